Source: an optimization exercise on an open RTL-to-GDS flow (aim: small area and a short achievable clock period). Production flows keep margins and buffers that such runs may drop.
At most, simulation tests tie the RTL to the original design; equivalence was not proved.
Order is by start time. A run may have started before the one above it ended, and the first run may already hold edits.
The series may have gaps, and a smaller design here may also do less where the tests do not look.
Function not checked in runs 14 to 18 and 21: the RTL went through the layout flow alone.

File: design.v
module fixed_point_alu (
    input clk,
    input rst,
    input [1:0] op,           
    input signed [15:0] a,    
    input signed [15:0] b,    
    output reg signed [23:0] out,   
    output reg overflow       
);
    localparam Q8_MAX_POS = 16'sh7FFF;    
    localparam Q8_MAX_NEG = 16'sh8000;    
    localparam Q16_MAX_POS = 24'sh7FFFFF;  
    localparam Q16_MAX_NEG = 24'sh800000;  
    reg signed [31:0] mul_result;   
    reg signed [23:0] add_sub_result;
    always @(posedge clk or posedge rst) begin
        if (rst) begin
            out <= 0;
            overflow <= 0;
        end else begin
            case (op)
                2'b00: begin
                    add_sub_result = a + b;
                    if ((a > 0 && b > 0 && add_sub_result < 0) || 
                        (a < 0 && b < 0 && add_sub_result > 0)) begin
                        overflow <= 1;
                        out <= (a[15] == 1) ? Q16_MAX_NEG : Q16_MAX_POS;
                    end else begin
                        overflow <= 0;
                        out <= { {8{add_sub_result[15]}}, add_sub_result };  
                    end
                end
                2'b01: begin
                    add_sub_result = a - b;
                    if ((a > 0 && b < 0 && add_sub_result < 0) || 
                        (a < 0 && b > 0 && add_sub_result > 0)) begin
                        overflow <= 1;
                        out <= (a[15] == 1) ? Q16_MAX_NEG : Q16_MAX_POS;
                    end else begin
                        overflow <= 0;
                        out <= { {8{add_sub_result[15]}}, add_sub_result };  
                    end
                end
               2'b10: begin
    mul_result = a * b;   
    if ($signed(mul_result[31:8]) > $signed(Q16_MAX_POS)) begin
        overflow <= 1;
        out <= Q16_MAX_POS;
    end else if ($signed(mul_result[31:8]) < $signed(Q16_MAX_NEG)) begin
        overflow <= 1;
        out <= Q16_MAX_NEG;
    end else begin
        overflow <= 0;
        out <= mul_result[31:8];   
    end
end
                2'b11: begin
                    if (b == 0) begin   
                        overflow <= 1;
                        out <= (a[15] == 1) ? Q16_MAX_NEG : Q16_MAX_POS;
                    end else begin
                        out <= (a << 8) / b;
                        overflow <= 0;
                    end
                end
                default: begin
                    out <= 0;
                    overflow <= 0;
                end
            endcase
        end
    end
endmodule
File: run.sh
#!/bin/bash
# synth_recipe.tcl (not shown) runs the flow's synth.tcl, then flattens the netlist and writes it again
# the make line also repeats each setting of config.mk as NAME=value (left out here)
make -C /OpenROAD-flow-scripts/flow DESIGN_CONFIG=/design/flow/config.mk WORK_HOME=/design/flow/orfs CLKGATE_MAP_FILE= SYNTH_SCRIPT=/design/flow/synth_recipe.tcl finish
File: config.mk
export PLATFORM = sky130hd
export DESIGN_NAME = fixed_point_alu
export DESIGN_NICKNAME = fixed_point_alu
export VERILOG_FILES = /design/flow/design.v
export SDC_FILE = /design/flow/constraint.sdc
export NUM_CORES = 4
export LEC_CHECK = 0
export CAP_MARGIN = 20
export CORE_MARGIN = 2
export CORE_UTILIZATION = 40
export SLEW_MARGIN = 20
File: constraint.sdc
create_clock -name core_clock -period 60.0 [get_ports {clk}]
set_input_delay 12.0000 -clock core_clock [delete_from_list [all_inputs] [get_ports {clk}]]
set_output_delay 12.0000 -clock core_clock [all_outputs]
set_load 0.01 [all_outputs]
==> results of run 1 <==
synthesized netlist by cell type, types with 52 or more instances:
cell type,count
inv_1,393
nor2_1,331
ha_1,407
a31oi_1,52
o21a_1,86
xor2_1,83
and2_1,73
nand3_1,86
a21oi_1,241
nand2_1,436
fa_1,264
clkbuf_1,111
o21ai_0,194
nor3_1,94
xnor2_1,195
a21o_1,117
sequential cells by signal, summed over array words and instances (netlist names):
signal	count
out	24
overflow	1
tightest hold or removal path, cell delays in order:
cell	delay [ns]
clkdlybuf4s50_1	0.39
inv_1	0.05
buf_4	0.39
repair_timing:
action / 4_1_cts / 5_1_grt
buffers inserted: 2 / 53
pin swaps: 4 / 75
cloned: 0 / 3
resized for setup: 45 / 209
setup endpoints to repair: 24 / 24
metal layers:
layer	vias to the layer above	global-route usage, %
li1	14730	-
met4	2	11.68
met2	1197	50.07
met5	-	0
met1	15130	37.69
met3	310	4.159
metrics by stage:
stage	hold WS (ns)	setup slack, ns	std cells
2_1_floorplan	12.03	0.02883	4066
3_3_place_gp	12.41	-1.883	5182
3_5_place_dp	12.42	-2.302	5182
4_1_cts	12.07	0.003297	5188
5_1_grt	12.12	-0.6351	5244
6_report	12.07	1.873	5245
layout make-up:
cell class                      instances  area, um2
Fill cell                            7482      39290
Multi-Input combinational cell       3493      28940
Timing Repair Buffer                  358       2932
Inverter                              395       1485
Tap cell                              969       1212
Sequential cell                        25      625.6
Clock buffer                            3      75.07
Clock inverter                          1      7.507
Antenna cell                            1      2.502
worst max path at each step:
stage | start | depth (start not counted) | end
floorplan | b[0] | 224 | out[18]$_DFF_PP0_
global placement | a[10] | 213 | out[6]$_DFF_PP0_
global route | a[0] | 222 | out[20]$_DFF_PP0_
detailed placement | a[10] | 214 | out[22]$_DFF_PP0_
finish | a[10] | 218 | out[4]$_DFF_PP0_
CTS | a[10] | 218 | out[22]$_DFF_PP0_
layout by cell type (no fill, tap or decap), types with 17 or more instances in the layout:
| cell type | netlist | final |
|---|---|---|
| nand2_1 | 436 | 429 |
| nand2b_1 | 45 | 45 |
| dfrtp_1 | 25 | 25 |
| and2_1 | 73 | 72 |
| a21boi_0 | 26 | 22 |
| and3_1 | 29 | 27 |
| a211oi_1 | 33 | 24 |
| mux2_2 | 34 | 34 |
| o31a_1 | 17 | 17 |
| nand4_1 | 43 | 43 |
| clkdlybuf4s50_1 | 0 | 58 |
| a21oi_1 | 241 | 221 |
| o21bai_1 | 22 | 20 |
| or2_2 | 30 | 28 |
| xnor2_1 | 195 | 184 |
| o21ai_1 | 9 | 21 |
| or3_1 | 42 | 39 |
| conb_1 | 1 | 36 |
| a31oi_1 | 52 | 45 |
| nor2_1 | 331 | 319 |
| o211ai_1 | 47 | 47 |
| o21a_1 | 86 | 82 |
| a41oi_1 | 22 | 20 |
| nor3_1 | 94 | 84 |
| mux2i_1 | 28 | 19 |
| inv_1 | 393 | 393 |
| buf_4 | 4 | 281 |
| o31ai_1 | 46 | 38 |
| nor2b_1 | 35 | 32 |
| xor2_1 | 83 | 83 |
| fa_1 | 264 | 264 |
| nand3_1 | 86 | 82 |
| ha_1 | 407 | 390 |
| o21ai_0 | 194 | 173 |
| a21o_1 | 117 | 116 |
| a21oi_2 | 1 | 20 |
cells by family (layout without fill, tap and decap cells):
logic type | after synthesis | count (layout) | synth area share [%]
simple gates | 1326 | 1327 | 20.80
buf+inv | 550 | 757 | 7.001
mux | 63 | 63 | 2.241
fa+ha+maj | 671 | 671 | 34.36
compound gates | 1116 | 1117 | 25.40
xor+xnor | 279 | 279 | 8.115
other cells | 1 | 37 | 0.01242
flops | 25 | 25 | 2.071
==> results.cfg, run 1 <==
[outcome]
outcome = complete, no violations

[clocking]
numClockSinks = 25
htree_num_levels = 1
cts_tree = done
cts-root-buf = clkbuf_16
cts.clk_slew.worst_paths_ns = 0.10
clock_path_buffers = 2
cts_hold_buf = 0
cts_buffers = 3

[die]
core_area_um2 = 74570
dieArea_um2 = 77730
die_w_um = 278.8
start_util_pct = 40.51
io_pins = 61
die_h_um = 278.8
core.rowCount = 100

[sta]
min_period_over_period_pct = 96.88
slew_headroom_pct = 34.34
setup_violations = 0
period_needed_ns = 58.13
final_hold_viol_count = 0
fin_tns_setup_ns = 0
tightest_slew_ns = 0.9766
drv_slew = 0
max_clock_freq_mhz = 17.20

[synth]
avgSynthCellArea_um2 = 7.493
synthCells = 4031
ys_ff_latch = 25
syn_area_um2 = 30210
yosysTopAreaCell = fa_1
async_flop_share_pct = 100.0
synth_edf_count = 0
synth_warnings = 1
ys.flop_type = dfrtp_1
ys_types = 107
synth_top_area_share_pct = 17.50
synth_area_leaders = fa_1 17%, ha_1 17%, xnor2_1 5.7%
synth-seq-area-share_pct = 2.071

[place]
gp_congestion = 1.006
io_buffers = 60
post-dp-hpwl_um = 94460
dpl_cell_area_um2 = 33540

[cells_and_area]
drive_gt1_share_pct = 14.67
final_area_um2 = 35280
fin_util_pct = 47.31
nNetsFinal = 4983
area_growth_pct = 16.80

[routing]
wl_met3_um = 8062
initialDrtViolationCount = 2759
drt.antenna.violating_nets = 0
wl_per_cell_um = 22.64
viasPerCell = 5.981
highest_layer = met5
drcViolationCount = 0
wl_met1_um = 49450
wirelength_um = 118700
firstDrtPassIters = 6
dr_wl_met2_um = 55180
via_count = 31370

[critical_path]
worst_setup_path_end_kind = register
crit_path_max_fanout = 14
start_kind = input port
cpLargestDelayFamily = compound AO/OA/AOI/OAI gates
worstSetupPathType = in2reg
required_ns = 60.15
slowest_stage = or4_4
slowest_delay_ns = 0.60
path_buf_inv = 23
crit_top_cell = ha_1
crit_arrival_ns = 58.27

[run]
drv_cap = 0

[grt]
grt_max_degree = 41
antenna_found_initial = 3
grt_pass1_vias = 30480
grt_remaining_overflow = 0
track_usage_pct = 29.50
grt_pass1_wl_um = 179200

[min_path]
hp-class = in2async
Power of run 1 is not shown: default switching activity piles up to over one toggle a cycle in this logic, so the estimate is an artifact.
==> inputs of run 2 (changes only) <==
==> design.v (replaced) <==
module fixed_point_alu (
    input clk,
    input rst,
    input [1:0] op,
    input signed [15:0] a,
    input signed [15:0] b,
    output signed [23:0] out,
    output overflow
);
    localparam K = 12;    
    wire [16:0] sum  = {a[15], a} + {b[15], b};
    wire [16:0] diff = {a[15], a} - {b[15], b};
    wire signed [31:0] prod = a * b;
    wire [15:0] na = a[15] ? -a : a;    
    wire [15:0] nb = b[15] ? -b : b;    
    wire [23:0] N = {na, 8'd0};
    wire [14:0] r [0:24];
    wire [23:0] q1;
    assign r[24] = 15'd0;
    genvar j;
    generate
        for (j = 23; j >= 24 - K; j = j - 1) begin : row1
            localparam integer WP = (24 - j) < 16 ? (24 - j) : 16;
            localparam integer WR = (24 - j) < 15 ? (24 - j) : 15;
            wire [WP-1:0] p;
            if (WP == 1) begin : p1
                assign p = N[j];
            end else begin : pn
                assign p = {r[j+1][WP-2:0], N[j]};
            end
            wire [WP:0] t = {1'b0, p} - {1'b0, nb[WP-1:0]};
            wire hi_zero;
            if (WP < 16) begin : hz
                assign hi_zero = ~|nb[15:WP];
            end else begin : hz1
                assign hi_zero = 1'b1;
            end
            assign q1[j] = hi_zero & ~t[WP];
            wire [WP-1:0] rn = q1[j] ? t[WP-1:0] : p;
            if (WR < 15) begin : rz
                assign r[j] = {{(15-WR){1'b0}}, rn[WR-1:0]};
            end else begin : rf
                assign r[j] = rn[14:0];
            end
        end
    endgenerate
    reg [1:0]  op_r;
    reg [23:0] res_r;       
    reg [15:0] d_r;         
    reg [15-K:0] n_r;       
    reg [14:0] rem_r;       
    reg sgn_r, neg_r, bz_r;
    always @(posedge clk or posedge rst) begin
        if (rst) begin
            op_r <= 2'd0;
            res_r <= 24'd0;
        end else begin
            op_r <= op;
            case (op)
                2'b00: res_r <= {{7{sum[16]}}, sum};
                2'b01: res_r <= {{7{diff[16]}}, diff};
                2'b10: res_r <= prod[31:8];
                default: res_r <= {q1[23:24-K], {(24-K){1'b0}}};
            endcase
        end
    end
    always @(posedge clk) begin
        d_r <= nb;
        n_r <= na[15-K:0];
        rem_r <= r[24-K];
        sgn_r <= a[15] ^ b[15];
        neg_r <= a[15];
        bz_r <= (b == 16'd0);
    end
    wire [14:0] s [0:24];
    wire [23:0] q;
    assign q[23:24-K] = res_r[23:24-K];
    assign s[24-K] = rem_r;
    wire [23:0] N2 = {{K{1'b0}}, n_r, 8'd0};
    generate
        for (j = 23 - K; j >= 0; j = j - 1) begin : row2
            localparam integer WP = (24 - j) < 16 ? (24 - j) : 16;
            localparam integer WR = (24 - j) < 15 ? (24 - j) : 15;
            wire [WP-1:0] p = {s[j+1][WP-2:0], N2[j]};
            wire [WP:0] t = {1'b0, p} - {1'b0, d_r[WP-1:0]};
            wire hi_zero;
            if (WP < 16) begin : hz
                assign hi_zero = ~|d_r[15:WP];
            end else begin : hz1
                assign hi_zero = 1'b1;
            end
            assign q[j] = hi_zero & ~t[WP];
            wire [WP-1:0] rn = q[j] ? t[WP-1:0] : p;
            if (WR < 15) begin : rz
                assign s[j] = {{(15-WR){1'b0}}, rn[WR-1:0]};
            end else begin : rf
                assign s[j] = rn[14:0];
            end
        end
    endgenerate
    wire [23:0] qs = sgn_r ? -q : q;
    wire div = (op_r == 2'b11);
    assign out = !div ? res_r : bz_r ? (neg_r ? 24'h800000 : 24'h7FFFFF) : qs;
    assign overflow = div & bz_r;
endmodule
--- a/config.mk
+++ b/config.mk
@@ -5,6 +5,7 @@
 export SDC_FILE = /design/flow/constraint.sdc
 export NUM_CORES = 4
 export LEC_CHECK = 0
+export ABC_AREA = 1
 export CAP_MARGIN = 20
 export CORE_MARGIN = 2
 export CORE_UTILIZATION = 40
==> results.cfg, run 2 <==
[synth]
synth_warnings = 1
synthCells = 4065
synth_top_family_by_area = adder cells
synth-adder-area-share_pct = 36.72
synth_top_area_share_pct = 20.10
synth_common_cells = 913 x nand2_1, 737 x inv_1, 369 x ha_1
synth_edf_count = 0
synth_xor_xnor_area_share_pct = 5.674
async_flop_share_pct = 42.62
ys_types = 69
synth_compound_area_share_pct = 15.37
syn_area_um2 = 27780
synth-seq-area-share_pct = 4.864
yosys.area_share.simple_pct = 24.91
ys_ff_latch = 61
yosysTopAreaCell = fa_1
muxShareOfSynthArea_pct = 0.07205
ys.flop_type = dfxtp_1
synth_most_common_cell = nand2_1
avgSynthCellArea_um2 = 6.835
synth_area_leaders = fa_1 20%, ha_1 17%, nand2_1 12%

[cells_and_area]
n_antenna_cell = 0
drive_gt1_share_pct = 6.199
reg_top3 = res_r (24), d_r (16), rem_r (12)
regMostFlops = res_r
area_growth_pct = 6.521
nNetsFinal = 4744
largest_reg_flops = 24
final_common_cell = nand2_1
layout_common_cells = 913 x nand2_1, 737 x inv_1, 369 x ha_1, 301 x a21oi_1, 279 x fa_1

[critical_path]
crit_top_cell = nand2_1
slowest_stage = and2_1
crit_path_max_fanout = 29
required_ns = 48.00
path_buf_inv = 18
start_kind = register
startpoint = d_r[1]$_DFF_P_
crit_arrival_ns = 29.59
worst_setup_path_end_kind = primary output
slowest_delay_ns = 0.73
cpLargestDelayFamily = simple AND/OR/NAND/NOR gates
worstSetupPathType = reg2out

[grt]
grt_remaining_overflow = 0
grt_pass1_vias = 25350
grt_max_degree = 38
track_usage_pct = 23.87
grt_pass1_wl_um = 136000
antenna_found_initial = 2

[sta]
slew_headroom_pct = 35.24
final_hold_viol_count = 0
fin_tns_setup_ns = 0
tightest_slew_ns = 0.9703
min_period_over_period_pct = 69.32
period_needed_ns = 41.59
rsz0062_at_grt = no
drv_slew = 0
max_clock_freq_mhz = 24.04
setup_violations = 0

[die]
die_w_um = 267.6
core.rowCount = 96
die_h_um = 267.6
io_pins = 61
dieArea_um2 = 71590
core_area_um2 = 68710
start_util_pct = 40.44

[clocking]
cts_setup_buffers = 0
cts_buffers = 9
clock_path_buffers = 2
cts.clk_slew.worst_paths_ns = 0.06
cts.repair.resized = 0
cts_hold_buf = 0
cts-root-buf = clkbuf_16
numClockSinks = 61
htree_num_levels = 3
cts_tree = done

[routing]
firstDrtPassIters = 5
via_count = 25830
viasPerCell = 5.171
drt.antenna.violating_nets = 0
drcViolationCount = 0
wl_per_cell_um = 16.77
wirelength_um = 83790
initialDrtViolationCount = 1769

[place]
post-dp-hpwl_um = 67330
gp_congestion = 0.9429
io_buffers = 60

[min_path]
min_from = b[0]
hp-class = in2reg

[run]
drv_cap = 0

[outcome]
outcome = complete, no violations
==> run 2: cell count changes after synthesis, moves of 60 or more <==
cell	delta
nand2_1	+477
inv_1	+344
nand3_1	+134
xnor2_1	-131
nor2_1	-121
a21o_1	-104
o21a_1	-79
nor3_1	-61
a21oi_1	+60
==> run 2: cell families after synthesis <==
group           Yosys count
xor+xnor                180
fa+ha+maj               648
buf+inv                 877
mux                       2
simple gates           1574
flops                    61
compound gates          723
==> run 2: worst paths after layout <==
check,endpoint,slack (ns),cells after the start
min in group asynchronous,res_r[10]$_DFF_PP0_,12.34,2
hold / removal,d_r[0]$_DFF_P_,12.24,2
max in group asynchronous,res_r[16]$_DFF_PP0_,47.06,2
setup / recovery,out[14],18.41,142
==> run 2: through the flow <==
| step | area (um2) | instances | hold slack (ns) | util (%) | worst slack [ns] |
|---|---|---|---|---|---|
| 3_3_place_gp | 29290 | 4980 | 12.57 | 42.63 | 19.42 |
| 4_1_cts | 29600 | 4996 | 12.21 | 43.08 | 18.38 |
| 6_report | 29600 | 4996 | 12.24 | 43.08 | 18.41 |
| 5_1_grt | 29600 | 4996 | 12.24 | 43.08 | 14.97 |
| 3_5_place_dp | 29290 | 4980 | 12.56 | 42.63 | 18.84 |
| 2_1_floorplan | 27780 | 4065 | 12.03 | - | 26.51 |
==> run 2: per-layer routing <==
layer | up-vias | global-route usage, % | routed length (um)
li1 | 12970 | - | -
met3 | 94 | 1.784 | 4671
met5 | - | 0 | 7
met2 | 676 | 39.96 | 38240
met4 | 2 | 5.073 | 1775
met1 | 12100 | 33.63 | 39100
==> run 2: area by class of cell <==
cell class | instances | area [um2]
Fill cell | 7248 | 39110
Clock inverter | 7 | 80.08
Inverter | 754 | 2833
Clock buffer | 9 | 225.2
Timing Repair Buffer | 107 | 948.4
Multi-Input combinational cell | 3127 | 22990
Sequential cell | 61 | 1351
Tap cell | 931 | 1165
Power of run 2 is left out for the same reason.
==> inputs of run 3 (changes only) <==
==> design.v (replaced) <==
module fixed_point_alu (
    input clk,
    input rst,
    input [1:0] op,
    input signed [15:0] a,
    input signed [15:0] b,
    output signed [23:0] out,
    output overflow
);
    wire sub = op[0];
    wire [16:0] bx = {b[15], b} ^ {17{sub}};
    wire [17:0] acy;
    wire [16:0] addsub;
    assign acy[0] = sub;
    genvar ai;
    generate for (ai = 0; ai < 17; ai = ai + 1) begin : asum
        wire xa = (ai == 16) ? a[15] : a[ai];
        assign addsub[ai] = xa ^ bx[ai] ^ acy[ai];
        assign acy[ai+1] = (xa & bx[ai]) | (xa & acy[ai]) | (bx[ai] & acy[ai]);
    end endgenerate
    wire pp_0_0 = a[0] & b[0];
    wire pp_0_1 = a[0] & b[1];
    wire pp_0_2 = a[0] & b[2];
    wire pp_0_3 = a[0] & b[3];
    wire pp_0_4 = a[0] & b[4];
    wire pp_0_5 = a[0] & b[5];
    wire pp_0_6 = a[0] & b[6];
    wire pp_0_7 = a[0] & b[7];
    wire pp_0_8 = a[0] & b[8];
    wire pp_0_9 = a[0] & b[9];
    wire pp_0_10 = a[0] & b[10];
    wire pp_0_11 = a[0] & b[11];
    wire pp_0_12 = a[0] & b[12];
    wire pp_0_13 = a[0] & b[13];
    wire pp_0_14 = a[0] & b[14];
    wire pp_0_15 = ~(a[0] & b[15]);
    wire pp_1_0 = a[1] & b[0];
    wire pp_1_1 = a[1] & b[1];
    wire pp_1_2 = a[1] & b[2];
    wire pp_1_3 = a[1] & b[3];
    wire pp_1_4 = a[1] & b[4];
    wire pp_1_5 = a[1] & b[5];
    wire pp_1_6 = a[1] & b[6];
    wire pp_1_7 = a[1] & b[7];
    wire pp_1_8 = a[1] & b[8];
    wire pp_1_9 = a[1] & b[9];
    wire pp_1_10 = a[1] & b[10];
    wire pp_1_11 = a[1] & b[11];
    wire pp_1_12 = a[1] & b[12];
    wire pp_1_13 = a[1] & b[13];
    wire pp_1_14 = a[1] & b[14];
    wire pp_1_15 = ~(a[1] & b[15]);
    wire pp_2_0 = a[2] & b[0];
    wire pp_2_1 = a[2] & b[1];
    wire pp_2_2 = a[2] & b[2];
    wire pp_2_3 = a[2] & b[3];
    wire pp_2_4 = a[2] & b[4];
    wire pp_2_5 = a[2] & b[5];
    wire pp_2_6 = a[2] & b[6];
    wire pp_2_7 = a[2] & b[7];
    wire pp_2_8 = a[2] & b[8];
    wire pp_2_9 = a[2] & b[9];
    wire pp_2_10 = a[2] & b[10];
    wire pp_2_11 = a[2] & b[11];
    wire pp_2_12 = a[2] & b[12];
    wire pp_2_13 = a[2] & b[13];
    wire pp_2_14 = a[2] & b[14];
    wire pp_2_15 = ~(a[2] & b[15]);
    wire pp_3_0 = a[3] & b[0];
    wire pp_3_1 = a[3] & b[1];
    wire pp_3_2 = a[3] & b[2];
    wire pp_3_3 = a[3] & b[3];
    wire pp_3_4 = a[3] & b[4];
    wire pp_3_5 = a[3] & b[5];
    wire pp_3_6 = a[3] & b[6];
    wire pp_3_7 = a[3] & b[7];
    wire pp_3_8 = a[3] & b[8];
    wire pp_3_9 = a[3] & b[9];
    wire pp_3_10 = a[3] & b[10];
    wire pp_3_11 = a[3] & b[11];
    wire pp_3_12 = a[3] & b[12];
    wire pp_3_13 = a[3] & b[13];
    wire pp_3_14 = a[3] & b[14];
    wire pp_3_15 = ~(a[3] & b[15]);
    wire pp_4_0 = a[4] & b[0];
    wire pp_4_1 = a[4] & b[1];
    wire pp_4_2 = a[4] & b[2];
    wire pp_4_3 = a[4] & b[3];
    wire pp_4_4 = a[4] & b[4];
    wire pp_4_5 = a[4] & b[5];
    wire pp_4_6 = a[4] & b[6];
    wire pp_4_7 = a[4] & b[7];
    wire pp_4_8 = a[4] & b[8];
    wire pp_4_9 = a[4] & b[9];
    wire pp_4_10 = a[4] & b[10];
    wire pp_4_11 = a[4] & b[11];
    wire pp_4_12 = a[4] & b[12];
    wire pp_4_13 = a[4] & b[13];
    wire pp_4_14 = a[4] & b[14];
    wire pp_4_15 = ~(a[4] & b[15]);
    wire pp_5_0 = a[5] & b[0];
    wire pp_5_1 = a[5] & b[1];
    wire pp_5_2 = a[5] & b[2];
    wire pp_5_3 = a[5] & b[3];
    wire pp_5_4 = a[5] & b[4];
    wire pp_5_5 = a[5] & b[5];
    wire pp_5_6 = a[5] & b[6];
    wire pp_5_7 = a[5] & b[7];
    wire pp_5_8 = a[5] & b[8];
    wire pp_5_9 = a[5] & b[9];
    wire pp_5_10 = a[5] & b[10];
    wire pp_5_11 = a[5] & b[11];
    wire pp_5_12 = a[5] & b[12];
    wire pp_5_13 = a[5] & b[13];
    wire pp_5_14 = a[5] & b[14];
    wire pp_5_15 = ~(a[5] & b[15]);
    wire pp_6_0 = a[6] & b[0];
    wire pp_6_1 = a[6] & b[1];
    wire pp_6_2 = a[6] & b[2];
    wire pp_6_3 = a[6] & b[3];
    wire pp_6_4 = a[6] & b[4];
    wire pp_6_5 = a[6] & b[5];
    wire pp_6_6 = a[6] & b[6];
    wire pp_6_7 = a[6] & b[7];
    wire pp_6_8 = a[6] & b[8];
    wire pp_6_9 = a[6] & b[9];
    wire pp_6_10 = a[6] & b[10];
    wire pp_6_11 = a[6] & b[11];
    wire pp_6_12 = a[6] & b[12];
    wire pp_6_13 = a[6] & b[13];
    wire pp_6_14 = a[6] & b[14];
    wire pp_6_15 = ~(a[6] & b[15]);
    wire pp_7_0 = a[7] & b[0];
    wire pp_7_1 = a[7] & b[1];
    wire pp_7_2 = a[7] & b[2];
    wire pp_7_3 = a[7] & b[3];
    wire pp_7_4 = a[7] & b[4];
    wire pp_7_5 = a[7] & b[5];
    wire pp_7_6 = a[7] & b[6];
    wire pp_7_7 = a[7] & b[7];
    wire pp_7_8 = a[7] & b[8];
    wire pp_7_9 = a[7] & b[9];
    wire pp_7_10 = a[7] & b[10];
    wire pp_7_11 = a[7] & b[11];
    wire pp_7_12 = a[7] & b[12];
    wire pp_7_13 = a[7] & b[13];
    wire pp_7_14 = a[7] & b[14];
    wire pp_7_15 = ~(a[7] & b[15]);
    wire pp_8_0 = a[8] & b[0];
    wire pp_8_1 = a[8] & b[1];
    wire pp_8_2 = a[8] & b[2];
    wire pp_8_3 = a[8] & b[3];
    wire pp_8_4 = a[8] & b[4];
    wire pp_8_5 = a[8] & b[5];
    wire pp_8_6 = a[8] & b[6];
    wire pp_8_7 = a[8] & b[7];
    wire pp_8_8 = a[8] & b[8];
    wire pp_8_9 = a[8] & b[9];
    wire pp_8_10 = a[8] & b[10];
    wire pp_8_11 = a[8] & b[11];
    wire pp_8_12 = a[8] & b[12];
    wire pp_8_13 = a[8] & b[13];
    wire pp_8_14 = a[8] & b[14];
    wire pp_8_15 = ~(a[8] & b[15]);
    wire pp_9_0 = a[9] & b[0];
    wire pp_9_1 = a[9] & b[1];
    wire pp_9_2 = a[9] & b[2];
    wire pp_9_3 = a[9] & b[3];
    wire pp_9_4 = a[9] & b[4];
    wire pp_9_5 = a[9] & b[5];
    wire pp_9_6 = a[9] & b[6];
    wire pp_9_7 = a[9] & b[7];
    wire pp_9_8 = a[9] & b[8];
    wire pp_9_9 = a[9] & b[9];
    wire pp_9_10 = a[9] & b[10];
    wire pp_9_11 = a[9] & b[11];
    wire pp_9_12 = a[9] & b[12];
    wire pp_9_13 = a[9] & b[13];
    wire pp_9_14 = a[9] & b[14];
    wire pp_9_15 = ~(a[9] & b[15]);
    wire pp_10_0 = a[10] & b[0];
    wire pp_10_1 = a[10] & b[1];
    wire pp_10_2 = a[10] & b[2];
    wire pp_10_3 = a[10] & b[3];
    wire pp_10_4 = a[10] & b[4];
    wire pp_10_5 = a[10] & b[5];
    wire pp_10_6 = a[10] & b[6];
    wire pp_10_7 = a[10] & b[7];
    wire pp_10_8 = a[10] & b[8];
    wire pp_10_9 = a[10] & b[9];
    wire pp_10_10 = a[10] & b[10];
    wire pp_10_11 = a[10] & b[11];
    wire pp_10_12 = a[10] & b[12];
    wire pp_10_13 = a[10] & b[13];
    wire pp_10_14 = a[10] & b[14];
    wire pp_10_15 = ~(a[10] & b[15]);
    wire pp_11_0 = a[11] & b[0];
    wire pp_11_1 = a[11] & b[1];
    wire pp_11_2 = a[11] & b[2];
    wire pp_11_3 = a[11] & b[3];
    wire pp_11_4 = a[11] & b[4];
    wire pp_11_5 = a[11] & b[5];
    wire pp_11_6 = a[11] & b[6];
    wire pp_11_7 = a[11] & b[7];
    wire pp_11_8 = a[11] & b[8];
    wire pp_11_9 = a[11] & b[9];
    wire pp_11_10 = a[11] & b[10];
    wire pp_11_11 = a[11] & b[11];
    wire pp_11_12 = a[11] & b[12];
    wire pp_11_13 = a[11] & b[13];
    wire pp_11_14 = a[11] & b[14];
    wire pp_11_15 = ~(a[11] & b[15]);
    wire pp_12_0 = a[12] & b[0];
    wire pp_12_1 = a[12] & b[1];
    wire pp_12_2 = a[12] & b[2];
    wire pp_12_3 = a[12] & b[3];
    wire pp_12_4 = a[12] & b[4];
    wire pp_12_5 = a[12] & b[5];
    wire pp_12_6 = a[12] & b[6];
    wire pp_12_7 = a[12] & b[7];
    wire pp_12_8 = a[12] & b[8];
    wire pp_12_9 = a[12] & b[9];
    wire pp_12_10 = a[12] & b[10];
    wire pp_12_11 = a[12] & b[11];
    wire pp_12_12 = a[12] & b[12];
    wire pp_12_13 = a[12] & b[13];
    wire pp_12_14 = a[12] & b[14];
    wire pp_12_15 = ~(a[12] & b[15]);
    wire pp_13_0 = a[13] & b[0];
    wire pp_13_1 = a[13] & b[1];
    wire pp_13_2 = a[13] & b[2];
    wire pp_13_3 = a[13] & b[3];
    wire pp_13_4 = a[13] & b[4];
    wire pp_13_5 = a[13] & b[5];
    wire pp_13_6 = a[13] & b[6];
    wire pp_13_7 = a[13] & b[7];
    wire pp_13_8 = a[13] & b[8];
    wire pp_13_9 = a[13] & b[9];
    wire pp_13_10 = a[13] & b[10];
    wire pp_13_11 = a[13] & b[11];
    wire pp_13_12 = a[13] & b[12];
    wire pp_13_13 = a[13] & b[13];
    wire pp_13_14 = a[13] & b[14];
    wire pp_13_15 = ~(a[13] & b[15]);
    wire pp_14_0 = a[14] & b[0];
    wire pp_14_1 = a[14] & b[1];
    wire pp_14_2 = a[14] & b[2];
    wire pp_14_3 = a[14] & b[3];
    wire pp_14_4 = a[14] & b[4];
    wire pp_14_5 = a[14] & b[5];
    wire pp_14_6 = a[14] & b[6];
    wire pp_14_7 = a[14] & b[7];
    wire pp_14_8 = a[14] & b[8];
    wire pp_14_9 = a[14] & b[9];
    wire pp_14_10 = a[14] & b[10];
    wire pp_14_11 = a[14] & b[11];
    wire pp_14_12 = a[14] & b[12];
    wire pp_14_13 = a[14] & b[13];
    wire pp_14_14 = a[14] & b[14];
    wire pp_14_15 = ~(a[14] & b[15]);
    wire pp_15_0 = ~(a[15] & b[0]);
    wire pp_15_1 = ~(a[15] & b[1]);
    wire pp_15_2 = ~(a[15] & b[2]);
    wire pp_15_3 = ~(a[15] & b[3]);
    wire pp_15_4 = ~(a[15] & b[4]);
    wire pp_15_5 = ~(a[15] & b[5]);
    wire pp_15_6 = ~(a[15] & b[6]);
    wire pp_15_7 = ~(a[15] & b[7]);
    wire pp_15_8 = ~(a[15] & b[8]);
    wire pp_15_9 = ~(a[15] & b[9]);
    wire pp_15_10 = ~(a[15] & b[10]);
    wire pp_15_11 = ~(a[15] & b[11]);
    wire pp_15_12 = ~(a[15] & b[12]);
    wire pp_15_13 = ~(a[15] & b[13]);
    wire pp_15_14 = ~(a[15] & b[14]);
    wire pp_15_15 = a[15] & b[15];
    wire ms1 = pp_0_13 ^ pp_1_12;
    wire mc2 = pp_0_13 & pp_1_12;
    wire ms3 = pp_0_14 ^ pp_1_13 ^ pp_2_12;
    wire mc4 = (pp_0_14 & pp_1_13) | (pp_0_14 & pp_2_12) | (pp_1_13 & pp_2_12);
    wire ms5 = pp_3_11 ^ pp_4_10;
    wire mc6 = pp_3_11 & pp_4_10;
    wire ms7 = pp_0_15 ^ pp_1_14 ^ pp_2_13;
    wire mc8 = (pp_0_15 & pp_1_14) | (pp_0_15 & pp_2_13) | (pp_1_14 & pp_2_13);
    wire ms9 = pp_3_12 ^ pp_4_11 ^ pp_5_10;
    wire mc10 = (pp_3_12 & pp_4_11) | (pp_3_12 & pp_5_10) | (pp_4_11 & pp_5_10);
    wire ms11 = pp_6_9 ^ pp_7_8;
    wire mc12 = pp_6_9 & pp_7_8;
    wire ms13 = pp_1_15 ^ pp_2_14 ^ pp_3_13;
    wire mc14 = (pp_1_15 & pp_2_14) | (pp_1_15 & pp_3_13) | (pp_2_14 & pp_3_13);
    wire ms15 = pp_4_12 ^ pp_5_11 ^ pp_6_10;
    wire mc16 = (pp_4_12 & pp_5_11) | (pp_4_12 & pp_6_10) | (pp_5_11 & pp_6_10);
    wire ms17 = pp_7_9 ^ pp_8_8 ^ pp_9_7;
    wire mc18 = (pp_7_9 & pp_8_8) | (pp_7_9 & pp_9_7) | (pp_8_8 & pp_9_7);
    wire ms19 = pp_2_15 ^ pp_3_14 ^ pp_4_13;
    wire mc20 = (pp_2_15 & pp_3_14) | (pp_2_15 & pp_4_13) | (pp_3_14 & pp_4_13);
    wire ms21 = pp_5_12 ^ pp_6_11 ^ pp_7_10;
    wire mc22 = (pp_5_12 & pp_6_11) | (pp_5_12 & pp_7_10) | (pp_6_11 & pp_7_10);
    wire ms23 = pp_3_15 ^ pp_4_14 ^ pp_5_13;
    wire mc24 = (pp_3_15 & pp_4_14) | (pp_3_15 & pp_5_13) | (pp_4_14 & pp_5_13);
    wire ms25 = pp_0_9 ^ pp_1_8;
    wire mc26 = pp_0_9 & pp_1_8;
    wire ms27 = pp_0_10 ^ pp_1_9 ^ pp_2_8;
    wire mc28 = (pp_0_10 & pp_1_9) | (pp_0_10 & pp_2_8) | (pp_1_9 & pp_2_8);
    wire ms29 = pp_3_7 ^ pp_4_6;
    wire mc30 = pp_3_7 & pp_4_6;
    wire ms31 = pp_0_11 ^ pp_1_10 ^ pp_2_9;
    wire mc32 = (pp_0_11 & pp_1_10) | (pp_0_11 & pp_2_9) | (pp_1_10 & pp_2_9);
    wire ms33 = pp_3_8 ^ pp_4_7 ^ pp_5_6;
    wire mc34 = (pp_3_8 & pp_4_7) | (pp_3_8 & pp_5_6) | (pp_4_7 & pp_5_6);
    wire ms35 = pp_6_5 ^ pp_7_4;
    wire mc36 = pp_6_5 & pp_7_4;
    wire ms37 = pp_0_12 ^ pp_1_11 ^ pp_2_10;
    wire mc38 = (pp_0_12 & pp_1_11) | (pp_0_12 & pp_2_10) | (pp_1_11 & pp_2_10);
    wire ms39 = pp_3_9 ^ pp_4_8 ^ pp_5_7;
    wire mc40 = (pp_3_9 & pp_4_8) | (pp_3_9 & pp_5_7) | (pp_4_8 & pp_5_7);
    wire ms41 = pp_6_6 ^ pp_7_5 ^ pp_8_4;
    wire mc42 = (pp_6_6 & pp_7_5) | (pp_6_6 & pp_8_4) | (pp_7_5 & pp_8_4);
    wire ms43 = pp_9_3 ^ pp_10_2;
    wire mc44 = pp_9_3 & pp_10_2;
    wire ms45 = pp_2_11 ^ pp_3_10 ^ pp_4_9;
    wire mc46 = (pp_2_11 & pp_3_10) | (pp_2_11 & pp_4_9) | (pp_3_10 & pp_4_9);
    wire ms47 = pp_5_8 ^ pp_6_7 ^ pp_7_6;
    wire mc48 = (pp_5_8 & pp_6_7) | (pp_5_8 & pp_7_6) | (pp_6_7 & pp_7_6);
    wire ms49 = pp_8_5 ^ pp_9_4 ^ pp_10_3;
    wire mc50 = (pp_8_5 & pp_9_4) | (pp_8_5 & pp_10_3) | (pp_9_4 & pp_10_3);
    wire ms51 = pp_11_2 ^ pp_12_1 ^ pp_13_0;
    wire mc52 = (pp_11_2 & pp_12_1) | (pp_11_2 & pp_13_0) | (pp_12_1 & pp_13_0);
    wire ms53 = pp_5_9 ^ pp_6_8 ^ pp_7_7;
    wire mc54 = (pp_5_9 & pp_6_8) | (pp_5_9 & pp_7_7) | (pp_6_8 & pp_7_7);
    wire ms55 = pp_8_6 ^ pp_9_5 ^ pp_10_4;
    wire mc56 = (pp_8_6 & pp_9_5) | (pp_8_6 & pp_10_4) | (pp_9_5 & pp_10_4);
    wire ms57 = pp_11_3 ^ pp_12_2 ^ pp_13_1;
    wire mc58 = (pp_11_3 & pp_12_2) | (pp_11_3 & pp_13_1) | (pp_12_2 & pp_13_1);
    wire ms59 = pp_14_0 ^ ms3 ^ ms5;
    wire mc60 = (pp_14_0 & ms3) | (pp_14_0 & ms5) | (ms3 & ms5);
    wire ms61 = pp_8_7 ^ pp_9_6 ^ pp_10_5;
    wire mc62 = (pp_8_7 & pp_9_6) | (pp_8_7 & pp_10_5) | (pp_9_6 & pp_10_5);
    wire ms63 = pp_11_4 ^ pp_12_3 ^ pp_13_2;
    wire mc64 = (pp_11_4 & pp_12_3) | (pp_11_4 & pp_13_2) | (pp_12_3 & pp_13_2);
    wire ms65 = pp_14_1 ^ pp_15_0 ^ ms7;
    wire mc66 = (pp_14_1 & pp_15_0) | (pp_14_1 & ms7) | (pp_15_0 & ms7);
    wire ms67 = ms9 ^ ms11 ^ mc4;
    wire mc68 = (ms9 & ms11) | (ms9 & mc4) | (ms11 & mc4);
    wire ms69 = pp_10_6 ^ pp_11_5 ^ pp_12_4;
    wire mc70 = (pp_10_6 & pp_11_5) | (pp_10_6 & pp_12_4) | (pp_11_5 & pp_12_4);
    wire ms71 = pp_13_3 ^ pp_14_2 ^ pp_15_1;
    wire mc72 = (pp_13_3 & pp_14_2) | (pp_13_3 & pp_15_1) | (pp_14_2 & pp_15_1);
    wire ms73 = 1'b1 ^ ms13 ^ ms15;
    wire mc74 = (1'b1 & ms13) | (1'b1 & ms15) | (ms13 & ms15);
    wire ms75 = ms17 ^ mc8 ^ mc10;
    wire mc76 = (ms17 & mc8) | (ms17 & mc10) | (mc8 & mc10);
    wire ms77 = pp_8_9 ^ pp_9_8 ^ pp_10_7;
    wire mc78 = (pp_8_9 & pp_9_8) | (pp_8_9 & pp_10_7) | (pp_9_8 & pp_10_7);
    wire ms79 = pp_11_6 ^ pp_12_5 ^ pp_13_4;
    wire mc80 = (pp_11_6 & pp_12_5) | (pp_11_6 & pp_13_4) | (pp_12_5 & pp_13_4);
    wire ms81 = pp_14_3 ^ pp_15_2 ^ ms19;
    wire mc82 = (pp_14_3 & pp_15_2) | (pp_14_3 & ms19) | (pp_15_2 & ms19);
    wire ms83 = ms21 ^ mc14 ^ mc16;
    wire mc84 = (ms21 & mc14) | (ms21 & mc16) | (mc14 & mc16);
    wire ms85 = pp_6_12 ^ pp_7_11 ^ pp_8_10;
    wire mc86 = (pp_6_12 & pp_7_11) | (pp_6_12 & pp_8_10) | (pp_7_11 & pp_8_10);
    wire ms87 = pp_9_9 ^ pp_10_8 ^ pp_11_7;
    wire mc88 = (pp_9_9 & pp_10_8) | (pp_9_9 & pp_11_7) | (pp_10_8 & pp_11_7);
    wire ms89 = pp_12_6 ^ pp_13_5 ^ pp_14_4;
    wire mc90 = (pp_12_6 & pp_13_5) | (pp_12_6 & pp_14_4) | (pp_13_5 & pp_14_4);
    wire ms91 = pp_15_3 ^ ms23 ^ mc20;
    wire mc92 = (pp_15_3 & ms23) | (pp_15_3 & mc20) | (ms23 & mc20);
    wire ms93 = pp_4_15 ^ pp_5_14 ^ pp_6_13;
    wire mc94 = (pp_4_15 & pp_5_14) | (pp_4_15 & pp_6_13) | (pp_5_14 & pp_6_13);
    wire ms95 = pp_7_12 ^ pp_8_11 ^ pp_9_10;
    wire mc96 = (pp_7_12 & pp_8_11) | (pp_7_12 & pp_9_10) | (pp_8_11 & pp_9_10);
    wire ms97 = pp_10_9 ^ pp_11_8 ^ pp_12_7;
    wire mc98 = (pp_10_9 & pp_11_8) | (pp_10_9 & pp_12_7) | (pp_11_8 & pp_12_7);
    wire ms99 = pp_13_6 ^ pp_14_5 ^ pp_15_4;
    wire mc100 = (pp_13_6 & pp_14_5) | (pp_13_6 & pp_15_4) | (pp_14_5 & pp_15_4);
    wire ms101 = pp_5_15 ^ pp_6_14 ^ pp_7_13;
    wire mc102 = (pp_5_15 & pp_6_14) | (pp_5_15 & pp_7_13) | (pp_6_14 & pp_7_13);
    wire ms103 = pp_8_12 ^ pp_9_11 ^ pp_10_10;
    wire mc104 = (pp_8_12 & pp_9_11) | (pp_8_12 & pp_10_10) | (pp_9_11 & pp_10_10);
    wire ms105 = pp_11_9 ^ pp_12_8 ^ pp_13_7;
    wire mc106 = (pp_11_9 & pp_12_8) | (pp_11_9 & pp_13_7) | (pp_12_8 & pp_13_7);
    wire ms107 = pp_6_15 ^ pp_7_14 ^ pp_8_13;
    wire mc108 = (pp_6_15 & pp_7_14) | (pp_6_15 & pp_8_13) | (pp_7_14 & pp_8_13);
    wire ms109 = pp_9_12 ^ pp_10_11 ^ pp_11_10;
    wire mc110 = (pp_9_12 & pp_10_11) | (pp_9_12 & pp_11_10) | (pp_10_11 & pp_11_10);
    wire ms111 = pp_7_15 ^ pp_8_14 ^ pp_9_13;
    wire mc112 = (pp_7_15 & pp_8_14) | (pp_7_15 & pp_9_13) | (pp_8_14 & pp_9_13);
    wire ms113 = pp_0_6 ^ pp_1_5;
    wire mc114 = pp_0_6 & pp_1_5;
    wire ms115 = pp_0_7 ^ pp_1_6 ^ pp_2_5;
    wire mc116 = (pp_0_7 & pp_1_6) | (pp_0_7 & pp_2_5) | (pp_1_6 & pp_2_5);
    wire ms117 = pp_3_4 ^ pp_4_3;
    wire mc118 = pp_3_4 & pp_4_3;
    wire ms119 = pp_0_8 ^ pp_1_7 ^ pp_2_6;
    wire mc120 = (pp_0_8 & pp_1_7) | (pp_0_8 & pp_2_6) | (pp_1_7 & pp_2_6);
    wire ms121 = pp_3_5 ^ pp_4_4 ^ pp_5_3;
    wire mc122 = (pp_3_5 & pp_4_4) | (pp_3_5 & pp_5_3) | (pp_4_4 & pp_5_3);
    wire ms123 = pp_6_2 ^ pp_7_1;
    wire mc124 = pp_6_2 & pp_7_1;
    wire ms125 = pp_2_7 ^ pp_3_6 ^ pp_4_5;
    wire mc126 = (pp_2_7 & pp_3_6) | (pp_2_7 & pp_4_5) | (pp_3_6 & pp_4_5);
    wire ms127 = pp_5_4 ^ pp_6_3 ^ pp_7_2;
    wire mc128 = (pp_5_4 & pp_6_3) | (pp_5_4 & pp_7_2) | (pp_6_3 & pp_7_2);
    wire ms129 = pp_8_1 ^ pp_9_0 ^ ms25;
    wire mc130 = (pp_8_1 & pp_9_0) | (pp_8_1 & ms25) | (pp_9_0 & ms25);
    wire ms131 = pp_5_5 ^ pp_6_4 ^ pp_7_3;
    wire mc132 = (pp_5_5 & pp_6_4) | (pp_5_5 & pp_7_3) | (pp_6_4 & pp_7_3);
    wire ms133 = pp_8_2 ^ pp_9_1 ^ pp_10_0;
    wire mc134 = (pp_8_2 & pp_9_1) | (pp_8_2 & pp_10_0) | (pp_9_1 & pp_10_0);
    wire ms135 = ms27 ^ ms29 ^ mc26;
    wire mc136 = (ms27 & ms29) | (ms27 & mc26) | (ms29 & mc26);
    wire ms137 = pp_8_3 ^ pp_9_2 ^ pp_10_1;
    wire mc138 = (pp_8_3 & pp_9_2) | (pp_8_3 & pp_10_1) | (pp_9_2 & pp_10_1);
    wire ms139 = pp_11_0 ^ ms31 ^ ms33;
    wire mc140 = (pp_11_0 & ms31) | (pp_11_0 & ms33) | (ms31 & ms33);
    wire ms141 = ms35 ^ mc28 ^ mc30;
    wire mc142 = (ms35 & mc28) | (ms35 & mc30) | (mc28 & mc30);
    wire ms143 = pp_11_1 ^ pp_12_0 ^ ms37;
    wire mc144 = (pp_11_1 & pp_12_0) | (pp_11_1 & ms37) | (pp_12_0 & ms37);
    wire ms145 = ms39 ^ ms41 ^ ms43;
    wire mc146 = (ms39 & ms41) | (ms39 & ms43) | (ms41 & ms43);
    wire ms147 = mc32 ^ mc34 ^ mc36;
    wire mc148 = (mc32 & mc34) | (mc32 & mc36) | (mc34 & mc36);
    wire ms149 = ms1 ^ ms45 ^ ms47;
    wire mc150 = (ms1 & ms45) | (ms1 & ms47) | (ms45 & ms47);
    wire ms151 = ms49 ^ ms51 ^ mc38;
    wire mc152 = (ms49 & ms51) | (ms49 & mc38) | (ms51 & mc38);
    wire ms153 = mc40 ^ mc42 ^ mc44;
    wire mc154 = (mc40 & mc42) | (mc40 & mc44) | (mc42 & mc44);
    wire ms155 = mc2 ^ ms53 ^ ms55;
    wire mc156 = (mc2 & ms53) | (mc2 & ms55) | (ms53 & ms55);
    wire ms157 = ms57 ^ ms59 ^ mc46;
    wire mc158 = (ms57 & ms59) | (ms57 & mc46) | (ms59 & mc46);
    wire ms159 = mc48 ^ mc50 ^ mc52;
    wire mc160 = (mc48 & mc50) | (mc48 & mc52) | (mc50 & mc52);
    wire ms161 = mc6 ^ ms61 ^ ms63;
    wire mc162 = (mc6 & ms61) | (mc6 & ms63) | (ms61 & ms63);
    wire ms163 = ms65 ^ ms67 ^ mc54;
    wire mc164 = (ms65 & ms67) | (ms65 & mc54) | (ms67 & mc54);
    wire ms165 = mc56 ^ mc58 ^ mc60;
    wire mc166 = (mc56 & mc58) | (mc56 & mc60) | (mc58 & mc60);
    wire ms167 = mc12 ^ ms69 ^ ms71;
    wire mc168 = (mc12 & ms69) | (mc12 & ms71) | (ms69 & ms71);
    wire ms169 = ms73 ^ ms75 ^ mc62;
    wire mc170 = (ms73 & ms75) | (ms73 & mc62) | (ms75 & mc62);
    wire ms171 = mc64 ^ mc66 ^ mc68;
    wire mc172 = (mc64 & mc66) | (mc64 & mc68) | (mc66 & mc68);
    wire ms173 = mc18 ^ ms77 ^ ms79;
    wire mc174 = (mc18 & ms77) | (mc18 & ms79) | (ms77 & ms79);
    wire ms175 = ms81 ^ ms83 ^ mc70;
    wire mc176 = (ms81 & ms83) | (ms81 & mc70) | (ms83 & mc70);
    wire ms177 = mc72 ^ mc74 ^ mc76;
    wire mc178 = (mc72 & mc74) | (mc72 & mc76) | (mc74 & mc76);
    wire ms179 = mc22 ^ ms85 ^ ms87;
    wire mc180 = (mc22 & ms85) | (mc22 & ms87) | (ms85 & ms87);
    wire ms181 = ms89 ^ ms91 ^ mc78;
    wire mc182 = (ms89 & ms91) | (ms89 & mc78) | (ms91 & mc78);
    wire ms183 = mc80 ^ mc82 ^ mc84;
    wire mc184 = (mc80 & mc82) | (mc80 & mc84) | (mc82 & mc84);
    wire ms185 = mc24 ^ ms93 ^ ms95;
    wire mc186 = (mc24 & ms93) | (mc24 & ms95) | (ms93 & ms95);
    wire ms187 = ms97 ^ ms99 ^ mc86;
    wire mc188 = (ms97 & ms99) | (ms97 & mc86) | (ms99 & mc86);
    wire ms189 = mc88 ^ mc90 ^ mc92;
    wire mc190 = (mc88 & mc90) | (mc88 & mc92) | (mc90 & mc92);
    wire ms191 = pp_14_6 ^ pp_15_5 ^ ms101;
    wire mc192 = (pp_14_6 & pp_15_5) | (pp_14_6 & ms101) | (pp_15_5 & ms101);
    wire ms193 = ms103 ^ ms105 ^ mc94;
    wire mc194 = (ms103 & ms105) | (ms103 & mc94) | (ms105 & mc94);
    wire ms195 = mc96 ^ mc98 ^ mc100;
    wire mc196 = (mc96 & mc98) | (mc96 & mc100) | (mc98 & mc100);
    wire ms197 = pp_12_9 ^ pp_13_8 ^ pp_14_7;
    wire mc198 = (pp_12_9 & pp_13_8) | (pp_12_9 & pp_14_7) | (pp_13_8 & pp_14_7);
    wire ms199 = pp_15_6 ^ ms107 ^ ms109;
    wire mc200 = (pp_15_6 & ms107) | (pp_15_6 & ms109) | (ms107 & ms109);
    wire ms201 = mc102 ^ mc104 ^ mc106;
    wire mc202 = (mc102 & mc104) | (mc102 & mc106) | (mc104 & mc106);
    wire ms203 = pp_10_12 ^ pp_11_11 ^ pp_12_10;
    wire mc204 = (pp_10_12 & pp_11_11) | (pp_10_12 & pp_12_10) | (pp_11_11 & pp_12_10);
    wire ms205 = pp_13_9 ^ pp_14_8 ^ pp_15_7;
    wire mc206 = (pp_13_9 & pp_14_8) | (pp_13_9 & pp_15_7) | (pp_14_8 & pp_15_7);
    wire ms207 = ms111 ^ mc108 ^ mc110;
    wire mc208 = (ms111 & mc108) | (ms111 & mc110) | (mc108 & mc110);
    wire ms209 = pp_8_15 ^ pp_9_14 ^ pp_10_13;
    wire mc210 = (pp_8_15 & pp_9_14) | (pp_8_15 & pp_10_13) | (pp_9_14 & pp_10_13);
    wire ms211 = pp_11_12 ^ pp_12_11 ^ pp_13_10;
    wire mc212 = (pp_11_12 & pp_12_11) | (pp_11_12 & pp_13_10) | (pp_12_11 & pp_13_10);
    wire ms213 = pp_14_9 ^ pp_15_8 ^ mc112;
    wire mc214 = (pp_14_9 & pp_15_8) | (pp_14_9 & mc112) | (pp_15_8 & mc112);
    wire ms215 = pp_9_15 ^ pp_10_14 ^ pp_11_13;
    wire mc216 = (pp_9_15 & pp_10_14) | (pp_9_15 & pp_11_13) | (pp_10_14 & pp_11_13);
    wire ms217 = pp_12_12 ^ pp_13_11 ^ pp_14_10;
    wire mc218 = (pp_12_12 & pp_13_11) | (pp_12_12 & pp_14_10) | (pp_13_11 & pp_14_10);
    wire ms219 = pp_10_15 ^ pp_11_14 ^ pp_12_13;
    wire mc220 = (pp_10_15 & pp_11_14) | (pp_10_15 & pp_12_13) | (pp_11_14 & pp_12_13);
    wire ms221 = pp_0_4 ^ pp_1_3;
    wire mc222 = pp_0_4 & pp_1_3;
    wire ms223 = pp_0_5 ^ pp_1_4 ^ pp_2_3;
    wire mc224 = (pp_0_5 & pp_1_4) | (pp_0_5 & pp_2_3) | (pp_1_4 & pp_2_3);
    wire ms225 = pp_3_2 ^ pp_4_1;
    wire mc226 = pp_3_2 & pp_4_1;
    wire ms227 = pp_2_4 ^ pp_3_3 ^ pp_4_2;
    wire mc228 = (pp_2_4 & pp_3_3) | (pp_2_4 & pp_4_2) | (pp_3_3 & pp_4_2);
    wire ms229 = pp_5_1 ^ pp_6_0 ^ ms113;
    wire mc230 = (pp_5_1 & pp_6_0) | (pp_5_1 & ms113) | (pp_6_0 & ms113);
    wire ms231 = pp_5_2 ^ pp_6_1 ^ pp_7_0;
    wire mc232 = (pp_5_2 & pp_6_1) | (pp_5_2 & pp_7_0) | (pp_6_1 & pp_7_0);
    wire ms233 = ms115 ^ ms117 ^ mc114;
    wire mc234 = (ms115 & ms117) | (ms115 & mc114) | (ms117 & mc114);
    wire ms235 = pp_8_0 ^ ms119 ^ ms121;
    wire mc236 = (pp_8_0 & ms119) | (pp_8_0 & ms121) | (ms119 & ms121);
    wire ms237 = ms123 ^ mc116 ^ mc118;
    wire mc238 = (ms123 & mc116) | (ms123 & mc118) | (mc116 & mc118);
    wire ms239 = ms125 ^ ms127 ^ ms129;
    wire mc240 = (ms125 & ms127) | (ms125 & ms129) | (ms127 & ms129);
    wire ms241 = mc120 ^ mc122 ^ mc124;
    wire mc242 = (mc120 & mc122) | (mc120 & mc124) | (mc122 & mc124);
    wire ms243 = ms131 ^ ms133 ^ ms135;
    wire mc244 = (ms131 & ms133) | (ms131 & ms135) | (ms133 & ms135);
    wire ms245 = mc126 ^ mc128 ^ mc130;
    wire mc246 = (mc126 & mc128) | (mc126 & mc130) | (mc128 & mc130);
    wire ms247 = ms137 ^ ms139 ^ ms141;
    wire mc248 = (ms137 & ms139) | (ms137 & ms141) | (ms139 & ms141);
    wire ms249 = mc132 ^ mc134 ^ mc136;
    wire mc250 = (mc132 & mc134) | (mc132 & mc136) | (mc134 & mc136);
    wire ms251 = ms143 ^ ms145 ^ ms147;
    wire mc252 = (ms143 & ms145) | (ms143 & ms147) | (ms145 & ms147);
    wire ms253 = mc138 ^ mc140 ^ mc142;
    wire mc254 = (mc138 & mc140) | (mc138 & mc142) | (mc140 & mc142);
    wire ms255 = ms149 ^ ms151 ^ ms153;
    wire mc256 = (ms149 & ms151) | (ms149 & ms153) | (ms151 & ms153);
    wire ms257 = mc144 ^ mc146 ^ mc148;
    wire mc258 = (mc144 & mc146) | (mc144 & mc148) | (mc146 & mc148);
    wire ms259 = ms155 ^ ms157 ^ ms159;
    wire mc260 = (ms155 & ms157) | (ms155 & ms159) | (ms157 & ms159);
    wire ms261 = mc150 ^ mc152 ^ mc154;
    wire mc262 = (mc150 & mc152) | (mc150 & mc154) | (mc152 & mc154);
    wire ms263 = ms161 ^ ms163 ^ ms165;
    wire mc264 = (ms161 & ms163) | (ms161 & ms165) | (ms163 & ms165);
    wire ms265 = mc156 ^ mc158 ^ mc160;
    wire mc266 = (mc156 & mc158) | (mc156 & mc160) | (mc158 & mc160);
    wire ms267 = ms167 ^ ms169 ^ ms171;
    wire mc268 = (ms167 & ms169) | (ms167 & ms171) | (ms169 & ms171);
    wire ms269 = mc162 ^ mc164 ^ mc166;
    wire mc270 = (mc162 & mc164) | (mc162 & mc166) | (mc164 & mc166);
    wire ms271 = ms173 ^ ms175 ^ ms177;
    wire mc272 = (ms173 & ms175) | (ms173 & ms177) | (ms175 & ms177);
    wire ms273 = mc168 ^ mc170 ^ mc172;
    wire mc274 = (mc168 & mc170) | (mc168 & mc172) | (mc170 & mc172);
    wire ms275 = ms179 ^ ms181 ^ ms183;
    wire mc276 = (ms179 & ms181) | (ms179 & ms183) | (ms181 & ms183);
    wire ms277 = mc174 ^ mc176 ^ mc178;
    wire mc278 = (mc174 & mc176) | (mc174 & mc178) | (mc176 & mc178);
    wire ms279 = ms185 ^ ms187 ^ ms189;
    wire mc280 = (ms185 & ms187) | (ms185 & ms189) | (ms187 & ms189);
    wire ms281 = mc180 ^ mc182 ^ mc184;
    wire mc282 = (mc180 & mc182) | (mc180 & mc184) | (mc182 & mc184);
    wire ms283 = ms191 ^ ms193 ^ ms195;
    wire mc284 = (ms191 & ms193) | (ms191 & ms195) | (ms193 & ms195);
    wire ms285 = mc186 ^ mc188 ^ mc190;
    wire mc286 = (mc186 & mc188) | (mc186 & mc190) | (mc188 & mc190);
    wire ms287 = ms197 ^ ms199 ^ ms201;
    wire mc288 = (ms197 & ms199) | (ms197 & ms201) | (ms199 & ms201);
    wire ms289 = mc192 ^ mc194 ^ mc196;
    wire mc290 = (mc192 & mc194) | (mc192 & mc196) | (mc194 & mc196);
    wire ms291 = ms203 ^ ms205 ^ ms207;
    wire mc292 = (ms203 & ms205) | (ms203 & ms207) | (ms205 & ms207);
    wire ms293 = mc198 ^ mc200 ^ mc202;
    wire mc294 = (mc198 & mc200) | (mc198 & mc202) | (mc200 & mc202);
    wire ms295 = ms209 ^ ms211 ^ ms213;
    wire mc296 = (ms209 & ms211) | (ms209 & ms213) | (ms211 & ms213);
    wire ms297 = mc204 ^ mc206 ^ mc208;
    wire mc298 = (mc204 & mc206) | (mc204 & mc208) | (mc206 & mc208);
    wire ms299 = pp_15_9 ^ ms215 ^ ms217;
    wire mc300 = (pp_15_9 & ms215) | (pp_15_9 & ms217) | (ms215 & ms217);
    wire ms301 = mc210 ^ mc212 ^ mc214;
    wire mc302 = (mc210 & mc212) | (mc210 & mc214) | (mc212 & mc214);
    wire ms303 = pp_13_12 ^ pp_14_11 ^ pp_15_10;
    wire mc304 = (pp_13_12 & pp_14_11) | (pp_13_12 & pp_15_10) | (pp_14_11 & pp_15_10);
    wire ms305 = ms219 ^ mc216 ^ mc218;
    wire mc306 = (ms219 & mc216) | (ms219 & mc218) | (mc216 & mc218);
    wire ms307 = pp_11_15 ^ pp_12_14 ^ pp_13_13;
    wire mc308 = (pp_11_15 & pp_12_14) | (pp_11_15 & pp_13_13) | (pp_12_14 & pp_13_13);
    wire ms309 = pp_14_12 ^ pp_15_11 ^ mc220;
    wire mc310 = (pp_14_12 & pp_15_11) | (pp_14_12 & mc220) | (pp_15_11 & mc220);
    wire ms311 = pp_12_15 ^ pp_13_14 ^ pp_14_13;
    wire mc312 = (pp_12_15 & pp_13_14) | (pp_12_15 & pp_14_13) | (pp_13_14 & pp_14_13);
    wire ms313 = pp_0_3 ^ pp_1_2;
    wire mc314 = pp_0_3 & pp_1_2;
    wire ms315 = pp_2_2 ^ pp_3_1 ^ pp_4_0;
    wire mc316 = (pp_2_2 & pp_3_1) | (pp_2_2 & pp_4_0) | (pp_3_1 & pp_4_0);
    wire ms317 = pp_5_0 ^ ms223 ^ ms225;
    wire mc318 = (pp_5_0 & ms223) | (pp_5_0 & ms225) | (ms223 & ms225);
    wire ms319 = ms227 ^ ms229 ^ mc224;
    wire mc320 = (ms227 & ms229) | (ms227 & mc224) | (ms229 & mc224);
    wire ms321 = ms231 ^ ms233 ^ mc228;
    wire mc322 = (ms231 & ms233) | (ms231 & mc228) | (ms233 & mc228);
    wire ms323 = ms235 ^ ms237 ^ mc232;
    wire mc324 = (ms235 & ms237) | (ms235 & mc232) | (ms237 & mc232);
    wire ms325 = ms239 ^ ms241 ^ mc236;
    wire mc326 = (ms239 & ms241) | (ms239 & mc236) | (ms241 & mc236);
    wire ms327 = ms243 ^ ms245 ^ mc240;
    wire mc328 = (ms243 & ms245) | (ms243 & mc240) | (ms245 & mc240);
    wire ms329 = ms247 ^ ms249 ^ mc244;
    wire mc330 = (ms247 & ms249) | (ms247 & mc244) | (ms249 & mc244);
    wire ms331 = ms251 ^ ms253 ^ mc248;
    wire mc332 = (ms251 & ms253) | (ms251 & mc248) | (ms253 & mc248);
    wire ms333 = ms255 ^ ms257 ^ mc252;
    wire mc334 = (ms255 & ms257) | (ms255 & mc252) | (ms257 & mc252);
    wire ms335 = ms259 ^ ms261 ^ mc256;
    wire mc336 = (ms259 & ms261) | (ms259 & mc256) | (ms261 & mc256);
    wire ms337 = ms263 ^ ms265 ^ mc260;
    wire mc338 = (ms263 & ms265) | (ms263 & mc260) | (ms265 & mc260);
    wire ms339 = ms267 ^ ms269 ^ mc264;
    wire mc340 = (ms267 & ms269) | (ms267 & mc264) | (ms269 & mc264);
    wire ms341 = ms271 ^ ms273 ^ mc268;
    wire mc342 = (ms271 & ms273) | (ms271 & mc268) | (ms273 & mc268);
    wire ms343 = ms275 ^ ms277 ^ mc272;
    wire mc344 = (ms275 & ms277) | (ms275 & mc272) | (ms277 & mc272);
    wire ms345 = ms279 ^ ms281 ^ mc276;
    wire mc346 = (ms279 & ms281) | (ms279 & mc276) | (ms281 & mc276);
    wire ms347 = ms283 ^ ms285 ^ mc280;
    wire mc348 = (ms283 & ms285) | (ms283 & mc280) | (ms285 & mc280);
    wire ms349 = ms287 ^ ms289 ^ mc284;
    wire mc350 = (ms287 & ms289) | (ms287 & mc284) | (ms289 & mc284);
    wire ms351 = ms291 ^ ms293 ^ mc288;
    wire mc352 = (ms291 & ms293) | (ms291 & mc288) | (ms293 & mc288);
    wire ms353 = ms295 ^ ms297 ^ mc292;
    wire mc354 = (ms295 & ms297) | (ms295 & mc292) | (ms297 & mc292);
    wire ms355 = ms299 ^ ms301 ^ mc296;
    wire mc356 = (ms299 & ms301) | (ms299 & mc296) | (ms301 & mc296);
    wire ms357 = ms303 ^ ms305 ^ mc300;
    wire mc358 = (ms303 & ms305) | (ms303 & mc300) | (ms305 & mc300);
    wire ms359 = ms307 ^ ms309 ^ mc304;
    wire mc360 = (ms307 & ms309) | (ms307 & mc304) | (ms309 & mc304);
    wire ms361 = pp_15_12 ^ ms311 ^ mc308;
    wire mc362 = (pp_15_12 & ms311) | (pp_15_12 & mc308) | (ms311 & mc308);
    wire ms363 = pp_13_15 ^ pp_14_14 ^ pp_15_13;
    wire mc364 = (pp_13_15 & pp_14_14) | (pp_13_15 & pp_15_13) | (pp_14_14 & pp_15_13);
    wire ms365 = pp_0_2 ^ pp_1_1;
    wire mc366 = pp_0_2 & pp_1_1;
    wire ms367 = pp_2_1 ^ pp_3_0 ^ ms313;
    wire mc368 = (pp_2_1 & pp_3_0) | (pp_2_1 & ms313) | (pp_3_0 & ms313);
    wire ms369 = ms221 ^ ms315 ^ mc314;
    wire mc370 = (ms221 & ms315) | (ms221 & mc314) | (ms315 & mc314);
    wire ms371 = mc222 ^ ms317 ^ mc316;
    wire mc372 = (mc222 & ms317) | (mc222 & mc316) | (ms317 & mc316);
    wire ms373 = mc226 ^ ms319 ^ mc318;
    wire mc374 = (mc226 & ms319) | (mc226 & mc318) | (ms319 & mc318);
    wire ms375 = mc230 ^ ms321 ^ mc320;
    wire mc376 = (mc230 & ms321) | (mc230 & mc320) | (ms321 & mc320);
    wire ms377 = mc234 ^ ms323 ^ mc322;
    wire mc378 = (mc234 & ms323) | (mc234 & mc322) | (ms323 & mc322);
    wire ms379 = mc238 ^ ms325 ^ mc324;
    wire mc380 = (mc238 & ms325) | (mc238 & mc324) | (ms325 & mc324);
    wire ms381 = mc242 ^ ms327 ^ mc326;
    wire mc382 = (mc242 & ms327) | (mc242 & mc326) | (ms327 & mc326);
    wire ms383 = mc246 ^ ms329 ^ mc328;
    wire mc384 = (mc246 & ms329) | (mc246 & mc328) | (ms329 & mc328);
    wire ms385 = mc250 ^ ms331 ^ mc330;
    wire mc386 = (mc250 & ms331) | (mc250 & mc330) | (ms331 & mc330);
    wire ms387 = mc254 ^ ms333 ^ mc332;
    wire mc388 = (mc254 & ms333) | (mc254 & mc332) | (ms333 & mc332);
    wire ms389 = mc258 ^ ms335 ^ mc334;
    wire mc390 = (mc258 & ms335) | (mc258 & mc334) | (ms335 & mc334);
    wire ms391 = mc262 ^ ms337 ^ mc336;
    wire mc392 = (mc262 & ms337) | (mc262 & mc336) | (ms337 & mc336);
    wire ms393 = mc266 ^ ms339 ^ mc338;
    wire mc394 = (mc266 & ms339) | (mc266 & mc338) | (ms339 & mc338);
    wire ms395 = mc270 ^ ms341 ^ mc340;
    wire mc396 = (mc270 & ms341) | (mc270 & mc340) | (ms341 & mc340);
    wire ms397 = mc274 ^ ms343 ^ mc342;
    wire mc398 = (mc274 & ms343) | (mc274 & mc342) | (ms343 & mc342);
    wire ms399 = mc278 ^ ms345 ^ mc344;
    wire mc400 = (mc278 & ms345) | (mc278 & mc344) | (ms345 & mc344);
    wire ms401 = mc282 ^ ms347 ^ mc346;
    wire mc402 = (mc282 & ms347) | (mc282 & mc346) | (ms347 & mc346);
    wire ms403 = mc286 ^ ms349 ^ mc348;
    wire mc404 = (mc286 & ms349) | (mc286 & mc348) | (ms349 & mc348);
    wire ms405 = mc290 ^ ms351 ^ mc350;
    wire mc406 = (mc290 & ms351) | (mc290 & mc350) | (ms351 & mc350);
    wire ms407 = mc294 ^ ms353 ^ mc352;
    wire mc408 = (mc294 & ms353) | (mc294 & mc352) | (ms353 & mc352);
    wire ms409 = mc298 ^ ms355 ^ mc354;
    wire mc410 = (mc298 & ms355) | (mc298 & mc354) | (ms355 & mc354);
    wire ms411 = mc302 ^ ms357 ^ mc356;
    wire mc412 = (mc302 & ms357) | (mc302 & mc356) | (ms357 & mc356);
    wire ms413 = mc306 ^ ms359 ^ mc358;
    wire mc414 = (mc306 & ms359) | (mc306 & mc358) | (ms359 & mc358);
    wire ms415 = mc310 ^ ms361 ^ mc360;
    wire mc416 = (mc310 & ms361) | (mc310 & mc360) | (ms361 & mc360);
    wire ms417 = mc312 ^ ms363 ^ mc362;
    wire mc418 = (mc312 & ms363) | (mc312 & mc362) | (ms363 & mc362);
    wire ms419 = pp_14_15 ^ pp_15_14 ^ mc364;
    wire mc420 = (pp_14_15 & pp_15_14) | (pp_14_15 & mc364) | (pp_15_14 & mc364);
    wire [31:0] mra = {1'b1, pp_15_15, ms419, ms417, ms415, ms413, ms411, ms409, ms407, ms405, ms403, ms401, ms399, ms397, ms395, ms393, ms391, ms389, ms387, ms385, ms383, ms381, ms379, ms377, ms375, ms373, ms371, ms369, ms367, pp_2_0, pp_0_1, pp_0_0};
    wire [31:0] mrb = {1'b0, mc420, mc418, mc416, mc414, mc412, mc410, mc408, mc406, mc404, mc402, mc400, mc398, mc396, mc394, mc392, mc390, mc388, mc386, mc384, mc382, mc380, mc378, mc376, mc374, mc372, mc370, mc368, mc366, ms365, pp_1_0, 1'b0};
    wire [32:0] mcy;
    wire [31:0] prod;
    assign mcy[0] = 1'b0;
    genvar mi;
    generate for (mi = 0; mi < 32; mi = mi + 1) begin : mcpa
        assign prod[mi] = mra[mi] ^ mrb[mi] ^ mcy[mi];
        assign mcy[mi+1] = (mra[mi] & mrb[mi]) | (mra[mi] & mcy[mi]) | (mrb[mi] & mcy[mi]);
    end endgenerate
    wire [15:0] na = a[15] ? -a : a;
    wire [15:0] E = b[15] ? b : ~b;
    wire cin = ~b[15];
    wire [23:0] N = {na, 8'd0};
    wire [23:0] q1;
    wire [0:0] d1_p23 = N[23];
    wire [1:0] d1_r23_t = {1'b0, d1_p23} + {1'b1, E[0:0]} + cin;
    assign q1[23] = (&E[15:1]) & ~d1_r23_t[1];
    wire [0:0] d1_rn23 = q1[23] ? d1_r23_t[0:0] : d1_p23;
    wire [14:0] d1_rem23 = {14'd0, d1_rn23[0:0]};
    wire [1:0] d1_p22 = {d1_rem23[0:0], N[22]};
    wire [2:0] d1_r22_t = {1'b0, d1_p22} + {1'b1, E[1:0]} + cin;
    assign q1[22] = (&E[15:2]) & ~d1_r22_t[2];
    wire [1:0] d1_rn22 = q1[22] ? d1_r22_t[1:0] : d1_p22;
    wire [14:0] d1_rem22 = {13'd0, d1_rn22[1:0]};
    wire [2:0] d1_p21 = {d1_rem22[1:0], N[21]};
    wire [3:0] d1_r21_t = {1'b0, d1_p21} + {1'b1, E[2:0]} + cin;
    assign q1[21] = (&E[15:3]) & ~d1_r21_t[3];
    wire [2:0] d1_rn21 = q1[21] ? d1_r21_t[2:0] : d1_p21;
    wire [14:0] d1_rem21 = {12'd0, d1_rn21[2:0]};
    wire [3:0] d1_p20 = {d1_rem21[2:0], N[20]};
    wire [4:0] d1_r20_t = {1'b0, d1_p20} + {1'b1, E[3:0]} + cin;
    assign q1[20] = (&E[15:4]) & ~d1_r20_t[4];
    wire [3:0] d1_rn20 = q1[20] ? d1_r20_t[3:0] : d1_p20;
    wire [14:0] d1_rem20 = {11'd0, d1_rn20[3:0]};
    wire [4:0] d1_p19 = {d1_rem20[3:0], N[19]};
    wire [5:0] d1_r19_t = {1'b0, d1_p19} + {1'b1, E[4:0]} + cin;
    assign q1[19] = (&E[15:5]) & ~d1_r19_t[5];
    wire [4:0] d1_rn19 = q1[19] ? d1_r19_t[4:0] : d1_p19;
    wire [14:0] d1_rem19 = {10'd0, d1_rn19[4:0]};
    wire [5:0] d1_p18 = {d1_rem19[4:0], N[18]};
    wire [6:0] d1_r18_t = {1'b0, d1_p18} + {1'b1, E[5:0]} + cin;
    assign q1[18] = (&E[15:6]) & ~d1_r18_t[6];
    wire [5:0] d1_rn18 = q1[18] ? d1_r18_t[5:0] : d1_p18;
    wire [14:0] d1_rem18 = {9'd0, d1_rn18[5:0]};
    wire [6:0] d1_p17 = {d1_rem18[5:0], N[17]};
    wire [7:0] d1_r17_t = {1'b0, d1_p17} + {1'b1, E[6:0]} + cin;
    assign q1[17] = (&E[15:7]) & ~d1_r17_t[7];
    wire [6:0] d1_rn17 = q1[17] ? d1_r17_t[6:0] : d1_p17;
    wire [14:0] d1_rem17 = {8'd0, d1_rn17[6:0]};
    wire [7:0] d1_p16 = {d1_rem17[6:0], N[16]};
    wire [8:0] d1_r16_t = {1'b0, d1_p16} + {1'b1, E[7:0]} + cin;
    assign q1[16] = (&E[15:8]) & ~d1_r16_t[8];
    wire [7:0] d1_rn16 = q1[16] ? d1_r16_t[7:0] : d1_p16;
    wire [14:0] d1_rem16 = {7'd0, d1_rn16[7:0]};
    wire [8:0] d1_p15 = {d1_rem16[7:0], N[15]};
    wire [9:0] d1_r15_t = {1'b0, d1_p15} + {1'b1, E[8:0]} + cin;
    assign q1[15] = (&E[15:9]) & ~d1_r15_t[9];
    wire [8:0] d1_rn15 = q1[15] ? d1_r15_t[8:0] : d1_p15;
    wire [14:0] d1_rem15 = {6'd0, d1_rn15[8:0]};
    wire [9:0] d1_p14 = {d1_rem15[8:0], N[14]};
    wire [10:0] d1_r14_t = {1'b0, d1_p14} + {1'b1, E[9:0]} + cin;
    assign q1[14] = (&E[15:10]) & ~d1_r14_t[10];
    wire [9:0] d1_rn14 = q1[14] ? d1_r14_t[9:0] : d1_p14;
    wire [14:0] d1_rem14 = {5'd0, d1_rn14[9:0]};
    wire [10:0] d1_p13 = {d1_rem14[9:0], N[13]};
    wire [11:0] d1_r13_t = {1'b0, d1_p13} + {1'b1, E[10:0]} + cin;
    assign q1[13] = (&E[15:11]) & ~d1_r13_t[11];
    wire [10:0] d1_rn13 = q1[13] ? d1_r13_t[10:0] : d1_p13;
    wire [14:0] d1_rem13 = {4'd0, d1_rn13[10:0]};
    wire [11:0] d1_p12 = {d1_rem13[10:0], N[12]};
    wire [12:0] d1_r12_t = {1'b0, d1_p12} + {1'b1, E[11:0]} + cin;
    assign q1[12] = (&E[15:12]) & ~d1_r12_t[12];
    wire [11:0] d1_rn12 = q1[12] ? d1_r12_t[11:0] : d1_p12;
    wire [14:0] d1_rem12 = {3'd0, d1_rn12[11:0]};
    wire [12:0] d1_p11 = {d1_rem12[11:0], N[11]};
    wire [13:0] d1_r11_t = {1'b0, d1_p11} + {1'b1, E[12:0]} + cin;
    assign q1[11] = (&E[15:13]) & ~d1_r11_t[13];
    wire [12:0] d1_rn11 = q1[11] ? d1_r11_t[12:0] : d1_p11;
    wire [14:0] d1_rem11 = {2'd0, d1_rn11[12:0]};
    wire [13:0] d1_p10 = {d1_rem11[12:0], N[10]};
    wire [14:0] d1_r10_t = {1'b0, d1_p10} + {1'b1, E[13:0]} + cin;
    assign q1[10] = (&E[15:14]) & ~d1_r10_t[14];
    wire [13:0] d1_rn10 = q1[10] ? d1_r10_t[13:0] : d1_p10;
    wire [14:0] d1_rem10 = {1'd0, d1_rn10[13:0]};
    reg [1:0] op_r;
    reg [23:0] res_r;   
    reg [14:0] e_r;     
    reg cin_r, a15_r;
    reg [4:0] remh_r;   
    reg [1:0] n_r;     
    always @(posedge clk or posedge rst) begin
        if (rst) begin
            op_r <= 2'd0;
            res_r <= 24'd0;
        end else begin
            op_r <= op;
            case (op)
                2'b00, 2'b01: res_r <= {{7{addsub[16]}}, addsub};
                2'b10: res_r <= prod[31:8];
                default: res_r <= {q1[23:10], d1_rem10[9:0]};
            endcase
        end
    end
    always @(posedge clk) begin
        e_r <= E[14:0];
        cin_r <= cin;
        a15_r <= a[15];
        n_r <= na[1:0];
        remh_r <= d1_rem10[14:10];
    end
    wire [15:0] E2 = {1'b1, e_r};
    wire [14:0] rem2 = {remh_r, res_r[9:0]};
    wire [23:0] N2 = {14'd0, n_r, 8'd0};
    wire [23:0] q;
    assign q[23:10] = res_r[23:10];
    wire [14:0] d2_p9 = {rem2[13:0], N2[9]};
    wire [15:0] d2_r9_t = {1'b0, d2_p9} + {1'b1, E2[14:0]} + cin_r;
    assign q[9] = (&E2[15:15]) & ~d2_r9_t[15];
    wire [14:0] d2_rn9 = q[9] ? d2_r9_t[14:0] : d2_p9;
    wire [14:0] d2_rem9 = d2_rn9[14:0];
    wire [15:0] d2_p8 = {d2_rem9[14:0], N2[8]};
    wire [16:0] d2_r8_t = {1'b0, d2_p8} + {1'b1, E2[15:0]} + cin_r;
    assign q[8] = 1'b1 & ~d2_r8_t[16];
    wire [15:0] d2_rn8 = q[8] ? d2_r8_t[15:0] : d2_p8;
    wire [14:0] d2_rem8 = d2_rn8[14:0];
    wire [15:0] d2_p7 = {d2_rem8[14:0], N2[7]};
    wire [16:0] d2_r7_t = {1'b0, d2_p7} + {1'b1, E2[15:0]} + cin_r;
    assign q[7] = 1'b1 & ~d2_r7_t[16];
    wire [15:0] d2_rn7 = q[7] ? d2_r7_t[15:0] : d2_p7;
    wire [14:0] d2_rem7 = d2_rn7[14:0];
    wire [15:0] d2_p6 = {d2_rem7[14:0], N2[6]};
    wire [16:0] d2_r6_t = {1'b0, d2_p6} + {1'b1, E2[15:0]} + cin_r;
    assign q[6] = 1'b1 & ~d2_r6_t[16];
    wire [15:0] d2_rn6 = q[6] ? d2_r6_t[15:0] : d2_p6;
    wire [14:0] d2_rem6 = d2_rn6[14:0];
    wire [15:0] d2_p5 = {d2_rem6[14:0], N2[5]};
    wire [16:0] d2_r5_t = {1'b0, d2_p5} + {1'b1, E2[15:0]} + cin_r;
    assign q[5] = 1'b1 & ~d2_r5_t[16];
    wire [15:0] d2_rn5 = q[5] ? d2_r5_t[15:0] : d2_p5;
    wire [14:0] d2_rem5 = d2_rn5[14:0];
    wire [15:0] d2_p4 = {d2_rem5[14:0], N2[4]};
    wire [16:0] d2_r4_t = {1'b0, d2_p4} + {1'b1, E2[15:0]} + cin_r;
    assign q[4] = 1'b1 & ~d2_r4_t[16];
    wire [15:0] d2_rn4 = q[4] ? d2_r4_t[15:0] : d2_p4;
    wire [14:0] d2_rem4 = d2_rn4[14:0];
    wire [15:0] d2_p3 = {d2_rem4[14:0], N2[3]};
    wire [16:0] d2_r3_t = {1'b0, d2_p3} + {1'b1, E2[15:0]} + cin_r;
    assign q[3] = 1'b1 & ~d2_r3_t[16];
    wire [15:0] d2_rn3 = q[3] ? d2_r3_t[15:0] : d2_p3;
    wire [14:0] d2_rem3 = d2_rn3[14:0];
    wire [15:0] d2_p2 = {d2_rem3[14:0], N2[2]};
    wire [16:0] d2_r2_t = {1'b0, d2_p2} + {1'b1, E2[15:0]} + cin_r;
    assign q[2] = 1'b1 & ~d2_r2_t[16];
    wire [15:0] d2_rn2 = q[2] ? d2_r2_t[15:0] : d2_p2;
    wire [14:0] d2_rem2 = d2_rn2[14:0];
    wire [15:0] d2_p1 = {d2_rem2[14:0], N2[1]};
    wire [16:0] d2_r1_t = {1'b0, d2_p1} + {1'b1, E2[15:0]} + cin_r;
    assign q[1] = 1'b1 & ~d2_r1_t[16];
    wire [15:0] d2_rn1 = q[1] ? d2_r1_t[15:0] : d2_p1;
    wire [14:0] d2_rem1 = d2_rn1[14:0];
    wire [15:0] d2_p0 = {d2_rem1[14:0], N2[0]};
    wire [16:0] d2_r0_t = {1'b0, d2_p0} + {1'b1, E2[15:0]} + cin_r;
    assign q[0] = 1'b1 & ~d2_r0_t[16];
    wire [15:0] d2_rn0 = q[0] ? d2_r0_t[15:0] : d2_p0;
    wire [14:0] d2_rem0 = d2_rn0[14:0];
    wire sgn = a15_r ^ ~cin_r;
    wire bz = cin_r & (&e_r);
    wire [23:0] qs;
    assign qs[0] = q[0];
    genvar qi;
    generate for (qi = 1; qi < 24; qi = qi + 1) begin : qneg
        assign qs[qi] = q[qi] ^ (sgn & (|q[qi-1:0]));
    end endgenerate
    wire div = op_r[1] & op_r[0];
    assign out = !div ? res_r : bz ? {a15_r, {23{~a15_r}}} : qs;
    assign overflow = div & bz;
endmodule
==> results.cfg, run 3 <==
[outcome]
outcome = complete, no violations

[routing]
via_count = 22000
drcViolationCount = 0
initialDrtViolationCount = 1164
drt.antenna.violating_nets = 0
firstDrtPassIters = 6
wirelength_um = 72290
wl_per_cell_um = 16.94
viasPerCell = 5.155

[sta]
slew_headroom_pct = 43.51
max_clock_freq_mhz = 25.44
setup_violations = 0
drv_slew = 0
fin_tns_setup_ns = 0
min_period_over_period_pct = 65.52
tightest_slew_ns = 0.8465
period_needed_ns = 39.31
final_hold_viol_count = 0
rsz0062_at_grt = no

[clocking]
cts_hold_buf = 0
cts_tree = done
cts_buffers = 5
numClockSinks = 49
cts.clk_slew.worst_paths_ns = 0.07
cts_setup_buffers = 0
cts.repair.resized = 0
cts-root-buf = clkbuf_16
htree_num_levels = 2
clock_path_buffers = 2

[cells_and_area]
largest_reg_flops = 24
drive_gt1_share_pct = 3.769
nNetsFinal = 4041
regMostFlops = res_r
seq_area_um2 = 1111
multi_input_area_um2 = 19120
area_growth_pct = 7.151
final_common_cell = nand2_1
layout_common_cells = 915 x nand2_1, 662 x inv_1, 257 x fa_1, 247 x ha_1, 230 x a21oi_1
reg_top3 = res_r (24), e_r (15), remh_r (4)
n_antenna_cell = 0
nFillCells = 6167

[place]
gp_congestion = 0.9180
io_buffers = 60
post-dp-hpwl_um = 55970

[synth]
synth_top_area_share_pct = 22.14
synth_most_common_cell = nand2_1
ys_ff_latch = 49
avgSynthCellArea_um2 = 6.646
synth_warnings = 1
synth-seq-area-share_pct = 4.782
async_flop_share_pct = 53.06
synthCells = 3496
ys_types = 58
synth_common_cells = 915 x nand2_1, 663 x inv_1, 257 x fa_1
yosysTopAreaCell = fa_1
synth_area_leaders = fa_1 22%, nand2_1 15%, ha_1 13%
ys.flop_type = dfrtp_1
synth_edf_count = 0
syn_area_um2 = 23240

[critical_path]
slowest_stage = clkdlybuf4s50_1
required_ns = 60.17
worstSetupPathType = in2reg
startpoint = a[1]
worst_setup_path_end_kind = register
start_kind = input port
crit_arrival_ns = 39.48
slowest_delay_ns = 0.72
crit_top_cell = nand2_1
crit_path_max_fanout = 21

[grt]
track_usage_pct = 24.26
grt_remaining_overflow = 0
grt_pass1_vias = 21730
grt_max_degree = 41
grt_pass1_wl_um = 116000
antenna_found_initial = 1

[die]
io_pins = 61
core.rowCount = 88
start_util_pct = 40.35
die_h_um = 245.0
die_w_um = 245.0
dieArea_um2 = 60030
core_area_um2 = 57590

[run]
drv_cap = 0

[min_path]
hp-class = in2async
run 3: stage by stage:
stage               setup slack [ns]  hold WS [ns]  utilization (%)  cells  area, um2
floorplan                      25.67         12.03                -   3496      23240
global placement               21.28         12.38            42.92   4258      24720
detailed placement             20.68         12.38            42.92   4258      24720
CTS                            20.84         12.08            43.21   4266      24880
global route                   17.00         12.08            43.24   4267      24900
finish                         20.69         12.10            43.24   4267      24900
run 3: final timing paths:
kind	endpoint	slack [ns]	cells after the start
max	res_r[2]$_DFF_PP0_	20.69	165
min	res_r[8]$_DFF_PP0_	12.10	2
max in group asynchronous	res_r[13]$_DFF_PP0_	47.48	3
min in group core_clock	cin_r$_DFF_P_	12.11	2
run 3: cell families after synthesis:
group	Yosys count	share of synthesized area [%]
xor+xnor	223	8.406
buf+inv	791	12.99
simple gates	1372	24.87
flops	49	4.782
compound gates	557	13.50
fa+ha+maj	504	35.44
run 3: area by class of cell:
type | count | share of cell area (%)
clock buffer | 6 | 0.6030
inverter | 675 | 10.18
multi-input combinational | 2656 | 76.80
tap | 765 | 3.844
clock inverter | 2 | 0.06533
timing repair buffer | 114 | 4.050
sequential | 49 | 4.463
run 3: layer usage:
metal  vias up  GRT usage [%]  wire length, um
met3       123          1.028             3385
met4         0          7.747             2443
met2       623          42.33            34090
met1     10290          32.25            32380
met5         -              0                0
li1      10960              -                -
run 3: critical path: cells and delay by family:
kind	cells	cell delay (ns)
AOI/OAI and AO/OA	54	7.70
adders and majority gates	14	4.79
xor gates and xnor gates	12	2.56
buffers and inverters	20	2.95
and+or+nand+nor	65	9.40
Power of run 3 is left out for the same reason.
==> inputs of run 4 (changes only) <==
--- a/config.mk
+++ b/config.mk
@@ -8,5 +8,5 @@
 export ABC_AREA = 1
 export CAP_MARGIN = 20
 export CORE_MARGIN = 2
-export CORE_UTILIZATION = 40
+export CORE_UTILIZATION = 65
 export SLEW_MARGIN = 20
==> results.cfg, run 4 <==
[outcome]
outcome = complete, no violations

[synth]
yosysTopAreaCell = fa_1
ys_ff_latch = 49
synth_xor_xnor_area_share_pct = 8.406
avgSynthCellArea_um2 = 6.646
ys.flop_type = dfrtp_1
synth_area_leaders = fa_1 22%, nand2_1 15%, ha_1 13%
async_flop_share_pct = 53.06
synth_common_cells = 915 x nand2_1, 663 x inv_1, 257 x fa_1
synth_edf_count = 0
synth_top_area_share_pct = 22.14
synth-adder-area-share_pct = 35.44
synthCells = 3496
ys_types = 58
syn_area_um2 = 23240
yosys.area_share.simple_pct = 24.87
synth_warnings = 1
synth-seq-area-share_pct = 4.782
muxShareOfSynthArea_pct = 0
synth_top_family_by_area = adder cells
synth_most_common_cell = nand2_1
synth_compound_area_share_pct = 13.50

[sta]
slew_headroom_pct = 43.48
rsz0062_at_grt = no
setup_violations = 0
period_needed_ns = 39.89
min_period_over_period_pct = 66.48
fin_tns_setup_ns = 0
final_hold_viol_count = 0
drv_slew = 0
max_clock_freq_mhz = 25.07
tightest_slew_ns = 0.8450

[min_path]
hp-class = in2async

[critical_path]
worstSetupPathType = in2reg
start_kind = input port
crit_arrival_ns = 40.14
required_ns = 60.25
slowest_delay_ns = 0.64
slowest_stage = nor4_1
worst_setup_path_end_kind = register
crit_path_max_fanout = 21
crit_top_cell = nand2_1

[grt]
grt_pass1_vias = 23060
antenna_found_initial = 2
grt_max_degree = 41
grt_remaining_overflow = 0
track_usage_pct = 40.59
grt_pass1_wl_um = 118200

[clocking]
cts-root-buf = clkbuf_16
htree_num_levels = 2
clock_path_buffers = 2
numClockSinks = 49
cts_setup_buffers = 0
cts_tree = done
cts.repair.resized = 0
cts.clk_slew.worst_paths_ns = 0.07
cts_hold_buf = 0
cts_buffers = 5

[routing]
drcViolationCount = 0
initialDrtViolationCount = 1805
firstDrtPassIters = 6
wirelength_um = 74050
via_count = 23170
wl_per_cell_um = 18.70
drt.antenna.violating_nets = 0
viasPerCell = 5.849

[cells_and_area]
nFillCells = 3122
area_growth_pct = 5.514
largest_reg_flops = 24
final_common_cell = nand2_1
nNetsFinal = 4039
drive_gt1_share_pct = 3.743
final_cells = 3961
reg_top3 = res_r (24), e_r (15), remh_r (4)
n_antenna_cell = 0
layout_common_cells = 915 x nand2_1, 662 x inv_1, 257 x fa_1, 247 x ha_1, 230 x a21oi_1
regMostFlops = res_r

[place]
io_buffers = 60
gp_congestion = 0.9948
post-dp-hpwl_um = 56680
place_inst = 3953

[die]
io_pins = 61
start_util_pct = 65.65
die_h_um = 193.1
core_area_um2 = 35400
dieArea_um2 = 37280
die_w_um = 193.1
core.rowCount = 69

[run]
drv_cap = 0
run 4: cell count changes in the layout (fill, tap and decap cells not counted), sizes merged:
cell	before	now
bufinv	0	1
buf	55	53
inv	670	672
clkinvlp	1	0
clkinv	6	4
run 4: cell families after synthesis:
family,Yosys count
xor gates and xnor gates,223
DFF,49
adders and majority gates,504
and+or+nand+nor,1372
AOI/OAI and AO/OA,557
buffers and inverters,791
run 4: routing by layer:
metal	track usage [%]	wire, um	up-vias
li1	-	-	10940
met1	49.90	28200	10870
met2	68.43	34320	1113
met3	9.466	8377	242
met4	17.07	3144	2
met5	0	10	-
run 4: through the flow:
step	worst slack (ns)	instance area, um2	hold slack (ns)	utilization (%)
2_1_floorplan	25.67	23240	12.03	-
3_3_place_gp	21.56	24330	12.68	68.75
3_5_place_dp	20.36	24330	12.44	68.75
4_1_cts	20.56	24520	12.12	69.28
5_1_grt	16.95	24520	12.13	69.26
6_report	20.11	24520	12.12	69.26
run 4: area by class of cell:
cell class / count / area [um2] / area share [%]
Clock buffer: 6 / 150.1 / 0.6124
Clock inverter: 2 / 38.79 / 0.1582
Inverter: 675 / 2534 / 10.33
Sequential cell: 49 / 1111 / 4.532
Tap cell: 461 / 576.8 / 2.353
Multi-Input combinational cell: 2656 / 19120 / 77.99
Timing Repair Buffer: 112 / 985.9 / 4.021
run 4: worst paths after layout:
check	slack, ns	startpoint	to	cells past startpoint
max in group asynchronous	47.44	rst	res_r[12]$_DFF_PP0_	2
setup / recovery	20.11	a[1]	res_r[7]$_DFF_PP0_	165
hold / removal	12.12	rst	res_r[7]$_DFF_PP0_	2
min in group core_clock	12.13	op[0]	op_r[0]$_DFF_PP0_	1
run 4: worst max-delay path: cells and delay by family:
kind	cells	cell delay, ns
xor gates and xnor gates	13	2.91
buffers and inverters	21	2.63
and+or+nand+nor	65	10.00
adders and majority gates	14	4.65
AOI/OAI and AO/OA	52	7.90
Power of run 4 is left out for the same reason.
==> inputs of run 5 (changes only) <==
==> design.v (replaced) <==
module fixed_point_alu (
    input clk,
    input rst,
    input [1:0] op,
    input signed [15:0] a,
    input signed [15:0] b,
    output signed [23:0] out,
    output overflow
);
    wire sub = op[0];
    wire [16:0] bx = {b[15], b} ^ {17{sub}};
    wire [17:0] acy;
    wire [16:0] addsub;
    assign acy[0] = sub;
    genvar ai;
    generate for (ai = 0; ai < 17; ai = ai + 1) begin : asum
        wire xa = (ai == 16) ? a[15] : a[ai];
        assign addsub[ai] = xa ^ bx[ai] ^ acy[ai];
        assign acy[ai+1] = (xa & bx[ai]) | (xa & acy[ai]) | (bx[ai] & acy[ai]);
    end endgenerate
    wire [16:0] bb = {b, 1'b0};
    wire [16:0] ax = {a[15], a};
    wire [17:0] ax2 = {a[15], a, 1'b0};
    wire bone0 = bb[1] ^ bb[0];
    wire btwo0 = (bb[2] & ~bb[1] & ~bb[0]) | (~bb[2] & bb[1] & bb[0]);
    wire bneg0 = bb[2];
    wire [16:0] bpp0 = ({17{bone0}} & ax | {17{btwo0}} & ax2[16:0]) ^ {17{bneg0}};
    wire bone1 = bb[3] ^ bb[2];
    wire btwo1 = (bb[4] & ~bb[3] & ~bb[2]) | (~bb[4] & bb[3] & bb[2]);
    wire bneg1 = bb[4];
    wire [16:0] bpp1 = ({17{bone1}} & ax | {17{btwo1}} & ax2[16:0]) ^ {17{bneg1}};
    wire bone2 = bb[5] ^ bb[4];
    wire btwo2 = (bb[6] & ~bb[5] & ~bb[4]) | (~bb[6] & bb[5] & bb[4]);
    wire bneg2 = bb[6];
    wire [16:0] bpp2 = ({17{bone2}} & ax | {17{btwo2}} & ax2[16:0]) ^ {17{bneg2}};
    wire bone3 = bb[7] ^ bb[6];
    wire btwo3 = (bb[8] & ~bb[7] & ~bb[6]) | (~bb[8] & bb[7] & bb[6]);
    wire bneg3 = bb[8];
    wire [16:0] bpp3 = ({17{bone3}} & ax | {17{btwo3}} & ax2[16:0]) ^ {17{bneg3}};
    wire bone4 = bb[9] ^ bb[8];
    wire btwo4 = (bb[10] & ~bb[9] & ~bb[8]) | (~bb[10] & bb[9] & bb[8]);
    wire bneg4 = bb[10];
    wire [16:0] bpp4 = ({17{bone4}} & ax | {17{btwo4}} & ax2[16:0]) ^ {17{bneg4}};
    wire bone5 = bb[11] ^ bb[10];
    wire btwo5 = (bb[12] & ~bb[11] & ~bb[10]) | (~bb[12] & bb[11] & bb[10]);
    wire bneg5 = bb[12];
    wire [16:0] bpp5 = ({17{bone5}} & ax | {17{btwo5}} & ax2[16:0]) ^ {17{bneg5}};
    wire bone6 = bb[13] ^ bb[12];
    wire btwo6 = (bb[14] & ~bb[13] & ~bb[12]) | (~bb[14] & bb[13] & bb[12]);
    wire bneg6 = bb[14];
    wire [16:0] bpp6 = ({17{bone6}} & ax | {17{btwo6}} & ax2[16:0]) ^ {17{bneg6}};
    wire bone7 = bb[15] ^ bb[14];
    wire btwo7 = (bb[16] & ~bb[15] & ~bb[14]) | (~bb[16] & bb[15] & bb[14]);
    wire bneg7 = bb[16];
    wire [16:0] bpp7 = ({17{bone7}} & ax | {17{btwo7}} & ax2[16:0]) ^ {17{bneg7}};
    wire ms1 = bpp0[10] ^ bpp1[8];
    wire mc2 = bpp0[10] & bpp1[8];
    wire ms3 = bpp0[11] ^ bpp1[9];
    wire mc4 = bpp0[11] & bpp1[9];
    wire ms5 = bpp0[12] ^ bpp1[10] ^ bpp2[8];
    wire mc6 = (bpp0[12] & bpp1[10]) | (bpp0[12] & bpp2[8]) | (bpp1[10] & bpp2[8]);
    wire ms7 = bpp3[6] ^ bpp4[4];
    wire mc8 = bpp3[6] & bpp4[4];
    wire ms9 = bpp0[13] ^ bpp1[11] ^ bpp2[9];
    wire mc10 = (bpp0[13] & bpp1[11]) | (bpp0[13] & bpp2[9]) | (bpp1[11] & bpp2[9]);
    wire ms11 = bpp3[7] ^ bpp4[5];
    wire mc12 = bpp3[7] & bpp4[5];
    wire ms13 = bpp0[14] ^ bpp1[12] ^ bpp2[10];
    wire mc14 = (bpp0[14] & bpp1[12]) | (bpp0[14] & bpp2[10]) | (bpp1[12] & bpp2[10]);
    wire ms15 = bpp3[8] ^ bpp4[6] ^ bpp5[4];
    wire mc16 = (bpp3[8] & bpp4[6]) | (bpp3[8] & bpp5[4]) | (bpp4[6] & bpp5[4]);
    wire ms17 = bpp6[2] ^ bpp7[0];
    wire mc18 = bpp6[2] & bpp7[0];
    wire ms19 = bpp0[15] ^ bpp1[13] ^ bpp2[11];
    wire mc20 = (bpp0[15] & bpp1[13]) | (bpp0[15] & bpp2[11]) | (bpp1[13] & bpp2[11]);
    wire ms21 = bpp3[9] ^ bpp4[7] ^ bpp5[5];
    wire mc22 = (bpp3[9] & bpp4[7]) | (bpp3[9] & bpp5[5]) | (bpp4[7] & bpp5[5]);
    wire ms23 = bpp6[3] ^ bpp7[1];
    wire mc24 = bpp6[3] & bpp7[1];
    wire ms25 = ~bpp0[16] ^ bpp1[14] ^ bpp2[12];
    wire mc26 = (~bpp0[16] & bpp1[14]) | (~bpp0[16] & bpp2[12]) | (bpp1[14] & bpp2[12]);
    wire ms27 = bpp3[10] ^ bpp4[8] ^ bpp5[6];
    wire mc28 = (bpp3[10] & bpp4[8]) | (bpp3[10] & bpp5[6]) | (bpp4[8] & bpp5[6]);
    wire ms29 = bpp6[4] ^ bpp7[2] ^ 1'b1;
    wire mc30 = (bpp6[4] & bpp7[2]) | (bpp6[4] & 1'b1) | (bpp7[2] & 1'b1);
    wire ms31 = bpp1[15] ^ bpp2[13] ^ bpp3[11];
    wire mc32 = (bpp1[15] & bpp2[13]) | (bpp1[15] & bpp3[11]) | (bpp2[13] & bpp3[11]);
    wire ms33 = bpp4[9] ^ bpp5[7] ^ bpp6[5];
    wire mc34 = (bpp4[9] & bpp5[7]) | (bpp4[9] & bpp6[5]) | (bpp5[7] & bpp6[5]);
    wire ms35 = bpp7[3] ^ 1'b1;
    wire mc36 = bpp7[3] & 1'b1;
    wire ms37 = ~bpp1[16] ^ bpp2[14] ^ bpp3[12];
    wire mc38 = (~bpp1[16] & bpp2[14]) | (~bpp1[16] & bpp3[12]) | (bpp2[14] & bpp3[12]);
    wire ms39 = bpp4[10] ^ bpp5[8] ^ bpp6[6];
    wire mc40 = (bpp4[10] & bpp5[8]) | (bpp4[10] & bpp6[6]) | (bpp5[8] & bpp6[6]);
    wire ms41 = bpp2[15] ^ bpp3[13] ^ bpp4[11];
    wire mc42 = (bpp2[15] & bpp3[13]) | (bpp2[15] & bpp4[11]) | (bpp3[13] & bpp4[11]);
    wire ms43 = bpp5[9] ^ bpp6[7];
    wire mc44 = bpp5[9] & bpp6[7];
    wire ms45 = ~bpp2[16] ^ bpp3[14] ^ bpp4[12];
    wire mc46 = (~bpp2[16] & bpp3[14]) | (~bpp2[16] & bpp4[12]) | (bpp3[14] & bpp4[12]);
    wire ms47 = bpp3[15] ^ bpp4[13];
    wire mc48 = bpp3[15] & bpp4[13];
    wire ms49 = bpp0[6] ^ bpp1[4];
    wire mc50 = bpp0[6] & bpp1[4];
    wire ms51 = bpp0[7] ^ bpp1[5];
    wire mc52 = bpp0[7] & bpp1[5];
    wire ms53 = bpp0[8] ^ bpp1[6] ^ bpp2[4];
    wire mc54 = (bpp0[8] & bpp1[6]) | (bpp0[8] & bpp2[4]) | (bpp1[6] & bpp2[4]);
    wire ms55 = bpp3[2] ^ bpp4[0];
    wire mc56 = bpp3[2] & bpp4[0];
    wire ms57 = bpp0[9] ^ bpp1[7] ^ bpp2[5];
    wire mc58 = (bpp0[9] & bpp1[7]) | (bpp0[9] & bpp2[5]) | (bpp1[7] & bpp2[5]);
    wire ms59 = bpp3[3] ^ bpp4[1];
    wire mc60 = bpp3[3] & bpp4[1];
    wire ms61 = bpp2[6] ^ bpp3[4] ^ bpp4[2];
    wire mc62 = (bpp2[6] & bpp3[4]) | (bpp2[6] & bpp4[2]) | (bpp3[4] & bpp4[2]);
    wire ms63 = bpp5[0] ^ bneg5 ^ ms1;
    wire mc64 = (bpp5[0] & bneg5) | (bpp5[0] & ms1) | (bneg5 & ms1);
    wire ms65 = bpp2[7] ^ bpp3[5] ^ bpp4[3];
    wire mc66 = (bpp2[7] & bpp3[5]) | (bpp2[7] & bpp4[3]) | (bpp3[5] & bpp4[3]);
    wire ms67 = bpp5[1] ^ ms3 ^ mc2;
    wire mc68 = (bpp5[1] & ms3) | (bpp5[1] & mc2) | (ms3 & mc2);
    wire ms69 = bpp5[2] ^ bpp6[0] ^ bneg6;
    wire mc70 = (bpp5[2] & bpp6[0]) | (bpp5[2] & bneg6) | (bpp6[0] & bneg6);
    wire ms71 = ms5 ^ ms7 ^ mc4;
    wire mc72 = (ms5 & ms7) | (ms5 & mc4) | (ms7 & mc4);
    wire ms73 = bpp5[3] ^ bpp6[1] ^ ms9;
    wire mc74 = (bpp5[3] & bpp6[1]) | (bpp5[3] & ms9) | (bpp6[1] & ms9);
    wire ms75 = ms11 ^ mc6 ^ mc8;
    wire mc76 = (ms11 & mc6) | (ms11 & mc8) | (mc6 & mc8);
    wire ms77 = bneg7 ^ ms13 ^ ms15;
    wire mc78 = (bneg7 & ms13) | (bneg7 & ms15) | (ms13 & ms15);
    wire ms79 = ms17 ^ mc10 ^ mc12;
    wire mc80 = (ms17 & mc10) | (ms17 & mc12) | (mc10 & mc12);
    wire ms81 = ms19 ^ ms21 ^ ms23;
    wire mc82 = (ms19 & ms21) | (ms19 & ms23) | (ms21 & ms23);
    wire ms83 = mc14 ^ mc16 ^ mc18;
    wire mc84 = (mc14 & mc16) | (mc14 & mc18) | (mc16 & mc18);
    wire ms85 = ms25 ^ ms27 ^ ms29;
    wire mc86 = (ms25 & ms27) | (ms25 & ms29) | (ms27 & ms29);
    wire ms87 = mc20 ^ mc22 ^ mc24;
    wire mc88 = (mc20 & mc22) | (mc20 & mc24) | (mc22 & mc24);
    wire ms89 = ms31 ^ ms33 ^ ms35;
    wire mc90 = (ms31 & ms33) | (ms31 & ms35) | (ms33 & ms35);
    wire ms91 = mc26 ^ mc28 ^ mc30;
    wire mc92 = (mc26 & mc28) | (mc26 & mc30) | (mc28 & mc30);
    wire ms93 = bpp7[4] ^ ms37 ^ ms39;
    wire mc94 = (bpp7[4] & ms37) | (bpp7[4] & ms39) | (ms37 & ms39);
    wire ms95 = mc32 ^ mc34 ^ mc36;
    wire mc96 = (mc32 & mc34) | (mc32 & mc36) | (mc34 & mc36);
    wire ms97 = bpp7[5] ^ 1'b1 ^ ms41;
    wire mc98 = (bpp7[5] & 1'b1) | (bpp7[5] & ms41) | (1'b1 & ms41);
    wire ms99 = ms43 ^ mc38 ^ mc40;
    wire mc100 = (ms43 & mc38) | (ms43 & mc40) | (mc38 & mc40);
    wire ms101 = bpp5[10] ^ bpp6[8] ^ bpp7[6];
    wire mc102 = (bpp5[10] & bpp6[8]) | (bpp5[10] & bpp7[6]) | (bpp6[8] & bpp7[6]);
    wire ms103 = ms45 ^ mc42 ^ mc44;
    wire mc104 = (ms45 & mc42) | (ms45 & mc44) | (mc42 & mc44);
    wire ms105 = bpp5[11] ^ bpp6[9] ^ bpp7[7];
    wire mc106 = (bpp5[11] & bpp6[9]) | (bpp5[11] & bpp7[7]) | (bpp6[9] & bpp7[7]);
    wire ms107 = 1'b1 ^ ms47 ^ mc46;
    wire mc108 = (1'b1 & ms47) | (1'b1 & mc46) | (ms47 & mc46);
    wire ms109 = ~bpp3[16] ^ bpp4[14] ^ bpp5[12];
    wire mc110 = (~bpp3[16] & bpp4[14]) | (~bpp3[16] & bpp5[12]) | (bpp4[14] & bpp5[12]);
    wire ms111 = bpp6[10] ^ bpp7[8] ^ mc48;
    wire mc112 = (bpp6[10] & bpp7[8]) | (bpp6[10] & mc48) | (bpp7[8] & mc48);
    wire ms113 = bpp4[15] ^ bpp5[13] ^ bpp6[11];
    wire mc114 = (bpp4[15] & bpp5[13]) | (bpp4[15] & bpp6[11]) | (bpp5[13] & bpp6[11]);
    wire ms115 = bpp7[9] ^ 1'b1;
    wire mc116 = bpp7[9] & 1'b1;
    wire ms117 = ~bpp4[16] ^ bpp5[14] ^ bpp6[12];
    wire mc118 = (~bpp4[16] & bpp5[14]) | (~bpp4[16] & bpp6[12]) | (bpp5[14] & bpp6[12]);
    wire ms119 = bpp5[15] ^ bpp6[13];
    wire mc120 = bpp5[15] & bpp6[13];
    wire ms121 = bpp0[4] ^ bpp1[2];
    wire mc122 = bpp0[4] & bpp1[2];
    wire ms123 = bpp0[5] ^ bpp1[3];
    wire mc124 = bpp0[5] & bpp1[3];
    wire ms125 = bpp2[2] ^ bpp3[0] ^ bneg3;
    wire mc126 = (bpp2[2] & bpp3[0]) | (bpp2[2] & bneg3) | (bpp3[0] & bneg3);
    wire ms127 = bpp2[3] ^ bpp3[1] ^ ms51;
    wire mc128 = (bpp2[3] & bpp3[1]) | (bpp2[3] & ms51) | (bpp3[1] & ms51);
    wire ms129 = bneg4 ^ ms53 ^ ms55;
    wire mc130 = (bneg4 & ms53) | (bneg4 & ms55) | (ms53 & ms55);
    wire ms131 = ms57 ^ ms59 ^ mc54;
    wire mc132 = (ms57 & ms59) | (ms57 & mc54) | (ms59 & mc54);
    wire ms133 = ms61 ^ ms63 ^ mc58;
    wire mc134 = (ms61 & ms63) | (ms61 & mc58) | (ms63 & mc58);
    wire ms135 = ms65 ^ ms67 ^ mc62;
    wire mc136 = (ms65 & ms67) | (ms65 & mc62) | (ms67 & mc62);
    wire ms137 = ms69 ^ ms71 ^ mc66;
    wire mc138 = (ms69 & ms71) | (ms69 & mc66) | (ms71 & mc66);
    wire ms139 = ms73 ^ ms75 ^ mc70;
    wire mc140 = (ms73 & ms75) | (ms73 & mc70) | (ms75 & mc70);
    wire ms141 = ms77 ^ ms79 ^ mc74;
    wire mc142 = (ms77 & ms79) | (ms77 & mc74) | (ms79 & mc74);
    wire ms143 = ms81 ^ ms83 ^ mc78;
    wire mc144 = (ms81 & ms83) | (ms81 & mc78) | (ms83 & mc78);
    wire ms145 = ms85 ^ ms87 ^ mc82;
    wire mc146 = (ms85 & ms87) | (ms85 & mc82) | (ms87 & mc82);
    wire ms147 = ms89 ^ ms91 ^ mc86;
    wire mc148 = (ms89 & ms91) | (ms89 & mc86) | (ms91 & mc86);
    wire ms149 = ms93 ^ ms95 ^ mc90;
    wire mc150 = (ms93 & ms95) | (ms93 & mc90) | (ms95 & mc90);
    wire ms151 = ms97 ^ ms99 ^ mc94;
    wire mc152 = (ms97 & ms99) | (ms97 & mc94) | (ms99 & mc94);
    wire ms153 = ms101 ^ ms103 ^ mc98;
    wire mc154 = (ms101 & ms103) | (ms101 & mc98) | (ms103 & mc98);
    wire ms155 = ms105 ^ ms107 ^ mc102;
    wire mc156 = (ms105 & ms107) | (ms105 & mc102) | (ms107 & mc102);
    wire ms157 = ms109 ^ ms111 ^ mc106;
    wire mc158 = (ms109 & ms111) | (ms109 & mc106) | (ms111 & mc106);
    wire ms159 = ms113 ^ ms115 ^ mc110;
    wire mc160 = (ms113 & ms115) | (ms113 & mc110) | (ms115 & mc110);
    wire ms161 = bpp7[10] ^ ms117 ^ mc114;
    wire mc162 = (bpp7[10] & ms117) | (bpp7[10] & mc114) | (ms117 & mc114);
    wire ms163 = bpp7[11] ^ 1'b1 ^ ms119;
    wire mc164 = (bpp7[11] & 1'b1) | (bpp7[11] & ms119) | (1'b1 & ms119);
    wire ms165 = ~bpp5[16] ^ bpp6[14] ^ bpp7[12];
    wire mc166 = (~bpp5[16] & bpp6[14]) | (~bpp5[16] & bpp7[12]) | (bpp6[14] & bpp7[12]);
    wire ms167 = bpp6[15] ^ bpp7[13];
    wire mc168 = bpp6[15] & bpp7[13];
    wire ms169 = bpp0[2] ^ bpp1[0];
    wire mc170 = bpp0[2] & bpp1[0];
    wire ms171 = bpp0[3] ^ bpp1[1];
    wire mc172 = bpp0[3] & bpp1[1];
    wire ms173 = bpp2[0] ^ bneg2 ^ ms121;
    wire mc174 = (bpp2[0] & bneg2) | (bpp2[0] & ms121) | (bneg2 & ms121);
    wire ms175 = bpp2[1] ^ ms123 ^ mc122;
    wire mc176 = (bpp2[1] & ms123) | (bpp2[1] & mc122) | (ms123 & mc122);
    wire ms177 = ms49 ^ ms125 ^ mc124;
    wire mc178 = (ms49 & ms125) | (ms49 & mc124) | (ms125 & mc124);
    wire ms179 = mc50 ^ ms127 ^ mc126;
    wire mc180 = (mc50 & ms127) | (mc50 & mc126) | (ms127 & mc126);
    wire ms181 = mc52 ^ ms129 ^ mc128;
    wire mc182 = (mc52 & ms129) | (mc52 & mc128) | (ms129 & mc128);
    wire ms183 = mc56 ^ ms131 ^ mc130;
    wire mc184 = (mc56 & ms131) | (mc56 & mc130) | (ms131 & mc130);
    wire ms185 = mc60 ^ ms133 ^ mc132;
    wire mc186 = (mc60 & ms133) | (mc60 & mc132) | (ms133 & mc132);
    wire ms187 = mc64 ^ ms135 ^ mc134;
    wire mc188 = (mc64 & ms135) | (mc64 & mc134) | (ms135 & mc134);
    wire ms189 = mc68 ^ ms137 ^ mc136;
    wire mc190 = (mc68 & ms137) | (mc68 & mc136) | (ms137 & mc136);
    wire ms191 = mc72 ^ ms139 ^ mc138;
    wire mc192 = (mc72 & ms139) | (mc72 & mc138) | (ms139 & mc138);
    wire ms193 = mc76 ^ ms141 ^ mc140;
    wire mc194 = (mc76 & ms141) | (mc76 & mc140) | (ms141 & mc140);
    wire ms195 = mc80 ^ ms143 ^ mc142;
    wire mc196 = (mc80 & ms143) | (mc80 & mc142) | (ms143 & mc142);
    wire ms197 = mc84 ^ ms145 ^ mc144;
    wire mc198 = (mc84 & ms145) | (mc84 & mc144) | (ms145 & mc144);
    wire ms199 = mc88 ^ ms147 ^ mc146;
    wire mc200 = (mc88 & ms147) | (mc88 & mc146) | (ms147 & mc146);
    wire ms201 = mc92 ^ ms149 ^ mc148;
    wire mc202 = (mc92 & ms149) | (mc92 & mc148) | (ms149 & mc148);
    wire ms203 = mc96 ^ ms151 ^ mc150;
    wire mc204 = (mc96 & ms151) | (mc96 & mc150) | (ms151 & mc150);
    wire ms205 = mc100 ^ ms153 ^ mc152;
    wire mc206 = (mc100 & ms153) | (mc100 & mc152) | (ms153 & mc152);
    wire ms207 = mc104 ^ ms155 ^ mc154;
    wire mc208 = (mc104 & ms155) | (mc104 & mc154) | (ms155 & mc154);
    wire ms209 = mc108 ^ ms157 ^ mc156;
    wire mc210 = (mc108 & ms157) | (mc108 & mc156) | (ms157 & mc156);
    wire ms211 = mc112 ^ ms159 ^ mc158;
    wire mc212 = (mc112 & ms159) | (mc112 & mc158) | (ms159 & mc158);
    wire ms213 = mc116 ^ ms161 ^ mc160;
    wire mc214 = (mc116 & ms161) | (mc116 & mc160) | (ms161 & mc160);
    wire ms215 = mc118 ^ ms163 ^ mc162;
    wire mc216 = (mc118 & ms163) | (mc118 & mc162) | (ms163 & mc162);
    wire ms217 = mc120 ^ ms165 ^ mc164;
    wire mc218 = (mc120 & ms165) | (mc120 & mc164) | (ms165 & mc164);
    wire ms219 = 1'b1 ^ ms167 ^ mc166;
    wire mc220 = (1'b1 & ms167) | (1'b1 & mc166) | (ms167 & mc166);
    wire ms221 = ~bpp6[16] ^ bpp7[14] ^ mc168;
    wire mc222 = (~bpp6[16] & bpp7[14]) | (~bpp6[16] & mc168) | (bpp7[14] & mc168);
    wire ms223 = bpp7[15] ^ 1'b1;
    wire mc224 = bpp7[15] & 1'b1;
    wire [31:0] mra = {1'b1, ~bpp7[16], ms223, ms221, ms219, ms217, ms215, ms213, ms211, ms209, ms207, ms205, ms203, ms201, ms199, ms197, ms195, ms193, ms191, ms189, ms187, ms185, ms183, ms181, ms179, ms177, ms175, ms173, ms171, bneg1, bpp0[1], bpp0[0]};
    wire [31:0] mrb = {1'b0, mc224, mc222, mc220, mc218, mc216, mc214, mc212, mc210, mc208, mc206, mc204, mc202, mc200, mc198, mc196, mc194, mc192, mc190, mc188, mc186, mc184, mc182, mc180, mc178, mc176, mc174, mc172, mc170, ms169, 1'b0, bneg0};
    wire [32:0] mcy;
    wire [31:0] prod;
    assign mcy[0] = 1'b0;
    genvar mi;
    generate for (mi = 0; mi < 32; mi = mi + 1) begin : mcpa
        assign prod[mi] = mra[mi] ^ mrb[mi] ^ mcy[mi];
        assign mcy[mi+1] = (mra[mi] & mrb[mi]) | (mra[mi] & mcy[mi]) | (mrb[mi] & mcy[mi]);
    end endgenerate
    wire [15:0] na = a[15] ? -a : a;
    wire [15:0] E = b[15] ? b : ~b;
    wire cin = ~b[15];
    wire [23:0] N = {na, 8'd0};
    wire [23:0] q1;
    wire [0:0] d1_p23 = N[23];
    wire [1:0] d1_r23_t = {1'b0, d1_p23} + {1'b1, E[0:0]} + cin;
    assign q1[23] = (&E[15:1]) & ~d1_r23_t[1];
    wire [0:0] d1_rn23 = q1[23] ? d1_r23_t[0:0] : d1_p23;
    wire [14:0] d1_rem23 = {14'd0, d1_rn23[0:0]};
    wire [1:0] d1_p22 = {d1_rem23[0:0], N[22]};
    wire [2:0] d1_r22_t = {1'b0, d1_p22} + {1'b1, E[1:0]} + cin;
    assign q1[22] = (&E[15:2]) & ~d1_r22_t[2];
    wire [1:0] d1_rn22 = q1[22] ? d1_r22_t[1:0] : d1_p22;
    wire [14:0] d1_rem22 = {13'd0, d1_rn22[1:0]};
    wire [2:0] d1_p21 = {d1_rem22[1:0], N[21]};
    wire [3:0] d1_r21_t = {1'b0, d1_p21} + {1'b1, E[2:0]} + cin;
    assign q1[21] = (&E[15:3]) & ~d1_r21_t[3];
    wire [2:0] d1_rn21 = q1[21] ? d1_r21_t[2:0] : d1_p21;
    wire [14:0] d1_rem21 = {12'd0, d1_rn21[2:0]};
    wire [3:0] d1_p20 = {d1_rem21[2:0], N[20]};
    wire [4:0] d1_r20_t = {1'b0, d1_p20} + {1'b1, E[3:0]} + cin;
    assign q1[20] = (&E[15:4]) & ~d1_r20_t[4];
    wire [3:0] d1_rn20 = q1[20] ? d1_r20_t[3:0] : d1_p20;
    wire [14:0] d1_rem20 = {11'd0, d1_rn20[3:0]};
    wire [4:0] d1_p19 = {d1_rem20[3:0], N[19]};
    wire [5:0] d1_r19_t = {1'b0, d1_p19} + {1'b1, E[4:0]} + cin;
    assign q1[19] = (&E[15:5]) & ~d1_r19_t[5];
    wire [4:0] d1_rn19 = q1[19] ? d1_r19_t[4:0] : d1_p19;
    wire [14:0] d1_rem19 = {10'd0, d1_rn19[4:0]};
    wire [5:0] d1_p18 = {d1_rem19[4:0], N[18]};
    wire [6:0] d1_r18_t = {1'b0, d1_p18} + {1'b1, E[5:0]} + cin;
    assign q1[18] = (&E[15:6]) & ~d1_r18_t[6];
    wire [5:0] d1_rn18 = q1[18] ? d1_r18_t[5:0] : d1_p18;
    wire [14:0] d1_rem18 = {9'd0, d1_rn18[5:0]};
    wire [6:0] d1_p17 = {d1_rem18[5:0], N[17]};
    wire [7:0] d1_r17_t = {1'b0, d1_p17} + {1'b1, E[6:0]} + cin;
    assign q1[17] = (&E[15:7]) & ~d1_r17_t[7];
    wire [6:0] d1_rn17 = q1[17] ? d1_r17_t[6:0] : d1_p17;
    wire [14:0] d1_rem17 = {8'd0, d1_rn17[6:0]};
    wire [7:0] d1_p16 = {d1_rem17[6:0], N[16]};
    wire [8:0] d1_r16_t = {1'b0, d1_p16} + {1'b1, E[7:0]} + cin;
    assign q1[16] = (&E[15:8]) & ~d1_r16_t[8];
    wire [7:0] d1_rn16 = q1[16] ? d1_r16_t[7:0] : d1_p16;
    wire [14:0] d1_rem16 = {7'd0, d1_rn16[7:0]};
    wire [8:0] d1_p15 = {d1_rem16[7:0], N[15]};
    wire [9:0] d1_r15_t = {1'b0, d1_p15} + {1'b1, E[8:0]} + cin;
    assign q1[15] = (&E[15:9]) & ~d1_r15_t[9];
    wire [8:0] d1_rn15 = q1[15] ? d1_r15_t[8:0] : d1_p15;
    wire [14:0] d1_rem15 = {6'd0, d1_rn15[8:0]};
    wire [9:0] d1_p14 = {d1_rem15[8:0], N[14]};
    wire [10:0] d1_r14_t = {1'b0, d1_p14} + {1'b1, E[9:0]} + cin;
    assign q1[14] = (&E[15:10]) & ~d1_r14_t[10];
    wire [9:0] d1_rn14 = q1[14] ? d1_r14_t[9:0] : d1_p14;
    wire [14:0] d1_rem14 = {5'd0, d1_rn14[9:0]};
    wire [10:0] d1_p13 = {d1_rem14[9:0], N[13]};
    wire [11:0] d1_r13_t = {1'b0, d1_p13} + {1'b1, E[10:0]} + cin;
    assign q1[13] = (&E[15:11]) & ~d1_r13_t[11];
    wire [10:0] d1_rn13 = q1[13] ? d1_r13_t[10:0] : d1_p13;
    wire [14:0] d1_rem13 = {4'd0, d1_rn13[10:0]};
    wire [11:0] d1_p12 = {d1_rem13[10:0], N[12]};
    wire [12:0] d1_r12_t = {1'b0, d1_p12} + {1'b1, E[11:0]} + cin;
    assign q1[12] = (&E[15:12]) & ~d1_r12_t[12];
    wire [11:0] d1_rn12 = q1[12] ? d1_r12_t[11:0] : d1_p12;
    wire [14:0] d1_rem12 = {3'd0, d1_rn12[11:0]};
    wire [12:0] d1_p11 = {d1_rem12[11:0], N[11]};
    wire [13:0] d1_r11_t = {1'b0, d1_p11} + {1'b1, E[12:0]} + cin;
    assign q1[11] = (&E[15:13]) & ~d1_r11_t[13];
    wire [12:0] d1_rn11 = q1[11] ? d1_r11_t[12:0] : d1_p11;
    wire [14:0] d1_rem11 = {2'd0, d1_rn11[12:0]};
    wire [13:0] d1_p10 = {d1_rem11[12:0], N[10]};
    wire [14:0] d1_r10_t = {1'b0, d1_p10} + {1'b1, E[13:0]} + cin;
    assign q1[10] = (&E[15:14]) & ~d1_r10_t[14];
    wire [13:0] d1_rn10 = q1[10] ? d1_r10_t[13:0] : d1_p10;
    wire [14:0] d1_rem10 = {1'd0, d1_rn10[13:0]};
    reg [1:0] op_r;
    reg [23:0] res_r;   
    reg [14:0] e_r;     
    reg cin_r, a15_r;
    reg [4:0] remh_r;   
    reg [1:0] n_r;     
    always @(posedge clk or posedge rst) begin
        if (rst) begin
            op_r <= 2'd0;
            res_r <= 24'd0;
        end else begin
            op_r <= op;
            case (op)
                2'b00, 2'b01: res_r <= {{7{addsub[16]}}, addsub};
                2'b10: res_r <= prod[31:8];
                default: res_r <= {q1[23:10], d1_rem10[9:0]};
            endcase
        end
    end
    always @(posedge clk) begin
        e_r <= E[14:0];
        cin_r <= cin;
        a15_r <= a[15];
        n_r <= na[1:0];
        remh_r <= d1_rem10[14:10];
    end
    wire [15:0] E2 = {1'b1, e_r};
    wire [14:0] rem2 = {remh_r, res_r[9:0]};
    wire [23:0] N2 = {14'd0, n_r, 8'd0};
    wire [23:0] q;
    assign q[23:10] = res_r[23:10];
    wire [14:0] d2_p9 = {rem2[13:0], N2[9]};
    wire [15:0] d2_r9_t = {1'b0, d2_p9} + {1'b1, E2[14:0]} + cin_r;
    assign q[9] = (&E2[15:15]) & ~d2_r9_t[15];
    wire [14:0] d2_rn9 = q[9] ? d2_r9_t[14:0] : d2_p9;
    wire [14:0] d2_rem9 = d2_rn9[14:0];
    wire [15:0] d2_p8 = {d2_rem9[14:0], N2[8]};
    wire [16:0] d2_r8_t = {1'b0, d2_p8} + {1'b1, E2[15:0]} + cin_r;
    assign q[8] = 1'b1 & ~d2_r8_t[16];
    wire [15:0] d2_rn8 = q[8] ? d2_r8_t[15:0] : d2_p8;
    wire [14:0] d2_rem8 = d2_rn8[14:0];
    wire [15:0] d2_p7 = {d2_rem8[14:0], N2[7]};
    wire [16:0] d2_r7_t = {1'b0, d2_p7} + {1'b1, E2[15:0]} + cin_r;
    assign q[7] = 1'b1 & ~d2_r7_t[16];
    wire [15:0] d2_rn7 = q[7] ? d2_r7_t[15:0] : d2_p7;
    wire [14:0] d2_rem7 = d2_rn7[14:0];
    wire [15:0] d2_p6 = {d2_rem7[14:0], N2[6]};
    wire [16:0] d2_r6_t = {1'b0, d2_p6} + {1'b1, E2[15:0]} + cin_r;
    assign q[6] = 1'b1 & ~d2_r6_t[16];
    wire [15:0] d2_rn6 = q[6] ? d2_r6_t[15:0] : d2_p6;
    wire [14:0] d2_rem6 = d2_rn6[14:0];
    wire [15:0] d2_p5 = {d2_rem6[14:0], N2[5]};
    wire [16:0] d2_r5_t = {1'b0, d2_p5} + {1'b1, E2[15:0]} + cin_r;
    assign q[5] = 1'b1 & ~d2_r5_t[16];
    wire [15:0] d2_rn5 = q[5] ? d2_r5_t[15:0] : d2_p5;
    wire [14:0] d2_rem5 = d2_rn5[14:0];
    wire [15:0] d2_p4 = {d2_rem5[14:0], N2[4]};
    wire [16:0] d2_r4_t = {1'b0, d2_p4} + {1'b1, E2[15:0]} + cin_r;
    assign q[4] = 1'b1 & ~d2_r4_t[16];
    wire [15:0] d2_rn4 = q[4] ? d2_r4_t[15:0] : d2_p4;
    wire [14:0] d2_rem4 = d2_rn4[14:0];
    wire [15:0] d2_p3 = {d2_rem4[14:0], N2[3]};
    wire [16:0] d2_r3_t = {1'b0, d2_p3} + {1'b1, E2[15:0]} + cin_r;
    assign q[3] = 1'b1 & ~d2_r3_t[16];
    wire [15:0] d2_rn3 = q[3] ? d2_r3_t[15:0] : d2_p3;
    wire [14:0] d2_rem3 = d2_rn3[14:0];
    wire [15:0] d2_p2 = {d2_rem3[14:0], N2[2]};
    wire [16:0] d2_r2_t = {1'b0, d2_p2} + {1'b1, E2[15:0]} + cin_r;
    assign q[2] = 1'b1 & ~d2_r2_t[16];
    wire [15:0] d2_rn2 = q[2] ? d2_r2_t[15:0] : d2_p2;
    wire [14:0] d2_rem2 = d2_rn2[14:0];
    wire [15:0] d2_p1 = {d2_rem2[14:0], N2[1]};
    wire [16:0] d2_r1_t = {1'b0, d2_p1} + {1'b1, E2[15:0]} + cin_r;
    assign q[1] = 1'b1 & ~d2_r1_t[16];
    wire [15:0] d2_rn1 = q[1] ? d2_r1_t[15:0] : d2_p1;
    wire [14:0] d2_rem1 = d2_rn1[14:0];
    wire [15:0] d2_p0 = {d2_rem1[14:0], N2[0]};
    wire [16:0] d2_r0_t = {1'b0, d2_p0} + {1'b1, E2[15:0]} + cin_r;
    assign q[0] = 1'b1 & ~d2_r0_t[16];
    wire [15:0] d2_rn0 = q[0] ? d2_r0_t[15:0] : d2_p0;
    wire [14:0] d2_rem0 = d2_rn0[14:0];
    wire sgn = a15_r ^ ~cin_r;
    wire bz = cin_r & (&e_r);
    wire [23:0] qs;
    assign qs[0] = q[0];
    genvar qi;
    generate for (qi = 1; qi < 24; qi = qi + 1) begin : qneg
        assign qs[qi] = q[qi] ^ (sgn & (|q[qi-1:0]));
    end endgenerate
    wire div = op_r[1] & op_r[0];
    assign out = !div ? res_r : bz ? {a15_r, {23{~a15_r}}} : qs;
    assign overflow = div & bz;
endmodule
--- a/config.mk
+++ b/config.mk
@@ -8,5 +8,5 @@
 export ABC_AREA = 1
 export CAP_MARGIN = 20
 export CORE_MARGIN = 2
-export CORE_UTILIZATION = 65
+export CORE_UTILIZATION = 40
 export SLEW_MARGIN = 20
==> results.cfg, run 5 <==
[die]
die_w_um = 235.4
die_h_um = 235.4
core_area_um2 = 52760
dieArea_um2 = 55430
io_pins = 61
core.rowCount = 84
start_util_pct = 40.61

[critical_path]
crit_top_cell = nand2_1
path_buf_inv = 20
cpLargestDelayFamily = simple AND/OR/NAND/NOR gates
slowest_delay_ns = 0.60
slowest_stage = clkinv_1
crit_arrival_ns = 40.84
crit_path_max_fanout = 25
start_kind = input port
required_ns = 60.21
worst_setup_path_end_kind = register
worstSetupPathType = in2reg

[synth]
synth-seq-area-share_pct = 5.186
synth_warnings = 1
synth_top_area_share_pct = 15.01
yosysTopAreaCell = ha_1
ys.flop_type = dfrtp_1
synthCells = 3207
avgSynthCellArea_um2 = 6.681
ys_ff_latch = 49
synth_most_common_cell = nand2_1
ys_types = 58
syn_area_um2 = 21430
async_flop_share_pct = 53.06
synth_edf_count = 0
synth_area_leaders = ha_1 15%, fa_1 13%, nand2_1 12%
synth_common_cells = 691 x nand2_1, 407 x inv_1, 267 x xor2_1

[cells_and_area]
final_cells = 3907
layout_common_cells = 691 x nand2_1, 407 x inv_1, 267 x xor2_1, 257 x ha_1, 241 x a21oi_1
largest_reg_flops = 24
final_common_cell = nand2_1
nNetsFinal = 3655
n_antenna_cell = 0
drive_gt1_share_pct = 4.318
area_growth_pct = 7.306
reg_top3 = res_r (24), e_r (15), remh_r (4)
regMostFlops = res_r

[clocking]
cts_setup_buffers = 0
cts_buffers = 5
cts-root-buf = clkbuf_16
cts_hold_buf = 0
cts.clk_slew.worst_paths_ns = 0.07
numClockSinks = 49
clock_path_buffers = 2
cts_tree = done
htree_num_levels = 2
cts.repair.resized = 0

[sta]
drv_slew = 0
final_hold_viol_count = 0
rsz0062_at_grt = no
slew_headroom_pct = 36.74
setup_violations = 0
min_period_over_period_pct = 67.72
tightest_slew_ns = 0.9478
max_clock_freq_mhz = 24.61
period_needed_ns = 40.63
fin_tns_setup_ns = 0

[run]
drv_cap = 0

[grt]
grt_pass1_vias = 20360
antenna_found_initial = 1
grt_remaining_overflow = 0
grt_pass1_wl_um = 109900
track_usage_pct = 24.63
grt_max_degree = 38

[place]
gp_congestion = 0.9436
io_buffers = 60
place_inst = 3898
post-dp-hpwl_um = 54760

[routing]
via_count = 21160
drcViolationCount = 0
drt.antenna.violating_nets = 0
wirelength_um = 69320
viasPerCell = 5.415
wl_per_cell_um = 17.74
firstDrtPassIters = 6
initialDrtViolationCount = 1627

[min_path]
hp-class = in2async

[outcome]
outcome = complete, no violations
[run 5: cell types whose count changed in the layout (fill, tap and decap cells not counted), moves of 16 or more]
cell	delta
fa_1	-113
o22ai_1	+116
clkinv_1	+16
nand2_1	-224
xor2_1	+120
inv_1	-255
o21ai_0	+28
[run 5: through the flow]
| stage | worst slack [ns] | hold WS, ns | utilization (%) | cell area (um2) |
|---|---|---|---|---|
| floorplan | 24.75 | 12.03 | - | 21430 |
| global placement | 20.22 | 12.71 | 43.23 | 22810 |
| detailed placement | 19.37 | 12.72 | 43.23 | 22810 |
| CTS | 19.56 | 12.40 | 43.52 | 22960 |
| global route | 15.62 | 12.12 | 43.58 | 22990 |
| finish | 19.37 | 12.07 | 43.58 | 22990 |
[run 5: cell families after synthesis]
logic type               Yosys count  synth area share, %
AND/OR/NAND/NOR                 1149                23.20
AO/OA/AOI/OAI                    705                18.70
buffers and inverters            549                9.916
adder cells (fa/ha/maj)          407                28.74
XOR/XNOR                         343                14.02
flip-flops                        49                5.186
multiplexers                       5               0.2336
[run 5: routing by layer]
metal | global-route usage (%) | routed length (um)
met1 | 33.23 | 31170
met2 | 40.25 | 30820
met3 | 3.553 | 4989
met4 | 8.280 | 2332
met5 | 0 | 12
[run 5: area by class of cell]
cell class | count | area (um2)
multi-input cells | 2609 | 18210
clock buffers | 6 | 138.9
flip-flops and latches | 49 | 1111
repair buffers | 109 | 988.4
well taps | 688 | 860.8
inverters | 444 | 1667
fillers | 5613 | 29770
clock inverters | 2 | 17.52
[run 5: worst max-delay path by stage]
stage / startpoint / to / slack, ns / cells after the start
floorplan: b[15] / res_r[7]$_DFF_PP0_ / 24.75 / 160
global placement: b[15] / res_r[1]$_DFF_PP0_ / 20.22 / 164
detailed placement: b[15] / res_r[1]$_DFF_PP0_ / 19.37 / 164
CTS: b[15] / res_r[8]$_DFF_PP0_ / 19.56 / 164
global route: b[15] / res_r[7]$_DFF_PP0_ / 15.62 / 166
finish: b[15] / res_r[8]$_DFF_PP0_ / 19.37 / 164
Power of run 5 is left out for the same reason.
==> inputs of run 6 (changes only) <==
--- a/design.v
+++ b/design.v
@@ -357,17 +357,12 @@
     assign q1[11] = (&E[15:13]) & ~d1_r11_t[13];
     wire [12:0] d1_rn11 = q1[11] ? d1_r11_t[12:0] : d1_p11;
     wire [14:0] d1_rem11 = {2'd0, d1_rn11[12:0]};
-    wire [13:0] d1_p10 = {d1_rem11[12:0], N[10]};
-    wire [14:0] d1_r10_t = {1'b0, d1_p10} + {1'b1, E[13:0]} + cin;
-    assign q1[10] = (&E[15:14]) & ~d1_r10_t[14];
-    wire [13:0] d1_rn10 = q1[10] ? d1_r10_t[13:0] : d1_p10;
-    wire [14:0] d1_rem10 = {1'd0, d1_rn10[13:0]};
     reg [1:0] op_r;
     reg [23:0] res_r;   
     reg [14:0] e_r;     
     reg cin_r, a15_r;
-    reg [4:0] remh_r;   
-    reg [1:0] n_r;     
+    reg [3:0] remh_r;   
+    reg [2:0] n_r;     
     always @(posedge clk or posedge rst) begin
         if (rst) begin
             op_r <= 2'd0;
@@ -377,7 +372,7 @@
             case (op)
                 2'b00, 2'b01: res_r <= {{7{addsub[16]}}, addsub};
                 2'b10: res_r <= prod[31:8];
-                default: res_r <= {q1[23:10], d1_rem10[9:0]};
+                default: res_r <= {q1[23:11], d1_rem11[10:0]};
             endcase
         end
     end
@@ -385,15 +380,20 @@
         e_r <= E[14:0];
         cin_r <= cin;
         a15_r <= a[15];
-        n_r <= na[1:0];
-        remh_r <= d1_rem10[14:10];
+        n_r <= na[2:0];
+        remh_r <= d1_rem11[14:11];
     end
     wire [15:0] E2 = {1'b1, e_r};
-    wire [14:0] rem2 = {remh_r, res_r[9:0]};
-    wire [23:0] N2 = {14'd0, n_r, 8'd0};
+    wire [14:0] rem2 = {remh_r, res_r[10:0]};
+    wire [23:0] N2 = {13'd0, n_r, 8'd0};
     wire [23:0] q;
-    assign q[23:10] = res_r[23:10];
-    wire [14:0] d2_p9 = {rem2[13:0], N2[9]};
+    assign q[23:11] = res_r[23:11];
+    wire [13:0] d2_p10 = {rem2[12:0], N2[10]};
+    wire [14:0] d2_r10_t = {1'b0, d2_p10} + {1'b1, E2[13:0]} + cin_r;
+    assign q[10] = (&E2[15:14]) & ~d2_r10_t[14];
+    wire [13:0] d2_rn10 = q[10] ? d2_r10_t[13:0] : d2_p10;
+    wire [14:0] d2_rem10 = {1'd0, d2_rn10[13:0]};
+    wire [14:0] d2_p9 = {d2_rem10[13:0], N2[9]};
     wire [15:0] d2_r9_t = {1'b0, d2_p9} + {1'b1, E2[14:0]} + cin_r;
     assign q[9] = (&E2[15:15]) & ~d2_r9_t[15];
     wire [14:0] d2_rn9 = q[9] ? d2_r9_t[14:0] : d2_p9;
==> results.cfg, run 6 <==
[outcome]
outcome = complete, no violations

[die]
die_h_um = 236.9
start_util_pct = 40.38
dieArea_um2 = 56100
core.rowCount = 85
core_area_um2 = 53710
io_pins = 61
die_w_um = 236.9

[clocking]
cts.clk_slew.worst_paths_ns = 0.07
cts_setup_buffers = 0
clock_path_buffers = 2
cts_buffers = 5
cts_hold_buf = 0
numClockSinks = 48
cts.repair.resized = 0
cts_tree = done
htree_num_levels = 2
cts-root-buf = clkbuf_16

[routing]
initialDrtViolationCount = 1807
drcViolationCount = 0
wl_per_cell_um = 17.98
via_count = 21420
drt.antenna.violating_nets = 0
firstDrtPassIters = 9
wirelength_um = 70730
viasPerCell = 5.445

[critical_path]
crit_path_max_fanout = 27
worstSetupPathType = reg2out
slowest_stage = clkdlybuf4s50_1
slowest_delay_ns = 0.63
start_kind = register
required_ns = 48.00
worst_setup_path_end_kind = primary output
crit_arrival_ns = 28.22
crit_top_cell = a21oi_1

[synth]
synth_most_common_cell = nand2_1
ys.flop_type = dfrtp_1
synth_common_cells = 667 x nand2_1, 428 x inv_1, 274 x xor2_1
synth_compound_area_share_pct = 19.01
async_flop_share_pct = 54.17
synth_edf_count = 0
synth_warnings = 1
yosysTopAreaCell = ha_1
synth_area_leaders = ha_1 15%, fa_1 13%, nand2_1 12%
synth_xor_xnor_area_share_pct = 14.01
muxShareOfSynthArea_pct = 0.1904
synth_top_area_share_pct = 15.23
synth-adder-area-share_pct = 28.89
avgSynthCellArea_um2 = 6.711
yosys.area_share.simple_pct = 22.80
syn_area_um2 = 21690
synthCells = 3232
synth-seq-area-share_pct = 5.030
ys_types = 64
ys_ff_latch = 48
synth_top_family_by_area = adder cells

[cells_and_area]
largest_reg_flops = 24
nNetsFinal = 3680
final_cells = 3933
final_area_um2 = 23170
regMostFlops = res_r
reg_top3 = res_r (24), e_r (15), n_r (3)
layout_common_cells = 667 x nand2_1, 427 x inv_1, 274 x xor2_1, 264 x ha_1, 230 x a21oi_1
area_growth_pct = 6.836
drive_gt1_share_pct = 4.141
final_common_cell = nand2_1

[place]
gp_congestion = 0.9380
io_buffers = 60
place_inst = 3924
post-dp-hpwl_um = 56640
dpl_cell_area_um2 = 23030

[run]
drv_cap = 0

[grt]
antenna_found_initial = 3
grt_remaining_overflow = 0
grt_max_degree = 39
track_usage_pct = 25.01
grt_pass1_wl_um = 112400
grt_pass1_vias = 20590

[sta]
fin_tns_setup_ns = 0
max_clock_freq_mhz = 24.86
drv_slew = 0
final_hold_viol_count = 0
rsz0062_at_grt = no
tightest_slew_ns = 1.002
setup_violations = 0
slew_headroom_pct = 33.02
period_needed_ns = 40.22
min_period_over_period_pct = 67.03

[min_path]
hp-class = in2async
==> run 6: cell count changes after synthesis, sizes merged, moves of 4 or more <==
cell    previous run  this run
clkbuf            75        79
nand2            711       692
inv              424       442
o21ai            227       259
clkinv            20        16
ha               257       264
o211ai            17        12
a21o               7        16
a21oi            244       233
o21bai            46        32
nand3            175       179
xor2             267       274
==> run 6: worst max-delay path by stage <==
stage	depth (start not counted)	slack, ns	from	endpoint
after global routing	145	16.61	e_r[1]$_DFF_P_	out[10]
after CTS	144	19.92	e_r[1]$_DFF_P_	out[19]
after floorplan	155	24.43	e_r[1]$_DFF_P_	out[4]
after global placement	144	20.22	e_r[1]$_DFF_P_	out[19]
after detailed placement	144	20.32	e_r[1]$_DFF_P_	out[19]
final	143	19.78	e_r[1]$_DFF_P_	out[15]
==> run 6: kinds of logic (layout without fill, tap and decap cells) <==
group | Yosys count | after routing
other cells | 0 | 1
fa+ha+maj | 415 | 415
simple gates | 1128 | 1128
buf+inv | 564 | 568
xor+xnor | 347 | 347
flops | 48 | 48
compound gates | 726 | 726
mux | 4 | 4
==> run 6: metrics by stage <==
step | hold WS (ns) | setup slack [ns] | utilization [%]
floorplan | 12.03 | 24.43 | -
global placement | 12.69 | 20.22 | 42.87
detailed placement | 12.70 | 20.32 | 42.87
CTS | 12.38 | 19.92 | 43.14
global route | 12.31 | 16.61 | 43.14
finish | 12.24 | 19.78 | 43.15
==> run 6: metal layers <==
metal | share of wire (%) | track usage [%] | routed length, um | vias up
met5 | 0 | 0 | 0 | -
met4 | 3.0 | 7.461 | 2123 | 0
met3 | 5.3 | 1.644 | 3753 | 117
met2 | 46 | 42.50 | 32810 | 664
met1 | 45 | 34.03 | 32050 | 9943
li1 | - | - | - | 10690
==> run 6: area by class of cell <==
| cell class | count | area, um2 |
|---|---|---|
| clock inverters | 3 | 18.77 |
| repair buffers | 102 | 915.9 |
| multi-input cells | 2620 | 18430 |
| well taps | 696 | 870.8 |
| fillers | 5679 | 30540 |
| diodes | 1 | 2.502 |
| inverters | 458 | 1722 |
| clock buffers | 5 | 125.1 |
| flip-flops and latches | 48 | 1091 |
==> run 6: worst max-delay path, delay by kind of cell, from the launching register on <==
kind | cells | cell delay [ns]
compound gates | 66 | 13.50
simple gates | 52 | 6.13
fa+ha+maj | 11 | 4.02
buf+inv | 14 | 3.94
flops | 1 | 0.31
Power of run 6 is left out for the same reason.
==> inputs of run 7 (changes only) <==
==> flow/run.sh (new file) <==
#!/bin/bash
# Standard layout, with timing repair asked for more setup slack than the
# clock needs, so that the critical paths get sized up.
export SETUP_SLACK_MARGIN=20
bash standard.sh > standard.log 2>&1
==> standard.sh (new file) <==
#!/bin/bash
# synth_recipe.tcl (not shown) runs the flow's synth.tcl, then flattens the netlist and writes it again
# the make line also repeats each setting of config.mk as NAME=value (left out here)
make -C /OpenROAD-flow-scripts/flow DESIGN_CONFIG=/design/flow/config.mk WORK_HOME=/design/flow/orfs CLKGATE_MAP_FILE= SYNTH_SCRIPT=/design/flow/synth_recipe.tcl "${@:-finish}"
removed: run.sh
==> results.cfg, run 7 <==
[die]
io_pins = 61
die_w_um = 236.9
core.rowCount = 85
dieArea_um2 = 56100
die_h_um = 236.9
core_area_um2 = 53710
start_util_pct = 40.38

[critical_path]
cpLargestDelayFamily = compound AO/OA/AOI/OAI gates
slowest_stage = clkdlybuf4s50_1
slowest_delay_ns = 0.60
crit_path_max_fanout = 27
start_kind = register
required_ns = 48.00
crit_arrival_ns = 25.44
worstSetupPathType = reg2out
path_buf_inv = 16
worst_setup_path_end_kind = primary output
crit_top_cell = nand2_1

[clocking]
htree_num_levels = 2
cts.clk_slew.worst_paths_ns = 0.07
cts_tree = done
cts_buffers = 5
cts-root-buf = clkbuf_16
cts_hold_buf = 0
clock_path_buffers = 2
numClockSinks = 48

[synth]
yosysTopAreaCell = ha_1
synthCells = 3232
ys.flop_type = dfrtp_1
synth_area_leaders = ha_1 15%, fa_1 13%, nand2_1 12%
synth_most_common_cell = nand2_1
synth_edf_count = 0
avgSynthCellArea_um2 = 6.711
async_flop_share_pct = 54.17
synth-seq-area-share_pct = 5.030
syn_area_um2 = 21690
ys_types = 64
synth_top_area_share_pct = 15.23
synth_warnings = 1
ys_ff_latch = 48
synth_common_cells = 667 x nand2_1, 428 x inv_1, 274 x xor2_1

[place]
io_buffers = 60
gp_congestion = 0.9380
post-dp-hpwl_um = 56640
dpl_cell_area_um2 = 23030

[sta]
max_clock_freq_mhz = 26.71
rsz0062_at_grt = yes
fin_tns_setup_ns = 0
setup_violations = 0
slew_headroom_pct = 36.04
tightest_slew_ns = 0.9563
drv_slew = 0
min_period_over_period_pct = 62.40
final_hold_viol_count = 0
period_needed_ns = 37.44

[routing]
via_count = 21480
wl_per_cell_um = 18.03
initialDrtViolationCount = 1868
drt.antenna.violating_nets = 0
viasPerCell = 5.446
firstDrtPassIters = 6
drcViolationCount = 0
wirelength_um = 71100

[grt]
track_usage_pct = 25.01
grt_remaining_overflow = 0
grt_pass1_vias = 20590
grt_pass1_wl_um = 112400
grt_max_degree = 39
antenna_found_initial = 3

[run]
drv_cap = 0

[cells_and_area]
layout_common_cells = 665 x nand2_1, 423 x inv_1, 274 x xor2_1, 264 x ha_1, 222 x a21oi_1
final_common_cell = nand2_1
drive_gt1_share_pct = 5.020
area_growth_pct = 7.655
nNetsFinal = 3691
final_area_um2 = 23350
regMostFlops = res_r
largest_reg_flops = 24
reg_top3 = res_r (24), e_r (15), n_r (3)

[min_path]
hp-class = in2async

[outcome]
outcome = complete, no violations
run 7: changes by cell type in the layout (fill, tap and decap cells not counted), moves of 4 or more:
cell,before,now
a21oi_1,230,222
a21oi_2,2,9
o21ai_0,212,193
inv_1,427,423
clkinvlp_4,0,6
buf_4,42,48
o21ai_1,46,63
run 7: kinds of logic after synthesis:
kind of cell	synth area share, %
and+or+nand+nor	22.80
AOI/OAI and AO/OA	19.01
buffers and inverters	10.06
adders and majority gates	28.89
xor gates and xnor gates	14.01
DFF	5.030
muxes	0.1904
run 7: routing by layer:
layer	routed length (um)	GRT usage (%)	vias to the layer above
li1	-	-	10720
met1	32000	34.02	9963
met2	33070	42.52	677
met3	3784	1.644	117
met4	2244	7.422	0
met5	0	0	-
run 7: per-stage QoR:
step                hold WS, ns  worst slack (ns)  util, %  std cells
floorplan                 12.03             24.43        -       3232
global route              12.31             19.92    43.47       3943
detailed placement        12.70             20.32    42.87       3924
finish                    12.23             22.56    43.48       3944
global placement          12.69             20.22    42.87       3924
CTS                       12.38             20.04    43.15       3932
run 7: what timing repair did:
item | CTS | global route
endpoints found under the setup margin | 6 | 30
cloned | 0 | 4
pin swaps | 0 | 2
gates resized for setup | 1 | 45
hold endpoints to repair | 0 | 0
buffers inserted | 0 | 7
run 7: final timing paths:
| path | start | end | slack, ns | cells past startpoint |
|---|---|---|---|---|
| max | e_r[1]$_DFF_P_ | out[10] | 22.56 | 143 |
| min | rst | res_r[5]$_DFF_PP0_ | 12.23 | 2 |
| max in group asynchronous | rst | res_r[14]$_DFF_PP0_ | 47.33 | 2 |
| min in group core_clock | a[0] | n_r[0]$_DFF_P_ | 12.39 | 1 |
run 7: area by class of cell:
type	count	area, um2
Antenna cell	1	2.502
Clock buffer	5	125.1
Clock inverter	3	18.77
Fill cell	5676	30360
Inverter	458	1743
Multi-Input combinational cell	2621	18500
Sequential cell	48	1094
Tap cell	696	870.8
Timing Repair Buffer	109	980.9
Timing Repair inverter	3	20.02
Power of run 7 is left out for the same reason.
==> inputs of run 8 (changes only) <==
==> flow/run.sh (replaced) <==
#!/bin/bash
# Standard layout, with timing repair asked for more setup slack than the
# clock needs, so that the critical paths get sized up.
export SETUP_SLACK_MARGIN=30
bash standard.sh > standard.log 2>&1
==> results.cfg, run 8 <==
[outcome]
outcome = complete, no violations

[grt]
antenna_found_initial = 2
grt_remaining_overflow = 0
grt_max_degree = 39
grt_pass1_vias = 23630
track_usage_pct = 28.30
grt_pass1_wl_um = 127000

[min_path]
hp-class = in2reg
whs_path_depth = 2

[die]
dieArea_um2 = 56100
core.rowCount = 85
die_w_um = 236.9
core_area_um2 = 53710
io_pins = 61
start_util_pct = 40.38
die_h_um = 236.9

[clocking]
clock_path_buffers = 2
cts-root-buf = clkbuf_16
cts_tree = done
cts.clk_slew.worst_paths_ns = 0.06
cts_buffers = 5
numClockSinks = 48
htree_num_levels = 2

[cells_and_area]
final_common_cell = nand2_1
multi_input_area_um2 = 22790
layout_common_cells = 531 x nand2_1, 428 x buf_4, 377 x inv_1, 257 x xor2_1, 168 x ha_1
largest_reg_flops = 24
nNetsFinal = 4168
seq_area_um2 = 1119
n_antenna_cell = 0
area_growth_pct = 46.76
reg_top3 = res_r (24), e_r (15), n_r (3)
drive_gt1_share_pct = 35.58
regMostFlops = res_r
nFillCells = 4667

[critical_path]
slowest_delay_ns = 0.45
path_buf_inv = 53
cpLargestDelayFamily = buffers and inverters
crit_top_cell = buf_4
cp_num_cells = 149
worstSetupPathType = reg2out
start_kind = register
worst_setup_path_end_kind = primary output
crit_arrival_ns = 20.38
required_ns = 48.00
crit_path_max_fanout = 8
slowest_stage = o21ai_0

[routing]
highest_layer = met5
initialDrtViolationCount = 1978
viasPerCell = 5.630
wl_per_cell_um = 19.63
dr_wl_met2_um = 40470
firstDrtPassIters = 7
wirelength_um = 86750
drt.antenna.violating_nets = 0
wl_met3_um = 6026
wl_met1_um = 35710
drcViolationCount = 0
via_count = 24890

[place]
post-dp-hpwl_um = 56560
gp_congestion = 0.9346
io_buffers = 60

[sta]
whs_ns = 12.03
slew_headroom_pct = 16.44
tightest_slew_ns = 1.246
max_clock_freq_mhz = 30.88
final_hold_viol_count = 0
min_period_over_period_pct = 53.97
fin_tns_setup_ns = 0
period_needed_ns = 32.38
drv_slew = 0
setup_violations = 0
rsz0062_at_grt = yes

[synth]
synth_common_cells = 667 x nand2_1, 428 x inv_1, 274 x xor2_1
synth-seq-area-share_pct = 5.030
synth_warnings = 1
yosysTopAreaCell = ha_1
synth_edf_count = 0
ys.flop_type = dfrtp_1
synth_top_area_share_pct = 15.23
avgSynthCellArea_um2 = 6.711
ys_ff_latch = 48
ys_types = 64
synthCells = 3232
syn_area_um2 = 21690
synth_most_common_cell = nand2_1
synth_area_leaders = ha_1 15%, fa_1 13%, nand2_1 12%
async_flop_share_pct = 54.17

[run]
drv_cap = 0
## run 8: path summary, 6_finish.rpt
| kind | to | from |
|---|---|---|
| max in group asynchronous | res_r[12]$_DFF_PP0_ | rst |
| hold / removal | e_r[0]$_DFF_P_ | b[15] |
| min in group asynchronous | res_r[0]$_DFF_PP0_ | rst |
| setup / recovery | out[9] | e_r[0]$_DFF_P_ |
## run 8: per-stage QoR
| step | area [um2] | util, % | setup WS [ns] | cells |
|---|---|---|---|---|
| after CTS | 28310 | 52.72 | 28.26 | 4255 |
| after global placement | 23950 | 44.59 | 24.66 | 3926 |
| after detailed placement | 23950 | 44.59 | 24.31 | 3926 |
| final | 31830 | 59.27 | 27.62 | 4420 |
| after global routing | 31830 | 59.27 | 26.60 | 4420 |
| after floorplan | 22900 | - | 28.04 | 3232 |
## run 8: area by class of cell
| cell class | count | area share [%] |
|---|---|---|
| Timing Repair inverter | 11 | 0.3184 |
| Clock inverter | 2 | 0.1101 |
| Timing Repair Buffer | 565 | 15.40 |
| Multi-Input combinational cell | 2634 | 71.60 |
| Sequential cell | 48 | 3.514 |
| Inverter | 458 | 5.912 |
| Tap cell | 696 | 2.736 |
| Clock buffer | 6 | 0.4049 |
## run 8: repair_timing
item / CTS / global route
pin swaps: 261 / 315
cloned: 23 / 3
setup buffers: 298 / 161
hold buffers: 0 / 0
gates resized for setup: 516 / 497
endpoints found under the setup margin: 40 / 39
endpoints found under the hold margin: 0 / 0
## run 8: per-layer routing
metal,vias to the layer above,global-route usage [%]
met4,2,10.93
met3,324,2.390
met5,-,0
met1,11750,36.73
met2,1106,48.72
li1,11710,-
## run 8: logic make-up after synthesis
logic type / Yosys count / share of synthesized area [%]
AND/OR/NAND/NOR: 1128 / 22.80
AO/OA/AOI/OAI: 726 / 19.01
buffers and inverters: 564 / 10.06
adder cells (fa/ha/maj): 415 / 28.89
XOR/XNOR: 347 / 14.01
flip-flops: 48 / 5.030
multiplexers: 4 / 0.1904
Power of run 8 is left out for the same reason.
==> inputs of run 9 (changes only) <==
==> flow/run.sh (replaced) <==
#!/bin/bash
# Standard layout, with timing repair asked for more setup slack than the
# clock needs, so that the critical paths get sized up.
export SETUP_SLACK_MARGIN=25
bash standard.sh > standard.log 2>&1
==> results.cfg, run 9 <==
[grt]
use_met3_pct = 2.017
antenna_found_initial = 1
track_usage_pct = 25.14
grt_remaining_overflow = 0
use_met2_pct = 42.83
grt_pass1_wl_um = 113600
grt_pass1_vias = 21080
top_usage_layer = met2
grt_max_degree = 40
gr-usage-met1_pct = 33.79

[synth]
synth_area_leaders = ha_1 15%, fa_1 13%, nand2_1 12%
synth_common_cells = 667 x nand2_1, 428 x inv_1, 274 x xor2_1
synth-seq-area-share_pct = 5.030
yosysTopAreaCell = ha_1
avgSynthCellArea_um2 = 6.711
ys_ff_latch = 48
synthCells = 3232
ys_types = 64
syn_area_um2 = 21690
synth_top_area_share_pct = 15.23
synth_edf_count = 0
ys.flop_type = dfrtp_1
async_flop_share_pct = 54.17
synth_warnings = 1
synth_most_common_cell = nand2_1

[sta]
rsz0062_at_grt = yes
setup_violations = 0
max_clock_freq_mhz = 29.69
drv_slew = 0
period_needed_ns = 33.69
slew_headroom_pct = 32.31
fin_tns_setup_ns = 0
final_hold_viol_count = 0
tightest_slew_ns = 1.012
min_period_over_period_pct = 56.14

[critical_path]
crit_top_cell = nand2_1
crit_arrival_ns = 21.69
required_ns = 48.00
slowest_stage = clkdlybuf4s50_1
worstSetupPathType = reg2out
slowest_delay_ns = 0.59
start_kind = register
worst_setup_path_end_kind = primary output
crit_path_max_fanout = 16

[routing]
initialDrtViolationCount = 1513
via_count = 22310
drt.antenna.violating_nets = 0
wl_per_cell_um = 18.08
viasPerCell = 5.462
drcViolationCount = 0
wirelength_um = 73830
firstDrtPassIters = 7

[clocking]
clock_path_buffers = 2
cts.clk_slew.worst_paths_ns = 0.06
cts-root-buf = clkbuf_16
cts_tree = done
cts_hold_buf = 0
htree_num_levels = 2
numClockSinks = 48
cts_buffers = 5

[die]
io_pins = 61
core.rowCount = 85
dieArea_um2 = 56100
start_util_pct = 40.38
core_area_um2 = 53710
die_h_um = 236.9
die_w_um = 236.9

[cells_and_area]
final_common_cell = nand2_1
fin_util_pct = 47.27
largest_reg_flops = 24
multi_input_area_um2 = 19330
seq_area_um2 = 1104
regMostFlops = res_r
nNetsFinal = 3832
drive_gt1_share_pct = 13.37
reg_top3 = res_r (24), e_r (15), n_r (3)
nFillCells = 5463
n_antenna_cell = 0
area_growth_pct = 17.05
layout_common_cells = 655 x nand2_1, 416 x inv_1, 268 x xor2_1, 251 x ha_1, 185 x a21oi_1

[run]
drv_cap = 0

[place]
gp_congestion = 0.9419
post-dp-hpwl_um = 55730
io_buffers = 60

[min_path]
hp-class = in2reg

[outcome]
outcome = complete, no violations
[run 9: critical path: cells and delay by family, from the launching register on]
family / cells / cell delay (ns)
AND/OR/NAND/NOR: 57 / 6.10
AO/OA/AOI/OAI: 55 / 7.94
buffers and inverters: 19 / 2.75
adder cells (fa/ha/maj): 11 / 4.07
flip-flops: 1 / 0.47
[run 9: per-layer routing]
metal  vias to the layer above  wire length (um)  share of wire, %
li1                      11020                 -                 -
met1                     10360             32170                44
met2                       773             34970                47
met3                       149              4226               5.7
met4                         2              2446               3.3
met5                         -                13             0.018
[run 9: logic make-up after synthesis]
logic type	Yosys count	share of synthesized area [%]
muxes	4	0.1904
buffers and inverters	564	10.06
DFF	48	5.030
and+or+nand+nor	1128	22.80
adders and majority gates	415	28.89
AOI/OAI and AO/OA	726	19.01
xor gates and xnor gates	347	14.01
[run 9: final timing paths]
kind | from | to | slack (ns) | cells past startpoint
max | res_r[6]$_DFF_PP0_ | out[1] | 26.31 | 142
min | a[0] | n_r[0]$_DFF_P_ | 12.22 | 1
max in group asynchronous | rst | res_r[22]$_DFF_PP0_ | 47.32 | 2
min in group asynchronous | rst | res_r[0]$_DFF_PP0_ | 12.24 | 2
[run 9: timing repair]
action,in CTS,in global routing
cloned,7,10
pin swaps,10,84
endpoints found under the setup margin,39,38
setup buffers,17,116
resized for setup,107,223
[run 9: area by class of cell]
| type | count | area share, % |
|---|---|---|
| sequential | 48 | 4.347 |
| clock buffer | 5 | 0.4929 |
| timing repair buffer | 238 | 8.191 |
| timing repair inverter | 7 | 0.1873 |
| clock inverter | 3 | 0.1824 |
| multi-input combinational | 2629 | 76.14 |
| tap | 696 | 3.430 |
| inverter | 458 | 7.033 |
[run 9: per-stage QoR]
step | hold slack (ns) | instance area (um2) | worst slack, ns | std cells
after floorplan | 12.03 | 21710 | 25.01 | 3232
after global placement | 12.72 | 23050 | 21.48 | 3925
after detailed placement | 12.72 | 23050 | 21.52 | 3925
after CTS | 12.20 | 23720 | 25.03 | 3957
after global routing | 12.20 | 25390 | 24.72 | 4084
final | 12.22 | 25390 | 26.31 | 4084
Power of run 9 is left out for the same reason.
==> inputs of run 10 (changes only) <==
==> flow/run.sh (replaced) <==
#!/bin/bash
# Standard layout, with timing repair asked for more setup slack than the
# clock needs, so that the critical paths get sized up.
export SETUP_SLACK_MARGIN=23
bash standard.sh > standard.log 2>&1
==> results.cfg, run 10 <==
[place]
place_ws_ns = 20.32
io_buffers = 60
gp_congestion = 0.9380
place_inst = 3924
dpl_cell_area_um2 = 23030
post-dp-hpwl_um = 56640

[synth]
synthCells = 3232
ys_types = 64
synth_warnings = 1
syn_area_um2 = 21690
ys.flop_type = dfrtp_1
avgSynthCellArea_um2 = 6.711
synth_top_area_share_pct = 15.23
synth_common_cells = 667 x nand2_1, 428 x inv_1, 274 x xor2_1
synth_area_leaders = ha_1 15%, fa_1 13%, nand2_1 12%
async_flop_share_pct = 54.17
yosysTopAreaCell = ha_1
synth-seq-area-share_pct = 5.030
ys_ff_latch = 48
synth_edf_count = 0
synth_most_common_cell = nand2_1

[cells_and_area]
regMostFlops = res_r
multi_input_area_um2 = 18860
seq_area_um2 = 1096
largest_reg_flops = 24
layout_common_cells = 660 x nand2_1, 423 x inv_1, 270 x xor2_1, 262 x ha_1, 211 x a21oi_1
final_area_um2 = 24110
final_common_cell = nand2_1
nNetsFinal = 3742
reg_top3 = res_r (24), e_r (15), n_r (3)
final_cells = 3995
nFillCells = 5614
area_growth_pct = 11.16
drive_gt1_share_pct = 8.126

[clocking]
htree_num_levels = 2
numClockSinks = 48
cts-root-buf = clkbuf_16
cts_buffers = 5
cts_hold_buf = 0
cts_tree = done
cts.clk_slew.worst_paths_ns = 0.07
clock_path_buffers = 2

[sta]
slew_headroom_pct = 19.62
tightest_slew_ns = 1.200
fin_tns_setup_ns = 0
setup_violations = 0
setup_ws_ns = 24.85
period_needed_ns = 35.15
max_clock_freq_mhz = 28.45
final_hold_viol_count = 0
drv_slew = 0
rsz0062_at_grt = no
min_period_over_period_pct = 58.59

[critical_path]
crit_path_max_fanout = 27
worst_setup_path_end_kind = primary output
required_ns = 48.00
worstSetupPathType = reg2out
worstSetupEndpoint = out[10]
startpoint = e_r[1]$_DFF_P_
crit_top_cell = nand2_1
slowest_stage = clkdlybuf4s50_1
slowest_delay_ns = 0.57
crit_arrival_ns = 23.15
start_kind = register

[min_path]
hp-class = in2async

[routing]
drcViolationCount = 0
wl_per_cell_um = 18.17
firstDrtPassIters = 5
viasPerCell = 5.477
via_count = 21880
initialDrtViolationCount = 1768
wirelength_um = 72580
drt.antenna.violating_nets = 0

[outcome]
outcome = complete, no violations

[grt]
track_usage_pct = 25.24
grt_max_degree = 39
grt_pass1_wl_um = 113500
grt_pass1_vias = 20740
antenna_found_initial = 2
grt_remaining_overflow = 0

[die]
core.rowCount = 85
io_pins = 61
core_area_um2 = 53710
die_w_um = 236.9
start_util_pct = 40.38
dieArea_um2 = 56100
die_h_um = 236.9

[run]
drv_cap = 0
==> run 10: cell counts after synthesis <==
No cell type changed its count.
==> run 10: worst min path at each step <==
stage	from	to	slack, ns	cells past startpoint
after floorplan	a[15]	a15_r$_DFF_P_	12.03	0
after global placement	a[0]	n_r[0]$_DFF_P_	12.69	1
after detailed placement	a[0]	n_r[0]$_DFF_P_	12.70	1
after CTS	a[0]	n_r[0]$_DFF_P_	12.38	1
after global routing	rst	res_r[3]$_DFF_PP0_	12.31	2
final	rst	res_r[5]$_DFF_PP0_	12.23	2
==> run 10: critical path, delay by kind of cell, from the launching register on <==
kind                       cells  cell delay, ns
AOI/OAI and AO/OA             58            9.62
adders and majority gates     11            3.94
buffers and inverters         17            2.61
DFF                            1            0.34
and+or+nand+nor               56            6.27
==> run 10: logic make-up (layout without fill, tap and decap cells) <==
family                   Yosys count  after routing  share of synthesized area [%]
AND/OR/NAND/NOR                 1128           1133                          22.80
multiplexers                       4              4                         0.1904
other                              0              1                              0
adder cells (fa/ha/maj)          415            415                          28.89
buffers and inverters            564            625                          10.06
flip-flops                        48             48                          5.030
AO/OA/AOI/OAI                    726            726                          19.01
XOR/XNOR                         347            347                          14.01
==> run 10: layout make-up <==
| type | instances | share of cell area [%] |
|---|---|---|
| Inverter | 458 | 7.359 |
| Clock inverter | 3 | 0.07785 |
| Tap cell | 696 | 3.612 |
| Multi-Input combinational cell | 2625 | 78.22 |
| Antenna cell | 1 | 0.01038 |
| Timing Repair Buffer | 155 | 5.548 |
| Sequential cell | 48 | 4.546 |
| Clock buffer | 5 | 0.5190 |
| Timing Repair inverter | 4 | 0.1038 |
==> run 10: metal layers <==
| layer | global-route usage, % | share of wire, % | vias to the layer above |
|---|---|---|---|
| met5 | 0 | 0 | - |
| met2 | 43.19 | 47 | 728 |
| met1 | 34.04 | 45 | 10210 |
| met3 | 1.644 | 5.5 | 111 |
| li1 | - | - | 10830 |
| met4 | 7.710 | 3.2 | 0 |
==> run 10: metrics by stage <==
| stage | utilization (%) | hold WS [ns] |
|---|---|---|
| floorplan | - | 12.03 |
| global placement | 42.87 | 12.69 |
| detailed placement | 42.87 | 12.70 |
| CTS | 43.51 | 12.38 |
| global route | 44.89 | 12.31 |
| finish | 44.89 | 12.23 |
==> run 10: repair_timing <==
action,CTS,global route
gates resized for setup,47,107
setup buffers,7,46
pin swaps,2,25
setup endpoints to repair,26,38
cloned,5,4
Power of run 10 is left out for the same reason.
==> inputs of run 11 (changes only) <==
==> flow/run.sh (replaced) <==
#!/bin/bash
# Standard layout, with timing repair asked for more setup slack than the
# clock needs, so that the critical paths get sized up.
export SETUP_SLACK_MARGIN=27
bash standard.sh > standard.log 2>&1
==> results.cfg, run 11 <==
[synth]
synthCells = 3232
synth_warnings = 1
synth_top_area_share_pct = 15.23
async_flop_share_pct = 54.17
ys_ff_latch = 48
synth-seq-area-share_pct = 5.030
yosysTopAreaCell = ha_1
synth_most_common_cell = nand2_1
ys_types = 64
synth_edf_count = 0
ys.flop_type = dfrtp_1
synth_area_leaders = ha_1 15%, fa_1 13%, nand2_1 12%
syn_area_um2 = 21690
synth_common_cells = 667 x nand2_1, 428 x inv_1, 274 x xor2_1
avgSynthCellArea_um2 = 6.711

[critical_path]
start_kind = register
crit_path_max_fanout = 7
slowest_delay_ns = 0.40
slowest_stage = fa_2
crit_top_cell = nand2_1
required_ns = 48.00
crit_arrival_ns = 20.52
worst_setup_path_end_kind = primary output
worstSetupPathType = reg2out

[grt]
antenna_found_initial = 2
grt_max_degree = 39
grt_pass1_wl_um = 118000
grt_remaining_overflow = 0
track_usage_pct = 26.33
grt_pass1_vias = 21820

[routing]
highest_layer = met4
firstDrtPassIters = 6
viasPerCell = 5.564
dr_wl_met2_um = 38210
via_count = 23550
initialDrtViolationCount = 1974
wl_per_cell_um = 19.00
wirelength_um = 80440
wl_met3_um = 5734
wl_met1_um = 33440
drcViolationCount = 0
drt.antenna.violating_nets = 0

[cells_and_area]
layout_common_cells = 592 x nand2_1, 394 x inv_1, 281 x buf_4, 261 x xor2_1, 194 x ha_1
nFillCells = 5099
n_antenna_cell = 0
nNetsFinal = 3981
largest_reg_flops = 24
regMostFlops = res_r
final_common_cell = nand2_1
reg_top3 = res_r (24), e_r (15), n_r (3)
area_growth_pct = 31.57
drive_gt1_share_pct = 25.73

[sta]
final_hold_viol_count = 0
max_clock_freq_mhz = 30.75
drv_slew = 0
min_period_over_period_pct = 54.21
tightest_slew_ns = 1.126
rsz0062_at_grt = yes
setup_violations = 0
period_needed_ns = 32.52
slew_headroom_pct = 24.88
fin_tns_setup_ns = 0

[die]
die_w_um = 236.9
dieArea_um2 = 56100
io_pins = 61
start_util_pct = 40.38
core_area_um2 = 53710
die_h_um = 236.9
core.rowCount = 85

[clocking]
cts_buffers = 5
clock_path_buffers = 2
numClockSinks = 48
htree_num_levels = 2
cts_tree = done
cts-root-buf = clkbuf_16
cts.clk_slew.worst_paths_ns = 0.07

[place]
post-dp-hpwl_um = 55950
io_buffers = 60
gp_congestion = 0.9252

[run]
drv_cap = 0

[min_path]
hp-class = in2reg

[outcome]
outcome = complete, no violations
==> run 11: worst paths after layout <==
check                                      end  slack (ns)           start  depth (start not counted)
max                                     out[5]       27.48  e_r[0]$_DFF_P_                        151
min                             n_r[0]$_DFF_P_       11.92            a[0]                          1
max in group asynchronous   res_r[6]$_DFF_PP0_       46.99             rst                          2
min in group asynchronous  res_r[10]$_DFF_PP0_       12.37             rst                          2
==> run 11: cells by family (layout without fill, tap and decap cells) <==
kind of cell,Yosys count,after routing,share of synthesized area [%]
compound gates,726,726,19.01
xor+xnor,347,347,14.01
fa+ha+maj,415,415,28.89
buf+inv,564,859,10.06
flops,48,48,5.030
mux,4,4,0.1904
simple gates,1128,1138,22.80
==> run 11: final cells by class <==
class / count / area [um2] / share of cell area [%]
multi-input cells: 2630 / 21200 / 74.28
inverters: 458 / 1808 / 6.336
flip-flops and latches: 48 / 1112 / 3.898
clock buffers: 5 / 125.1 / 0.4385
repair buffers: 381 / 3264 / 11.44
clock inverters: 3 / 68.82 / 0.2412
repair inverters: 12 / 90.09 / 0.3157
well taps: 696 / 870.8 / 3.052
==> run 11: critical path: cells and delay by family (launching register included) <==
kind | cells | cell delay, ns
AOI/OAI and AO/OA | 57 | 7.84
adders and majority gates | 12 | 3.51
buffers and inverters | 22 | 2.63
DFF | 1 | 0.36
and+or+nand+nor | 60 | 5.79
==> run 11: repair_timing <==
| action | CTS | global route |
|---|---|---|
| gates cloned | 13 | 10 |
| pin swaps | 86 | 233 |
| hold buffers | 0 | 0 |
| endpoints found under the setup margin | 39 | 38 |
| endpoints found under the hold margin | 0 | 0 |
| setup buffers | 101 | 175 |
| gates resized for setup | 263 | 542 |
==> run 11: metal layers <==
| metal | vias up | global-route usage (%) |
|---|---|---|
| met4 | 0 | 8.400 |
| met1 | 11080 | 34.78 |
| met5 | - | 0 |
| li1 | 11320 | - |
| met3 | 188 | 2.938 |
| met2 | 968 | 44.85 |
==> run 11: through the flow <==
stage | cell area (um2) | hold slack (ns) | utilization (%) | instances | worst slack, ns
finish | 28540 | 11.92 | 53.13 | 4233 | 27.48
CTS | 24860 | 12.08 | 46.29 | 4047 | 27.00
global placement | 23120 | 12.61 | 43.04 | 3925 | 21.73
floorplan | 21820 | 12.03 | - | 3232 | 27.01
detailed placement | 23120 | 12.62 | 43.04 | 3925 | 21.71
global route | 28540 | 11.92 | 53.13 | 4233 | 26.28
Power of run 11 is left out for the same reason.
==> inputs of run 12 (changes only) <==
--- a/design.v
+++ b/design.v
@@ -357,12 +357,17 @@
     assign q1[11] = (&E[15:13]) & ~d1_r11_t[13];
     wire [12:0] d1_rn11 = q1[11] ? d1_r11_t[12:0] : d1_p11;
     wire [14:0] d1_rem11 = {2'd0, d1_rn11[12:0]};
+    wire [13:0] d1_p10 = {d1_rem11[12:0], N[10]};
+    wire [14:0] d1_r10_t = {1'b0, d1_p10} + {1'b1, E[13:0]} + cin;
+    assign q1[10] = (&E[15:14]) & ~d1_r10_t[14];
+    wire [13:0] d1_rn10 = q1[10] ? d1_r10_t[13:0] : d1_p10;
+    wire [14:0] d1_rem10 = {1'd0, d1_rn10[13:0]};
     reg [1:0] op_r;
     reg [23:0] res_r;   
     reg [14:0] e_r;     
     reg cin_r, a15_r;
-    reg [3:0] remh_r;   
-    reg [2:0] n_r;     
+    reg [4:0] remh_r;   
+    reg [1:0] n_r;     
     always @(posedge clk or posedge rst) begin
         if (rst) begin
             op_r <= 2'd0;
@@ -372,7 +377,7 @@
             case (op)
                 2'b00, 2'b01: res_r <= {{7{addsub[16]}}, addsub};
                 2'b10: res_r <= prod[31:8];
-                default: res_r <= {q1[23:11], d1_rem11[10:0]};
+                default: res_r <= {q1[23:10], d1_rem10[9:0]};
             endcase
         end
     end
@@ -380,20 +385,15 @@
         e_r <= E[14:0];
         cin_r <= cin;
         a15_r <= a[15];
-        n_r <= na[2:0];
-        remh_r <= d1_rem11[14:11];
+        n_r <= na[1:0];
+        remh_r <= d1_rem10[14:10];
     end
     wire [15:0] E2 = {1'b1, e_r};
-    wire [14:0] rem2 = {remh_r, res_r[10:0]};
-    wire [23:0] N2 = {13'd0, n_r, 8'd0};
+    wire [14:0] rem2 = {remh_r, res_r[9:0]};
+    wire [23:0] N2 = {14'd0, n_r, 8'd0};
     wire [23:0] q;
-    assign q[23:11] = res_r[23:11];
-    wire [13:0] d2_p10 = {rem2[12:0], N2[10]};
-    wire [14:0] d2_r10_t = {1'b0, d2_p10} + {1'b1, E2[13:0]} + cin_r;
-    assign q[10] = (&E2[15:14]) & ~d2_r10_t[14];
-    wire [13:0] d2_rn10 = q[10] ? d2_r10_t[13:0] : d2_p10;
-    wire [14:0] d2_rem10 = {1'd0, d2_rn10[13:0]};
-    wire [14:0] d2_p9 = {d2_rem10[13:0], N2[9]};
+    assign q[23:10] = res_r[23:10];
+    wire [14:0] d2_p9 = {rem2[13:0], N2[9]};
     wire [15:0] d2_r9_t = {1'b0, d2_p9} + {1'b1, E2[14:0]} + cin_r;
     assign q[9] = (&E2[15:15]) & ~d2_r9_t[15];
     wire [14:0] d2_rn9 = q[9] ? d2_r9_t[14:0] : d2_p9;
==> flow/run.sh (replaced) <==
#!/bin/bash
# The standard layout (standard.sh), with timing repair asked for more setup
# slack than the clock needs, so that it sizes up the critical paths.
export SETUP_SLACK_MARGIN=23

bash standard.sh > standard.log 2>&1
==> results.cfg, run 12 <==
[die]
start_util_pct = 40.61
die_w_um = 235.4
dieArea_um2 = 55430
io_pins = 61
die_h_um = 235.4
core.rowCount = 84
core_area_um2 = 52760

[synth]
ys_ff_latch = 49
synth_most_common_cell = nand2_1
synth_top_area_share_pct = 15.01
synth_common_cells = 691 x nand2_1, 407 x inv_1, 267 x xor2_1
synth-seq-area-share_pct = 5.186
synthCells = 3207
avgSynthCellArea_um2 = 6.681
ys_types = 58
synth_warnings = 1
synth_edf_count = 0
async_flop_share_pct = 53.06
ys.flop_type = dfrtp_1
syn_area_um2 = 21430
yosysTopAreaCell = ha_1
synth_area_leaders = ha_1 15%, fa_1 13%, nand2_1 12%

[clocking]
cts-root-buf = clkbuf_16
numClockSinks = 49
clock_path_buffers = 2
htree_num_levels = 2
cts_tree = done
cts_hold_buf = 0
cts_buffers = 5
cts.clk_slew.worst_paths_ns = 0.07

[routing]
via_count = 21810
wirelength_um = 72380
drcViolationCount = 0
initialDrtViolationCount = 1820
viasPerCell = 5.440
drt.antenna.violating_nets = 0
wl_per_cell_um = 18.05
firstDrtPassIters = 6

[critical_path]
crit_path_max_fanout = 13
crit_arrival_ns = 35.49
start_kind = input port
crit_top_cell = nand2_1
startpoint = b[5]
slowest_stage = clkdlybuf4s50_1
worst_setup_path_end_kind = register
worstSetupPathType = in2reg
required_ns = 60.17
slowest_delay_ns = 0.94

[place]
gp_congestion = 0.9436
post-dp-hpwl_um = 54760
io_buffers = 60

[sta]
drv_slew = 0
max_clock_freq_mhz = 28.31
rsz0062_at_grt = no
min_period_over_period_pct = 58.88
final_hold_viol_count = 0
tightest_slew_ns = 0.9406
fin_tns_setup_ns = 0
setup_violations = 0
slew_headroom_pct = 37.23
period_needed_ns = 35.33

[cells_and_area]
regMostFlops = res_r
largest_reg_flops = 24
nNetsFinal = 3756
layout_common_cells = 680 x nand2_1, 393 x inv_1, 261 x xor2_1, 253 x ha_1, 222 x a21oi_1
final_common_cell = nand2_1
drive_gt1_share_pct = 10.57
area_growth_pct = 14.04
reg_top3 = res_r (24), e_r (15), remh_r (4)
nFillCells = 5518

[grt]
track_usage_pct = 24.85
grt_pass1_vias = 20470
antenna_found_initial = 1
grt_max_degree = 38
grt_pass1_wl_um = 110800
grt_remaining_overflow = 0

[outcome]
outcome = complete, no violations

[min_path]
hp-class = in2async

[run]
drv_cap = 0
run 12: changes by cell type after synthesis, moves of 5 or more:
cell,delta
a21oi_1,+11
xor2_1,-7
o211ai_1,+5
nand2_1,+24
a21o_1,-9
ha_1,-7
o21bai_1,+14
nand2_4,-8
inv_1,-21
o21ai_1,-28
run 12: repair_timing:
action | CTS | global route
setup endpoints to repair | 40 | 40
hold endpoints to repair | 0 | 0
buffers inserted | 10 | 75
gates cloned | 4 | 12
gates resized for setup | 49 | 154
pin swaps | 3 | 46
run 12: per-layer routing:
layer  global-route usage (%)  share of wire (%)
met1                    33.61                 45
met2                    40.86                 45
met3                    3.377                6.9
met4                    7.933                3.5
met5                        0              0.017
run 12: cells by family (layout without fill, tap and decap cells):
family | after synthesis | after routing | synth area share, %
XOR/XNOR | 343 | 343 | 14.02
AO/OA/AOI/OAI | 705 | 705 | 18.70
other | 0 | 1 | 0
multiplexers | 5 | 5 | 0.2336
AND/OR/NAND/NOR | 1149 | 1158 | 23.20
flip-flops | 49 | 49 | 5.186
adder cells (fa/ha/maj) | 407 | 407 | 28.74
buffers and inverters | 549 | 653 | 9.916
run 12: final cells by class:
type,count,area [um2],area share [%]
antenna,1,2.502,0.01024
clock buffer,6,138.9,0.5684
clock inverter,2,17.52,0.07169
inverter,444,1744,7.138
multi-input combinational,2618,18780,76.85
sequential,49,1115,4.562
tap,688,860.8,3.523
timing repair buffer,196,1747,7.148
timing repair inverter,5,31.28,0.1280
run 12: metrics by stage:
step           hold slack [ns]  area [um2]  setup WS (ns)  utilization (%)  std cells
3_3_place_gp             12.71       22810          20.22            43.23       3898
2_1_floorplan            12.03       21430          24.75                -       3207
3_5_place_dp             12.72       22810          19.37            43.23       3898
5_1_grt                  12.12       24430          22.64            46.31       4008
4_1_cts                  12.17       23220          22.98            44.02       3920
6_report                 12.07       24430          24.67            46.31       4009
run 12: path summary, 6_finish.rpt:
kind | endpoint | cells after the start
min | res_r[3]$_DFF_PP0_ | 2
max in group asynchronous | res_r[11]$_DFF_PP0_ | 3
min in group core_clock | n_r[0]$_DFF_P_ | 1
max | res_r[10]$_DFF_PP0_ | 150
run 12: critical path, delay by kind of cell:
kind            cells  cell delay [ns]
compound gates     57             8.21
buf+inv            14             2.33
fa+ha+maj          13             4.79
xor+xnor            8             1.60
mux                 1             0.26
simple gates       57             6.25
Power of run 12 is left out for the same reason.
==> inputs of run 13 (changes only) <==
--- a/design.v
+++ b/design.v
@@ -357,17 +357,12 @@
     assign q1[11] = (&E[15:13]) & ~d1_r11_t[13];
     wire [12:0] d1_rn11 = q1[11] ? d1_r11_t[12:0] : d1_p11;
     wire [14:0] d1_rem11 = {2'd0, d1_rn11[12:0]};
-    wire [13:0] d1_p10 = {d1_rem11[12:0], N[10]};
-    wire [14:0] d1_r10_t = {1'b0, d1_p10} + {1'b1, E[13:0]} + cin;
-    assign q1[10] = (&E[15:14]) & ~d1_r10_t[14];
-    wire [13:0] d1_rn10 = q1[10] ? d1_r10_t[13:0] : d1_p10;
-    wire [14:0] d1_rem10 = {1'd0, d1_rn10[13:0]};
     reg [1:0] op_r;
     reg [23:0] res_r;   
     reg [14:0] e_r;     
     reg cin_r, a15_r;
-    reg [4:0] remh_r;   
-    reg [1:0] n_r;     
+    reg [3:0] remh_r;   
+    reg [2:0] n_r;     
     always @(posedge clk or posedge rst) begin
         if (rst) begin
             op_r <= 2'd0;
@@ -377,7 +372,7 @@
             case (op)
                 2'b00, 2'b01: res_r <= {{7{addsub[16]}}, addsub};
                 2'b10: res_r <= prod[31:8];
-                default: res_r <= {q1[23:10], d1_rem10[9:0]};
+                default: res_r <= {q1[23:11], d1_rem11[10:0]};
             endcase
         end
     end
@@ -385,15 +380,20 @@
         e_r <= E[14:0];
         cin_r <= cin;
         a15_r <= a[15];
-        n_r <= na[1:0];
-        remh_r <= d1_rem10[14:10];
+        n_r <= na[2:0];
+        remh_r <= d1_rem11[14:11];
     end
     wire [15:0] E2 = {1'b1, e_r};
-    wire [14:0] rem2 = {remh_r, res_r[9:0]};
-    wire [23:0] N2 = {14'd0, n_r, 8'd0};
+    wire [14:0] rem2 = {remh_r, res_r[10:0]};
+    wire [23:0] N2 = {13'd0, n_r, 8'd0};
     wire [23:0] q;
-    assign q[23:10] = res_r[23:10];
-    wire [14:0] d2_p9 = {rem2[13:0], N2[9]};
+    assign q[23:11] = res_r[23:11];
+    wire [13:0] d2_p10 = {rem2[12:0], N2[10]};
+    wire [14:0] d2_r10_t = {1'b0, d2_p10} + {1'b1, E2[13:0]} + cin_r;
+    assign q[10] = (&E2[15:14]) & ~d2_r10_t[14];
+    wire [13:0] d2_rn10 = q[10] ? d2_r10_t[13:0] : d2_p10;
+    wire [14:0] d2_rem10 = {1'd0, d2_rn10[13:0]};
+    wire [14:0] d2_p9 = {d2_rem10[13:0], N2[9]};
     wire [15:0] d2_r9_t = {1'b0, d2_p9} + {1'b1, E2[14:0]} + cin_r;
     assign q[9] = (&E2[15:15]) & ~d2_r9_t[15];
     wire [14:0] d2_rn9 = q[9] ? d2_r9_t[14:0] : d2_p9;
==> flow/run.sh (replaced) <==
#!/bin/bash
# The standard layout (standard.sh), with timing repair asked for more setup
# slack than the clock needs, so that it sizes up the critical paths.
export SETUP_SLACK_MARGIN=23
export BUFFER_PORTS_ARGS="-buffer_cell sky130_fd_sc_hd__buf_2"
bash standard.sh > standard.log 2>&1
==> results.cfg, run 13 <==
[critical_path]
crit_top_cell = nand2_1
start_kind = register
worstSetupPathType = reg2out
worst_setup_path_end_kind = primary output
slowest_delay_ns = 0.46
crit_path_max_fanout = 27
crit_arrival_ns = 23.06
cpLargestDelayFamily = compound AO/OA/AOI/OAI gates
cp_num_cells = 147
worstSetupEndpoint = out[4]
required_ns = 48.00
path_buf_inv = 16
startpoint = e_r[1]$_DFF_P_
slowest_stage = fa_1

[place]
post-dp-hpwl_um = 55990
gp_congestion = 0.9320
io_buffers = 60

[sta]
final_hold_viol_count = 0
fin_tns_setup_ns = 0
period_needed_ns = 35.06
min_period_over_period_pct = 58.43
max_clock_freq_mhz = 28.52
drv_slew = 0
slew_headroom_pct = 39.37
rsz0062_at_grt = no
tightest_slew_ns = 0.9038
setup_violations = 0

[synth]
synth_most_common_cell = nand2_1
synth_top_family_by_area = adder cells
yosys.area_share.simple_pct = 22.80
synth_xor_xnor_area_share_pct = 14.01
synth_edf_count = 0
synth-adder-area-share_pct = 28.89
synthCells = 3232
ys.flop_type = dfrtp_1
synth_top_area_share_pct = 15.23
synth_warnings = 1
synth_common_cells = 667 x nand2_1, 428 x inv_1, 274 x xor2_1
synth_compound_area_share_pct = 19.01
muxShareOfSynthArea_pct = 0.1904
ys_ff_latch = 48
yosysTopAreaCell = ha_1
syn_area_um2 = 21690
avgSynthCellArea_um2 = 6.711
ys_types = 64
synth-seq-area-share_pct = 5.030
async_flop_share_pct = 54.17
synth_area_leaders = ha_1 15%, fa_1 13%, nand2_1 12%

[die]
io_pins = 61
dieArea_um2 = 56100
die_h_um = 236.9
core_area_um2 = 53710
die_w_um = 236.9
core.rowCount = 85
start_util_pct = 40.38

[grt]
use_met2_pct = 42.62
grt_remaining_overflow = 0
grt_pass1_wl_um = 112500
track_usage_pct = 24.95
grt_max_degree = 40
gr-usage-met1_pct = 34.21
grt_pass1_vias = 20630
use_met3_pct = 1.784
top_usage_layer = met2
antenna_found_initial = 1

[cells_and_area]
nNetsFinal = 3731
layout_common_cells = 660 x nand2_1, 423 x inv_1, 270 x xor2_1, 262 x ha_1, 215 x a21oi_1
n_antenna_cell = 0
largest_reg_flops = 24
reg_top3 = res_r (24), e_r (15), n_r (3)
final_common_cell = nand2_1
drive_gt1_share_pct = 9.522
area_growth_pct = 9.230
regMostFlops = res_r

[routing]
initialDrtViolationCount = 1455
drt.antenna.violating_nets = 0
via_count = 21750
viasPerCell = 5.461
wirelength_um = 71570
wl_per_cell_um = 17.97
firstDrtPassIters = 5
drcViolationCount = 0

[clocking]
cts_buffers = 5
numClockSinks = 48
cts.clk_slew.worst_paths_ns = 0.06
cts-root-buf = clkbuf_16
clock_path_buffers = 2
cts_tree = done
htree_num_levels = 2

[run]
drv_cap = 0

[min_path]
hp-class = in2async

[outcome]
outcome = complete, no violations
[run 13: worst min-delay path by stage]
stage	startpoint	endpoint	slack [ns]	depth (start not counted)
floorplan	a[15]	a15_r$_DFF_P_	12.03	0
detailed placement	a[0]	n_r[0]$_DFF_P_	12.25	1
global placement	a[0]	n_r[0]$_DFF_P_	12.25	1
global route	rst	res_r[1]$_DFF_PP0_	11.90	2
finish	rst	res_r[8]$_DFF_PP0_	11.84	2
CTS	a[0]	n_r[0]$_DFF_P_	11.94	1
[run 13: through the flow]
step | hold slack, ns | std cells | worst slack (ns) | instance area (um2) | util, %
4_1_cts | 11.94 | 3936 | 23.00 | 22980 | 42.78
6_report | 11.84 | 3983 | 24.94 | 23690 | 44.11
5_1_grt | 11.90 | 3983 | 22.85 | 23690 | 44.11
3_3_place_gp | 12.25 | 3916 | 20.83 | 22670 | 42.20
2_1_floorplan | 12.03 | 3232 | 24.43 | 21690 | -
3_5_place_dp | 12.25 | 3916 | 20.78 | 22670 | 42.20
[run 13: kinds of logic after synthesis]
kind of cell | Yosys count
DFF | 48
and+or+nand+nor | 1128
AOI/OAI and AO/OA | 726
muxes | 4
buffers and inverters | 564
adders and majority gates | 415
xor gates and xnor gates | 347
[run 13: timing repair]
action | CTS | global route
resized for setup | 32 | 117
hold endpoints to repair | 0 | 0
hold buffers | 0 | 0
gates cloned | 4 | 5
buffers inserted | 8 | 41
pin swaps | 3 | 24
endpoints found under the setup margin | 24 | 38
[run 13: layout make-up]
cell class	instances	area [um2]
fillers	5627	30020
multi-input cells	2624	18810
inverters	458	1770
flip-flops and latches	48	1096
repair buffers	144	955.9
well taps	696	870.8
clock buffers	6	138.9
repair inverters	5	30.03
clock inverters	2	15.01
[run 13: layer usage]
layer  vias to the layer above  part of all wire (%)
li1                      10820                     -
met1                     10200                    45
met2                       643                    47
met3                        93                   5.5
met4                         0                   2.3
met5                         -                     0
Power of run 13 is left out for the same reason.
==> run 14: too many edits to list; what changed since run 13 <==
design.v: 457 -> 1033 lines; modules unchanged: 0
  fixed_point_alu: edited, 457 -> 1033 lines, shown in part
==> module fixed_point_alu, changes in run 14, first 37 of 778 lines <==
@@ -293,69 +293,277 @@
     wire [23:0] N = {na, 8'd0};
     wire [23:0] q1;
     wire [0:0] d1_p23 = N[23];
-    wire [1:0] d1_r23_t = {1'b0, d1_p23} + {1'b1, E[0:0]} + cin;
-    assign q1[23] = (&E[15:1]) & ~d1_r23_t[1];
-    wire [0:0] d1_rn23 = q1[23] ? d1_r23_t[0:0] : d1_p23;
+    wire [0:0] d1_r23_g = d1_p23 & E[0:0];
+    wire [0:0] d1_r23_o = d1_p23 | E[0:0];
+    wire d1_r23_G1 = d1_r23_g[0] | (d1_r23_o[0] & cin);
+    assign q1[23] = (&E[15:1]) & d1_r23_G1;
+    wire [0:0] d1_r23_r;
+    assign d1_r23_r[0] = d1_p23[0] ^ (q1[23] & (E[0] ^ cin));
+    wire [0:0] d1_rn23 = d1_r23_r;
     wire [14:0] d1_rem23 = {14'd0, d1_rn23[0:0]};
     wire [1:0] d1_p22 = {d1_rem23[0:0], N[22]};
-    wire [2:0] d1_r22_t = {1'b0, d1_p22} + {1'b1, E[1:0]} + cin;
-    assign q1[22] = (&E[15:2]) & ~d1_r22_t[2];
-    wire [1:0] d1_rn22 = q1[22] ? d1_r22_t[1:0] : d1_p22;
+    wire [1:0] d1_r22_g = d1_p22 & E[1:0];
+    wire [1:0] d1_r22_o = d1_p22 | E[1:0];
+    wire d1_r22_G1 = d1_r22_g[0] | (d1_r22_o[0] & cin);
+    wire d1_r22_G2 = d1_r22_g[1] | (d1_r22_o[1] & d1_r22_G1);
+    assign q1[22] = (&E[15:2]) & d1_r22_G2;
+    wire [1:0] d1_r22_r;
+    assign d1_r22_r[0] = d1_p22[0] ^ (q1[22] & (E[0] ^ cin));
+    assign d1_r22_r[1] = d1_p22[1] ^ (q1[22] & (E[1] ^ d1_r22_G1));
+    wire [1:0] d1_rn22 = d1_r22_r;
     wire [14:0] d1_rem22 = {13'd0, d1_rn22[1:0]};
     wire [2:0] d1_p21 = {d1_rem22[1:0], N[21]};
-    wire [3:0] d1_r21_t = {1'b0, d1_p21} + {1'b1, E[2:0]} + cin;
-    assign q1[21] = (&E[15:3]) & ~d1_r21_t[3];
-    wire [2:0] d1_rn21 = q1[21] ? d1_r21_t[2:0] : d1_p21;
+    wire [2:0] d1_r21_g = d1_p21 & E[2:0];
+    wire [2:0] d1_r21_o = d1_p21 | E[2:0];
+    wire d1_r21_G1 = d1_r21_g[0] | (d1_r21_o[0] & cin);
+    wire d1_r21_G2 = d1_r21_g[1] | (d1_r21_o[1] & d1_r21_G1);
==> flow/run.sh (replaced) <==
#!/bin/bash
# The standard layout (standard.sh), with timing repair asked for more setup
# slack than the clock needs, so that it sizes up the critical paths.
export SETUP_SLACK_MARGIN=0
export BUFFER_PORTS_ARGS="-buffer_cell sky130_fd_sc_hd__buf_2"
bash standard.sh > standard.log 2>&1
==> results.cfg, run 14 <==
[outcome]
outcome = complete, no violations

[sta]
min_period_over_period_pct = 60.47
period_needed_ns = 36.28
drv_slew = 0
fin_tns_setup_ns = 0
slew_headroom_pct = 29.92
setup_violations = 0
max_clock_freq_mhz = 27.56
final_hold_viol_count = 0
rsz0062_at_grt = no
whs_ns = 11.69
tightest_slew_ns = 1.051

[die]
start_util_pct = 40.24
core.rowCount = 85
dieArea_um2 = 55680
core_area_um2 = 53500
die_w_um = 236.0
die_h_um = 236.0
io_pins = 61

[synth]
avgSynthCellArea_um2 = 6.241
synth_area_leaders = nand2_1 15%, xor2_1 12%, fa_1 11%
ys_types = 82
synth-seq-area-share_pct = 5.069
synth_most_common_cell = nand2_1
yosysTopAreaCell = nand2_1
synth_warnings = 1
synth_edf_count = 0
ys.flop_type = dfrtp_1
synth_top_area_share_pct = 15.26
synth_common_cells = 875 x nand2_1, 498 x inv_1, 356 x nand3_1
synthCells = 3449
ys_ff_latch = 48
syn_area_um2 = 21520
async_flop_share_pct = 54.17

[critical_path]
crit_path_max_fanout = 24
worst_setup_path_end_kind = primary output
crit_top_cell = nand3_1
required_ns = 48.00
cpLargestDelayFamily = simple AND/OR/NAND/NOR gates
worstSetupPathType = reg2out
slowest_stage = a21oi_1
start_kind = register
path_buf_inv = 8
slowest_delay_ns = 0.82
crit_arrival_ns = 24.28

[clocking]
cts_buffers = 5
cts-root-buf = clkbuf_16
cts_hold_buf = 0
cts_tree = done
cts.clk_slew.worst_paths_ns = 0.07
clock_path_buffers = 2
htree_num_levels = 2
numClockSinks = 48
cts_setup_buffers = 0
cts.repair.resized = 0

[grt]
grt_pass1_wl_um = 108100
grt_remaining_overflow = 0
track_usage_pct = 24.28
grt_max_degree = 36
antenna_found_initial = 0
grt_pass1_vias = 19700

[routing]
drt.antenna.violating_nets = 0
wl_per_cell_um = 16.78
viasPerCell = 5.244
via_count = 21530
initialDrtViolationCount = 1825
firstDrtPassIters = 6
drcViolationCount = 0
wirelength_um = 68890

[cells_and_area]
area_growth_pct = 1.506
largest_reg_flops = 24
drive_gt1_share_pct = 12.29
nNetsFinal = 3591
regMostFlops = res_r
reg_top3 = res_r (24), e_r (15), n_r (3)
layout_common_cells = 875 x nand2_1, 498 x inv_1, 356 x nand3_1, 303 x xor2_1, 267 x nor2_1
nFillCells = 5833
final_common_cell = nand2_1

[place]
io_buffers = 60
post-dp-hpwl_um = 53100
gp_congestion = 0.9559

[min_path]
hp-class = in2async

[run]
drv_cap = 0
## run 14: through the flow
stage	cells	cell area [um2]	worst slack [ns]	util (%)
3_5_place_dp	4096	21680	24.13	40.52
3_3_place_gp	4096	21680	24.69	40.52
5_1_grt	4105	21850	20.19	40.84
4_1_cts	4104	21830	23.83	40.81
6_report	4106	21850	23.72	40.84
2_1_floorplan	3449	21520	30.48	-
## run 14: final timing paths
check	startpoint	end	slack, ns	depth (start not counted)
min	rst	res_r[5]$_DFF_PP0_	11.69	2
max	e_r[2]$_DFF_P_	out[14]	23.72	188
min in group core_clock	op[1]	op_r[1]$_DFF_PP0_	11.92	1
max in group asynchronous	rst	res_r[22]$_DFF_PP0_	47.88	3
## run 14: cells by family (layout without fill, tap and decap cells)
kind of cell,after synthesis,after routing,share of synthesized area (%)
AO/OA/AOI/OAI,367,367,11.00
XOR/XNOR,348,348,15.15
adder cells (fa/ha/maj),153,153,13.01
buffers and inverters,712,672,16.66
flip-flops,48,48,5.069
multiplexers,3,3,0.1395
other,0,1,0
AND/OR/NAND/NOR,1818,1818,38.96
## run 14: metal layers
metal  track usage [%]  wire length, um  part of all wire, %  up-vias
met1             32.52            30420                   44     9838
met5                 0                0                    0        -
met2             40.93            31580                   46      743
met4             8.879             2518                  3.7        0
met3             1.779             4369                  6.3      117
li1                  -                -                    -    10830
## run 14: cell type report
type,instances,area [um2],area share (%)
diodes,1,2.502,0.01145
clock buffers,6,138.9,0.6357
clock inverters,2,13.76,0.06299
inverters,549,2153,9.856
multi-input cells,2689,16860,77.16
flip-flops and latches,48,1091,4.994
well taps,696,870.8,3.986
repair buffers,115,720.7,3.299
Power of run 14 is left out for the same reason.
--- run 15: outline of the changes from run 14 ---
design.v: 1033 -> 1361 lines; modules unchanged: 0
  fixed_point_alu: edited, 1033 -> 1361 lines, shown in part
==> module fixed_point_alu, changes in run 15, first 33 of 1465 lines <==
@@ -316,27 +316,31 @@
     wire [2:0] d1_r21_g = d1_p21 & E[2:0];
     wire [2:0] d1_r21_o = d1_p21 | E[2:0];
     wire d1_r21_G1 = d1_r21_g[0] | (d1_r21_o[0] & cin);
-    wire d1_r21_G2 = d1_r21_g[1] | (d1_r21_o[1] & d1_r21_G1);
-    wire d1_r21_G3 = d1_r21_g[2] | (d1_r21_o[2] & d1_r21_G2);
+    wire d1_r21_G2 = d1_r21_g[2] | (d1_r21_o[2] & d1_r21_g[1]);
+    wire d1_r21_P2 = d1_r21_o[2] & d1_r21_o[1];
+    wire d1_r21_G3 = d1_r21_G2 | (d1_r21_P2 & d1_r21_G1);
+    wire d1_r21_G4 = d1_r21_g[1] | (d1_r21_o[1] & d1_r21_G1);
     assign q1[21] = (&E[15:3]) & d1_r21_G3;
     wire [2:0] d1_r21_r;
     assign d1_r21_r[0] = d1_p21[0] ^ (q1[21] & (E[0] ^ cin));
     assign d1_r21_r[1] = d1_p21[1] ^ (q1[21] & (E[1] ^ d1_r21_G1));
-    assign d1_r21_r[2] = d1_p21[2] ^ (q1[21] & (E[2] ^ d1_r21_G2));
+    assign d1_r21_r[2] = d1_p21[2] ^ (q1[21] & (E[2] ^ d1_r21_G4));
     wire [2:0] d1_rn21 = d1_r21_r;
     wire [14:0] d1_rem21 = {12'd0, d1_rn21[2:0]};
     wire [3:0] d1_p20 = {d1_rem21[2:0], N[20]};
     wire [3:0] d1_r20_g = d1_p20 & E[3:0];
     wire [3:0] d1_r20_o = d1_p20 | E[3:0];
     wire d1_r20_G1 = d1_r20_g[0] | (d1_r20_o[0] & cin);
-    wire d1_r20_G2 = d1_r20_g[1] | (d1_r20_o[1] & d1_r20_G1);
-    wire d1_r20_G3 = d1_r20_g[2] | (d1_r20_o[2] & d1_r20_G2);
-    wire d1_r20_G4 = d1_r20_g[3] | (d1_r20_o[3] & d1_r20_G3);
-    assign q1[20] = (&E[15:4]) & d1_r20_G4;
+    wire d1_r20_G2 = d1_r20_g[2] | (d1_r20_o[2] & d1_r20_g[1]);
+    wire d1_r20_P2 = d1_r20_o[2] & d1_r20_o[1];
+    wire d1_r20_G3 = d1_r20_G2 | (d1_r20_P2 & d1_r20_G1);
+    wire d1_r20_G4 = d1_r20_g[1] | (d1_r20_o[1] & d1_r20_G1);
+    wire d1_r20_G5 = d1_r20_g[3] | (d1_r20_o[3] & d1_r20_G3);
+    assign q1[20] = (&E[15:4]) & d1_r20_G5;
     wire [3:0] d1_r20_r;
==> results.cfg, run 15 <==
[outcome]
outcome = complete, no violations

[critical_path]
crit_path_max_fanout = 38
required_ns = 48.00
worstSetupPathType = reg2out
slowest_stage = dfxtp_1
start_kind = register
crit_top_cell = nand2_1
worst_setup_path_end_kind = primary output
crit_arrival_ns = 17.81
slowest_delay_ns = 0.78

[routing]
wl_per_cell_um = 16.36
firstDrtPassIters = 6
wirelength_um = 82020
initialDrtViolationCount = 1849
drt.antenna.violating_nets = 0
via_count = 27090
viasPerCell = 5.403
drcViolationCount = 0

[grt]
grt_pass1_vias = 25410
track_usage_pct = 25.88
grt_remaining_overflow = 0
antenna_found_initial = 0
grt_max_degree = 39
grt_pass1_wl_um = 133300

[place]
place_inst = 5004
io_buffers = 60
gp_congestion = 0.9217
post-dp-hpwl_um = 64650

[clocking]
clock_path_buffers = 2
numClockSinks = 48
cts_setup_buffers = 0
cts_buffers = 5
cts.clk_slew.worst_paths_ns = 0.06
cts_hold_buf = 0
htree_num_levels = 2
cts_tree = done
cts.repair.resized = 0
cts-root-buf = clkbuf_16

[cells_and_area]
largest_reg_flops = 24
layout_common_cells = 1,441 x nand2_1, 626 x nand3_1, 552 x inv_1, 249 x xor2_1, 235 x nor2_1
reg_top3 = res_r (24), e_r (15), n_r (3)
nNetsFinal = 4413
area_growth_pct = 1.835
final_cells = 5013
drive_gt1_share_pct = 9.454
final_common_cell = nand2_1
n_antenna_cell = 0
regMostFlops = res_r

[sta]
rsz0062_at_grt = no
max_clock_freq_mhz = 33.54
period_needed_ns = 29.81
slew_headroom_pct = 27.42
setup_violations = 0
fin_tns_setup_ns = 0
drv_slew = 0
final_hold_viol_count = 0
tightest_slew_ns = 1.081
min_period_over_period_pct = 49.69

[synth]
synth-seq-area-share_pct = 4.470
syn_area_um2 = 24410
ys_types = 73
avgSynthCellArea_um2 = 5.685
synth_area_leaders = nand2_1 22%, nand3_1 13%, fa_1 9.8%
yosysTopAreaCell = nand2_1
synth_common_cells = 1,441 x nand2_1, 626 x nand3_1, 553 x inv_1
synth_edf_count = 0
ys_ff_latch = 48
synth_warnings = 1
synth_top_area_share_pct = 22.16
ys.flop_type = dfrtp_1
synth_most_common_cell = nand2_1
async_flop_share_pct = 54.17
synthCells = 4293

[min_path]
hp-class = in2async

[die]
core_area_um2 = 60360
start_util_pct = 40.44
io_pins = 61
die_h_um = 251.0
dieArea_um2 = 63010
die_w_um = 251.0
core.rowCount = 90

[run]
drv_cap = 0
==> run 15: cell count changes after synthesis, moves of 19 or more <==
cell	before	now
clkbuf_1	43	63
inv_1	498	553
nand2_1	875	1441
nand2_2	65	98
nand3_1	356	626
nand4_1	41	125
nor2_1	268	237
nor3_1	33	14
o21ai_2	30	4
or2_2	36	5
xnor2_1	30	10
xor2_1	303	252
==> run 15: area by class of cell <==
cell class	instances	area [um2]
Fill cell	6768	35500
Tap cell	782	978.4
Clock inverter	2	38.79
Clock buffer	6	138.9
Inverter	604	2282
Sequential cell	48	1092
Multi-Input combinational cell	3449	19520
Timing Repair Buffer	122	805.8
==> run 15: through the flow <==
stage,hold WS [ns],setup slack [ns],util (%),instance area (um2)
2_1_floorplan,12.03,34.64,-,24410
3_3_place_gp,12.23,30.64,40.78,24610
3_5_place_dp,12.07,30.34,40.82,24640
4_1_cts,11.75,29.99,41.12,24820
5_1_grt,11.76,28.22,41.18,24850
6_report,11.73,30.19,41.18,24850
==> run 15: worst paths after layout <==
kind / startpoint / end / slack [ns]
max: e_r[2]$_DFF_P_ / out[13] / 30.19
min: rst / op_r[0]$_DFF_PP0_ / 11.73
max in group asynchronous: rst / res_r[11]$_DFF_PP0_ / 47.80
min in group core_clock: a[0] / n_r[0]$_DFF_P_ / 11.93
==> run 15: worst max-delay path, delay by kind of cell (launching register included) <==
kind	cells	cell delay, ns
buf+inv	10	2.33
compound gates	7	1.25
flops	1	0.78
simple gates	90	13.04
==> run 15: cell families (layout without fill, tap and decap cells) <==
group,count (synthesis),in the layout,share of synthesized area (%)
buffers and inverters,796,734,15.74
flip-flops,48,48,4.470
multiplexers,3,3,0.1230
AND/OR/NAND/NOR,2702,2702,50.40
adder cells (fa/ha/maj),149,149,11.31
XOR/XNOR,265,265,9.602
AO/OA/AOI/OAI,330,330,8.351
==> run 15: routing by layer <==
metal  track usage [%]  part of all wire (%)  vias to the layer above
met5                 0                     0                        -
met4             9.150                   3.5                        0
met3             1.584                   5.2                      153
met2             46.90                    49                      789
met1             32.33                    42                    12530
li1                  -                     -                    13610
Power of run 15 is left out for the same reason.
==> inputs of run 16 (changes only) <==
--- a/design.v
+++ b/design.v
@@ -279,14 +279,125 @@
     wire mc224 = bpp7[15] & 1'b1;
     wire [31:0] mra = {1'b1, ~bpp7[16], ms223, ms221, ms219, ms217, ms215, ms213, ms211, ms209, ms207, ms205, ms203, ms201, ms199, ms197, ms195, ms193, ms191, ms189, ms187, ms185, ms183, ms181, ms179, ms177, ms175, ms173, ms171, bneg1, bpp0[1], bpp0[0]};
     wire [31:0] mrb = {1'b0, mc224, mc222, mc220, mc218, mc216, mc214, mc212, mc210, mc208, mc206, mc204, mc202, mc200, mc198, mc196, mc194, mc192, mc190, mc188, mc186, mc184, mc182, mc180, mc178, mc176, mc174, mc172, mc170, ms169, 1'b0, bneg0};
-    wire [32:0] mcy;
+    wire [31:0] mg = mra & mrb;
+    wire [31:0] mo = mra | mrb;
+    wire mc_G1 = mg[0];
+    wire mc_G2 = mg[2] | (mo[2] & mg[1]);
+    wire mc_P2 = mo[2] & mo[1];
+    wire mc_G3 = mg[4] | (mo[4] & mg[3]);
+    wire mc_P3 = mo[4] & mo[3];
+    wire mc_G4 = mg[6] | (mo[6] & mg[5]);
+    wire mc_P4 = mo[6] & mo[5];
+    wire mc_G5 = mg[8] | (mo[8] & mg[7]);
+    wire mc_P5 = mo[8] & mo[7];
+    wire mc_G6 = mg[10] | (mo[10] & mg[9]);
+    wire mc_P6 = mo[10] & mo[9];
+    wire mc_G7 = mg[12] | (mo[12] & mg[11]);
+    wire mc_P7 = mo[12] & mo[11];
+    wire mc_G8 = mg[14] | (mo[14] & mg[13]);
+    wire mc_P8 = mo[14] & mo[13];
+    wire mc_G9 = mg[16] | (mo[16] & mg[15]);
+    wire mc_P9 = mo[16] & mo[15];
+    wire mc_G10 = mg[18] | (mo[18] & mg[17]);
+    wire mc_P10 = mo[18] & mo[17];
+    wire mc_G11 = mg[20] | (mo[20] & mg[19]);
+    wire mc_P11 = mo[20] & mo[19];
+    wire mc_G12 = mg[22] | (mo[22] & mg[21]);
+    wire mc_P12 = mo[22] & mo[21];
+    wire mc_G13 = mg[24] | (mo[24] & mg[23]);
+    wire mc_P13 = mo[24] & mo[23];
+    wire mc_G14 = mg[26] | (mo[26] & mg[25]);
+    wire mc_P14 = mo[26] & mo[25];
+    wire mc_G15 = mg[28] | (mo[28] & mg[27]);
+    wire mc_P15 = mo[28] & mo[27];
+    wire mc_G16 = mg[30] | (mo[30] & mg[29]);
+    wire mc_P16 = mo[30] & mo[29];
+    wire mc_G17 = mc_G2 | (mc_P2 & mc_G1);
+    wire mc_G18 = mc_G4 | (mc_P4 & mc_G3);
+    wire mc_P18 = mc_P4 & mc_P3;
+    wire mc_G19 = mc_G6 | (mc_P6 & mc_G5);
+    wire mc_P19 = mc_P6 & mc_P5;
+    wire mc_G20 = mc_G8 | (mc_P8 & mc_G7);
+    wire mc_P20 = mc_P8 & mc_P7;
+    wire mc_G21 = mc_G10 | (mc_P10 & mc_G9);
+    wire mc_P21 = mc_P10 & mc_P9;
+    wire mc_G22 = mc_G12 | (mc_P12 & mc_G11);
+    wire mc_P22 = mc_P12 & mc_P11;
+    wire mc_G23 = mc_G14 | (mc_P14 & mc_G13);
+    wire mc_P23 = mc_P14 & mc_P13;
+    wire mc_G24 = mc_G16 | (mc_P16 & mc_G15);
+    wire mc_P24 = mc_P16 & mc_P15;
+    wire mc_G25 = mc_G18 | (mc_P18 & mc_G17);
+    wire mc_G26 = mc_G20 | (mc_P20 & mc_G19);
+    wire mc_P26 = mc_P20 & mc_P19;
+    wire mc_G27 = mc_G22 | (mc_P22 & mc_G21);
+    wire mc_P27 = mc_P22 & mc_P21;
+    wire mc_G28 = mc_G24 | (mc_P24 & mc_G23);
+    wire mc_P28 = mc_P24 & mc_P23;
+    wire mc_G29 = mc_G26 | (mc_P26 & mc_G25);
+    wire mc_G30 = mc_G28 | (mc_P28 & mc_G27);
+    wire mc_P30 = mc_P28 & mc_P27;
+    wire mc_G31 = mc_G30 | (mc_P30 & mc_G29);
+    wire mc_G32 = mc_G27 | (mc_P27 & mc_G29);
+    wire mc_G33 = mc_G19 | (mc_P19 & mc_G25);
+    wire mc_G34 = mc_G21 | (mc_P21 & mc_G29);
+    wire mc_G35 = mc_G23 | (mc_P23 & mc_G32);
+    wire mc_G36 = mc_G3 | (mc_P3 & mc_G17);
+    wire mc_G37 = mc_G5 | (mc_P5 & mc_G25);
+    wire mc_G38 = mc_G7 | (mc_P7 & mc_G33);
+    wire mc_G39 = mc_G9 | (mc_P9 & mc_G29);
+    wire mc_G40 = mc_G11 | (mc_P11 & mc_G34);
+    wire mc_G41 = mc_G13 | (mc_P13 & mc_G32);
+    wire mc_G42 = mc_G15 | (mc_P15 & mc_G35);
+    wire mc_G43 = mg[1] | (mo[1] & mc_G1);
+    wire mc_G44 = mg[3] | (mo[3] & mc_G17);
+    wire mc_G45 = mg[5] | (mo[5] & mc_G36);
+    wire mc_G46 = mg[7] | (mo[7] & mc_G25);
+    wire mc_G47 = mg[9] | (mo[9] & mc_G37);
+    wire mc_G48 = mg[11] | (mo[11] & mc_G33);
+    wire mc_G49 = mg[13] | (mo[13] & mc_G38);
+    wire mc_G50 = mg[15] | (mo[15] & mc_G29);
+    wire mc_G51 = mg[17] | (mo[17] & mc_G39);
+    wire mc_G52 = mg[19] | (mo[19] & mc_G34);
+    wire mc_G53 = mg[21] | (mo[21] & mc_G40);
+    wire mc_G54 = mg[23] | (mo[23] & mc_G32);
+    wire mc_G55 = mg[25] | (mo[25] & mc_G41);
+    wire mc_G56 = mg[27] | (mo[27] & mc_G35);
+    wire mc_G57 = mg[29] | (mo[29] & mc_G42);
+    wire mc_G58 = mg[31] | (mo[31] & mc_G31);
     wire [31:0] prod;
-    assign mcy[0] = 1'b0;
-    genvar mi;
-    generate for (mi = 0; mi < 32; mi = mi + 1) begin : mcpa
-        assign prod[mi] = mra[mi] ^ mrb[mi] ^ mcy[mi];
-        assign mcy[mi+1] = (mra[mi] & mrb[mi]) | (mra[mi] & mcy[mi]) | (mrb[mi] & mcy[mi]);
-    end endgenerate
+    assign prod[0] = mra[0] ^ mrb[0] ^ 1'b0;
+    assign prod[1] = mra[1] ^ mrb[1] ^ mc_G1;
+    assign prod[2] = mra[2] ^ mrb[2] ^ mc_G43;
+    assign prod[3] = mra[3] ^ mrb[3] ^ mc_G17;
+    assign prod[4] = mra[4] ^ mrb[4] ^ mc_G44;
+    assign prod[5] = mra[5] ^ mrb[5] ^ mc_G36;
+    assign prod[6] = mra[6] ^ mrb[6] ^ mc_G45;
+    assign prod[7] = mra[7] ^ mrb[7] ^ mc_G25;
+    assign prod[8] = mra[8] ^ mrb[8] ^ mc_G46;
+    assign prod[9] = mra[9] ^ mrb[9] ^ mc_G37;
+    assign prod[10] = mra[10] ^ mrb[10] ^ mc_G47;
+    assign prod[11] = mra[11] ^ mrb[11] ^ mc_G33;
+    assign prod[12] = mra[12] ^ mrb[12] ^ mc_G48;
+    assign prod[13] = mra[13] ^ mrb[13] ^ mc_G38;
+    assign prod[14] = mra[14] ^ mrb[14] ^ mc_G49;
+    assign prod[15] = mra[15] ^ mrb[15] ^ mc_G29;
+    assign prod[16] = mra[16] ^ mrb[16] ^ mc_G50;
+    assign prod[17] = mra[17] ^ mrb[17] ^ mc_G39;
+    assign prod[18] = mra[18] ^ mrb[18] ^ mc_G51;
+    assign prod[19] = mra[19] ^ mrb[19] ^ mc_G34;
+    assign prod[20] = mra[20] ^ mrb[20] ^ mc_G52;
+    assign prod[21] = mra[21] ^ mrb[21] ^ mc_G40;
+    assign prod[22] = mra[22] ^ mrb[22] ^ mc_G53;
+    assign prod[23] = mra[23] ^ mrb[23] ^ mc_G32;
+    assign prod[24] = mra[24] ^ mrb[24] ^ mc_G54;
+    assign prod[25] = mra[25] ^ mrb[25] ^ mc_G41;
+    assign prod[26] = mra[26] ^ mrb[26] ^ mc_G55;
+    assign prod[27] = mra[27] ^ mrb[27] ^ mc_G35;
+    assign prod[28] = mra[28] ^ mrb[28] ^ mc_G56;
+    assign prod[29] = mra[29] ^ mrb[29] ^ mc_G42;
+    assign prod[30] = mra[30] ^ mrb[30] ^ mc_G57;
+    assign prod[31] = mra[31] ^ mrb[31] ^ mc_G31;
     wire [15:0] na = a[15] ? -a : a;
     wire [15:0] E = b[15] ? b : ~b;
     wire cin = ~b[15];
==> results.cfg, run 16 <==
[outcome]
outcome = complete, no violations

[routing]
via_count = 27650
wl_per_cell_um = 15.93
wirelength_um = 82070
firstDrtPassIters = 5
viasPerCell = 5.370
drt.antenna.violating_nets = 0
drcViolationCount = 0
initialDrtViolationCount = 2432

[synth]
synth-seq-area-share_pct = 4.467
ys.flop_type = dfrtp_1
synth_warnings = 1
synth_area_leaders = nand2_1 24%, nand3_1 13%, inv_1 9.2%
synth_most_common_cell = nand2_1
ys_types = 66
yosysTopAreaCell = nand2_1
synth_edf_count = 0
async_flop_share_pct = 54.17
synth_top_area_share_pct = 23.63
synthCells = 4447
syn_area_um2 = 24430
avgSynthCellArea_um2 = 5.493
ys_ff_latch = 48
synth_common_cells = 1,538 x nand2_1, 626 x nand3_1, 600 x inv_1

[cells_and_area]
reg_top3 = res_r (24), e_r (15), n_r (3)
fin_util_pct = 41.52
regMostFlops = res_r
area_growth_pct = 2.602
layout_common_cells = 1,538 x nand2_1, 626 x nand3_1, 599 x inv_1, 284 x nor2_1, 250 x xor2_1
largest_reg_flops = 24
drive_gt1_share_pct = 6.067
nFillCells = 6811
final_common_cell = nand2_1
n_antenna_cell = 0
final_cells = 5150
nNetsFinal = 4584

[die]
die_h_um = 251.1
dieArea_um2 = 63060
core_area_um2 = 60360
core.rowCount = 90
io_pins = 61
die_w_um = 251.1
start_util_pct = 40.47

[critical_path]
slowest_stage = a21oi_2
crit_arrival_ns = 18.72
crit_path_max_fanout = 39
worstSetupPathType = reg2out
start_kind = register
crit_top_cell = nand2_1
slowest_delay_ns = 0.94
worst_setup_path_end_kind = primary output
required_ns = 48.00

[min_path]
hp-class = in2async

[clocking]
htree_num_levels = 2
cts_tree = done
cts_setup_buffers = 0
cts_buffers = 5
cts_hold_buf = 0
cts-root-buf = clkbuf_16
numClockSinks = 48
cts.clk_slew.worst_paths_ns = 0.07
cts.repair.resized = 0
clock_path_buffers = 2

[sta]
min_period_over_period_pct = 51.20
max_clock_freq_mhz = 32.56
rsz0062_at_grt = no
whs_ns = 11.62
fin_tns_setup_ns = 0
setup_violations = 0
period_needed_ns = 30.72
drv_slew = 0
final_hold_viol_count = 0
slew_headroom_pct = 27.94
tightest_slew_ns = 1.077

[grt]
grt_pass1_wl_um = 132700
antenna_found_initial = 0
grt_max_degree = 40
track_usage_pct = 25.75
grt_pass1_vias = 25320
grt_remaining_overflow = 0

[place]
gp_congestion = 0.9706
post-dp-hpwl_um = 65220
place_inst = 5141
io_buffers = 60

[run]
drv_cap = 0
run 16: logic make-up (layout without fill, tap and decap cells):
logic type	Yosys count	after routing	synth area share (%)
buffers and inverters	845	766	15.16
AOI/OAI and AO/OA	360	360	8.928
DFF	48	48	4.467
xor gates and xnor gates	269	269	9.737
muxes	2	2	0.08196
adders and majority gates	181	181	12.59
and+or+nand+nor	2742	2742	49.03
run 16: cell type report:
type	instances	area [um2]	share of cell area [%]
Multi-Input combinational cell	3554	19680	78.51
Inverter	649	2437	9.725
Clock inverter	3	68.82	0.2746
Clock buffer	5	125.1	0.4992
Sequential cell	48	1091	4.353
Tap cell	782	978.4	3.904
Timing Repair Buffer	109	685.7	2.736
run 16: stage by stage:
step,cell area [um2],worst slack (ns)
final,25060,29.28
after detailed placement,24840,29.98
after floorplan,24430,36.95
after CTS,25040,29.64
after global routing,25060,27.28
after global placement,24840,30.15
run 16: critical path: cells and delay by family, from the launching register on:
| kind | cells | cell delay, ns |
|---|---|---|
| buffers and inverters | 4 | 1.36 |
| AO/OA/AOI/OAI | 11 | 3.21 |
| flip-flops | 1 | 0.80 |
| AND/OR/NAND/NOR | 75 | 12.84 |
run 16: final timing paths:
kind                                  from                   to  cells past startpoint
worst max-delay path       e_r[13]$_DFF_P_              out[13]                     90
worst min-delay path                   rst   res_r[5]$_DFF_PP0_                      2
max in group asynchronous              rst  res_r[10]$_DFF_PP0_                      3
min in group core_clock              op[1]    op_r[1]$_DFF_PP0_                      1
run 16: metal layers:
layer  GRT usage (%)  vias to the layer above  routed length (um)
met1           33.30                    12630               35690
li1                -                    14010                   -
met2           44.84                      873               38130
met3           2.040                      141                5244
met5               0                        -                   0
met4           9.218                        0                3004
Power of run 16 is left out for the same reason.
==> inputs of run 17 (changes only) <==
==> flow/run.sh (replaced) <==
#!/bin/bash
# The standard layout (standard.sh), with timing repair asked for more setup
# slack than the clock needs, so that it sizes up the critical paths.
export SETUP_SLACK_MARGIN=33
export BUFFER_PORTS_ARGS="-buffer_cell sky130_fd_sc_hd__buf_2"
bash standard.sh > standard.log 2>&1
==> results.cfg, run 17 <==
[outcome]
outcome = complete, no violations

[grt]
grt_remaining_overflow = 0
antenna_found_initial = 0
grt_pass1_wl_um = 140800
grt_pass1_vias = 26270
grt_max_degree = 37
track_usage_pct = 27.61

[die]
start_util_pct = 40.47
die_h_um = 251.1
dieArea_um2 = 63060
core_area_um2 = 60360
die_w_um = 251.1
io_pins = 61
core.rowCount = 90

[critical_path]
worstSetupPathType = reg2out
required_ns = 48.00
slowest_delay_ns = 0.40
slowest_stage = a22oi_2
start_kind = register
crit_arrival_ns = 14.73
worst_setup_path_end_kind = primary output
path_buf_inv = 24
cpLargestDelayFamily = simple AND/OR/NAND/NOR gates
crit_top_cell = nand2_1
crit_path_max_fanout = 8

[sta]
fin_tns_setup_ns = 0
min_period_over_period_pct = 44.55
max_clock_freq_mhz = 37.41
tightest_slew_ns = 1.174
setup_violations = 0
drv_slew = 0
rsz0062_at_grt = no
final_hold_viol_count = 0
period_needed_ns = 26.73
slew_headroom_pct = 21.47

[cells_and_area]
drive_gt1_share_pct = 18.68
final_common_cell = nand2_1
reg_top3 = res_r (24), e_r (15), n_r (3)
fin_util_pct = 48.61
area_growth_pct = 20.11
final_area_um2 = 29340
regMostFlops = res_r
layout_common_cells = 1,353 x nand2_1, 589 x inv_1, 551 x nand3_1, 248 x xor2_1, 233 x nor2_1
nNetsFinal = 4798
nFillCells = 6410
n_antenna_cell = 0
largest_reg_flops = 24

[routing]
wirelength_um = 93780
viasPerCell = 5.524
firstDrtPassIters = 9
via_count = 29630
initialDrtViolationCount = 2569
drt.antenna.violating_nets = 0
drcViolationCount = 0
wl_per_cell_um = 17.48

[clocking]
clock_path_buffers = 2
cts.clk_slew.worst_paths_ns = 0.07
cts_hold_buf = 0
cts_tree = done
cts_buffers = 5
numClockSinks = 48
htree_num_levels = 2
cts-root-buf = clkbuf_16

[synth]
synth_area_leaders = nand2_1 24%, nand3_1 13%, inv_1 9.2%
ys_ff_latch = 48
muxShareOfSynthArea_pct = 0.08195
syn_area_um2 = 24430
yosysTopAreaCell = nand2_1
synth-adder-area-share_pct = 12.59
synth_common_cells = 1,538 x nand2_1, 626 x nand3_1, 600 x inv_1
synth-seq-area-share_pct = 4.467
synth_top_area_share_pct = 23.63
ys_types = 66
synth_top_family_by_area = simple AND/OR/NAND/NOR gates
synth_warnings = 1
ys.flop_type = dfrtp_1
synthCells = 4447
yosys.area_share.simple_pct = 49.03
async_flop_share_pct = 54.17
avgSynthCellArea_um2 = 5.493
synth_compound_area_share_pct = 8.928
synth_xor_xnor_area_share_pct = 9.737
synth_edf_count = 0
synth_most_common_cell = nand2_1

[place]
post-dp-hpwl_um = 65220
io_buffers = 60
gp_congestion = 0.9706
dpl_cell_area_um2 = 24840

[min_path]
hp-class = in2async

[run]
drv_cap = 0
-- run 17: cell count changes in the layout (fill, tap and decap cells not counted), sizes merged, moves of 3 or more --
cell / change
nand2: +6
nand3: +25
buf: +172
clkbuf: +8
inv: -3
clkinvlp: +5
-- run 17: layer usage --
layer / GRT usage [%] / share of wire (%)
met5: 0 / 0
met4: 13.95 / 6.3
met3: 2.765 / 7.3
met2: 47.61 / 47
met1: 34.20 / 40
-- run 17: repair_timing --
action	CTS	global route
setup endpoints to repair	38	39
resized for setup	117	458
pin swaps	36	173
setup buffers	44	130
gates cloned	23	16
-- run 17: final cells by class --
| type | count | area (um2) | share of cell area, % |
|---|---|---|---|
| well taps | 782 | 978.4 | 3.335 |
| inverters | 649 | 2501 | 8.525 |
| repair inverters | 2 | 13.76 | 0.04691 |
| repair buffers | 289 | 2510 | 8.554 |
| flip-flops and latches | 48 | 1120 | 3.817 |
| multi-input cells | 3586 | 22020 | 75.06 |
| clock buffers | 5 | 125.1 | 0.4264 |
| clock inverters | 3 | 68.82 | 0.2345 |
-- run 17: cell families (layout without fill, tap and decap cells) --
family | Yosys count | after routing
DFF | 48 | 48
xor gates and xnor gates | 269 | 269
buffers and inverters | 845 | 948
and+or+nand+nor | 2742 | 2773
adders and majority gates | 181 | 181
muxes | 2 | 2
AOI/OAI and AO/OA | 360 | 361
-- run 17: worst paths after layout --
check,startpoint,endpoint,slack [ns],cells after the start
hold / removal,rst,res_r[5]$_DFF_PP0_,11.62,2
max in group asynchronous,rst,res_r[10]$_DFF_PP0_,47.99,3
setup / recovery,e_r[4]$_DFF_P_,out[11],33.27,117
min in group core_clock,op[1],op_r[1]$_DFF_PP0_,11.93,1
-- run 17: stage by stage --
| stage | setup WS, ns | std cells | hold slack (ns) |
|---|---|---|---|
| after floorplan | 36.95 | 4447 | 12.03 |
| after global placement | 30.15 | 5141 | 12.23 |
| final | 33.27 | 5364 | 11.62 |
| after detailed placement | 29.98 | 5141 | 12.23 |
| after CTS | 33.01 | 5216 | 11.91 |
| after global routing | 32.59 | 5364 | 11.62 |
Power of run 17 is left out for the same reason.
==> inputs of run 18 (changes only) <==
==> flow/run.sh (replaced) <==
#!/bin/bash
# The standard layout (standard.sh), with timing repair asked for more setup
# slack than the clock needs, so that it sizes up the critical paths.
export SETUP_SLACK_MARGIN=30
export BUFFER_PORTS_ARGS="-buffer_cell sky130_fd_sc_hd__buf_2"
bash standard.sh > standard.log 2>&1
==> results.cfg, run 18 <==
[cells_and_area]
largest_reg_flops = 24
drive_gt1_share_pct = 6.778
final_common_cell = nand2_1
n_antenna_cell = 0
nFillCells = 6784
nNetsFinal = 4598
layout_common_cells = 1,537 x nand2_1, 625 x nand3_1, 598 x inv_1, 281 x nor2_1, 250 x xor2_1
fin_util_pct = 42.12
multi_input_area_um2 = 19980
reg_top3 = res_r (24), e_r (15), n_r (3)
regMostFlops = res_r
seq_area_um2 = 1094
area_growth_pct = 4.072

[sta]
max_clock_freq_mhz = 34.98
rsz0062_at_grt = no
tightest_slew_ns = 1.254
min_period_over_period_pct = 47.64
drv_slew = 0
setup_violations = 0
fin_tns_setup_ns = 0
period_needed_ns = 28.58
slew_headroom_pct = 16.30
final_hold_viol_count = 0

[die]
core_area_um2 = 60360
start_util_pct = 40.47
die_h_um = 251.1
dieArea_um2 = 63060
die_w_um = 251.1
io_pins = 61
core.rowCount = 90

[grt]
track_usage_pct = 25.75
antenna_found_initial = 0
grt_pass1_vias = 25340
grt_max_degree = 40
grt_pass1_wl_um = 132700
grt_remaining_overflow = 0

[critical_path]
slowest_delay_ns = 0.71
crit_top_cell = nand2_1
crit_path_max_fanout = 34
required_ns = 48.00
crit_arrival_ns = 16.58
start_kind = register
worst_setup_path_end_kind = primary output
slowest_stage = dfxtp_1
worstSetupPathType = reg2out

[routing]
firstDrtPassIters = 6
initialDrtViolationCount = 2519
wirelength_um = 84950
viasPerCell = 5.394
drcViolationCount = 0
via_count = 27850
wl_per_cell_um = 16.45
drt.antenna.violating_nets = 0

[synth]
synth_area_leaders = nand2_1 24%, nand3_1 13%, inv_1 9.2%
avgSynthCellArea_um2 = 5.493
synth_edf_count = 0
ys.flop_type = dfrtp_1
ys_types = 66
yosysTopAreaCell = nand2_1
synth-seq-area-share_pct = 4.467
async_flop_share_pct = 54.17
synth_top_area_share_pct = 23.63
synthCells = 4447
synth_common_cells = 1,538 x nand2_1, 626 x nand3_1, 600 x inv_1
ys_ff_latch = 48
syn_area_um2 = 24430
synth_warnings = 1
synth_most_common_cell = nand2_1

[clocking]
cts_buffers = 5
cts_hold_buf = 0
cts-root-buf = clkbuf_16
htree_num_levels = 2
clock_path_buffers = 2
cts.clk_slew.worst_paths_ns = 0.07
numClockSinks = 48
cts_tree = done

[min_path]
hp-class = in2async

[place]
io_buffers = 60
gp_congestion = 0.9706
post-dp-hpwl_um = 65220

[run]
drv_cap = 0

[outcome]
outcome = complete, no violations
==> run 18: cell counts after synthesis <==
No cell type changed its count.
==> run 18: worst max-delay path by stage <==
stage,start,endpoint,slack [ns],cells after the start
CTS,e_r[5]$_DFF_P_,out[13],30.14,98
global placement,e_r[13]$_DFF_P_,out[15],30.15,93
floorplan,res_r[7]$_DFF_PP0_,out[12],36.95,114
global route,e_r[4]$_DFF_P_,out[18],30.03,113
finish,e_r[5]$_DFF_P_,out[18],31.42,107
detailed placement,e_r[13]$_DFF_P_,out[13],29.98,91
==> run 18: metrics by stage <==
step           instances  setup slack (ns)  instance area, um2  hold WS [ns]
2_1_floorplan       4447             36.95               24430         12.03
3_3_place_gp        5141             30.15               24840         12.23
3_5_place_dp        5141             29.98               24840         12.23
4_1_cts             5149             30.14               25050         11.91
5_1_grt             5164             30.03               25420         11.62
6_report            5164             31.42               25420         11.62
==> run 18: kinds of logic after synthesis <==
family / after synthesis / share of synthesized area (%)
AOI/OAI and AO/OA: 360 / 8.928
xor gates and xnor gates: 269 / 9.737
adders and majority gates: 181 / 12.59
buffers and inverters: 845 / 15.16
DFF: 48 / 4.467
muxes: 2 / 0.08196
and+or+nand+nor: 2742 / 49.03
==> run 18: worst max-delay path, delay by kind of cell, from the launching register on <==
family | cells | cell delay (ns)
compound gates | 8 | 1.57
buf+inv | 10 | 1.21
flops | 1 | 0.71
simple gates | 89 | 12.65
==> run 18: area by class of cell <==
type | instances | share of cell area (%)
clock buffer | 5 | 0.4922
timing repair buffer | 112 | 2.835
multi-input combinational | 3564 | 78.61
clock inverter | 3 | 0.2707
timing repair inverter | 1 | 0.01969
tap | 782 | 3.849
sequential | 48 | 4.302
inverter | 649 | 9.622
==> run 18: metal layers <==
layer	share of wire (%)	GRT usage, %	wire length [um]	up-vias
li1	-	-	-	14080
met1	42	33.30	36060	12740
met2	47	44.90	40210	875
met3	6.3	2.029	5384	158
met4	3.9	9.150	3293	0
met5	0	0	0	-
==> run 18: repair_timing <==
action | CTS | global route
cloned | 0 | 11
gates resized for setup | 3 | 39
endpoints found under the hold margin | 0 | 0
endpoints found under the setup margin | 20 | 24
pin swaps | 0 | 5
buffers inserted | 0 | 3
Power of run 18 is left out for the same reason.
==> inputs of run 19 (changes only) <==
--- a/design.v
+++ b/design.v
@@ -768,12 +768,63 @@
     assign d1_r11_r[12] = d1_p11[12] ^ (q1[11] & (E[12] ^ d1_r11_G21));
     wire [12:0] d1_rn11 = d1_r11_r;
     wire [14:0] d1_rem11 = {2'd0, d1_rn11[12:0]};
+    wire [13:0] d1_p10 = {d1_rem11[12:0], N[10]};
+    wire [13:0] d1_r10_g = d1_p10 & E[13:0];
+    wire [13:0] d1_r10_o = d1_p10 | E[13:0];
+    wire d1_r10_G1 = d1_r10_g[0] | (d1_r10_o[0] & cin);
+    wire d1_r10_G2 = d1_r10_g[2] | (d1_r10_o[2] & d1_r10_g[1]);
+    wire d1_r10_P2 = d1_r10_o[2] & d1_r10_o[1];
+    wire d1_r10_G3 = d1_r10_g[4] | (d1_r10_o[4] & d1_r10_g[3]);
+    wire d1_r10_P3 = d1_r10_o[4] & d1_r10_o[3];
+    wire d1_r10_G4 = d1_r10_g[6] | (d1_r10_o[6] & d1_r10_g[5]);
+    wire d1_r10_P4 = d1_r10_o[6] & d1_r10_o[5];
+    wire d1_r10_G5 = d1_r10_g[8] | (d1_r10_o[8] & d1_r10_g[7]);
+    wire d1_r10_P5 = d1_r10_o[8] & d1_r10_o[7];
+    wire d1_r10_G6 = d1_r10_g[10] | (d1_r10_o[10] & d1_r10_g[9]);
+    wire d1_r10_P6 = d1_r10_o[10] & d1_r10_o[9];
+    wire d1_r10_G7 = d1_r10_g[12] | (d1_r10_o[12] & d1_r10_g[11]);
+    wire d1_r10_P7 = d1_r10_o[12] & d1_r10_o[11];
+    wire d1_r10_G8 = d1_r10_G2 | (d1_r10_P2 & d1_r10_G1);
+    wire d1_r10_G9 = d1_r10_G4 | (d1_r10_P4 & d1_r10_G3);
+    wire d1_r10_P9 = d1_r10_P4 & d1_r10_P3;
+    wire d1_r10_G10 = d1_r10_G6 | (d1_r10_P6 & d1_r10_G5);
+    wire d1_r10_P10 = d1_r10_P6 & d1_r10_P5;
+    wire d1_r10_G11 = d1_r10_G9 | (d1_r10_P9 & d1_r10_G8);
+    wire d1_r10_G12 = d1_r10_G10 | (d1_r10_P10 & d1_r10_G11);
+    wire d1_r10_G13 = d1_r10_G3 | (d1_r10_P3 & d1_r10_G8);
+    wire d1_r10_G14 = d1_r10_G5 | (d1_r10_P5 & d1_r10_G11);
+    wire d1_r10_G15 = d1_r10_G7 | (d1_r10_P7 & d1_r10_G12);
+    wire d1_r10_G16 = d1_r10_g[1] | (d1_r10_o[1] & d1_r10_G1);
+    wire d1_r10_G17 = d1_r10_g[3] | (d1_r10_o[3] & d1_r10_G8);
+    wire d1_r10_G18 = d1_r10_g[5] | (d1_r10_o[5] & d1_r10_G13);
+    wire d1_r10_G19 = d1_r10_g[7] | (d1_r10_o[7] & d1_r10_G11);
+    wire d1_r10_G20 = d1_r10_g[9] | (d1_r10_o[9] & d1_r10_G14);
+    wire d1_r10_G21 = d1_r10_g[11] | (d1_r10_o[11] & d1_r10_G12);
+    wire d1_r10_G22 = d1_r10_g[13] | (d1_r10_o[13] & d1_r10_G15);
+    assign q1[10] = (&E[15:14]) & d1_r10_G22;
+    wire [13:0] d1_r10_r;
+    assign d1_r10_r[0] = d1_p10[0] ^ (q1[10] & (E[0] ^ cin));
+    assign d1_r10_r[1] = d1_p10[1] ^ (q1[10] & (E[1] ^ d1_r10_G1));
+    assign d1_r10_r[2] = d1_p10[2] ^ (q1[10] & (E[2] ^ d1_r10_G16));
+    assign d1_r10_r[3] = d1_p10[3] ^ (q1[10] & (E[3] ^ d1_r10_G8));
+    assign d1_r10_r[4] = d1_p10[4] ^ (q1[10] & (E[4] ^ d1_r10_G17));
+    assign d1_r10_r[5] = d1_p10[5] ^ (q1[10] & (E[5] ^ d1_r10_G13));
+    assign d1_r10_r[6] = d1_p10[6] ^ (q1[10] & (E[6] ^ d1_r10_G18));
+    assign d1_r10_r[7] = d1_p10[7] ^ (q1[10] & (E[7] ^ d1_r10_G11));
+    assign d1_r10_r[8] = d1_p10[8] ^ (q1[10] & (E[8] ^ d1_r10_G19));
+    assign d1_r10_r[9] = d1_p10[9] ^ (q1[10] & (E[9] ^ d1_r10_G14));
+    assign d1_r10_r[10] = d1_p10[10] ^ (q1[10] & (E[10] ^ d1_r10_G20));
+    assign d1_r10_r[11] = d1_p10[11] ^ (q1[10] & (E[11] ^ d1_r10_G12));
+    assign d1_r10_r[12] = d1_p10[12] ^ (q1[10] & (E[12] ^ d1_r10_G21));
+    assign d1_r10_r[13] = d1_p10[13] ^ (q1[10] & (E[13] ^ d1_r10_G15));
+    wire [13:0] d1_rn10 = d1_r10_r;
+    wire [14:0] d1_rem10 = {1'd0, d1_rn10[13:0]};
     reg [1:0] op_r;
     reg [23:0] res_r;   
     reg [14:0] e_r;     
     reg cin_r, a15_r;
-    reg [3:0] remh_r;   
-    reg [2:0] n_r;     
+    reg [4:0] remh_r;   
+    reg [1:0] n_r;     
     always @(posedge clk or posedge rst) begin
         if (rst) begin
             op_r <= 2'd0;
@@ -783,7 +834,7 @@
             case (op)
                 2'b00, 2'b01: res_r <= {{7{addsub[16]}}, addsub};
                 2'b10: res_r <= prod[31:8];
-                default: res_r <= {q1[23:11], d1_rem11[10:0]};
+                default: res_r <= {q1[23:10], d1_rem10[9:0]};
             endcase
         end
     end
@@ -791,66 +842,15 @@
         e_r <= E[14:0];
         cin_r <= cin;
         a15_r <= a[15];
-        n_r <= na[2:0];
-        remh_r <= d1_rem11[14:11];
+        n_r <= na[1:0];
+        remh_r <= d1_rem10[14:10];
     end
     wire [15:0] E2 = {1'b1, e_r};
-    wire [14:0] rem2 = {remh_r, res_r[10:0]};
-    wire [23:0] N2 = {13'd0, n_r, 8'd0};
+    wire [14:0] rem2 = {remh_r, res_r[9:0]};
+    wire [23:0] N2 = {14'd0, n_r, 8'd0};
     wire [23:0] q;
-    assign q[23:11] = res_r[23:11];
-    wire [13:0] d2_p10 = {rem2[12:0], N2[10]};
-    wire [13:0] d2_r10_g = d2_p10 & E2[13:0];
-    wire [13:0] d2_r10_o = d2_p10 | E2[13:0];
-    wire d2_r10_G1 = d2_r10_g[0] | (d2_r10_o[0] & cin_r);
-    wire d2_r10_G2 = d2_r10_g[2] | (d2_r10_o[2] & d2_r10_g[1]);
-    wire d2_r10_P2 = d2_r10_o[2] & d2_r10_o[1];
-    wire d2_r10_G3 = d2_r10_g[4] | (d2_r10_o[4] & d2_r10_g[3]);
-    wire d2_r10_P3 = d2_r10_o[4] & d2_r10_o[3];
-    wire d2_r10_G4 = d2_r10_g[6] | (d2_r10_o[6] & d2_r10_g[5]);
-    wire d2_r10_P4 = d2_r10_o[6] & d2_r10_o[5];
-    wire d2_r10_G5 = d2_r10_g[8] | (d2_r10_o[8] & d2_r10_g[7]);
-    wire d2_r10_P5 = d2_r10_o[8] & d2_r10_o[7];
-    wire d2_r10_G6 = d2_r10_g[10] | (d2_r10_o[10] & d2_r10_g[9]);
-    wire d2_r10_P6 = d2_r10_o[10] & d2_r10_o[9];
-    wire d2_r10_G7 = d2_r10_g[12] | (d2_r10_o[12] & d2_r10_g[11]);
-    wire d2_r10_P7 = d2_r10_o[12] & d2_r10_o[11];
-    wire d2_r10_G8 = d2_r10_G2 | (d2_r10_P2 & d2_r10_G1);
-    wire d2_r10_G9 = d2_r10_G4 | (d2_r10_P4 & d2_r10_G3);
-    wire d2_r10_P9 = d2_r10_P4 & d2_r10_P3;
-    wire d2_r10_G10 = d2_r10_G6 | (d2_r10_P6 & d2_r10_G5);
-    wire d2_r10_P10 = d2_r10_P6 & d2_r10_P5;
-    wire d2_r10_G11 = d2_r10_G9 | (d2_r10_P9 & d2_r10_G8);
-    wire d2_r10_G12 = d2_r10_G10 | (d2_r10_P10 & d2_r10_G11);
-    wire d2_r10_G13 = d2_r10_G3 | (d2_r10_P3 & d2_r10_G8);
-    wire d2_r10_G14 = d2_r10_G5 | (d2_r10_P5 & d2_r10_G11);
-    wire d2_r10_G15 = d2_r10_G7 | (d2_r10_P7 & d2_r10_G12);
-    wire d2_r10_G16 = d2_r10_g[1] | (d2_r10_o[1] & d2_r10_G1);
-    wire d2_r10_G17 = d2_r10_g[3] | (d2_r10_o[3] & d2_r10_G8);
-    wire d2_r10_G18 = d2_r10_g[5] | (d2_r10_o[5] & d2_r10_G13);
-    wire d2_r10_G19 = d2_r10_g[7] | (d2_r10_o[7] & d2_r10_G11);
-    wire d2_r10_G20 = d2_r10_g[9] | (d2_r10_o[9] & d2_r10_G14);
-    wire d2_r10_G21 = d2_r10_g[11] | (d2_r10_o[11] & d2_r10_G12);
-    wire d2_r10_G22 = d2_r10_g[13] | (d2_r10_o[13] & d2_r10_G15);
-    assign q[10] = (&E2[15:14]) & d2_r10_G22;
-    wire [13:0] d2_r10_r;
-    assign d2_r10_r[0] = d2_p10[0] ^ (q[10] & (E2[0] ^ cin_r));
-    assign d2_r10_r[1] = d2_p10[1] ^ (q[10] & (E2[1] ^ d2_r10_G1));
-    assign d2_r10_r[2] = d2_p10[2] ^ (q[10] & (E2[2] ^ d2_r10_G16));
-    assign d2_r10_r[3] = d2_p10[3] ^ (q[10] & (E2[3] ^ d2_r10_G8));
-    assign d2_r10_r[4] = d2_p10[4] ^ (q[10] & (E2[4] ^ d2_r10_G17));
-    assign d2_r10_r[5] = d2_p10[5] ^ (q[10] & (E2[5] ^ d2_r10_G13));
-    assign d2_r10_r[6] = d2_p10[6] ^ (q[10] & (E2[6] ^ d2_r10_G18));
-    assign d2_r10_r[7] = d2_p10[7] ^ (q[10] & (E2[7] ^ d2_r10_G11));
-    assign d2_r10_r[8] = d2_p10[8] ^ (q[10] & (E2[8] ^ d2_r10_G19));
-    assign d2_r10_r[9] = d2_p10[9] ^ (q[10] & (E2[9] ^ d2_r10_G14));
-    assign d2_r10_r[10] = d2_p10[10] ^ (q[10] & (E2[10] ^ d2_r10_G20));
-    assign d2_r10_r[11] = d2_p10[11] ^ (q[10] & (E2[11] ^ d2_r10_G12));
-    assign d2_r10_r[12] = d2_p10[12] ^ (q[10] & (E2[12] ^ d2_r10_G21));
-    assign d2_r10_r[13] = d2_p10[13] ^ (q[10] & (E2[13] ^ d2_r10_G15));
-    wire [13:0] d2_rn10 = d2_r10_r;
-    wire [14:0] d2_rem10 = {1'd0, d2_rn10[13:0]};
-    wire [14:0] d2_p9 = {d2_rem10[13:0], N2[9]};
+    assign q[23:10] = res_r[23:10];
+    wire [14:0] d2_p9 = {rem2[13:0], N2[9]};
     wire [14:0] d2_r9_g = d2_p9 & E2[14:0];
     wire [14:0] d2_r9_o = d2_p9 | E2[14:0];
     wire d2_r9_G1 = d2_r9_g[0] | (d2_r9_o[0] & cin_r);
==> flow/run.sh (replaced) <==
#!/bin/bash
# The standard layout (standard.sh), with timing repair asked for more setup
# slack than the clock needs, so that it sizes up the critical paths.
export SETUP_SLACK_MARGIN=0
export BUFFER_PORTS_ARGS="-buffer_cell sky130_fd_sc_hd__buf_2"
bash standard.sh > standard.log 2>&1
==> results.cfg, run 19 <==
[place]
io_buffers = 60
gp_congestion = 0.9620
post-dp-hpwl_um = 66020

[synth]
synth_warnings = 1
synth_top_area_share_pct = 22.16
avgSynthCellArea_um2 = 5.642
synth_area_leaders = nand2_1 22%, nand3_1 12%, xor2_1 9.1%
ys_types = 71
synth-seq-area-share_pct = 4.538
async_flop_share_pct = 53.06
ys_ff_latch = 49
synth_common_cells = 1,445 x nand2_1, 579 x nand3_1, 549 x inv_1
synthCells = 4339
yosysTopAreaCell = nand2_1
ys.flop_type = dfrtp_1
syn_area_um2 = 24480
synth_edf_count = 0
synth_most_common_cell = nand2_1

[cells_and_area]
largest_reg_flops = 24
layout_common_cells = 1,445 x nand2_1, 579 x nand3_1, 549 x inv_1, 271 x nor2_1, 255 x xor2_1
reg_top3 = res_r (24), e_r (15), remh_r (4)
regMostFlops = res_r
final_common_cell = nand2_1
drive_gt1_share_pct = 8.421
area_growth_pct = 2.545
nNetsFinal = 4479

[sta]
fin_tns_setup_ns = 0
final_hold_viol_count = 0
rsz0062_at_grt = no
setup_violations = 0
min_period_over_period_pct = 47.36
slew_headroom_pct = 33.45
period_needed_ns = 28.42
max_clock_freq_mhz = 35.19
whs_ns = 11.71
tightest_slew_ns = 0.9954
drv_slew = 0

[run]
drv_cap = 0

[die]
core_area_um2 = 60470
dieArea_um2 = 63200
core.rowCount = 90
start_util_pct = 40.48
die_h_um = 251.4
io_pins = 61
die_w_um = 251.4

[clocking]
cts-root-buf = clkbuf_16
cts.clk_slew.worst_paths_ns = 0.07
cts_setup_buffers = 0
cts_hold_buf = 0
htree_num_levels = 2
clock_path_buffers = 2
numClockSinks = 49
cts_tree = done
cts_buffers = 5
cts.repair.resized = 0

[critical_path]
worst_setup_path_end_kind = primary output
worstSetupPathType = reg2out
slowest_stage = nand2_1
crit_arrival_ns = 16.42
crit_top_cell = nand2_1
required_ns = 48.00
crit_path_max_fanout = 36
start_kind = register
slowest_delay_ns = 0.57

[routing]
wirelength_um = 84500
firstDrtPassIters = 8
initialDrtViolationCount = 2078
drcViolationCount = 0
drt.antenna.violating_nets = 0
via_count = 27210
viasPerCell = 5.392
wl_per_cell_um = 16.75

[outcome]
outcome = complete, no violations

[grt]
grt_remaining_overflow = 0
grt_pass1_vias = 24890
grt_max_degree = 39
track_usage_pct = 26.35
antenna_found_initial = 1
grt_pass1_wl_um = 134000

[min_path]
hp-class = in2async
[run 19: cell count changes after synthesis, moves of 12 or more]
cell and delta:
buf_4 -14, o21ai_0 -23, nand3_1 -47, inv_1 -51, nand2_2 +20, clkbuf_1 +12, nor2_1 -13, o21ai_1 +28
inv_2 +29, nand2_1 -93
[run 19: layer usage]
metal,vias up,GRT usage [%],wire [um],part of all wire (%)
met5,-,0,12,0.014
met4,2,10.41,3329,3.9
met3,154,2.226,5277,6.2
met2,901,45.83,39780,47
met1,12460,33.65,36090,43
li1,13690,-,-,-
[run 19: final cells by class]
class                           count  area [um2]
Antenna cell                        1       2.502
Clock buffer                        6       138.9
Clock inverter                      2       13.76
Fill cell                        6725       35370
Inverter                          628        2357
Multi-Input combinational cell   3473       19850
Sequential cell                    49        1111
Tap cell                          782       978.4
Timing Repair Buffer              105       653.1
[run 19: worst max-delay path, delay by kind of cell (launching register included)]
kind            cells  cell delay [ns]
buf+inv             6             0.79
fa+ha+maj           2             0.43
xor+xnor            3             0.68
simple gates       78            11.60
flops               1             0.48
compound gates     11             2.02
[run 19: worst max-delay path by stage]
stage | start | end | slack, ns | cells past startpoint
after floorplan | cin_r$_DFF_P_ | out[19] | 37.09 | 106
after global placement | cin_r$_DFF_P_ | out[3] | 32.32 | 101
after detailed placement | cin_r$_DFF_P_ | out[9] | 32.02 | 100
after CTS | cin_r$_DFF_P_ | out[9] | 31.66 | 100
after global routing | cin_r$_DFF_P_ | out[8] | 29.57 | 106
final | cin_r$_DFF_P_ | out[9] | 31.58 | 100
[run 19: cells by family after synthesis]
group                    count (synthesis)  synth area share, %
flip-flops                              49                4.538
XOR/XNOR                               283                10.57
AO/OA/AOI/OAI                          358                9.041
adder cells (fa/ha/maj)                184                12.70
multiplexers                             3               0.1227
buffers and inverters                  817                14.53
AND/OR/NAND/NOR                       2645                48.50
[run 19: per-stage QoR]
stage	utilization [%]	cells	worst slack [ns]	area, um2
final	41.51	5046	31.58	25100
after global routing	41.51	5045	29.57	25100
after CTS	41.45	5043	31.66	25060
after detailed placement	41.19	5035	32.02	24910
after global placement	41.18	5035	32.32	24900
after floorplan	-	4339	37.09	24480
Power of run 19 is left out for the same reason.
==> inputs of run 20 (changes only) <==
--- a/design.v
+++ b/design.v
@@ -819,12 +819,71 @@
     assign d1_r10_r[13] = d1_p10[13] ^ (q1[10] & (E[13] ^ d1_r10_G15));
     wire [13:0] d1_rn10 = d1_r10_r;
     wire [14:0] d1_rem10 = {1'd0, d1_rn10[13:0]};
+    wire [14:0] d1_p9 = {d1_rem10[13:0], N[9]};
+    wire [14:0] d1_r9_g = d1_p9 & E[14:0];
+    wire [14:0] d1_r9_o = d1_p9 | E[14:0];
+    wire d1_r9_G1 = d1_r9_g[0] | (d1_r9_o[0] & cin);
+    wire d1_r9_G2 = d1_r9_g[2] | (d1_r9_o[2] & d1_r9_g[1]);
+    wire d1_r9_P2 = d1_r9_o[2] & d1_r9_o[1];
+    wire d1_r9_G3 = d1_r9_g[4] | (d1_r9_o[4] & d1_r9_g[3]);
+    wire d1_r9_P3 = d1_r9_o[4] & d1_r9_o[3];
+    wire d1_r9_G4 = d1_r9_g[6] | (d1_r9_o[6] & d1_r9_g[5]);
+    wire d1_r9_P4 = d1_r9_o[6] & d1_r9_o[5];
+    wire d1_r9_G5 = d1_r9_g[8] | (d1_r9_o[8] & d1_r9_g[7]);
+    wire d1_r9_P5 = d1_r9_o[8] & d1_r9_o[7];
+    wire d1_r9_G6 = d1_r9_g[10] | (d1_r9_o[10] & d1_r9_g[9]);
+    wire d1_r9_P6 = d1_r9_o[10] & d1_r9_o[9];
+    wire d1_r9_G7 = d1_r9_g[12] | (d1_r9_o[12] & d1_r9_g[11]);
+    wire d1_r9_P7 = d1_r9_o[12] & d1_r9_o[11];
+    wire d1_r9_G8 = d1_r9_g[14] | (d1_r9_o[14] & d1_r9_g[13]);
+    wire d1_r9_P8 = d1_r9_o[14] & d1_r9_o[13];
+    wire d1_r9_G9 = d1_r9_G2 | (d1_r9_P2 & d1_r9_G1);
+    wire d1_r9_G10 = d1_r9_G4 | (d1_r9_P4 & d1_r9_G3);
+    wire d1_r9_P10 = d1_r9_P4 & d1_r9_P3;
+    wire d1_r9_G11 = d1_r9_G6 | (d1_r9_P6 & d1_r9_G5);
+    wire d1_r9_P11 = d1_r9_P6 & d1_r9_P5;
+    wire d1_r9_G12 = d1_r9_G8 | (d1_r9_P8 & d1_r9_G7);
+    wire d1_r9_P12 = d1_r9_P8 & d1_r9_P7;
+    wire d1_r9_G13 = d1_r9_G10 | (d1_r9_P10 & d1_r9_G9);
+    wire d1_r9_G14 = d1_r9_G12 | (d1_r9_P12 & d1_r9_G11);
+    wire d1_r9_P14 = d1_r9_P12 & d1_r9_P11;
+    wire d1_r9_G15 = d1_r9_G14 | (d1_r9_P14 & d1_r9_G13);
+    wire d1_r9_G16 = d1_r9_G11 | (d1_r9_P11 & d1_r9_G13);
+    wire d1_r9_G17 = d1_r9_G3 | (d1_r9_P3 & d1_r9_G9);
+    wire d1_r9_G18 = d1_r9_G5 | (d1_r9_P5 & d1_r9_G13);
+    wire d1_r9_G19 = d1_r9_G7 | (d1_r9_P7 & d1_r9_G16);
+    wire d1_r9_G20 = d1_r9_g[1] | (d1_r9_o[1] & d1_r9_G1);
+    wire d1_r9_G21 = d1_r9_g[3] | (d1_r9_o[3] & d1_r9_G9);
+    wire d1_r9_G22 = d1_r9_g[5] | (d1_r9_o[5] & d1_r9_G17);
+    wire d1_r9_G23 = d1_r9_g[7] | (d1_r9_o[7] & d1_r9_G13);
+    wire d1_r9_G24 = d1_r9_g[9] | (d1_r9_o[9] & d1_r9_G18);
+    wire d1_r9_G25 = d1_r9_g[11] | (d1_r9_o[11] & d1_r9_G16);
+    wire d1_r9_G26 = d1_r9_g[13] | (d1_r9_o[13] & d1_r9_G19);
+    assign q1[9] = (&E[15:15]) & d1_r9_G15;
+    wire [14:0] d1_r9_r;
+    assign d1_r9_r[0] = d1_p9[0] ^ (q1[9] & (E[0] ^ cin));
+    assign d1_r9_r[1] = d1_p9[1] ^ (q1[9] & (E[1] ^ d1_r9_G1));
+    assign d1_r9_r[2] = d1_p9[2] ^ (q1[9] & (E[2] ^ d1_r9_G20));
+    assign d1_r9_r[3] = d1_p9[3] ^ (q1[9] & (E[3] ^ d1_r9_G9));
+    assign d1_r9_r[4] = d1_p9[4] ^ (q1[9] & (E[4] ^ d1_r9_G21));
+    assign d1_r9_r[5] = d1_p9[5] ^ (q1[9] & (E[5] ^ d1_r9_G17));
+    assign d1_r9_r[6] = d1_p9[6] ^ (q1[9] & (E[6] ^ d1_r9_G22));
+    assign d1_r9_r[7] = d1_p9[7] ^ (q1[9] & (E[7] ^ d1_r9_G13));
+    assign d1_r9_r[8] = d1_p9[8] ^ (q1[9] & (E[8] ^ d1_r9_G23));
+    assign d1_r9_r[9] = d1_p9[9] ^ (q1[9] & (E[9] ^ d1_r9_G18));
+    assign d1_r9_r[10] = d1_p9[10] ^ (q1[9] & (E[10] ^ d1_r9_G24));
+    assign d1_r9_r[11] = d1_p9[11] ^ (q1[9] & (E[11] ^ d1_r9_G16));
+    assign d1_r9_r[12] = d1_p9[12] ^ (q1[9] & (E[12] ^ d1_r9_G25));
+    assign d1_r9_r[13] = d1_p9[13] ^ (q1[9] & (E[13] ^ d1_r9_G19));
+    assign d1_r9_r[14] = d1_p9[14] ^ (q1[9] & (E[14] ^ d1_r9_G26));
+    wire [14:0] d1_rn9 = d1_r9_r;
+    wire [14:0] d1_rem9 = d1_rn9[14:0];
     reg [1:0] op_r;
     reg [23:0] res_r;   
     reg [14:0] e_r;     
     reg cin_r, a15_r;
-    reg [4:0] remh_r;   
-    reg [1:0] n_r;     
+    reg [5:0] remh_r;   
+    reg [0:0] n_r;     
     always @(posedge clk or posedge rst) begin
         if (rst) begin
             op_r <= 2'd0;
@@ -834,7 +893,7 @@
             case (op)
                 2'b00, 2'b01: res_r <= {{7{addsub[16]}}, addsub};
                 2'b10: res_r <= prod[31:8];
-                default: res_r <= {q1[23:10], d1_rem10[9:0]};
+                default: res_r <= {q1[23:9], d1_rem9[8:0]};
             endcase
         end
     end
@@ -842,74 +901,15 @@
         e_r <= E[14:0];
         cin_r <= cin;
         a15_r <= a[15];
-        n_r <= na[1:0];
-        remh_r <= d1_rem10[14:10];
+        n_r <= na[0:0];
+        remh_r <= d1_rem9[14:9];
     end
     wire [15:0] E2 = {1'b1, e_r};
-    wire [14:0] rem2 = {remh_r, res_r[9:0]};
-    wire [23:0] N2 = {14'd0, n_r, 8'd0};
+    wire [14:0] rem2 = {remh_r, res_r[8:0]};
+    wire [23:0] N2 = {15'd0, n_r, 8'd0};
     wire [23:0] q;
-    assign q[23:10] = res_r[23:10];
-    wire [14:0] d2_p9 = {rem2[13:0], N2[9]};
-    wire [14:0] d2_r9_g = d2_p9 & E2[14:0];
-    wire [14:0] d2_r9_o = d2_p9 | E2[14:0];
-    wire d2_r9_G1 = d2_r9_g[0] | (d2_r9_o[0] & cin_r);
-    wire d2_r9_G2 = d2_r9_g[2] | (d2_r9_o[2] & d2_r9_g[1]);
-    wire d2_r9_P2 = d2_r9_o[2] & d2_r9_o[1];
-    wire d2_r9_G3 = d2_r9_g[4] | (d2_r9_o[4] & d2_r9_g[3]);
-    wire d2_r9_P3 = d2_r9_o[4] & d2_r9_o[3];
-    wire d2_r9_G4 = d2_r9_g[6] | (d2_r9_o[6] & d2_r9_g[5]);
-    wire d2_r9_P4 = d2_r9_o[6] & d2_r9_o[5];
-    wire d2_r9_G5 = d2_r9_g[8] | (d2_r9_o[8] & d2_r9_g[7]);
-    wire d2_r9_P5 = d2_r9_o[8] & d2_r9_o[7];
-    wire d2_r9_G6 = d2_r9_g[10] | (d2_r9_o[10] & d2_r9_g[9]);
-    wire d2_r9_P6 = d2_r9_o[10] & d2_r9_o[9];
-    wire d2_r9_G7 = d2_r9_g[12] | (d2_r9_o[12] & d2_r9_g[11]);
-    wire d2_r9_P7 = d2_r9_o[12] & d2_r9_o[11];
-    wire d2_r9_G8 = d2_r9_g[14] | (d2_r9_o[14] & d2_r9_g[13]);
-    wire d2_r9_P8 = d2_r9_o[14] & d2_r9_o[13];
-    wire d2_r9_G9 = d2_r9_G2 | (d2_r9_P2 & d2_r9_G1);
-    wire d2_r9_G10 = d2_r9_G4 | (d2_r9_P4 & d2_r9_G3);
-    wire d2_r9_P10 = d2_r9_P4 & d2_r9_P3;
-    wire d2_r9_G11 = d2_r9_G6 | (d2_r9_P6 & d2_r9_G5);
-    wire d2_r9_P11 = d2_r9_P6 & d2_r9_P5;
-    wire d2_r9_G12 = d2_r9_G8 | (d2_r9_P8 & d2_r9_G7);
-    wire d2_r9_P12 = d2_r9_P8 & d2_r9_P7;
-    wire d2_r9_G13 = d2_r9_G10 | (d2_r9_P10 & d2_r9_G9);
-    wire d2_r9_G14 = d2_r9_G12 | (d2_r9_P12 & d2_r9_G11);
-    wire d2_r9_P14 = d2_r9_P12 & d2_r9_P11;
-    wire d2_r9_G15 = d2_r9_G14 | (d2_r9_P14 & d2_r9_G13);
-    wire d2_r9_G16 = d2_r9_G11 | (d2_r9_P11 & d2_r9_G13);
-    wire d2_r9_G17 = d2_r9_G3 | (d2_r9_P3 & d2_r9_G9);
-    wire d2_r9_G18 = d2_r9_G5 | (d2_r9_P5 & d2_r9_G13);
-    wire d2_r9_G19 = d2_r9_G7 | (d2_r9_P7 & d2_r9_G16);
-    wire d2_r9_G20 = d2_r9_g[1] | (d2_r9_o[1] & d2_r9_G1);
-    wire d2_r9_G21 = d2_r9_g[3] | (d2_r9_o[3] & d2_r9_G9);
-    wire d2_r9_G22 = d2_r9_g[5] | (d2_r9_o[5] & d2_r9_G17);
-    wire d2_r9_G23 = d2_r9_g[7] | (d2_r9_o[7] & d2_r9_G13);
-    wire d2_r9_G24 = d2_r9_g[9] | (d2_r9_o[9] & d2_r9_G18);
-    wire d2_r9_G25 = d2_r9_g[11] | (d2_r9_o[11] & d2_r9_G16);
-    wire d2_r9_G26 = d2_r9_g[13] | (d2_r9_o[13] & d2_r9_G19);
-    assign q[9] = (&E2[15:15]) & d2_r9_G15;
-    wire [14:0] d2_r9_r;
-    assign d2_r9_r[0] = d2_p9[0] ^ (q[9] & (E2[0] ^ cin_r));
-    assign d2_r9_r[1] = d2_p9[1] ^ (q[9] & (E2[1] ^ d2_r9_G1));
-    assign d2_r9_r[2] = d2_p9[2] ^ (q[9] & (E2[2] ^ d2_r9_G20));
-    assign d2_r9_r[3] = d2_p9[3] ^ (q[9] & (E2[3] ^ d2_r9_G9));
-    assign d2_r9_r[4] = d2_p9[4] ^ (q[9] & (E2[4] ^ d2_r9_G21));
-    assign d2_r9_r[5] = d2_p9[5] ^ (q[9] & (E2[5] ^ d2_r9_G17));
-    assign d2_r9_r[6] = d2_p9[6] ^ (q[9] & (E2[6] ^ d2_r9_G22));
-    assign d2_r9_r[7] = d2_p9[7] ^ (q[9] & (E2[7] ^ d2_r9_G13));
-    assign d2_r9_r[8] = d2_p9[8] ^ (q[9] & (E2[8] ^ d2_r9_G23));
-    assign d2_r9_r[9] = d2_p9[9] ^ (q[9] & (E2[9] ^ d2_r9_G18));
-    assign d2_r9_r[10] = d2_p9[10] ^ (q[9] & (E2[10] ^ d2_r9_G24));
-    assign d2_r9_r[11] = d2_p9[11] ^ (q[9] & (E2[11] ^ d2_r9_G16));
-    assign d2_r9_r[12] = d2_p9[12] ^ (q[9] & (E2[12] ^ d2_r9_G25));
-    assign d2_r9_r[13] = d2_p9[13] ^ (q[9] & (E2[13] ^ d2_r9_G19));
-    assign d2_r9_r[14] = d2_p9[14] ^ (q[9] & (E2[14] ^ d2_r9_G26));
-    wire [14:0] d2_rn9 = d2_r9_r;
-    wire [14:0] d2_rem9 = d2_rn9[14:0];
-    wire [15:0] d2_p8 = {d2_rem9[14:0], N2[8]};
+    assign q[23:9] = res_r[23:9];
+    wire [15:0] d2_p8 = {rem2[14:0], N2[8]};
     wire [15:0] d2_r8_g = d2_p8 & E2[15:0];
     wire [15:0] d2_r8_o = d2_p8 | E2[15:0];
     wire d2_r8_G1 = d2_r8_g[0] | (d2_r8_o[0] & cin_r);
==> results.cfg, run 20 <==
[outcome]
outcome = complete, no violations

[grt]
track_usage_pct = 23.58
grt_max_degree = 42
antenna_found_initial = 0
grt_remaining_overflow = 0
grt_pass1_wl_um = 122200
grt_pass1_vias = 23110

[place]
dpl_cell_area_um2 = 24260
post-dp-hpwl_um = 58950
io_buffers = 60
gp_congestion = 0.9059

[clocking]
cts_tree = done
cts_hold_buf = 0
cts.clk_slew.worst_paths_ns = 0.07
cts-root-buf = clkbuf_16
cts_buffers = 5
cts.repair.resized = 0
numClockSinks = 50
htree_num_levels = 2
clock_path_buffers = 2
cts_setup_buffers = 0

[cells_and_area]
largest_reg_flops = 24
drive_gt1_share_pct = 9.406
regMostFlops = res_r
final_area_um2 = 24430
nNetsFinal = 4192
reg_top3 = res_r (24), e_r (15), remh_r (6)
layout_common_cells = 1,227 x nand2_1, 501 x inv_1, 466 x nand3_1, 281 x nor2_1, 262 x xor2_1
area_growth_pct = 0.5147
final_common_cell = nand2_1
n_antenna_cell = 0

[critical_path]
worst_setup_path_end_kind = primary output
required_ns = 48.00
slowest_stage = dfxtp_1
worstSetupPathType = reg2out
slowest_delay_ns = 0.71
start_kind = register
crit_top_cell = nand2_1
crit_path_max_fanout = 36
crit_arrival_ns = 16.67

[synth]
synth_common_cells = 1,227 x nand2_1, 501 x inv_1, 466 x nand3_1
synth_area_leaders = nand2_1 19%, nand3_1 9.6%, xor2_1 9.4%
synth-seq-area-share_pct = 4.654
avgSynthCellArea_um2 = 5.995
ys_ff_latch = 50
ys.flop_type = dfrtp_1
synth_edf_count = 0
synth_top_area_share_pct = 18.95
synthCells = 4054
synth_warnings = 1
syn_area_um2 = 24300
synth_most_common_cell = nand2_1
ys_types = 87
yosysTopAreaCell = nand2_1
async_flop_share_pct = 52.00

[sta]
setup_violations = 0
slew_headroom_pct = 27.93
rsz0062_at_grt = no
max_clock_freq_mhz = 34.87
tightest_slew_ns = 1.077
drv_slew = 0
fin_tns_setup_ns = 0
final_hold_viol_count = 0
min_period_over_period_pct = 47.79
period_needed_ns = 28.67
whs_ns = 11.68

[routing]
wl_per_cell_um = 15.77
drt.antenna.violating_nets = 0
via_count = 25310
viasPerCell = 5.319
initialDrtViolationCount = 1998
firstDrtPassIters = 8
drcViolationCount = 0
wirelength_um = 75050

[min_path]
hp-class = in2async

[die]
core_area_um2 = 60250
die_h_um = 250.5
start_util_pct = 40.34
die_w_um = 250.5
io_pins = 61
core.rowCount = 90
dieArea_um2 = 62750

[run]
drv_cap = 0
==> run 20: worst max path at each step <==
stage                   start            endpoint  slack (ns)  cells after the start
2_1_floorplan   cin_r$_DFF_P_             out[11]       36.05                    111
3_3_place_gp             b[0]  res_r[9]$_DFF_PP0_       31.45                    129
3_5_place_dp             b[0]  res_r[9]$_DFF_PP0_       31.30                    131
4_1_cts        e_r[2]$_DFF_P_             out[15]       31.41                    107
5_1_grt        e_r[2]$_DFF_P_             out[13]       29.00                    109
6_report       e_r[2]$_DFF_P_             out[15]       31.33                    107
==> run 20: logic make-up after synthesis <==
| logic type | after synthesis | synth area share (%) |
|---|---|---|
| buffers and inverters | 730 | 15.28 |
| AO/OA/AOI/OAI | 436 | 11.09 |
| XOR/XNOR | 316 | 12.22 |
| multiplexers | 3 | 0.1236 |
| flip-flops | 50 | 4.654 |
| adder cells (fa/ha/maj) | 182 | 12.70 |
| AND/OR/NAND/NOR | 2337 | 43.93 |
==> run 20: critical path: cells and delay by family (launching register included) <==
kind | cells | cell delay, ns
buffers and inverters | 7 | 0.67
AO/OA/AOI/OAI | 26 | 4.74
flip-flops | 1 | 0.71
XOR/XNOR | 1 | 0.18
AND/OR/NAND/NOR | 73 | 9.97
==> run 20: layer usage <==
metal  track usage (%)  routed length, um
met4             5.304               1483
met2             40.31              34930
met1             32.21              34270
met5                 0                  0
met3             1.922               4368
==> run 20: final cells by class <==
class | count | area [um2]
fillers | 6694 | 35820
multi-input cells | 3274 | 19480
inverters | 555 | 2158
flip-flops and latches | 50 | 1131
well taps | 782 | 978.4
repair buffers | 89 | 525.5
clock buffers | 5 | 125.1
clock inverters | 3 | 28.78
==> run 20: per-stage QoR <==
stage	setup slack, ns	util [%]	instances
2_1_floorplan	36.05	-	4054
3_3_place_gp	31.45	40.26	4749
3_5_place_dp	31.30	40.26	4749
4_1_cts	31.41	40.52	4757
5_1_grt	29.00	40.55	4758
6_report	31.33	40.55	4758
Power of run 20 is left out for the same reason.
==> inputs of run 21 (changes only) <==
--- a/design.v
+++ b/design.v
@@ -878,12 +878,73 @@
     assign d1_r9_r[14] = d1_p9[14] ^ (q1[9] & (E[14] ^ d1_r9_G26));
     wire [14:0] d1_rn9 = d1_r9_r;
     wire [14:0] d1_rem9 = d1_rn9[14:0];
+    wire [15:0] d1_p8 = {d1_rem9[14:0], N[8]};
+    wire [15:0] d1_r8_g = d1_p8 & E[15:0];
+    wire [15:0] d1_r8_o = d1_p8 | E[15:0];
+    wire d1_r8_G1 = d1_r8_g[0] | (d1_r8_o[0] & cin);
+    wire d1_r8_G2 = d1_r8_g[2] | (d1_r8_o[2] & d1_r8_g[1]);
+    wire d1_r8_P2 = d1_r8_o[2] & d1_r8_o[1];
+    wire d1_r8_G3 = d1_r8_g[4] | (d1_r8_o[4] & d1_r8_g[3]);
+    wire d1_r8_P3 = d1_r8_o[4] & d1_r8_o[3];
+    wire d1_r8_G4 = d1_r8_g[6] | (d1_r8_o[6] & d1_r8_g[5]);
+    wire d1_r8_P4 = d1_r8_o[6] & d1_r8_o[5];
+    wire d1_r8_G5 = d1_r8_g[8] | (d1_r8_o[8] & d1_r8_g[7]);
+    wire d1_r8_P5 = d1_r8_o[8] & d1_r8_o[7];
+    wire d1_r8_G6 = d1_r8_g[10] | (d1_r8_o[10] & d1_r8_g[9]);
+    wire d1_r8_P6 = d1_r8_o[10] & d1_r8_o[9];
+    wire d1_r8_G7 = d1_r8_g[12] | (d1_r8_o[12] & d1_r8_g[11]);
+    wire d1_r8_P7 = d1_r8_o[12] & d1_r8_o[11];
+    wire d1_r8_G8 = d1_r8_g[14] | (d1_r8_o[14] & d1_r8_g[13]);
+    wire d1_r8_P8 = d1_r8_o[14] & d1_r8_o[13];
+    wire d1_r8_G9 = d1_r8_G2 | (d1_r8_P2 & d1_r8_G1);
+    wire d1_r8_G10 = d1_r8_G4 | (d1_r8_P4 & d1_r8_G3);
+    wire d1_r8_P10 = d1_r8_P4 & d1_r8_P3;
+    wire d1_r8_G11 = d1_r8_G6 | (d1_r8_P6 & d1_r8_G5);
+    wire d1_r8_P11 = d1_r8_P6 & d1_r8_P5;
+    wire d1_r8_G12 = d1_r8_G8 | (d1_r8_P8 & d1_r8_G7);
+    wire d1_r8_P12 = d1_r8_P8 & d1_r8_P7;
+    wire d1_r8_G13 = d1_r8_G10 | (d1_r8_P10 & d1_r8_G9);
+    wire d1_r8_G14 = d1_r8_G12 | (d1_r8_P12 & d1_r8_G11);
+    wire d1_r8_P14 = d1_r8_P12 & d1_r8_P11;
+    wire d1_r8_G15 = d1_r8_G14 | (d1_r8_P14 & d1_r8_G13);
+    wire d1_r8_G16 = d1_r8_G11 | (d1_r8_P11 & d1_r8_G13);
+    wire d1_r8_G17 = d1_r8_G3 | (d1_r8_P3 & d1_r8_G9);
+    wire d1_r8_G18 = d1_r8_G5 | (d1_r8_P5 & d1_r8_G13);
+    wire d1_r8_G19 = d1_r8_G7 | (d1_r8_P7 & d1_r8_G16);
+    wire d1_r8_G20 = d1_r8_g[1] | (d1_r8_o[1] & d1_r8_G1);
+    wire d1_r8_G21 = d1_r8_g[3] | (d1_r8_o[3] & d1_r8_G9);
+    wire d1_r8_G22 = d1_r8_g[5] | (d1_r8_o[5] & d1_r8_G17);
+    wire d1_r8_G23 = d1_r8_g[7] | (d1_r8_o[7] & d1_r8_G13);
+    wire d1_r8_G24 = d1_r8_g[9] | (d1_r8_o[9] & d1_r8_G18);
+    wire d1_r8_G25 = d1_r8_g[11] | (d1_r8_o[11] & d1_r8_G16);
+    wire d1_r8_G26 = d1_r8_g[13] | (d1_r8_o[13] & d1_r8_G19);
+    wire d1_r8_G27 = d1_r8_g[15] | (d1_r8_o[15] & d1_r8_G15);
+    assign q1[8] = 1'b1 & d1_r8_G27;
+    wire [15:0] d1_r8_r;
+    assign d1_r8_r[0] = d1_p8[0] ^ (q1[8] & (E[0] ^ cin));
+    assign d1_r8_r[1] = d1_p8[1] ^ (q1[8] & (E[1] ^ d1_r8_G1));
+    assign d1_r8_r[2] = d1_p8[2] ^ (q1[8] & (E[2] ^ d1_r8_G20));
+    assign d1_r8_r[3] = d1_p8[3] ^ (q1[8] & (E[3] ^ d1_r8_G9));
+    assign d1_r8_r[4] = d1_p8[4] ^ (q1[8] & (E[4] ^ d1_r8_G21));
+    assign d1_r8_r[5] = d1_p8[5] ^ (q1[8] & (E[5] ^ d1_r8_G17));
+    assign d1_r8_r[6] = d1_p8[6] ^ (q1[8] & (E[6] ^ d1_r8_G22));
+    assign d1_r8_r[7] = d1_p8[7] ^ (q1[8] & (E[7] ^ d1_r8_G13));
+    assign d1_r8_r[8] = d1_p8[8] ^ (q1[8] & (E[8] ^ d1_r8_G23));
+    assign d1_r8_r[9] = d1_p8[9] ^ (q1[8] & (E[9] ^ d1_r8_G18));
+    assign d1_r8_r[10] = d1_p8[10] ^ (q1[8] & (E[10] ^ d1_r8_G24));
+    assign d1_r8_r[11] = d1_p8[11] ^ (q1[8] & (E[11] ^ d1_r8_G16));
+    assign d1_r8_r[12] = d1_p8[12] ^ (q1[8] & (E[12] ^ d1_r8_G25));
+    assign d1_r8_r[13] = d1_p8[13] ^ (q1[8] & (E[13] ^ d1_r8_G19));
+    assign d1_r8_r[14] = d1_p8[14] ^ (q1[8] & (E[14] ^ d1_r8_G26));
+    assign d1_r8_r[15] = d1_p8[15] ^ (q1[8] & (E[15] ^ d1_r8_G15));
+    wire [15:0] d1_rn8 = d1_r8_r;
+    wire [14:0] d1_rem8 = d1_rn8[14:0];
     reg [1:0] op_r;
     reg [23:0] res_r;   
     reg [14:0] e_r;     
     reg cin_r, a15_r;
-    reg [5:0] remh_r;   
-    reg [0:0] n_r;     
+    reg [6:0] remh_r;   
+    reg [-1:0] n_r;     
     always @(posedge clk or posedge rst) begin
         if (rst) begin
             op_r <= 2'd0;
@@ -893,7 +954,7 @@
             case (op)
                 2'b00, 2'b01: res_r <= {{7{addsub[16]}}, addsub};
                 2'b10: res_r <= prod[31:8];
-                default: res_r <= {q1[23:9], d1_rem9[8:0]};
+                default: res_r <= {q1[23:8], d1_rem8[7:0]};
             endcase
         end
     end
@@ -901,76 +962,15 @@
         e_r <= E[14:0];
         cin_r <= cin;
         a15_r <= a[15];
-        n_r <= na[0:0];
-        remh_r <= d1_rem9[14:9];
+        n_r <= na[-1:0];
+        remh_r <= d1_rem8[14:8];
     end
     wire [15:0] E2 = {1'b1, e_r};
-    wire [14:0] rem2 = {remh_r, res_r[8:0]};
-    wire [23:0] N2 = {15'd0, n_r, 8'd0};
+    wire [14:0] rem2 = {remh_r, res_r[7:0]};
+    wire [23:0] N2 = {16'd0, n_r, 8'd0};
     wire [23:0] q;
-    assign q[23:9] = res_r[23:9];
-    wire [15:0] d2_p8 = {rem2[14:0], N2[8]};
-    wire [15:0] d2_r8_g = d2_p8 & E2[15:0];
-    wire [15:0] d2_r8_o = d2_p8 | E2[15:0];
-    wire d2_r8_G1 = d2_r8_g[0] | (d2_r8_o[0] & cin_r);
-    wire d2_r8_G2 = d2_r8_g[2] | (d2_r8_o[2] & d2_r8_g[1]);
-    wire d2_r8_P2 = d2_r8_o[2] & d2_r8_o[1];
-    wire d2_r8_G3 = d2_r8_g[4] | (d2_r8_o[4] & d2_r8_g[3]);
-    wire d2_r8_P3 = d2_r8_o[4] & d2_r8_o[3];
-    wire d2_r8_G4 = d2_r8_g[6] | (d2_r8_o[6] & d2_r8_g[5]);
-    wire d2_r8_P4 = d2_r8_o[6] & d2_r8_o[5];
-    wire d2_r8_G5 = d2_r8_g[8] | (d2_r8_o[8] & d2_r8_g[7]);
-    wire d2_r8_P5 = d2_r8_o[8] & d2_r8_o[7];
-    wire d2_r8_G6 = d2_r8_g[10] | (d2_r8_o[10] & d2_r8_g[9]);
-    wire d2_r8_P6 = d2_r8_o[10] & d2_r8_o[9];
-    wire d2_r8_G7 = d2_r8_g[12] | (d2_r8_o[12] & d2_r8_g[11]);
-    wire d2_r8_P7 = d2_r8_o[12] & d2_r8_o[11];
-    wire d2_r8_G8 = d2_r8_g[14] | (d2_r8_o[14] & d2_r8_g[13]);
-    wire d2_r8_P8 = d2_r8_o[14] & d2_r8_o[13];
-    wire d2_r8_G9 = d2_r8_G2 | (d2_r8_P2 & d2_r8_G1);
-    wire d2_r8_G10 = d2_r8_G4 | (d2_r8_P4 & d2_r8_G3);
-    wire d2_r8_P10 = d2_r8_P4 & d2_r8_P3;
-    wire d2_r8_G11 = d2_r8_G6 | (d2_r8_P6 & d2_r8_G5);
-    wire d2_r8_P11 = d2_r8_P6 & d2_r8_P5;
-    wire d2_r8_G12 = d2_r8_G8 | (d2_r8_P8 & d2_r8_G7);
-    wire d2_r8_P12 = d2_r8_P8 & d2_r8_P7;
-    wire d2_r8_G13 = d2_r8_G10 | (d2_r8_P10 & d2_r8_G9);
-    wire d2_r8_G14 = d2_r8_G12 | (d2_r8_P12 & d2_r8_G11);
-    wire d2_r8_P14 = d2_r8_P12 & d2_r8_P11;
-    wire d2_r8_G15 = d2_r8_G14 | (d2_r8_P14 & d2_r8_G13);
-    wire d2_r8_G16 = d2_r8_G11 | (d2_r8_P11 & d2_r8_G13);
-    wire d2_r8_G17 = d2_r8_G3 | (d2_r8_P3 & d2_r8_G9);
-    wire d2_r8_G18 = d2_r8_G5 | (d2_r8_P5 & d2_r8_G13);
-    wire d2_r8_G19 = d2_r8_G7 | (d2_r8_P7 & d2_r8_G16);
-    wire d2_r8_G20 = d2_r8_g[1] | (d2_r8_o[1] & d2_r8_G1);
-    wire d2_r8_G21 = d2_r8_g[3] | (d2_r8_o[3] & d2_r8_G9);
-    wire d2_r8_G22 = d2_r8_g[5] | (d2_r8_o[5] & d2_r8_G17);
-    wire d2_r8_G23 = d2_r8_g[7] | (d2_r8_o[7] & d2_r8_G13);
-    wire d2_r8_G24 = d2_r8_g[9] | (d2_r8_o[9] & d2_r8_G18);
-    wire d2_r8_G25 = d2_r8_g[11] | (d2_r8_o[11] & d2_r8_G16);
-    wire d2_r8_G26 = d2_r8_g[13] | (d2_r8_o[13] & d2_r8_G19);
-    wire d2_r8_G27 = d2_r8_g[15] | (d2_r8_o[15] & d2_r8_G15);
-    assign q[8] = 1'b1 & d2_r8_G27;
-    wire [15:0] d2_r8_r;
-    assign d2_r8_r[0] = d2_p8[0] ^ (q[8] & (E2[0] ^ cin_r));
-    assign d2_r8_r[1] = d2_p8[1] ^ (q[8] & (E2[1] ^ d2_r8_G1));
-    assign d2_r8_r[2] = d2_p8[2] ^ (q[8] & (E2[2] ^ d2_r8_G20));
-    assign d2_r8_r[3] = d2_p8[3] ^ (q[8] & (E2[3] ^ d2_r8_G9));
-    assign d2_r8_r[4] = d2_p8[4] ^ (q[8] & (E2[4] ^ d2_r8_G21));
-    assign d2_r8_r[5] = d2_p8[5] ^ (q[8] & (E2[5] ^ d2_r8_G17));
-    assign d2_r8_r[6] = d2_p8[6] ^ (q[8] & (E2[6] ^ d2_r8_G22));
-    assign d2_r8_r[7] = d2_p8[7] ^ (q[8] & (E2[7] ^ d2_r8_G13));
-    assign d2_r8_r[8] = d2_p8[8] ^ (q[8] & (E2[8] ^ d2_r8_G23));
-    assign d2_r8_r[9] = d2_p8[9] ^ (q[8] & (E2[9] ^ d2_r8_G18));
-    assign d2_r8_r[10] = d2_p8[10] ^ (q[8] & (E2[10] ^ d2_r8_G24));
-    assign d2_r8_r[11] = d2_p8[11] ^ (q[8] & (E2[11] ^ d2_r8_G16));
-    assign d2_r8_r[12] = d2_p8[12] ^ (q[8] & (E2[12] ^ d2_r8_G25));
-    assign d2_r8_r[13] = d2_p8[13] ^ (q[8] & (E2[13] ^ d2_r8_G19));
-    assign d2_r8_r[14] = d2_p8[14] ^ (q[8] & (E2[14] ^ d2_r8_G26));
-    assign d2_r8_r[15] = d2_p8[15] ^ (q[8] & (E2[15] ^ d2_r8_G15));
-    wire [15:0] d2_rn8 = d2_r8_r;
-    wire [14:0] d2_rem8 = d2_rn8[14:0];
-    wire [15:0] d2_p7 = {d2_rem8[14:0], N2[7]};
+    assign q[23:8] = res_r[23:8];
+    wire [15:0] d2_p7 = {rem2[14:0], N2[7]};
     wire [15:0] d2_r7_g = d2_p7 & E2[15:0];
     wire [15:0] d2_r7_o = d2_p7 | E2[15:0];
     wire d2_r7_G1 = d2_r7_g[0] | (d2_r7_o[0] & cin_r);
==> results.cfg, run 21 <==
[synth]
ys_ff_latch = 50
async_flop_share_pct = 52.00
yosysTopAreaCell = nand2_1
synth_area_leaders = nand2_1 19%, nand3_1 9.7%, xor2_1 9.7%
yosys.area_share.simple_pct = 44.53
muxShareOfSynthArea_pct = 0.08195
synth_warnings = 2
synthCells = 4102
ys.flop_type = dfrtp_1
synth_most_common_cell = nand2_1
synth_common_cells = 1,205 x nand2_1, 517 x inv_1, 475 x nand3_1
synth-adder-area-share_pct = 12.63
synth-seq-area-share_pct = 4.630
ys_types = 85
synth_top_family_by_area = simple AND/OR/NAND/NOR gates
syn_area_um2 = 24430
synth_compound_area_share_pct = 10.73
synth_xor_xnor_area_share_pct = 11.84
synth_top_area_share_pct = 18.52
avgSynthCellArea_um2 = 5.955
synth_edf_count = 0

[routing]
wl_per_cell_um = 16.33
firstDrtPassIters = 6
viasPerCell = 5.325
wirelength_um = 78460
drt.antenna.violating_nets = 0
drcViolationCount = 0
initialDrtViolationCount = 2134
via_count = 25590

[clocking]
cts.repair.resized = 0
cts-root-buf = clkbuf_16
clock_path_buffers = 2
numClockSinks = 50
cts_setup_buffers = 0
cts.clk_slew.worst_paths_ns = 0.08
cts_buffers = 5
htree_num_levels = 2
cts_hold_buf = 0
cts_tree = done

[critical_path]
crit_arrival_ns = 18.31
slowest_stage = a211o_1
required_ns = 48.00
startpoint = cin_r$_DFF_P_
crit_top_cell = nand2_1
worst_setup_path_end_kind = primary output
start_kind = register
worstSetupPathType = reg2out
slowest_delay_ns = 0.65
crit_path_max_fanout = 34

[die]
io_pins = 61
core.rowCount = 90
die_w_um = 251.1
dieArea_um2 = 63060
start_util_pct = 40.47
core_area_um2 = 60360
die_h_um = 251.1

[cells_and_area]
reg_top3 = res_r (24), e_r (15), remh_r (7)
fin_util_pct = 40.76
area_growth_pct = 0.7169
layout_common_cells = 1,205 x nand2_1, 516 x inv_1, 475 x nand3_1, 278 x nor2_1, 270 x xor2_1
n_antenna_cell = 0
drive_gt1_share_pct = 10.31
final_common_cell = nand2_1
nNetsFinal = 4240
regMostFlops = res_r
largest_reg_flops = 24

[place]
gp_congestion = 0.9338
io_buffers = 60
post-dp-hpwl_um = 61590
place_ws_ns = 30.15

[sta]
rsz0062_at_grt = no
setup_ws_ns = 29.69
drv_slew = 0
min_period_over_period_pct = 50.52
max_clock_freq_mhz = 32.99
final_hold_viol_count = 0
fin_tns_setup_ns = 0
whs_ns = 11.85
tightest_slew_ns = 1.052
period_needed_ns = 30.31
slew_headroom_pct = 29.85
setup_violations = 0

[grt]
track_usage_pct = 24.76
grt_max_degree = 42
grt_pass1_vias = 23270
grt_pass1_wl_um = 126900
grt_remaining_overflow = 0
antenna_found_initial = 4

[min_path]
hp-class = in2async

[run]
drv_cap = 0

[outcome]
outcome = complete, no violations
==> run 21: worst max path at each step <==
stage	slack (ns)	endpoint	depth (start not counted)
after floorplan	35.18	out[11]	117
after global placement	30.23	res_r[7]$_DFF_PP0_	126
after detailed placement	30.15	res_r[2]$_DFF_PP0_	128
after CTS	29.98	out[20]	113
after global routing	27.48	out[20]	118
final	29.69	out[20]	113
==> run 21: area by class of cell <==
type,instances,area [um2]
Clock buffer,5,125.1
Clock inverter,3,28.78
Fill cell,6685,35760
Inverter,585,2261
Multi-Input combinational cell,3286,19520
Sequential cell,50,1131
Tap cell,782,978.4
Timing Repair Buffer,95,563.0
==> run 21: cell families (layout without fill, tap and decap cells) <==
| kind of cell | Yosys count | after routing |
|---|---|---|
| flip-flops | 50 | 50 |
| multiplexers | 2 | 2 |
| AND/OR/NAND/NOR | 2352 | 2352 |
| AO/OA/AOI/OAI | 433 | 433 |
| XOR/XNOR | 317 | 317 |
| buffers and inverters | 766 | 688 |
| adder cells (fa/ha/maj) | 182 | 182 |
==> run 21: metal layers <==
metal  global-route usage (%)  wire length (um)
met5                        0                 7
met2                    40.31             34770
met3                    2.899              5350
met4                    6.480              2181
met1                    34.60             36150
==> run 21: stage by stage <==
| stage | cell area, um2 | cells |
|---|---|---|
| 2_1_floorplan | 24430 | 4102 |
| 5_1_grt | 24600 | 4806 |
| 3_5_place_dp | 24440 | 4798 |
| 4_1_cts | 24600 | 4806 |
| 3_3_place_gp | 24440 | 4798 |
| 6_report | 24600 | 4806 |
==> run 21: worst max-delay path: cells and delay by family (launching register included) <==
family	cells	cell delay [ns]
and+or+nand+nor	75	9.37
AOI/OAI and AO/OA	33	6.95
buffers and inverters	3	0.78
DFF	1	0.42
adders and majority gates	1	0.25
xor gates and xnor gates	1	0.17
Power of run 21 is left out for the same reason.
==> inputs of run 22 (changes only) <==
==> design.v: back to that of run 20 <==
--- a/flow/run.sh
+++ b/flow/run.sh
@@ -3,4 +3,5 @@
 # slack than the clock needs, so that it sizes up the critical paths.
 export SETUP_SLACK_MARGIN=0
 export BUFFER_PORTS_ARGS="-buffer_cell sky130_fd_sc_hd__buf_2"
+export REMOVE_ABC_BUFFERS=1
 bash standard.sh > standard.log 2>&1
==> results.cfg, run 22 <==
[grt]
grt_remaining_overflow = 0
grt_pass1_wl_um = 128300
grt_pass1_vias = 23820
grt_max_degree = 37
track_usage_pct = 25.20
antenna_found_initial = 2

[cells_and_area]
drive_gt1_share_pct = 9.586
regMostFlops = res_r
reg_top3 = res_r (24), e_r (15), remh_r (6)
final_common_cell = nand2_1
area_growth_pct = 0.7772
largest_reg_flops = 24
layout_common_cells = 1,227 x nand2_1, 501 x inv_1, 466 x nand3_1, 281 x nor2_1, 262 x xor2_1
n_antenna_cell = 0
nNetsFinal = 4201

[synth]
async_flop_share_pct = 52.00
yosysTopAreaCell = nand2_1
synth-seq-area-share_pct = 4.654
synth_top_area_share_pct = 18.95
syn_area_um2 = 24300
synth_edf_count = 0
ys.flop_type = dfrtp_1
ys_types = 87
synthCells = 4054
avgSynthCellArea_um2 = 5.995
synth_area_leaders = nand2_1 19%, nand3_1 9.6%, xor2_1 9.4%
ys_ff_latch = 50
synth_warnings = 1
synth_most_common_cell = nand2_1
synth_common_cells = 1,227 x nand2_1, 501 x inv_1, 466 x nand3_1

[clocking]
cts_hold_buf = 0
clock_path_buffers = 2
numClockSinks = 50
cts_tree = done
cts.repair.resized = 0
cts-root-buf = clkbuf_16
cts_setup_buffers = 0
cts_buffers = 5
cts.clk_slew.worst_paths_ns = 0.07
htree_num_levels = 2

[die]
die_h_um = 250.5
core.rowCount = 90
core_area_um2 = 60250
die_w_um = 250.5
start_util_pct = 40.34
io_pins = 61
dieArea_um2 = 62750

[sta]
tightest_slew_ns = 0.9473
slew_headroom_pct = 36.61
drv_slew = 0
rsz0062_at_grt = no
fin_tns_setup_ns = 0
period_needed_ns = 29.57
setup_violations = 0
final_hold_viol_count = 0
min_period_over_period_pct = 49.28
max_clock_freq_mhz = 33.82

[critical_path]
slowest_delay_ns = 0.73
crit_path_max_fanout = 36
required_ns = 48.00
slowest_stage = dfxtp_1
start_kind = register
worstSetupPathType = reg2out
crit_arrival_ns = 17.57
crit_top_cell = nand2_1
worst_setup_path_end_kind = primary output

[routing]
wl_per_cell_um = 16.74
firstDrtPassIters = 6
wirelength_um = 79790
viasPerCell = 5.357
via_count = 25540
drcViolationCount = 0
drt.antenna.violating_nets = 0
initialDrtViolationCount = 2316

[min_path]
hp-class = in2async

[outcome]
outcome = complete, no violations

[run]
drv_cap = 0

[place]
post-dp-hpwl_um = 62840
gp_congestion = 0.9804
io_buffers = 60
[run 22: changes by cell type after synthesis, moves of 14 or more]
cell | before | now
nand2_1 | 1205 | 1227
o21ai_1 | 52 | 38
clkbuf_8 | 29 | 43
nand2_2 | 86 | 59
inv_1 | 517 | 501
nand3_2 | 48 | 30
[run 22: cell type report]
class / instances / area (um2)
Fill cell: 6645 / 35750
Multi-Input combinational cell: 3274 / 19480
Inverter: 555 / 2158
Sequential cell: 50 / 1131
Tap cell: 782 / 978.4
Timing Repair Buffer: 98 / 595.6
Clock buffer: 5 / 125.1
Clock inverter: 3 / 26.28
[run 22: final timing paths]
path,startpoint,to,slack [ns],cells past startpoint
setup / recovery,e_r[2]$_DFF_P_,out[9],30.43,108
hold / removal,rst,res_r[14]$_DFF_PP0_,11.64,2
max in group asynchronous,rst,res_r[16]$_DFF_PP0_,47.94,3
min in group core_clock,a[0],n_r$_DFF_P_,11.94,1
[run 22: cells by family (layout without fill, tap and decap cells)]
kind of cell    count (synthesis)  count (layout)  synth area share [%]
compound gates                436             436                 11.09
xor+xnor                      316             316                 12.22
fa+ha+maj                     182             182                 12.70
buf+inv                       730             661                 15.28
flops                          50              50                 4.654
mux                             3               3                0.1236
simple gates                 2337            2337                 43.93
[run 22: per-layer routing]
metal,vias up,global-route usage [%],routed length [um]
li1,12840,-,-
met1,11760,33.61,35570
met2,805,42.05,36360
met3,131,2.234,4811
met4,2,9.752,3034
met5,-,0,12
[run 22: per-stage QoR]
step	hold slack, ns	util, %	cells	cell area, um2	worst slack (ns)
detailed placement	12.25	40.38	4758	24330	30.75
floorplan	12.03	-	3879	22750	34.98
global route	11.65	40.65	4767	24490	28.19
CTS	11.94	40.63	4766	24480	30.38
finish	11.64	40.65	4767	24490	30.43
global placement	12.25	40.38	4758	24330	30.89
[run 22: worst max-delay path: cells and delay by family, from the launching register on]
kind	cells	cell delay [ns]
buffers and inverters	7	0.83
xor gates and xnor gates	2	0.35
DFF	1	0.73
and+or+nand+nor	75	10.62
AOI/OAI and AO/OA	24	4.54
Power of run 22 is left out for the same reason.
==> inputs of run 23 (changes only) <==
--- a/flow/run.sh
+++ b/flow/run.sh
@@ -3,5 +3,4 @@
 # slack than the clock needs, so that it sizes up the critical paths.
 export SETUP_SLACK_MARGIN=0
 export BUFFER_PORTS_ARGS="-buffer_cell sky130_fd_sc_hd__buf_2"
-export REMOVE_ABC_BUFFERS=1
 bash standard.sh > standard.log 2>&1
--- a/config.mk
+++ b/config.mk
@@ -8,5 +8,5 @@
 export ABC_AREA = 1
 export CAP_MARGIN = 20
 export CORE_MARGIN = 2
-export CORE_UTILIZATION = 40
+export CORE_UTILIZATION = 55
 export SLEW_MARGIN = 20
==> results.cfg, run 23 <==
[outcome]
outcome = complete, no violations

[clocking]
cts.clk_slew.worst_paths_ns = 0.07
cts_setup_buffers = 0
clock_path_buffers = 2
cts-root-buf = clkbuf_16
cts_hold_buf = 0
htree_num_levels = 2
numClockSinks = 50
cts_tree = done
cts.repair.resized = 0
cts_buffers = 5

[grt]
track_usage_pct = 34.83
grt_pass1_vias = 24850
gr-usage-met1_pct = 44.39
grt_remaining_overflow = 0
antenna_found_initial = 4
use_met2_pct = 60.89
grt_pass1_wl_um = 130400
use_met3_pct = 3.617
grt_max_degree = 42
top_usage_layer = met2

[cells_and_area]
area_growth_pct = -0.5510
layout_common_cells = 1,227 x nand2_1, 500 x inv_1, 466 x nand3_1, 281 x nor2_1, 262 x xor2_1
multi_input_area_um2 = 19470
n_antenna_cell = 0
seq_area_um2 = 1131
nNetsFinal = 4189
largest_reg_flops = 24
final_common_cell = nand2_1
regMostFlops = res_r
nFillCells = 4543
reg_top3 = res_r (24), e_r (15), remh_r (6)
drive_gt1_share_pct = 9.313

[sta]
setup_violations = 0
min_period_over_period_pct = 49.65
slew_headroom_pct = 23.56
final_hold_viol_count = 0
drv_slew = 0
rsz0062_at_grt = no
tightest_slew_ns = 1.142
period_needed_ns = 29.79
max_clock_freq_mhz = 33.57
fin_tns_setup_ns = 0

[synth]
syn_area_um2 = 24300
yosysTopAreaCell = nand2_1
synth-seq-area-share_pct = 4.654
synth_most_common_cell = nand2_1
synthCells = 4054
ys_ff_latch = 50
ys_types = 87
synth_top_area_share_pct = 18.95
ys.flop_type = dfrtp_1
async_flop_share_pct = 52.00
synth_common_cells = 1,227 x nand2_1, 501 x inv_1, 466 x nand3_1
synth_edf_count = 0
synth_warnings = 1
synth_area_leaders = nand2_1 19%, nand3_1 9.6%, xor2_1 9.4%
avgSynthCellArea_um2 = 5.995

[critical_path]
crit_arrival_ns = 17.79
slowest_stage = dfxtp_1
required_ns = 48.00
start_kind = register
crit_top_cell = nand2_1
crit_path_max_fanout = 36
worstSetupPathType = reg2out
worst_setup_path_end_kind = primary output
slowest_delay_ns = 0.72

[place]
post-dp-hpwl_um = 63780
io_buffers = 60
gp_congestion = 0.9732

[routing]
wirelength_um = 81900
via_count = 26550
initialDrtViolationCount = 2457
firstDrtPassIters = 8
drt.antenna.violating_nets = 0
drcViolationCount = 0
viasPerCell = 5.815
wl_per_cell_um = 17.94

[die]
die_h_um = 214.2
core.rowCount = 77
dieArea_um2 = 45890
core_area_um2 = 43930
die_w_um = 214.2
io_pins = 61
start_util_pct = 55.32

[min_path]
hp-class = in2async

[run]
drv_cap = 0
[run 23: cell types whose count changed in the layout (fill, tap and decap cells not counted), sizes merged]
cell | previous run | this run
bufinv | 2 | 3
buf | 98 | 86
inv | 533 | 531
clkbuf | 5 | 6
[run 23: area by class of cell]
class,count,share of cell area [%]
clock buffer,6,0.5746
multi-input combinational,3274,80.54
inverter,555,8.930
timing repair buffer,86,2.050
clock inverter,2,0.1605
sequential,50,4.680
tap,592,3.065
[run 23: through the flow]
stage | std cells | hold WS (ns) | util (%) | cell area (um2) | worst slack (ns)
2_1_floorplan | 4054 | 12.03 | - | 24300 | 36.05
3_3_place_gp | 4557 | 12.22 | 54.61 | 23990 | 30.76
3_5_place_dp | 4557 | 12.22 | 54.61 | 23990 | 30.51
4_1_cts | 4565 | 11.90 | 55.02 | 24170 | 30.51
5_1_grt | 4565 | 11.90 | 55.02 | 24170 | 28.28
6_report | 4565 | 11.83 | 55.02 | 24170 | 30.21
[run 23: worst max-delay path: cells and delay by family (launching register included)]
family	cells	cell delay (ns)
AND/OR/NAND/NOR	71	10.61
AO/OA/AOI/OAI	24	4.52
buffers and inverters	9	1.11
flip-flops	1	0.72
XOR/XNOR	2	0.37
[run 23: logic make-up (layout without fill, tap and decap cells)]
family | after synthesis | after routing | synth area share (%)
simple gates | 2337 | 2337 | 43.93
xor+xnor | 316 | 316 | 12.22
flops | 50 | 50 | 4.654
buf+inv | 730 | 649 | 15.28
fa+ha+maj | 182 | 182 | 12.70
compound gates | 436 | 436 | 11.09
mux | 3 | 3 | 0.1236
[run 23: layer usage]
layer / wire, um / vias up
met5: 27 / -
met4: 2781 / 4
met3: 6109 / 161
met2: 38940 / 1107
met1: 34050 / 12430
li1: - / 12840
[run 23: worst paths after layout]
kind	start	to	slack (ns)	cells past startpoint
worst min-delay path	rst	res_r[4]$_DFF_PP0_	11.83	2
worst max-delay path	e_r[2]$_DFF_P_	out[8]	30.21	106
min in group core_clock	op[1]	op_r[1]$_DFF_PP0_	11.93	1
max in group asynchronous	rst	res_r[22]$_DFF_PP0_	47.73	2
Power of run 23 is left out for the same reason.
==> inputs of run 24 (changes only) <==
==> flow/run.sh (replaced) <==
#!/bin/bash
# The standard layout (standard.sh), with timing repair asked for more setup
# slack than the clock needs, so that it sizes up the critical paths.
export SETUP_SLACK_MARGIN=30
export BUFFER_PORTS_ARGS="-buffer_cell sky130_fd_sc_hd__buf_2"
bash standard.sh > standard.log 2>&1
--- a/config.mk
+++ b/config.mk
@@ -8,5 +8,5 @@
 export ABC_AREA = 1
 export CAP_MARGIN = 20
 export CORE_MARGIN = 2
-export CORE_UTILIZATION = 55
+export CORE_UTILIZATION = 40
 export SLEW_MARGIN = 20
==> results.cfg, run 24 <==
[die]
dieArea_um2 = 62750
die_w_um = 250.5
core_area_um2 = 60250
start_util_pct = 40.34
die_h_um = 250.5
core.rowCount = 90
io_pins = 61

[synth]
async_flop_share_pct = 52.00
synth_top_area_share_pct = 18.95
synthCells = 4054
synth_warnings = 1
ys_types = 87
synth_top_family_by_area = simple AND/OR/NAND/NOR gates
synth_most_common_cell = nand2_1
syn_area_um2 = 24300
synth-seq-area-share_pct = 4.654
synth_common_cells = 1,227 x nand2_1, 501 x inv_1, 466 x nand3_1
synth_area_leaders = nand2_1 19%, nand3_1 9.6%, xor2_1 9.4%
yosysTopAreaCell = nand2_1
synth_compound_area_share_pct = 11.09
yosys.area_share.simple_pct = 43.93
avgSynthCellArea_um2 = 5.995
ys_ff_latch = 50
synth_edf_count = 0
synth-adder-area-share_pct = 12.70
muxShareOfSynthArea_pct = 0.1236
ys.flop_type = dfrtp_1
synth_xor_xnor_area_share_pct = 12.22

[routing]
drt.antenna.violating_nets = 0
wirelength_um = 75480
firstDrtPassIters = 6
viasPerCell = 5.332
via_count = 25380
initialDrtViolationCount = 1950
wl_per_cell_um = 15.86
drcViolationCount = 0

[cells_and_area]
nNetsFinal = 4194
seq_area_um2 = 1132
multi_input_area_um2 = 19540
regMostFlops = res_r
layout_common_cells = 1,226 x nand2_1, 501 x inv_1, 466 x nand3_1, 278 x nor2_1, 262 x xor2_1
largest_reg_flops = 24
drive_gt1_share_pct = 9.578
n_antenna_cell = 0
nFillCells = 6693
final_common_cell = nand2_1
area_growth_pct = 0.7669
reg_top3 = res_r (24), e_r (15), remh_r (6)
final_area_um2 = 24490

[clocking]
cts_buffers = 5
numClockSinks = 50
cts_tree = done
htree_num_levels = 2
cts_setup_buffers = 0
clock_path_buffers = 2
cts-root-buf = clkbuf_16
cts.clk_slew.worst_paths_ns = 0.07

[sta]
final_hold_viol_count = 0
period_needed_ns = 28.28
tightest_slew_ns = 1.033
setup_violations = 0
min_period_over_period_pct = 47.13
slew_headroom_pct = 30.72
rsz0062_at_grt = yes
drv_slew = 0
max_clock_freq_mhz = 35.36
fin_tns_setup_ns = 0

[grt]
antenna_found_initial = 0
track_usage_pct = 23.58
grt_pass1_wl_um = 122200
grt_pass1_vias = 23110
grt_remaining_overflow = 0
grt_max_degree = 42

[place]
gp_congestion = 0.9059
dpl_cell_area_um2 = 24260
post-dp-hpwl_um = 58950
io_buffers = 60

[critical_path]
required_ns = 60.17
worst_setup_path_end_kind = register
slowest_delay_ns = 0.97
crit_top_cell = nand2_1
cpLargestDelayFamily = simple AND/OR/NAND/NOR gates
crit_path_max_fanout = 41
start_kind = input port
worstSetupPathType = in2reg
crit_arrival_ns = 28.45
path_buf_inv = 12
slowest_stage = clkinv_1

[min_path]
hp-class = in2async

[run]
drv_cap = 0

[outcome]
outcome = complete, no violations
-- run 24: changes by cell type in the layout (fill, tap and decap cells not counted), moves of 2 or more --
| cell | before | now |
|---|---|---|
| buf_4 | 26 | 28 |
| nand3_4 | 5 | 9 |
| nand3_2 | 30 | 28 |
| nor2_1 | 281 | 278 |
| nor2_2 | 20 | 23 |
-- run 24: cell families (layout without fill, tap and decap cells) --
family,Yosys count,count (layout)
AND/OR/NAND/NOR,2337,2339
buffers and inverters,730,652
AO/OA/AOI/OAI,436,436
XOR/XNOR,316,316
adder cells (fa/ha/maj),182,182
flip-flops,50,50
multiplexers,3,3
-- run 24: layout make-up --
cell class	count	area share (%)
Clock buffer	5	0.5109
Clock inverter	3	0.1175
Inverter	555	8.813
Multi-Input combinational cell	3276	79.79
Sequential cell	50	4.624
Tap cell	782	3.995
Timing Repair Buffer	89	2.146
-- run 24: metrics by stage --
step                      util (%)  setup WS (ns)  hold WS (ns)  cells
after floorplan                  -          36.05         12.03   4054
after global placement       40.26          31.45         12.24   4749
after detailed placement     40.26          31.30         12.24   4749
after CTS                    40.52          31.41         11.92   4757
after global routing         40.65          30.00         11.68   4760
final                        40.65          31.72         11.68   4760
-- run 24: layer usage --
metal  vias to the layer above  routed length [um]  track usage, %  part of all wire [%]
met5                         -                   0               0                     0
met4                         0                1398           5.304                   1.9
li1                      12830                   -               -                     -
met3                        72                4750           1.922                   6.3
met2                       731               35160           40.31                    47
met1                     11750               34170           32.21                    45
-- run 24: path summary, 6_finish.rpt --
| check | startpoint | endpoint | slack (ns) | cells past startpoint |
|---|---|---|---|---|
| min | rst | res_r[1]$_DFF_PP0_ | 11.68 | 2 |
| min in group core_clock | op[1] | op_r[1]$_DFF_PP0_ | 11.93 | 1 |
| max | b[0] | res_r[9]$_DFF_PP0_ | 31.72 | 129 |
| max in group asynchronous | rst | res_r[23]$_DFF_PP0_ | 47.88 | 3 |
-- run 24: timing repair --
action | in CTS | in global routing
gates resized for setup | 0 | 9
hold buffers | 0 | 0
endpoints found under the setup margin | 0 | 40
Power of run 24 is left out for the same reason.
==> inputs of run 25 (changes only) <==
==> flow/run.sh (replaced) <==
#!/bin/bash
# The standard layout (standard.sh), with timing repair asked for more setup
# slack than the clock needs, so that it sizes up the critical paths.
export SETUP_SLACK_MARGIN=34
export BUFFER_PORTS_ARGS="-buffer_cell sky130_fd_sc_hd__buf_2"
bash standard.sh > standard.log 2>&1
==> results.cfg, run 25 <==
[synth]
ys.flop_type = dfrtp_1
synth_top_area_share_pct = 18.95
avgSynthCellArea_um2 = 5.995
synth_area_leaders = nand2_1 19%, nand3_1 9.6%, xor2_1 9.4%
synth_edf_count = 0
synth_warnings = 1
synth_common_cells = 1,227 x nand2_1, 501 x inv_1, 466 x nand3_1
yosysTopAreaCell = nand2_1
syn_area_um2 = 24300
synthCells = 4054
ys_ff_latch = 50
synth-seq-area-share_pct = 4.654
synth_most_common_cell = nand2_1
async_flop_share_pct = 52.00
ys_types = 87

[cells_and_area]
multi_input_area_um2 = 23240
layout_common_cells = 926 x nand2_1, 479 x inv_1, 346 x nand3_1, 280 x nand2_2, 243 x xor2_1
seq_area_um2 = 1145
area_growth_pct = 25.75
drive_gt1_share_pct = 30.25
final_area_um2 = 30560
regMostFlops = res_r
reg_top3 = res_r (24), e_r (15), remh_r (6)
largest_reg_flops = 24
nNetsFinal = 4471
nFillCells = 6071
final_common_cell = nand2_1

[run]
drv_cap = 0

[sta]
period_needed_ns = 25.84
min_period_over_period_pct = 43.06
drv_slew = 0
slew_headroom_pct = 24.53
max_clock_freq_mhz = 38.70
setup_violations = 0
rsz0062_at_grt = yes
fin_tns_setup_ns = 0
final_hold_viol_count = 0
tightest_slew_ns = 1.125

[grt]
grt_max_degree = 42
antenna_found_initial = 2
grt_pass1_wl_um = 127200
grt_remaining_overflow = 0
track_usage_pct = 24.68
grt_pass1_vias = 23730

[place]
gp_congestion = 0.9059
post-dp-hpwl_um = 58950
dpl_cell_area_um2 = 24260
io_buffers = 60

[critical_path]
required_ns = 48.00
start_kind = register
path_buf_inv = 6
slowest_delay_ns = 0.36
startpoint = e_r[0]$_DFF_P_
worst_setup_path_end_kind = primary output
cp_num_cells = 108
worstSetupPathType = reg2out
cpLargestDelayFamily = simple AND/OR/NAND/NOR gates
crit_arrival_ns = 13.84
slowest_stage = dfxtp_2
crit_path_max_fanout = 8
worstSetupEndpoint = out[11]

[routing]
drt.antenna.violating_nets = 0
wirelength_um = 87790
drcViolationCount = 0
viasPerCell = 5.532
via_count = 27870
wl_per_cell_um = 17.43
initialDrtViolationCount = 2430
firstDrtPassIters = 8

[clocking]
cts-root-buf = clkbuf_16
htree_num_levels = 2
numClockSinks = 50
cts_hold_buf = 0
cts_tree = done
cts_buffers = 5
clock_path_buffers = 2
cts.clk_slew.worst_paths_ns = 0.07

[die]
core.rowCount = 90
start_util_pct = 40.34
dieArea_um2 = 62750
die_w_um = 250.5
core_area_um2 = 60250
io_pins = 61
die_h_um = 250.5

[min_path]
hp-class = in2async

[outcome]
outcome = complete, no violations
-- run 25: what timing repair did --
| action | in CTS | in global routing |
|---|---|---|
| resized for setup | 118 | 836 |
| buffers inserted | 40 | 205 |
| cloned | 15 | 19 |
| setup endpoints to repair | 41 | 41 |
| pin swaps | 33 | 414 |
-- run 25: cell families (layout without fill, tap and decap cells) --
kind of cell	after synthesis	in the layout	share of synthesized area, %
AO/OA/AOI/OAI	436	436	11.09
AND/OR/NAND/NOR	2337	2363	43.93
multiplexers	3	3	0.1236
XOR/XNOR	316	316	12.22
flip-flops	50	50	4.654
other	0	1	0
adder cells (fa/ha/maj)	182	182	12.70
buffers and inverters	730	905	15.28
-- run 25: final cells by class --
cell class                 instances  share of cell area, %
sequential                        50                  3.746
timing repair buffer             339                  9.044
clock inverter                     3                0.09416
multi-input combinational       3300                  76.05
antenna                            1               0.008188
tap                              782                  3.202
inverter                         555                  7.398
clock buffer                       5                 0.4094
timing repair inverter             3                0.05322
-- run 25: routing by layer --
metal | part of all wire (%) | wire length (um) | track usage [%]
met1 | 42 | 36720 | 33.45
met2 | 48 | 41970 | 42.17
met3 | 6.6 | 5766 | 1.974
met4 | 3.8 | 3325 | 6.433
met5 | 0.011 | 10 | 0
-- run 25: how the worst min path moves through the flow --
stage | endpoint | depth (start not counted)
floorplan | a15_r$_DFF_P_ | 0
detailed placement | op_r[1]$_DFF_PP0_ | 1
global placement | op_r[1]$_DFF_PP0_ | 1
CTS | op_r[1]$_DFF_PP0_ | 1
finish | res_r[1]$_DFF_PP0_ | 2
global route | res_r[5]$_DFF_PP0_ | 2
-- run 25: per-stage QoR --
step / std cells / utilization [%] / hold slack, ns / setup WS, ns
after floorplan: 4054 / - / 12.03 / 36.05
after global placement: 4749 / 40.26 / 12.24 / 31.45
after detailed placement: 4749 / 40.26 / 12.24 / 31.30
after CTS: 4812 / 42.30 / 11.92 / 34.01
after global routing: 5037 / 50.72 / 11.68 / 33.38
final: 5038 / 50.73 / 11.69 / 34.16
Power of run 25 is left out for the same reason.
==> inputs of run 26 (changes only) <==
==> flow/run.sh (replaced) <==
#!/bin/bash
# The standard layout (standard.sh), with timing repair asked for more setup
# slack than the clock needs, so that it sizes up the critical paths.
export SETUP_SLACK_MARGIN=32
export BUFFER_PORTS_ARGS="-buffer_cell sky130_fd_sc_hd__buf_2"
bash standard.sh > standard.log 2>&1
--- a/config.mk
+++ b/config.mk
@@ -6,7 +6,7 @@
 export NUM_CORES = 4
 export LEC_CHECK = 0
 export ABC_AREA = 1
-export CAP_MARGIN = 20
+export CAP_MARGIN = 0
 export CORE_MARGIN = 2
 export CORE_UTILIZATION = 40
-export SLEW_MARGIN = 20
+export SLEW_MARGIN = 0
==> results.cfg, run 26 <==
[synth]
synth_most_common_cell = nand2_1
ys_types = 87
synth_warnings = 1
synth_common_cells = 1,227 x nand2_1, 501 x inv_1, 466 x nand3_1
synth_edf_count = 0
synthCells = 4054
async_flop_share_pct = 52.00
synth-seq-area-share_pct = 4.654
ys_ff_latch = 50
synth_area_leaders = nand2_1 19%, nand3_1 9.6%, xor2_1 9.4%
yosysTopAreaCell = nand2_1
syn_area_um2 = 24300
synth_top_area_share_pct = 18.95
avgSynthCellArea_um2 = 5.995
ys.flop_type = dfrtp_1

[critical_path]
crit_path_max_fanout = 14
crit_top_cell = nand2_1
required_ns = 60.22
crit_arrival_ns = 26.85
worstSetupPathType = in2reg
start_kind = input port
worst_setup_path_end_kind = register
slowest_delay_ns = 0.36
slowest_stage = nor3_2

[sta]
drv_slew = 0
final_hold_viol_count = 0
setup_ws_ns = 33.37
period_needed_ns = 26.63
whs_ns = 11.93
min_period_over_period_pct = 44.38
tightest_slew_ns = 1.225
fin_tns_setup_ns = 0
setup_violations = 0
max_clock_freq_mhz = 37.55
rsz0062_at_grt = no
slew_headroom_pct = 17.78

[routing]
via_count = 25790
drcViolationCount = 0
drt.antenna.violating_nets = 0
wirelength_um = 77770
firstDrtPassIters = 7
wl_per_cell_um = 16.13
initialDrtViolationCount = 1994
viasPerCell = 5.350

[place]
gp_congestion = 0.9059
post-dp-hpwl_um = 58950
io_buffers = 60
place_ws_ns = 31.30

[run]
drv_cap = 0

[die]
io_pins = 61
start_util_pct = 40.34
die_w_um = 250.5
core.rowCount = 90
dieArea_um2 = 62750
core_area_um2 = 60250
die_h_um = 250.5

[cells_and_area]
area_growth_pct = 4.958
seq_area_um2 = 1134
drive_gt1_share_pct = 12.33
n_antenna_cell = 0
layout_common_cells = 1,208 x nand2_1, 496 x inv_1, 462 x nand3_1, 270 x nor2_1, 261 x xor2_1
regMostFlops = res_r
fin_util_pct = 42.34
largest_reg_flops = 24
nFillCells = 6592
nNetsFinal = 4254
final_common_cell = nand2_1
multi_input_area_um2 = 20080
reg_top3 = res_r (24), e_r (15), remh_r (6)

[clocking]
htree_num_levels = 2
cts.clk_slew.worst_paths_ns = 0.07
cts-root-buf = clkbuf_16
cts_buffers = 5
numClockSinks = 50
cts_hold_buf = 0
clock_path_buffers = 2
cts_tree = done

[min_path]
min_from = op[1]
min_to = op_r[1]$_DFF_PP0_
hp-class = in2reg
whs_path_depth = 1

[grt]
antenna_found_initial = 0
grt_pass1_wl_um = 122300
track_usage_pct = 23.58
grt_pass1_vias = 23120
grt_remaining_overflow = 0
grt_max_degree = 42

[outcome]
outcome = complete, no violations
[run 26: cell count changes in the layout (fill, tap and decap cells not counted), sizes merged]
cell	before	now
buf	332	137
clkbuf	12	7
clkinv	19	18
clkinvlp	9	8
diode	1	0
inv	531	530
nand2	1327	1317
nand3	511	507
[run 26: repair_timing]
item | 4_1_cts | 5_1_grt
pin swaps | 0 | 25
gates resized for setup | 7 | 114
gates cloned | 0 | 13
buffers inserted | 0 | 50
endpoints found under the setup margin | 40 | 41
[run 26: stage by stage]
stage / area [um2] / std cells
3_3_place_gp: 24260 / 4749
3_5_place_dp: 24260 / 4749
4_1_cts: 24440 / 4757
6_report: 25510 / 4820
2_1_floorplan: 24300 / 4054
5_1_grt: 25510 / 4820
[run 26: area by class of cell]
| type | instances | share of cell area, % |
|---|---|---|
| multi-input combinational | 3286 | 78.71 |
| clock inverter | 3 | 0.1128 |
| sequential | 50 | 4.444 |
| inverter | 555 | 8.653 |
| clock buffer | 5 | 0.4905 |
| tap | 782 | 3.836 |
| timing repair buffer | 139 | 3.752 |
[run 26: worst max path at each step]
| stage | start | end | slack [ns] | cells past startpoint |
|---|---|---|---|---|
| after CTS | cin_r$_DFF_P_ | out[15] | 32.01 | 110 |
| after floorplan | cin_r$_DFF_P_ | out[11] | 36.05 | 111 |
| after detailed placement | b[0] | res_r[9]$_DFF_PP0_ | 31.30 | 131 |
| final | b[15] | res_r[0]$_DFF_PP0_ | 33.37 | 133 |
| after global routing | cin_r$_DFF_P_ | out[13] | 31.91 | 112 |
| after global placement | b[0] | res_r[9]$_DFF_PP0_ | 31.45 | 129 |
[run 26: kinds of logic (layout without fill, tap and decap cells)]
group	count (synthesis)	after routing	share of synthesized area (%)
AND/OR/NAND/NOR	2337	2349	43.93
multiplexers	3	3	0.1236
flip-flops	50	50	4.654
adder cells (fa/ha/maj)	182	182	12.70
XOR/XNOR	316	316	12.22
AO/OA/AOI/OAI	436	436	11.09
buffers and inverters	730	702	15.28
[run 26: critical path: cells and delay by family]
kind | cells | cell delay (ns)
compound gates | 5 | 1.01
xor+xnor | 1 | 0.20
fa+ha+maj | 1 | 0.35
buf+inv | 15 | 1.99
simple gates | 111 | 11.19
[run 26: routing by layer]
| metal | vias to the layer above | routed length (um) | GRT usage (%) |
|---|---|---|---|
| met1 | 11930 | 34880 | 32.21 |
| met5 | - | 0 | 0 |
| met4 | 0 | 1659 | 5.304 |
| met2 | 775 | 36390 | 40.33 |
| li1 | 13000 | - | - |
| met3 | 88 | 4846 | 1.922 |
Power of run 26 is left out for the same reason.
==> inputs of run 27 (changes only) <==
--- a/config.mk
+++ b/config.mk
@@ -6,7 +6,7 @@
 export NUM_CORES = 4
 export LEC_CHECK = 0
 export ABC_AREA = 1
-export CAP_MARGIN = 0
+export CAP_MARGIN = 20
 export CORE_MARGIN = 2
 export CORE_UTILIZATION = 40
-export SLEW_MARGIN = 0
+export SLEW_MARGIN = 20
==> results.cfg, run 27 <==
[outcome]
outcome = complete, no violations

[routing]
drt.antenna.violating_nets = 0
initialDrtViolationCount = 1985
firstDrtPassIters = 10
viasPerCell = 5.355
wl_per_cell_um = 16.18
via_count = 25820
wirelength_um = 77990
drcViolationCount = 0

[cells_and_area]
seq_area_um2 = 1134
final_common_cell = nand2_1
regMostFlops = res_r
n_antenna_cell = 0
reg_top3 = res_r (24), e_r (15), remh_r (6)
drive_gt1_share_pct = 12.38
multi_input_area_um2 = 20080
nFillCells = 6589
layout_common_cells = 1,208 x nand2_1, 496 x inv_1, 462 x nand3_1, 270 x nor2_1, 261 x xor2_1
nNetsFinal = 4255
area_growth_pct = 5.035
largest_reg_flops = 24

[synth]
synth_warnings = 1
ys.flop_type = dfrtp_1
syn_area_um2 = 24300
avgSynthCellArea_um2 = 5.995
synth_area_leaders = nand2_1 19%, nand3_1 9.6%, xor2_1 9.4%
ys_types = 87
synth_common_cells = 1,227 x nand2_1, 501 x inv_1, 466 x nand3_1
yosysTopAreaCell = nand2_1
synth_most_common_cell = nand2_1
synth_edf_count = 0
synthCells = 4054
synth-seq-area-share_pct = 4.654
async_flop_share_pct = 52.00
ys_ff_latch = 50
synth_top_area_share_pct = 18.95

[critical_path]
worstSetupPathType = in2reg
crit_arrival_ns = 26.85
crit_path_max_fanout = 14
required_ns = 60.22
crit_top_cell = nand2_1
worst_setup_path_end_kind = register
slowest_delay_ns = 0.37
cpLargestDelayFamily = simple AND/OR/NAND/NOR gates
slowest_stage = nor3_2
start_kind = input port
path_buf_inv = 15

[grt]
grt_pass1_wl_um = 122300
grt_pass1_vias = 23120
grt_remaining_overflow = 0
antenna_found_initial = 0
track_usage_pct = 23.58
grt_max_degree = 42

[sta]
rsz0062_at_grt = no
period_needed_ns = 26.62
min_period_over_period_pct = 44.37
fin_tns_setup_ns = 0
slew_headroom_pct = 32.38
final_hold_viol_count = 0
tightest_slew_ns = 1.014
setup_ws_ns = 33.38
max_clock_freq_mhz = 37.56
setup_violations = 0
drv_slew = 0

[clocking]
cts_hold_buf = 0
cts_buffers = 5
cts-root-buf = clkbuf_16
htree_num_levels = 2
cts_tree = done
numClockSinks = 50
clock_path_buffers = 2
cts.clk_slew.worst_paths_ns = 0.07

[die]
dieArea_um2 = 62750
die_h_um = 250.5
io_pins = 61
core_area_um2 = 60250
die_w_um = 250.5
start_util_pct = 40.34
core.rowCount = 90

[place]
post-dp-hpwl_um = 58950
place_ws_ns = 31.30
io_buffers = 60
gp_congestion = 0.9059

[run]
drv_cap = 0

[min_path]
hp-class = in2async
==> run 27: cells by family (layout without fill, tap and decap cells) <==
logic type | after synthesis | after routing | synth area share (%)
DFF | 50 | 50 | 4.654
muxes | 3 | 3 | 0.1236
buffers and inverters | 730 | 703 | 15.28
xor gates and xnor gates | 316 | 316 | 12.22
AOI/OAI and AO/OA | 436 | 436 | 11.09
and+or+nand+nor | 2337 | 2349 | 43.93
adders and majority gates | 182 | 182 | 12.70
==> run 27: final timing paths <==
kind / from / endpoint / slack (ns) / cells past startpoint
worst max-delay path: b[15] / res_r[0]$_DFF_PP0_ / 33.38 / 133
worst min-delay path: rst / res_r[5]$_DFF_PP0_ / 11.68 / 2
max in group asynchronous: rst / res_r[23]$_DFF_PP0_ / 47.88 / 3
min in group core_clock: op[1] / op_r[1]$_DFF_PP0_ / 11.93 / 1
==> run 27: through the flow <==
stage	utilization (%)	hold WS, ns	area (um2)	std cells
6_report	42.37	11.68	25530	4821
5_1_grt	42.37	11.68	25530	4821
4_1_cts	40.56	11.92	24440	4757
3_5_place_dp	40.26	12.24	24260	4749
3_3_place_gp	40.26	12.24	24260	4749
2_1_floorplan	-	12.03	24300	4054
==> run 27: cell type report <==
cell class	instances	area share (%)
clock buffers	5	0.4901
repair buffers	140	3.808
clock inverters	3	0.1127
multi-input cells	3286	78.67
inverters	555	8.646
well taps	782	3.833
flip-flops and latches	50	4.441
==> run 27: per-layer routing <==
layer | global-route usage (%) | wire [um] | up-vias
met3 | 1.922 | 4808 | 84
met5 | 0 | 0 | -
met1 | 32.21 | 34900 | 11980
met2 | 40.33 | 36550 | 762
met4 | 5.304 | 1729 | 0
li1 | - | - | 12990
==> run 27: timing repair <==
action                                  4_1_cts  5_1_grt
endpoints found under the setup margin       40       41
pin swaps                                     0       25
gates cloned                                  0       13
gates resized for setup                       7      114
buffers inserted                              0       50
Power of run 27 is left out for the same reason.
==> inputs of run 28 (changes only) <==
--- a/config.mk
+++ b/config.mk
@@ -9,4 +9,5 @@
 export CAP_MARGIN = 20
 export CORE_MARGIN = 2
 export CORE_UTILIZATION = 40
+export PLACE_DENSITY = 0.75
 export SLEW_MARGIN = 20
==> results.cfg, run 28 <==
[critical_path]
slowest_stage = ha_4
start_kind = input port
slowest_delay_ns = 0.34
startpoint = b[15]
crit_top_cell = nand2_1
worstSetupPathType = in2reg
worst_setup_path_end_kind = register
crit_path_max_fanout = 14
required_ns = 60.17
crit_arrival_ns = 26.79

[die]
core.rowCount = 90
die_w_um = 250.5
core_area_um2 = 60250
start_util_pct = 40.34
die_h_um = 250.5
dieArea_um2 = 62750
io_pins = 61

[synth]
muxShareOfSynthArea_pct = 0.1236
synth_top_area_share_pct = 18.95
synth-adder-area-share_pct = 12.70
yosysTopAreaCell = nand2_1
ys.flop_type = dfrtp_1
synth_edf_count = 0
async_flop_share_pct = 52.00
synth_xor_xnor_area_share_pct = 12.22
synth_top_family_by_area = simple AND/OR/NAND/NOR gates
synth_common_cells = 1,227 x nand2_1, 501 x inv_1, 466 x nand3_1
yosys.area_share.simple_pct = 43.93
ys_types = 87
avgSynthCellArea_um2 = 5.995
synth-seq-area-share_pct = 4.654
synth_area_leaders = nand2_1 19%, nand3_1 9.6%, xor2_1 9.4%
synth_most_common_cell = nand2_1
synth_compound_area_share_pct = 11.09
synth_warnings = 1
ys_ff_latch = 50
syn_area_um2 = 24300
synthCells = 4054

[run]
drv_cap = 0

[min_path]
hp-class = in2reg
min_from = op[1]

[clocking]
clock_path_buffers = 2
cts-root-buf = clkbuf_16
cts_tree = done
cts_buffers = 5
numClockSinks = 50
cts.clk_slew.worst_paths_ns = 0.07
htree_num_levels = 2

[routing]
firstDrtPassIters = 6
wl_per_cell_um = 15.38
initialDrtViolationCount = 2392
wirelength_um = 74240
via_count = 26350
drt.antenna.violating_nets = 0
drcViolationCount = 0
viasPerCell = 5.457

[cells_and_area]
area_growth_pct = 5.323
layout_common_cells = 1,209 x nand2_1, 498 x inv_1, 458 x nand3_1, 271 x nor2_1, 261 x xor2_1
drive_gt1_share_pct = 12.48
n_antenna_cell = 0
final_common_cell = nand2_1
multi_input_area_um2 = 20070
reg_top3 = res_r (24), e_r (15), remh_r (6)
nNetsFinal = 4262
largest_reg_flops = 24
nFillCells = 6285
seq_area_um2 = 1135
regMostFlops = res_r

[sta]
max_clock_freq_mhz = 37.56
period_needed_ns = 26.62
drv_slew = 0
rsz0062_at_grt = yes
tightest_slew_ns = 1.135
slew_headroom_pct = 23.80
final_hold_viol_count = 0
setup_violations = 0
fin_tns_setup_ns = 0
min_period_over_period_pct = 44.37

[place]
io_buffers = 60
gp_congestion = 0.9553
post-dp-hpwl_um = 55470

[outcome]
outcome = complete, no violations

[grt]
grt_pass1_wl_um = 115700
grt_max_degree = 42
grt_pass1_vias = 23270
antenna_found_initial = 1
grt_remaining_overflow = 0
track_usage_pct = 21.97
[run 28: cell counts after synthesis]
No cell type changed its count.
[run 28: cell families (layout without fill, tap and decap cells)]
logic type / count (synthesis) / count (layout)
AOI/OAI and AO/OA: 436 / 436
xor gates and xnor gates: 316 / 317
adders and majority gates: 182 / 182
muxes: 3 / 3
DFF: 50 / 50
buffers and inverters: 730 / 709
and+or+nand+nor: 2337 / 2349
[run 28: layout make-up]
type / instances / area share (%)
tap: 782 / 3.822
timing repair buffer: 146 / 4.140
sequential: 50 / 4.433
clock inverter: 3 / 0.1026
inverter: 555 / 8.593
multi-input combinational: 3287 / 78.42
clock buffer: 5 / 0.4888
[run 28: final timing paths]
check / endpoint / slack [ns] / depth (start not counted)
max in group asynchronous: res_r[21]$_DFF_PP0_ / 47.44 / 2
min in group asynchronous: res_r[2]$_DFF_PP0_ / 11.97 / 2
min: op_r[1]$_DFF_PP0_ / 11.92 / 1
max: res_r[9]$_DFF_PP0_ / 33.38 / 132
[run 28: metal layers]
layer,vias to the layer above,routed length (um),part of all wire (%),global-route usage [%]
met5,-,11,0.015,0
met4,2,2959,4.0,7.853
met3,208,6074,8.2,2.026
met2,1128,33420,45,37.02
met1,12020,31770,43,29.21
li1,12990,-,-,-
[run 28: repair_timing]
action	CTS	global route
gates resized for setup	4	113
cloned	0	14
endpoints found under the setup margin	33	41
hold buffers	0	0
setup buffers	0	56
pin swaps	0	32
[run 28: metrics by stage]
step                hold WS [ns]  cells  instance area [um2]  utilization [%]  worst slack (ns)
floorplan                  12.03   4054                24300                -             36.05
finish                     11.92   4828                25600            42.49             33.38
global placement           12.23   4750                24250            40.26             31.77
detailed placement         12.23   4750                24250            40.26             31.57
global route               11.92   4828                25600            42.49             31.84
CTS                        11.91   4758                24420            40.54             31.96
[run 28: critical path, delay by kind of cell]
| kind | cells | cell delay [ns] |
|---|---|---|
| buffers and inverters | 12 | 1.54 |
| adder cells (fa/ha/maj) | 1 | 0.34 |
| AND/OR/NAND/NOR | 112 | 11.48 |
| AO/OA/AOI/OAI | 7 | 1.36 |
Power of run 28 is left out for the same reason.
==> inputs of run 29 (changes only) <==
==> design.v: back to that of run 19 <==
--- a/config.mk
+++ b/config.mk
@@ -9,5 +9,4 @@
 export CAP_MARGIN = 20
 export CORE_MARGIN = 2
 export CORE_UTILIZATION = 40
-export PLACE_DENSITY = 0.75
 export SLEW_MARGIN = 20
==> results.cfg, run 29 <==
[outcome]
outcome = complete, no violations

[critical_path]
crit_arrival_ns = 14.63
crit_top_cell = nand2_1
required_ns = 48.00
worst_setup_path_end_kind = primary output
start_kind = register
slowest_stage = xnor2_1
worstSetupPathType = reg2out
slowest_delay_ns = 0.67
crit_path_max_fanout = 21

[sta]
fin_tns_setup_ns = 0
slew_headroom_pct = 33.86
setup_violations = 0
rsz0062_at_grt = no
setup_ws_ns = 33.37
final_hold_viol_count = 0
whs_ns = 11.71
drv_slew = 0
tightest_slew_ns = 0.9891
max_clock_freq_mhz = 37.55
period_needed_ns = 26.63
min_period_over_period_pct = 44.38

[cells_and_area]
drive_gt1_share_pct = 9.360
reg_top3 = res_r (24), e_r (15), remh_r (4)
largest_reg_flops = 24
nNetsFinal = 4500
layout_common_cells = 1,440 x nand2_1, 577 x nand3_1, 549 x inv_1, 269 x nor2_1, 253 x xor2_1
final_common_cell = nand2_1
area_growth_pct = 4.206
nFillCells = 6684
final_cells = 5067
regMostFlops = res_r

[synth]
ys_types = 71
synthCells = 4339
synth_edf_count = 0
synth_warnings = 1
avgSynthCellArea_um2 = 5.642
synth_area_leaders = nand2_1 22%, nand3_1 12%, xor2_1 9.1%
synth_top_area_share_pct = 22.16
yosysTopAreaCell = nand2_1
ys_ff_latch = 49
async_flop_share_pct = 53.06
synth_most_common_cell = nand2_1
synth-seq-area-share_pct = 4.538
syn_area_um2 = 24480
synth_common_cells = 1,445 x nand2_1, 579 x nand3_1, 549 x inv_1
ys.flop_type = dfrtp_1

[routing]
wl_per_cell_um = 17.03
viasPerCell = 5.439
via_count = 27560
wirelength_um = 86290
drt.antenna.violating_nets = 0
firstDrtPassIters = 6
initialDrtViolationCount = 2051
drcViolationCount = 0

[grt]
gr-usage-met1_pct = 33.65
use_met2_pct = 45.85
grt_pass1_vias = 24900
grt_max_degree = 39
track_usage_pct = 26.35
grt_pass1_wl_um = 134000
use_met3_pct = 2.226
top_usage_layer = met2
antenna_found_initial = 1
grt_remaining_overflow = 0

[place]
gp_congestion = 0.9620
place_inst = 5035
io_buffers = 60
post-dp-hpwl_um = 66020
place_ws_ns = 32.02

[clocking]
cts_tree = done
htree_num_levels = 2
cts_hold_buf = 0
clock_path_buffers = 2
cts_buffers = 5
numClockSinks = 49
cts.clk_slew.worst_paths_ns = 0.07
cts-root-buf = clkbuf_16

[die]
start_util_pct = 40.48
dieArea_um2 = 63200
die_h_um = 251.4
io_pins = 61
core.rowCount = 90
core_area_um2 = 60470
die_w_um = 251.4

[run]
drv_cap = 0

[min_path]
hp-class = in2async
run 29: logic make-up (layout without fill, tap and decap cells):
| family | after synthesis | count (layout) | synth area share [%] |
|---|---|---|---|
| fa+ha+maj | 184 | 184 | 12.70 |
| flops | 49 | 49 | 4.538 |
| compound gates | 358 | 358 | 9.041 |
| buf+inv | 817 | 753 | 14.53 |
| xor+xnor | 283 | 283 | 10.57 |
| simple gates | 2645 | 2654 | 48.50 |
| mux | 3 | 3 | 0.1227 |
| other cells | 0 | 1 | 0 |
run 29: worst max-delay path: cells and delay by family, from the launching register on:
family	cells	cell delay (ns)
and+or+nand+nor	75	9.78
AOI/OAI and AO/OA	10	1.67
xor gates and xnor gates	4	1.30
buffers and inverters	6	0.66
adders and majority gates	2	0.43
DFF	1	0.40
run 29: area by class of cell:
type / instances / area (um2) / share of cell area (%)
multi-input cells: 3482 / 20160 / 79.01
repair buffers: 117 / 743.2 / 2.913
well taps: 782 / 978.4 / 3.835
inverters: 628 / 2366 / 9.275
diodes: 1 / 2.502 / 0.009809
clock inverters: 2 / 13.76 / 0.05395
flip-flops and latches: 49 / 1112 / 4.360
clock buffers: 6 / 138.9 / 0.5444
run 29: path summary, 6_finish.rpt:
kind                                start                  end  slack, ns  depth (start not counted)
setup / recovery           n_r[1]$_DFF_P_               out[1]      33.37                         97
hold / removal                        rst   res_r[3]$_DFF_PP0_      11.71                          2
max in group asynchronous             rst  res_r[22]$_DFF_PP0_      47.85                          3
min in group core_clock             op[1]    op_r[1]$_DFF_PP0_      11.94                          1
run 29: metal layers:
metal | up-vias | share of wire, %
met4 | 2 | 4.3
met3 | 187 | 6.1
met1 | 12630 | 42
met5 | - | 0.014
met2 | 986 | 47
li1 | 13760 | -
run 29: through the flow:
stage / instance area, um2 / utilization [%]
floorplan: 24480 / -
global placement: 24900 / 41.18
detailed placement: 24910 / 41.19
CTS: 25070 / 41.46
global route: 25510 / 42.18
finish: 25510 / 42.19
run 29: what timing repair did:
action | 4_1_cts | 5_1_grt
gates cloned | 0 | 9
gates resized for setup | 2 | 43
pin swaps | 0 | 8
setup endpoints to repair | 21 | 39
setup buffers | 0 | 12
Power of run 29 is left out for the same reason.
==> inputs of run 30 (changes only) <==
==> design.v: back to that of run 20 <==
--- a/flow/run.sh
+++ b/flow/run.sh
@@ -3,4 +3,5 @@
 # slack than the clock needs, so that it sizes up the critical paths.
 export SETUP_SLACK_MARGIN=32
 export BUFFER_PORTS_ARGS="-buffer_cell sky130_fd_sc_hd__buf_2"
+export SETUP_MOVE_SEQUENCE=unbuffer,sizeup,swap
 bash standard.sh > standard.log 2>&1
==> results.cfg, run 30 <==
[outcome]
outcome = complete, no violations

[sta]
rsz0062_at_grt = no
fin_tns_setup_ns = 0
drv_slew = 0
final_hold_viol_count = 0
setup_violations = 0
max_clock_freq_mhz = 37.53
slew_headroom_pct = 31.86
min_period_over_period_pct = 44.40
tightest_slew_ns = 1.022
period_needed_ns = 26.64

[critical_path]
slowest_delay_ns = 0.54
required_ns = 48.00
crit_top_cell = nand2_1
slowest_stage = dfxtp_2
worst_setup_path_end_kind = primary output
start_kind = register
worstSetupPathType = reg2out
crit_path_max_fanout = 36
crit_arrival_ns = 14.64

[synth]
yosysTopAreaCell = nand2_1
synth_area_leaders = nand2_1 19%, nand3_1 9.6%, xor2_1 9.4%
avgSynthCellArea_um2 = 5.995
ys.flop_type = dfrtp_1
synthCells = 4054
synth_top_area_share_pct = 18.95
synth_most_common_cell = nand2_1
synth_warnings = 1
ys_types = 87
synth-seq-area-share_pct = 4.654
ys_ff_latch = 50
synth_common_cells = 1,227 x nand2_1, 501 x inv_1, 466 x nand3_1
syn_area_um2 = 24300
async_flop_share_pct = 52.00
synth_edf_count = 0

[grt]
grt_pass1_wl_um = 122300
grt_pass1_vias = 23120
grt_max_degree = 42
antenna_found_initial = 1
grt_remaining_overflow = 0
track_usage_pct = 23.58

[clocking]
cts.clk_slew.worst_paths_ns = 0.07
numClockSinks = 50
cts_setup_buffers = 0
cts_hold_buf = 0
clock_path_buffers = 2
cts_tree = done
cts_buffers = 5
htree_num_levels = 2
cts-root-buf = clkbuf_16

[die]
io_pins = 61
die_h_um = 250.5
dieArea_um2 = 62750
core_area_um2 = 60250
die_w_um = 250.5
start_util_pct = 40.34
core.rowCount = 90

[run]
drv_cap = 0

[place]
gp_congestion = 0.9059
post-dp-hpwl_um = 58950
io_buffers = 60
place_inst = 4749

[cells_and_area]
reg_top3 = res_r (24), e_r (15), remh_r (6)
drive_gt1_share_pct = 14.31
n_antenna_cell = 0
final_cells = 4758
area_growth_pct = 5.128
final_common_cell = nand2_1
layout_common_cells = 1,129 x nand2_1, 493 x inv_1, 438 x nand3_1, 266 x nor2_1, 260 x xor2_1
largest_reg_flops = 24
nNetsFinal = 4192
regMostFlops = res_r

[routing]
firstDrtPassIters = 6
wirelength_um = 75700
wl_per_cell_um = 15.91
drcViolationCount = 0
initialDrtViolationCount = 1998
drt.antenna.violating_nets = 0
via_count = 25380
viasPerCell = 5.334

[min_path]
hp-class = in2async
-- run 30: area by class of cell --
type	count	area, um2
clock inverter	3	28.78
sequential	50	1141
fill	6590	34700
timing repair buffer	89	549.3
clock buffer	5	125.1
tap	782	978.4
multi-input combinational	3274	20530
inverter	555	2200
-- run 30: logic make-up (layout without fill, tap and decap cells) --
family,count (synthesis),after routing,synth area share [%]
simple gates,2337,2337,43.93
fa+ha+maj,182,182,12.70
buf+inv,730,652,15.28
compound gates,436,436,11.09
flops,50,50,4.654
mux,3,3,0.1236
xor+xnor,316,316,12.22
-- run 30: what timing repair did --
action / in CTS / in global routing
gates resized for setup: 7 / 274
pin swaps: 0 / 127
endpoints found under the setup margin: 40 / 41
endpoints found under the hold margin: 0 / 0
-- run 30: path summary, 6_finish.rpt --
| check | from | end | slack, ns | depth (start not counted) |
|---|---|---|---|---|
| min | rst | res_r[1]$_DFF_PP0_ | 11.68 | 2 |
| max in group asynchronous | rst | res_r[23]$_DFF_PP0_ | 47.88 | 3 |
| max | e_r[2]$_DFF_P_ | out[1] | 33.36 | 105 |
| min in group core_clock | op[1] | op_r[1]$_DFF_PP0_ | 11.94 | 1 |
-- run 30: critical path, delay by kind of cell, from the launching register on --
family          cells  cell delay (ns)
compound gates     25             4.19
xor+xnor            2             0.36
buf+inv             6             0.65
flops               1             0.54
simple gates       72             8.48
-- run 30: stage by stage --
step                util (%)  hold WS, ns  cell area [um2]  setup slack [ns]
global placement       40.26        12.24            24260             31.45
CTS                    40.56        11.92            24440             32.01
detailed placement     40.26        12.24            24260             31.30
floorplan                  -        12.03            24300             36.05
global route           42.41        11.68            25550             31.88
finish                 42.41        11.68            25550             33.36
-- run 30: metal layers --
layer | global-route usage (%) | share of wire (%) | up-vias
met3 | 1.922 | 5.5 | 77
li1 | - | - | 12840
met4 | 5.304 | 2.1 | 0
met1 | 32.21 | 46 | 11790
met2 | 40.33 | 47 | 676
met5 | 0 | 0 | -
Power of run 30 is left out for the same reason.
==> inputs of run 31 (changes only) <==
==> flow/run.sh (replaced) <==
#!/bin/bash
# The standard layout (standard.sh), with timing repair asked for more setup
# slack than the clock needs, so that it sizes up the critical paths.
export SETUP_SLACK_MARGIN=33
export BUFFER_PORTS_ARGS="-buffer_cell sky130_fd_sc_hd__buf_2"
export SETUP_MOVE_SEQUENCE=unbuffer,sizeup,swap
bash standard.sh > standard.log 2>&1
==> results.cfg, run 31 <==
[outcome]
outcome = complete, no violations

[synth]
synth_warnings = 1
synth_most_common_cell = nand2_1
synth_area_leaders = nand2_1 19%, nand3_1 9.6%, xor2_1 9.4%
synth_top_area_share_pct = 18.95
synth_edf_count = 0
synth_common_cells = 1,227 x nand2_1, 501 x inv_1, 466 x nand3_1
ys_ff_latch = 50
syn_area_um2 = 24300
synth-seq-area-share_pct = 4.654
ys.flop_type = dfrtp_1
avgSynthCellArea_um2 = 5.995
async_flop_share_pct = 52.00
ys_types = 87
synthCells = 4054
yosysTopAreaCell = nand2_1

[cells_and_area]
seq_area_um2 = 1144
reg_top3 = res_r (24), e_r (15), remh_r (6)
drive_gt1_share_pct = 23.16
nFillCells = 6393
largest_reg_flops = 24
regMostFlops = res_r
area_growth_pct = 13.66
n_antenna_cell = 0
fin_util_pct = 45.85
nNetsFinal = 4192
final_common_cell = nand2_1
multi_input_area_um2 = 22550
layout_common_cells = 971 x nand2_1, 483 x inv_1, 341 x nand3_1, 255 x xor2_1, 226 x nand2_2

[place]
place_ws_ns = 31.30
io_buffers = 60
post-dp-hpwl_um = 58950
gp_congestion = 0.9059

[critical_path]
crit_path_max_fanout = 36
worstSetupPathType = reg2out
path_buf_inv = 4
crit_arrival_ns = 14.84
required_ns = 48.00
cpLargestDelayFamily = simple AND/OR/NAND/NOR gates
worst_setup_path_end_kind = primary output
slowest_delay_ns = 0.44
crit_top_cell = nand2_4
slowest_stage = nand3_4
start_kind = register

[sta]
setup_violations = 0
rsz0062_at_grt = yes
drv_slew = 0
final_hold_viol_count = 0
max_clock_freq_mhz = 37.26
setup_ws_ns = 33.16
slew_headroom_pct = 31.07
fin_tns_setup_ns = 0
period_needed_ns = 26.84
tightest_slew_ns = 1.034
min_period_over_period_pct = 44.73

[die]
die_h_um = 250.5
dieArea_um2 = 62750
core.rowCount = 90
io_pins = 61
core_area_um2 = 60250
die_w_um = 250.5
start_util_pct = 40.34

[routing]
firstDrtPassIters = 7
wl_per_cell_um = 16.51
drcViolationCount = 0
initialDrtViolationCount = 1913
via_count = 25870
drt.antenna.violating_nets = 0
wirelength_um = 78530
viasPerCell = 5.436

[grt]
grt_remaining_overflow = 0
grt_max_degree = 42
track_usage_pct = 23.66
grt_pass1_vias = 23210
grt_pass1_wl_um = 122700
antenna_found_initial = 0

[clocking]
cts-root-buf = clkbuf_16
numClockSinks = 50
cts_buffers = 5
htree_num_levels = 2
cts_tree = done
clock_path_buffers = 2
cts.clk_slew.worst_paths_ns = 0.07
cts_hold_buf = 0
cts_setup_buffers = 0

[min_path]
hp-class = in2async

[run]
drv_cap = 0
[run 31: cell types whose count changed in the layout (fill, tap and decap cells not counted), sizes merged]
| cell | change |
|---|---|
| clkinv | +4 |
| inv | -4 |
[run 31: cells by family after synthesis]
kind of cell	after synthesis	synth area share, %
and+or+nand+nor	2337	43.93
buffers and inverters	730	15.28
AOI/OAI and AO/OA	436	11.09
xor gates and xnor gates	316	12.22
adders and majority gates	182	12.70
DFF	50	4.654
muxes	3	0.1236
[run 31: area by class of cell]
type                    count  area share [%]
flip-flops and latches     50           4.140
inverters                 555           8.103
multi-input cells        3274           81.65
clock buffers               5          0.4529
well taps                 782           3.542
clock inverters             3          0.1042
repair buffers             89           2.011
[run 31: routing by layer]
metal | global-route usage (%) | vias to the layer above | wire length (um) | part of all wire [%]
met2 | 40.61 | 729 | 37330 | 48
met1 | 32.33 | 12180 | 35150 | 45
li1 | - | 12860 | - | -
met4 | 5.098 | 0 | 1760 | 2.2
met3 | 1.850 | 100 | 4295 | 5.5
met5 | 0 | - | 0 | 0
[run 31: path summary, 6_finish.rpt]
path                        startpoint                   to  cells after the start
setup / recovery           n_r$_DFF_P_              out[16]                    104
hold / removal                     rst   res_r[1]$_DFF_PP0_                      2
max in group asynchronous          rst  res_r[23]$_DFF_PP0_                      3
min in group core_clock          op[1]    op_r[1]$_DFF_PP0_                      1
[run 31: through the flow]
step / instances / hold WS (ns) / area (um2)
2_1_floorplan: 4054 / 12.03 / 24300
3_3_place_gp: 4749 / 12.24 / 24260
3_5_place_dp: 4749 / 12.24 / 24260
4_1_cts: 4757 / 11.92 / 24700
5_1_grt: 4758 / 11.68 / 27620
6_report: 4758 / 11.68 / 27620
[run 31: timing repair]
item | 4_1_cts | 5_1_grt
resized for setup | 60 | 728
endpoints found under the setup margin | 41 | 41
pin swaps | 12 | 321
Power of run 31 is left out for the same reason.
==> inputs of run 32 (changes only) <==
==> flow/run.sh (replaced) <==
#!/bin/bash
# The standard layout (standard.sh), with timing repair asked for more setup
# slack than the clock needs, so that it sizes up the critical paths.
export SETUP_SLACK_MARGIN=32
export BUFFER_PORTS_ARGS="-buffer_cell sky130_fd_sc_hd__buf_2"
bash standard.sh > standard.log 2>&1
--- a/config.mk
+++ b/config.mk
@@ -8,5 +8,5 @@
 export ABC_AREA = 1
 export CAP_MARGIN = 20
 export CORE_MARGIN = 2
-export CORE_UTILIZATION = 40
+export CORE_UTILIZATION = 50
 export SLEW_MARGIN = 20
==> results.cfg, run 32 <==
[synth]
syn_area_um2 = 24300
synth_warnings = 1
async_flop_share_pct = 52.00
yosysTopAreaCell = nand2_1
synthCells = 4054
ys.flop_type = dfrtp_1
synth-seq-area-share_pct = 4.654
synth_top_area_share_pct = 18.95
synth_common_cells = 1,227 x nand2_1, 501 x inv_1, 466 x nand3_1
ys_ff_latch = 50
ys_types = 87
avgSynthCellArea_um2 = 5.995
synth_most_common_cell = nand2_1
synth_edf_count = 0
synth_area_leaders = nand2_1 19%, nand3_1 9.6%, xor2_1 9.4%

[cells_and_area]
area_growth_pct = 5.601
final_common_cell = nand2_1
nFillCells = 5141
multi_input_area_um2 = 20150
reg_top3 = res_r (24), e_r (15), remh_r (6)
final_cells = 4683
drive_gt1_share_pct = 13.45
fin_util_pct = 53.64
nNetsFinal = 4283
largest_reg_flops = 24
layout_common_cells = 1,205 x nand2_1, 496 x inv_1, 458 x nand3_1, 268 x nor2_1, 262 x xor2_1
regMostFlops = res_r
seq_area_um2 = 1136

[run]
drv_cap = 0

[sta]
max_clock_freq_mhz = 37.32
setup_violations = 0
min_period_over_period_pct = 44.66
fin_tns_setup_ns = 0
whs_ns = 11.76
period_needed_ns = 26.79
tightest_slew_ns = 1.271
slew_headroom_pct = 14.97
final_hold_viol_count = 0
drv_slew = 0
rsz0062_at_grt = no

[critical_path]
crit_path_max_fanout = 19
required_ns = 48.00
worstSetupPathType = reg2out
crit_top_cell = nand2_1
start_kind = register
worst_setup_path_end_kind = primary output
crit_arrival_ns = 14.79
slowest_stage = dfxtp_2
slowest_delay_ns = 0.40
startpoint = cin_r$_DFF_P_

[routing]
drt.antenna.violating_nets = 0
via_count = 26020
wl_per_cell_um = 17.38
viasPerCell = 5.556
drcViolationCount = 0
initialDrtViolationCount = 2173
firstDrtPassIters = 6
wirelength_um = 81370

[place]
post-dp-hpwl_um = 60330
io_buffers = 60
place_inst = 4587
gp_congestion = 0.9126

[die]
core.rowCount = 80
die_w_um = 224.5
die_h_um = 224.5
start_util_pct = 50.79
dieArea_um2 = 50390
io_pins = 61
core_area_um2 = 47850

[clocking]
clock_path_buffers = 2
cts-root-buf = clkbuf_16
cts_hold_buf = 0
htree_num_levels = 2
cts_buffers = 5
cts.clk_slew.worst_paths_ns = 0.07
cts_tree = done
numClockSinks = 50

[grt]
track_usage_pct = 30.97
antenna_found_initial = 1
gr-usage-met1_pct = 41.12
top_usage_layer = met2
use_met2_pct = 53.17
grt_max_degree = 42
grt_remaining_overflow = 0
use_met3_pct = 3.135
grt_pass1_wl_um = 126300
grt_pass1_vias = 23320

[min_path]
hp-class = in2async

[outcome]
outcome = complete, no violations
run 32: layout make-up:
cell class,count,area share [%]
clock inverter,3,0.1121
timing repair buffer,167,4.856
sequential,50,4.427
timing repair inverter,1,0.01950
tap,615,2.998
antenna,1,0.009750
multi-input combinational,3286,78.50
inverter,555,8.595
clock buffer,5,0.4875
run 32: logic make-up after synthesis:
kind of cell             Yosys count  synth area share, %
AND/OR/NAND/NOR                 2337                43.93
buffers and inverters            730                15.28
AO/OA/AOI/OAI                    436                11.09
XOR/XNOR                         316                12.22
adder cells (fa/ha/maj)          182                12.70
flip-flops                        50                4.654
multiplexers                       3               0.1236
run 32: how the worst max path moves through the flow:
stage,slack (ns),end
floorplan,36.05,out[11]
global placement,30.96,out[11]
detailed placement,30.77,out[11]
CTS,31.97,out[11]
global route,31.93,res_r[2]$_DFF_PP0_
finish,33.21,out[5]
run 32: repair_timing:
action / CTS / global route
pin swaps: 4 / 32
buffers inserted: 10 / 62
setup endpoints to repair: 39 / 41
gates cloned: 2 / 13
gates resized for setup: 16 / 133
run 32: layer usage:
layer  part of all wire (%)  wire (um)
met5                      0          0
met4                    3.4       2758
met3                    6.6       5351
met2                     47      38120
met1                     43      35150
run 32: per-stage QoR:
step / instance area [um2] / setup slack, ns
global route: 25660 / 31.93
global placement: 24080 / 30.96
detailed placement: 24100 / 30.77
floorplan: 24300 / 36.05
finish: 25660 / 33.21
CTS: 24480 / 31.97
run 32: worst max-delay path: cells and delay by family (launching register included):
family / cells / cell delay [ns]
AOI/OAI and AO/OA: 28 / 4.81
and+or+nand+nor: 73 / 7.93
buffers and inverters: 9 / 0.88
xor gates and xnor gates: 2 / 0.39
DFF: 1 / 0.40
Power of run 32 is left out for the same reason.
==> inputs of run 33 (changes only) <==
--- a/config.mk
+++ b/config.mk
@@ -8,5 +8,6 @@
 export ABC_AREA = 1
 export CAP_MARGIN = 20
 export CORE_MARGIN = 2
-export CORE_UTILIZATION = 50
+export CORE_UTILIZATION = 40
+export GPL_ROUTABILITY_DRIVEN = 0
 export SLEW_MARGIN = 20
==> results.cfg, run 33 <==
[sta]
drv_slew = 0
rsz0062_at_grt = no
setup_violations = 0
slew_headroom_pct = 31.88
tightest_slew_ns = 1.022
max_clock_freq_mhz = 37.58
period_needed_ns = 26.61
min_period_over_period_pct = 44.35
fin_tns_setup_ns = 0
final_hold_viol_count = 0

[grt]
grt_pass1_wl_um = 123600
track_usage_pct = 23.91
antenna_found_initial = 0
grt_max_degree = 42
grt_remaining_overflow = 0
grt_pass1_vias = 23330

[die]
start_util_pct = 40.34
core_area_um2 = 60250
io_pins = 61
dieArea_um2 = 62750
die_w_um = 250.5
die_h_um = 250.5
core.rowCount = 90

[place]
post-dp-hpwl_um = 59060
place_inst = 4752
io_buffers = 60

[synth]
ys_ff_latch = 50
synth_top_area_share_pct = 18.95
ys.flop_type = dfrtp_1
async_flop_share_pct = 52.00
yosysTopAreaCell = nand2_1
synth_warnings = 1
synth_most_common_cell = nand2_1
avgSynthCellArea_um2 = 5.995
synth_area_leaders = nand2_1 19%, nand3_1 9.6%, xor2_1 9.4%
syn_area_um2 = 24300
ys_types = 87
synth-seq-area-share_pct = 4.654
synthCells = 4054
synth_common_cells = 1,227 x nand2_1, 501 x inv_1, 466 x nand3_1
synth_edf_count = 0

[critical_path]
required_ns = 60.17
crit_arrival_ns = 26.77
crit_top_cell = nand2_1
worstSetupPathType = in2reg
crit_path_max_fanout = 25
slowest_stage = nor3_1
worst_setup_path_end_kind = register
startpoint = b[15]
start_kind = input port
slowest_delay_ns = 0.32

[clocking]
cts.clk_slew.worst_paths_ns = 0.07
cts_tree = done
numClockSinks = 50
cts_buffers = 5
cts-root-buf = clkbuf_16
clock_path_buffers = 2
htree_num_levels = 2

[min_path]
hp-class = in2async

[routing]
wirelength_um = 78280
drt.antenna.violating_nets = 0
initialDrtViolationCount = 2209
drcViolationCount = 0
via_count = 25770
firstDrtPassIters = 6
viasPerCell = 5.339
wl_per_cell_um = 16.22

[cells_and_area]
nFillCells = 6626
nNetsFinal = 4261
drive_gt1_share_pct = 12.56
n_antenna_cell = 0
largest_reg_flops = 24
layout_common_cells = 1,211 x nand2_1, 496 x inv_1, 461 x nand3_1, 266 x nor2_1, 261 x xor2_1
regMostFlops = res_r
reg_top3 = res_r (24), e_r (15), remh_r (6)
final_cells = 4827
final_common_cell = nand2_1
area_growth_pct = 5.339

[run]
drv_cap = 0

[outcome]
outcome = complete, no violations
==> run 33: cell counts after synthesis <==
Identical to the previous run, type by type.
==> run 33: cell type report <==
cell class	count	area (um2)	share of cell area (%)
clock buffer	6	138.9	0.5425
clock inverter	2	38.79	0.1515
inverter	555	2206	8.616
multi-input combinational	3287	20060	78.36
sequential	50	1135	4.433
tap	782	978.4	3.822
timing repair buffer	145	1044	4.076
==> run 33: timing repair <==
item                                    in CTS  in global routing
endpoints found under the setup margin      40                 41
setup buffers                                0                 52
resized for setup                           12                109
hold buffers                                 0                  0
gates cloned                                 2                 13
pin swaps                                    1                 28
==> run 33: stage by stage <==
step	hold WS [ns]	utilization, %	setup WS (ns)	area, um2
after floorplan	12.03	-	36.05	24300
after global placement	12.23	40.30	31.32	24280
after detailed placement	12.23	40.30	31.23	24280
after CTS	11.92	40.71	32.03	24530
after global routing	11.89	42.49	31.94	25600
final	11.83	42.49	33.39	25600
==> run 33: kinds of logic (layout without fill, tap and decap cells) <==
family | after synthesis | count (layout) | share of synthesized area, %
AO/OA/AOI/OAI | 436 | 436 | 11.09
XOR/XNOR | 316 | 316 | 12.22
adder cells (fa/ha/maj) | 182 | 182 | 12.70
buffers and inverters | 730 | 708 | 15.28
flip-flops | 50 | 50 | 4.654
multiplexers | 3 | 3 | 0.1236
AND/OR/NAND/NOR | 2337 | 2350 | 43.93
==> run 33: path summary, 6_finish.rpt <==
kind                                        to  cells past startpoint
setup / recovery            res_r[9]$_DFF_PP0_                    130
hold / removal              res_r[1]$_DFF_PP0_                      2
max in group asynchronous  res_r[16]$_DFF_PP0_                      2
min in group core_clock      op_r[1]$_DFF_PP0_                      1
==> run 33: per-layer routing <==
metal	GRT usage, %	routed length (um)
met5	0	0
met4	5.646	1987
met3	2.016	4908
met2	40.90	36020
met1	32.52	35370
==> run 33: worst max-delay path, delay by kind of cell <==
| family | cells | cell delay, ns |
|---|---|---|
| and+or+nand+nor | 108 | 10.84 |
| xor gates and xnor gates | 1 | 0.13 |
| buffers and inverters | 13 | 2.14 |
| AOI/OAI and AO/OA | 8 | 1.53 |
Power of run 33 is left out for the same reason.
==> inputs of run 34 (changes only) <==
==> flow/run.sh (replaced) <==
#!/bin/bash
# The standard layout (standard.sh), with timing repair asked for more setup
# slack than the clock needs, so that it sizes up the critical paths.
export SETUP_SLACK_MARGIN=33
export BUFFER_PORTS_ARGS="-buffer_cell sky130_fd_sc_hd__buf_2"
bash standard.sh > standard.log 2>&1
--- a/config.mk
+++ b/config.mk
@@ -9,5 +9,4 @@
 export CAP_MARGIN = 20
 export CORE_MARGIN = 2
 export CORE_UTILIZATION = 40
-export GPL_ROUTABILITY_DRIVEN = 0
 export SLEW_MARGIN = 20
==> results.cfg, run 34 <==
[clocking]
htree_num_levels = 2
cts.clk_slew.worst_paths_ns = 0.07
cts_buffers = 5
clock_path_buffers = 2
cts-root-buf = clkbuf_16
numClockSinks = 50
cts_tree = done
cts_hold_buf = 0

[die]
dieArea_um2 = 62750
die_w_um = 250.5
start_util_pct = 40.34
core.rowCount = 90
io_pins = 61
die_h_um = 250.5
core_area_um2 = 60250

[synth]
synth_area_leaders = nand2_1 19%, nand3_1 9.6%, xor2_1 9.4%
synth-seq-area-share_pct = 4.654
avgSynthCellArea_um2 = 5.995
synth_edf_count = 0
async_flop_share_pct = 52.00
syn_area_um2 = 24300
ys.flop_type = dfrtp_1
synth_warnings = 1
ys_types = 87
synthCells = 4054
ys_ff_latch = 50
synth_common_cells = 1,227 x nand2_1, 501 x inv_1, 466 x nand3_1
synth_top_area_share_pct = 18.95
yosysTopAreaCell = nand2_1
synth_most_common_cell = nand2_1

[grt]
grt_pass1_vias = 23410
antenna_found_initial = 1
grt_pass1_wl_um = 124700
track_usage_pct = 24.12
grt_remaining_overflow = 0
grt_max_degree = 42

[sta]
final_hold_viol_count = 0
min_period_over_period_pct = 43.24
setup_violations = 0
whs_ns = 11.69
fin_tns_setup_ns = 0
slew_headroom_pct = 32.06
max_clock_freq_mhz = 38.55
period_needed_ns = 25.94
drv_slew = 0
setup_ws_ns = 34.06
rsz0062_at_grt = no
tightest_slew_ns = 1.019

[routing]
firstDrtPassIters = 6
via_count = 26530
drt.antenna.violating_nets = 0
drcViolationCount = 0
wl_per_cell_um = 16.70
viasPerCell = 5.409
wirelength_um = 81910
initialDrtViolationCount = 2210

[place]
gp_congestion = 0.9059
place_ws_ns = 31.30
dpl_cell_area_um2 = 24260
io_buffers = 60
post-dp-hpwl_um = 58950

[critical_path]
start_kind = input port
crit_path_max_fanout = 23
startpoint = b[15]
path_buf_inv = 11
required_ns = 60.18
crit_arrival_ns = 26.12
slowest_stage = a21oi_4
crit_top_cell = nand2_1
slowest_delay_ns = 0.39
cpLargestDelayFamily = simple AND/OR/NAND/NOR gates
worst_setup_path_end_kind = register
worstSetupPathType = in2reg

[cells_and_area]
nFillCells = 6465
area_growth_pct = 11.20
drive_gt1_share_pct = 17.39
final_area_um2 = 27020
n_antenna_cell = 0
nNetsFinal = 4338
largest_reg_flops = 24
final_common_cell = nand2_1
layout_common_cells = 1,140 x nand2_1, 493 x inv_1, 446 x nand3_1, 260 x xor2_1, 252 x nor2_1
regMostFlops = res_r
reg_top3 = res_r (24), e_r (15), remh_r (6)

[min_path]
hp-class = in2async

[outcome]
outcome = complete, no violations

[run]
drv_cap = 0
-- run 34: cell counts after synthesis --
Identical to the previous run, type by type.
-- run 34: cell families (layout without fill, tap and decap cells) --
kind of cell    count (synthesis)  after routing  share of synthesized area [%]
simple gates                 2337           2365                          43.93
flops                          50             50                          4.654
mux                             3              3                         0.1236
xor+xnor                      316            316                          12.22
fa+ha+maj                     182            182                          12.70
buf+inv                       730            770                          15.28
compound gates                436            436                          11.09
-- run 34: per-layer routing --
metal	GRT usage (%)	part of all wire, %	up-vias	wire length [um]
li1	-	-	13190	-
met1	33.03	43	12310	35630
met2	41.24	47	911	38520
met3	1.746	6.7	116	5520
met4	5.577	2.7	0	2240
met5	0	0	-	0
-- run 34: through the flow --
step / util (%) / std cells
2_1_floorplan: - / 4054
3_3_place_gp: 40.26 / 4749
3_5_place_dp: 40.26 / 4749
4_1_cts: 41.27 / 4778
5_1_grt: 44.86 / 4904
6_report: 44.86 / 4904
-- run 34: how the worst max path moves through the flow --
stage | to | depth (start not counted)
after floorplan | out[11] | 111
after global placement | res_r[9]$_DFF_PP0_ | 129
after detailed placement | res_r[9]$_DFF_PP0_ | 131
after CTS | remh_r[5]$_DFF_P_ | 134
after global routing | out[23] | 114
final | res_r[9]$_DFF_PP0_ | 124
-- run 34: repair_timing --
| action | 4_1_cts | 5_1_grt |
|---|---|---|
| pin swaps | 7 | 119 |
| setup buffers | 15 | 99 |
| gates resized for setup | 50 | 271 |
| endpoints found under the setup margin | 41 | 41 |
| gates cloned | 6 | 26 |
-- run 34: cell type report --
cell class / instances / area, um2 / area share (%)
well taps: 782 / 978.4 / 3.621
repair buffers: 205 / 1568 / 5.801
clock inverters: 3 / 28.78 / 0.1065
inverters: 555 / 2225 / 8.232
multi-input cells: 3302 / 20950 / 77.51
repair inverters: 2 / 13.76 / 0.05093
clock buffers: 5 / 125.1 / 0.4630
flip-flops and latches: 50 / 1139 / 4.213
Power of run 34 is left out for the same reason.
==> inputs of run 35 (changes only) <==
==> flow/run.sh (replaced) <==
#!/bin/bash
# The standard layout (standard.sh), with timing repair asked for more setup
# slack than the clock needs, so that it sizes up the critical paths.
export SETUP_SLACK_MARGIN=31
export BUFFER_PORTS_ARGS="-buffer_cell sky130_fd_sc_hd__buf_2"
bash standard.sh > standard.log 2>&1
==> results.cfg, run 35 <==
[cells_and_area]
final_common_cell = nand2_1
n_antenna_cell = 0
regMostFlops = res_r
final_area_um2 = 24800
largest_reg_flops = 24
reg_top3 = res_r (24), e_r (15), remh_r (6)
area_growth_pct = 2.059
nFillCells = 6660
nNetsFinal = 4209
drive_gt1_share_pct = 10.37
layout_common_cells = 1,224 x nand2_1, 498 x inv_1, 465 x nand3_1, 277 x nor2_1, 262 x xor2_1

[critical_path]
slowest_stage = clkinvlp_4
required_ns = 60.18
start_kind = input port
crit_top_cell = nand2_1
slowest_delay_ns = 0.46
crit_path_max_fanout = 26
cp_num_cells = 135
cpLargestDelayFamily = simple AND/OR/NAND/NOR gates
worstSetupPathType = in2reg
crit_arrival_ns = 27.48
path_buf_inv = 12
worst_setup_path_end_kind = register

[sta]
fin_tns_setup_ns = 0
drv_slew = 0
slew_headroom_pct = 38.27
rsz0062_at_grt = yes
final_hold_viol_count = 0
period_needed_ns = 27.30
max_clock_freq_mhz = 36.63
min_period_over_period_pct = 45.50
tightest_slew_ns = 0.9203
setup_violations = 0

[die]
start_util_pct = 40.34
die_w_um = 250.5
core_area_um2 = 60250
io_pins = 61
core.rowCount = 90
die_h_um = 250.5
dieArea_um2 = 62750

[clocking]
cts-root-buf = clkbuf_16
clock_path_buffers = 2
numClockSinks = 50
cts_hold_buf = 0
cts_buffers = 5
htree_num_levels = 2
cts.clk_slew.worst_paths_ns = 0.07
cts_tree = done

[synth]
synth_area_leaders = nand2_1 19%, nand3_1 9.6%, xor2_1 9.4%
ys_types = 87
synth_common_cells = 1,227 x nand2_1, 501 x inv_1, 466 x nand3_1
ys_ff_latch = 50
synth-seq-area-share_pct = 4.654
syn_area_um2 = 24300
async_flop_share_pct = 52.00
synth_edf_count = 0
avgSynthCellArea_um2 = 5.995
synth_top_area_share_pct = 18.95
synth_most_common_cell = nand2_1
yosysTopAreaCell = nand2_1
ys.flop_type = dfrtp_1
synth_warnings = 1
synthCells = 4054

[routing]
drt.antenna.violating_nets = 0
initialDrtViolationCount = 1961
wl_per_cell_um = 15.99
wirelength_um = 76350
viasPerCell = 5.324
firstDrtPassIters = 6
drcViolationCount = 0
via_count = 25420

[min_path]
hp-class = in2async

[grt]
grt_pass1_wl_um = 122200
track_usage_pct = 23.58
grt_pass1_vias = 23110
antenna_found_initial = 0
grt_max_degree = 42
grt_remaining_overflow = 0

[place]
gp_congestion = 0.9059
io_buffers = 60
dpl_cell_area_um2 = 24260
post-dp-hpwl_um = 58950

[run]
drv_cap = 0

[outcome]
outcome = complete, no violations
[run 35: cell count changes in the layout (fill, tap and decap cells not counted), sizes merged, moves of 4 or more]
cell and delta:
nand2 -16, clkinv +4, clkbuf -5, nand3 -8, buf -99, clkinvlp -4
[run 35: timing repair]
action	CTS	global route
endpoints found under the hold margin	0	0
buffers inserted	0	12
setup endpoints to repair	0	41
resized for setup	0	45
[run 35: cell type report]
type	count	area (um2)	share of cell area, %
multi-input cells	3278	19710	79.48
inverters	555	2180	8.787
flip-flops and latches	50	1132	4.565
well taps	782	978.4	3.945
repair buffers	101	640.6	2.583
clock buffers	5	125.1	0.5044
clock inverters	3	28.78	0.1160
repair inverters	1	5.005	0.02018
[run 35: path summary, 6_finish.rpt]
kind,start,slack (ns),endpoint
worst min-delay path,rst,11.69,res_r[1]$_DFF_PP0_
min in group core_clock,op[1],11.93,op_r[1]$_DFF_PP0_
worst max-delay path,b[15],32.70,remh_r[4]$_DFF_P_
max in group asynchronous,rst,47.87,res_r[23]$_DFF_PP0_
[run 35: kinds of logic after synthesis]
family,count (synthesis),share of synthesized area [%]
AND/OR/NAND/NOR,2337,43.93
buffers and inverters,730,15.28
AO/OA/AOI/OAI,436,11.09
XOR/XNOR,316,12.22
adder cells (fa/ha/maj),182,12.70
flip-flops,50,4.654
multiplexers,3,0.1236
[run 35: layer usage]
| layer | track usage, % | part of all wire, % | vias up |
|---|---|---|---|
| li1 | - | - | 12880 |
| met5 | 0 | 0 | - |
| met4 | 5.304 | 1.9 | 0 |
| met1 | 32.21 | 45 | 11740 |
| met3 | 1.922 | 6.0 | 74 |
| met2 | 40.31 | 47 | 732 |
[run 35: through the flow]
stage	std cells	hold slack (ns)	setup slack, ns	util [%]
floorplan	4054	12.03	36.05	-
global placement	4749	12.24	31.45	40.26
detailed placement	4749	12.24	31.30	40.26
CTS	4757	11.92	31.41	40.52
global route	4775	11.68	30.94	41.17
finish	4775	11.69	32.70	41.17
Power of run 35 is left out for the same reason.

==> re-timing with driven ports <==
The results above use ideal ports. As a check the final layouts listed here were re-extracted and re-timed, cells and wires unchanged.
Step 1 (the two cells are an assumption about what drives the block):
set clk [get_ports {clk}]
set_driving_cell -lib_cell sky130_fd_sc_hd__clkbuf_16 $clk
set_driving_cell -lib_cell sky130_fd_sc_hd__buf_2 [delete_from_list [all_inputs] $clk]
Step 2, shift: input delay + t, output delay - t, t = (earliest + latest rising clock arrival at the registers) / 2. This alone moves slack from input paths to output paths.
Three values: no drivers, after step 1, after step 2; two values: the first two.
run	shift t [ns]	slack for setup (ns)	clock arrival spread, ns	pins driven straight from the clock port
run 1	0.353	1.873 / 1.905 / 1.552	0.021 / 0.021	1
run 2	0.370	18.409 / 18.367 / 18.738	0.007 / 0.007	1
run 3	0.330	20.687 / 20.704 / 20.375	0.009 / 0.009	1
run 4	0.339	20.111 / 20.096 / 19.757	0.012 / 0.012	1
run 5	0.326	19.369 / 19.385 / 19.059	0.016 / 0.016	1
run 6	0.329	19.781 / 19.741 / 20.070	0.014 / 0.015	1
run 7	0.330	22.558 / 22.518 / 22.686	0.015 / 0.015	1
run 8	0.330	27.617 / 27.573 / 27.903	0.006 / 0.006	1
run 9	0.331	26.315 / 26.272 / 26.363	0.008 / 0.007	1
run 10	0.329	24.846 / 24.807 / 24.884	0.015 / 0.015	1
run 11	0.350	27.476 / 27.431 / 27.781	0.012 / 0.011	1
run 12	0.330	24.673 / 24.688 / 24.358	0.013 / 0.013	1
run 13	0.325	24.941 / 24.899 / 24.983	0.011 / 0.011	1
run 14	0.326	23.718 / 23.674 / 24.000	0.010 / 0.010	1
run 15	0.339	30.186 / 30.139 / 30.478	0.006 / 0.006	1
run 16	0.342	29.283 / 29.232 / 29.574	0.006 / 0.006	1
run 17	0.347	33.271 / 33.220 / 33.567	0.006 / 0.007	1
run 18	0.344	31.415 / 31.364 / 31.536	0.006 / 0.006	1
run 19	0.349	31.582 / 31.524 / 31.873	0.006 / 0.006	1
run 20	0.341	31.326 / 31.281 / 31.169	0.005 / 0.005	1
run 21	0.350	29.688 / 29.641 / 29.951	0.012 / 0.012	1
run 22	0.341	30.433 / 30.382 / 30.723	0.007 / 0.008	1
run 23	0.349	30.212 / 30.164 / 30.200	0.004 / 0.004	1
run 24	0.341	31.721 / 31.745 / 31.405	0.005 / 0.005	1
run 25	0.336	34.162 / 34.120 / 33.881	0.005 / 0.006	1
run 26	0.340	33.369 / 33.394 / 33.054	0.004 / 0.005	1
run 27	0.339	33.377 / 33.401 / 33.062	0.006 / 0.006	1
run 28	0.330	33.377 / 33.354 / 33.064	0.008 / 0.008	1
run 29	0.348	33.370 / 33.313 / 33.292	0.007 / 0.007	1
run 30	0.338	33.358 / 33.314 / 33.098	0.007 / 0.006	1
run 31	0.341	33.164 / 33.120 / 33.009	0.005 / 0.006	1
run 32	0.349	33.206 / 33.164 / 33.102	0.008 / 0.008	1
run 33	0.335	33.392 / 33.415 / 33.080	0.003 / 0.003	1
run 34	0.341	34.058 / 34.069 / 33.740	0.006 / 0.006	1
run 35	0.338	32.698 / 32.723 / 32.385	0.006 / 0.006	1
After both steps setup and hold are still met in every run listed. For run 4, which loses most, drivers alone change the setup slack by -0.015 ns; drivers and shift together by -0.354 ns.
